Background: an optimization exercise with open tools, aiming at small area and a short achievable clock period. Do not read the settings as production practice.
RTL that was checked went through simulation tests only; none was proved equivalent to the original.
Order is by start time. A run may have started before the one above it ended, and the first run may already hold edits.
Not every run is shown, and edits may drop behaviour that the tests do not exercise.
Only the layout flow was run in runs 8, 12 to 14, 20, 21, 24, 29, 34, 36 and 38; the RTL was not checked for function there.

==> config.mk <==
export PLATFORM = sky130hd
export DESIGN_NAME = finalproject
export DESIGN_NICKNAME = finalproject
export VERILOG_FILES = /design/flow/design.v
export SDC_FILE = /design/flow/constraint.sdc
export NUM_CORES = 4
export LEC_CHECK = 0
export CAP_MARGIN = 20
export CORE_MARGIN = 2
export CORE_UTILIZATION = 40
export SLEW_MARGIN = 20
==> design.v <==
module finalproject #(
    parameter CLK_FREQ_HZ = 8_000,
    parameter SCAN_RATE   = 1000
)(
    input  wire        CLK,
    input  wire        RST_N,
    input  wire [3:0]  ROWS,
    output reg  [3:0]  COLS,
    output reg  [7:0]  HEX0,
    output reg  [7:0]  HEX1,
    output reg  [7:0]  HEX2,
    output reg  [9:0]  LEDS,
    output reg  [7:0]  DBG
);
    localparam integer COUNT_MAX = CLK_FREQ_HZ / SCAN_RATE;
    reg [$clog2(COUNT_MAX)-1:0] clk_cnt;
    reg clk_en;
    always @(posedge CLK or negedge RST_N) begin
        if (!RST_N) begin
            clk_cnt <= 0;
            clk_en  <= 0;
        end else begin
            if (clk_cnt == COUNT_MAX-1) begin
                clk_cnt <= 0;
                clk_en  <= 1;
            end else begin
                clk_cnt <= clk_cnt + 1;
                clk_en  <= 0;
            end
        end
    end
    reg [1:0] col_index;
    always @(posedge CLK or negedge RST_N) begin
        if (!RST_N) begin
            col_index <= 0;
            COLS <= 4'b1110;
        end else if (clk_en) begin
            case (col_index)
                2'd0: COLS <= 4'b1110;
                2'd1: COLS <= 4'b1101;
                2'd2: COLS <= 4'b1011;
                2'd3: COLS <= 4'b0111;
            endcase
            col_index <= col_index + 1;
        end
    end
    reg [3:0] key_value;
    reg key_pressed;
    reg [3:0] prev_rows;
    reg [15:0] debounce_timer;
    reg key_ready;
    always @(posedge CLK or negedge RST_N) begin
        if (!RST_N) begin
            key_value <= 4'hF;
            key_pressed <= 0;
            prev_rows <= 4'b1111;
            debounce_timer <= 0;
            key_ready <= 1;
        end else if (clk_en) begin
            key_pressed <= 0;
            if (key_ready) begin
                if (ROWS != 4'b1111 && prev_rows == 4'b1111) begin
                    case ({COLS, ROWS})
                        8'b1110_1110: begin key_value <= 4'd1; key_pressed <= 1; end
                        8'b1110_1101: begin key_value <= 4'd4; key_pressed <= 1; end
                        8'b1110_1011: begin key_value <= 4'd7; key_pressed <= 1; end
                        8'b1110_0111: begin key_value <= 4'hE; key_pressed <= 1; end
                        8'b1101_1110: begin key_value <= 4'd2; key_pressed <= 1; end
                        8'b1101_1101: begin key_value <= 4'd5; key_pressed <= 1; end
                        8'b1101_1011: begin key_value <= 4'd8; key_pressed <= 1; end
                        8'b1101_0111: begin key_value <= 4'd0; key_pressed <= 1; end
                        8'b1011_1110: begin key_value <= 4'd3; key_pressed <= 1; end
                        8'b1011_1101: begin key_value <= 4'd6; key_pressed <= 1; end
                        8'b1011_1011: begin key_value <= 4'd9; key_pressed <= 1; end
                        8'b1011_0111: begin key_value <= 4'hF; key_pressed <= 1; end
                        8'b0111_1110: begin key_value <= 4'hA; key_pressed <= 1; end
                        8'b0111_1101: begin key_value <= 4'hB; key_pressed <= 1; end
                        8'b0111_1011: begin key_value <= 4'hC; key_pressed <= 1; end
                        8'b0111_0111: begin key_value <= 4'hD; key_pressed <= 1; end
                        default: key_pressed <= 0;
                    endcase
                    if (key_pressed) begin
                        key_ready <= 0;
                        debounce_timer <= 0;
                    end
                end
            end else begin
                debounce_timer <= debounce_timer + 1;
                if (debounce_timer >= 16'd1000) begin
                    key_ready <= 1;
                end
            end
            prev_rows <= ROWS;
        end
    end
    reg [6:0] operand1;
    reg [6:0] operand2;
    reg [2:0] operation;
    reg [7:0] result;
    reg calculation_done;
    reg display_result;
    reg input_first_operand;
    reg [1:0] digit_count;
    reg [3:0] display_digit1;
    reg [3:0] display_digit0;
    localparam integer INPUT_DELAY = CLK_FREQ_HZ;
    reg [$clog2(INPUT_DELAY+1)-1:0] input_delay_counter;
    reg [3:0] last_key;
    reg input_ready;
    localparam OP_NONE = 3'd0;
    localparam OP_ADD  = 3'd1;
    localparam OP_SUB  = 3'd2;
    localparam OP_MUL  = 3'd3;
    localparam OP_DIV  = 3'd4;
    reg key_pressed_prev;
    always @(posedge CLK or negedge RST_N) begin
        if (!RST_N) begin
            key_pressed_prev <= 0;
        end else begin
            key_pressed_prev <= key_pressed;
        end
    end
    wire key_rising_edge = key_pressed && !key_pressed_prev;
    always @(posedge CLK or negedge RST_N) begin
        if (!RST_N) begin
            operand1 <= 0;
            operand2 <= 0;
            operation <= OP_NONE;
            result <= 0;
            calculation_done <= 0;
            display_result <= 0;
            input_first_operand <= 1;
            digit_count <= 0;
            display_digit1 <= 0;
            display_digit0 <= 0;
            input_delay_counter <= 0;
            input_ready <= 1;
            last_key <= 4'h0;
        end else begin
            if (!input_ready) begin
                input_delay_counter <= input_delay_counter + 1;
                if (input_delay_counter >= INPUT_DELAY) begin  
                    input_ready <= 1;
                    input_delay_counter <= 0;
                end
            end
            if (key_rising_edge && input_ready) begin
                last_key <= key_value;
                if (key_value == 4'hE) begin
                    operand1 <= 0;
                    operand2 <= 0;
                    operation <= OP_NONE;
                    result <= 0;
                    calculation_done <= 0;
                    display_result <= 0;
                    input_first_operand <= 1;
                    digit_count <= 0;
                    display_digit1 <= 0;
                    display_digit0 <= 0;
                    input_ready <= 1;
                end else if (!calculation_done) begin
                    input_ready <= 0;
                    if (key_value <= 4'd9) begin
                        if (input_first_operand) begin
                            case (digit_count)
                                2'd0: begin
                                    operand1 <= key_value;
                                    display_digit1 <= 0;
                                    display_digit0 <= key_value;
                                    digit_count <= 1;
                                end
                                2'd1: begin
                                    operand1 <= (operand1 * 7'd10) + key_value;
                                    display_digit1 <= operand1[3:0];
                                    display_digit0 <= key_value;
                                    digit_count <= 2;
                                end
                                default: begin
                                    operand1 <= key_value;
                                    display_digit1 <= 0;
                                    display_digit0 <= key_value;
                                    digit_count <= 1;
                                end
                            endcase
                        end else begin
                            case (digit_count)
                                2'd0: begin
                                    operand2 <= key_value;
                                    display_digit1 <= 0;
                                    display_digit0 <= key_value;
                                    digit_count <= 1;
                                end
                                2'd1: begin
                                    operand2 <= (operand2 * 7'd10) + key_value;
                                    display_digit1 <= operand2[3:0];
                                    display_digit0 <= key_value;
                                    digit_count <= 2;
                                end
                                default: begin
                                    operand2 <= key_value;
                                    display_digit1 <= 0;
                                    display_digit0 <= key_value;
                                    digit_count <= 1;
                                end
                            endcase
                        end
                    end else if (key_value >= 4'hA && key_value <= 4'hD) begin
                        case (key_value)
                            4'hA: operation <= OP_ADD;
                            4'hB: operation <= OP_SUB;
                            4'hC: operation <= OP_MUL;
                            4'hD: operation <= OP_DIV;
                        endcase
                        display_result <= 0;
                        input_first_operand <= 0;
                        digit_count <= 0;
                    end else if (key_value == 4'hF) begin
                        calculation_done <= 1;
                        display_result <= 1;
                        case (operation)
                            OP_ADD: result <= operand1 + operand2;
                            OP_SUB: result <= (operand1 >= operand2) ? (operand1 - operand2) : 0;
                            OP_MUL: result <= operand1 * operand2;
                            OP_DIV: result <= (operand2 != 0) ? (operand1 / operand2) : 8'hEE;
                            default: result <= 0;
                        endcase
                    end
                end
            end
        end
    end
    function [6:0] bcd2seg7;
        input [3:0] bcd;
        begin
            case (bcd)
                4'd0: bcd2seg7 = 7'b1000000;
                4'd1: bcd2seg7 = 7'b1111001;
                4'd2: bcd2seg7 = 7'b0100100;
                4'd3: bcd2seg7 = 7'b0110000;
                4'd4: bcd2seg7 = 7'b0011001;
                4'd5: bcd2seg7 = 7'b0010010;
                4'd6: bcd2seg7 = 7'b0000010;
                4'd7: bcd2seg7 = 7'b1111000;
                4'd8: bcd2seg7 = 7'b0000000;
                4'd9: bcd2seg7 = 7'b0010000;
                4'hA: bcd2seg7 = 7'b0001000;
                4'hB: bcd2seg7 = 7'b0000011;
                4'hC: bcd2seg7 = 7'b1000110;
                4'hD: bcd2seg7 = 7'b0100001;
                4'hE: bcd2seg7 = 7'b0000110;
                4'hF: bcd2seg7 = 7'b0001110;
                default: bcd2seg7 = 7'b1111111;
            endcase
        end
    endfunction
    function [3:0] get_tens_digit;
        input [6:0] number;
        begin
            if (number >= 90) get_tens_digit = 4'd9;
            else if (number >= 80) get_tens_digit = 4'd8;
            else if (number >= 70) get_tens_digit = 4'd7;
            else if (number >= 60) get_tens_digit = 4'd6;
            else if (number >= 50) get_tens_digit = 4'd5;
            else if (number >= 40) get_tens_digit = 4'd4;
            else if (number >= 30) get_tens_digit = 4'd3;
            else if (number >= 20) get_tens_digit = 4'd2;
            else if (number >= 10) get_tens_digit = 4'd1;
            else get_tens_digit = 4'd0;
        end
    endfunction
    function [3:0] get_units_digit;
        input [6:0] number;
        begin
            get_units_digit = number - (get_tens_digit(number) * 10);
        end
    endfunction
    reg [3:0] op_display;
    always @(*) begin
        case (operation)
            OP_ADD: op_display = 4'hA;
            OP_SUB: op_display = 4'hB;
            OP_MUL: op_display = 4'hC;
            OP_DIV: op_display = 4'hD;
            default: op_display = 4'hF;
        endcase
        if (display_result) begin
            if (result == 8'hEE && operation == OP_DIV) begin
                HEX0 = {1'b1, bcd2seg7(4'hE)};
                HEX1 = {1'b1, bcd2seg7(4'hE)};
            end else begin
                HEX0 = {1'b1, bcd2seg7(get_units_digit(result[6:0]))};
                HEX1 = {1'b1, bcd2seg7(get_tens_digit(result[6:0]))};
            end
            HEX2 = {1'b1, bcd2seg7(op_display)};
        end else begin
            HEX0 = {1'b1, bcd2seg7(display_digit0)};
            if (digit_count == 2'd2) begin
                HEX1 = {1'b1, bcd2seg7(display_digit1)};
            end else begin
                HEX1 = 8'b11111111;
            end
            if (operation != OP_NONE) begin
                HEX2 = {1'b1, bcd2seg7(op_display)};
            end else begin
                HEX2 = 8'b11111111;
            end
        end
        LEDS[9] = calculation_done;
        LEDS[8] = (operation != OP_NONE);
        LEDS[7] = input_first_operand;
        LEDS[6:5] = digit_count;
        LEDS[4] = input_ready;
        LEDS[3:0] = last_key;
        DBG[3:0] = operand1[3:0];
        DBG[7:4] = {operation, calculation_done};
    end
endmodule
==> run.sh <==
#!/bin/bash
# synth_recipe.tcl (not shown) runs the flow's synth.tcl, then flattens the netlist and writes it again
# the make line also repeats each setting of config.mk as NAME=value (left out here)
make -C /OpenROAD-flow-scripts/flow DESIGN_CONFIG=/design/flow/config.mk WORK_HOME=/design/flow/orfs CLKGATE_MAP_FILE= SYNTH_SCRIPT=/design/flow/synth_recipe.tcl finish
==> constraint.sdc <==
create_clock -name core_clock -period 10.0 [get_ports {CLK}]
set_input_delay 2.0000 -clock core_clock [delete_from_list [all_inputs] [get_ports {CLK}]]
set_output_delay 2.0000 -clock core_clock [all_outputs]
set_load 0.01 [all_outputs]
==> run summary, run 1 <==
Hold Vio Cnt, Final=0; Total Routed Length=24,900 µm; vias=8,471; initial antenna violation count=0; status=finished clean; initial core utilization=40.6%; worst min path class=reg2reg; cts bufs inserted=9; Worst-Skew Late Latency=about 0.37 ns; Global Route Usage Sum=19.4%; largest net degree at the start of global routing=70; register area share after synthesis=a little under a quarter; ANT nets after route=0; fraction of synthesized cell area taken by the top area cell type=20.2%; crit path DAT=9.58 ns; worst-margin pin slew=between 1 and 1.5 ns; setup TNS=0 ns; fraction of registers with async set or reset after synthesis=between 90% and 100%; WS Path Type=reg2reg; vias in the first global route=slightly below 8,000; most common cell in the synthesized netlist=nand2_1; share of cells above drive strength 1=under 10%; # port buffers=48; Post-Syn Instances=roughly 1,200; # setup viols final=0; Core Region=roughly 0.024 mm²; # nets final=1,318; clk slew on worst S/H paths=about 0.080 ns; drt pass-1 iters=5; htree depth=3; CP delay by family, top=compound AO/OA/AOI/OAI gates; PnR worst setup slack=0.640 ns; Top Ports=52; Avg Synthesized Cell Area=~8.4 µm²; Post-DP Area=around 0.010 mm²; fmax=between 100 and 150 MHz; CTS max path bufs=2; largest cells by area after synthesis=dfrtp_1 (20%), ha_1 (14%), nand2_1 (4.8%); CTS tree=done; antenna cells=0; CTS Root Buffer Type=clkbuf_16; # DRC=0; cell area after synthesis=0.00981 mm²; Post-DP HPWL=~19,000 µm; # clock sinks=slightly above 90; predominant post-synthesis flop cell=dfrtp_1; GRT overflow=0; DR WL/cell=16.5 µm; Synth top cells by count=nand2_1 (125), ha_1 (113), nor2_1 (88); Slew Viols, Final=0; die height=161 µm; Worst slew margin=around 27%; MaxCap Viol Count=0; Setup crit end kind=register; global-route wire length before repair=about 40,000 µm; period utilisation layout=between 90% and 100%; RD Place Congestion=about 0.87; row count=57; Die X=~160 µm; fin util=around 45%; final worst clock skew=around 0.016 ns; design area=around 0.011 mm²; critical-path maximum fanout=11; CP Buf/Inv Count=3; Place WS=around 0.22 ns; CP peak stage delay=~0.57 ns; area grow syn2layout=11.4%; FF+latch count, synth=93; min cycle time layout=9.36 ns; Setup crit start kind=register; Synth warnings=1; die area=roughly 0.026 mm²; CP required=between 10 and 15 ns; CP dominant cell by count=ha_1; cell taking the most area after synthesis=dfrtp_1; Post-synth EDFFs=0; slowest CP cell=or4_4; initial detailed-routing violation count=569; vias per cell=between 5 and 6; Unique masters post-synth=94
[flip-flops by register name, indices dropped and copies added, names as in the netlist, 2 cells and up]
| register | count |
|---|---|
| operation | 3 |
| display_digit1 | 4 |
| operand1 | 7 |
| operand2 | 7 |
| digit_count | 2 |
| display_digit0 | 4 |
| prev_rows | 4 |
| debounce_timer | 16 |
| clk_cnt | 3 |
| COLS | 4 |
| last_key | 4 |
| key_value | 4 |
| result | 8 |
| input_delay_counter | 13 |
| col_index | 2 |
[area by class of cell]
class                           instances  area (µm²)
Inverter                               78         293
Clock buffer                            9         225
Fill cell                            2378       13300
Multi-Input combinational cell        924        6890
Sequential cell                        93        2340
Clock inverter                          7        91.3
Timing Repair Buffer                   74         673
Tap cell                              324         405
[per-layer routing]
layer	share of wire, %	vias to the layer above	wire length, µm	track usage [%]
li1	-	4175	-	-
met1	47	4048	11700	27.0
met2	46	215	11500	31.2
met3	5.2	33	1300	3.36
met4	2.0	0	486	5.20
met5	0	-	0	0
[logic make-up after synthesis]
family                     Yosys count  share of synthesized area [%]
and+or+nand+nor                    374                           18.7
buffers and inverters              148                           6.48
muxes                               38                           4.58
AOI/OAI and AO/OA                  314                           22.1
xor gates and xnor gates            61                           5.80
DFF                                 93                           23.9
adders and majority gates          133                           18.4
other                                2                         0.0766
[worst paths after layout]
check / start / slack, ns / to / depth (start not counted)
min in group asynchronous: RST_N / 1.54 / debounce_timer[7]$_DFFE_PN0P_ / 1
max in group asynchronous: RST_N / 7.21 / display_digit1[3]$_DFFE_PN0P_ / 2
worst max-delay path: operand2[5]$_DFFE_PN0P_ / 0.64 / result[0]$_DFFE_PN0P_ / 39
worst min-delay path: clk_cnt[0]$_DFF_PN0_ / 0.43 / clk_cnt[0]$_DFF_PN0_ / 1
worst max register to register: operand2[5]$_DFFE_PN0P_ / 0.64 / result[0]$_DFFE_PN0P_ / 39
worst min register to register: clk_cnt[0]$_DFF_PN0_ / 0.43 / clk_cnt[0]$_DFF_PN0_ / 1
[timing repair]
item | 4_1_cts | 5_1_grt
buffers inserted | 0 | 7
hold buffers | 0 | 0
hold endpoints to repair | 0 | 0
setup endpoints to repair | 0 | 1
gates resized for setup | 0 | 15
[per-stage QoR]
| step | hold slack, ns | std cells |
|---|---|---|
| floorplan | 0.393 | 1165 |
| global placement | 0.419 | 1486 |
| detailed placement | 0.426 | 1486 |
| CTS | 0.442 | 1502 |
| global route | 0.474 | 1509 |
| finish | 0.432 | 1509 |
[placed cells by master, fill, tap and decap left out, drive strengths merged, types with 11 or more instances in the layout]
cell type        n
clkdlybuf4s50   47
inv             80
nand2b          16
o21a            18
mux2            19
nor3            30
and2            11
dfrtp           79
dfstp           14
xnor2           37
nand2          125
o31ai           19
nor2            88
a211oi          12
ha             113
xor2            22
a21o            17
nand4           13
nand3           16
fa              19
buf             27
a21oi           69
mux2i           17
nor2b           18
o21ai           70
Power of run 1 is not shown: the default activity estimate is doubtful for this run.
==> run 2: changes to the inputs <==
==> design.v (replaced) <==
module finalproject #(
    parameter CLK_FREQ_HZ = 8_000,
    parameter SCAN_RATE   = 1000
)(
    input  wire        CLK,
    input  wire        RST_N,
    input  wire [3:0]  ROWS,
    output reg  [3:0]  COLS,
    output wire [7:0]  HEX0,
    output wire [7:0]  HEX1,
    output wire [7:0]  HEX2,
    output wire [9:0]  LEDS,
    output wire [7:0]  DBG
);
    reg [2:0] cnt;
    reg       tick;        
    reg       first;       
    reg       first_ev;    
    always @(posedge CLK or negedge RST_N) begin
        if (!RST_N) begin
            cnt      <= 3'd0;
            tick     <= 1'b0;
            first    <= 1'b1;
            first_ev <= 1'b1;
            COLS     <= 4'b1110;
        end else begin
            cnt  <= cnt + 3'd1;
            tick <= (cnt == 3'd7);
            if (tick) begin
                first <= 1'b0;
                if (!first) COLS <= {COLS[2:0], COLS[3]};
            end
            if (cnt == 3'd1 && !first) first_ev <= 1'b0;
        end
    end
    reg [3:0] rows_q;      
    reg       idle_q;      
    always @(posedge CLK or negedge RST_N) begin
        if (!RST_N) begin
            rows_q <= 4'b1111;
            idle_q <= 1'b1;
        end else if (tick) begin
            rows_q <= ROWS;
            idle_q <= (rows_q == 4'b1111);
        end
    end
    wire [3:0] col_t = first_ev ? COLS : {COLS[0], COLS[3:1]};
    wire [1:0] cidx = {~col_t[3] | ~col_t[2], ~col_t[3] | ~col_t[1]};
    wire [1:0] ridx = {~rows_q[3] | ~rows_q[2], ~rows_q[3] | ~rows_q[1]};
    wire one_row = (rows_q == 4'b1110) | (rows_q == 4'b1101) |
                   (rows_q == 4'b1011) | (rows_q == 4'b0111);
    wire ev = (cnt == 3'd1) & idle_q & one_row;
    reg [3:0] code;
    always @(*) begin
        case ({cidx, ridx})
            4'b00_00: code = 4'd1;  4'b00_01: code = 4'd4;
            4'b00_10: code = 4'd7;  4'b00_11: code = 4'hE;
            4'b01_00: code = 4'd2;  4'b01_01: code = 4'd5;
            4'b01_10: code = 4'd8;  4'b01_11: code = 4'd0;
            4'b10_00: code = 4'd3;  4'b10_01: code = 4'd6;
            4'b10_10: code = 4'd9;  4'b10_11: code = 4'hF;
            4'b11_00: code = 4'hA;  4'b11_01: code = 4'hB;
            4'b11_10: code = 4'hC;  default:  code = 4'hD;
        endcase
    end
    wire k_clr   = (cidx == 2'd0) & (ridx == 2'd3);
    wire k_eq    = (cidx == 2'd2) & (ridx == 2'd3);
    wire k_op    = (cidx == 2'd3);
    wire k_digit = ~k_clr & ~k_eq & ~k_op;
    function [6:0] seg;
        input [3:0] v;
        begin
            case (v)
                4'd0: seg = 7'b1000000;  4'd1: seg = 7'b1111001;
                4'd2: seg = 7'b0100100;  4'd3: seg = 7'b0110000;
                4'd4: seg = 7'b0011001;  4'd5: seg = 7'b0010010;
                4'd6: seg = 7'b0000010;  4'd7: seg = 7'b1111000;
                4'd8: seg = 7'b0000000;  4'd9: seg = 7'b0010000;
                4'hA: seg = 7'b0001000;  4'hB: seg = 7'b0000011;
                4'hC: seg = 7'b1000110;  4'hD: seg = 7'b0100001;
                4'hE: seg = 7'b0000110;  default: seg = 7'b0001110;
            endcase
        end
    endfunction
    reg [6:0] opa, opb;
    reg [2:0] op;
    reg       opsel;
    reg       done;
    reg       first_op;
    reg [1:0] dcnt;
    reg [3:0] last_key;
    reg       ready;
    reg [6:0] hex0, hex1, hex2;
    reg [12:0] lfsr;
    reg [6:0] R, Q;
    reg [1:0] ph;
    localparam PH_IDLE = 2'd0, PH_START = 2'd1, PH_STEP = 2'd2, PH_CONV = 2'd3;
    wire acc   = ev & ready;
    wire work  = acc & ~k_clr & ~done;
    wire [3:0] x   = first_op ? opa[3:0] : opb[3:0];
    wire [6:0] x10 = {x, 3'b000} + {2'b00, x, 1'b0} + {3'b000, code};
    wire [6:0] nv  = (dcnt == 2'd1) ? x10 : {3'b000, code};
    localparam [12:0] LFSR_SEED = 13'h0001;
    localparam [12:0] LFSR_END  = 13'h1914;
    wire [12:0] lfsr_nx = {lfsr[11:0], lfsr[12] ^ lfsr[3] ^ lfsr[2] ^ lfsr[0]};
    always @(posedge CLK or negedge RST_N) begin
        if (!RST_N) begin
            opa <= 0; opb <= 0; op <= 0; opsel <= 0; done <= 0;
            first_op <= 1; dcnt <= 0; last_key <= 0; ready <= 1;
            hex0 <= 7'b1000000; hex1 <= 7'b1111111; hex2 <= 7'b1111111;
            lfsr <= LFSR_SEED;
        end else begin
            lfsr <= lfsr_nx;
            if (!ready && lfsr == LFSR_END) ready <= 1'b1;
            if (acc) begin
                last_key <= code;
                if (k_clr) begin
                    opa <= 0; opb <= 0; op <= 0; opsel <= 0; done <= 0;
                    first_op <= 1; dcnt <= 0;
                    hex0 <= 7'b1000000; hex1 <= 7'b1111111; hex2 <= 7'b1111111;
                end else if (!done) begin
                    ready <= 1'b0;
                    lfsr <= LFSR_SEED;
                    if (k_digit) begin
                        if (first_op) opa <= nv; else opb <= nv;
                        hex0 <= seg(code);
                        hex1 <= (dcnt == 2'd1) ? seg(x) : 7'b1111111;
                        dcnt <= (dcnt == 2'd1) ? 2'd2 : 2'd1;
                    end else if (k_op) begin
                        op <= {1'b0, ridx} + 3'd1;
                        opsel <= 1'b1;
                        first_op <= 1'b0;
                        dcnt <= 2'd0;
                        hex1 <= 7'b1111111;
                        hex2 <= seg(code);
                    end else begin
                        done <= 1'b1;
                        hex0 <= seg(R[3:0]);
                        hex1 <= seg(Q[3:0]);
                        if (!opsel) hex2 <= seg(4'hF);
                    end
                end
            end
        end
    end
    wire op_add = (op == 3'd1);
    wire op_sub = (op == 3'd2);
    wire op_mul = (op == 3'd3);
    wire op_div = (op == 3'd4);
    wire conv = (ph == PH_CONV);
    wire [6:0] y   = conv ? 7'd10 : (op_mul ? opa : opb);
    wire       sub = conv | op_sub | op_div;
    wire [7:0] sum = {1'b0, R} + {1'b0, y ^ {7{sub}}} + {7'd0, sub};
    wire       ge  = sum[7];           
    wire       qeb = (Q == opb);
    always @(posedge CLK or negedge RST_N) begin
        if (!RST_N) begin
            R <= 0; Q <= 0; ph <= PH_IDLE;
        end else if (acc & k_clr) begin
            R <= 0; Q <= 0; ph <= PH_IDLE;
        end else if (work & ~k_eq) begin
            Q <= 0; ph <= PH_START;
        end else begin
            case (ph)
                PH_START: begin
                    Q <= 0;
                    if (op_div & qeb) begin
                        R <= 7'd14; Q <= 7'd14; ph <= PH_IDLE;
                    end else begin
                        R <= (op_add | op_sub | op_div) ? opa : 7'd0;
                        ph <= PH_STEP;
                    end
                end
                PH_STEP: begin
                    if (op_add) begin
                        R <= sum[6:0]; ph <= PH_CONV;
                    end else if (op_sub) begin
                        R <= ge ? sum[6:0] : 7'd0; ph <= PH_CONV;
                    end else if (op_mul) begin
                        if (qeb) begin Q <= 0; ph <= PH_CONV; end
                        else begin R <= sum[6:0]; Q <= Q + 7'd1; end
                    end else if (op_div) begin
                        if (ge) begin R <= sum[6:0]; Q <= Q + 7'd1; end
                        else begin R <= Q; Q <= 0; ph <= PH_CONV; end
                    end else begin
                        ph <= PH_CONV;
                    end
                end
                PH_CONV: begin
                    if (ge & ~(Q[3] & Q[0])) begin
                        R <= sum[6:0]; Q <= Q + 7'd1;
                    end else ph <= PH_IDLE;
                end
                default: ;
            endcase
        end
    end
    assign HEX0 = {1'b1, hex0};
    assign HEX1 = {1'b1, hex1};
    assign HEX2 = {1'b1, hex2};
    assign LEDS = {done, opsel, first_op, dcnt, ready, last_key};
    assign DBG  = {op, done, opa[3:0]};
endmodule
==> run summary, run 2 <==
Worst slew margin=32.7% (+5.5 points); CP dominant cell by count=inv_1; die area=0.0178 mm² (-31%); largest net degree at the start of global routing=53 (-24%); slowest CP cell=dfstp_2; predominant post-synthesis flop cell=dfrtp_1; status=finished clean; min cycle time layout=4.57 ns (-4.79 ns); cell taking the most area after synthesis=dfrtp_1; vias=5,644 (-33%); Die X=133 µm (-17%); antenna cells=0 (unchanged); Global Route Usage Sum=21.2% (+1.8 points); final worst clock skew=0.00952 ns (-0.00650 ns); Hold Vio Cnt, Final=0 (unchanged); Synth top cells by count=dfrtp_1 (64), nand2_1 (64), a21oi_1 (53); global-route wire length before repair=30,000 µm (-27%); htree depth=3 (unchanged); CP required=10.23 ns (about the same); GRT overflow=0 (unchanged); cell area after synthesis=0.00669 mm² (-32%); vias per cell=5.76 (+2.6%); register area share after synthesis=34.9% (+11 points); initial core utilization=40.6% (+0.068 points); initial detailed-routing violation count=424 (-25%); WS Path Type=reg2reg; largest cells by area after synthesis=dfrtp_1 (24%), dfstp_2 (11%), ha_1 (9.2%); die height=133 µm (-17%); CP cell instances=and2_1 > inv_1 > ha_1 > and4b_1 > nor2_2 > a32o_1 > inv_2 > fa_1 > inv_1 > fa_1 > inv_1 > a21o_1 > a21oi_1 > xnor2_1 > nor2_1 > mux2_2; dpl cells=964 (-35%); Slew Viols, Final=0 (unchanged); # DRC=0 (unchanged); RSZ-0062 raised after global routing=no; post-route insts no fill=980 (-35%); period utilisation layout=45.7% (-48 points); share of cells above drive strength 1=13.0% (+3.6 points); # port buffers=48 (unchanged); clk slew on worst S/H paths=0.06 ns (-0.02 ns); area grow syn2layout=12.4%; worst-margin pin slew=1.01 ns (-0.0738 ns); Post-synth EDFFs=0 (unchanged); fill cell count=1,613 (-32%); vias in the first global route=5,470 (-31%); max reg flops=13 (-3); worst min path class=reg2reg; critical-path maximum fanout=11 (unchanged); Setup crit end kind=register; Post-Syn Instances=739 (-36%); fmax=219 MHz (+100%); cts bufs inserted=9 (unchanged); Biggest register=lfsr; R2R Setup Slk=5.43 ns (+4.79 ns); Post-CTS Setup Bufs=0 (unchanged); drt pass-1 iters=5 (unchanged); FF+latch count, synth=92 (-1.1%); post-CTS sizing=0 (unchanged); MaxCap Viol Count=0 (unchanged); Post-DP HPWL=13,700 µm (-26%); Hold EP=cnt[0]$_DFF_PN0_; R2R Path Start=rows_q[2]$_DFFE_PN1P_; # clock sinks=92 (-1.1%); cts hold-fix bufs=0 (unchanged); fraction of synthesized cell area taken by the top area cell type=23.9% (+3.8 points); Core Region=0.0165 mm² (-32%); Total Routed Length=18,000 µm (-28%); DR WL/cell=18.3 µm (+11%); RD Place Congestion=0.912 (+4.5%); CP peak stage delay=0.58 ns (about the same); CTS max path bufs=2 (unchanged); Reg2Reg Depth=16 (-59%); CTS tree=done; CTS Root Buffer Type=clkbuf_16; Worst-Skew Late Latency=0.35 ns (-0.02 ns); r2r endpoint=opb[6]$_DFFE_PN0P_; Unique masters post-synth=80 (-15%); Hold Path Origin=cnt[0]$_DFF_PN0_; # nets final=813 (-38%); Avg Synthesized Cell Area=9.05 µm² (+7.4%); commonest non-fill, non-tap cells in the layout=dfrtp_1 (64), nand2_1 (64), a21oi_1 (53); ANT nets after route=0 (unchanged); Top Ports=52 (unchanged); setup TNS=0 ns (unchanged); worst setup path startpoint=rows_q[2]$_DFFE_PN1P_; # setup viols final=0 (unchanged); fraction of registers with async set or reset after synthesis=100% (unchanged); row count=47 (-18%); crit path DAT=4.81 ns (-4.77 ns); initial antenna violation count=0 (unchanged); hold depth=1 (unchanged); Synth warnings=1 (unchanged); Setup crit start kind=register
==> run 2: cell type report <==
type                       instances  area (µm²)  share of cell area, %
tap                              220         275                   3.66
clock inverter                     4        32.5                  0.433
timing repair buffer              51         500                   6.65
inverter                          43         164                   2.18
sequential                        92        2340                   31.1
multi-input combinational        558        3960                   52.6
clock buffer                      12         256                   3.41
==> run 2: how the worst max path moves through the flow <==
stage | end | slack [ns] | cells after the start
after detailed placement | opb[6]$_DFFE_PN0P_ | 5.46 | 16
after global placement | opa[6]$_DFFE_PN0P_ | 5.68 | 16
final | opb[6]$_DFFE_PN0P_ | 5.43 | 16
after CTS | opb[6]$_DFFE_PN0P_ | 5.45 | 16
after floorplan | opa[6]$_DFFE_PN0P_ | 6.17 | 18
after global routing | opb[6]$_DFFE_PN0P_ | 5.12 | 16
==> run 2: worst max-delay path, delay by kind of cell (launching register included) <==
kind / cells / cell delay, ns
adder cells (fa/ha/maj): 3 / 1.28
AND/OR/NAND/NOR: 4 / 1.08
AO/OA/AOI/OAI: 3 / 0.65
flip-flops: 1 / 0.58
buffers and inverters: 4 / 0.47
multiplexers: 1 / 0.26
XOR/XNOR: 1 / 0.13
==> run 2: stage by stage <==
step                      worst slack (ns)  hold slack (ns)  instance area [µm²]  utilization (%)
final                                 5.43            0.454                 7520             45.7
after global routing                  5.12            0.491                 7520             45.7
after global placement                5.68            0.441                 7230             43.9
after detailed placement              5.46            0.449                 7230             43.9
after CTS                             5.45            0.459                 7520             45.7
after floorplan                       6.17            0.428                 6700                -
==> run 2: routing by layer <==
metal  GRT usage (%)  wire (µm)
met1            29.6       8320
met2            33.2       8300
met3            3.12        852
met4            8.63        509
met5               0          0
==> run 2: kinds of logic (layout without fill, tap and decap cells) <==
logic type / after synthesis / after routing / synth area share [%]
flip-flops: 92 / 92 / 34.9
other: 1 / 3 / 0.0561
AND/OR/NAND/NOR: 230 / 230 / 17.1
multiplexers: 41 / 41 / 6.98
AO/OA/AOI/OAI: 205 / 205 / 21.1
XOR/XNOR: 27 / 27 / 3.53
adder cells (fa/ha/maj): 52 / 52 / 10.1
buffers and inverters: 91 / 110 / 6.23
Power of run 2 is not shown: the default activity estimate is doubtful for this run.
==> run 3: changes to the inputs <==
--- a/config.mk
+++ b/config.mk
@@ -5,7 +5,10 @@
 export SDC_FILE = /design/flow/constraint.sdc
 export NUM_CORES = 4
 export LEC_CHECK = 0
+export ABC_CLOCK_PERIOD_IN_PS = 3000
 export CAP_MARGIN = 20
 export CORE_MARGIN = 2
 export CORE_UTILIZATION = 40
+export SETUP_SLACK_MARGIN = 5
 export SLEW_MARGIN = 20
+export TNS_END_PERCENT = 100
==> run summary, run 3 <==
Worst-Skew Late Latency=0.35 ns (about the same); setup TNS=0 ns (unchanged); Slew Viols, Final=0 (unchanged); Worst Setup EP=opb[6]$_DFFE_PN0P_; largest net degree at the start of global routing=53 (unchanged); register area share after synthesis=34.9% (unchanged); Post-DP HPWL=13,700 µm (unchanged); worst setup path startpoint=rows_q[2]$_DFFE_PN1P_; status=finished clean; Worst slew margin=32.7% (unchanged); post-CTS sizing=0 (unchanged); drt pass-1 iters=5 (unchanged); ANT nets after route=0 (unchanged); period utilisation layout=45.7% (unchanged); die area=0.0178 mm² (unchanged); Avg Synthesized Cell Area=9.05 µm² (unchanged); hold slack=0.454 ns (unchanged); Biggest register=lfsr; vias per cell=5.76 (unchanged); # setup viols final=0 (unchanged); FF+latch count, synth=92 (unchanged); Setup crit start kind=register; cell area after synthesis=0.00669 mm² (unchanged); area grow syn2layout=12.4% (unchanged); Post-synth EDFFs=0 (unchanged); cts hold-fix bufs=0 (unchanged); # port buffers=48 (unchanged); initial core utilization=40.6% (unchanged); Core Region=0.0165 mm² (unchanged); commonest non-fill, non-tap cells in the layout=dfrtp_1 (64), nand2_1 (64), a21oi_1 (53); vias=5,644 (unchanged); Sequential Area=0.00234 mm² (unchanged); Synth top cells by count=dfrtp_1 (64), nand2_1 (64), a21oi_1 (53); htree depth=3 (unchanged); # clock sinks=92 (unchanged); share of cells above drive strength 1=13.0% (unchanged); CTS Root Buffer Type=clkbuf_16; crit path DAT=4.81 ns (about the same); RSZ-0062 raised after global routing=no; cts bufs inserted=9 (unchanged); predominant post-synthesis flop cell=dfrtp_1; Global Route Usage Sum=21.2% (unchanged); post-route insts no fill=980 (unchanged); Unique masters post-synth=80 (unchanged); Hold Vio Cnt, Final=0 (unchanged); R2R Setup Slk=5.43 ns (about the same); vias in the first global route=5,470 (unchanged); cell taking the most area after synthesis=dfrtp_1; Post-CTS Setup Bufs=0 (unchanged); row count=47 (unchanged); worst-margin pin slew=1.01 ns (unchanged); Die X=133 µm (unchanged); final worst clock skew=0.00952 ns (unchanged); # nets final=813 (unchanged); multi-input logic area=0.00396 mm² (unchanged); global-route wire length before repair=30,000 µm (unchanged); MaxCap Viol Count=0 (unchanged); antenna cells=0 (unchanged); Total Routed Length=18,000 µm (unchanged); critical-path maximum fanout=11 (unchanged); largest cells by area after synthesis=dfrtp_1 (24%), dfstp_2 (11%), ha_1 (9.2%); R2R Path Start=rows_q[2]$_DFFE_PN1P_; fill cell count=1,613 (unchanged); initial detailed-routing violation count=424 (unchanged); fmax=219 MHz (unchanged); Post-Syn Instances=739 (unchanged); min cycle time layout=4.57 ns (unchanged); CP required=10.23 ns (about the same); r2r endpoint=opb[6]$_DFFE_PN0P_; DR WL/cell=18.3 µm (unchanged); max reg flops=13 (unchanged); CTS tree=done; CTS max path bufs=2 (unchanged); fraction of synthesized cell area taken by the top area cell type=23.9% (unchanged); worst min path class=reg2reg; RD Place Congestion=0.912 (unchanged); GRT overflow=0 (unchanged); Setup crit end kind=register; # DRC=0 (unchanged); dpl cells=964 (unchanged); initial antenna violation count=0 (unchanged); Top Ports=52 (unchanged); clk slew on worst S/H paths=0.06 ns (about the same); WS Path Type=reg2reg; Reg2Reg Depth=16 (unchanged); fraction of registers with async set or reset after synthesis=100% (unchanged); Synth warnings=1 (unchanged); die height=133 µm (unchanged)
==> run 3: cell counts after synthesis <==
Identical to the previous run, type by type.
==> run 3: logic make-up after synthesis <==
family,synth area share (%)
buffers and inverters,6.23
AOI/OAI and AO/OA,21.1
xor gates and xnor gates,3.53
adders and majority gates,10.1
other,0.0561
muxes,6.98
and+or+nand+nor,17.1
DFF,34.9
==> run 3: area by class of cell <==
cell class / instances / area share, %
Sequential cell: 92 / 31.1
Inverter: 43 / 2.18
Clock buffer: 12 / 3.41
Tap cell: 220 / 3.66
Timing Repair Buffer: 51 / 6.65
Clock inverter: 4 / 0.433
Multi-Input combinational cell: 558 / 52.6
==> run 3: worst min path at each step <==
stage          slack, ns                to  depth (start not counted)              from
2_1_floorplan       0.43  cnt[0]$_DFF_PN0_                          1  cnt[0]$_DFF_PN0_
3_5_place_dp        0.45  cnt[0]$_DFF_PN0_                          1  cnt[0]$_DFF_PN0_
3_3_place_gp        0.44  cnt[0]$_DFF_PN0_                          1  cnt[0]$_DFF_PN0_
4_1_cts             0.46  cnt[0]$_DFF_PN0_                          1  cnt[0]$_DFF_PN0_
6_report            0.45  cnt[0]$_DFF_PN0_                          1  cnt[0]$_DFF_PN0_
5_1_grt             0.49  cnt[0]$_DFF_PN0_                          1  cnt[0]$_DFF_PN0_
==> run 3: critical path: stages (launching register included) <==
cell     delay (ns)
dfstp_2        0.58
and2_1         0.38
inv_1          0.15
ha_1           0.27
and4b_1        0.22
nor2_2         0.42
a32o_1         0.47
inv_2          0.18
fa_1           0.55
inv_1          0.07
fa_1           0.46
inv_1          0.07
a21o_1         0.11
a21oi_1        0.07
xnor2_1        0.13
nor2_1         0.06
mux2_2         0.26
==> run 3: through the flow <==
stage | setup WS (ns) | area, µm² | utilization, %
floorplan | 6.17 | 6700 | -
global placement | 5.68 | 7230 | 43.9
detailed placement | 5.46 | 7230 | 43.9
CTS | 5.45 | 7520 | 45.7
global route | 5.12 | 7520 | 45.7
finish | 5.43 | 7520 | 45.7
==> run 3: metal layers <==
| metal | global-route usage [%] | share of wire (%) | up-vias |
|---|---|---|---|
| met4 | 8.63 | 2.8 | 0 |
| li1 | - | - | 2682 |
| met1 | 29.6 | 46 | 2751 |
| met3 | 3.12 | 4.7 | 40 |
| met2 | 33.2 | 46 | 171 |
| met5 | 0 | 0 | - |
Power of run 3 is not shown: the default activity estimate is doubtful for this run.
==> run 4: changes to the inputs <==
==> design.v (replaced) <==
module finalproject #(
    parameter CLK_FREQ_HZ = 8_000,
    parameter SCAN_RATE   = 1000
)(
    input  wire        CLK,
    input  wire        RST_N,
    input  wire [3:0]  ROWS,
    output reg  [3:0]  COLS,
    output wire [7:0]  HEX0,
    output wire [7:0]  HEX1,
    output wire [7:0]  HEX2,
    output wire [9:0]  LEDS,
    output wire [7:0]  DBG
);
    reg [2:0] cnt;
    reg       tick;        
    reg       first;       
    always @(posedge CLK or negedge RST_N) begin
        if (!RST_N) begin
            cnt   <= 3'd0;
            tick  <= 1'b0;
            first <= 1'b1;
            COLS  <= 4'b1110;
        end else begin
            cnt  <= cnt + 3'd1;
            tick <= (cnt == 3'd7);
            if (tick) begin
                first <= 1'b0;
                if (!first) COLS <= {COLS[2:0], COLS[3]};
            end
        end
    end
    wire one_row = (ROWS == 4'b1110) | (ROWS == 4'b1101) |
                   (ROWS == 4'b1011) | (ROWS == 4'b0111);
    wire [1:0] cidx = {~COLS[3] | ~COLS[2], ~COLS[3] | ~COLS[1]};
    wire [1:0] ridx = {~ROWS[3] | ~ROWS[2], ~ROWS[3] | ~ROWS[1]};
    reg [3:0] kcode;
    always @(*) begin
        case ({cidx, ridx})
            4'b00_00: kcode = 4'd1;  4'b00_01: kcode = 4'd4;
            4'b00_10: kcode = 4'd7;  4'b00_11: kcode = 4'hE;
            4'b01_00: kcode = 4'd2;  4'b01_01: kcode = 4'd5;
            4'b01_10: kcode = 4'd8;  4'b01_11: kcode = 4'd0;
            4'b10_00: kcode = 4'd3;  4'b10_01: kcode = 4'd6;
            4'b10_10: kcode = 4'd9;  4'b10_11: kcode = 4'hF;
            4'b11_00: kcode = 4'hA;  4'b11_01: kcode = 4'hB;
            4'b11_10: kcode = 4'hC;  default:  kcode = 4'hD;
        endcase
    end
    reg [3:0] code;        
    reg       kev;         
    reg       idle;        
    always @(posedge CLK) code <= kcode;
    always @(posedge CLK or negedge RST_N) begin
        if (!RST_N) begin
            kev  <= 1'b0;
            idle <= 1'b1;
        end else begin
            kev <= tick & idle & one_row;
            if (tick) idle <= (ROWS == 4'b1111);
        end
    end
    wire k_clr   = (code == 4'hE);
    wire k_eq    = (code == 4'hF);
    wire k_op    = code[3] & (code[2] ^ code[1]);
    wire k_digit = ~k_clr & ~k_eq & ~k_op;
    function [6:0] seg;
        input [3:0] v;
        begin
            case (v)
                4'd0: seg = 7'b1000000;  4'd1: seg = 7'b1111001;
                4'd2: seg = 7'b0100100;  4'd3: seg = 7'b0110000;
                4'd4: seg = 7'b0011001;  4'd5: seg = 7'b0010010;
                4'd6: seg = 7'b0000010;  4'd7: seg = 7'b1111000;
                4'd8: seg = 7'b0000000;  4'd9: seg = 7'b0010000;
                4'hA: seg = 7'b0001000;  4'hB: seg = 7'b0000011;
                4'hC: seg = 7'b1000110;  4'hD: seg = 7'b0100001;
                4'hE: seg = 7'b0000110;  default: seg = 7'b0001110;
            endcase
        end
    endfunction
    reg [6:0] opa, opb;
    reg [2:0] op;
    reg       opsel;
    reg       done;
    reg       first_op;
    reg [1:0] dcnt;
    reg [3:0] last_key;
    reg       ready;
    reg [6:0] hex0, hex1, hex2;
    reg [12:0] lfsr;
    reg [6:0] R, Q;
    wire acc   = kev & ready;
    wire work  = acc & ~k_clr & ~done;      
    wire w_dig = work & k_digit;
    wire w_op  = work & k_op;
    wire w_eq  = work & k_eq;
    wire w_clr = acc & k_clr;
    wire       two = (dcnt == 2'd1);
    wire [6:0] x10 = {last_key, 3'b000} + {2'b00, last_key, 1'b0} + {3'b000, code};
    wire [6:0] nv  = two ? x10 : {3'b000, code};
    localparam [12:0] LFSR_SEED = 13'h0001;
    localparam [12:0] LFSR_END  = 13'h1914;
    wire [12:0] lfsr_nx = {lfsr[11:0], lfsr[12] ^ lfsr[3] ^ lfsr[2] ^ lfsr[0]};
    always @(posedge CLK)
        lfsr <= work ? LFSR_SEED : lfsr_nx;
    wire [3:0] s0 = k_eq ? R[3:0] : (k_clr ? 4'd0 : code);
    wire [3:0] s1 = k_eq ? Q[3:0] : last_key;
    wire       b1 = w_clr | w_op | (w_dig & ~two);
    wire [2:0] op_n   = w_clr ? 3'd0 : (w_op ? code[2:0] - 3'd1 : op);
    wire       done_n = ~w_clr & (done | w_eq);
    function [6:0] seg2;
        input [2:0] o;
        input       d;
        begin
            case (o)
                3'd1: seg2 = 7'b0001000;
                3'd2: seg2 = 7'b0000011;
                3'd3: seg2 = 7'b1000110;
                3'd4: seg2 = 7'b0100001;
                default: seg2 = d ? 7'b0001110 : 7'b1111111;
            endcase
        end
    endfunction
    always @(posedge CLK or negedge RST_N) begin
        if (!RST_N) begin
            opa <= 0; opb <= 0; op <= 0; opsel <= 0; done <= 0;
            first_op <= 1; dcnt <= 0; last_key <= 0; ready <= 1;
            hex0 <= 7'b1000000; hex1 <= 7'b1111111; hex2 <= 7'b1111111;
        end else begin
            if (work) ready <= 1'b0;
            else if (lfsr == LFSR_END) ready <= 1'b1;
            if (acc) last_key <= code;
            if (w_clr | (w_dig & first_op)) opa <= w_clr ? 7'd0 : nv;
            if (w_clr | (w_dig & ~first_op)) opb <= w_clr ? 7'd0 : nv;
            op <= op_n;
            done <= done_n;
            if (w_clr | w_op) opsel <= w_op;
            if (w_clr | w_op) first_op <= w_clr;
            if (w_clr | w_op | w_dig) dcnt <= w_dig ? (two ? 2'd2 : 2'd1) : 2'd0;
            if (w_clr | w_dig | w_eq) hex0 <= seg(s0);
            if (w_clr | w_op | w_dig | w_eq) hex1 <= b1 ? 7'b1111111 : seg(s1);
            if (w_clr | w_op | w_eq) hex2 <= seg2(op_n, done_n);
        end
    end
    reg [1:0] ph;
    localparam PH_IDLE = 2'd0, PH_START = 2'd1, PH_STEP = 2'd2, PH_CONV = 2'd3;
    wire op_add = (op == 3'd1);
    wire op_sub = (op == 3'd2);
    wire op_mul = (op == 3'd3);
    wire op_div = (op == 3'd4);
    wire conv  = (ph == PH_CONV);
    wire start = (ph == PH_START);
    wire step  = (ph == PH_STEP);
    wire [6:0] y   = conv ? 7'd10 : ((op_mul | start) ? opa : opb);
    wire       sub = conv | ((op_sub | op_div) & ~start);
    wire [6:0] yy  = y ^ {7{sub}};
    wire [7:0] c;
    wire [6:0] sum;
    assign c[0] = sub;
    genvar i;
    generate for (i = 0; i < 7; i = i + 1) begin : g_add
        assign sum[i]  = R[i] ^ yy[i] ^ c[i];
        assign c[i+1]  = (R[i] & yy[i]) | (c[i] & (R[i] ^ yy[i]));
    end endgenerate
    wire ge   = c[7];                  
    wire ge10 = R[6] | R[5] | R[4] | (R[3] & (R[2] | R[1]));
    wire qeb  = (Q == opb);
    wire [6:0] qinc = Q + 7'd1;
    wire err     = start & op_div & qeb;               
    wire r_sum   = (start & (op_add | op_sub | op_div) & ~qeb) |
                   (start & (op_add | op_sub) & qeb) |
                   (step & (op_add | (op_sub & ge) | (op_mul & ~qeb) | (op_div & ge))) |
                   (conv & ge10 & ~(Q[3] & Q[0]));
    wire r_zero  = step & op_sub & ~ge;
    wire r_q     = step & op_div & ~ge;
    wire q_inc   = (step & ((op_mul & ~qeb) | (op_div & ge))) |
                   (conv & ge10 & ~(Q[3] & Q[0]));
    wire q_zero  = step & ((op_mul & qeb) | (op_div & ~ge));
    wire to_step = start & ~err;
    wire to_conv = step & (op_add | op_sub | (op_mul & qeb) | (op_div & ~ge) | ~(op_add | op_sub | op_mul | op_div));
    wire to_idle = err | (conv & ~(ge10 & ~(Q[3] & Q[0])));
    always @(posedge CLK or negedge RST_N) begin
        if (!RST_N) begin
            R <= 0; Q <= 0; ph <= PH_IDLE;
        end else if (w_clr | w_dig | w_op) begin
            R <= 0; Q <= 0; ph <= w_clr ? PH_IDLE : PH_START;
        end else begin
            if (err) R <= 7'd14;
            else if (r_sum) R <= sum;
            else if (r_zero) R <= 7'd0;
            else if (r_q) R <= Q;
            if (err) Q <= 7'd14;
            else if (q_inc) Q <= qinc;
            else if (q_zero) Q <= 7'd0;
            if (to_step) ph <= PH_STEP;
            else if (to_conv) ph <= PH_CONV;
            else if (to_idle) ph <= PH_IDLE;
        end
    end
    assign HEX0 = {1'b1, hex0};
    assign HEX1 = {1'b1, hex1};
    assign HEX2 = {1'b1, hex2};
    assign LEDS = {done, opsel, first_op, dcnt, ready, last_key};
    assign DBG  = {op, done, opa[3:0]};
endmodule
==> config.mk (replaced) <==
export PLATFORM = sky130hd
export DESIGN_NAME = finalproject
export DESIGN_NICKNAME = finalproject
export VERILOG_FILES = /design/flow/design.v
export SDC_FILE = /design/flow/constraint.sdc
export NUM_CORES = 4
export LEC_CHECK = 0
export CAP_MARGIN = 20
export CORE_MARGIN = 2
export CORE_UTILIZATION = 40
export SLEW_MARGIN = 20
==> run summary, run 4 <==
vias in the first global route=4,460 (-18%); final worst clock skew=0.0121 ns (+0.00261 ns); CP cell instances=nor2b_1 > or2_2 > mux2i_1 > nor2_1 > a21oi_1 > a21oi_1 > fa_1 > fa_1 > fa_1 > inv_1 > fa_1 > fa_1 > inv_1 > fa_1 > or3b_2 > a211oi_1 > o21ai_0 > and3_1 > a2bb2oi_1 > a211oi_1; CP dominant cell by count=fa_1; Die X=122 µm (-8.3%); fraction of synthesized cell area taken by the top area cell type=23.7% (-0.23 points); Sequential Area=0.00224 mm² (-4.0%); Setup crit start kind=register; predominant post-synthesis flop cell=dfrtp_1; CP Buf/Inv Count=2 (-2); htree depth=3 (unchanged); min cycle time layout=5.54 ns (+0.972 ns); Biggest register=lfsr; fill cell count=1,340 (-17%); WS Path Type=reg2reg; Post-Syn Instances=600 (-19%); CTS Root Buffer Type=clkbuf_16; # port buffers=48 (unchanged); Worst slew margin=32.2% (-0.42 points); multi-input logic area=0.00306 mm² (-23%); register area share after synthesis=40.1% (+5.2 points); Hold Vio Cnt, Final=0 (unchanged); Unique masters post-synth=73 (-8.8%); commonest non-fill, non-tap cells in the layout=nand2_1 (74), nor2_1 (55), dfrtp_1 (53); CP delay by family, top=adder cells; Post-CTS Setup Bufs=0 (unchanged); ANT nets after route=0 (unchanged); Post-DP HPWL=9810 µm (-28%); initial antenna violation count=0 (unchanged); clk slew on worst S/H paths=0.07 ns (about the same); DR WL/cell=16.6 µm (-9.4%); worst min path class=reg2reg; # setup viols final=0 (unchanged); Slew Viols, Final=0 (unchanged); crit path DAT=5.77 ns (+0.96 ns); CTS max path bufs=2 (unchanged); worst-margin pin slew=1.02 ns (+0.00527 ns); RSZ-0062 raised after global routing=no; Core Region=0.0138 mm² (-16%); MaxCap Viol Count=0 (unchanged); Synth top cells by count=nand2_1 (74), nor2_1 (55), dfrtp_1 (53); R2R Path Start=ph[0]$_DFFE_PN0P_; Hold Path Origin=cnt[0]$_DFF_PN0_; period utilisation layout=55.4% (+9.7 points); cts bufs inserted=9 (unchanged); largest cells by area after synthesis=dfrtp_1 (24%), dfstp_2 (10%), dfxtp_1 (6.1%); status=finished clean; CP required=10.23 ns (about the same); vias per cell=5.54 (-3.8%); Avg Synthesized Cell Area=9.32 µm² (+3.0%); drt pass-1 iters=5 (unchanged); global-route wire length before repair=22,600 µm (-25%); cell taking the most area after synthesis=dfrtp_1; critical-path maximum fanout=14 (+3); PnR worst setup slack=4.46 ns (-0.972 ns); Top Ports=52 (unchanged); largest net degree at the start of global routing=76 (+43%); Global Route Usage Sum=19.5% (-1.7 points); Place WS=4.58 ns (-0.879 ns); # clock sinks=92 (unchanged); share of cells above drive strength 1=9.39% (-3.6 points); GRT overflow=0 (unchanged); worst setup path startpoint=ph[0]$_DFFE_PN0P_; Setup crit end kind=register; slowest CP cell=dfrtp_1; most common cell in the synthesized netlist=nand2_1; # nets final=662 (-19%); FF+latch count, synth=92 (unchanged); post-CTS sizing=0 (unchanged); cell area after synthesis=0.00559 mm² (-16%); # DRC=0 (unchanged); Synth warnings=1 (unchanged); row count=43 (-8.5%); cts hold-fix bufs=0 (unchanged); vias=4,478 (-21%); initial core utilization=40.6% (about the same); die height=122 µm (-8.3%); Worst-Skew Late Latency=0.36 ns (about the same); initial detailed-routing violation count=306 (-28%); commonest non-fill, non-tap cell in the layout=nand2_1; CP peak stage delay=0.62 ns (+0.04 ns); antenna cells=0 (unchanged); fraction of registers with async set or reset after synthesis=81.5% (-18 points); max reg flops=13 (unchanged); RD Place Congestion=0.885 (-2.9%); Post-synth EDFFs=0 (unchanged); die area=0.0149 mm² (-16%); CTS tree=done; setup TNS=0 ns (unchanged); fmax=180 MHz (-18%); Total Routed Length=13,400 µm (-25%); area grow syn2layout=14.2%
==> run 4: changes by cell type after synthesis, moves of 8 or more <==
cell | before | now
a211oi_1 | 2 | 12
clkbuf_1 | 25 | 15
ha_1 | 49 | 25
a21oi_1 | 53 | 28
a21o_1 | 13 | 5
mux2_2 | 27 | 4
dfxtp_1 | 0 | 17
dfrtp_1 | 64 | 53
mux2i_1 | 11 | 19
nand3_1 | 25 | 11
inv_1 | 41 | 25
nand2_1 | 64 | 74
o21ai_0 | 38 | 28
nor2b_1 | 18 | 4
==> run 4: routing by layer <==
metal  vias up  wire length, µm  track usage (%)
met2        96             6370             31.7
met4         0              252             5.46
li1       2145                -                -
met1      2206             6210             25.5
met3        31              605             5.62
met5         -                0                0
==> run 4: cell type report <==
cell class	instances	area share [%]
flip-flops and latches	92	35.1
clock buffers	11	3.80
repair buffers	48	7.48
well taps	180	3.52
inverters	25	1.47
multi-input cells	447	47.9
clock inverters	5	0.685
==> run 4: path summary, 6_finish.rpt <==
path	to	slack, ns	cells past startpoint
min in group asynchronous	Q[1]$_DFFE_PN0P_	1.79	1
worst min-delay path	cnt[0]$_DFF_PN0_	0.42	1
worst min register to register	cnt[0]$_DFF_PN0_	0.42	1
max in group asynchronous	hex0[1]$_DFFE_PN0P_	7.61	1
worst max-delay path	R[6]$_DFFE_PN0P_	4.46	20
worst max register to register	R[6]$_DFFE_PN0P_	4.46	20
==> run 4: stage by stage <==
stage / util, % / hold slack (ns) / std cells / area, µm²
6_report: 46.4 / 0.423 / 808 / 6390
3_5_place_dp: 44.3 / 0.418 / 792 / 6100
2_1_floorplan: - / 0.401 / 602 / 5600
3_3_place_gp: 44.3 / 0.414 / 792 / 6100
5_1_grt: 46.4 / 0.476 / 808 / 6390
4_1_cts: 46.4 / 0.429 / 808 / 6390
==> run 4: cell families after synthesis <==
family | count (synthesis) | synth area share (%)
flops | 92 | 40.1
other cells | 1 | 0.0670
xor+xnor | 30 | 4.97
simple gates | 212 | 18.5
buf+inv | 63 | 5.28
mux | 24 | 4.61
compound gates | 145 | 18.0
fa+ha+maj | 33 | 8.45
Power of run 4 is not shown: the default activity estimate is doubtful for this run.
==> run 5: changes to the inputs <==
--- a/design.v
+++ b/design.v
@@ -144,6 +144,7 @@
         end
     end
     reg [1:0] ph;
+    reg       cy;
     localparam PH_IDLE = 2'd0, PH_START = 2'd1, PH_STEP = 2'd2, PH_CONV = 2'd3;
     wire op_add = (op == 3'd1);
     wire op_sub = (op == 3'd2);
@@ -152,50 +153,55 @@
     wire conv  = (ph == PH_CONV);
     wire start = (ph == PH_START);
     wire step  = (ph == PH_STEP);
-    wire [6:0] y   = conv ? 7'd10 : ((op_mul | start) ? opa : opb);
-    wire       sub = conv | ((op_sub | op_div) & ~start);
-    wire [6:0] yy  = y ^ {7{sub}};
+    wire       sub = conv | op_sub | op_div;
+    wire [6:0] yy  = (conv ? 7'd10 : opb) ^ {7{sub}};
+    wire [6:0] p = R ^ yy;
+    wire [6:0] g = R & yy;
     wire [7:0] c;
-    wire [6:0] sum;
     assign c[0] = sub;
-    genvar i;
-    generate for (i = 0; i < 7; i = i + 1) begin : g_add
-        assign sum[i]  = R[i] ^ yy[i] ^ c[i];
-        assign c[i+1]  = (R[i] & yy[i]) | (c[i] & (R[i] ^ yy[i]));
-    end endgenerate
-    wire ge   = c[7];                  
+    assign c[1] = g[0] | (p[0] & c[0]);
+    assign c[2] = g[1] | (p[1] & g[0]) | (p[1] & p[0] & c[0]);
+    wire g32 = g[3] | (p[3] & g[2]);
+    wire p32 = p[3] & p[2];
+    assign c[3] = g[2] | (p[2] & c[2]);
+    assign c[4] = g32 | (p32 & c[2]);
+    wire g54 = g[5] | (p[5] & g[4]);
+    wire p54 = p[5] & p[4];
+    assign c[5] = g[4] | (p[4] & c[4]);
+    assign c[6] = g54 | (p54 & c[4]);
+    assign c[7] = g[6] | (p[6] & c[6]);
+    wire [6:0] sum = p ^ c[6:0];
     wire ge10 = R[6] | R[5] | R[4] | (R[3] & (R[2] | R[1]));
-    wire qeb  = (Q == opb);
+    wire qea  = (Q == opa);
+    wire bz   = (opb == 7'd0);
     wire [6:0] qinc = Q + 7'd1;
-    wire err     = start & op_div & qeb;               
-    wire r_sum   = (start & (op_add | op_sub | op_div) & ~qeb) |
-                   (start & (op_add | op_sub) & qeb) |
-                   (step & (op_add | (op_sub & ge) | (op_mul & ~qeb) | (op_div & ge))) |
-                   (conv & ge10 & ~(Q[3] & Q[0]));
-    wire r_zero  = step & op_sub & ~ge;
-    wire r_q     = step & op_div & ~ge;
-    wire q_inc   = (step & ((op_mul & ~qeb) | (op_div & ge))) |
-                   (conv & ge10 & ~(Q[3] & Q[0]));
-    wire q_zero  = step & ((op_mul & qeb) | (op_div & ~ge));
-    wire to_step = start & ~err;
-    wire to_conv = step & (op_add | op_sub | (op_mul & qeb) | (op_div & ~ge) | ~(op_add | op_sub | op_mul | op_div));
-    wire to_idle = err | (conv & ~(ge10 & ~(Q[3] & Q[0])));
-    always @(posedge CLK or negedge RST_N) begin
-        if (!RST_N) begin
-            R <= 0; Q <= 0; ph <= PH_IDLE;
-        end else if (w_clr | w_dig | w_op) begin
-            R <= 0; Q <= 0; ph <= w_clr ? PH_IDLE : PH_START;
-        end else begin
-            if (err) R <= 7'd14;
-            else if (r_sum) R <= sum;
-            else if (r_zero) R <= 7'd0;
-            else if (r_q) R <= Q;
-            if (err) Q <= 7'd14;
-            else if (q_inc) Q <= qinc;
-            else if (q_zero) Q <= 7'd0;
-            if (to_step) ph <= PH_STEP;
-            else if (to_conv) ph <= PH_CONV;
-            else if (to_idle) ph <= PH_IDLE;
+    wire cgo  = conv & ge10 & ~(Q[3] & Q[0]);
+    wire err  = start & op_div & bz;
+    wire sub1 = Q[6];                     
+    wire r_a    = start & (op_add | op_sub | (op_div & ~bz));
+    wire r_zero = (start & ~(op_add | op_sub | op_div)) | (step & op_sub & ~sub1 & ~cy);
+    wire r_sum  = (step & (op_add | (op_sub & sub1) | (op_mul & ~qea) | (op_div & cy))) | cgo;
+    wire r_q    = step & op_div & ~cy;
+    wire q_m1   = start & (op_sub | op_div);
+    wire q_inc  = (step & ((op_sub & sub1) | (op_mul & ~qea) | (op_div & cy))) | cgo;
+    wire q_zero = (start & ~(op_sub | op_div)) | (step & ((op_mul & qea) | (op_div & ~cy)));
+    wire stay   = (op_sub & sub1) | (op_mul & ~qea) | (op_div & cy);
+    always @(posedge CLK or negedge RST_N) begin
+        if (!RST_N) begin
+            R <= 0; Q <= 0; ph <= PH_IDLE; cy <= 1'b0;
+        end else begin
+            cy <= start | c[7];
+            if (w_clr | w_dig | w_op) begin
+                R <= 0; Q <= 0; ph <= w_clr ? PH_IDLE : PH_START;
+            end else begin
+                R <= ({7{err}} & 7'd14) | ({7{r_a}} & opa) | ({7{r_sum}} & sum) | ({7{r_q}} & Q) |
+                     ({7{~(err | r_a | r_zero | r_sum | r_q)}} & R);
+                Q <= ({7{err | q_m1}} & {~err, ~err, ~err, 3'b111, ~err}) | ({7{q_inc}} & qinc) |
+                     ({7{~(err | q_m1 | q_inc | q_zero)}} & Q);
+                if (start) ph <= err ? PH_IDLE : PH_STEP;
+                else if (step & ~stay) ph <= PH_CONV;
+                else if (conv & ~cgo) ph <= PH_IDLE;
+            end
         end
     end
     assign HEX0 = {1'b1, hex0};
==> run summary, run 5 <==
FF+latch count, synth=93 (+1.1%); Setup crit start kind=register; register area share after synthesis=40.9% (+0.79 points); Post-CTS Setup Bufs=0 (unchanged); die height=122 µm (-0.40%); hold slack=0.422 ns (-0.00143 ns); vias=4,465 (-0.29%); cell area after synthesis=0.00555 mm² (-0.83%); period utilisation layout=37.1% (-18 points); # port buffers=48 (unchanged); most crowded layer after global routing=met2; predominant post-synthesis flop cell=dfrtp_1; Setup crit end kind=register; # clock sinks=93 (+1.1%); die area=0.0148 mm² (-0.80%); CTS Root Buffer Type=clkbuf_16; RD Place Congestion=0.914 (+3.2%); initial detailed-routing violation count=337 (+10%); r2r endpoint=R[6]$_DFF_PN0_; Worst-Skew Late Latency=0.36 ns (about the same); fraction of synthesized cell area taken by the top area cell type=24.4% (+0.65 points); R2R Path Start=op[1]$_DFF_PN0_; Hold EP=cnt[0]$_DFF_PN0_; initial antenna violation count=0 (unchanged); R2R Setup Slk=6.29 ns (+1.83 ns); met2 Usage GRT=30.4% (-1.3 points); GRT overflow=0 (unchanged); Post-synth EDFFs=0 (unchanged); Die X=122 µm (-0.40%); htree depth=3 (unchanged); Slew Viols, Final=0 (unchanged); hold depth=1 (unchanged); commonest non-fill, non-tap cell in the layout=nand2_1; min cycle time layout=3.71 ns (-1.83 ns); Worst slew margin=31.0% (-1.2 points); max reg flops=13 (unchanged); MaxCap Viol Count=0 (unchanged); clk slew on worst S/H paths=0.07 ns (about the same); worst-margin pin slew=1.03 ns (+0.0100 ns); drt pass-1 iters=6 (+1); # DRC=0 (unchanged); row count=43 (unchanged); DR WL/cell=16.6 µm (-0.37%); Reg2Reg Depth=12 (-40%); post-route insts no fill=809 (+0.12%); setup TNS=0 ns (unchanged); Synth top cells by count=nand2_1 (69), dfrtp_1 (54), nor2_1 (46); critical-path maximum fanout=9 (-5); Global Route Usage Sum=19.1% (-0.40 points); RSZ-0062 raised after global routing=no; Total Routed Length=13,400 µm (-0.25%); initial core utilization=40.4% (-0.18 points); WS Path Type=reg2reg; commonest non-fill, non-tap cells in the layout=nand2_1 (69), dfrtp_1 (54), clkdlybuf4s50_1 (47); cts bufs inserted=9 (unchanged); Avg Synthesized Cell Area=9.39 µm² (+0.68%); Core Region=0.0137 mm² (-0.39%); Post-DP HPWL=9930 µm (+1.2%); # setup viols final=0 (unchanged); most common cell in the synthesized netlist=nand2_1; cell taking the most area after synthesis=dfrtp_1; CTS tree=done; fmax=269 MHz (+49%); crit path DAT=3.97 ns (-1.80 ns); fill cell count=1,314 (-1.9%); Unique masters post-synth=64 (-12%); Post-Syn Instances=591 (-1.5%); Biggest register=lfsr; largest net degree at the start of global routing=77 (+1.3%); CTS max path bufs=2 (unchanged); largest cells by area after synthesis=dfrtp_1 (24%), dfstp_2 (10%), ha_1 (7.0%); Top Ports=52 (unchanged); grt met1 use=24.8% (-0.71 points); area grow syn2layout=15.5%; worst min path class=reg2reg; vias in the first global route=4,315 (-3.3%); ANT nets after route=0 (unchanged); Synth warnings=1 (unchanged); dpl cells=793 (+0.13%); fraction of registers with async set or reset after synthesis=81.7% (+0.20 points); global-route wire length before repair=22,000 µm (-2.5%); share of cells above drive strength 1=11.3% (+1.9 points); final worst clock skew=0.0135 ns (+0.00134 ns); antenna cells=0 (unchanged); # nets final=666 (+0.60%); post-CTS sizing=0 (unchanged); cts hold-fix bufs=0 (unchanged); vias per cell=5.52 (-0.41%); CP required=10.25 ns (+0.02 ns); Hold Path Origin=cnt[0]$_DFF_PN0_; Hold Vio Cnt, Final=0 (unchanged); met3 Use GR=4.82% (-0.80 points); status=finished clean
-- run 5: cell count changes after synthesis, sizes merged, moves of 6 or more --
cell | previous run | this run
a211oi | 13 | 6
ha | 25 | 31
nor2 | 56 | 46
nor2b | 4 | 21
buf | 23 | 17
mux2i | 19 | 11
and2 | 13 | 3
mux2 | 4 | 18
a22o | 7 | 1
xor2 | 24 | 17
a21oi | 29 | 39
-- run 5: through the flow --
| step | worst slack (ns) | area [µm²] | utilization [%] |
|---|---|---|---|
| 2_1_floorplan | 6.60 | 5560 | - |
| 3_3_place_gp | 6.50 | 6110 | 44.5 |
| 3_5_place_dp | 6.33 | 6110 | 44.5 |
| 4_1_cts | 6.30 | 6410 | 46.7 |
| 5_1_grt | 6.00 | 6410 | 46.7 |
| 6_report | 6.29 | 6410 | 46.7 |
-- run 5: logic make-up (layout without fill, tap and decap cells) --
family,count (synthesis),in the layout,synth area share (%)
simple gates,197,197,17.4
compound gates,152,152,18.0
flops,93,93,40.9
buf+inv,56,92,4.76
fa+ha+maj,36,36,8.80
mux,30,30,6.04
xor+xnor,26,26,4.10
other cells,1,3,0.0676
-- run 5: routing by layer --
metal / up-vias / wire (µm)
li1: 2144 / -
met4: 0 / 387
met1: 2161 / 5950
met3: 31 / 680
met2: 129 / 6390
met5: - / 0
-- run 5: worst max-delay path by stage --
stage	cells past startpoint	to	startpoint
2_1_floorplan	13	R[6]$_DFF_PN0_	op[1]$_DFF_PN0_
3_3_place_gp	12	R[6]$_DFF_PN0_	op[1]$_DFF_PN0_
3_5_place_dp	12	R[6]$_DFF_PN0_	op[1]$_DFF_PN0_
4_1_cts	12	R[6]$_DFF_PN0_	op[1]$_DFF_PN0_
5_1_grt	12	R[6]$_DFF_PN0_	op[1]$_DFF_PN0_
6_report	12	R[6]$_DFF_PN0_	op[1]$_DFF_PN0_
-- run 5: final cells by class --
type                       count  area (µm²)  area share, %
timing repair buffer          51         500           7.81
clock inverter                 6        67.6           1.05
sequential                    93        2270           35.4
clock buffer                  10         229           3.57
inverter                      25        93.8           1.46
tap                          180         225           3.51
multi-input combinational    444        3020           47.2
-- run 5: worst max-delay path, cell delays in order, from the launching register on --
cell and delay (ns):
dfrtp_1 0.47, nand2b_1 0.31, a21oi_1 0.68, xnor2_1 0.19
nand2_1 0.07, ha_1 0.29, a21boi_0 0.14, o21ai_0 0.28
a21oi_1 0.15, a31oi_1 0.22, fa_1 0.43, nor2b_1 0.14
a211oi_1 0.23
Power of run 5 is not shown: the default activity estimate is doubtful for this run.
==> run 6: changes to the inputs <==
==> flow/run.sh (new file) <==
#!/bin/bash
# Own flow: the standard layout (standard.sh, unchanged synthesis,
# floorplan, power grid, placement, CTS and routing), with two changes:
#  - the port buffers are plain buffers instead of the delay cells that
#    buffer_ports picks by default;
#  - setup repair aims at a margin below the clock period.
# Each tool's full output stays in orfs/logs; make's output goes to
# standard.log in this folder.
set -euo pipefail
bash standard.sh \
  "BUFFER_PORTS_ARGS=-buffer_cell sky130_fd_sc_hd__buf_2" \
  SETUP_SLACK_MARGIN=7 \
  finish > standard.log 2>&1
==> standard.sh (new file) <==
#!/bin/bash
# synth_recipe.tcl (not shown) runs the flow's synth.tcl, then flattens the netlist and writes it again
# the make line also repeats each setting of config.mk as NAME=value (left out here)
make -C /OpenROAD-flow-scripts/flow DESIGN_CONFIG=/design/flow/config.mk WORK_HOME=/design/flow/orfs CLKGATE_MAP_FILE= SYNTH_SCRIPT=/design/flow/synth_recipe.tcl "${@:-finish}"
removed: run.sh
==> run summary, run 6 <==
status=finished clean; largest net degree at the start of global routing=77 (unchanged); CP Depth=2 (-10); Post-DP Area=0.00591 mm² (-3.3%); Unique masters post-synth=64 (unchanged); CTS Root Buffer Type=clkbuf_16; CP cell instances=buf_4 > buf_6; global-route wire length before repair=22,600 µm (+2.7%); cell area after synthesis=0.00555 mm² (unchanged); Place WS=6.77 ns (+0.442 ns); GRT overflow=0 (unchanged); DR WL/cell=16.2 µm (-2.3%); design area=0.00656 mm² (+2.4%); CTS tree=done; Post-DP HPWL=9890 µm (-0.42%); antenna cells=0 (unchanged); vias=4,548 (+1.9%); die area=0.0148 mm² (unchanged); CTS max path bufs=2 (unchanged); predominant post-synthesis flop cell=dfrtp_1; FF+latch count, synth=93 (unchanged); CP required=8.00 ns (-2.25 ns); min cycle time layout=3.05 ns (-0.665 ns); worst-margin pin slew=0.965 ns (-0.0597 ns); Top Ports=52 (unchanged); # nets final=689 (+3.5%); initial core utilization=40.4% (unchanged); cts bufs inserted=9 (unchanged); initial antenna violation count=0 (unchanged); Post-Syn Instances=591 (unchanged); row count=43 (unchanged); drt pass-1 iters=5 (-1); slowest CP cell=dfrtp_2; period utilisation layout=30.5% (-6.7 points); Reg2Reg Depth=12 (unchanged); Hold Vio Cnt, Final=0 (unchanged); die height=122 µm (unchanged); post-route insts no fill=832 (+2.8%); Synth warnings=1 (unchanged); fraction of synthesized cell area taken by the top area cell type=24.4% (unchanged); cell taking the most area after synthesis=dfrtp_1; vias per cell=5.47 (-0.96%); ANT nets after route=0 (unchanged); final worst clock skew=0.00629 ns (-0.00719 ns); fill cell count=1,301 (-0.99%); register area share after synthesis=40.9% (unchanged); setup TNS=0 ns (unchanged); CP peak stage delay=0.43 ns (-0.25 ns); initial detailed-routing violation count=238 (-29%); max reg flops=13 (unchanged); commonest non-fill, non-tap cell in the layout=nand2_1; Post-synth EDFFs=0 (unchanged); Worst-Skew Late Latency=0.36 ns (about the same); hold depth=1 (unchanged); RSZ-0062 raised after global routing=yes; crit path DAT=1.05 ns (-2.92 ns); fmax=328 MHz (+22%); RD Place Congestion=0.922 (+0.96%); worst min path class=reg2reg; CP delay by family, top=flip-flops; Avg Synthesized Cell Area=9.39 µm² (unchanged); Die X=122 µm (unchanged); Core Region=0.0137 mm² (unchanged); Setup crit start kind=register; critical-path maximum fanout=5 (-4); Worst slew margin=35.6% (+4.6 points); clk slew on worst S/H paths=0.07 ns (about the same); vias in the first global route=4,555 (+5.6%); # clock sinks=93 (unchanged); fraction of registers with async set or reset after synthesis=81.7% (unchanged); WS Path Type=reg2out; area grow syn2layout=18.3%; Biggest register=lfsr; # port buffers=48 (unchanged); CP Buf/Inv Count=2 (+2); Setup crit end kind=output pin; Slew Viols, Final=0 (unchanged); # DRC=0 (unchanged); dpl cells=794 (+0.13%); Synth top cells by count=nand2_1 (69), dfrtp_1 (54), nor2_1 (46); commonest non-fill, non-tap cells in the layout=nand2_1 (69), nor2_1 (46), dfrtp_1 (45); htree depth=3 (unchanged); MaxCap Viol Count=0 (unchanged); share of cells above drive strength 1=24.7% (+13 points); largest cells by area after synthesis=dfrtp_1 (24%), dfstp_2 (10%), ha_1 (7.0%); PnR worst setup slack=6.95 ns (+0.665 ns); most common cell in the synthesized netlist=nand2_1; # setup viols final=0 (unchanged); Global Route Usage Sum=19.4% (+0.29 points); Total Routed Length=13,500 µm (+0.50%)
run 6: cells by family (layout without fill, tap and decap cells):
kind of cell | after synthesis | after routing | share of synthesized area (%)
mux | 30 | 30 | 6.04
other cells | 1 | 3 | 0.0676
xor+xnor | 26 | 26 | 4.10
buf+inv | 56 | 115 | 4.76
fa+ha+maj | 36 | 36 | 8.80
flops | 93 | 93 | 40.9
simple gates | 197 | 197 | 17.4
compound gates | 152 | 152 | 18.0
run 6: cell type report:
type | instances | area (µm²) | area share [%]
Clock buffer | 10 | 250 | 3.81
Clock inverter | 6 | 60.1 | 0.915
Inverter | 25 | 93.8 | 1.43
Multi-Input combinational cell | 444 | 3090 | 47.0
Sequential cell | 93 | 2280 | 34.8
Tap cell | 180 | 225 | 3.43
Timing Repair Buffer | 74 | 567 | 8.64
run 6: worst paths after layout:
| kind | end | from | slack (ns) |
|---|---|---|---|
| worst max-delay path | DBG[6] | op[1]$_DFF_PN0_ | 6.95 |
| worst min-delay path | cnt[0]$_DFF_PN0_ | cnt[0]$_DFF_PN0_ | 0.43 |
| worst max register to register | R[6]$_DFF_PN0_ | op[1]$_DFF_PN0_ | 7.10 |
| worst min register to register | cnt[0]$_DFF_PN0_ | cnt[0]$_DFF_PN0_ | 0.43 |
| max in group asynchronous | last_key[2]$_DFFE_PN0P_ | RST_N | 7.51 |
| min in group asynchronous | Q[2]$_DFF_PN0_ | RST_N | 1.77 |
run 6: layer usage:
layer  global-route usage [%]  part of all wire [%]  routed length [µm]
met1                     25.1                    44                5930
met2                     31.4                    48                6440
met3                     3.79                   4.9                 664
met4                     9.20                   3.2                 435
met5                        0                     0                   0
run 6: per-stage QoR:
stage	utilization [%]	hold WS (ns)
after floorplan	-	0.401
after global placement	43.1	0.412
after detailed placement	43.1	0.425
after CTS	47.0	0.436
after global routing	47.8	0.446
final	47.8	0.432
run 6: repair_timing:
item / in CTS / in global routing
setup endpoints to repair: 31 / 33
hold buffers: 0 / 0
resized for setup: 27 / 12
pin swaps: 1 / 3
setup buffers: 14 / 7
Power of run 6 is not shown: the default activity estimate is doubtful for this run.
==> run 7: changes to the inputs <==
--- a/config.mk
+++ b/config.mk
@@ -8,4 +8,5 @@
 export CAP_MARGIN = 20
 export CORE_MARGIN = 2
 export CORE_UTILIZATION = 40
+export CTS_BUF_LIST = sky130_fd_sc_hd__clkbuf_4 sky130_fd_sc_hd__clkbuf_8
 export SLEW_MARGIN = 20
==> run summary, run 7 <==
CP peak stage delay=0.56 ns (+0.13 ns); critical-path maximum fanout=2 (-3); Post-Syn Instances=591 (unchanged); fraction of synthesized cell area taken by the top area cell type=24.4% (unchanged); most common cell in the synthesized netlist=nand2_1; CTS Root Buffer Type=clkbuf_8; row count=43 (unchanged); Avg Synthesized Cell Area=9.39 µm² (unchanged); area grow syn2layout=18.1%; Hold Vio Cnt, Final=0 (unchanged); Hold Path Origin=cnt[0]$_DFF_PN0_; initial detailed-routing violation count=251 (+5.5%); Setup crit start kind=register; vias=4,608 (+1.3%); CP delay by family, top=flip-flops; antenna cells=0 (unchanged); Unique masters post-synth=64 (unchanged); share of cells above drive strength 1=25.8% (+1.1 points); setup TNS=0 ns (unchanged); Core Region=0.0137 mm² (unchanged); cell area after synthesis=0.00555 mm² (unchanged); Hold EP=cnt[0]$_DFF_PN0_; Top Ports=52 (unchanged); CP required=8.00 ns (about the same); CP cell instances=buf_6; PnR worst setup slack=6.95 ns (-0.00357 ns); vias per cell=5.47 (+0.12%); # setup viols final=0 (unchanged); fmax=328 MHz (-0.12%); drt pass-1 iters=5 (unchanged); Post-synth EDFFs=0 (unchanged); global-route wire length before repair=22,600 µm (-0.15%); clk slew on worst S/H paths=0.11 ns (+0.04 ns); RD Place Congestion=0.922 (unchanged); status=finished clean; Slew Viols, Final=0 (unchanged); RSZ-0062 raised after global routing=yes; MaxCap Viol Count=0 (unchanged); cell taking the most area after synthesis=dfrtp_1; FF+latch count, synth=93 (unchanged); fraction of registers with async set or reset after synthesis=81.7% (unchanged); Post-DP HPWL=9890 µm (unchanged); Synth warnings=1 (unchanged); Biggest register=lfsr; WS Path Type=reg2out; Synth top cells by count=nand2_1 (69), dfrtp_1 (54), nor2_1 (46); largest net degree at the start of global routing=77 (unchanged); register area share after synthesis=40.9% (unchanged); slowest CP cell=dfstp_2; htree depth=3 (unchanged); CTS max path bufs=2 (unchanged); worst min path class=reg2reg; Total Routed Length=13,500 µm (+0.48%); vias in the first global route=4,553 (-0.044%); # clock sinks=93 (unchanged); R2R Path Start=op[2]$_DFF_PN0_; predominant post-synthesis flop cell=dfrtp_1; die height=122 µm (unchanged); # port buffers=48 (unchanged); # DRC=0 (unchanged); initial core utilization=40.4% (unchanged); cts hold-fix bufs=0 (unchanged); min cycle time layout=3.05 ns (+0.00357 ns); CP Buf/Inv Count=1 (-1); commonest non-fill, non-tap cells in the layout=nand2_1 (69), nor2_1 (46), dfrtp_1 (45); largest cells by area after synthesis=dfrtp_1 (24%), dfstp_2 (10%), ha_1 (7.0%); GRT overflow=0 (unchanged); final worst clock skew=0.0103 ns (+0.00406 ns); worst-margin pin slew=0.968 ns (+0.00235 ns); CTS tree=done; max reg flops=13 (unchanged); hold depth=1 (unchanged); Global Route Usage Sum=19.4% (-0.022 points); Worst-Skew Late Latency=0.39 ns (+0.03 ns); crit path DAT=1.05 ns (about the same); period utilisation layout=30.5% (+0.036 points); initial antenna violation count=0 (unchanged); commonest non-fill, non-tap cell in the layout=nand2_1; die area=0.0148 mm² (unchanged); DR WL/cell=16.1 µm (-0.72%); # nets final=699 (+1.5%); Die X=122 µm (unchanged); Setup crit end kind=output pin; R2R Setup Slk=7.08 ns (-0.02 ns); ANT nets after route=0 (unchanged); cts bufs inserted=9 (unchanged); Worst slew margin=35.5% (-0.16 points); r2r endpoint=R[6]$_DFF_PN0_; Reg2Reg Depth=13 (+1); Place WS=6.77 ns (unchanged)
==> run 7: cell count changes in the layout (fill, tap and decap cells not counted), sizes merged <==
cell    before  now
buf         73   83
bufinv       0    1
clkbuf      11   10
==> run 7: routing by layer <==
layer | vias up | track usage [%] | share of wire [%]
li1 | 2213 | - | -
met1 | 2246 | 24.9 | 44
met2 | 125 | 31.8 | 48
met3 | 24 | 3.32 | 4.6
met4 | 0 | 9.20 | 3.0
met5 | - | 0 | 0
==> run 7: what timing repair did <==
action,CTS,global route
gates resized for setup,31,9
pin swaps,1,4
setup buffers,28,3
setup endpoints to repair,39,32
gates cloned,0,0
==> run 7: how the worst max path moves through the flow <==
stage                         startpoint              to  slack [ns]  cells past startpoint
global route        first_op$_DFFE_PN1P_         LEDS[7]        6.90                      1
floorplan                op[1]$_DFF_PN0_  R[6]$_DFF_PN0_        7.00                     13
finish              first_op$_DFFE_PN1P_         LEDS[7]        6.95                      1
global placement         op[2]$_DFF_PN0_  R[6]$_DFF_PN0_        6.93                     12
detailed placement       op[2]$_DFF_PN0_  R[6]$_DFF_PN0_        6.77                     12
CTS                 first_op$_DFFE_PN1P_         LEDS[7]        6.92                      1
==> run 7: cell families (layout without fill, tap and decap cells) <==
logic type	count (synthesis)	after routing	share of synthesized area [%]
other cells	1	3	0.0676
xor+xnor	26	26	4.10
flops	93	93	40.9
buf+inv	56	125	4.76
compound gates	152	152	18.0
fa+ha+maj	36	36	8.80
mux	30	30	6.04
simple gates	197	197	17.4
==> run 7: final cells by class <==
class / instances / area, µm²
multi-input combinational: 444 / 3080
inverter: 25 / 93.8
clock buffer: 9 / 124
fill: 1315 / 7170
timing repair buffer: 84 / 654
sequential: 93 / 2280
tap: 180 / 225
clock inverter: 7 / 90.1
==> run 7: metrics by stage <==
stage	std cells	hold WS (ns)	utilization, %	instance area, µm²
detailed placement	794	0.425	43.1	5910
finish	842	0.436	47.7	6550
floorplan	593	0.401	-	5590
global placement	794	0.412	43.1	5910
global route	842	0.451	47.7	6550
CTS	838	0.440	47.2	6470
Power of run 7 is not shown: the default activity estimate is doubtful for this run.
==> run 8: changes to the inputs <==
--- a/design.v
+++ b/design.v
@@ -63,20 +63,17 @@
     wire k_clr   = (code == 4'hE);
     wire k_eq    = (code == 4'hF);
     wire k_op    = code[3] & (code[2] ^ code[1]);
-    wire k_digit = ~k_clr & ~k_eq & ~k_op;
+    wire k_digit = ~code[3] | ~(code[2] | code[1]);
     function [6:0] seg;
         input [3:0] v;
         begin
-            case (v)
-                4'd0: seg = 7'b1000000;  4'd1: seg = 7'b1111001;
-                4'd2: seg = 7'b0100100;  4'd3: seg = 7'b0110000;
-                4'd4: seg = 7'b0011001;  4'd5: seg = 7'b0010010;
-                4'd6: seg = 7'b0000010;  4'd7: seg = 7'b1111000;
-                4'd8: seg = 7'b0000000;  4'd9: seg = 7'b0010000;
-                4'hA: seg = 7'b0001000;  4'hB: seg = 7'b0000011;
-                4'hC: seg = 7'b1000110;  4'hD: seg = 7'b0100001;
-                4'hE: seg = 7'b0000110;  default: seg = 7'b0001110;
-            endcase
+            seg[0] = (v[0] & ~v[1] & ~v[2] & ~v[3]) | (v[0] & ~v[1] & v[2] & v[3]) | (~v[0] & ~v[1] & v[2] & ~v[3]) | (v[0] & v[1] & ~v[2] & v[3]);
+            seg[1] = (~v[0] & v[2] & v[3]) | (v[0] & ~v[1] & v[2] & ~v[3]) | (~v[0] & v[1] & v[2]) | (v[0] & v[1] & v[3]);
+            seg[2] = (~v[0] & v[1] & ~v[2] & ~v[3]) | (v[1] & v[2] & v[3]) | (~v[0] & v[2] & v[3]);
+            seg[3] = (v[0] & ~v[1] & ~v[2] & ~v[3]) | (~v[0] & ~v[1] & v[2] & ~v[3]) | (~v[0] & v[1] & ~v[2] & v[3]) | (v[0] & v[1] & v[2]);
+            seg[4] = (v[0] & ~v[3]) | (~v[1] & v[2] & ~v[3]) | (v[0] & ~v[1] & ~v[2]);
+            seg[5] = (v[0] & ~v[1] & v[2] & v[3]) | (v[1] & ~v[2] & ~v[3]) | (v[0] & ~v[2] & ~v[3]) | (v[0] & v[1] & ~v[3]);
+            seg[6] = (~v[0] & ~v[1] & v[2] & v[3]) | (v[0] & v[1] & v[2] & ~v[3]) | (~v[1] & ~v[2] & ~v[3]);
         end
     endfunction
     reg [6:0] opa, opb;
@@ -89,7 +86,8 @@
     reg       ready;
     reg [6:0] hex0, hex1, hex2;
     reg [12:0] lfsr;
-    reg [6:0] R, Q;
+    reg [6:0] R, Q;        
+    reg       e_start, e_step, e_conv, e_seg;
     wire acc   = kev & ready;
     wire work  = acc & ~k_clr & ~done;      
     wire w_dig = work & k_digit;
@@ -104,24 +102,10 @@
     wire [12:0] lfsr_nx = {lfsr[11:0], lfsr[12] ^ lfsr[3] ^ lfsr[2] ^ lfsr[0]};
     always @(posedge CLK)
         lfsr <= work ? LFSR_SEED : lfsr_nx;
-    wire [3:0] s0 = k_eq ? R[3:0] : (k_clr ? 4'd0 : code);
-    wire [3:0] s1 = k_eq ? Q[3:0] : last_key;
-    wire       b1 = w_clr | w_op | (w_dig & ~two);
+    wire [3:0] s0   = e_seg ? Q[3:0] : (k_eq ? R[3:0] : code);
+    wire [6:0] seg0 = seg(s0);
     wire [2:0] op_n   = w_clr ? 3'd0 : (w_op ? code[2:0] - 3'd1 : op);
     wire       done_n = ~w_clr & (done | w_eq);
-    function [6:0] seg2;
-        input [2:0] o;
-        input       d;
-        begin
-            case (o)
-                3'd1: seg2 = 7'b0001000;
-                3'd2: seg2 = 7'b0000011;
-                3'd3: seg2 = 7'b1000110;
-                3'd4: seg2 = 7'b0100001;
-                default: seg2 = d ? 7'b0001110 : 7'b1111111;
-            endcase
-        end
-    endfunction
     always @(posedge CLK or negedge RST_N) begin
         if (!RST_N) begin
             opa <= 0; opb <= 0; op <= 0; opsel <= 0; done <= 0;
@@ -138,23 +122,29 @@
             if (w_clr | w_op) opsel <= w_op;
             if (w_clr | w_op) first_op <= w_clr;
             if (w_clr | w_op | w_dig) dcnt <= w_dig ? (two ? 2'd2 : 2'd1) : 2'd0;
-            if (w_clr | w_dig | w_eq) hex0 <= seg(s0);
-            if (w_clr | w_op | w_dig | w_eq) hex1 <= b1 ? 7'b1111111 : seg(s1);
-            if (w_clr | w_op | w_eq) hex2 <= seg2(op_n, done_n);
-        end
-    end
-    reg [1:0] ph;
-    reg       cy;
-    localparam PH_IDLE = 2'd0, PH_START = 2'd1, PH_STEP = 2'd2, PH_CONV = 2'd3;
+            if (w_clr) hex0 <= 7'b1000000;
+            else if (w_dig | w_eq) hex0 <= seg0;
+            if (w_eq) hex1 <= Q;
+            else if (w_dig & two) hex1 <= hex0;
+            else if (w_clr | w_op | w_dig) hex1 <= 7'b1111111;
+            if (w_clr) hex2 <= 7'b1111111;
+            else if (w_op)
+                case (code[2:0])
+                    3'b010:  hex2 <= 7'b0001000;     
+                    3'b011:  hex2 <= 7'b0000011;     
+                    3'b100:  hex2 <= 7'b1000110;     
+                    default: hex2 <= 7'b0100001;     
+                endcase
+            else if (w_eq & ~opsel) hex2 <= 7'b0001110;   
+        end
+    end
+    reg cy;
     wire op_add = (op == 3'd1);
     wire op_sub = (op == 3'd2);
     wire op_mul = (op == 3'd3);
     wire op_div = (op == 3'd4);
-    wire conv  = (ph == PH_CONV);
-    wire start = (ph == PH_START);
-    wire step  = (ph == PH_STEP);
-    wire       sub = conv | op_sub | op_div;
-    wire [6:0] yy  = (conv ? 7'd10 : opb) ^ {7{sub}};
+    wire       sub = e_conv | op_sub | op_div;
+    wire [6:0] yy  = (e_conv ? 7'd10 : opb) ^ {7{sub}};
     wire [6:0] p = R ^ yy;
     wire [6:0] g = R & yy;
     wire [7:0] c;
@@ -175,33 +165,33 @@
     wire qea  = (Q == opa);
     wire bz   = (opb == 7'd0);
     wire [6:0] qinc = Q + 7'd1;
-    wire cgo  = conv & ge10 & ~(Q[3] & Q[0]);
-    wire err  = start & op_div & bz;
+    wire cgo  = e_conv & ge10 & ~(Q[3] & Q[0]);
+    wire err  = e_start & op_div & bz;
     wire sub1 = Q[6];                     
-    wire r_a    = start & (op_add | op_sub | (op_div & ~bz));
-    wire r_zero = (start & ~(op_add | op_sub | op_div)) | (step & op_sub & ~sub1 & ~cy);
-    wire r_sum  = (step & (op_add | (op_sub & sub1) | (op_mul & ~qea) | (op_div & cy))) | cgo;
-    wire r_q    = step & op_div & ~cy;
-    wire q_m1   = start & (op_sub | op_div);
-    wire q_inc  = (step & ((op_sub & sub1) | (op_mul & ~qea) | (op_div & cy))) | cgo;
-    wire q_zero = (start & ~(op_sub | op_div)) | (step & ((op_mul & qea) | (op_div & ~cy)));
+    wire r_a    = e_start & (op_add | op_sub | (op_div & ~bz));
+    wire r_zero = (e_start & ~(op_add | op_sub | op_div)) | (e_step & op_sub & ~sub1 & ~cy);
+    wire r_sum  = (e_step & (op_add | (op_sub & sub1) | (op_mul & ~qea) | (op_div & cy))) | cgo;
+    wire r_q    = e_step & op_div & ~cy;
+    wire q_m1   = e_start & (op_sub | op_div);
+    wire q_inc  = (e_step & ((op_sub & sub1) | (op_mul & ~qea) | (op_div & cy))) | cgo;
+    wire q_zero = (e_start & ~(op_sub | op_div)) | (e_step & ((op_mul & qea) | (op_div & ~cy)));
     wire stay   = (op_sub & sub1) | (op_mul & ~qea) | (op_div & cy);
-    always @(posedge CLK or negedge RST_N) begin
-        if (!RST_N) begin
-            R <= 0; Q <= 0; ph <= PH_IDLE; cy <= 1'b0;
-        end else begin
-            cy <= start | c[7];
-            if (w_clr | w_dig | w_op) begin
-                R <= 0; Q <= 0; ph <= w_clr ? PH_IDLE : PH_START;
-            end else begin
-                R <= ({7{err}} & 7'd14) | ({7{r_a}} & opa) | ({7{r_sum}} & sum) | ({7{r_q}} & Q) |
-                     ({7{~(err | r_a | r_zero | r_sum | r_q)}} & R);
-                Q <= ({7{err | q_m1}} & {~err, ~err, ~err, 3'b111, ~err}) | ({7{q_inc}} & qinc) |
-                     ({7{~(err | q_m1 | q_inc | q_zero)}} & Q);
-                if (start) ph <= err ? PH_IDLE : PH_STEP;
-                else if (step & ~stay) ph <= PH_CONV;
-                else if (conv & ~cgo) ph <= PH_IDLE;
-            end
+    wire trig   = w_clr | w_dig | w_op;
+    always @(posedge CLK) begin
+        cy <= e_start | c[7];
+        R <= ({7{err}} & 7'd14) | ({7{r_a}} & opa) | ({7{r_sum}} & sum) | ({7{r_q}} & Q) |
+             ({7{~(err | r_a | r_zero | r_sum | r_q)}} & R);
+        Q <= ({7{err | q_m1}} & {~err, ~err, ~err, 3'b111, ~err}) | ({7{q_inc}} & qinc) |
+             ({7{e_seg}} & seg0) | ({7{~(err | q_m1 | q_inc | q_zero | e_seg)}} & Q);
+    end
+    always @(posedge CLK or negedge RST_N) begin
+        if (!RST_N) begin
+            e_start <= 1'b1; e_step <= 1'b0; e_conv <= 1'b0; e_seg <= 1'b0;
+        end else begin
+            e_start <= trig;
+            e_step  <= ~trig & ((e_start & ~err) | (e_step & stay));
+            e_conv  <= ~trig & ((e_step & ~stay) | cgo);
+            e_seg   <= ~trig & ((e_conv & ~cgo) | err);
         end
     end
     assign HEX0 = {1'b1, hex0};
--- a/config.mk
+++ b/config.mk
@@ -8,5 +8,4 @@
 export CAP_MARGIN = 20
 export CORE_MARGIN = 2
 export CORE_UTILIZATION = 40
-export CTS_BUF_LIST = sky130_fd_sc_hd__clkbuf_4 sky130_fd_sc_hd__clkbuf_8
 export SLEW_MARGIN = 20
==> run summary, run 8 <==
initial detailed-routing violation count=337 (+34%); cts bufs inserted=9 (unchanged); CP Buf/Inv Count=1 (unchanged); htree depth=3 (unchanged); global-route wire length before repair=23,200 µm (+2.7%); min cycle time layout=3.04 ns (-0.00851 ns); Die X=122 µm (about the same); cell area after synthesis=0.00555 mm² (+0.11%); Post-DP Area=0.00583 mm² (-1.3%); PnR worst setup slack=6.96 ns (+0.00851 ns); fill cell count=1,330 (+1.1%); max reg flops=13 (unchanged); largest family of logic cells by synthesized area=simple AND/OR/NAND/NOR gates; vias per cell=5.53 (+1.1%); CTS Root Buffer Type=clkbuf_16; row count=43 (unchanged); period utilisation layout=30.4% (-0.085 points); fraction of the mapped netlist area in simple logic gates=21.7% (+4.4 points); initial core utilization=40.5% (+0.046 points); mux cell area share after synthesis=2.21% (-3.8 points); Total Routed Length=14,400 µm (+6.5%); cell taking the most area after synthesis=dfrtp_1; CTS tree=done; clk slew on worst S/H paths=0.07 ns (-0.04 ns); Setup crit start kind=register; Place WS=6.70 ns (-0.0740 ns); RD Place Congestion=0.944 (+2.4%); # setup viols final=0 (unchanged); die height=122 µm (about the same); Post-DP HPWL=10,300 µm (+4.4%); # port buffers=48 (unchanged); WS Path Type=reg2out; CP delay by family, top=flip-flops; # DRC=0 (unchanged); crit path DAT=1.04 ns (about the same); largest net degree at the start of global routing=64 (-17%); post-synthesis xor/xnor area fraction=4.57% (+0.47 points); FF+latch count, synth=95 (+2.2%); final worst clock skew=0.00848 ns (-0.00186 ns); CP required=8.00 ns (about the same); predominant post-synthesis flop cell=dfrtp_1; fraction of registers with async set or reset after synthesis=66.3% (-15 points); fin util=47.2% (-0.50 points); Adder-Cell Fraction of Synth Area=6.71% (-2.1 points); # clock sinks=95 (+2.2%); critical-path maximum fanout=2 (unchanged); Post-synth EDFFs=0 (unchanged); register area share after synthesis=40.4% (-0.47 points); status=finished clean; Synth Area in Compound Gates=18.9% (+0.93 points); Worst-Skew Late Latency=0.35 ns (-0.04 ns); largest cells by area after synthesis=dfrtp_1 (18%), dfxtp_1 (12%), dfstp_2 (11%); CP cell instances=buf_6; Synth top cells by count=nand2_1 (77), nor2_1 (54), dfrtp_1 (40); Top Ports=52 (unchanged); Core Region=0.0137 mm² (unchanged); Worst slew margin=33.3% (-2.2 points); Synth warnings=1 (unchanged); Global Route Usage Sum=20.1% (+0.68 points); area grow syn2layout=16.7%; MaxCap Viol Count=0 (unchanged); worst min path class=reg2reg; Post-Syn Instances=609 (+3.0%); worst-margin pin slew=0.998 ns (+0.0303 ns); GRT overflow=0 (unchanged); die area=0.0148 mm² (+0.11%); Slew Viols, Final=0 (unchanged); commonest non-fill, non-tap cell in the layout=nand2_1; cts hold-fix bufs=0 (unchanged); fraction of synthesized cell area taken by the top area cell type=18.0% (-6.3 points); most common cell in the synthesized netlist=nand2_1; fmax=329 MHz (+0.28%); R2R Setup Slk=6.96 ns (-0.12 ns); antenna cells=0 (unchanged); vias=4,657 (+1.1%); # nets final=689 (-1.4%); Hold Vio Cnt, Final=0 (unchanged); Avg Synthesized Cell Area=9.12 µm² (-2.8%); share of cells above drive strength 1=23.7% (-2.1 points); setup TNS=0 ns (unchanged); CTS max path bufs=2 (unchanged); RSZ-0062 raised after global routing=yes; initial antenna violation count=0 (unchanged); Biggest register=lfsr; design area=0.00648 mm² (-1.1%); drt pass-1 iters=9 (+4); DR WL/cell=17.1 µm (+6.5%); vias in the first global route=4,440 (-2.5%); commonest non-fill, non-tap cells in the layout=nand2_1 (77), nor2_1 (54), a21oi_1 (34); ANT nets after route=0 (unchanged); CP peak stage delay=0.58 ns (+0.02 ns); Setup crit end kind=output pin; Unique masters post-synth=83 (+30%); slowest CP cell=dfstp_2
run 8: layout make-up:
type | instances | area, µm² | share of cell area [%]
clock buffers | 11 | 264 | 4.07
clock inverters | 5 | 48.8 | 0.753
inverters | 20 | 75.1 | 1.16
multi-input cells | 457 | 3050 | 47.1
flip-flops and latches | 95 | 2260 | 34.8
well taps | 180 | 225 | 3.47
repair buffers | 74 | 561 | 8.65
run 8: through the flow:
stage               cells  hold WS [ns]
CTS                   832         0.431
floorplan             611         0.401
global route          842         0.457
finish                842         0.436
global placement      800         0.414
detailed placement    800         0.422
run 8: repair_timing:
action | CTS | global route
endpoints found under the setup margin | 45 | 30
gates resized for setup | 30 | 1
gates cloned | 0 | 1
buffers inserted | 16 | 9
pin swaps | 1 | 6
run 8: path summary, 6_finish.rpt:
kind	start	cells past startpoint	to
min	cnt[0]$_DFF_PN0_	1	cnt[0]$_DFF_PN0_
max reg2reg	op[2]$_DFFE_PN0P_	13	R[6]$_DFF_P_
min in group asynchronous	RST_N	2	dcnt[1]$_DFFE_PN0P_
max	first_op$_DFFE_PN1P_	1	LEDS[7]
max in group asynchronous	RST_N	2	done$_DFF_PN0_
min reg2reg	cnt[0]$_DFF_PN0_	1	cnt[0]$_DFF_PN0_
run 8: worst reg2reg max path: stages (launching register included):
cell and delay, ns:
dfrtp_2 0.46, nand2b_4 0.18, a21oi_4 0.22, xnor2_1 0.15, nor2_1 0.07, ha_1 0.32
nand2_1 0.09, o21ai_1 0.07, o41a_1 0.41, a21o_1 0.19, a21oi_2 0.14, fa_1 0.42
mux2i_1 0.14, a221o_1 0.12
run 8: layer usage:
layer | track usage, % | routed length [µm] | vias up
li1 | - | - | 2238
met1 | 26.0 | 6330 | 2284
met2 | 33.8 | 7190 | 121
met3 | 4.73 | 648 | 14
met4 | 5.32 | 233 | 0
met5 | 0 | 0 | -
run 8: cells by family after synthesis:
group / after synthesis
AOI/OAI and AO/OA: 151
xor gates and xnor gates: 29
adders and majority gates: 27
buffers and inverters: 60
DFF: 95
muxes: 12
other: 1
and+or+nand+nor: 234
Power of run 8 is not shown: the default activity estimate is doubtful for this run.
==> run 9: changes to the inputs <==
--- a/design.v
+++ b/design.v
@@ -86,8 +86,6 @@
     reg       ready;
     reg [6:0] hex0, hex1, hex2;
     reg [12:0] lfsr;
-    reg [6:0] R, Q;        
-    reg       e_start, e_step, e_conv, e_seg;
     wire acc   = kev & ready;
     wire work  = acc & ~k_clr & ~done;      
     wire w_dig = work & k_digit;
@@ -102,8 +100,93 @@
     wire [12:0] lfsr_nx = {lfsr[11:0], lfsr[12] ^ lfsr[3] ^ lfsr[2] ^ lfsr[0]};
     always @(posedge CLK)
         lfsr <= work ? LFSR_SEED : lfsr_nx;
-    wire [3:0] s0   = e_seg ? Q[3:0] : (k_eq ? R[3:0] : code);
+    localparam S_IDLE = 3'd0, S_WAIT = 3'd1, S_START = 3'd2, S_LOOP = 3'd3,
+               S_FIX = 3'd4, S_CONV = 3'd5, S_SEG = 3'd6;
+    reg [7:0] R, Q;
+    reg       c, qc, eqf;
+    reg [2:0] st;
+    wire op_add = (op == 3'd1);
+    wire op_sub = (op == 3'd2);
+    wire op_mul = (op == 3'd3);
+    wire op_div = (op == 3'd4);
+    wire k0 = (cnt == 3'd0);
+    wire k7 = (cnt == 3'd7);
+    wire [7:0] opa8 = {1'b0, opa};
+    wire [7:0] opb8 = {1'b0, opb};
+    wire ab = opa8[cnt];
+    wire bb = opb8[cnt];
+    wire tb = (cnt == 3'd1) | (cnt == 3'd3);                  
+    wire eb = (cnt == 3'd1) | (cnt == 3'd2) | (cnt == 3'd3);   
+    wire bz  = (opb == 7'd0);
+    wire err = op_div & bz;
+    wire ld  = op_add | op_sub | op_div;
+    wire in_conv = (st == S_CONV);
+    wire sub = in_conv | op_sub | op_div;
+    wire rb  = R[0];
+    wire qb  = Q[0];
+    wire yb  = (in_conv ? tb : bb) ^ sub;
+    wire cin = k0 ? sub : c;
+    wire sb  = rb ^ yb ^ cin;
+    wire cout = (rb & yb) | (cin & (rb ^ yb));
+    wire qcin = k0 | qc;
+    wire qs  = qb ^ qcin;
+    reg nbR, nbQ;
+    always @(*) begin
+        case (st)
+            S_START: begin
+                nbR = err ? eb : (ld & ab);
+                nbQ = err ? eb : ld;
+            end
+            S_LOOP, S_CONV: begin
+                nbR = sb;
+                nbQ = qs;
+            end
+            S_FIX: begin
+                nbR = op_div ? qb : (op_mul & rb);
+                nbQ = 1'b0;
+            end
+            default: begin
+                nbR = rb;
+                nbQ = qb;
+            end
+        endcase
+        if (k7) begin
+            nbR = 1'b0;
+            nbQ = 1'b0;
+        end
+    end
+    wire ge10 = R[7] | R[6] | R[5] | (R[4] & (R[3] | R[2]));
+    wire q9   = Q[4] & Q[1];
+    wire [2:0] s_cs = (ge10 & ~q9) ? S_CONV : S_SEG;
+    wire [3:0] units = {R[2], R[1], R[0], R[7]};       
+    wire [3:0] s0   = (st == S_SEG) ? Q[4:1] : (k_eq ? (units & {4{opsel}}) : code);
     wire [6:0] seg0 = seg(s0);
+    reg [2:0] st_n;
+    always @(*) begin
+        case (st)
+            S_WAIT:  st_n = S_START;
+            S_START: st_n = err ? S_SEG : ((ld | (op_mul & ~eqf)) ? S_LOOP : s_cs);
+            S_LOOP:  st_n = op_mul ? (eqf ? S_FIX : S_LOOP) :
+                            op_div ? (c ? S_LOOP : S_FIX) :
+                            op_sub ? (c ? s_cs : S_FIX) : s_cs;
+            S_FIX:   st_n = s_cs;
+            S_CONV:  st_n = s_cs;
+            default: st_n = S_IDLE;
+        endcase
+    end
+    always @(posedge CLK) begin
+        c   <= cout;
+        qc  <= qcin & qb;
+        eqf <= (k0 | eqf) & ~(nbQ ^ ab);
+        R   <= {nbR, R[7:1]};
+        if ((st == S_SEG) & k7) Q <= {1'b0, seg0};
+        else Q <= {nbQ, Q[7:1]};
+    end
+    always @(posedge CLK or negedge RST_N) begin
+        if (!RST_N) st <= S_IDLE;
+        else if (w_dig | w_op) st <= S_WAIT;
+        else if (k7) st <= st_n;
+    end
     wire [2:0] op_n   = w_clr ? 3'd0 : (w_op ? code[2:0] - 3'd1 : op);
     wire       done_n = ~w_clr & (done | w_eq);
     always @(posedge CLK or negedge RST_N) begin
@@ -124,7 +207,7 @@
             if (w_clr | w_op | w_dig) dcnt <= w_dig ? (two ? 2'd2 : 2'd1) : 2'd0;
             if (w_clr) hex0 <= 7'b1000000;
             else if (w_dig | w_eq) hex0 <= seg0;
-            if (w_eq) hex1 <= Q;
+            if (w_eq) hex1 <= opsel ? {Q[5:0], Q[7]} : 7'b1000000;
             else if (w_dig & two) hex1 <= hex0;
             else if (w_clr | w_op | w_dig) hex1 <= 7'b1111111;
             if (w_clr) hex2 <= 7'b1111111;
@@ -138,62 +221,6 @@
             else if (w_eq & ~opsel) hex2 <= 7'b0001110;   
         end
     end
-    reg cy;
-    wire op_add = (op == 3'd1);
-    wire op_sub = (op == 3'd2);
-    wire op_mul = (op == 3'd3);
-    wire op_div = (op == 3'd4);
-    wire       sub = e_conv | op_sub | op_div;
-    wire [6:0] yy  = (e_conv ? 7'd10 : opb) ^ {7{sub}};
-    wire [6:0] p = R ^ yy;
-    wire [6:0] g = R & yy;
-    wire [7:0] c;
-    assign c[0] = sub;
-    assign c[1] = g[0] | (p[0] & c[0]);
-    assign c[2] = g[1] | (p[1] & g[0]) | (p[1] & p[0] & c[0]);
-    wire g32 = g[3] | (p[3] & g[2]);
-    wire p32 = p[3] & p[2];
-    assign c[3] = g[2] | (p[2] & c[2]);
-    assign c[4] = g32 | (p32 & c[2]);
-    wire g54 = g[5] | (p[5] & g[4]);
-    wire p54 = p[5] & p[4];
-    assign c[5] = g[4] | (p[4] & c[4]);
-    assign c[6] = g54 | (p54 & c[4]);
-    assign c[7] = g[6] | (p[6] & c[6]);
-    wire [6:0] sum = p ^ c[6:0];
-    wire ge10 = R[6] | R[5] | R[4] | (R[3] & (R[2] | R[1]));
-    wire qea  = (Q == opa);
-    wire bz   = (opb == 7'd0);
-    wire [6:0] qinc = Q + 7'd1;
-    wire cgo  = e_conv & ge10 & ~(Q[3] & Q[0]);
-    wire err  = e_start & op_div & bz;
-    wire sub1 = Q[6];                     
-    wire r_a    = e_start & (op_add | op_sub | (op_div & ~bz));
-    wire r_zero = (e_start & ~(op_add | op_sub | op_div)) | (e_step & op_sub & ~sub1 & ~cy);
-    wire r_sum  = (e_step & (op_add | (op_sub & sub1) | (op_mul & ~qea) | (op_div & cy))) | cgo;
-    wire r_q    = e_step & op_div & ~cy;
-    wire q_m1   = e_start & (op_sub | op_div);
-    wire q_inc  = (e_step & ((op_sub & sub1) | (op_mul & ~qea) | (op_div & cy))) | cgo;
-    wire q_zero = (e_start & ~(op_sub | op_div)) | (e_step & ((op_mul & qea) | (op_div & ~cy)));
-    wire stay   = (op_sub & sub1) | (op_mul & ~qea) | (op_div & cy);
-    wire trig   = w_clr | w_dig | w_op;
-    always @(posedge CLK) begin
-        cy <= e_start | c[7];
-        R <= ({7{err}} & 7'd14) | ({7{r_a}} & opa) | ({7{r_sum}} & sum) | ({7{r_q}} & Q) |
-             ({7{~(err | r_a | r_zero | r_sum | r_q)}} & R);
-        Q <= ({7{err | q_m1}} & {~err, ~err, ~err, 3'b111, ~err}) | ({7{q_inc}} & qinc) |
-             ({7{e_seg}} & seg0) | ({7{~(err | q_m1 | q_inc | q_zero | e_seg)}} & Q);
-    end
-    always @(posedge CLK or negedge RST_N) begin
-        if (!RST_N) begin
-            e_start <= 1'b1; e_step <= 1'b0; e_conv <= 1'b0; e_seg <= 1'b0;
-        end else begin
-            e_start <= trig;
-            e_step  <= ~trig & ((e_start & ~err) | (e_step & stay));
-            e_conv  <= ~trig & ((e_step & ~stay) | cgo);
-            e_seg   <= ~trig & ((e_conv & ~cgo) | err);
-        end
-    end
     assign HEX0 = {1'b1, hex0};
     assign HEX1 = {1'b1, hex1};
     assign HEX2 = {1'b1, hex2};
==> run summary, run 9 <==
commonest non-fill, non-tap cell in the layout=nand2_1; final worst clock skew=0.00727 ns (-0.00121 ns); Setup crit start kind=register; crit path DAT=1.01 ns (-0.03 ns); hold slack=0.350 ns (-0.0865 ns); fin util=47.5% (+0.23 points); Biggest register=lfsr; Worst-Skew Late Latency=0.35 ns (about the same); R2R Path Start=code[0]$_DFF_P_; Top Ports=52 (unchanged); area grow syn2layout=14.8%; worst setup path startpoint=COLS[1]$_DFFE_PN1P_; initial detailed-routing violation count=313 (-7.1%); cell taking the most area after synthesis=dfrtp_1; GRT overflow=0 (unchanged); Hold Vio Cnt, Final=0 (unchanged); design area=0.00606 mm² (-6.4%); MaxCap Viol Count=0 (unchanged); WS Path Type=reg2out; cts hold-fix bufs=0 (unchanged); fmax=332 MHz (+1.2%); CTS Root Buffer Type=clkbuf_16; vias in the first global route=4,239 (-4.5%); initial antenna violation count=0 (unchanged); die height=119 µm (-2.4%); CP peak stage delay=0.56 ns (-0.02 ns); register area share after synthesis=43.6% (+3.1 points); Synth top cells by count=nand2_1 (72), nor2_1 (48), dfrtp_1 (40); drt pass-1 iters=5 (-4); vias per cell=5.42 (-2.0%); critical-path maximum fanout=2 (unchanged); die area=0.0141 mm² (-4.8%); cell area after synthesis=0.00528 mm² (-4.9%); CP Buf/Inv Count=1 (unchanged); largest cells by area after synthesis=dfrtp_1 (19%), dfxtp_1 (14%), dfstp_2 (11%); CP delay by family, top=flip-flops; RD Place Congestion=0.899 (-4.8%); slowest CP cell=dfstp_2; largest net degree at the start of global routing=63 (-1.6%); Total Routed Length=12,900 µm (-10%); Core Region=0.0128 mm² (-6.9%); Global Route Usage Sum=19.4% (-0.68 points); max reg flops=13 (unchanged); commonest non-fill, non-tap cells in the layout=nand2_1 (72), nor2_1 (48), o21ai_0 (38); Unique masters post-synth=79 (-4.8%); FF+latch count, synth=98 (+3.2%); Setup crit end kind=output pin; period utilisation layout=30.1% (-0.36 points); antenna cells=0 (unchanged); Post-DP Area=0.00554 mm² (-4.9%); initial core utilization=41.3% (+0.85 points); vias=4,282 (-8.1%); # clock sinks=98 (+3.2%); Post-synth EDFFs=0 (unchanged); cts bufs inserted=9 (unchanged); share of cells above drive strength 1=19.7% (-4.0 points); # port buffers=48 (unchanged); htree depth=3 (unchanged); worst min path class=reg2reg; CTS tree=done; ANT nets after route=0 (unchanged); Die X=119 µm (-2.4%); Avg Synthesized Cell Area=9.10 µm² (-0.18%); fraction of registers with async set or reset after synthesis=63.3% (-3.1 points); Hold Path Origin=R[1]$_DFF_P_; Slew Viols, Final=0 (unchanged); CP cell instances=buf_6; # setup viols final=0 (unchanged); predominant post-synthesis flop cell=dfrtp_1; # nets final=641 (-7.0%); CP required=8.00 ns (about the same); row count=41 (-4.7%); most common cell in the synthesized netlist=nand2_1; leading registers by flop count=lfsr x13, Q x8, R x8; worst-margin pin slew=0.862 ns (-0.136 ns); Post-Syn Instances=580 (-4.8%); RSZ-0062 raised after global routing=yes; min cycle time layout=3.01 ns (-0.0358 ns); setup TNS=0 ns (unchanged); DR WL/cell=16.3 µm (-4.6%); global-route wire length before repair=22,000 µm (-5.4%); fraction of synthesized cell area taken by the top area cell type=19.0% (+0.94 points); CTS max path bufs=2 (unchanged); clk slew on worst S/H paths=0.06 ns (about the same); Synth warnings=1 (unchanged); # DRC=0 (unchanged); Post-DP HPWL=9190 µm (-11%); Worst slew margin=42.4% (+9.1 points); status=finished clean
run 9: final cells by class:
| type | instances | area [µm²] |
|---|---|---|
| repair buffers | 63 | 478 |
| clock buffers | 12 | 246 |
| clock inverters | 4 | 52.6 |
| multi-input cells | 419 | 2680 |
| fillers | 1237 | 6710 |
| well taps | 172 | 215 |
| flip-flops and latches | 98 | 2310 |
| inverters | 22 | 82.6 |
run 9: path summary, 6_finish.rpt:
check / slack, ns / depth (start not counted) / end
max in group asynchronous: 7.55 / 2 / done$_DFF_PN0_
worst max-delay path: 6.99 / 1 / COLS[1]
min in group asynchronous: 1.84 / 2 / st[0]$_DFFE_PN0P_
worst min register to register: 0.35 / 0 / R[0]$_DFF_P_
worst max register to register: 7.22 / 7 / opb[2]$_DFFE_PN0P_
worst min-delay path: 0.35 / 0 / R[0]$_DFF_P_
run 9: kinds of logic (layout without fill, tap and decap cells):
| logic type | count (synthesis) | count (layout) | synth area share, % |
|---|---|---|---|
| AO/OA/AOI/OAI | 146 | 146 | 18.1 |
| XOR/XNOR | 12 | 12 | 1.99 |
| adder cells (fa/ha/maj) | 22 | 22 | 5.64 |
| buffers and inverters | 65 | 101 | 5.78 |
| flip-flops | 98 | 98 | 43.6 |
| multiplexers | 20 | 20 | 4.53 |
| other | 1 | 3 | 0.0710 |
| AND/OR/NAND/NOR | 216 | 216 | 20.3 |
run 9: timing repair:
| item | 4_1_cts | 5_1_grt |
|---|---|---|
| setup endpoints to repair | 24 | 22 |
| resized for setup | 27 | 1 |
| setup buffers | 11 | 1 |
| gates cloned | 0 | 0 |
| endpoints found under the hold margin | 0 | 0 |
run 9: per-layer routing:
| metal | GRT usage, % | wire length [µm] |
|---|---|---|
| met1 | 26.0 | 6040 |
| met2 | 32.0 | 6250 |
| met5 | 0 | 0 |
| met4 | 5.06 | 153 |
| met3 | 3.88 | 457 |
run 9: stage by stage:
step / cells / worst slack (ns)
5_1_grt: 790 / 6.97
3_5_place_dp: 762 / 7.10
4_1_cts: 789 / 6.99
3_3_place_gp: 762 / 7.13
2_1_floorplan: 582 / 7.22
6_report: 790 / 6.99
Power of run 9 is not shown: the default activity estimate is doubtful for this run.
==> run 10: changes to the inputs <==
--- a/config.mk
+++ b/config.mk
@@ -5,6 +5,7 @@
 export SDC_FILE = /design/flow/constraint.sdc
 export NUM_CORES = 4
 export LEC_CHECK = 0
+export ABC_AREA = 1
 export CAP_MARGIN = 20
 export CORE_MARGIN = 2
 export CORE_UTILIZATION = 40
==> run summary, run 10 <==
status=finished clean; period utilisation layout=30.2% (+0.076 points); CTS tree=done; Worst-Skew Late Latency=0.34 ns (about the same); # clock sinks=98 (unchanged); initial detailed-routing violation count=232 (-26%); Slew Viols, Final=0 (unchanged); max reg flops=13 (unchanged); Hold Vio Cnt, Final=0 (unchanged); slowest CP cell=dfstp_2; commonest non-fill, non-tap cell in the layout=nand2_1; share of cells above drive strength 1=18.5% (-1.3 points); CTS max path bufs=2 (unchanged); MaxCap Viol Count=0 (unchanged); Setup crit end kind=output pin; Synth warnings=1 (unchanged); # setup viols final=0 (unchanged); Die X=116 µm (-2.2%); CP Buf/Inv Count=1 (unchanged); Post-DP HPWL=9020 µm (-1.9%); die area=0.0135 mm² (-4.3%); cell taking the most area after synthesis=dfrtp_1; WS Path Type=reg2out; htree depth=3 (unchanged); cts bufs inserted=9 (unchanged); global-route wire length before repair=19,900 µm (-9.5%); fin util=47.4% (about the same); vias in the first global route=4,095 (-3.4%); register area share after synthesis=45.6% (+2.0 points); hold slack=0.351 ns (+0.00150 ns); clk slew on worst S/H paths=0.07 ns (about the same); final worst clock skew=0.00670 ns (-0.000569 ns); Core Region=0.0125 mm² (-2.4%); Top Ports=52 (unchanged); initial core utilization=40.5% (-0.88 points); fill cell count=1,267 (+2.4%); commonest non-fill, non-tap cells in the layout=nand2_1 (157), inv_1 (92), nor2_1 (62); RSZ-0062 raised after global routing=yes; CP cell instances=buf_6; Worst slew margin=46.7% (+4.3 points); vias=4,279 (-0.070%); drt pass-1 iters=4 (-1); predominant post-synthesis flop cell=dfrtp_1; fraction of registers with async set or reset after synthesis=63.3% (unchanged); # nets final=727 (+13%); DR WL/cell=13.6 µm (-17%); Setup crit start kind=register; Global Route Usage Sum=19.0% (-0.35 points); FF+latch count, synth=98 (unchanged); CTS Root Buffer Type=clkbuf_16; Unique masters post-synth=49 (-38%); fmax=332 MHz (-0.25%); ANT nets after route=0 (unchanged); CP peak stage delay=0.56 ns (about the same); most common cell in the synthesized netlist=nand2_1; critical-path maximum fanout=2 (unchanged); # DRC=0 (unchanged); crit path DAT=1.02 ns (about the same); antenna cells=0 (unchanged); GRT overflow=0 (unchanged); Biggest register=lfsr; CP required=8.00 ns (about the same); fraction of synthesized cell area taken by the top area cell type=19.8% (+0.89 points); R2R Setup Slk=7.40 ns (+0.18 ns); Total Routed Length=11,900 µm (-7.7%); largest net degree at the start of global routing=63 (unchanged); # port buffers=48 (unchanged); cell area after synthesis=0.00504 mm² (-4.5%); Post-synth EDFFs=0 (unchanged); vias per cell=4.88 (-9.9%); min cycle time layout=3.02 ns (+0.00762 ns); leading registers by flop count=lfsr x13, Q x8, R x8; area grow syn2layout=17.3%; Post-Syn Instances=643 (+11%); Avg Synthesized Cell Area=7.84 µm² (-14%); worst-margin pin slew=0.800 ns (-0.0620 ns); initial antenna violation count=0 (unchanged); Synth top cells by count=nand2_1 (157), inv_1 (92), nor2_1 (62); setup TNS=0 ns (unchanged); largest cells by area after synthesis=dfrtp_1 (20%), dfxtp_1 (14%), nand2_1 (12%); worst min path class=reg2reg; die height=116 µm (-2.2%); row count=41 (unchanged); CP delay by family, top=flip-flops; RD Place Congestion=0.815 (-9.4%)
## run 10: changes by cell type after synthesis, sizes merged, moves of 6 or more
cell	change
nand2	+91
inv	+79
o21ai	+33
nor2	+21
nor2b	-21
clkbuf	-20
nand3	+18
mux2i	-16
o31ai	-13
and2	-10
buf	-8
nor3	-8
a31oi	-6
nand2b	-6
## run 10: per-layer routing
layer	part of all wire, %	GRT usage (%)	vias up	wire (µm)
li1	-	-	2146	-
met1	49	25.5	2021	5780
met2	45	30.9	95	5410
met3	4.3	3.79	17	515
met4	1.7	6.51	0	206
met5	0	0	-	0
## run 10: final timing paths
| path | startpoint | to | cells after the start |
|---|---|---|---|
| max | hex0[6]$_DFFE_PN1P_ | HEX0[6] | 1 |
| min | R[6]$_DFF_P_ | R[5]$_DFF_P_ | 0 |
| max reg2reg | cnt[0]$_DFF_PN0_ | R[7]$_SDFF_PP0_ | 11 |
| min reg2reg | R[6]$_DFF_P_ | R[5]$_DFF_P_ | 0 |
| max in group asynchronous | RST_N | opsel$_DFFE_PN0P_ | 2 |
| min in group asynchronous | RST_N | opa[6]$_DFFE_PN0P_ | 2 |
## run 10: cell families (layout without fill, tap and decap cells)
group / after synthesis / count (layout) / synth area share, %
AO/OA/AOI/OAI: 115 / 115 / 12.4
other: 1 / 3 / 0.0744
multiplexers: 1 / 1 / 0.223
flip-flops: 98 / 98 / 45.6
buffers and inverters: 117 / 176 / 9.63
AND/OR/NAND/NOR: 284 / 284 / 25.4
XOR/XNOR: 5 / 5 / 0.868
adder cells (fa/ha/maj): 22 / 22 / 5.90
## run 10: layout make-up
class / count / area [µm²] / area share, %
Multi-Input combinational cell: 430 / 2270 / 38.3
Inverter: 102 / 383 / 6.47
Sequential cell: 98 / 2300 / 38.9
Timing Repair Buffer: 58 / 440 / 7.45
Tap cell: 172 / 215 / 3.64
Clock buffer: 12 / 278 / 4.70
Clock inverter: 4 / 31.3 / 0.529
## run 10: timing repair
item                                   CTS  global route
hold buffers                             0             0
setup buffers                            6             3
endpoints found under the hold margin    0             0
gates cloned                             0             0
resized for setup                       25             0
setup endpoints to repair               21            21
## run 10: stage by stage
| step | area [µm²] | worst slack, ns | std cells |
|---|---|---|---|
| 5_1_grt | 5910 | 6.97 | 876 |
| 6_report | 5910 | 6.98 | 876 |
| 3_3_place_gp | 5410 | 7.24 | 851 |
| 2_1_floorplan | 5050 | 7.34 | 645 |
| 4_1_cts | 5890 | 6.97 | 873 |
| 3_5_place_dp | 5410 | 7.11 | 851 |
Power of run 10 is not shown: the default activity estimate is doubtful for this run.
==> run 11: changes to the inputs <==
--- a/flow/run.sh
+++ b/flow/run.sh
@@ -8,6 +8,6 @@
 # standard.log in this folder.
 set -euo pipefail
 bash standard.sh \
-  "BUFFER_PORTS_ARGS=-buffer_cell sky130_fd_sc_hd__buf_2" \
+  "BUFFER_PORTS_ARGS=-buffer_cell sky130_fd_sc_hd__buf_1" \
   SETUP_SLACK_MARGIN=7 \
   finish > standard.log 2>&1
--- a/config.mk
+++ b/config.mk
@@ -9,4 +9,5 @@
 export CAP_MARGIN = 20
 export CORE_MARGIN = 2
 export CORE_UTILIZATION = 40
+export CTS_BUF_LIST = sky130_fd_sc_hd__clkbuf_8
 export SLEW_MARGIN = 20
==> run summary, run 11 <==
status=finished clean; GRT overflow=0 (unchanged); period utilisation layout=30.6% (+0.42 points); Post-Syn Instances=643 (unchanged); # setup viols final=0 (unchanged); predominant post-synthesis flop cell=dfrtp_1; Core Region=0.0125 mm² (unchanged); # DRC=0 (unchanged); MaxCap Viol Count=0 (unchanged); critical-path maximum fanout=4 (+2); Setup crit start kind=register; commonest non-fill, non-tap cells in the layout=nand2_1 (157), inv_1 (93), nor2_1 (62); dpl cells=851 (unchanged); Die X=116 µm (unchanged); # nets final=734 (+0.96%); Biggest register=lfsr; global-route wire length before repair=20,100 µm (+1.4%); Post-DP HPWL=9020 µm (about the same); DR WL/cell=13.6 µm (-0.12%); CP required=8.00 ns (about the same); worst min path class=reg2reg; # port buffers=48 (unchanged); antenna cells=0 (unchanged); CP cell instances=buf_6; R2R Setup Slk=7.47 ns (+0.07 ns); area grow syn2layout=16.2%; Avg Synthesized Cell Area=7.84 µm² (unchanged); register area share after synthesis=45.6% (unchanged); RSZ-0062 raised after global routing=yes; post-route insts no fill=883 (+0.80%); vias per cell=4.81 (-1.6%); Worst-Skew Late Latency=0.37 ns (+0.03 ns); # clock sinks=98 (unchanged); fraction of synthesized cell area taken by the top area cell type=19.8% (unchanged); leading registers by flop count=lfsr x13, Q x8, R x8; Unique masters post-synth=49 (unchanged); WS Path Type=reg2out; Top Ports=52 (unchanged); Global Route Usage Sum=19.2% (+0.15 points); Setup crit end kind=output pin; CTS tree=done; max reg flops=13 (unchanged); vias=4,245 (-0.79%); worst-margin pin slew=0.811 ns (+0.0114 ns); CTS max path bufs=2 (unchanged); initial core utilization=40.5% (unchanged); RD Place Congestion=0.818 (+0.43%); die height=116 µm (unchanged); setup TNS=0 ns (unchanged); FF+latch count, synth=98 (unchanged); cts bufs inserted=9 (unchanged); min cycle time layout=3.06 ns (+0.0424 ns); Worst slew margin=45.9% (-0.76 points); CP delay by family, top=flip-flops; largest net degree at the start of global routing=63 (unchanged); Hold Vio Cnt, Final=0 (unchanged); fmax=327 MHz (-1.4%); initial antenna violation count=0 (unchanged); commonest non-fill, non-tap cell in the layout=nand2_1; CP peak stage delay=0.58 ns (+0.02 ns); share of cells above drive strength 1=17.2% (-1.3 points); Synth top cells by count=nand2_1 (157), inv_1 (92), nor2_1 (62); Total Routed Length=12,000 µm (+0.68%); most common cell in the synthesized netlist=nand2_1; drt pass-1 iters=4 (unchanged); die area=0.0135 mm² (unchanged); crit path DAT=1.06 ns (+0.04 ns); htree depth=3 (unchanged); CP Buf/Inv Count=1 (unchanged); fraction of registers with async set or reset after synthesis=63.3% (unchanged); slowest CP cell=dfstp_2; fill cell count=1,257 (-0.79%); Synth warnings=1 (unchanged); vias in the first global route=4,180 (+2.1%); ANT nets after route=0 (unchanged); clk slew on worst S/H paths=0.10 ns (+0.03 ns); final worst clock skew=0.00796 ns (+0.00126 ns); initial detailed-routing violation count=185 (-20%); cell taking the most area after synthesis=dfrtp_1; cell area after synthesis=0.00504 mm² (unchanged); Post-synth EDFFs=0 (unchanged); CTS Root Buffer Type=clkbuf_8; Slew Viols, Final=0 (unchanged); row count=41 (unchanged); largest cells by area after synthesis=dfrtp_1 (20%), dfxtp_1 (14%), nand2_1 (12%)
==> run 11: path summary, 6_finish.rpt <==
kind,from,end,cells past startpoint
worst max-delay path,COLS[3]$_DFFE_PN1P_,COLS[3],1
worst max register to register,cnt[0]$_DFF_PN0_,R[7]$_SDFF_PP0_,11
worst min-delay path,R[4]$_DFF_P_,R[3]$_DFF_P_,0
worst min register to register,R[4]$_DFF_P_,R[3]$_DFF_P_,0
min in group asynchronous,RST_N,opa[4]$_DFFE_PN0P_,2
max in group asynchronous,RST_N,done$_DFF_PN0_,2
==> run 11: kinds of logic after synthesis <==
kind of cell,Yosys count,synth area share [%]
xor+xnor,5,0.868
other cells,1,0.0744
fa+ha+maj,22,5.90
flops,98,45.6
compound gates,115,12.4
mux,1,0.223
simple gates,284,25.4
buf+inv,117,9.63
==> run 11: layout make-up <==
type / instances / area (µm²) / share of cell area [%]
flip-flops and latches: 98 / 2300 / 39.3
multi-input cells: 430 / 2270 / 38.7
repair buffers: 65 / 485 / 8.29
inverters: 102 / 383 / 6.53
well taps: 172 / 215 / 3.67
clock buffers: 11 / 151 / 2.58
clock inverters: 5 / 55.1 / 0.940
==> run 11: layer usage <==
layer	wire length [µm]	vias to the layer above	global-route usage (%)
met5	0	-	0
met4	120	0	4.37
met3	526	9	5.40
met2	5550	90	31.6
met1	5800	1994	25.2
li1	-	2152	-
==> run 11: metrics by stage <==
| step | hold slack, ns | cell area [µm²] | worst slack (ns) | util [%] |
|---|---|---|---|---|
| CTS | 0.359 | 5740 | 6.92 | 46.1 |
| detailed placement | 0.340 | 5350 | 7.08 | 42.9 |
| global placement | 0.332 | 5350 | 7.21 | 42.9 |
| global route | 0.362 | 5860 | 6.89 | 47.0 |
| floorplan | 0.325 | 5050 | 7.34 | - |
| finish | 0.357 | 5860 | 6.94 | 47.0 |
==> run 11: timing repair <==
action,CTS,global route
hold buffers,0,0
setup buffers,4,12
gates cloned,0,0
endpoints found under the hold margin,0,0
setup endpoints to repair,25,32
resized for setup,47,14
Power of run 11 is not shown: the default activity estimate is doubtful for this run.
==> run 12: changes to the inputs <==
--- a/design.v
+++ b/design.v
@@ -5,7 +5,7 @@
     input  wire        CLK,
     input  wire        RST_N,
     input  wire [3:0]  ROWS,
-    output reg  [3:0]  COLS,
+    output wire [3:0]  COLS,
     output wire [7:0]  HEX0,
     output wire [7:0]  HEX1,
     output wire [7:0]  HEX2,
@@ -15,24 +15,25 @@
     reg [2:0] cnt;
     reg       tick;        
     reg       first;       
+    reg [3:0] ncols;       
     always @(posedge CLK or negedge RST_N) begin
         if (!RST_N) begin
             cnt   <= 3'd0;
             tick  <= 1'b0;
             first <= 1'b1;
-            COLS  <= 4'b1110;
+            ncols <= 4'b0001;
         end else begin
             cnt  <= cnt + 3'd1;
             tick <= (cnt == 3'd7);
             if (tick) begin
                 first <= 1'b0;
-                if (!first) COLS <= {COLS[2:0], COLS[3]};
+                if (!first) ncols <= {ncols[2:0], ncols[3]};
             end
         end
     end
     wire one_row = (ROWS == 4'b1110) | (ROWS == 4'b1101) |
                    (ROWS == 4'b1011) | (ROWS == 4'b0111);
-    wire [1:0] cidx = {~COLS[3] | ~COLS[2], ~COLS[3] | ~COLS[1]};
+    wire [1:0] cidx = {ncols[3] | ncols[2], ncols[3] | ncols[1]};
     wire [1:0] ridx = {~ROWS[3] | ~ROWS[2], ~ROWS[3] | ~ROWS[1]};
     reg [3:0] kcode;
     always @(*) begin
@@ -80,11 +81,16 @@
     reg [2:0] op;
     reg       opsel;
     reg       done;
-    reg       first_op;
+    reg       nfirst_op;   
+    wire      first_op = ~nfirst_op;
     reg [1:0] dcnt;
     reg [3:0] last_key;
-    reg       ready;
-    reg [6:0] hex0, hex1, hex2;
+    reg       nready;      
+    wire      ready = ~nready;
+    reg [6:0] nh0, nh1, nh2;
+    wire [6:0] hex0 = nh0 ^ 7'b1000000;
+    wire [6:0] hex1 = ~nh1;
+    wire [6:0] hex2 = ~nh2;
     reg [12:0] lfsr;
     wire acc   = kev & ready;
     wire work  = acc & ~k_clr & ~done;      
@@ -192,38 +198,39 @@
     always @(posedge CLK or negedge RST_N) begin
         if (!RST_N) begin
             opa <= 0; opb <= 0; op <= 0; opsel <= 0; done <= 0;
-            first_op <= 1; dcnt <= 0; last_key <= 0; ready <= 1;
-            hex0 <= 7'b1000000; hex1 <= 7'b1111111; hex2 <= 7'b1111111;
+            nfirst_op <= 0; dcnt <= 0; last_key <= 0; nready <= 0;
+            nh0 <= 7'd0; nh1 <= 7'd0; nh2 <= 7'd0;
         end else begin
-            if (work) ready <= 1'b0;
-            else if (lfsr == LFSR_END) ready <= 1'b1;
+            if (work) nready <= 1'b1;
+            else if (lfsr == LFSR_END) nready <= 1'b0;
             if (acc) last_key <= code;
             if (w_clr | (w_dig & first_op)) opa <= w_clr ? 7'd0 : nv;
             if (w_clr | (w_dig & ~first_op)) opb <= w_clr ? 7'd0 : nv;
             op <= op_n;
             done <= done_n;
             if (w_clr | w_op) opsel <= w_op;
-            if (w_clr | w_op) first_op <= w_clr;
+            if (w_clr | w_op) nfirst_op <= ~w_clr;
             if (w_clr | w_op | w_dig) dcnt <= w_dig ? (two ? 2'd2 : 2'd1) : 2'd0;
-            if (w_clr) hex0 <= 7'b1000000;
-            else if (w_dig | w_eq) hex0 <= seg0;
-            if (w_eq) hex1 <= opsel ? {Q[5:0], Q[7]} : 7'b1000000;
-            else if (w_dig & two) hex1 <= hex0;
-            else if (w_clr | w_op | w_dig) hex1 <= 7'b1111111;
-            if (w_clr) hex2 <= 7'b1111111;
+            if (w_clr) nh0 <= (7'b1000000) ^ 7'b1000000;
+            else if (w_dig | w_eq) nh0 <= (seg0) ^ 7'b1000000;
+            if (w_eq) nh1 <= ~(opsel ? {Q[5:0], Q[7]} : 7'b1000000);
+            else if (w_dig & two) nh1 <= ~(hex0);
+            else if (w_clr | w_op | w_dig) nh1 <= ~(7'b1111111);
+            if (w_clr) nh2 <= ~(7'b1111111);
             else if (w_op)
                 case (code[2:0])
-                    3'b010:  hex2 <= 7'b0001000;     
-                    3'b011:  hex2 <= 7'b0000011;     
-                    3'b100:  hex2 <= 7'b1000110;     
-                    default: hex2 <= 7'b0100001;     
+                    3'b010:  nh2 <= ~(7'b0001000);     
+                    3'b011:  nh2 <= ~(7'b0000011);     
+                    3'b100:  nh2 <= ~(7'b1000110);     
+                    default: nh2 <= ~(7'b0100001);     
                 endcase
-            else if (w_eq & ~opsel) hex2 <= 7'b0001110;   
+            else if (w_eq & ~opsel) nh2 <= ~(7'b0001110);   
         end
     end
     assign HEX0 = {1'b1, hex0};
     assign HEX1 = {1'b1, hex1};
     assign HEX2 = {1'b1, hex2};
     assign LEDS = {done, opsel, first_op, dcnt, ready, last_key};
+    assign COLS = ~ncols;
     assign DBG  = {op, done, opa[3:0]};
 endmodule
--- a/flow/run.sh
+++ b/flow/run.sh
@@ -8,6 +8,6 @@
 # standard.log in this folder.
 set -euo pipefail
 bash standard.sh \
-  "BUFFER_PORTS_ARGS=-buffer_cell sky130_fd_sc_hd__buf_1" \
+  "BUFFER_PORTS_ARGS=-buffer_cell sky130_fd_sc_hd__buf_2" \
   SETUP_SLACK_MARGIN=7 \
   finish > standard.log 2>&1
--- a/config.mk
+++ b/config.mk
@@ -9,5 +9,4 @@
 export CAP_MARGIN = 20
 export CORE_MARGIN = 2
 export CORE_UTILIZATION = 40
-export CTS_BUF_LIST = sky130_fd_sc_hd__clkbuf_8
 export SLEW_MARGIN = 20
==> run summary, run 12 <==
status=finished clean; Post-DP HPWL=8850 µm (-2.0%); hold depth=0 (unchanged); wire length on met3=430 µm (-18%); RSZ-0062 raised after global routing=yes; Hold EP=R[4]$_DFF_P_; wl on met1=5800 µm (about the same); die height=118 µm (+1.7%); Total Routed Length=11,700 µm (-2.4%); period utilisation layout=30.3% (-0.31 points); r2r endpoint=opa[3]$_DFFE_PN0P_; area grow syn2layout=12.0%; met2 WL=5390 µm (-2.8%); cell taking the most area after synthesis=dfrtp_1; clk slew on worst S/H paths=0.07 ns (-0.03 ns); WS Path Type=reg2out; htree depth=3 (unchanged); CTS tree=done; cts hold-fix bufs=0 (unchanged); vias=4,244 (-0.024%); Hold Path Origin=R[5]$_DFF_P_; vias in the first global route=4,158 (-0.53%); Hold Vio Cnt, Final=0 (unchanged); GRT overflow=0 (unchanged); commonest non-fill, non-tap cell in the layout=nand2_1; Worst-Skew Late Latency=0.35 ns (-0.02 ns); post-route insts no fill=879 (-0.45%); Avg Synthesized Cell Area=7.88 µm² (+0.50%); worst-margin pin slew=0.796 ns (-0.0153 ns); critical-path maximum fanout=2 (-2); share of cells above drive strength 1=16.3% (-0.89 points); min cycle time layout=3.03 ns (-0.0310 ns); setup TNS=0 ns (unchanged); Biggest register=lfsr; initial antenna violation count=0 (unchanged); Sequential Area=0.00228 mm² (-1.1%); RD Place Congestion=0.818 (about the same); Reg2Reg Depth=8 (-3); Post-Syn Instances=663 (+3.1%); crit path DAT=1.03 ns (-0.03 ns); initial detailed-routing violation count=213 (+15%); # nets final=729 (-0.68%); top routing layer in use=met4; row count=41 (unchanged); # port buffers=48 (unchanged); cts bufs inserted=9 (unchanged); worst min path class=reg2reg; CTS max path bufs=2 (unchanged); drt pass-1 iters=4 (unchanged); Die X=118 µm (+1.7%); ANT nets after route=0 (unchanged); Worst slew margin=46.9% (+1.0 points); Unique masters post-synth=48 (-2.0%); Core Region=0.0127 mm² (+1.6%); Global Route Usage Sum=17.6% (-1.6 points); fraction of synthesized cell area taken by the top area cell type=28.2% (+8.4 points); CP required=8.00 ns (about the same); R2R Setup Slk=7.47 ns (about the same); cell area after synthesis=0.00523 mm² (+3.6%); die area=0.0140 mm² (+3.5%); fill cell count=1,300 (+3.4%); predominant post-synthesis flop cell=dfrtp_1; Post-synth EDFFs=0 (unchanged); # clock sinks=98 (unchanged); global-route wire length before repair=20,100 µm (about the same); final worst clock skew=0.0121 ns (+0.00413 ns); CTS Root Buffer Type=clkbuf_16; MaxCap Viol Count=0 (unchanged); Slew Viols, Final=0 (unchanged); initial core utilization=41.2% (+0.79 points); Setup crit start kind=register; multi-input logic area=0.00233 mm² (+2.7%); dpl cells=860 (+1.1%); R2R Path Start=code[3]$_DFF_P_; # setup viols final=0 (unchanged); FF+latch count, synth=98 (unchanged); leading registers by flop count=lfsr x13, Q x8, R x8; register area share after synthesis=43.5% (-2.0 points); fraction of registers with async set or reset after synthesis=63.3% (unchanged); largest cells by area after synthesis=dfrtp_1 (28%), dfxtp_1 (14%), nand2_1 (11%); antenna cells=0 (unchanged); # DRC=0 (unchanged); Synth top cells by count=nand2_1 (148), inv_1 (106), o21ai_0 (63); fmax=330 MHz (+1.0%); largest net degree at the start of global routing=63 (unchanged); DR WL/cell=13.3 µm (-1.9%); commonest non-fill, non-tap cells in the layout=nand2_1 (148), inv_1 (103), o21ai_0 (63); vias per cell=4.83 (+0.43%); max reg flops=13 (unchanged); Top Ports=52 (unchanged); Synth warnings=1 (unchanged); most common cell in the synthesized netlist=nand2_1; Setup crit end kind=output pin
run 12: final cells by class:
| class | count | share of cell area, % |
|---|---|---|
| multi-input combinational | 426 | 39.7 |
| clock buffer | 11 | 4.15 |
| sequential | 98 | 38.9 |
| clock inverter | 5 | 1.32 |
| tap | 172 | 3.68 |
| inverter | 115 | 7.37 |
| timing repair buffer | 52 | 4.83 |
run 12: cell families (layout without fill, tap and decap cells):
kind of cell | Yosys count | count (layout) | synth area share (%)
XOR/XNOR | 6 | 6 | 1.01
flip-flops | 98 | 98 | 43.5
AND/OR/NAND/NOR | 286 | 286 | 25.8
other | 1 | 3 | 0.0718
AO/OA/AOI/OAI | 110 | 110 | 12.1
adder cells (fa/ha/maj) | 21 | 21 | 5.46
buffers and inverters | 141 | 183 | 12.1
run 12: worst max-delay path: stages (launching register included):
cell and delay, ns:
dfstp_2 0.54, inv_2 0.04, buf_6 0.11
run 12: metal layers:
layer | up-vias | global-route usage [%]
met3 | 5 | 4.39
li1 | 2165 | -
met5 | - | 0
met1 | 1986 | 24.0
met4 | 0 | 3.99
met2 | 88 | 28.3
run 12: how the worst max path moves through the flow:
| stage | from | endpoint | slack (ns) | depth (start not counted) |
|---|---|---|---|---|
| detailed placement | ROWS[3] | code[1]$_DFF_P_ | 7.18 | 5 |
| global placement | RST_N | nh0[4]$_DFFE_PN0P_ | 7.23 | 2 |
| CTS | ncols[0]$_DFFE_PN1P_ | COLS[0] | 6.95 | 2 |
| finish | ncols[0]$_DFFE_PN1P_ | COLS[0] | 6.97 | 2 |
| floorplan | nfirst_op$_DFFE_PN0P_ | LEDS[7] | 7.42 | 2 |
| global route | ncols[0]$_DFFE_PN1P_ | COLS[0] | 6.93 | 2 |
run 12: what timing repair did:
action / CTS / global route
setup endpoints to repair: 3 / 6
setup buffers: 0 / 3
gates resized for setup: 4 / 3
pin swaps: 0 / 0
run 12: metrics by stage:
stage / setup slack, ns / utilization [%] / instance area, µm² / hold WS, ns
2_1_floorplan: 7.42 / - / 5230 / 0.325
3_3_place_gp: 7.23 / 43.4 / 5500 / 0.330
3_5_place_dp: 7.18 / 43.4 / 5500 / 0.338
4_1_cts: 6.95 / 46.0 / 5830 / 0.355
5_1_grt: 6.93 / 46.2 / 5860 / 0.358
6_report: 6.97 / 46.2 / 5860 / 0.353
Power of run 12 is not shown: the default activity estimate is doubtful for this run.
==> run 13: changes to the inputs <==
--- a/flow/run.sh
+++ b/flow/run.sh
@@ -9,5 +9,5 @@
 set -euo pipefail
 bash standard.sh \
   "BUFFER_PORTS_ARGS=-buffer_cell sky130_fd_sc_hd__buf_2" \
-  SETUP_SLACK_MARGIN=7 \
+  SETUP_SLACK_MARGIN=7.4 \
   finish > standard.log 2>&1
==> run summary, run 13 <==
worst-margin pin slew=0.803 ns (+0.00698 ns); Post-DP Area=0.00550 mm² (unchanged); Unique masters post-synth=48 (unchanged); initial antenna violation count=0 (unchanged); cts bufs inserted=9 (unchanged); CTS tree=done; CTS max path bufs=2 (unchanged); commonest non-fill, non-tap cells in the layout=nand2_1 (148), inv_1 (96), o21ai_0 (63); vias in the first global route=4,256 (+2.4%); fraction of synthesized cell area taken by the top area cell type=28.2% (unchanged); predominant post-synthesis flop cell=dfrtp_1; # DRC=0 (unchanged); WS Path Type=reg2out; Total Routed Length=12,200 µm (+3.8%); Global Route Usage Sum=18.0% (+0.41 points); die height=118 µm (unchanged); critical-path maximum fanout=2 (unchanged); CP delay by family, top=flip-flops; largest net degree at the start of global routing=63 (unchanged); CP cell instances=inv_2 > buf_6; worst min path class=reg2reg; share of cells above drive strength 1=21.7% (+5.4 points); vias per cell=4.82 (-0.16%); cell area after synthesis=0.00523 mm² (unchanged); Setup crit start kind=register; clk slew on worst S/H paths=0.06 ns (about the same); GRT overflow=0 (unchanged); htree depth=3 (unchanged); Avg Synthesized Cell Area=7.88 µm² (unchanged); crit path DAT=1.03 ns (about the same); largest cells by area after synthesis=dfrtp_1 (28%), dfxtp_1 (14%), nand2_1 (11%); Hold Vio Cnt, Final=0 (unchanged); initial detailed-routing violation count=216 (+1.4%); Reg2Reg Depth=8 (unchanged); Slew Viols, Final=0 (unchanged); status=finished clean; R2R Path Start=code[3]$_DFF_P_; fraction of registers with async set or reset after synthesis=63.3% (unchanged); ANT nets after route=0 (unchanged); CTS Root Buffer Type=clkbuf_16; FF+latch count, synth=98 (unchanged); max reg flops=13 (unchanged); Worst-Skew Late Latency=0.35 ns (about the same); cell taking the most area after synthesis=dfrtp_1; fin util=48.9% (+2.7 points); Biggest register=lfsr; setup TNS=0 ns (unchanged); vias=4,406 (+3.8%); Worst Setup EP=COLS[0]; die area=0.0140 mm² (unchanged); CP Buf/Inv Count=2 (unchanged); final worst clock skew=0.0124 ns (+0.000267 ns); leading registers by flop count=lfsr x13, Q x8, R x8; # port buffers=48 (unchanged); commonest non-fill, non-tap cell in the layout=nand2_1; min cycle time layout=3.03 ns (-0.000720 ns); period utilisation layout=30.3% (about the same); Worst slew margin=46.5% (-0.47 points); design area=0.00620 mm² (+5.9%); initial core utilization=41.2% (unchanged); register area share after synthesis=43.5% (unchanged); Core Region=0.0127 mm² (unchanged); row count=41 (unchanged); DR WL/cell=13.3 µm (-0.18%); Post-synth EDFFs=0 (unchanged); CP required=8.00 ns (about the same); slowest CP cell=dfstp_2; CP Depth=2 (unchanged); Die X=118 µm (unchanged); area grow syn2layout=18.7%; r2r endpoint=opa[3]$_DFFE_PN0P_; RSZ-0062 raised after global routing=yes; Post-DP HPWL=8850 µm (unchanged); MaxCap Viol Count=0 (unchanged); Synth top cells by count=nand2_1 (148), inv_1 (106), o21ai_0 (63); fmax=330 MHz (about the same); Post-Syn Instances=663 (unchanged); fill cell count=1,260 (-3.1%); antenna cells=0 (unchanged); global-route wire length before repair=20,600 µm (+2.2%); Top Ports=52 (unchanged); worst setup path startpoint=ncols[0]$_DFFE_PN1P_; R2R Setup Slk=7.64 ns (+0.17 ns); RD Place Congestion=0.818 (unchanged); # setup viols final=0 (unchanged); most common cell in the synthesized netlist=nand2_1; CP peak stage delay=0.54 ns (about the same); # clock sinks=98 (unchanged); drt pass-1 iters=4 (unchanged); Synth warnings=1 (unchanged); # nets final=764 (+4.8%); Setup crit end kind=output pin
-- run 13: what timing repair did --
action                                  CTS  global route
hold buffers                              0             0
resized for setup                        10            20
buffers inserted                         25            13
endpoints found under the setup margin   43            50
-- run 13: layer usage --
layer  vias to the layer above  GRT usage [%]  share of wire, %
met5                         -              0                 0
met4                         0           3.99              0.77
met3                         7           4.39               3.6
met2                        89           29.2                47
met1                      2078           24.5                49
li1                       2232              -                 -
-- run 13: worst min-delay path by stage --
stage / from / endpoint / cells after the start / slack (ns)
3_3_place_gp: R[4]$_DFF_P_ / R[3]$_DFF_P_ / 0 / 0.33
6_report: R[5]$_DFF_P_ / R[4]$_DFF_P_ / 0 / 0.35
5_1_grt: R[4]$_DFF_P_ / R[3]$_DFF_P_ / 0 / 0.36
3_5_place_dp: R[3]$_DFF_P_ / R[2]$_DFF_P_ / 0 / 0.34
2_1_floorplan: R[4]$_DFF_P_ / R[3]$_DFF_P_ / 0 / 0.32
4_1_cts: R[4]$_DFF_P_ / R[3]$_DFF_P_ / 0 / 0.36
-- run 13: cell families (layout without fill, tap and decap cells) --
group	Yosys count	in the layout	share of synthesized area, %
xor+xnor	6	6	1.01
flops	98	98	43.5
compound gates	110	110	12.1
simple gates	286	286	25.8
fa+ha+maj	21	21	5.46
other cells	1	3	0.0718
buf+inv	141	218	12.1
-- run 13: metrics by stage --
step | worst slack (ns) | hold WS (ns) | cells
after floorplan | 7.42 | 0.325 | 665
after global placement | 7.23 | 0.330 | 860
after detailed placement | 7.18 | 0.338 | 860
after CTS | 6.95 | 0.355 | 901
after global routing | 6.93 | 0.358 | 914
final | 6.97 | 0.353 | 914
-- run 13: final cells by class --
| cell class | count | area (µm²) | area share, % |
|---|---|---|---|
| Clock inverter | 5 | 77.6 | 1.25 |
| Tap cell | 172 | 215 | 3.47 |
| Inverter | 115 | 435 | 7.02 |
| Multi-Input combinational cell | 426 | 2330 | 37.6 |
| Sequential cell | 98 | 2280 | 36.8 |
| Timing Repair Buffer | 87 | 621 | 10.0 |
| Clock buffer | 11 | 243 | 3.91 |
Power of run 13 is not shown: the default activity estimate is doubtful for this run.
==> run 14: changes to the inputs <==
--- a/flow/run.sh
+++ b/flow/run.sh
@@ -9,5 +9,5 @@
 set -euo pipefail
 bash standard.sh \
   "BUFFER_PORTS_ARGS=-buffer_cell sky130_fd_sc_hd__buf_2" \
-  SETUP_SLACK_MARGIN=7.4 \
+  SETUP_SLACK_MARGIN=7.2 \
   finish > standard.log 2>&1
==> run summary, run 14 <==
initial core utilization=41.2% (unchanged); die area=0.0140 mm² (unchanged); Synth warnings=1 (unchanged); clk slew on worst S/H paths=0.06 ns (about the same); DR WL/cell=13.2 µm (-0.39%); row count=41 (unchanged); vias per cell=4.81 (-0.18%); setup TNS=0 ns (unchanged); Sequential Area=0.00228 mm² (-0.11%); most common cell in the synthesized netlist=nand2_1; MaxCap Viol Count=0 (unchanged); initial antenna violation count=0 (unchanged); # nets final=764 (unchanged); Post-DP HPWL=8850 µm (unchanged); Avg Synthesized Cell Area=7.88 µm² (unchanged); largest cells by area after synthesis=dfrtp_1 (28%), dfxtp_1 (14%), nand2_1 (11%); Hold Path Origin=R[5]$_DFF_P_; fraction of synthesized cell area taken by the top area cell type=28.2% (unchanged); share of cells above drive strength 1=21.3% (-0.40 points); FF+latch count, synth=98 (unchanged); fraction of registers with async set or reset after synthesis=63.3% (unchanged); R2R Setup Slk=7.48 ns (-0.16 ns); CTS Root Buffer Type=clkbuf_16; predominant post-synthesis flop cell=dfrtp_1; cell area after synthesis=0.00523 mm² (unchanged); Post-Syn Instances=663 (unchanged); fraction of the mapped netlist area in simple logic gates=25.8% (unchanged); Post-synth EDFFs=0 (unchanged); Setup crit end kind=output pin; Post-DP Area=0.00550 mm² (unchanged); design area=0.00620 mm² (about the same); ANT nets after route=0 (unchanged); hold depth=0 (unchanged); commonest non-fill, non-tap cells in the layout=nand2_1 (148), inv_1 (96), o21ai_0 (63); cell taking the most area after synthesis=dfrtp_1; multi-input logic area=0.00233 mm² (-0.11%); Hold EP=R[4]$_DFF_P_; drt pass-1 iters=5 (+1); # DRC=0 (unchanged); worst-margin pin slew=0.805 ns (+0.00230 ns); largest family of logic cells by synthesized area=simple AND/OR/NAND/NOR gates; # setup viols final=0 (unchanged); RD Place Congestion=0.818 (unchanged); status=finished clean; Biggest register=lfsr; mux cell area share after synthesis=0% (unchanged); # clock sinks=98 (unchanged); cts bufs inserted=9 (unchanged); period utilisation layout=30.2% (about the same); Worst slew margin=46.3% (-0.15 points); commonest non-fill, non-tap cell in the layout=nand2_1; Unique masters post-synth=48 (unchanged); fmax=331 MHz (about the same); vias=4,398 (-0.18%); antenna cells=0 (unchanged); r2r endpoint=opa[3]$_DFFE_PN0P_; initial detailed-routing violation count=209 (-3.2%); vias in the first global route=4,256 (unchanged); Setup crit start kind=register; min cycle time layout=3.02 ns (-0.00160 ns); Worst-Skew Late Latency=0.35 ns (about the same); max reg flops=13 (unchanged); Adder-Cell Fraction of Synth Area=5.46% (unchanged); area grow syn2layout=18.6% (about the same); largest net degree at the start of global routing=63 (unchanged); Die X=118 µm (unchanged); die height=118 µm (unchanged); RSZ-0062 raised after global routing=yes; Synth top cells by count=nand2_1 (148), inv_1 (106), o21ai_0 (63); worst min path class=reg2reg; Reg2Reg Depth=8 (unchanged); post-synthesis xor/xnor area fraction=1.01% (unchanged); global-route wire length before repair=20,600 µm (unchanged); Slew Viols, Final=0 (unchanged); crit path DAT=1.02 ns (about the same); critical-path maximum fanout=2 (unchanged); fill cell count=1,262 (+0.16%); Hold Vio Cnt, Final=0 (unchanged); htree depth=3 (unchanged); Synth Area in Compound Gates=12.1% (unchanged); WS Path Type=reg2out; R2R Path Start=code[3]$_DFF_P_; register area share after synthesis=43.5% (unchanged); # port buffers=48 (unchanged); leading registers by flop count=lfsr x13, Q x8, R x8; CP required=8.00 ns (about the same); Global Route Usage Sum=18.0% (unchanged); CTS max path bufs=2 (unchanged); Core Region=0.0127 mm² (unchanged); GRT overflow=0 (unchanged); Total Routed Length=12,100 µm (-0.39%); Top Ports=52 (unchanged); CTS tree=done; final worst clock skew=0.0119 ns (-0.000418 ns)
-- run 14: what timing repair did --
action	4_1_cts	5_1_grt
cloned	0	0
resized for setup	10	17
hold buffers	0	0
setup buffers	25	13
endpoints found under the setup margin	43	44
-- run 14: stage by stage --
step / utilization, % / setup slack, ns / std cells / hold slack [ns]
6_report: 48.9 / 6.98 / 914 / 0.353
2_1_floorplan: - / 7.42 / 665 / 0.325
5_1_grt: 48.9 / 6.93 / 914 / 0.358
3_3_place_gp: 43.4 / 7.23 / 860 / 0.330
3_5_place_dp: 43.4 / 7.18 / 860 / 0.338
4_1_cts: 47.7 / 6.95 / 901 / 0.355
-- run 14: area by class of cell --
| class | count | area share [%] |
|---|---|---|
| inverters | 115 | 7.03 |
| flip-flops and latches | 98 | 36.8 |
| clock inverters | 5 | 1.25 |
| repair buffers | 87 | 10.0 |
| clock buffers | 11 | 3.92 |
| well taps | 172 | 3.47 |
| multi-input cells | 426 | 37.6 |
-- run 14: metal layers --
| layer | vias to the layer above | part of all wire, % | global-route usage (%) |
|---|---|---|---|
| met4 | 0 | 0.56 | 3.99 |
| met5 | - | 0 | 0 |
| met3 | 6 | 3.6 | 4.39 |
| met1 | 2068 | 49 | 24.5 |
| met2 | 90 | 47 | 29.2 |
| li1 | 2234 | - | - |
-- run 14: how the worst max path moves through the flow --
stage | start | end | slack [ns]
2_1_floorplan | nfirst_op$_DFFE_PN0P_ | LEDS[7] | 7.42
3_3_place_gp | RST_N | nh0[4]$_DFFE_PN0P_ | 7.23
3_5_place_dp | ROWS[3] | code[1]$_DFF_P_ | 7.18
4_1_cts | ncols[0]$_DFFE_PN1P_ | COLS[0] | 6.95
5_1_grt | ncols[0]$_DFFE_PN1P_ | COLS[0] | 6.93
6_report | ncols[0]$_DFFE_PN1P_ | COLS[0] | 6.98
-- run 14: cells by family (layout without fill, tap and decap cells) --
group | Yosys count | count (layout)
buffers and inverters | 141 | 218
AOI/OAI and AO/OA | 110 | 110
DFF | 98 | 98
xor gates and xnor gates | 6 | 6
and+or+nand+nor | 286 | 286
adders and majority gates | 21 | 21
other | 1 | 3
-- run 14: worst max-delay path, cell delays in order (launching register included) --
cell and delay (ns):
dfstp_2 0.54, inv_2 0.04, buf_6 0.11
Power of run 14 is not shown: the default activity estimate is doubtful for this run.
==> run 15: changes to the inputs <==
--- a/design.v
+++ b/design.v
@@ -15,25 +15,26 @@
     reg [2:0] cnt;
     reg       tick;        
     reg       first;       
-    reg [3:0] ncols;       
+    reg [3:0] colsx;       
+    assign COLS = colsx ^ 4'b1110;
     always @(posedge CLK or negedge RST_N) begin
         if (!RST_N) begin
             cnt   <= 3'd0;
             tick  <= 1'b0;
             first <= 1'b1;
-            ncols <= 4'b0001;
+            colsx <= 4'b0000;
         end else begin
             cnt  <= cnt + 3'd1;
             tick <= (cnt == 3'd7);
             if (tick) begin
                 first <= 1'b0;
-                if (!first) ncols <= {ncols[2:0], ncols[3]};
+                if (!first) colsx <= {COLS[2:0], COLS[3]} ^ 4'b1110;
             end
         end
     end
     wire one_row = (ROWS == 4'b1110) | (ROWS == 4'b1101) |
                    (ROWS == 4'b1011) | (ROWS == 4'b0111);
-    wire [1:0] cidx = {ncols[3] | ncols[2], ncols[3] | ncols[1]};
+    wire [1:0] cidx = {~COLS[3] | ~COLS[2], ~COLS[3] | ~COLS[1]};
     wire [1:0] ridx = {~ROWS[3] | ~ROWS[2], ~ROWS[3] | ~ROWS[1]};
     reg [3:0] kcode;
     always @(*) begin
@@ -231,6 +232,5 @@
     assign HEX1 = {1'b1, hex1};
     assign HEX2 = {1'b1, hex2};
     assign LEDS = {done, opsel, first_op, dcnt, ready, last_key};
-    assign COLS = ~ncols;
     assign DBG  = {op, done, opa[3:0]};
 endmodule
==> run summary, run 15 <==
status=finished clean; setup TNS=0 ns (unchanged); share of cells above drive strength 1=20.5% (-0.79 points); r2r endpoint=opa[6]$_DFFE_PN0P_; Die X=117 µm (-0.74%); CTS tree=done; largest net degree at the start of global routing=63 (unchanged); ANT nets after route=0 (unchanged); commonest non-fill, non-tap cells in the layout=nand2_1 (173), inv_1 (92), dfrtp_1 (58); cell area after synthesis=0.00515 mm² (-1.5%); Core Region=0.0126 mm² (-0.81%); Biggest register=lfsr; worst-margin pin slew=0.807 ns (+0.00141 ns); WS Path Type=reg2out; PnR worst setup slack=7.09 ns (+0.114 ns); Synth top cells by count=nand2_1 (173), inv_1 (101), dfrtp_1 (60); Avg Synthesized Cell Area=7.66 µm² (-2.9%); Top Ports=52 (unchanged); post-route insts no fill=923 (+0.98%); Post-Syn Instances=672 (+1.4%); vias per cell=4.81 (about the same); worst min path class=reg2reg; CP required=8.00 ns (about the same); Sequential Area=0.00228 mm² (about the same); # port buffers=48 (unchanged); antenna cells=0 (unchanged); Synth warnings=1 (unchanged); Total Routed Length=12,400 µm (+2.4%); CP Buf/Inv Count=1 (-1); dpl cells=870 (+1.2%); Post-DP HPWL=9020 µm (+2.0%); cts bufs inserted=9 (unchanged); Hold Vio Cnt, Final=0 (unchanged); Unique masters post-synth=45 (-6.3%); R2R Setup Slk=7.54 ns (+0.06 ns); RSZ-0062 raised after global routing=yes; crit path DAT=0.91 ns (-0.11 ns); predominant post-synthesis flop cell=dfrtp_1; Slew Viols, Final=0 (unchanged); Post-synth EDFFs=0 (unchanged); cell taking the most area after synthesis=dfrtp_1; CP delay by family, top=flip-flops; fraction of synthesized cell area taken by the top area cell type=29.2% (+0.93 points); row count=41 (unchanged); DR WL/cell=13.4 µm (+1.4%); initial antenna violation count=0 (unchanged); min cycle time layout=2.91 ns (-0.114 ns); multi-input logic area=0.00229 mm² (-1.7%); CP cell instances=buf_2; die area=0.0138 mm² (-1.5%); # setup viols final=0 (unchanged); global-route wire length before repair=20,900 µm (+1.5%); # nets final=773 (+1.2%); Worst Setup EP=DBG[5]; max reg flops=13 (unchanged); Reg2Reg Depth=11 (+3); drt pass-1 iters=4 (-1); fill cell count=1,261 (-0.079%); Place WS=7.16 ns (-0.0142 ns); Global Route Usage Sum=18.6% (+0.57 points); # DRC=0 (unchanged); critical-path maximum fanout=4 (+2); die height=117 µm (-0.74%); CP peak stage delay=0.41 ns (-0.13 ns); commonest non-fill, non-tap cell in the layout=nand2_1; MaxCap Viol Count=0 (unchanged); period utilisation layout=29.1% (-1.1 points); Setup crit start kind=register; largest cells by area after synthesis=dfrtp_1 (29%), dfxtp_1 (14%), nand2_1 (13%); initial core utilization=40.9% (-0.30 points); initial detailed-routing violation count=269 (+29%); fmax=344 MHz (+3.9%); most common cell in the synthesized netlist=nand2_1; worst setup path startpoint=op[0]$_DFFE_PN0P_; # clock sinks=98 (unchanged); R2R Path Start=code[3]$_DFF_P_; register area share after synthesis=44.2% (+0.65 points); slowest CP cell=dfrtp_1; htree depth=3 (unchanged); GRT overflow=0 (unchanged); Worst slew margin=46.2% (-0.094 points); fraction of registers with async set or reset after synthesis=63.3% (unchanged); CP Depth=1 (-1); RD Place Congestion=0.888 (+8.5%); Setup crit end kind=output pin; leading registers by flop count=lfsr x13, Q x8, R x8; CTS Root Buffer Type=clkbuf_16; FF+latch count, synth=98 (unchanged); cts hold-fix bufs=0 (unchanged); vias=4,438 (+0.91%); final worst clock skew=0.00731 ns (-0.00464 ns); area grow syn2layout=19.3%; CTS max path bufs=2 (unchanged); hold slack=0.352 ns (-0.000378 ns); clk slew on worst S/H paths=0.07 ns (about the same); vias in the first global route=4,343 (+2.0%); Worst-Skew Late Latency=0.34 ns (about the same)
-- run 15: cells by family (layout without fill, tap and decap cells) --
| group | after synthesis | after routing | synth area share [%] |
|---|---|---|---|
| adder cells (fa/ha/maj) | 21 | 21 | 5.54 |
| multiplexers | 1 | 1 | 0.219 |
| AO/OA/AOI/OAI | 110 | 110 | 12.3 |
| buffers and inverters | 137 | 214 | 11.5 |
| other | 1 | 3 | 0.0729 |
| AND/OR/NAND/NOR | 299 | 299 | 25.4 |
| XOR/XNOR | 5 | 5 | 0.851 |
| flip-flops | 98 | 98 | 44.2 |
-- run 15: through the flow --
step                utilization, %  instance area (µm²)
detailed placement            43.3                 5450
CTS                           47.9                 6020
global placement              43.3                 5450
global route                  48.8                 6140
finish                        48.8                 6140
floorplan                        -                 5150
-- run 15: how the worst min path moves through the flow --
stage | startpoint | to | slack, ns | cells past startpoint
after floorplan | R[4]$_DFF_P_ | R[3]$_DFF_P_ | 0.32 | 0
after global placement | R[4]$_DFF_P_ | R[3]$_DFF_P_ | 0.33 | 0
after detailed placement | R[4]$_DFF_P_ | R[3]$_DFF_P_ | 0.34 | 0
after CTS | R[5]$_DFF_P_ | R[4]$_DFF_P_ | 0.35 | 0
after global routing | R[5]$_DFF_P_ | R[4]$_DFF_P_ | 0.36 | 0
final | R[5]$_DFF_P_ | R[4]$_DFF_P_ | 0.35 | 0
-- run 15: what timing repair did --
| item | 4_1_cts | 5_1_grt |
|---|---|---|
| buffers inserted | 28 | 9 |
| resized for setup | 10 | 15 |
| endpoints found under the setup margin | 43 | 44 |
| hold endpoints to repair | 0 | 0 |
-- run 15: area by class of cell --
type                    count  share of cell area (%)
clock inverters             5                    1.02
flip-flops and latches     98                    37.1
well taps                 172                    3.51
inverters                 112                    6.91
multi-input cells         439                    37.3
clock buffers              11                    4.30
repair buffers             86                    9.89
-- run 15: metal layers --
layer	share of wire [%]	global-route usage [%]	up-vias
met5	0	0	-
met4	1.5	5.95	0
met3	3.9	3.60	16
met2	45	29.1	87
met1	49	26.1	2069
li1	-	-	2266
Power of run 15 is not shown: the default activity estimate is doubtful for this run.
==> run 16: changes to the inputs <==
--- a/flow/run.sh
+++ b/flow/run.sh
@@ -9,5 +9,5 @@
 set -euo pipefail
 bash standard.sh \
   "BUFFER_PORTS_ARGS=-buffer_cell sky130_fd_sc_hd__buf_2" \
-  SETUP_SLACK_MARGIN=7.2 \
+  SETUP_SLACK_MARGIN=7.1 \
   finish > standard.log 2>&1
==> run summary, run 16 <==
# port buffers=48 (unchanged); CP delay by family, top=flip-flops; crit path DAT=0.92 ns (about the same); FF+latch count, synth=98 (unchanged); # setup viols final=0 (unchanged); Die X=117 µm (unchanged); slowest CP cell=dfrtp_1; CP Buf/Inv Count=1 (unchanged); initial detailed-routing violation count=234 (-13%); Setup crit end kind=output pin; # nets final=768 (-0.65%); Hold EP=R[4]$_DFF_P_; DR WL/cell=13.5 µm (+0.43%); setup TNS=0 ns (unchanged); commonest non-fill, non-tap cell in the layout=nand2_1; ANT nets after route=0 (unchanged); fraction of synthesized cell area taken by the top area cell type=29.2% (unchanged); CP Depth=1 (unchanged); largest net degree at the start of global routing=63 (unchanged); predominant post-synthesis flop cell=dfrtp_1; area grow syn2layout=18.4%; Total Routed Length=12,400 µm (-0.11%); fraction of registers with async set or reset after synthesis=63.3% (unchanged); Post-synth EDFFs=0 (unchanged); CTS max path bufs=2 (unchanged); Slew Viols, Final=0 (unchanged); Unique masters post-synth=45 (unchanged); max reg flops=13 (unchanged); RD Place Congestion=0.888 (unchanged); Global Route Usage Sum=18.6% (-0.031 points); CTS tree=done; share of cells above drive strength 1=19.8% (-0.67 points); dpl cells=870 (unchanged); Synth top cells by count=nand2_1 (173), inv_1 (101), dfrtp_1 (60); initial core utilization=40.9% (unchanged); fmax=343 MHz (-0.14%); final worst clock skew=0.00851 ns (+0.00120 ns); Post-Syn Instances=672 (unchanged); r2r endpoint=R[7]$_SDFF_PP0_; # DRC=0 (unchanged); die area=0.0138 mm² (unchanged); Avg Synthesized Cell Area=7.66 µm² (unchanged); Hold Path Origin=R[5]$_DFF_P_; Synth warnings=1 (unchanged); CP required=8.00 ns (about the same); Worst-Skew Late Latency=0.34 ns (about the same); hold depth=0 (unchanged); vias per cell=4.83 (+0.48%); vias in the first global route=4,324 (-0.44%); Core Region=0.0126 mm² (unchanged); CP cell instances=buf_2; CTS Root Buffer Type=clkbuf_16; fill cell count=1,252 (-0.71%); grt met1 use=26.1% (unchanged); clk slew on worst S/H paths=0.07 ns (about the same); Hold Vio Cnt, Final=0 (unchanged); min cycle time layout=2.92 ns (+0.00409 ns); die height=117 µm (unchanged); global-route wire length before repair=20,800 µm (-0.17%); most crowded layer after global routing=met2; # clock sinks=98 (unchanged); cts bufs inserted=9 (unchanged); MaxCap Viol Count=0 (unchanged); vias=4,435 (-0.068%); commonest non-fill, non-tap cells in the layout=nand2_1 (173), inv_1 (92), dfrtp_1 (59); Reg2Reg Depth=11 (unchanged); htree depth=3 (unchanged); WS Path Type=reg2out; initial antenna violation count=0 (unchanged); Biggest register=lfsr; met2 Usage GRT=28.9% (-0.11 points); status=finished clean; most common cell in the synthesized netlist=nand2_1; RSZ-0062 raised after global routing=yes; R2R Path Start=cnt[0]$_DFF_PN0_; antenna cells=0 (unchanged); GRT overflow=0 (unchanged); Post-DP HPWL=9020 µm (unchanged); leading registers by flop count=lfsr x13, Q x8, R x8; largest cells by area after synthesis=dfrtp_1 (29%), dfxtp_1 (14%), nand2_1 (13%); Worst slew margin=46.3% (+0.13 points); drt pass-1 iters=5 (+1); R2R Setup Slk=7.45 ns (-0.09 ns); critical-path maximum fanout=4 (unchanged); cell area after synthesis=0.00515 mm² (unchanged); register area share after synthesis=44.2% (unchanged); met3 Use GR=3.60% (unchanged); Setup crit start kind=register; CP peak stage delay=0.42 ns (about the same); period utilisation layout=29.2% (+0.041 points); Top Ports=52 (unchanged); post-route insts no fill=918 (-0.54%); worst-margin pin slew=0.805 ns (-0.00195 ns); cell taking the most area after synthesis=dfrtp_1; row count=41 (unchanged); worst min path class=reg2reg
[run 16: cell counts after synthesis]
No cell type changed its count.
[run 16: worst max-delay path by stage]
stage,slack [ns],end,startpoint
global placement,7.25,nh1[1]$_DFFE_PN0P_,RST_N
CTS,7.06,COLS[2],colsx[2]$_DFFE_PN0P_
floorplan,7.41,kev$_DFF_PN0_,ROWS[2]
finish,7.08,DBG[5],op[0]$_DFFE_PN0P_
detailed placement,7.16,kev$_DFF_PN0_,ROWS[3]
global route,7.04,COLS[2],colsx[2]$_DFFE_PN0P_
[run 16: final cells by class]
cell class                 count  area (µm²)  share of cell area, %
multi-input combinational    439        2290                   37.6
sequential                    98        2280                   37.4
clock buffer                  11         264                   4.33
inverter                     112         424                   6.96
timing repair buffer          81         563                   9.24
tap                          172         215                   3.53
clock inverter                 5        62.6                   1.03
[run 16: timing repair]
action / 4_1_cts / 5_1_grt
endpoints found under the hold margin: 0 / 0
setup buffers: 20 / 12
hold buffers: 0 / 0
gates resized for setup: 10 / 13
endpoints found under the setup margin: 31 / 39
[run 16: cell families after synthesis]
kind of cell,after synthesis,share of synthesized area (%)
compound gates,110,12.3
buf+inv,137,11.5
simple gates,299,25.4
other cells,1,0.0729
xor+xnor,5,0.851
fa+ha+maj,21,5.54
flops,98,44.2
mux,1,0.219
[run 16: stage by stage]
stage | hold slack, ns | setup slack, ns | utilization [%] | instance area, µm²
after detailed placement | 0.342 | 7.16 | 43.3 | 5450
final | 0.353 | 7.08 | 48.5 | 6090
after CTS | 0.355 | 7.06 | 47.4 | 5960
after floorplan | 0.325 | 7.41 | - | 5150
after global routing | 0.358 | 7.04 | 48.5 | 6090
after global placement | 0.332 | 7.25 | 43.3 | 5450
[run 16: per-layer routing]
metal	part of all wire, %	up-vias
met2	45	108
met4	1.2	0
li1	-	2251
met3	4.7	12
met5	0	-
met1	49	2064
Power of run 16 is not shown: the default activity estimate is doubtful for this run.
==> run 17: changes to the inputs <==
--- a/flow/run.sh
+++ b/flow/run.sh
@@ -9,5 +9,5 @@
 set -euo pipefail
 bash standard.sh \
   "BUFFER_PORTS_ARGS=-buffer_cell sky130_fd_sc_hd__buf_2" \
-  SETUP_SLACK_MARGIN=7.1 \
+  SETUP_SLACK_MARGIN=7 \
   finish > standard.log 2>&1
--- a/config.mk
+++ b/config.mk
@@ -9,4 +9,6 @@
 export CAP_MARGIN = 20
 export CORE_MARGIN = 2
 export CORE_UTILIZATION = 40
+export CTS_CLUSTER_DIAMETER = 100
+export CTS_CLUSTER_SIZE = 30
 export SLEW_MARGIN = 20
==> run summary, run 17 <==
Biggest register=lfsr; WS Path Type=reg2out; min cycle time layout=2.96 ns (+0.0419 ns); Adder-Cell Fraction of Synth Area=5.54% (unchanged); initial core utilization=40.9% (unchanged); CP required=8.00 ns (about the same); # clock sinks=98 (unchanged); DR WL/cell=13.5 µm (-0.19%); CTS tree=done; max reg flops=13 (unchanged); Post-synth EDFFs=0 (unchanged); drt pass-1 iters=5 (unchanged); final worst clock skew=0.00752 ns (-0.000985 ns); clk slew on worst S/H paths=0.07 ns (about the same); row count=41 (unchanged); RD Place Congestion=0.888 (unchanged); Synth top cells by count=nand2_1 (173), inv_1 (101), dfrtp_1 (60); Setup crit start kind=register; vias=4,305 (-2.9%); share of cells above drive strength 1=15.5% (-4.3 points); Worst slew margin=46.6% (+0.26 points); dpl cells=870 (unchanged); Sequential Area=0.00228 mm² (about the same); CP delay by family, top=flip-flops; MaxCap Viol Count=0 (unchanged); largest family of logic cells by synthesized area=simple AND/OR/NAND/NOR gates; Setup crit end kind=output pin; Hold Vio Cnt, Final=0 (unchanged); htree depth=3 (unchanged); # port buffers=48 (unchanged); initial detailed-routing violation count=238 (+1.7%); CP Buf/Inv Count=2 (+1); worst min path class=reg2reg; # setup viols final=0 (unchanged); CTS max path bufs=2 (unchanged); antenna cells=0 (unchanged); FF+latch count, synth=98 (unchanged); Avg Synthesized Cell Area=7.66 µm² (unchanged); predominant post-synthesis flop cell=dfrtp_1; vias per cell=4.85 (+0.46%); fill cell count=1,273 (+1.7%); Post-Syn Instances=672 (unchanged); setup TNS=0 ns (unchanged); commonest non-fill, non-tap cell in the layout=nand2_1; ANT nets after route=0 (unchanged); period utilisation layout=29.6% (+0.42 points); commonest non-fill, non-tap cells in the layout=nand2_1 (173), inv_1 (98), dfrtp_1 (58); Synth Area in Compound Gates=12.3% (unchanged); largest net degree at the start of global routing=63 (unchanged); # nets final=737 (-4.0%); Unique masters post-synth=45 (unchanged); cts hold-fix bufs=0 (unchanged); post-synthesis xor/xnor area fraction=0.851% (unchanged); crit path DAT=0.96 ns (+0.04 ns); vias in the first global route=4,225 (-2.3%); register area share after synthesis=44.2% (unchanged); Global Route Usage Sum=18.2% (-0.37 points); die height=117 µm (unchanged); critical-path maximum fanout=4 (unchanged); CTS Root Buffer Type=clkbuf_16; RSZ-0062 raised after global routing=yes; Die X=117 µm (unchanged); largest cells by area after synthesis=dfrtp_1 (29%), dfxtp_1 (14%), nand2_1 (13%); area grow syn2layout=12.5%; Total Routed Length=11,900 µm (-3.6%); fraction of registers with async set or reset after synthesis=63.3% (unchanged); Core Region=0.0126 mm² (unchanged); GRT overflow=0 (unchanged); slowest CP cell=dfrtp_1; CP cell instances=inv_1 > buf_2; leading registers by flop count=lfsr x13, Q x8, R x8; initial antenna violation count=0 (unchanged); die area=0.0138 mm² (unchanged); fraction of synthesized cell area taken by the top area cell type=29.2% (unchanged); status=finished clean; fmax=338 MHz (-1.4%); CP peak stage delay=0.41 ns (about the same); post-route insts no fill=887 (-3.4%); cell area after synthesis=0.00515 mm² (unchanged); cts bufs inserted=9 (unchanged); most common cell in the synthesized netlist=nand2_1; Post-DP HPWL=9020 µm (unchanged); # DRC=0 (unchanged); global-route wire length before repair=20,500 µm (-1.8%); multi-input logic area=0.00229 mm² (unchanged); mux cell area share after synthesis=0.219% (unchanged); Slew Viols, Final=0 (unchanged); fraction of the mapped netlist area in simple logic gates=25.4% (unchanged); worst-margin pin slew=0.801 ns (-0.00394 ns); cell taking the most area after synthesis=dfrtp_1; Top Ports=52 (unchanged); Worst-Skew Late Latency=0.34 ns (about the same); fin util=46.1% (-2.4 points); Synth warnings=1 (unchanged)
run 17: cell counts after synthesis:
Identical to the previous run, type by type.
run 17: through the flow:
step                      area (µm²)  setup WS (ns)  hold WS, ns
after floorplan                 5150           7.41        0.325
after global placement          5450           7.25        0.332
after detailed placement        5450           7.16        0.342
after CTS                       5790           7.01        0.355
after global routing            5790           7.00        0.358
final                           5790           7.04        0.353
run 17: routing by layer:
layer  track usage [%]  wire length, µm  vias to the layer above
met2              28.1             5330                       95
met1              25.7             5900                     2008
met4              5.95              170                        0
li1                  -                -                     2189
met3              3.55              541                       13
met5                 0                0                        -
run 17: cells by family (layout without fill, tap and decap cells):
kind of cell / Yosys count / count (layout)
compound gates: 110 / 110
other cells: 1 / 3
mux: 1 / 1
xor+xnor: 5 / 5
simple gates: 299 / 299
buf+inv: 137 / 178
fa+ha+maj: 21 / 21
flops: 98 / 98
run 17: final timing paths:
kind	start	endpoint	slack, ns	cells after the start
max reg2reg	cnt[0]$_DFF_PN0_	R[7]$_SDFF_PP0_	7.42	11
max	colsx[2]$_DFFE_PN0P_	COLS[2]	7.04	2
max in group asynchronous	RST_N	colsx[3]$_DFFE_PN0P_	7.60	2
min reg2reg	R[5]$_DFF_P_	R[4]$_DFF_P_	0.35	0
min	R[5]$_DFF_P_	R[4]$_DFF_P_	0.35	0
min in group asynchronous	RST_N	opa[2]$_DFFE_PN0P_	1.82	2
run 17: final cells by class:
type	count	area share, %
multi-input combinational	439	39.5
sequential	98	39.3
inverter	112	7.26
clock buffer	11	4.56
timing repair buffer	50	4.52
tap	172	3.72
clock inverter	5	1.08
run 17: repair_timing:
action                     CTS  global route
gates resized for setup      2             4
buffers inserted             1             0
hold endpoints to repair     0             0
setup endpoints to repair    2             3
gates cloned                 0             0
Power of run 17 is not shown: the default activity estimate is doubtful for this run.
==> run 18: changes to the inputs <==
--- a/flow/run.sh
+++ b/flow/run.sh
@@ -9,5 +9,5 @@
 set -euo pipefail
 bash standard.sh \
   "BUFFER_PORTS_ARGS=-buffer_cell sky130_fd_sc_hd__buf_2" \
-  SETUP_SLACK_MARGIN=7 \
+  SETUP_SLACK_MARGIN=6.8 \
   finish > standard.log 2>&1
--- a/config.mk
+++ b/config.mk
@@ -9,6 +9,4 @@
 export CAP_MARGIN = 20
 export CORE_MARGIN = 2
 export CORE_UTILIZATION = 40
-export CTS_CLUSTER_DIAMETER = 100
-export CTS_CLUSTER_SIZE = 30
 export SLEW_MARGIN = 20
==> run summary, run 18 <==
Worst slew margin=46.6% (about the same); Reg2Reg Depth=11 (unchanged); Avg Synthesized Cell Area=7.66 µm² (unchanged); Post-synth EDFFs=0 (unchanged); die height=117 µm (unchanged); most common cell in the synthesized netlist=nand2_1; initial antenna violation count=0 (unchanged); antenna cells=0 (unchanged); Adder-Cell Fraction of Synth Area=5.54% (unchanged); Post-DP HPWL=9020 µm (unchanged); fraction of the mapped netlist area in simple logic gates=25.4% (unchanged); commonest non-fill, non-tap cell in the layout=nand2_1; final worst clock skew=0.00682 ns (-0.000703 ns); post-synthesis xor/xnor area fraction=0.851% (unchanged); row count=41 (unchanged); CP peak stage delay=0.57 ns (+0.16 ns); Core Region=0.0126 mm² (unchanged); CTS Root Buffer Type=clkbuf_16; min cycle time layout=3.12 ns (+0.166 ns); Post-Syn Instances=672 (unchanged); commonest non-fill, non-tap cells in the layout=nand2_1 (173), inv_1 (101), dfrtp_1 (60); drt pass-1 iters=4 (-1); CP Buf/Inv Count=1 (-1); CTS tree=done; Post-DP Area=0.00545 mm² (unchanged); fmax=320 MHz (-5.3%); RD Place Congestion=0.888 (unchanged); # clock sinks=98 (unchanged); CP cell instances=buf_2; area grow syn2layout=12.2%; hold depth=0 (unchanged); vias in the first global route=4,222 (-0.071%); largest family of logic cells by synthesized area=simple AND/OR/NAND/NOR gates; die area=0.0138 mm² (unchanged); critical-path maximum fanout=10 (+6); Worst-Skew Late Latency=0.34 ns (about the same); ANT nets after route=0 (unchanged); predominant post-synthesis flop cell=dfrtp_1; Post-CTS Setup Bufs=0 (-1); CP Depth=1 (-1); RSZ-0062 raised after global routing=no; CP delay by family, top=flip-flops; post-CTS sizing=0 (-2); Slew Viols, Final=0 (unchanged); cts bufs inserted=9 (unchanged); vias=4,304 (-0.023%); # setup viols final=0 (unchanged); Setup crit end kind=output pin; MaxCap Viol Count=0 (unchanged); initial detailed-routing violation count=255 (+7.1%); largest net degree at the start of global routing=63 (unchanged); FF+latch count, synth=98 (unchanged); Setup crit start kind=register; fraction of synthesized cell area taken by the top area cell type=29.2% (unchanged); design area=0.00577 mm² (-0.28%); vias per cell=4.86 (about the same); Synth warnings=1 (unchanged); Biggest register=lfsr; initial core utilization=40.9% (unchanged); Global Route Usage Sum=18.2% (about the same); Synth top cells by count=nand2_1 (173), inv_1 (101), dfrtp_1 (60); global-route wire length before repair=20,500 µm (about the same); period utilisation layout=31.2% (+1.7 points); CP required=8.00 ns (about the same); share of cells above drive strength 1=14.7% (-0.82 points); CTS max path bufs=2 (unchanged); worst min path class=reg2reg; setup TNS=0 ns (unchanged); # DRC=0 (unchanged); slowest CP cell=dfrtp_1; worst-margin pin slew=0.801 ns (-0.000104 ns); max reg flops=13 (unchanged); mux cell area share after synthesis=0.219% (unchanged); DR WL/cell=13.5 µm (+0.26%); crit path DAT=1.12 ns (+0.16 ns); register area share after synthesis=44.2% (unchanged); # port buffers=48 (unchanged); fraction of registers with async set or reset after synthesis=63.3% (unchanged); largest cells by area after synthesis=dfrtp_1 (29%), dfxtp_1 (14%), nand2_1 (13%); Total Routed Length=12,000 µm (+0.15%); Top Ports=52 (unchanged); cts hold-fix bufs=0 (unchanged); Hold Vio Cnt, Final=0 (unchanged); WS Path Type=reg2out; clk slew on worst S/H paths=0.07 ns (about the same); status=finished clean; # nets final=736 (-0.14%); GRT overflow=0 (unchanged); Unique masters post-synth=45 (unchanged); cell area after synthesis=0.00515 mm² (unchanged); htree depth=3 (unchanged); cell taking the most area after synthesis=dfrtp_1; Die X=117 µm (unchanged); Synth Area in Compound Gates=12.3% (unchanged); leading registers by flop count=lfsr x13, Q x8, R x8
==> run 18: through the flow <==
| step | hold slack, ns | instances | setup WS [ns] | util (%) |
|---|---|---|---|---|
| global route | 0.358 | 886 | 6.84 | 45.9 |
| CTS | 0.355 | 886 | 6.88 | 45.9 |
| detailed placement | 0.342 | 870 | 7.16 | 43.3 |
| global placement | 0.332 | 870 | 7.25 | 43.3 |
| finish | 0.353 | 886 | 6.88 | 45.9 |
| floorplan | 0.325 | 674 | 7.41 | - |
==> run 18: cell type report <==
cell class                 count  area, µm²
timing repair buffer          49        248
clock buffer                  11        264
inverter                     112        420
sequential                    98       2270
fill                        1275       6800
multi-input combinational    439       2290
clock inverter                 5       62.6
tap                          172        215
==> run 18: path summary, 6_finish.rpt <==
check	from	endpoint	slack [ns]
worst min-delay path	R[5]$_DFF_P_	R[4]$_DFF_P_	0.35
max in group asynchronous	RST_N	nh0[2]$_DFFE_PN0P_	7.64
worst max-delay path	opsel$_DFFE_PN0P_	LEDS[8]	6.88
worst min register to register	R[5]$_DFF_P_	R[4]$_DFF_P_	0.35
min in group asynchronous	RST_N	opa[0]$_DFFE_PN0P_	1.82
worst max register to register	cnt[0]$_DFF_PN0_	R[7]$_SDFF_PP0_	7.43
==> run 18: worst register-to-register path: cells and delay by family, from the launching register on <==
kind / cells / cell delay, ns
adder cells (fa/ha/maj): 1 / 0.52
AND/OR/NAND/NOR: 3 / 0.28
XOR/XNOR: 1 / 0.16
AO/OA/AOI/OAI: 4 / 0.65
buffers and inverters: 2 / 0.35
flip-flops: 1 / 0.52
==> run 18: kinds of logic after synthesis <==
group           after synthesis
compound gates              110
xor+xnor                      5
fa+ha+maj                    21
buf+inv                     137
flops                        98
mux                           1
other cells                   1
simple gates                299
==> run 18: per-layer routing <==
| layer | vias to the layer above | GRT usage [%] | wire length (µm) | part of all wire [%] |
|---|---|---|---|---|
| li1 | 2183 | - | - | - |
| met1 | 2009 | 25.7 | 5970 | 50 |
| met2 | 97 | 27.9 | 5310 | 44 |
| met3 | 15 | 3.60 | 498 | 4.2 |
| met4 | 0 | 6.17 | 186 | 1.6 |
| met5 | - | 0 | 0 | 0 |
Power of run 18 is not shown: the default activity estimate is doubtful for this run.
==> run 19: changes to the inputs <==
--- a/flow/run.sh
+++ b/flow/run.sh
@@ -9,5 +9,5 @@
 set -euo pipefail
 bash standard.sh \
   "BUFFER_PORTS_ARGS=-buffer_cell sky130_fd_sc_hd__buf_2" \
-  SETUP_SLACK_MARGIN=6.8 \
+  SETUP_SLACK_MARGIN=7 \
   finish > standard.log 2>&1
==> run summary, run 19 <==
cell area after synthesis=0.00515 mm² (unchanged); Die X=117 µm (unchanged); share of cells above drive strength 1=15.5% (+0.82 points); # DRC=0 (unchanged); global-route wire length before repair=20,500 µm (about the same); CTS max path bufs=2 (unchanged); GRT overflow=0 (unchanged); period utilisation layout=29.6% (-1.7 points); WS Path Type=reg2out; Global Route Usage Sum=18.2% (about the same); # setup viols final=0 (unchanged); commonest non-fill, non-tap cells in the layout=nand2_1 (173), inv_1 (98), dfrtp_1 (58); MaxCap Viol Count=0 (unchanged); Total Routed Length=11,900 µm (-0.15%); cell taking the most area after synthesis=dfrtp_1; largest net degree at the start of global routing=63 (unchanged); Worst slew margin=46.6% (about the same); CP required=8.00 ns (about the same); RSZ-0062 raised after global routing=yes; Unique masters post-synth=45 (unchanged); DR WL/cell=13.5 µm (-0.26%); FF+latch count, synth=98 (unchanged); die area=0.0138 mm² (unchanged); Top Ports=52 (unchanged); Post-DP HPWL=9020 µm (unchanged); # clock sinks=98 (unchanged); Biggest register=lfsr; antenna cells=0 (unchanged); ANT nets after route=0 (unchanged); Core Region=0.0126 mm² (unchanged); status=finished clean; Synth top cells by count=nand2_1 (173), inv_1 (101), dfrtp_1 (60); Post-synth EDFFs=0 (unchanged); vias=4,305 (+0.023%); CTS tree=done; CTS Root Buffer Type=clkbuf_16; drt pass-1 iters=5 (+1); max reg flops=13 (unchanged); initial core utilization=40.9% (unchanged); htree depth=3 (unchanged); leading registers by flop count=lfsr x13, Q x8, R x8; vias per cell=4.85 (about the same); fraction of registers with async set or reset after synthesis=63.3% (unchanged); Setup crit start kind=register; Setup crit end kind=output pin; vias in the first global route=4,225 (+0.071%); critical-path maximum fanout=4 (-6); Post-Syn Instances=672 (unchanged); fmax=338 MHz (+5.6%); RD Place Congestion=0.888 (unchanged); # port buffers=48 (unchanged); # nets final=737 (+0.14%); Worst-Skew Late Latency=0.34 ns (about the same); setup TNS=0 ns (unchanged); die height=117 µm (unchanged); final worst clock skew=0.00752 ns (+0.000703 ns); crit path DAT=0.96 ns (-0.16 ns); worst-margin pin slew=0.801 ns (+0.000104 ns); register area share after synthesis=44.2% (unchanged); min cycle time layout=2.96 ns (-0.166 ns); commonest non-fill, non-tap cell in the layout=nand2_1; largest cells by area after synthesis=dfrtp_1 (29%), dfxtp_1 (14%), nand2_1 (13%); cts bufs inserted=9 (unchanged); initial antenna violation count=0 (unchanged); clk slew on worst S/H paths=0.07 ns (about the same); most common cell in the synthesized netlist=nand2_1; Avg Synthesized Cell Area=7.66 µm² (unchanged); R2R Setup Slk=7.42 ns (about the same); Hold Vio Cnt, Final=0 (unchanged); predominant post-synthesis flop cell=dfrtp_1; initial detailed-routing violation count=238 (-6.7%); Slew Viols, Final=0 (unchanged); Synth warnings=1 (unchanged); area grow syn2layout=12.5%; fraction of synthesized cell area taken by the top area cell type=29.2% (unchanged); worst min path class=reg2reg; row count=41 (unchanged)
-- run 19: what timing repair did --
item | CTS | global route
hold buffers | 0 | 0
buffers inserted | 1 | 0
setup endpoints to repair | 2 | 3
cloned | 0 | 0
gates resized for setup | 2 | 4
-- run 19: final timing paths --
path	cells past startpoint	from	endpoint
min in group asynchronous	2	RST_N	opa[2]$_DFFE_PN0P_
min	0	R[5]$_DFF_P_	R[4]$_DFF_P_
max in group asynchronous	2	RST_N	colsx[3]$_DFFE_PN0P_
max	2	colsx[2]$_DFFE_PN0P_	COLS[2]
min reg2reg	0	R[5]$_DFF_P_	R[4]$_DFF_P_
max reg2reg	11	cnt[0]$_DFF_PN0_	R[7]$_SDFF_PP0_
-- run 19: critical path: stages (launching register included) --
cell and delay (ns):
dfrtp_1 0.41, inv_1 0.08, buf_2 0.12
-- run 19: layout make-up --
type / instances / area, µm²
timing repair buffer: 50 / 262
clock inverter: 5 / 62.6
sequential: 98 / 2280
tap: 172 / 215
clock buffer: 11 / 264
inverter: 112 / 420
multi-input combinational: 439 / 2290
fill: 1273 / 6780
-- run 19: through the flow --
| step | worst slack (ns) | hold slack (ns) | instances | util [%] | cell area, µm² |
|---|---|---|---|---|---|
| 2_1_floorplan | 7.41 | 0.325 | 674 | - | 5150 |
| 3_3_place_gp | 7.25 | 0.332 | 870 | 43.3 | 5450 |
| 3_5_place_dp | 7.16 | 0.342 | 870 | 43.3 | 5450 |
| 4_1_cts | 7.01 | 0.355 | 887 | 46.1 | 5790 |
| 5_1_grt | 7.00 | 0.358 | 887 | 46.1 | 5790 |
| 6_report | 7.04 | 0.353 | 887 | 46.1 | 5790 |
-- run 19: cells by family after synthesis --
logic type	count (synthesis)	share of synthesized area, %
AND/OR/NAND/NOR	299	25.4
buffers and inverters	137	11.5
AO/OA/AOI/OAI	110	12.3
flip-flops	98	44.2
adder cells (fa/ha/maj)	21	5.54
XOR/XNOR	5	0.851
other	1	0.0729
multiplexers	1	0.219
-- run 19: metal layers --
| metal | up-vias | global-route usage, % | part of all wire [%] |
|---|---|---|---|
| li1 | 2189 | - | - |
| met1 | 2008 | 25.7 | 49 |
| met2 | 95 | 28.1 | 45 |
| met3 | 13 | 3.55 | 4.5 |
| met5 | - | 0 | 0 |
| met4 | 0 | 5.95 | 1.4 |
Power of run 19 is not shown: the default activity estimate is doubtful for this run.
==> run 20: changes to the inputs <==
--- a/design.v
+++ b/design.v
@@ -92,7 +92,7 @@
     wire [6:0] hex0 = nh0 ^ 7'b1000000;
     wire [6:0] hex1 = ~nh1;
     wire [6:0] hex2 = ~nh2;
-    reg [12:0] lfsr;
+    reg [9:0] lfsr;
     wire acc   = kev & ready;
     wire work  = acc & ~k_clr & ~done;      
     wire w_dig = work & k_digit;
@@ -102,9 +102,9 @@
     wire       two = (dcnt == 2'd1);
     wire [6:0] x10 = {last_key, 3'b000} + {2'b00, last_key, 1'b0} + {3'b000, code};
     wire [6:0] nv  = two ? x10 : {3'b000, code};
-    localparam [12:0] LFSR_SEED = 13'h0001;
-    localparam [12:0] LFSR_END  = 13'h1914;
-    wire [12:0] lfsr_nx = {lfsr[11:0], lfsr[12] ^ lfsr[3] ^ lfsr[2] ^ lfsr[0]};
+    localparam [9:0] LFSR_SEED = 10'h001;
+    localparam [9:0] LFSR_END  = 10'h2d3;
+    wire [9:0] lfsr_nx = {lfsr[8:0], lfsr[9] ^ lfsr[6]};
     always @(posedge CLK)
         lfsr <= work ? LFSR_SEED : lfsr_nx;
     localparam S_IDLE = 3'd0, S_WAIT = 3'd1, S_START = 3'd2, S_LOOP = 3'd3,
@@ -203,7 +203,7 @@
             nh0 <= 7'd0; nh1 <= 7'd0; nh2 <= 7'd0;
         end else begin
             if (work) nready <= 1'b1;
-            else if (lfsr == LFSR_END) nready <= 1'b0;
+            else if (lfsr == LFSR_END && cnt == 3'd2) nready <= 1'b0;
             if (acc) last_key <= code;
             if (w_clr | (w_dig & first_op)) opa <= w_clr ? 7'd0 : nv;
             if (w_clr | (w_dig & ~first_op)) opb <= w_clr ? 7'd0 : nv;
==> run summary, run 20 <==
Core Region=0.0125 mm² (-0.82%); vias per cell=4.78 (-1.4%); CTS Root Buffer Type=clkbuf_16; status=finished clean; WS Path Type=reg2out; htree depth=3 (unchanged); fmax=340 MHz (+0.46%); max reg flops=10 (-3); # nets final=707 (-4.1%); Total Routed Length=11,100 µm (-7.1%); cell taking the most area after synthesis=dfrtp_1; fill cell count=1,268 (-0.39%); Unique masters post-synth=43 (-4.4%); FF+latch count, synth=95 (-3.1%); area grow syn2layout=12.5% (about the same); Top Ports=52 (unchanged); crit path DAT=0.94 ns (-0.02 ns); DR WL/cell=13.0 µm (-3.7%); Setup crit end kind=output pin; Hold Vio Cnt, Final=0 (unchanged); # clock sinks=95 (-3.1%); slowest CP cell=dfrtp_1; Synth top cells by count=nand2_1 (158), inv_1 (84), dfrtp_1 (60), o21ai_0 (60), nor2_1 (53); initial detailed-routing violation count=197 (-17%); predominant post-synthesis flop cell=dfrtp_1; # DRC=0 (unchanged); share of cells above drive strength 1=17.1% (+1.6 points); Global Route Usage Sum=17.9% (-0.28 points); wire length on met3=372 µm (-31%); CP peak stage delay=0.39 ns (-0.02 ns); vias=4,095 (-4.9%); vias in the first global route=3,860 (-8.6%); commonest non-fill, non-tap cells in the layout=nand2_1 (158), inv_1 (83), o21ai_0 (60); RD Place Congestion=0.935 (+5.3%); worst min path class=reg2reg; Post-DP HPWL=8450 µm (-6.4%); Die X=116 µm (-0.93%); # setup viols final=0 (unchanged); most common cell in the synthesized netlist=nand2_1; critical-path maximum fanout=3 (-1); min cycle time layout=2.94 ns (-0.0136 ns); top routing layer in use=met4; ANT nets after route=0 (unchanged); CTS tree=done; largest net degree at the start of global routing=63 (unchanged); Post-synth EDFFs=0 (unchanged); # port buffers=48 (unchanged); clk slew on worst S/H paths=0.07 ns (about the same); Worst-Skew Late Latency=0.34 ns (about the same); drt pass-1 iters=5 (unchanged); global-route wire length before repair=18,900 µm (-7.5%); CP cell instances=inv_2 > buf_2; die height=116 µm (-0.93%); period utilisation layout=29.4% (-0.14 points); Avg Synthesized Cell Area=7.91 µm² (+3.3%); fraction of registers with async set or reset after synthesis=65.3% (+2.0 points); Synth warnings=1 (unchanged); CP required=8.00 ns (about the same); met2 WL=5040 µm (-5.4%); initial core utilization=40.5% (-0.46 points); setup TNS=0 ns (unchanged); MaxCap Viol Count=0 (unchanged); CTS max path bufs=2 (unchanged); Post-Syn Instances=638 (-5.1%); worst-margin pin slew=0.797 ns (-0.00382 ns); Setup crit start kind=register; largest cells by area after synthesis=dfrtp_1 (30%), dfxtp_1 (13%), nand2_1 (12%); commonest non-fill, non-tap cell in the layout=nand2_1; leading registers by flop count=lfsr x10, Q x8, R x8; cts bufs inserted=9 (unchanged); cell area after synthesis=0.00505 mm² (-1.9%); final worst clock skew=0.00350 ns (-0.00403 ns); fraction of synthesized cell area taken by the top area cell type=29.7% (+0.57 points); antenna cells=0 (unchanged); die area=0.0135 mm² (-1.9%); wl on met1=5530 µm (-6.2%); initial antenna violation count=0 (unchanged); Slew Viols, Final=0 (unchanged); Biggest register=lfsr; RSZ-0062 raised after global routing=no; row count=41 (unchanged); Worst slew margin=46.9% (+0.25 points); GRT overflow=0 (unchanged); register area share after synthesis=43.9% (-0.32 points)
-- run 20: worst paths after layout --
kind / start / slack (ns) / cells past startpoint / end
worst min register to register: R[4]$_DFF_P_ / 0.35 / 0 / R[3]$_DFF_P_
worst min-delay path: R[4]$_DFF_P_ / 0.35 / 0 / R[3]$_DFF_P_
max in group asynchronous: RST_N / 7.61 / 2 / opsel$_DFFE_PN0P_
worst max register to register: code[3]$_DFF_P_ / 7.56 / 8 / opa[3]$_DFFE_PN0P_
min in group asynchronous: RST_N / 1.80 / 2 / kev$_DFF_PN0_
worst max-delay path: nfirst_op$_DFFE_PN0P_ / 7.06 / 2 / LEDS[7]
-- run 20: cell families after synthesis --
family	Yosys count	synth area share, %
AO/OA/AOI/OAI	105	11.8
XOR/XNOR	3	0.521
adder cells (fa/ha/maj)	22	5.90
buffers and inverters	121	10.7
flip-flops	95	43.9
multiplexers	1	0.223
other	1	0.0743
AND/OR/NAND/NOR	290	26.9
-- run 20: metal layers --
metal	GRT usage (%)	vias to the layer above
met2	28.0	72
met4	5.71	0
met3	3.58	11
li1	-	2098
met5	0	-
met1	25.1	1914
-- run 20: stage by stage --
step	std cells	instance area (µm²)	utilization (%)	hold slack, ns	setup slack, ns
2_1_floorplan	640	5050	-	0.325	7.37
3_3_place_gp	837	5340	42.9	0.331	7.20
3_5_place_dp	837	5340	42.9	0.340	7.14
4_1_cts	853	5650	45.3	0.353	7.01
5_1_grt	856	5680	45.6	0.355	7.00
6_report	856	5680	45.6	0.351	7.06
-- run 20: cell type report --
class | count | area [µm²] | share of cell area (%)
well taps | 172 | 215 | 3.79
clock buffers | 9 | 225 | 3.97
clock inverters | 7 | 80.1 | 1.41
flip-flops and latches | 95 | 2220 | 39.0
inverters | 97 | 364 | 6.41
multi-input cells | 424 | 2300 | 40.5
repair buffers | 52 | 277 | 4.87
-- run 20: timing repair --
item,in CTS,in global routing
gates resized for setup,2,1
setup endpoints to repair,2,3
setup buffers,0,3
hold buffers,0,0
-- run 20: critical path, delay by kind of cell, from the launching register on --
kind | cells | cell delay, ns
buffers and inverters | 2 | 0.21
flip-flops | 1 | 0.39
Power of run 20 is not shown: the default activity estimate is doubtful for this run.
==> run 21: changes to the inputs <==
--- a/config.mk
+++ b/config.mk
@@ -9,4 +9,5 @@
 export CAP_MARGIN = 20
 export CORE_MARGIN = 2
 export CORE_UTILIZATION = 40
+export CTS_BUF_LIST = sky130_fd_sc_hd__clkbuf_8 sky130_fd_sc_hd__clkbuf_16
 export SLEW_MARGIN = 20
==> run summary, run 21 <==
die height=116 µm (unchanged); largest cells by area after synthesis=dfrtp_1 (30%), dfxtp_1 (13%), nand2_1 (12%); fraction of registers with async set or reset after synthesis=65.3% (unchanged); # nets final=707 (unchanged); Synth warnings=1 (unchanged); FF+latch count, synth=95 (unchanged); register area share after synthesis=43.9% (unchanged); Sequential Area=0.00222 mm² (unchanged); Synth top cells by count=nand2_1 (158), inv_1 (84), dfrtp_1 (60), o21ai_0 (60), nor2_1 (53); drt pass-1 iters=5 (unchanged); worst setup path startpoint=nfirst_op$_DFFE_PN0P_; R2R Setup Slk=7.56 ns (about the same); vias=4,095 (unchanged); DR WL/cell=13.0 µm (unchanged); setup TNS=0 ns (unchanged); max reg flops=10 (unchanged); commonest non-fill, non-tap cells in the layout=nand2_1 (158), inv_1 (83), o21ai_0 (60); fraction of synthesized cell area taken by the top area cell type=29.7% (unchanged); Global Route Usage Sum=17.9% (unchanged); CTS Root Buffer Type=clkbuf_16; fmax=340 MHz (unchanged); initial core utilization=40.5% (unchanged); Avg Synthesized Cell Area=7.91 µm² (unchanged); Biggest register=lfsr; hold depth=0 (unchanged); Post-DP HPWL=8450 µm (unchanged); initial antenna violation count=0 (unchanged); final worst clock skew=0.00350 ns (unchanged); # DRC=0 (unchanged); # port buffers=48 (unchanged); Die X=116 µm (unchanged); fill cell count=1,268 (unchanged); initial detailed-routing violation count=197 (unchanged); Worst slew margin=46.9% (unchanged); Top Ports=52 (unchanged); Core Region=0.0125 mm² (unchanged); CTS tree=done; most common cell in the synthesized netlist=nand2_1; row count=41 (unchanged); Reg2Reg Depth=8 (unchanged); WS Path Type=reg2out; min cycle time layout=2.94 ns (unchanged); CTS max path bufs=2 (unchanged); r2r endpoint=opa[3]$_DFFE_PN0P_; htree depth=3 (unchanged); vias per cell=4.78 (unchanged); ANT nets after route=0 (unchanged); worst min path class=reg2reg; Total Routed Length=11,100 µm (unchanged); global-route wire length before repair=18,900 µm (unchanged); Slew Viols, Final=0 (unchanged); GRT overflow=0 (unchanged); cell area after synthesis=0.00505 mm² (unchanged); Setup crit end kind=output pin; period utilisation layout=29.4% (unchanged); critical-path maximum fanout=3 (unchanged); Unique masters post-synth=43 (unchanged); CP required=8.00 ns (about the same); cts hold-fix bufs=0 (unchanged); Setup crit start kind=register; MaxCap Viol Count=0 (unchanged); largest net degree at the start of global routing=63 (unchanged); predominant post-synthesis flop cell=dfrtp_1; cell taking the most area after synthesis=dfrtp_1; cts bufs inserted=9 (unchanged); die area=0.0135 mm² (unchanged); antenna cells=0 (unchanged); vias in the first global route=3,860 (unchanged); Worst-Skew Late Latency=0.34 ns (about the same); Post-synth EDFFs=0 (unchanged); R2R Path Start=code[3]$_DFF_P_; Post-Syn Instances=638 (unchanged); Worst Setup EP=LEDS[7]; multi-input logic area=0.00230 mm² (unchanged); Hold Vio Cnt, Final=0 (unchanged); # setup viols final=0 (unchanged); RSZ-0062 raised after global routing=no; commonest non-fill, non-tap cell in the layout=nand2_1; # clock sinks=95 (unchanged); share of cells above drive strength 1=17.1% (unchanged); clk slew on worst S/H paths=0.07 ns (about the same); crit path DAT=0.94 ns (about the same); area grow syn2layout=12.5% (unchanged); RD Place Congestion=0.935 (unchanged); worst-margin pin slew=0.797 ns (unchanged); leading registers by flop count=lfsr x10, Q x8, R x8; status=finished clean
-- run 21: cells by family after synthesis --
logic type,synth area share (%)
xor gates and xnor gates,0.521
buffers and inverters,10.7
other,0.0743
DFF,43.9
muxes,0.223
adders and majority gates,5.90
and+or+nand+nor,26.9
AOI/OAI and AO/OA,11.8
-- run 21: what timing repair did --
item,in CTS,in global routing
gates resized for setup,2,1
setup buffers,0,3
setup endpoints to repair,2,3
-- run 21: critical path: stages (launching register included) --
cell,delay (ns)
dfrtp_1,0.39
inv_2,0.08
buf_2,0.13
-- run 21: stage by stage --
stage	setup WS (ns)	instance area [µm²]	std cells	hold WS (ns)	util (%)
after floorplan	7.37	5050	640	0.325	-
after global placement	7.20	5340	837	0.331	42.9
after detailed placement	7.14	5340	837	0.340	42.9
after CTS	7.01	5650	853	0.353	45.3
after global routing	7.00	5680	856	0.355	45.6
final	7.06	5680	856	0.351	45.6
-- run 21: routing by layer --
layer	share of wire, %	global-route usage (%)	vias up
li1	-	-	2098
met1	50	25.1	1914
met2	45	28.0	72
met3	3.4	3.58	11
met4	1.4	5.71	0
met5	0	0	-
-- run 21: how the worst min path moves through the flow --
stage                    to    startpoint  slack, ns
2_1_floorplan  R[3]$_DFF_P_  R[4]$_DFF_P_       0.32
3_3_place_gp   R[3]$_DFF_P_  R[4]$_DFF_P_       0.33
3_5_place_dp   R[3]$_DFF_P_  R[4]$_DFF_P_       0.34
4_1_cts        R[2]$_DFF_P_  R[3]$_DFF_P_       0.35
5_1_grt        R[2]$_DFF_P_  R[3]$_DFF_P_       0.36
6_report       R[3]$_DFF_P_  R[4]$_DFF_P_       0.35
-- run 21: cell type report --
cell class	count	area share, %
sequential	95	39.0
tap	172	3.79
multi-input combinational	424	40.5
clock buffer	9	3.97
timing repair buffer	52	4.87
inverter	97	6.41
clock inverter	7	1.41
Power of run 21 is not shown: the default activity estimate is doubtful for this run.
==> run 22: changes to the inputs <==
--- a/design.v
+++ b/design.v
@@ -112,7 +112,6 @@
     reg [7:0] R, Q;
     reg       c, qc, eqf;
     reg [2:0] st;
-    wire op_add = (op == 3'd1);
     wire op_sub = (op == 3'd2);
     wire op_mul = (op == 3'd3);
     wire op_div = (op == 3'd4);
@@ -126,7 +125,7 @@
     wire eb = (cnt == 3'd1) | (cnt == 3'd2) | (cnt == 3'd3);   
     wire bz  = (opb == 7'd0);
     wire err = op_div & bz;
-    wire ld  = op_add | op_sub | op_div;
+    wire ld  = ~op_mul;    
     wire in_conv = (st == S_CONV);
     wire sub = in_conv | op_sub | op_div;
     wire rb  = R[0];
@@ -172,7 +171,7 @@
     always @(*) begin
         case (st)
             S_WAIT:  st_n = S_START;
-            S_START: st_n = err ? S_SEG : ((ld | (op_mul & ~eqf)) ? S_LOOP : s_cs);
+            S_START: st_n = err ? S_SEG : ((ld | ~eqf) ? S_LOOP : s_cs);
             S_LOOP:  st_n = op_mul ? (eqf ? S_FIX : S_LOOP) :
                             op_div ? (c ? S_LOOP : S_FIX) :
                             op_sub ? (c ? s_cs : S_FIX) : s_cs;
--- a/config.mk
+++ b/config.mk
@@ -9,5 +9,4 @@
 export CAP_MARGIN = 20
 export CORE_MARGIN = 2
 export CORE_UTILIZATION = 40
-export CTS_BUF_LIST = sky130_fd_sc_hd__clkbuf_8 sky130_fd_sc_hd__clkbuf_16
 export SLEW_MARGIN = 20
==> run summary, run 22 <==
Top Ports=52 (unchanged); fraction of registers with async set or reset after synthesis=65.3% (unchanged); GRT overflow=0 (unchanged); # setup viols final=0 (unchanged); Core Region=0.0121 mm² (-3.2%); commonest non-fill, non-tap cells in the layout=nand2_1 (159), inv_1 (86), o21ai_0 (64); RD Place Congestion=0.889 (-4.9%); initial detailed-routing violation count=189 (-4.1%); PnR worst setup slack=7.05 ns (-0.00850 ns); die area=0.0133 mm² (-1.8%); cell taking the most area after synthesis=dfrtp_1; area grow syn2layout=12.1%; die height=115 µm (-0.92%); register area share after synthesis=44.7% (+0.85 points); Worst slew margin=46.1% (-0.72 points); predominant post-synthesis flop cell=dfrtp_1; cell area after synthesis=0.00495 mm² (-1.9%); Hold Vio Cnt, Final=0 (unchanged); antenna cells=0 (unchanged); share of cells above drive strength 1=16.0% (-1.1 points); Slew Viols, Final=0 (unchanged); leading registers by flop count=lfsr x10, Q x8, R x8; global-route wire length before repair=18,600 µm (-1.9%); ANT nets after route=0 (unchanged); wl on met1=5320 µm (-3.9%); worst min path class=reg2reg; Place WS=7.20 ns (+0.0616 ns); Biggest register=lfsr; initial core utilization=41.0% (+0.56 points); Unique masters post-synth=45 (+4.7%); multi-input logic area=0.00219 mm² (-4.8%); Setup crit start kind=register; fill cell count=1,272 (+0.32%); DR WL/cell=13.1 µm (+1.3%); # port buffers=48 (unchanged); CTS tree=done; period utilisation layout=29.5% (+0.085 points); CP required=8.00 ns (about the same); setup TNS=0 ns (unchanged); Worst-Skew Late Latency=0.34 ns (about the same); largest cells by area after synthesis=dfrtp_1 (30%), dfxtp_1 (13%), nand2_1 (12%); min cycle time layout=2.95 ns (+0.00850 ns); Die X=115 µm (-0.92%); Total Routed Length=11,000 µm (-0.43%); CTS max path bufs=2 (unchanged); Setup crit end kind=output pin; cts bufs inserted=9 (unchanged); Global Route Usage Sum=17.8% (-0.16 points); commonest non-fill, non-tap cell in the layout=nand2_1; most common cell in the synthesized netlist=nand2_1; fraction of synthesized cell area taken by the top area cell type=30.3% (+0.58 points); # clock sinks=95 (unchanged); Post-Syn Instances=631 (-1.1%); max reg flops=10 (unchanged); drt pass-1 iters=4 (-1); fmax=339 MHz (-0.29%); MaxCap Viol Count=0 (unchanged); vias=4,044 (-1.2%); Sequential Area=0.00222 mm² (+0.11%); initial antenna violation count=0 (unchanged); FF+latch count, synth=95 (unchanged); row count=40 (-2.4%); # nets final=696 (-1.6%); # DRC=0 (unchanged); crit path DAT=0.95 ns (about the same); largest net degree at the start of global routing=63 (unchanged); WS Path Type=reg2out; final worst clock skew=0.00810 ns (+0.00461 ns); met2 WL=5090 µm (+0.95%); status=finished clean; wire length on met3=469 µm (+26%); vias in the first global route=3,819 (-1.1%); top routing layer in use=met4; Synth top cells by count=nand2_1 (159), inv_1 (88), o21ai_0 (64); clk slew on worst S/H paths=0.07 ns (about the same); CTS Root Buffer Type=clkbuf_16; Avg Synthesized Cell Area=7.85 µm² (-0.82%); Post-synth EDFFs=0 (unchanged); vias per cell=4.81 (+0.52%); Synth warnings=1 (unchanged); critical-path maximum fanout=6 (+3); RSZ-0062 raised after global routing=yes; htree depth=3 (unchanged); worst-margin pin slew=0.808 ns (+0.0108 ns); Post-DP HPWL=8300 µm (-1.8%)
[run 22: critical path, stage by stage, from the launching register on]
cell and delay (ns):
dfrtp_2 0.44, inv_1 0.06, buf_2 0.12
[run 22: layout make-up]
type | instances | area share [%]
Inverter | 98 | 6.63
Tap cell | 168 | 3.79
Multi-Input combinational cell | 414 | 39.5
Sequential cell | 95 | 40.0
Clock buffer | 10 | 4.30
Clock inverter | 6 | 1.24
Timing Repair Buffer | 50 | 4.60
[run 22: stage by stage]
stage	hold WS (ns)	area (µm²)	util (%)	cells
4_1_cts	0.355	5550	46.0	841
3_3_place_gp	0.330	5230	43.4	824
6_report	0.354	5550	46.0	841
3_5_place_dp	0.343	5230	43.4	824
2_1_floorplan	0.325	4960	-	633
5_1_grt	0.365	5550	46.0	841
[run 22: repair_timing]
| item | in CTS | in global routing |
|---|---|---|
| gates resized for setup | 2 | 3 |
| setup buffers | 1 | 0 |
| hold buffers | 0 | 0 |
| pin swaps | 0 | 0 |
| endpoints found under the setup margin | 2 | 3 |
[run 22: layer usage]
metal,vias to the layer above,GRT usage [%]
li1,2072,-
met1,1871,24.6
met5,-,0
met4,0,6.83
met2,87,27.6
met3,14,3.48
[run 22: cells by family after synthesis]
| group | count (synthesis) | synth area share, % |
|---|---|---|
| AOI/OAI and AO/OA | 109 | 12.3 |
| buffers and inverters | 124 | 11.1 |
| adders and majority gates | 22 | 6.01 |
| and+or+nand+nor | 274 | 24.7 |
| muxes | 1 | 0.227 |
| DFF | 95 | 44.7 |
| other | 1 | 0.0757 |
| xor gates and xnor gates | 5 | 0.884 |
[run 22: path summary, 6_finish.rpt]
kind,startpoint,to,slack [ns],depth (start not counted)
hold reg to reg,R[3]$_DFF_P_,R[2]$_DFF_P_,0.35,0
setup / recovery,colsx[3]$_DFFE_PN0P_,COLS[3],7.05,2
setup reg to reg,code[3]$_DFF_P_,opa[3]$_DFFE_PN0P_,7.61,8
hold / removal,R[3]$_DFF_P_,R[2]$_DFF_P_,0.35,0
max in group asynchronous,RST_N,colsx[3]$_DFFE_PN0P_,7.60,2
min in group asynchronous,RST_N,opa[1]$_DFFE_PN0P_,1.83,2
Power of run 22 is not shown: the default activity estimate is doubtful for this run.
==> run 23: changes to the inputs <==
--- a/flow/run.sh
+++ b/flow/run.sh
@@ -9,5 +9,5 @@
 set -euo pipefail
 bash standard.sh \
   "BUFFER_PORTS_ARGS=-buffer_cell sky130_fd_sc_hd__buf_2" \
-  SETUP_SLACK_MARGIN=7 \
+  SETUP_SLACK_MARGIN=6.9 \
   finish > standard.log 2>&1
==> run summary, run 23 <==
slowest CP cell=dfrtp_2; cts hold-fix bufs=0 (unchanged); Post-DP HPWL=8300 µm (unchanged); row count=40 (unchanged); CTS tree=done; MaxCap Viol Count=0 (unchanged); Synth warnings=1 (unchanged); worst-margin pin slew=0.807 ns (-0.00111 ns); status=finished clean; Global Route Usage Sum=17.7% (-0.045 points); Post-Syn Instances=631 (unchanged); fraction of synthesized cell area taken by the top area cell type=30.3% (unchanged); area grow syn2layout=11.9%; CTS Root Buffer Type=clkbuf_16; vias in the first global route=3,815 (-0.10%); Hold Path Origin=R[3]$_DFF_P_; initial antenna violation count=0 (unchanged); crit path DAT=0.99 ns (+0.04 ns); # clock sinks=95 (unchanged); ANT nets after route=0 (unchanged); CP peak stage delay=0.49 ns (+0.05 ns); predominant post-synthesis flop cell=dfrtp_1; Worst slew margin=46.2% (+0.074 points); worst min path class=reg2reg; Core Region=0.0121 mm² (unchanged); vias=4,031 (-0.32%); leading registers by flop count=lfsr x10, Q x8, R x8; Hold EP=R[2]$_DFF_P_; Top Ports=52 (unchanged); drt pass-1 iters=4 (unchanged); initial core utilization=41.0% (unchanged); RSZ-0062 raised after global routing=no; CP Buf/Inv Count=1 (-1); critical-path maximum fanout=9 (+3); worst setup path startpoint=opsel$_DFFE_PN0P_; FF+latch count, synth=95 (unchanged); initial detailed-routing violation count=191 (+1.1%); fin util=45.9% (-0.083 points); CTS max path bufs=2 (unchanged); largest net degree at the start of global routing=63 (unchanged); clk slew on worst S/H paths=0.07 ns (about the same); Slew Viols, Final=0 (unchanged); CP required=8.00 ns (about the same); Post-synth EDFFs=0 (unchanged); # setup viols final=0 (unchanged); # nets final=695 (-0.14%); vias per cell=4.80 (-0.20%); min cycle time layout=2.99 ns (+0.0418 ns); DR WL/cell=13.1 µm (-0.30%); htree depth=3 (unchanged); RD Place Congestion=0.889 (unchanged); Worst-Skew Late Latency=0.34 ns (about the same); most common cell in the synthesized netlist=nand2_1; Die X=115 µm (unchanged); die area=0.0133 mm² (unchanged); CP delay by family, top=flip-flops; antenna cells=0 (unchanged); Setup crit start kind=register; WS Path Type=reg2out; period utilisation layout=29.9% (+0.42 points); r2r endpoint=opa[3]$_DFFE_PN0P_; commonest non-fill, non-tap cells in the layout=nand2_1 (159), inv_1 (88), o21ai_0 (64); R2R Setup Slk=7.60 ns (about the same); Hold Vio Cnt, Final=0 (unchanged); Unique masters post-synth=45 (unchanged); Synth top cells by count=nand2_1 (159), inv_1 (88), o21ai_0 (64); cts bufs inserted=9 (unchanged); final worst clock skew=0.00831 ns (+0.000203 ns); global-route wire length before repair=18,500 µm (-0.26%); # port buffers=48 (unchanged); largest cells by area after synthesis=dfrtp_1 (30%), dfxtp_1 (13%), nand2_1 (12%); cell area after synthesis=0.00495 mm² (unchanged); share of cells above drive strength 1=15.3% (-0.72 points); fmax=334 MHz (-1.4%); Reg2Reg Depth=8 (unchanged); Biggest register=lfsr; hold slack=0.354 ns (-0.000285 ns); Setup crit end kind=output pin; cell taking the most area after synthesis=dfrtp_1; hold depth=0 (unchanged); # DRC=0 (unchanged); Avg Synthesized Cell Area=7.85 µm² (unchanged); R2R Path Start=code[3]$_DFF_P_; GRT overflow=0 (unchanged); Total Routed Length=11,000 µm (-0.42%); fraction of registers with async set or reset after synthesis=65.3% (unchanged); register area share after synthesis=44.7% (unchanged); max reg flops=10 (unchanged); CP cell instances=buf_2; commonest non-fill, non-tap cell in the layout=nand2_1; setup TNS=0 ns (unchanged); die height=115 µm (unchanged)
run 23: cell count changes in the layout (fill, tap and decap cells not counted):
cell / change
dfrtp_2: -2
dfrtp_1: +2
inv_1: +2
inv_2: -2
buf_4: -1
run 23: layout make-up:
| type | count | area [µm²] |
|---|---|---|
| clock buffer | 10 | 239 |
| inverter | 98 | 368 |
| multi-input combinational | 414 | 2190 |
| fill | 1272 | 6520 |
| tap | 168 | 210 |
| timing repair buffer | 49 | 248 |
| clock inverter | 6 | 68.8 |
| sequential | 95 | 2220 |
run 23: cells by family (layout without fill, tap and decap cells):
kind of cell / after synthesis / after routing / synth area share [%]
mux: 1 / 1 / 0.227
fa+ha+maj: 22 / 22 / 6.01
compound gates: 109 / 109 / 12.3
other cells: 1 / 3 / 0.0757
xor+xnor: 5 / 5 / 0.884
flops: 95 / 95 / 44.7
buf+inv: 124 / 163 / 11.1
simple gates: 274 / 274 / 24.7
run 23: what timing repair did:
item / 4_1_cts / 5_1_grt
buffers inserted: 0 / 0
resized for setup: 1 / 0
endpoints found under the setup margin: 1 / 0
run 23: worst max path at each step:
stage                               to  cells after the start
floorplan                      LEDS[7]                      2
global placement    nh0[1]$_DFFE_PN0P_                      2
detailed placement  nh1[6]$_DFFE_PN0P_                      2
CTS                            LEDS[8]                      1
global route                   LEDS[7]                      2
finish                         LEDS[8]                      1
run 23: through the flow:
stage	setup WS, ns	area [µm²]	instances
after floorplan	7.42	4960	633
after global placement	7.23	5230	824
after detailed placement	7.20	5230	824
after CTS	6.99	5540	840
after global routing	6.96	5540	840
final	7.01	5540	840
run 23: routing by layer:
| metal | share of wire (%) | routed length (µm) | global-route usage (%) |
|---|---|---|---|
| met5 | 0 | 0 | 0 |
| met4 | 1.1 | 123 | 6.83 |
| met3 | 3.8 | 418 | 3.48 |
| met2 | 47 | 5120 | 27.4 |
| met1 | 49 | 5340 | 24.6 |
run 23: worst register-to-register path, delay by kind of cell, from the launching register on:
kind | cells | cell delay (ns)
AND/OR/NAND/NOR | 1 | 0.09
AO/OA/AOI/OAI | 2 | 0.44
buffers and inverters | 3 | 0.26
adder cells (fa/ha/maj) | 2 | 1.03
flip-flops | 1 | 0.51
Power of run 23 is not shown: the default activity estimate is doubtful for this run.
==> run 24: changes to the inputs <==
--- a/design.v
+++ b/design.v
@@ -110,7 +110,7 @@
     localparam S_IDLE = 3'd0, S_WAIT = 3'd1, S_START = 3'd2, S_LOOP = 3'd3,
                S_FIX = 3'd4, S_CONV = 3'd5, S_SEG = 3'd6;
     reg [7:0] R, Q;
-    reg       c, qc, eqf;
+    reg       c, qc, qz;
     reg [2:0] st;
     wire op_sub = (op == 3'd2);
     wire op_mul = (op == 3'd3);
@@ -134,21 +134,22 @@
     wire cin = k0 ? sub : c;
     wire sb  = rb ^ yb ^ cin;
     wire cout = (rb & yb) | (cin & (rb ^ yb));
+    wire qx  = (st == S_START) ? ~ab : qb;
     wire qcin = k0 | qc;
-    wire qs  = qb ^ qcin;
+    wire qs  = qx ^ qcin;
     reg nbR, nbQ;
     always @(*) begin
         case (st)
             S_START: begin
                 nbR = err ? eb : (ld & ab);
-                nbQ = err ? eb : ld;
+                nbQ = err ? eb : (ld | qs);
             end
             S_LOOP, S_CONV: begin
                 nbR = sb;
                 nbQ = qs;
             end
             S_FIX: begin
-                nbR = op_div ? qb : (op_mul & rb);
+                nbR = op_div & qb;
                 nbQ = 1'b0;
             end
             default: begin
@@ -171,8 +172,8 @@
     always @(*) begin
         case (st)
             S_WAIT:  st_n = S_START;
-            S_START: st_n = err ? S_SEG : ((ld | ~eqf) ? S_LOOP : s_cs);
-            S_LOOP:  st_n = op_mul ? (eqf ? S_FIX : S_LOOP) :
+            S_START: st_n = err ? S_SEG : ((ld | ~qz) ? S_LOOP : s_cs);
+            S_LOOP:  st_n = op_mul ? (qz ? s_cs : S_LOOP) :
                             op_div ? (c ? S_LOOP : S_FIX) :
                             op_sub ? (c ? s_cs : S_FIX) : s_cs;
             S_FIX:   st_n = s_cs;
@@ -182,8 +183,8 @@
     end
     always @(posedge CLK) begin
         c   <= cout;
-        qc  <= qcin & qb;
-        eqf <= (k0 | eqf) & ~(nbQ ^ ab);
+        qc  <= qcin & qx;
+        qz  <= (k0 | qz) & ~nbQ;             
         R   <= {nbR, R[7:1]};
         if ((st == S_SEG) & k7) Q <= {1'b0, seg0};
         else Q <= {nbQ, Q[7:1]};
--- a/flow/run.sh
+++ b/flow/run.sh
@@ -9,5 +9,5 @@
 set -euo pipefail
 bash standard.sh \
   "BUFFER_PORTS_ARGS=-buffer_cell sky130_fd_sc_hd__buf_2" \
-  SETUP_SLACK_MARGIN=6.9 \
+  SETUP_SLACK_MARGIN=7 \
   finish > standard.log 2>&1
==> run summary, run 24 <==
status=finished clean; CP Buf/Inv Count=1 (unchanged); CP peak stage delay=0.45 ns (-0.04 ns); CTS Root Buffer Type=clkbuf_16; min cycle time layout=2.96 ns (-0.0311 ns); worst setup path startpoint=op[1]$_DFFE_PN0P_; Synth warnings=1 (unchanged); share of cells above drive strength 1=16.8% (+1.5 points); area grow syn2layout=11.0%; crit path DAT=0.96 ns (-0.03 ns); FF+latch count, synth=95 (unchanged); Worst Setup EP=DBG[6]; antenna cells=0 (unchanged); Place WS=7.18 ns (-0.0244 ns); global-route wire length before repair=19,300 µm (+4.2%); initial detailed-routing violation count=251 (+31%); Setup crit end kind=output pin; worst min path class=reg2reg; fmax=338 MHz (+1.0%); cell area after synthesis=0.00509 mm² (+2.9%); CP Depth=1 (unchanged); vias in the first global route=3,970 (+4.1%); Hold Vio Cnt, Final=0 (unchanged); Synth top cells by count=nand2_1 (172), inv_1 (82), dfrtp_1 (60); design area=0.00566 mm² (+2.1%); CP required=8.00 ns (about the same); most common cell in the synthesized netlist=nand2_1; max reg flops=10 (unchanged); CTS tree=done; fraction of synthesized cell area taken by the top area cell type=29.5% (-0.86 points); cts hold-fix bufs=0 (unchanged); Total Routed Length=11,600 µm (+5.4%); cell taking the most area after synthesis=dfrtp_1; Post-DP HPWL=8690 µm (+4.7%); clk slew on worst S/H paths=0.06 ns (about the same); Worst slew margin=44.3% (-1.9 points); WS Path Type=reg2out; final worst clock skew=0.00688 ns (-0.00143 ns); initial antenna violation count=0 (unchanged); leading registers by flop count=lfsr x10, Q x8, R x8; cts bufs inserted=9 (unchanged); Avg Synthesized Cell Area=7.80 µm² (-0.56%); R2R Path Start=code[3]$_DFF_P_; Die X=117 µm (+1.4%); vias=4,181 (+3.7%); # DRC=0 (unchanged); Slew Viols, Final=0 (unchanged); ANT nets after route=0 (unchanged); slowest CP cell=dfrtp_1; r2r endpoint=opb[3]$_DFFE_PN0P_; largest net degree at the start of global routing=63 (unchanged); commonest non-fill, non-tap cells in the layout=nand2_1 (172), inv_1 (79), dfrtp_1 (58); # port buffers=48 (unchanged); # clock sinks=95 (unchanged); most crowded layer after global routing=met2; Worst-Skew Late Latency=0.34 ns (about the same); fraction of registers with async set or reset after synthesis=65.3% (unchanged); drt pass-1 iters=5 (+1); Setup crit start kind=register; Post-Syn Instances=653 (+3.5%); row count=41 (+2.5%); die height=117 µm (+1.4%); die area=0.0137 mm² (+2.8%); critical-path maximum fanout=5 (-4); commonest non-fill, non-tap cell in the layout=nand2_1; vias per cell=4.81 (+0.26%); Reg2Reg Depth=8 (unchanged); R2R Setup Slk=7.63 ns (+0.03 ns); RD Place Congestion=0.875 (-1.5%); period utilisation layout=29.6% (-0.31 points); hold slack=0.346 ns (-0.00717 ns); initial core utilization=40.7% (-0.34 points); Post-DP Area=0.00538 mm² (+2.8%); worst-margin pin slew=0.836 ns (+0.0289 ns); Core Region=0.0125 mm² (+3.8%); met3 Use GR=3.09% (-0.39 points); Top Ports=52 (unchanged); CP cell instances=buf_2; met2 Usage GRT=28.4% (+1.1 points); GRT overflow=0 (unchanged); PnR worst setup slack=7.04 ns (+0.0311 ns); largest cells by area after synthesis=dfrtp_1 (29%), dfxtp_1 (13%), nand2_1 (13%); RSZ-0062 raised after global routing=yes; CP delay by family, top=flip-flops; Global Route Usage Sum=18.1% (+0.41 points); # setup viols final=0 (unchanged); setup TNS=0 ns (unchanged); CTS max path bufs=2 (unchanged); DR WL/cell=13.3 µm (+1.9%); MaxCap Viol Count=0 (unchanged); Biggest register=lfsr; Post-synth EDFFs=0 (unchanged); htree depth=3 (unchanged); predominant post-synthesis flop cell=dfrtp_1; grt met1 use=25.4% (+0.73 points); Unique masters post-synth=43 (-4.4%); # nets final=719 (+3.5%); register area share after synthesis=43.5% (-1.3 points)
## run 24: worst min-delay path by stage
| stage | endpoint | cells after the start | slack, ns | from |
|---|---|---|---|---|
| after detailed placement | R[3]$_DFF_P_ | 0 | 0.33 | R[4]$_DFF_P_ |
| after CTS | R[3]$_DFF_P_ | 0 | 0.35 | R[4]$_DFF_P_ |
| after floorplan | R[3]$_DFF_P_ | 0 | 0.32 | R[4]$_DFF_P_ |
| after global placement | R[3]$_DFF_P_ | 0 | 0.33 | R[4]$_DFF_P_ |
| after global routing | R[3]$_DFF_P_ | 0 | 0.36 | R[4]$_DFF_P_ |
| final | R[3]$_DFF_P_ | 0 | 0.35 | R[4]$_DFF_P_ |
## run 24: kinds of logic after synthesis
| kind of cell | Yosys count | share of synthesized area, % |
|---|---|---|
| other | 1 | 0.0736 |
| and+or+nand+nor | 311 | 28.5 |
| xor gates and xnor gates | 4 | 0.688 |
| muxes | 1 | 0.221 |
| AOI/OAI and AO/OA | 102 | 10.9 |
| buffers and inverters | 118 | 10.6 |
| DFF | 95 | 43.5 |
| adders and majority gates | 21 | 5.60 |
## run 24: per-layer routing
layer,part of all wire (%),vias up
met1,48,1937
met5,0,-
met3,4.3,12
met2,46,89
met4,1.4,0
li1,-,2143
## run 24: through the flow
stage | util, % | instances
finish | 45.2 | 869
global route | 45.2 | 869
CTS | 45.2 | 869
detailed placement | 43.0 | 852
global placement | 43.0 | 852
floorplan | - | 655
## run 24: cell type report
cell class              count  area (µm²)
fillers                  1289        6860
multi-input cells         442        2350
flip-flops and latches     95        2220
inverters                  94         353
repair buffers             50         255
clock buffers              11         233
well taps                 172         215
clock inverters             5        33.8
## run 24: repair_timing
action / 4_1_cts / 5_1_grt
resized for setup: 2 / 3
pin swaps: 0 / 0
setup buffers: 1 / 0
setup endpoints to repair: 2 / 3
Power of run 24 is not shown: the default activity estimate is doubtful for this run.
==> run 25: changes to the inputs <==
--- a/design.v
+++ b/design.v
@@ -110,7 +110,7 @@
     localparam S_IDLE = 3'd0, S_WAIT = 3'd1, S_START = 3'd2, S_LOOP = 3'd3,
                S_FIX = 3'd4, S_CONV = 3'd5, S_SEG = 3'd6;
     reg [7:0] R, Q;
-    reg       c, qc, qz;
+    reg       c, qc, eqf;
     reg [2:0] st;
     wire op_sub = (op == 3'd2);
     wire op_mul = (op == 3'd3);
@@ -134,22 +134,21 @@
     wire cin = k0 ? sub : c;
     wire sb  = rb ^ yb ^ cin;
     wire cout = (rb & yb) | (cin & (rb ^ yb));
-    wire qx  = (st == S_START) ? ~ab : qb;
     wire qcin = k0 | qc;
-    wire qs  = qx ^ qcin;
+    wire qs  = qb ^ qcin;
     reg nbR, nbQ;
     always @(*) begin
         case (st)
             S_START: begin
                 nbR = err ? eb : (ld & ab);
-                nbQ = err ? eb : (ld | qs);
+                nbQ = err ? eb : ld;
             end
             S_LOOP, S_CONV: begin
                 nbR = sb;
                 nbQ = qs;
             end
             S_FIX: begin
-                nbR = op_div & qb;
+                nbR = op_div ? qb : (op_mul & rb);
                 nbQ = 1'b0;
             end
             default: begin
@@ -172,8 +171,8 @@
     always @(*) begin
         case (st)
             S_WAIT:  st_n = S_START;
-            S_START: st_n = err ? S_SEG : ((ld | ~qz) ? S_LOOP : s_cs);
-            S_LOOP:  st_n = op_mul ? (qz ? s_cs : S_LOOP) :
+            S_START: st_n = err ? S_SEG : ((ld | ~eqf) ? S_LOOP : s_cs);
+            S_LOOP:  st_n = op_mul ? (eqf ? S_FIX : S_LOOP) :
                             op_div ? (c ? S_LOOP : S_FIX) :
                             op_sub ? (c ? s_cs : S_FIX) : s_cs;
             S_FIX:   st_n = s_cs;
@@ -183,8 +182,8 @@
     end
     always @(posedge CLK) begin
         c   <= cout;
-        qc  <= qcin & qx;
-        qz  <= (k0 | qz) & ~nbQ;             
+        qc  <= qcin & qb;
+        eqf <= (k0 | eqf) & ~(nbQ ^ ab);
         R   <= {nbR, R[7:1]};
         if ((st == S_SEG) & k7) Q <= {1'b0, seg0};
         else Q <= {nbQ, Q[7:1]};
--- a/flow/run.sh
+++ b/flow/run.sh
@@ -8,6 +8,6 @@
 # standard.log in this folder.
 set -euo pipefail
 bash standard.sh \
-  "BUFFER_PORTS_ARGS=-buffer_cell sky130_fd_sc_hd__buf_2" \
+  "BUFFER_PORTS_ARGS=-buffer_cell sky130_fd_sc_hd__buf_1" \
   SETUP_SLACK_MARGIN=7 \
   finish > standard.log 2>&1
==> run summary, run 25 <==
setup TNS=0 ns (unchanged); commonest non-fill, non-tap cells in the layout=nand2_1 (159), inv_1 (87), o21ai_0 (64); max reg flops=10 (unchanged); Slew Viols, Final=0 (unchanged); Global Route Usage Sum=17.2% (-0.93 points); Setup crit start kind=register; largest net degree at the start of global routing=63 (unchanged); global-route wire length before repair=18,000 µm (-7.0%); period utilisation layout=29.6% (-0.035 points); WS Path Type=reg2out; status=finished clean; die area=0.0133 mm² (-2.7%); slowest CP cell=dfrtp_2; Post-synth EDFFs=0 (unchanged); fmax=338 MHz (+0.12%); ANT nets after route=0 (unchanged); FF+latch count, synth=95 (unchanged); fin util=45.6% (+0.39 points); cell area after synthesis=0.00495 mm² (-2.8%); Unique masters post-synth=45 (+4.7%); CP required=8.00 ns (about the same); CP Buf/Inv Count=2 (+1); CP delay by family, top=flip-flops; Total Routed Length=11,000 µm (-4.7%); row count=40 (-2.4%); Synth top cells by count=nand2_1 (159), inv_1 (88), o21ai_0 (64); # port buffers=48 (unchanged); Setup crit end kind=output pin; initial antenna violation count=0 (unchanged); cts bufs inserted=9 (unchanged); # nets final=697 (-3.1%); CTS max path bufs=2 (unchanged); cts hold-fix bufs=0 (unchanged); final worst clock skew=0.00888 ns (+0.00201 ns); R2R Setup Slk=7.61 ns (-0.02 ns); die height=115 µm (-1.4%); cell taking the most area after synthesis=dfrtp_1; initial detailed-routing violation count=187 (-25%); min cycle time layout=2.96 ns (-0.00354 ns); # DRC=0 (unchanged); Synth warnings=1 (unchanged); Post-DP HPWL=8270 µm (-4.8%); Worst slew margin=45.5% (+1.3 points); vias in the first global route=3,730 (-6.0%); worst min path class=reg2reg; Hold Path Origin=R[5]$_DFF_P_; predominant post-synthesis flop cell=dfrtp_1; R2R Path Start=code[3]$_DFF_P_; drt pass-1 iters=6 (+1); register area share after synthesis=44.7% (+1.3 points); area grow syn2layout=11.0% (about the same); Worst-Skew Late Latency=0.34 ns (about the same); leading registers by flop count=lfsr x10, Q x8, R x8; commonest non-fill, non-tap cell in the layout=nand2_1; vias per cell=4.84 (+0.52%); CP cell instances=inv_1 > clkbuf_2; CTS tree=done; fraction of synthesized cell area taken by the top area cell type=30.3% (+0.86 points); Die X=115 µm (-1.4%); DR WL/cell=13.1 µm (-1.7%); RD Place Congestion=0.925 (+5.7%); vias=4,072 (-2.6%); fraction of registers with async set or reset after synthesis=65.3% (unchanged); CP peak stage delay=0.44 ns (about the same); RSZ-0062 raised after global routing=yes; Core Region=0.0121 mm² (-3.6%); Top Ports=52 (unchanged); share of cells above drive strength 1=9.79% (-7.0 points); CTS Root Buffer Type=clkbuf_16; Biggest register=lfsr; # clock sinks=95 (unchanged); # setup viols final=0 (unchanged); Avg Synthesized Cell Area=7.85 µm² (+0.56%); worst setup path startpoint=colsx[3]$_DFFE_PN0P_; most common cell in the synthesized netlist=nand2_1; clk slew on worst S/H paths=0.07 ns (about the same); critical-path maximum fanout=6 (+1); Post-Syn Instances=631 (-3.4%); worst-margin pin slew=0.817 ns (-0.0189 ns); initial core utilization=41.0% (+0.34 points); htree depth=3 (unchanged); GRT overflow=0 (unchanged); MaxCap Viol Count=0 (unchanged); crit path DAT=0.96 ns (about the same); antenna cells=0 (unchanged); Hold Vio Cnt, Final=0 (unchanged); largest cells by area after synthesis=dfrtp_1 (30%), dfxtp_1 (13%), nand2_1 (12%); fill cell count=1,249 (-3.1%)
run 25: what timing repair did:
action,CTS,global route
endpoints found under the setup margin,3,6
setup buffers,0,2
gates resized for setup,4,5
run 25: metal layers:
layer | routed length, µm | vias to the layer above | GRT usage, %
met5 | 0 | - | 0
met4 | 218 | 0 | 5.94
met3 | 521 | 18 | 3.32
met2 | 5010 | 81 | 27.1
met1 | 5300 | 1891 | 23.8
li1 | - | 2082 | -
run 25: final timing paths:
kind / depth (start not counted) / endpoint
worst max-delay path: 2 / COLS[3]
worst min-delay path: 0 / R[4]$_DFF_P_
worst max register to register: 8 / opb[3]$_DFFE_PN0P_
worst min register to register: 0 / R[4]$_DFF_P_
max in group asynchronous: 2 / colsx[3]$_DFFE_PN0P_
min in group asynchronous: 2 / opa[0]$_DFFE_PN0P_
run 25: area by class of cell:
class | count | area [µm²] | share of cell area, %
Sequential cell | 95 | 2220 | 40.4
Multi-Input combinational cell | 414 | 2190 | 39.9
Inverter | 98 | 368 | 6.69
Clock buffer | 9 | 225 | 4.10
Timing Repair Buffer | 51 | 210 | 3.82
Tap cell | 168 | 210 | 3.82
Clock inverter | 7 | 72.6 | 1.32
run 25: worst register-to-register path, cell delays in order, from the launching register on:
cell and delay [ns]:
dfxtp_1 0.49, inv_1 0.14, fa_1 0.50, inv_1 0.07, fa_1 0.53, inv_1 0.04
a211oi_1 0.37, nand2_1 0.10, o21ai_0 0.09
run 25: stage by stage:
| stage | setup slack [ns] | hold WS (ns) | instances | instance area (µm²) |
|---|---|---|---|---|
| 2_1_floorplan | 7.42 | 0.325 | 633 | 4960 |
| 6_report | 7.04 | 0.350 | 842 | 5500 |
| 3_3_place_gp | 7.22 | 0.330 | 824 | 5170 |
| 5_1_grt | 6.99 | 0.363 | 842 | 5500 |
| 3_5_place_dp | 7.17 | 0.336 | 824 | 5170 |
| 4_1_cts | 7.00 | 0.350 | 840 | 5480 |
run 25: cells by family after synthesis:
family	share of synthesized area (%)
adders and majority gates	6.01
xor gates and xnor gates	0.884
and+or+nand+nor	24.7
buffers and inverters	11.1
other	0.0757
muxes	0.227
AOI/OAI and AO/OA	12.3
DFF	44.7
Power of run 25 is not shown: the default activity estimate is doubtful for this run.
==> run 26: changes to the inputs <==
--- a/config.mk
+++ b/config.mk
@@ -8,5 +8,5 @@
 export ABC_AREA = 1
 export CAP_MARGIN = 20
 export CORE_MARGIN = 2
-export CORE_UTILIZATION = 40
+export CORE_UTILIZATION = 60
 export SLEW_MARGIN = 20
==> run summary, run 26 <==
Post-DP HPWL=8090 µm (-2.2%); max reg flops=10 (unchanged); CP cell instances=buf_1; Hold Vio Cnt, Final=0 (unchanged); worst-margin pin slew=0.800 ns (-0.0171 ns); DR WL/cell=14.1 µm (+7.6%); WS Path Type=reg2out; Worst slew margin=46.7% (+1.1 points); period utilisation layout=29.8% (+0.24 points); fraction of synthesized cell area taken by the top area cell type=30.3% (unchanged); register area share after synthesis=44.7% (unchanged); most common cell in the synthesized netlist=nand2_1; CP peak stage delay=0.46 ns (+0.02 ns); Biggest register=lfsr; largest cells by area after synthesis=dfrtp_1 (30%), dfxtp_1 (13%), nand2_1 (12%); row count=33 (-18%); FF+latch count, synth=95 (unchanged); slowest CP cell=dfrtp_2; Top Ports=52 (unchanged); critical-path maximum fanout=7 (+1); # DRC=0 (unchanged); RD Place Congestion=0.909 (-1.7%); clk slew on worst S/H paths=0.09 ns (+0.02 ns); Unique masters post-synth=45 (unchanged); leading registers by flop count=lfsr x10, Q x8, R x8; predominant post-synthesis flop cell=dfrtp_1; hold depth=0 (unchanged); cts bufs inserted=9 (unchanged); crit path DAT=0.98 ns (+0.02 ns); # setup viols final=0 (unchanged); antenna cells=0 (unchanged); Hold Path Origin=R[4]$_DFF_P_; largest family of logic cells by synthesized area=simple AND/OR/NAND/NOR gates; min cycle time layout=2.98 ns (+0.0237 ns); Synth Area in Compound Gates=12.3% (unchanged); global-route wire length before repair=18,100 µm (+0.96%); drt pass-1 iters=5 (-1); CTS tree=done; CTS Root Buffer Type=clkbuf_8; share of cells above drive strength 1=11.8% (+2.0 points); CTS max path bufs=2 (unchanged); CP Buf/Inv Count=1 (-1); Avg Synthesized Cell Area=7.85 µm² (unchanged); post-synthesis xor/xnor area fraction=0.885% (unchanged); CP Depth=1 (-1); CP required=8.00 ns (about the same); initial antenna violation count=0 (unchanged); Reg2Reg Depth=10 (+2); Hold EP=R[3]$_DFF_P_; Worst-Skew Late Latency=0.36 ns (+0.02 ns); fraction of the mapped netlist area in simple logic gates=24.7% (unchanged); # clock sinks=95 (unchanged); CP delay by family, top=flip-flops; ANT nets after route=0 (unchanged); vias per cell=5.30 (+9.6%); Post-synth EDFFs=0 (unchanged); R2R Setup Slk=7.48 ns (-0.13 ns); largest net degree at the start of global routing=63 (unchanged); cell area after synthesis=0.00495 mm² (unchanged); fraction of registers with async set or reset after synthesis=65.3% (unchanged); r2r endpoint=opb[6]$_DFFE_PN0P_; area grow syn2layout=8.69%; Synth top cells by count=nand2_1 (159), inv_1 (88), o21ai_0 (64); Core Region=0.00809 mm² (-33%); die height=94.8 µm (-18%); cell taking the most area after synthesis=dfrtp_1; fmax=335 MHz (-0.79%); worst setup path startpoint=opsel$_DFFE_PN0P_; vias=4,159 (+2.1%); initial detailed-routing violation count=227 (+21%); initial core utilization=61.2% (+20 points); # nets final=703 (+0.86%); die area=0.00899 mm² (-32%); commonest non-fill, non-tap cell in the layout=nand2_1; setup TNS=0 ns (unchanged); status=finished clean; Post-Syn Instances=631 (unchanged); GRT overflow=0 (unchanged); Slew Viols, Final=0 (unchanged); htree depth=3 (unchanged); final worst clock skew=0.0143 ns (+0.00546 ns); commonest non-fill, non-tap cells in the layout=nand2_1 (159), inv_1 (85), o21ai_0 (64); R2R Path Start=code[3]$_DFF_P_; worst min path class=reg2reg; MaxCap Viol Count=0 (unchanged); Synth warnings=1 (unchanged); RSZ-0062 raised after global routing=yes; Total Routed Length=11,100 µm (+0.29%); Setup crit end kind=output pin; Global Route Usage Sum=25.9% (+8.7 points); mux cell area share after synthesis=0.227% (unchanged); Die X=94.8 µm (-18%); Adder-Cell Fraction of Synth Area=6.01% (unchanged); Setup crit start kind=register; # port buffers=48 (unchanged); vias in the first global route=3,838 (+2.9%)
run 26: through the flow:
stage	setup WS (ns)	area, µm²	cells	hold slack (ns)	utilization [%]
final	7.02	5380	785	0.356	66.5
after global routing	6.97	5380	785	0.366	66.5
after CTS	6.98	5300	778	0.358	65.5
after detailed placement	7.21	5090	761	0.337	63.0
after global placement	7.24	5090	761	0.327	63.0
after floorplan	7.42	4960	633	0.325	-
run 26: cells by family after synthesis:
group	count (synthesis)
AO/OA/AOI/OAI	109
multiplexers	1
other	1
AND/OR/NAND/NOR	274
buffers and inverters	124
flip-flops	95
adder cells (fa/ha/maj)	22
XOR/XNOR	5
run 26: what timing repair did:
item | 4_1_cts | 5_1_grt
endpoints found under the setup margin | 6 | 17
cloned | 0 | 0
hold buffers | 0 | 0
setup buffers | 1 | 7
gates resized for setup | 6 | 14
run 26: how the worst max path moves through the flow:
stage,end,slack (ns)
after floorplan,LEDS[7],7.42
after global placement,nh2[0]$_DFFE_PN0P_,7.24
after detailed placement,code[2]$_DFF_P_,7.21
after CTS,LEDS[8],6.98
after global routing,LEDS[8],6.97
final,LEDS[8],7.02
run 26: routing by layer:
layer	global-route usage [%]	up-vias	routed length, µm
met1	36.1	1966	5270
li1	-	2072	-
met4	9.18	0	229
met5	0	-	0
met3	5.27	20	569
met2	40.1	101	5010
run 26: final cells by class:
type                            count  area (µm²)
Sequential cell                    95        2220
Tap cell                          105         131
Timing Repair Buffer               57         278
Clock buffer                       10         128
Clock inverter                      6        67.6
Multi-Input combinational cell    414        2190
Inverter                           98         368
Fill cell                         727        2710
Power of run 26 is not shown: the default activity estimate is doubtful for this run.
==> run 27: changes to the inputs <==
--- a/config.mk
+++ b/config.mk
@@ -8,5 +8,6 @@
 export ABC_AREA = 1
 export CAP_MARGIN = 20
 export CORE_MARGIN = 2
-export CORE_UTILIZATION = 60
+export CORE_UTILIZATION = 40
+export PLACE_DENSITY = 0.75
 export SLEW_MARGIN = 20
==> run summary, run 27 <==
# port buffers=48 (unchanged); row count=40 (+21%); area grow syn2layout=11.5%; global-route wire length before repair=18,500 µm (+2.3%); initial antenna violation count=0 (unchanged); GRT overflow=0 (unchanged); cell area after synthesis=0.00495 mm² (unchanged); Hold Vio Cnt, Final=0 (unchanged); most common cell in the synthesized netlist=nand2_1; CP delay by family, top=flip-flops; Slew Viols, Final=0 (unchanged); CTS Root Buffer Type=clkbuf_16; vias in the first global route=3,880 (+1.1%); Synth warnings=1 (unchanged); largest net degree at the start of global routing=63 (unchanged); slowest CP cell=dfrtp_2; # clock sinks=95 (unchanged); CP peak stage delay=0.44 ns (-0.02 ns); hold slack=0.351 ns (-0.00526 ns); PnR worst setup slack=7.03 ns (+0.00896 ns); wire length on met3=557 µm (-2.1%); worst setup path startpoint=colsx[3]$_DFFE_PN0P_; clk slew on worst S/H paths=0.07 ns (-0.02 ns); CTS max path bufs=2 (unchanged); FF+latch count, synth=95 (unchanged); vias per cell=4.82 (-9.1%); drt pass-1 iters=7 (+2); Unique masters post-synth=45 (unchanged); die area=0.0133 mm² (+48%); Worst slew margin=46.8% (+0.071 points); top routing layer in use=met4; Avg Synthesized Cell Area=7.85 µm² (unchanged); cell taking the most area after synthesis=dfrtp_1; initial core utilization=41.0% (-20 points); period utilisation layout=29.7% (-0.090 points); RSZ-0062 raised after global routing=yes; fill cell count=1,181 (+62%); CP required=8.00 ns (about the same); vias=4,060 (-2.4%); commonest non-fill, non-tap cells in the layout=nand2_1 (159), inv_1 (86), o21ai_0 (64); wl on met1=5160 µm (-2.0%); Die X=115 µm (+22%); worst-margin pin slew=0.799 ns (-0.00107 ns); Worst-Skew Late Latency=0.34 ns (-0.02 ns); R2R Path Start=code[3]$_DFF_P_; Core Region=0.0121 mm² (+49%); die height=115 µm (+22%); min cycle time layout=2.97 ns (-0.00896 ns); share of cells above drive strength 1=10.7% (-1.1 points); DR WL/cell=12.9 µm (-8.9%); max reg flops=10 (unchanged); Setup crit start kind=register; CTS tree=done; CP Buf/Inv Count=2 (+1); Setup crit end kind=output pin; Post-synth EDFFs=0 (unchanged); Synth top cells by count=nand2_1 (159), inv_1 (88), o21ai_0 (64); initial detailed-routing violation count=238 (+4.8%); met2 WL=4910 µm (-2.1%); ANT nets after route=0 (unchanged); RD Place Congestion=0.877 (-3.6%); worst min path class=reg2reg; fraction of registers with async set or reset after synthesis=65.3% (unchanged); largest cells by area after synthesis=dfrtp_1 (30%), dfxtp_1 (13%), nand2_1 (12%); Top Ports=52 (unchanged); fmax=336 MHz (+0.30%); status=finished clean; # setup viols final=0 (unchanged); Hold Path Origin=R[4]$_DFF_P_; # nets final=698 (-0.71%); commonest non-fill, non-tap cell in the layout=nand2_1; MaxCap Viol Count=0 (unchanged); Post-Syn Instances=631 (unchanged); leading registers by flop count=lfsr x10, Q x8, R x8; predominant post-synthesis flop cell=dfrtp_1; fraction of synthesized cell area taken by the top area cell type=30.3% (unchanged); Place WS=7.22 ns (+0.0105 ns); WS Path Type=reg2out; # DRC=0 (unchanged); crit path DAT=0.97 ns (about the same); cts hold-fix bufs=0 (unchanged); critical-path maximum fanout=6 (-1); cts bufs inserted=9 (unchanged); final worst clock skew=0.00782 ns (-0.00652 ns); setup TNS=0 ns (unchanged); htree depth=3 (unchanged); antenna cells=0 (unchanged); Post-DP HPWL=8130 µm (+0.59%); register area share after synthesis=44.7% (unchanged); Global Route Usage Sum=17.6% (-8.3 points); Biggest register=lfsr; CP cell instances=inv_1 > buf_1; Total Routed Length=10,800 µm (-2.2%)
run 27: logic make-up (layout without fill, tap and decap cells):
kind of cell,count (synthesis),in the layout,share of synthesized area [%]
AND/OR/NAND/NOR,274,274,24.7
other,1,3,0.0757
multiplexers,1,1,0.227
buffers and inverters,124,166,11.1
adder cells (fa/ha/maj),22,22,6.01
XOR/XNOR,5,5,0.884
AO/OA/AOI/OAI,109,109,12.3
flip-flops,95,95,44.7
run 27: per-stage QoR:
step                      instances  cell area (µm²)  utilization (%)
final                           843             5520             45.8
after global routing            843             5520             45.8
after CTS                       840             5480             45.4
after detailed placement        824             5170             42.9
after global placement          824             5170             42.9
after floorplan                 633             4960                -
run 27: layout make-up:
type	count	area (µm²)	share of cell area, %
flip-flops and latches	95	2220	40.2
multi-input cells	414	2190	39.7
inverters	98	368	6.66
repair buffers	52	229	4.15
clock buffers	9	225	4.08
well taps	168	210	3.81
clock inverters	7	78.8	1.43
run 27: repair_timing:
item | CTS | global route
endpoints found under the hold margin | 0 | 0
setup buffers | 0 | 3
resized for setup | 4 | 11
endpoints found under the setup margin | 3 | 11
run 27: worst paths after layout:
path,to,slack [ns],cells past startpoint
worst min-delay path,R[3]$_DFF_P_,0.35,0
max in group asynchronous,colsx[3]$_DFFE_PN0P_,7.59,2
worst max register to register,opa[3]$_DFFE_PN0P_,7.60,8
worst max-delay path,COLS[3],7.03,2
worst min register to register,R[3]$_DFF_P_,0.35,0
min in group asynchronous,nh1[0]$_DFFE_PN0P_,1.81,2
run 27: metal layers:
layer,up-vias,global-route usage [%]
met5,-,0
met4,0,7.23
met3,14,3.85
met2,95,27.1
met1,1884,24.2
li1,2067,-
Power of run 27 is not shown: the default activity estimate is doubtful for this run.
==> run 28: changes to the inputs <==
--- a/config.mk
+++ b/config.mk
@@ -5,9 +5,7 @@
 export SDC_FILE = /design/flow/constraint.sdc
 export NUM_CORES = 4
 export LEC_CHECK = 0
-export ABC_AREA = 1
 export CAP_MARGIN = 20
 export CORE_MARGIN = 2
 export CORE_UTILIZATION = 40
-export PLACE_DENSITY = 0.75
 export SLEW_MARGIN = 20
==> run summary, run 28 <==
Unique masters post-synth=73 (+62%); row count=41 (+2.5%); die height=119 µm (+3.2%); max reg flops=10 (unchanged); cell taking the most area after synthesis=dfrtp_1; GRT overflow=0 (unchanged); Top Ports=52 (unchanged); worst min path class=reg2reg; CP required=8.00 ns (about the same); # DRC=0 (unchanged); initial core utilization=41.4% (+0.31 points); FF+latch count, synth=95 (unchanged); share of cells above drive strength 1=11.7% (+0.99 points); period utilisation layout=29.9% (+0.12 points); CTS max path bufs=2 (unchanged); Biggest register=lfsr; status=finished clean; # setup viols final=0 (unchanged); fmax=335 MHz (-0.39%); die area=0.0141 mm² (+6.5%); Total Routed Length=12,800 µm (+18%); Synth top cells by count=dfrtp_1 (60), nand2_1 (51), o21ai_0 (47); final worst clock skew=0.00500 ns (-0.00282 ns); commonest non-fill, non-tap cell in the layout=dfrtp_1; area grow syn2layout=9.52%; largest family of logic cells by synthesized area=compound AO/OA/AOI/OAI gates; Avg Synthesized Cell Area=9.08 µm² (+16%); top routing layer in use=met4; cell area after synthesis=0.00528 mm² (+6.7%); critical-path maximum fanout=3 (-3); min cycle time layout=2.99 ns (+0.0118 ns); Worst slew margin=41.2% (-5.6 points); antenna cells=0 (unchanged); met2 WL=6120 µm (+25%); global-route wire length before repair=21,100 µm (+14%); cts bufs inserted=9 (unchanged); drt pass-1 iters=5 (-2); initial antenna violation count=0 (unchanged); register area share after synthesis=41.9% (-2.8 points); initial detailed-routing violation count=317 (+33%); Die X=119 µm (+3.2%); leading registers by flop count=lfsr x10, Q x8, R x8; most common cell in the synthesized netlist=dfrtp_1; MaxCap Viol Count=0 (unchanged); # port buffers=48 (unchanged); vias in the first global route=4,183 (+7.8%); worst-margin pin slew=0.882 ns (+0.0834 ns); clk slew on worst S/H paths=0.06 ns (about the same); crit path DAT=0.99 ns (+0.02 ns); post-synthesis xor/xnor area fraction=1.99% (+1.1 points); Post-DP HPWL=9440 µm (+16%); Global Route Usage Sum=18.7% (+1.1 points); RSZ-0062 raised after global routing=yes; RD Place Congestion=0.894 (+1.9%); Core Region=0.0128 mm² (+5.9%); mux cell area share after synthesis=5.16% (+4.9 points); # nets final=632 (-9.5%); fraction of the mapped netlist area in simple logic gates=16.7% (-8.0 points); CTS tree=done; ANT nets after route=0 (unchanged); Synth warnings=1 (unchanged); Adder-Cell Fraction of Synth Area=5.64% (-0.38 points); Worst-Skew Late Latency=0.35 ns (about the same); vias=4,275 (+5.3%); commonest non-fill, non-tap cells in the layout=dfrtp_1 (52), nand2_1 (51), o21ai_0 (47); setup TNS=0 ns (unchanged); htree depth=3 (unchanged); design area=0.00579 mm² (+4.8%); cts hold-fix bufs=0 (unchanged); largest cells by area after synthesis=dfrtp_1 (28%), dfxtp_1 (13%), ha_1 (4.5%); predominant post-synthesis flop cell=dfrtp_1; Post-DP Area=0.00543 mm² (+4.9%); largest net degree at the start of global routing=63 (unchanged); Hold Vio Cnt, Final=0 (unchanged); DR WL/cell=16.4 µm (+27%); WS Path Type=reg2out; Post-synth EDFFs=0 (unchanged); Post-Syn Instances=582 (-7.8%); CTS Root Buffer Type=clkbuf_16; Setup crit end kind=output pin; # clock sinks=95 (unchanged); vias per cell=5.47 (+14%); fin util=45.3% (-0.48 points); wire length on met3=601 µm (+7.9%); fraction of synthesized cell area taken by the top area cell type=28.4% (-1.9 points); Synth Area in Compound Gates=20.2% (+7.9 points); Setup crit start kind=register; fraction of registers with async set or reset after synthesis=65.3% (unchanged); Slew Viols, Final=0 (unchanged); wl on met1=5750 µm (+11%)
==> run 28: final timing paths <==
check / start / endpoint / slack, ns / cells past startpoint
max in group asynchronous: RST_N / opsel$_DFFE_PN0P_ / 7.60 / 2
min reg2reg: R[3]$_DFF_P_ / R[2]$_DFF_P_ / 0.35 / 0
max reg2reg: code[0]$_DFF_P_ / opb[5]$_DFFE_PN0P_ / 7.22 / 7
max: colsx[3]$_DFFE_PN0P_ / COLS[3] / 7.01 / 2
min: R[3]$_DFF_P_ / R[2]$_DFF_P_ / 0.35 / 0
min in group asynchronous: RST_N / opb[5]$_DFFE_PN0P_ / 1.81 / 2
==> run 28: critical path, stage by stage, from the launching register on <==
cell and delay [ns]:
dfrtp_2 0.41, inv_1 0.09, clkbuf_2 0.14
==> run 28: what timing repair did <==
action	in CTS	in global routing
endpoints found under the setup margin	8	9
setup buffers	3	4
resized for setup	12	8
==> run 28: area by class of cell <==
type,count,area (µm²)
Fill cell,1263,6990
Multi-Input combinational cell,398,2640
Inverter,44,165
Sequential cell,95,2220
Clock inverter,4,47.5
Tap cell,172,215
Timing Repair Buffer,56,255
Clock buffer,12,236
==> run 28: kinds of logic (layout without fill, tap and decap cells) <==
family | after synthesis | after routing
AOI/OAI and AO/OA | 163 | 163
muxes | 22 | 22
other | 1 | 3
buffers and inverters | 91 | 116
xor gates and xnor gates | 12 | 12
and+or+nand+nor | 176 | 176
adders and majority gates | 22 | 22
DFF | 95 | 95
==> run 28: per-layer routing <==
metal	up-vias	GRT usage, %
li1	2077	-
met1	2053	23.9
met3	23	3.88
met5	-	0
met2	122	30.9
met4	0	7.66
==> run 28: through the flow <==
stage               setup slack [ns]  instances  hold slack [ns]
detailed placement              7.08        758            0.338
global placement                7.16        758            0.330
finish                          7.01        781            0.351
global route                    6.98        781            0.362
floorplan                       7.21        584            0.324
CTS                             6.98        777            0.352
Power of run 28 is not shown: the default activity estimate is doubtful for this run.
==> run 29: changes to the inputs <==
--- a/design.v
+++ b/design.v
@@ -80,10 +80,10 @@
     endfunction
     reg [6:0] opa, opb;
     reg [2:0] op;
-    reg       opsel;
     reg       done;
     reg       nfirst_op;   
     wire      first_op = ~nfirst_op;
+    wire      opsel = nfirst_op;
     reg [1:0] dcnt;
     reg [3:0] last_key;
     reg       nready;      
@@ -197,7 +197,7 @@
     wire       done_n = ~w_clr & (done | w_eq);
     always @(posedge CLK or negedge RST_N) begin
         if (!RST_N) begin
-            opa <= 0; opb <= 0; op <= 0; opsel <= 0; done <= 0;
+            opa <= 0; opb <= 0; op <= 0; done <= 0;
             nfirst_op <= 0; dcnt <= 0; last_key <= 0; nready <= 0;
             nh0 <= 7'd0; nh1 <= 7'd0; nh2 <= 7'd0;
         end else begin
@@ -208,7 +208,6 @@
             if (w_clr | (w_dig & ~first_op)) opb <= w_clr ? 7'd0 : nv;
             op <= op_n;
             done <= done_n;
-            if (w_clr | w_op) opsel <= w_op;
             if (w_clr | w_op) nfirst_op <= ~w_clr;
             if (w_clr | w_op | w_dig) dcnt <= w_dig ? (two ? 2'd2 : 2'd1) : 2'd0;
             if (w_clr) nh0 <= (7'b1000000) ^ 7'b1000000;
--- a/config.mk
+++ b/config.mk
@@ -5,6 +5,7 @@
 export SDC_FILE = /design/flow/constraint.sdc
 export NUM_CORES = 4
 export LEC_CHECK = 0
+export ABC_AREA = 1
 export CAP_MARGIN = 20
 export CORE_MARGIN = 2
 export CORE_UTILIZATION = 40
==> run summary, run 29 <==
cell area after synthesis=0.00498 mm² (-5.8%); # nets final=704 (+11%); final worst clock skew=0.00784 ns (+0.00283 ns); commonest non-fill, non-tap cell in the layout=nand2_1; # DRC=0 (unchanged); vias in the first global route=3,806 (-9.0%); initial core utilization=41.3% (-0.090 points); # setup viols final=0 (unchanged); CP required=8.00 ns (about the same); R2R Path Start=cnt[1]$_DFF_PN0_; initial detailed-routing violation count=265 (-16%); cts hold-fix bufs=0 (unchanged); cts bufs inserted=9 (unchanged); die height=116 µm (-2.8%); CTS tree=done; Worst Setup EP=LEDS[7]; Post-synth EDFFs=0 (unchanged); # clock sinks=94 (-1.1%); vias=4,060 (-5.0%); crit path DAT=0.98 ns (about the same); leading registers by flop count=lfsr x10, Q x8, R x8; Unique masters post-synth=49 (-33%); area grow syn2layout=11.8%; worst-margin pin slew=0.779 ns (-0.103 ns); Global Route Usage Sum=17.9% (-0.83 points); global-route wire length before repair=18,500 µm (-12%); initial antenna violation count=0 (unchanged); Total Routed Length=11,100 µm (-13%); Synth warnings=1 (unchanged); GRT overflow=0 (unchanged); setup TNS=0 ns (unchanged); Top Ports=52 (unchanged); fraction of registers with async set or reset after synthesis=64.9% (-0.37 points); CTS max path bufs=2 (unchanged); Biggest register=lfsr; die area=0.0134 mm² (-5.6%); WS Path Type=reg2out; Worst-Skew Late Latency=0.35 ns (about the same); commonest non-fill, non-tap cells in the layout=nand2_1 (155), inv_1 (86), o21ai_0 (58); row count=40 (-2.4%); largest net degree at the start of global routing=62 (-1.6%); htree depth=3 (unchanged); RD Place Congestion=0.859 (-3.8%); Worst slew margin=48.1% (+6.9 points); Setup crit end kind=output pin; ANT nets after route=0 (unchanged); MaxCap Viol Count=0 (unchanged); fraction of synthesized cell area taken by the top area cell type=29.7% (+1.2 points); fmax=336 MHz (+0.24%); RSZ-0062 raised after global routing=yes; r2r endpoint=R[7]$_SDFF_PP0_; worst setup path startpoint=nfirst_op$_DFFE_PN0P_; cell taking the most area after synthesis=dfrtp_1; share of cells above drive strength 1=11.5% (-0.20 points); Core Region=0.0121 mm² (-5.6%); critical-path maximum fanout=6 (+3); Hold Vio Cnt, Final=0 (unchanged); drt pass-1 iters=4 (-1); Reg2Reg Depth=12 (+5); Hold Path Origin=R[6]$_DFF_P_; min cycle time layout=2.98 ns (-0.00724 ns); FF+latch count, synth=94 (-1.1%); status=finished clean; most common cell in the synthesized netlist=nand2_1; R2R Setup Slk=7.49 ns (+0.27 ns); Setup crit start kind=register; Post-DP HPWL=8510 µm (-9.9%); Die X=116 µm (-2.8%); largest cells by area after synthesis=dfrtp_1 (30%), dfxtp_1 (13%), nand2_1 (12%); clk slew on worst S/H paths=0.07 ns (about the same); # port buffers=48 (unchanged); vias per cell=4.78 (-13%); register area share after synthesis=44.0% (+2.1 points); period utilisation layout=29.8% (-0.072 points); Slew Viols, Final=0 (unchanged); Avg Synthesized Cell Area=7.89 µm² (-13%); worst min path class=reg2reg; Synth top cells by count=nand2_1 (155), inv_1 (87), dfrtp_1 (59); CTS Root Buffer Type=clkbuf_16; antenna cells=0 (unchanged); predominant post-synthesis flop cell=dfrtp_1; Post-Syn Instances=631 (+8.4%); max reg flops=10 (unchanged); DR WL/cell=13.1 µm (-20%)
## run 29: cell types whose count changed in the layout (fill, tap and decap cells not counted), moves of 8 or more
| cell | delta |
|---|---|
| nand2_1 | +104 |
| inv_1 | +45 |
| nand3_1 | +15 |
| mux2_2 | -13 |
| a21oi_1 | -12 |
| and2_1 | -12 |
| o21ai_0 | +11 |
| nor2b_1 | -10 |
| nor2_1 | +9 |
| nor2_4 | +9 |
| xnor2_1 | -8 |
## run 29: cell families (layout without fill, tap and decap cells)
kind of cell / after synthesis / in the layout / synth area share [%]
flops: 94 / 94 / 44.0
buf+inv: 125 / 173 / 11.3
fa+ha+maj: 22 / 22 / 5.98
mux: 2 / 2 / 0.427
simple gates: 275 / 275 / 25.2
xor+xnor: 2 / 2 / 0.352
compound gates: 110 / 110 / 12.7
other cells: 1 / 3 / 0.0753
## run 29: worst min-delay path by stage
stage	endpoint	slack, ns	cells past startpoint
after floorplan	R[3]$_DFF_P_	0.32	0
after global placement	R[3]$_DFF_P_	0.33	0
after detailed placement	R[2]$_DFF_P_	0.34	0
after CTS	R[5]$_DFF_P_	0.35	0
after global routing	R[2]$_DFF_P_	0.35	0
final	R[5]$_DFF_P_	0.35	0
## run 29: worst max-delay path: stages (launching register included)
cell and delay, ns:
dfrtp_2 0.44, clkinv_4 0.08, buf_6 0.12
## run 29: layout make-up
| class | instances | area [µm²] |
|---|---|---|
| clock buffer | 9 | 225 |
| clock inverter | 7 | 57.6 |
| fill | 1237 | 6500 |
| inverter | 101 | 392 |
| multi-input combinational | 414 | 2230 |
| sequential | 94 | 2190 |
| tap | 168 | 210 |
| timing repair buffer | 56 | 255 |
## run 29: repair_timing
| action | in CTS | in global routing |
|---|---|---|
| buffers inserted | 4 | 3 |
| setup endpoints to repair | 4 | 9 |
| resized for setup | 6 | 7 |
| pin swaps | 0 | 0 |
## run 29: routing by layer
layer / global-route usage (%) / part of all wire, % / vias up
met5: 0 / 0 / -
met4: 8.67 / 1.5 / 0
met3: 2.72 / 4.0 / 11
met2: 27.3 / 45 / 85
met1: 25.0 / 49 / 1881
li1: - / - / 2083
## run 29: through the flow
stage / hold WS (ns) / cell area, µm² / worst slack, ns / utilization (%) / instances
after global placement: 0.331 / 5210 / 7.08 / 43.2 / 826
after CTS: 0.351 / 5530 / 6.99 / 45.9 / 846
after floorplan: 0.325 / 4980 / 7.18 / - / 633
after detailed placement: 0.341 / 5210 / 7.03 / 43.2 / 826
final: 0.350 / 5570 / 7.02 / 46.1 / 849
after global routing: 0.355 / 5570 / 6.97 / 46.1 / 849
Power of run 29 is not shown: the default activity estimate is doubtful for this run.
==> run 30: changes to the inputs <==
--- a/design.v
+++ b/design.v
@@ -80,10 +80,10 @@
     endfunction
     reg [6:0] opa, opb;
     reg [2:0] op;
+    reg       opsel;
     reg       done;
     reg       nfirst_op;   
     wire      first_op = ~nfirst_op;
-    wire      opsel = nfirst_op;
     reg [1:0] dcnt;
     reg [3:0] last_key;
     reg       nready;      
@@ -197,7 +197,7 @@
     wire       done_n = ~w_clr & (done | w_eq);
     always @(posedge CLK or negedge RST_N) begin
         if (!RST_N) begin
-            opa <= 0; opb <= 0; op <= 0; done <= 0;
+            opa <= 0; opb <= 0; op <= 0; opsel <= 0; done <= 0;
             nfirst_op <= 0; dcnt <= 0; last_key <= 0; nready <= 0;
             nh0 <= 7'd0; nh1 <= 7'd0; nh2 <= 7'd0;
         end else begin
@@ -208,6 +208,7 @@
             if (w_clr | (w_dig & ~first_op)) opb <= w_clr ? 7'd0 : nv;
             op <= op_n;
             done <= done_n;
+            if (w_clr | w_op) opsel <= w_op;
             if (w_clr | w_op) nfirst_op <= ~w_clr;
             if (w_clr | w_op | w_dig) dcnt <= w_dig ? (two ? 2'd2 : 2'd1) : 2'd0;
             if (w_clr) nh0 <= (7'b1000000) ^ 7'b1000000;
--- a/config.mk
+++ b/config.mk
@@ -6,7 +6,7 @@
 export NUM_CORES = 4
 export LEC_CHECK = 0
 export ABC_AREA = 1
-export CAP_MARGIN = 20
+export CAP_MARGIN = 10
 export CORE_MARGIN = 2
 export CORE_UTILIZATION = 40
-export SLEW_MARGIN = 20
+export SLEW_MARGIN = 10
==> run summary, run 30 <==
max reg flops=10 (unchanged); ANT nets after route=0 (unchanged); critical-path maximum fanout=6 (unchanged); Hold Vio Cnt, Final=0 (unchanged); leading registers by flop count=lfsr x10, Q x8, R x8; Biggest register=lfsr; Worst Setup EP=COLS[3]; antenna cells=0 (unchanged); # nets final=697 (-0.99%); clk slew on worst S/H paths=0.07 ns (about the same); # clock sinks=95 (+1.1%); # setup viols final=0 (unchanged); cts bufs inserted=9 (unchanged); Total Routed Length=11,000 µm (-0.66%); worst setup path startpoint=colsx[3]$_DFFE_PN0P_; cell area after synthesis=0.00495 mm² (-0.53%); Avg Synthesized Cell Area=7.85 µm² (-0.53%); Post-Syn Instances=631 (unchanged); CP peak stage delay=0.44 ns (about the same); register area share after synthesis=44.7% (+0.74 points); crit path DAT=0.96 ns (-0.02 ns); Unique masters post-synth=45 (-8.2%); WS Path Type=reg2out; Worst slew margin=45.5% (-2.5 points); period utilisation layout=29.6% (-0.19 points); hold slack=0.350 ns (-0.000754 ns); cts hold-fix bufs=0 (unchanged); GRT overflow=0 (unchanged); drt pass-1 iters=6 (+2); CTS tree=done; FF+latch count, synth=95 (+1.1%); MaxCap Viol Count=0 (unchanged); R2R Path Start=code[3]$_DFF_P_; RD Place Congestion=0.925 (+7.7%); commonest non-fill, non-tap cell in the layout=nand2_1; Setup crit start kind=register; vias per cell=4.84 (+1.1%); R2R Setup Slk=7.61 ns (+0.12 ns); initial antenna violation count=0 (unchanged); fill cell count=1,249 (+0.97%); Reg2Reg Depth=8 (-4); vias=4,072 (+0.30%); status=finished clean; predominant post-synthesis flop cell=dfrtp_1; Synth top cells by count=nand2_1 (159), inv_1 (88), o21ai_0 (64); Worst-Skew Late Latency=0.34 ns (about the same); initial detailed-routing violation count=187 (-29%); Synth warnings=1 (unchanged); largest net degree at the start of global routing=63 (+1.6%); fmax=338 MHz (+0.65%); die height=115 µm (-0.26%); worst min path class=reg2reg; CTS max path bufs=2 (unchanged); slowest CP cell=dfrtp_2; Global Route Usage Sum=17.2% (-0.72 points); Core Region=0.0121 mm² (unchanged); dpl cells=824 (-0.24%); htree depth=3 (unchanged); share of cells above drive strength 1=9.79% (-1.7 points); CP required=8.00 ns (about the same); RSZ-0062 raised after global routing=yes; largest cells by area after synthesis=dfrtp_1 (30%), dfxtp_1 (13%), nand2_1 (12%); initial core utilization=41.0% (-0.22 points); CTS Root Buffer Type=clkbuf_16; Post-DP HPWL=8270 µm (-2.8%); Hold Path Origin=R[5]$_DFF_P_; cell taking the most area after synthesis=dfrtp_1; post-route insts no fill=842 (-0.82%); setup TNS=0 ns (unchanged); Post-synth EDFFs=0 (unchanged); area grow syn2layout=11.0%; die area=0.0133 mm² (-0.51%); r2r endpoint=opb[3]$_DFFE_PN0P_; fraction of registers with async set or reset after synthesis=65.3% (+0.37 points); most common cell in the synthesized netlist=nand2_1; fraction of synthesized cell area taken by the top area cell type=30.3% (+0.66 points); global-route wire length before repair=18,000 µm (-3.1%); Top Ports=52 (unchanged); Setup crit end kind=output pin; # DRC=0 (unchanged); commonest non-fill, non-tap cells in the layout=nand2_1 (159), inv_1 (87), o21ai_0 (64); worst-margin pin slew=0.817 ns (+0.0378 ns); row count=40 (unchanged); min cycle time layout=2.96 ns (-0.0192 ns); Slew Viols, Final=0 (unchanged); DR WL/cell=13.1 µm (+0.17%); final worst clock skew=0.00888 ns (+0.00104 ns); # port buffers=48 (unchanged); CP cell instances=inv_1 > clkbuf_2; Die X=115 µm (-0.26%); vias in the first global route=3,730 (-2.0%)
## run 30: cell count changes after synthesis, sizes merged, moves of 2 or more
cell / delta
o21ai: +4
xnor2: +3
nand3: -7
o22ai: -4
a21oi: +3
nor2: -3
clkinv: -3
nor3: +2
nand3b: +2
nand4: +3
## run 30: per-stage QoR
| stage | setup WS (ns) | util, % | instance area (µm²) |
|---|---|---|---|
| after floorplan | 7.42 | - | 4960 |
| after global placement | 7.22 | 42.9 | 5170 |
| after detailed placement | 7.17 | 42.9 | 5170 |
| after CTS | 7.00 | 45.4 | 5480 |
| after global routing | 6.99 | 45.6 | 5500 |
| final | 7.04 | 45.6 | 5500 |
## run 30: cell families (layout without fill, tap and decap cells)
logic type | count (synthesis) | after routing | synth area share (%)
and+or+nand+nor | 274 | 274 | 24.7
AOI/OAI and AO/OA | 109 | 109 | 12.3
muxes | 1 | 1 | 0.227
DFF | 95 | 95 | 44.7
buffers and inverters | 124 | 165 | 11.1
adders and majority gates | 22 | 22 | 6.01
xor gates and xnor gates | 5 | 5 | 0.884
other | 1 | 3 | 0.0757
## run 30: cell type report
| class | count | area, µm² | area share (%) |
|---|---|---|---|
| clock inverter | 7 | 72.6 | 1.32 |
| sequential | 95 | 2220 | 40.4 |
| tap | 168 | 210 | 3.82 |
| timing repair buffer | 51 | 210 | 3.82 |
| multi-input combinational | 414 | 2190 | 39.9 |
| clock buffer | 9 | 225 | 4.10 |
| inverter | 98 | 368 | 6.69 |
## run 30: how the worst min path moves through the flow
stage	end	depth (start not counted)	slack (ns)
floorplan	R[3]$_DFF_P_	0	0.32
global placement	R[3]$_DFF_P_	0	0.33
detailed placement	R[4]$_DFF_P_	0	0.34
CTS	R[4]$_DFF_P_	0	0.35
global route	R[2]$_DFF_P_	0	0.36
finish	R[4]$_DFF_P_	0	0.35
## run 30: what timing repair did
action / CTS / global route
resized for setup: 4 / 5
buffers inserted: 0 / 2
endpoints found under the setup margin: 3 / 6
## run 30: per-layer routing
metal | vias up | routed length [µm] | share of wire (%) | GRT usage [%]
li1 | 2082 | - | - | -
met1 | 1891 | 5300 | 48 | 23.8
met2 | 81 | 5010 | 45 | 27.1
met3 | 18 | 521 | 4.7 | 3.32
met4 | 0 | 218 | 2.0 | 5.94
met5 | - | 0 | 0 | 0
## run 30: worst max-delay path, delay by kind of cell, from the launching register on
kind / cells / cell delay [ns]
flops: 1 / 0.44
buf+inv: 2 / 0.18
Power of run 30 is not shown: the default activity estimate is doubtful for this run.
==> run 31: changes to the inputs <==
--- a/config.mk
+++ b/config.mk
@@ -6,7 +6,7 @@
 export NUM_CORES = 4
 export LEC_CHECK = 0
 export ABC_AREA = 1
-export CAP_MARGIN = 10
+export CAP_MARGIN = 0
 export CORE_MARGIN = 2
 export CORE_UTILIZATION = 40
-export SLEW_MARGIN = 10
+export SLEW_MARGIN = 0
==> run summary, run 31 <==
RSZ-0062 raised after global routing=yes; cts hold-fix bufs=0 (unchanged); vias=4,072 (unchanged); DR WL/cell=13.1 µm (unchanged); # port buffers=48 (unchanged); Die X=115 µm (unchanged); register area share after synthesis=44.7% (unchanged); fill cell count=1,249 (unchanged); CTS max path bufs=2 (unchanged); Hold Vio Cnt, Final=0 (unchanged); Worst-Skew Late Latency=0.34 ns (about the same); Biggest register=lfsr; Top Ports=52 (unchanged); # nets final=697 (unchanged); leading registers by flop count=lfsr x10, Q x8, R x8; hold slack=0.350 ns (unchanged); predominant post-synthesis flop cell=dfrtp_1; cell taking the most area after synthesis=dfrtp_1; Avg Synthesized Cell Area=7.85 µm² (unchanged); Post-DP Area=0.00517 mm² (unchanged); # clock sinks=95 (unchanged); Unique masters post-synth=45 (unchanged); Post-synth EDFFs=0 (unchanged); initial antenna violation count=0 (unchanged); final worst clock skew=0.00888 ns (unchanged); CTS Root Buffer Type=clkbuf_16; largest net degree at the start of global routing=63 (unchanged); Core Region=0.0121 mm² (unchanged); die area=0.0133 mm² (unchanged); cts bufs inserted=9 (unchanged); # DRC=0 (unchanged); MaxCap Viol Count=0 (unchanged); Global Route Usage Sum=17.2% (unchanged); drt pass-1 iters=6 (unchanged); commonest non-fill, non-tap cell in the layout=nand2_1; largest cells by area after synthesis=dfrtp_1 (30%), dfxtp_1 (13%), nand2_1 (12%); vias per cell=4.84 (unchanged); min cycle time layout=2.96 ns (unchanged); Post-DP HPWL=8270 µm (unchanged); CP required=8.00 ns (about the same); crit path DAT=0.96 ns (about the same); period utilisation layout=29.6% (unchanged); row count=40 (unchanged); worst min path class=reg2reg; clk slew on worst S/H paths=0.07 ns (about the same); fraction of registers with async set or reset after synthesis=65.3% (unchanged); antenna cells=0 (unchanged); Synth top cells by count=nand2_1 (159), inv_1 (88), o21ai_0 (64); critical-path maximum fanout=6 (unchanged); worst-margin pin slew=0.817 ns (unchanged); FF+latch count, synth=95 (unchanged); setup TNS=0 ns (unchanged); ANT nets after route=0 (unchanged); initial detailed-routing violation count=187 (unchanged); # setup viols final=0 (unchanged); RD Place Congestion=0.925 (unchanged); Total Routed Length=11,000 µm (unchanged); dpl cells=824 (unchanged); post-route insts no fill=842 (unchanged); share of cells above drive strength 1=9.79% (unchanged); cell area after synthesis=0.00495 mm² (unchanged); Setup crit start kind=register; Synth warnings=1 (unchanged); commonest non-fill, non-tap cells in the layout=nand2_1 (159), inv_1 (87), o21ai_0 (64); Worst slew margin=45.5% (unchanged); vias in the first global route=3,730 (unchanged); most common cell in the synthesized netlist=nand2_1; die height=115 µm (unchanged); status=finished clean; GRT overflow=0 (unchanged); Slew Viols, Final=0 (unchanged); max reg flops=10 (unchanged); global-route wire length before repair=18,000 µm (unchanged); area grow syn2layout=11.0% (unchanged); WS Path Type=reg2out; htree depth=3 (unchanged); fmax=338 MHz (unchanged); Post-Syn Instances=631 (unchanged); design area=0.00550 mm² (unchanged); initial core utilization=41.0% (unchanged); CTS tree=done; fraction of synthesized cell area taken by the top area cell type=30.3% (unchanged); Setup crit end kind=output pin
==> run 31: cell counts after synthesis <==
No cell type changed its count.
==> run 31: worst paths after layout <==
kind	start	endpoint	slack, ns	cells past startpoint
hold reg to reg	R[5]$_DFF_P_	R[4]$_DFF_P_	0.35	0
setup reg to reg	code[3]$_DFF_P_	opb[3]$_DFFE_PN0P_	7.61	8
hold / removal	R[5]$_DFF_P_	R[4]$_DFF_P_	0.35	0
max in group asynchronous	RST_N	colsx[3]$_DFFE_PN0P_	7.59	2
setup / recovery	colsx[3]$_DFFE_PN0P_	COLS[3]	7.04	2
min in group asynchronous	RST_N	opa[0]$_DFFE_PN0P_	1.83	2
==> run 31: layout make-up <==
cell class	count	area (µm²)	share of cell area (%)
flip-flops and latches	95	2220	40.4
multi-input cells	414	2190	39.9
inverters	98	368	6.69
clock buffers	9	225	4.10
repair buffers	51	210	3.82
well taps	168	210	3.82
clock inverters	7	72.6	1.32
==> run 31: logic make-up after synthesis <==
group | synth area share (%)
adder cells (fa/ha/maj) | 6.01
XOR/XNOR | 0.884
other | 0.0757
AND/OR/NAND/NOR | 24.7
buffers and inverters | 11.1
AO/OA/AOI/OAI | 12.3
multiplexers | 0.227
flip-flops | 44.7
==> run 31: what timing repair did <==
item,in CTS,in global routing
gates resized for setup,4,5
endpoints found under the setup margin,3,6
setup buffers,0,2
pin swaps,0,0
==> run 31: per-layer routing <==
layer | vias to the layer above | global-route usage [%] | share of wire [%]
met1 | 1891 | 23.8 | 48
met3 | 18 | 3.32 | 4.7
met4 | 0 | 5.94 | 2.0
met5 | - | 0 | 0
met2 | 81 | 27.1 | 45
li1 | 2082 | - | -
==> run 31: worst max-delay path, stage by stage, from the launching register on <==
cell      delay (ns)
dfrtp_2         0.44
inv_1           0.06
clkbuf_2        0.12
==> run 31: per-stage QoR <==
stage                     util [%]  setup slack (ns)
after floorplan                  -              7.42
after global placement        42.9              7.22
after detailed placement      42.9              7.17
after CTS                     45.4              7.00
after global routing          45.6              6.99
final                         45.6              7.04
Power of run 31 is not shown: the default activity estimate is doubtful for this run.
==> run 32: changes to the inputs <==
--- a/config.mk
+++ b/config.mk
@@ -6,7 +6,8 @@
 export NUM_CORES = 4
 export LEC_CHECK = 0
 export ABC_AREA = 1
-export CAP_MARGIN = 0
+export CAP_MARGIN = 20
 export CORE_MARGIN = 2
 export CORE_UTILIZATION = 40
-export SLEW_MARGIN = 0
+export GPL_TIMING_DRIVEN = 0
+export SLEW_MARGIN = 20
==> run summary, run 32 <==
fmax=330 MHz (-2.2%); Worst slew margin=65.8% (+20 points); cts hold-fix bufs=0 (unchanged); # nets final=739 (+6.0%); post-synthesis xor/xnor area fraction=0.885% (unchanged); slowest CP cell=dfrtp_1; clk slew on worst S/H paths=0.07 ns (about the same); MaxCap Viol Count=0 (unchanged); # clock sinks=95 (unchanged); period utilisation layout=30.3% (+0.67 points); commonest non-fill, non-tap cell in the layout=nand2_1; Die X=115 µm (unchanged); Global Route Usage Sum=18.5% (+1.3 points); Avg Synthesized Cell Area=7.85 µm² (unchanged); CTS tree=done; CP delay by family, top=flip-flops; Worst-Skew Late Latency=0.35 ns (about the same); cell area after synthesis=0.00495 mm² (unchanged); CP cell instances=inv_2 > buf_6 > buf_6; max reg flops=10 (unchanged); multi-input logic area=0.00219 mm² (unchanged); Slew Viols, Final=0 (unchanged); largest net degree at the start of global routing=32 (-49%); Synth top cells by count=nand2_1 (159), inv_1 (88), o21ai_0 (64); WS Path Type=reg2out; Post-synth EDFFs=0 (unchanged); cts bufs inserted=9 (unchanged); ANT nets after route=0 (unchanged); mux cell area share after synthesis=0.227% (unchanged); Setup crit end kind=output pin; Core Region=0.0121 mm² (unchanged); CP dominant cell by count=buf_6; final worst clock skew=0.00922 ns (+0.000340 ns); R2R Setup Slk=7.56 ns (-0.05 ns); leading registers by flop count=lfsr x10, Q x8, R x8; cell taking the most area after synthesis=dfrtp_1; critical-path maximum fanout=2 (-4); Synth Area in Compound Gates=12.3% (unchanged); worst-margin pin slew=0.511 ns (-0.306 ns); initial antenna violation count=0 (unchanged); Unique masters post-synth=45 (unchanged); commonest non-fill, non-tap cells in the layout=nand2_1 (159), inv_1 (86), o21ai_0 (64); Top Ports=52 (unchanged); GRT overflow=0 (unchanged); Post-DP HPWL=8530 µm (+3.2%); largest family of logic cells by synthesized area=simple AND/OR/NAND/NOR gates; initial detailed-routing violation count=197 (+5.3%); vias in the first global route=4,067 (+9.0%); CTS Root Buffer Type=clkbuf_16; post-route insts no fill=885 (+5.1%); RD Place Congestion=0.896 (-3.1%); largest cells by area after synthesis=dfrtp_1 (30%), dfxtp_1 (13%), nand2_1 (12%); drt pass-1 iters=5 (-1); predominant post-synthesis flop cell=dfrtp_1; # DRC=0 (unchanged); most common cell in the synthesized netlist=nand2_1; fraction of synthesized cell area taken by the top area cell type=30.3% (unchanged); global-route wire length before repair=19,200 µm (+6.9%); fraction of registers with async set or reset after synthesis=65.3% (unchanged); htree depth=3 (unchanged); CTS max path bufs=2 (unchanged); fill cell count=1,187 (-5.0%); fraction of the mapped netlist area in simple logic gates=24.7% (unchanged); Adder-Cell Fraction of Synth Area=6.01% (unchanged); # setup viols final=0 (unchanged); worst min path class=reg2reg; CP Buf/Inv Count=3 (+1); # port buffers=48 (unchanged); FF+latch count, synth=95 (unchanged); CP required=8.00 ns (about the same); Synth warnings=1 (unchanged); register area share after synthesis=44.7% (unchanged); die area=0.0133 mm² (unchanged); RSZ-0062 raised after global routing=yes; min cycle time layout=3.03 ns (+0.0665 ns); row count=40 (unchanged); Hold Vio Cnt, Final=0 (unchanged); dpl cells=851 (+3.3%); Biggest register=lfsr; hold slack=0.351 ns (+0.00160 ns); share of cells above drive strength 1=16.1% (+6.3 points); initial core utilization=41.0% (unchanged); setup TNS=0 ns (unchanged); vias=4,213 (+3.5%); DR WL/cell=12.9 µm (-1.5%); status=finished clean; die height=115 µm (unchanged); Sequential Area=0.00222 mm² (-0.11%); vias per cell=4.76 (-1.6%); Post-Syn Instances=631 (unchanged); Total Routed Length=11,400 µm (+3.5%); CP peak stage delay=0.40 ns (-0.04 ns); Setup crit start kind=register; crit path DAT=1.03 ns (+0.07 ns); area grow syn2layout=20.0%
## run 32: cell counts after synthesis
Identical to the previous run, type by type.
## run 32: path summary, 6_finish.rpt
| kind | cells after the start | start | end |
|---|---|---|---|
| max | 3 | nfirst_op$_DFFE_PN0P_ | LEDS[7] |
| min | 0 | R[4]$_DFF_P_ | R[3]$_DFF_P_ |
| max reg2reg | 13 | cnt[1]$_DFF_PN0_ | R[7]$_SDFF_PP0_ |
| min reg2reg | 0 | R[4]$_DFF_P_ | R[3]$_DFF_P_ |
| max in group asynchronous | 3 | RST_N | done$_DFF_PN0_ |
| min in group asynchronous | 1 | RST_N | opa[4]$_DFFE_PN0P_ |
## run 32: cell families (layout without fill, tap and decap cells)
family,count (synthesis),count (layout)
xor+xnor,5,5
simple gates,274,274
buf+inv,124,207
fa+ha+maj,22,22
flops,95,95
compound gates,109,109
other cells,1,4
mux,1,1
## run 32: area by class of cell
type | count | share of cell area [%]
diodes | 1 | 0.0421
clock buffers | 10 | 4.02
inverters | 98 | 6.19
multi-input cells | 414 | 36.9
well taps | 168 | 3.54
flip-flops and latches | 95 | 37.3
repair buffers | 67 | 7.35
clock inverters | 6 | 1.12
plain buffers | 26 | 3.54
## run 32: metrics by stage
stage               utilization, %  instance area [µm²]  worst slack, ns
floorplan                        -                 4960             7.42
global placement              44.3                 5350             4.59
CTS                           48.1                 5800             6.95
finish                        49.3                 5940             6.97
detailed placement            44.7                 5390             7.15
global route                  49.2                 5940             6.97
## run 32: routing by layer
layer	vias up	part of all wire [%]	GRT usage, %
met3	17	3.3	3.00
met2	66	46	29.3
met5	-	0	0
met1	1965	48	25.1
li1	2165	-	-
met4	0	2.2	7.95
## run 32: timing repair
action / CTS / global route
gates resized for setup: 15 / 27
gates cloned: 0 / 0
endpoints found under the setup margin: 11 / 19
setup buffers: 8 / 9
Power of run 32 is not shown: the default activity estimate is doubtful for this run.
==> run 33: changes to the inputs <==
--- a/config.mk
+++ b/config.mk
@@ -9,5 +9,5 @@
 export CAP_MARGIN = 20
 export CORE_MARGIN = 2
 export CORE_UTILIZATION = 40
-export GPL_TIMING_DRIVEN = 0
+export GPL_ROUTABILITY_DRIVEN = 0
 export SLEW_MARGIN = 20
==> run summary, run 33 <==
status=finished clean; htree depth=3 (unchanged); MaxCap Viol Count=0 (unchanged); hold depth=0 (unchanged); worst-margin pin slew=0.817 ns (+0.306 ns); commonest non-fill, non-tap cells in the layout=nand2_1 (159), inv_1 (87), o21ai_0 (64); initial core utilization=41.0% (unchanged); # setup viols final=0 (unchanged); slowest CP cell=dfrtp_2; cell taking the most area after synthesis=dfrtp_1; Unique masters post-synth=45 (unchanged); ANT nets after route=0 (unchanged); GRT overflow=0 (unchanged); FF+latch count, synth=95 (unchanged); drt pass-1 iters=6 (+1); worst setup path startpoint=colsx[3]$_DFFE_PN0P_; # DRC=0 (unchanged); Post-DP HPWL=8270 µm (-3.1%); Hold EP=R[4]$_DFF_P_; Worst-Skew Late Latency=0.34 ns (about the same); CTS max path bufs=2 (unchanged); Top Ports=52 (unchanged); setup TNS=0 ns (unchanged); clk slew on worst S/H paths=0.07 ns (about the same); antenna cells=0 (-1); Hold Vio Cnt, Final=0 (unchanged); row count=40 (unchanged); R2R Path Start=code[3]$_DFF_P_; vias=4,072 (-3.3%); die height=115 µm (unchanged); CP delay by family, top=flip-flops; RSZ-0062 raised after global routing=yes; Reg2Reg Depth=8 (-5); largest cells by area after synthesis=dfrtp_1 (30%), dfxtp_1 (13%), nand2_1 (12%); CP cell instances=inv_1 > clkbuf_2; initial detailed-routing violation count=187 (-5.1%); min cycle time layout=2.96 ns (-0.0665 ns); Setup crit start kind=register; Core Region=0.0121 mm² (unchanged); cell area after synthesis=0.00495 mm² (unchanged); Setup crit end kind=output pin; # clock sinks=95 (unchanged); DR WL/cell=13.1 µm (+1.5%); CP peak stage delay=0.44 ns (+0.04 ns); largest net degree at the start of global routing=63 (+97%); Biggest register=lfsr; R2R Setup Slk=7.61 ns (+0.05 ns); Hold Path Origin=R[5]$_DFF_P_; global-route wire length before repair=18,000 µm (-6.4%); area grow syn2layout=11.0%; fraction of synthesized cell area taken by the top area cell type=30.3% (unchanged); predominant post-synthesis flop cell=dfrtp_1; Synth warnings=1 (unchanged); Slew Viols, Final=0 (unchanged); CTS Root Buffer Type=clkbuf_16; die area=0.0133 mm² (unchanged); Synth top cells by count=nand2_1 (159), inv_1 (88), o21ai_0 (64); fmax=338 MHz (+2.2%); r2r endpoint=opb[3]$_DFFE_PN0P_; cts bufs inserted=9 (unchanged); Worst slew margin=45.5% (-20 points); leading registers by flop count=lfsr x10, Q x8, R x8; final worst clock skew=0.00888 ns (-0.000340 ns); Post-synth EDFFs=0 (unchanged); critical-path maximum fanout=6 (+4); commonest non-fill, non-tap cell in the layout=nand2_1; CTS tree=done; period utilisation layout=29.6% (-0.67 points); # nets final=697 (-5.7%); # port buffers=48 (unchanged); WS Path Type=reg2out; fraction of registers with async set or reset after synthesis=65.3% (unchanged); initial antenna violation count=0 (unchanged); vias per cell=4.84 (+1.6%); Global Route Usage Sum=17.2% (-1.3 points); Post-Syn Instances=631 (unchanged); register area share after synthesis=44.7% (unchanged); crit path DAT=0.96 ns (-0.07 ns); CP required=8.00 ns (about the same); Avg Synthesized Cell Area=7.85 µm² (unchanged); vias in the first global route=3,730 (-8.3%); cts hold-fix bufs=0 (unchanged); most common cell in the synthesized netlist=nand2_1; max reg flops=10 (unchanged); Total Routed Length=11,000 µm (-3.4%); CP Buf/Inv Count=2 (-1); worst min path class=reg2reg; share of cells above drive strength 1=9.79% (-6.3 points); Die X=115 µm (unchanged)
==> run 33: cell counts after synthesis <==
Identical to the previous run, type by type.
==> run 33: timing repair <==
action / 4_1_cts / 5_1_grt
setup buffers: 0 / 2
setup endpoints to repair: 3 / 6
resized for setup: 4 / 5
pin swaps: 0 / 0
==> run 33: how the worst max path moves through the flow <==
stage	depth (start not counted)	endpoint
3_5_place_dp	6	code[2]$_DFF_P_
6_report	2	COLS[3]
3_3_place_gp	2	nh0[1]$_DFFE_PN0P_
2_1_floorplan	2	LEDS[7]
4_1_cts	2	COLS[3]
5_1_grt	2	COLS[3]
==> run 33: cells by family (layout without fill, tap and decap cells) <==
| logic type | Yosys count | in the layout | share of synthesized area (%) |
|---|---|---|---|
| DFF | 95 | 95 | 44.7 |
| and+or+nand+nor | 274 | 274 | 24.7 |
| adders and majority gates | 22 | 22 | 6.01 |
| muxes | 1 | 1 | 0.227 |
| AOI/OAI and AO/OA | 109 | 109 | 12.3 |
| buffers and inverters | 124 | 165 | 11.1 |
| xor gates and xnor gates | 5 | 5 | 0.884 |
| other | 1 | 3 | 0.0757 |
==> run 33: stage by stage <==
stage	cell area [µm²]	worst slack (ns)	instances	util, %	hold slack (ns)
after floorplan	4960	7.42	633	-	0.325
after global placement	5170	7.22	824	42.9	0.330
after detailed placement	5170	7.17	824	42.9	0.336
after CTS	5480	7.00	840	45.4	0.350
after global routing	5500	6.99	842	45.6	0.363
final	5500	7.04	842	45.6	0.350
==> run 33: layout make-up <==
type	count	area, µm²
Timing Repair Buffer	51	210
Multi-Input combinational cell	414	2190
Inverter	98	368
Fill cell	1249	6570
Tap cell	168	210
Sequential cell	95	2220
Clock buffer	9	225
Clock inverter	7	72.6
==> run 33: routing by layer <==
layer  up-vias  global-route usage, %  wire length, µm
met3        18                   3.32              521
met1      1891                   23.8             5300
met2        81                   27.1             5010
met5         -                      0                0
li1       2082                      -                -
met4         0                   5.94              218
Power of run 33 is not shown: the default activity estimate is doubtful for this run.
==> run 34: changes to the inputs <==
--- a/design.v
+++ b/design.v
@@ -156,10 +156,6 @@
                 nbQ = qb;
             end
         endcase
-        if (k7) begin
-            nbR = 1'b0;
-            nbQ = 1'b0;
-        end
     end
     wire ge10 = R[7] | R[6] | R[5] | (R[4] & (R[3] | R[2]));
     wire q9   = Q[4] & Q[1];
--- a/config.mk
+++ b/config.mk
@@ -9,5 +9,4 @@
 export CAP_MARGIN = 20
 export CORE_MARGIN = 2
 export CORE_UTILIZATION = 40
-export GPL_ROUTABILITY_DRIVEN = 0
 export SLEW_MARGIN = 20
==> run summary, run 34 <==
CP cell instances=inv_2 > buf_4; antenna cells=0 (unchanged); leading registers by flop count=lfsr x10, Q x8, R x8; CTS tree=done; htree depth=3 (unchanged); most common cell in the synthesized netlist=nand2_1; die height=115 µm (+0.17%); Post-Syn Instances=628 (-0.48%); min cycle time layout=2.97 ns (+0.00994 ns); post-synthesis xor/xnor area fraction=0.881% (-0.0031 points); CTS max path bufs=2 (unchanged); fraction of the mapped netlist area in simple logic gates=25.1% (+0.42 points); final worst clock skew=0.00440 ns (-0.00448 ns); worst setup path startpoint=nfirst_op$_DFFE_PN0P_; largest cells by area after synthesis=dfrtp_1 (30%), dfxtp_1 (13%), nand2_1 (11%); max reg flops=10 (unchanged); # setup viols final=0 (unchanged); mux cell area share after synthesis=0.227% (-0.00080 points); Worst Setup EP=LEDS[7]; Global Route Usage Sum=17.8% (+0.65 points); largest family of logic cells by synthesized area=simple AND/OR/NAND/NOR gates; r2r endpoint=opb[6]$_DFFE_PN0P_; initial detailed-routing violation count=164 (-12%); critical-path maximum fanout=3 (-3); cts hold-fix bufs=0 (unchanged); Setup crit end kind=output pin; WS Path Type=reg2out; Synth top cells by count=nand2_1 (142), inv_1 (90), dfrtp_1 (60); # nets final=699 (+0.29%); # port buffers=48 (unchanged); ANT nets after route=0 (unchanged); Total Routed Length=11,100 µm (+0.90%); row count=40 (unchanged); clk slew on worst S/H paths=0.07 ns (about the same); Unique masters post-synth=42 (-6.7%); met2 Usage GRT=27.6% (+0.50 points); Synth Area in Compound Gates=12.2% (-0.094 points); CP peak stage delay=0.39 ns (-0.05 ns); # DRC=0 (unchanged); Synth warnings=1 (unchanged); fraction of registers with async set or reset after synthesis=65.3% (unchanged); cell taking the most area after synthesis=dfrtp_1; RSZ-0062 raised after global routing=yes; Die X=115 µm (+0.17%); area grow syn2layout=11.9%; Worst-Skew Late Latency=0.34 ns (about the same); Core Region=0.0121 mm² (unchanged); crit path DAT=0.97 ns (about the same); predominant post-synthesis flop cell=dfrtp_1; CTS Root Buffer Type=clkbuf_16; largest net degree at the start of global routing=63 (unchanged); RD Place Congestion=~0.86; Slew Viols, Final=0 (unchanged); vias=4,056 (-0.39%); cts bufs inserted=9 (unchanged); period utilisation layout=29.7% (+0.099 points); drt pass-1 iters=5 (-1); Top Ports=52 (unchanged); met3 Use GR=2.20% (-1.1 points); Biggest register=lfsr; FF+latch count, synth=95 (unchanged); initial antenna violation count=0 (unchanged); worst min path class=reg2reg; global-route wire length before repair=18,800 µm (+4.6%); most crowded layer after global routing=met2; vias in the first global route=3,908 (+4.8%); Reg2Reg Depth=11 (+3); fmax=337 MHz (-0.33%); Avg Synthesized Cell Area=7.91 µm² (+0.83%); Post-DP HPWL=8390 µm (+1.5%); R2R Setup Slk=7.56 ns (-0.05 ns); slowest CP cell=dfrtp_1; Adder-Cell Fraction of Synth Area=5.99% (-0.021 points); vias per cell=4.81 (-0.63%); DR WL/cell=13.2 µm (+0.66%); grt met1 use=25.4% (+1.6 points); CP required=8.00 ns (about the same); GRT overflow=0 (unchanged); initial core utilization=41.2% (+0.15 points); R2R Path Start=code[3]$_DFF_P_; Post-synth EDFFs=0 (unchanged); worst-margin pin slew=0.822 ns (+0.00512 ns); commonest non-fill, non-tap cells in the layout=nand2_1 (142), inv_1 (88), dfrtp_1 (57); setup TNS=0 ns (unchanged); share of cells above drive strength 1=10.7% (+0.86 points); fraction of synthesized cell area taken by the top area cell type=30.2% (-0.11 points); # clock sinks=95 (unchanged); Hold Vio Cnt, Final=0 (unchanged); commonest non-fill, non-tap cell in the layout=nand2_1; die area=0.0133 mm² (+0.34%); cell area after synthesis=0.00497 mm² (+0.35%); status=finished clean; Worst slew margin=45.2% (-0.34 points); Setup crit start kind=register; register area share after synthesis=44.6% (-0.16 points); MaxCap Viol Count=0 (unchanged)
## run 34: cell count changes in the layout (fill, tap and decap cells not counted), moves of 5 or more
cell and delta:
o311ai_0 -6, nor2_1 +8, buf_4 +5, o21ai_2 +5, nand3_1 +10, nand2_1 -17, o21ai_0 -13
## run 34: worst max-delay path, delay by kind of cell, from the launching register on
family | cells | cell delay [ns]
DFF | 1 | 0.39
buffers and inverters | 2 | 0.24
## run 34: final cells by class
type                       instances  area, µm²
sequential                        95       2220
clock inverter                     6       50.0
inverter                         100        375
fill                            1207       6500
multi-input combinational        410       2210
timing repair buffer              55        241
tap                              168        210
clock buffer                      10        250
## run 34: worst min-delay path by stage
stage | start | endpoint | slack (ns) | cells past startpoint
after floorplan | R[4]$_DFF_P_ | R[3]$_DFF_P_ | 0.32 | 0
after global placement | R[4]$_DFF_P_ | R[3]$_DFF_P_ | 0.33 | 0
after detailed placement | R[4]$_DFF_P_ | R[3]$_DFF_P_ | 0.34 | 0
after CTS | R[4]$_DFF_P_ | R[3]$_DFF_P_ | 0.35 | 0
after global routing | R[4]$_DFF_P_ | R[3]$_DFF_P_ | 0.36 | 0
final | R[4]$_DFF_P_ | R[3]$_DFF_P_ | 0.35 | 0
## run 34: cell families (layout without fill, tap and decap cells)
family	Yosys count	after routing
AND/OR/NAND/NOR	275	275
XOR/XNOR	5	5
adder cells (fa/ha/maj)	22	22
AO/OA/AOI/OAI	104	104
buffers and inverters	125	171
multiplexers	1	1
other	1	3
flip-flops	95	95
## run 34: what timing repair did
item | in CTS | in global routing
pin swaps | 0 | 0
resized for setup | 7 | 3
endpoints found under the setup margin | 6 | 5
setup buffers | 3 | 3
## run 34: layer usage
metal | part of all wire (%) | up-vias
met5 | 0 | -
met4 | 1.0 | 0
met3 | 4.7 | 6
met2 | 45 | 86
met1 | 49 | 1886
li1 | - | 2078
## run 34: per-stage QoR
stage	std cells	area (µm²)	setup WS [ns]	hold slack [ns]	util (%)
floorplan	630	4980	7.36	0.325	-
global placement	822	5200	7.21	0.331	43.1
detailed placement	822	5200	7.05	0.335	43.1
CTS	841	5530	7.01	0.350	45.9
global route	844	5560	6.98	0.358	46.1
finish	844	5560	7.03	0.349	46.1
Power of run 34 is not shown: the default activity estimate is doubtful for this run.
==> run 35: changes to the inputs <==
--- a/design.v
+++ b/design.v
@@ -14,21 +14,21 @@
 );
     reg [2:0] cnt;
     reg       tick;        
-    reg       first;       
+    reg       started;     
     reg [3:0] colsx;       
     assign COLS = colsx ^ 4'b1110;
     always @(posedge CLK or negedge RST_N) begin
         if (!RST_N) begin
             cnt   <= 3'd0;
             tick  <= 1'b0;
-            first <= 1'b1;
+            started <= 1'b0;
             colsx <= 4'b0000;
         end else begin
             cnt  <= cnt + 3'd1;
             tick <= (cnt == 3'd7);
             if (tick) begin
-                first <= 1'b0;
-                if (!first) colsx <= {COLS[2:0], COLS[3]} ^ 4'b1110;
+                started <= 1'b1;
+                if (started) colsx <= {COLS[2:0], COLS[3]} ^ 4'b1110;
             end
         end
     end
@@ -51,15 +51,15 @@
     end
     reg [3:0] code;        
     reg       kev;         
-    reg       idle;        
+    reg       busy;        
     always @(posedge CLK) code <= kcode;
     always @(posedge CLK or negedge RST_N) begin
         if (!RST_N) begin
             kev  <= 1'b0;
-            idle <= 1'b1;
+            busy <= 1'b0;
         end else begin
-            kev <= tick & idle & one_row;
-            if (tick) idle <= (ROWS == 4'b1111);
+            kev <= tick & ~busy & one_row;
+            if (tick) busy <= (ROWS != 4'b1111);
         end
     end
     wire k_clr   = (code == 4'hE);
@@ -80,10 +80,10 @@
     endfunction
     reg [6:0] opa, opb;
     reg [2:0] op;
-    reg       opsel;
     reg       done;
     reg       nfirst_op;   
     wire      first_op = ~nfirst_op;
+    wire      opsel = nfirst_op;
     reg [1:0] dcnt;
     reg [3:0] last_key;
     reg       nready;      
@@ -156,6 +156,10 @@
                 nbQ = qb;
             end
         endcase
+        if (k7) begin
+            nbR = 1'b0;
+            nbQ = 1'b0;
+        end
     end
     wire ge10 = R[7] | R[6] | R[5] | (R[4] & (R[3] | R[2]));
     wire q9   = Q[4] & Q[1];
@@ -193,7 +197,7 @@
     wire       done_n = ~w_clr & (done | w_eq);
     always @(posedge CLK or negedge RST_N) begin
         if (!RST_N) begin
-            opa <= 0; opb <= 0; op <= 0; opsel <= 0; done <= 0;
+            opa <= 0; opb <= 0; op <= 0; done <= 0;
             nfirst_op <= 0; dcnt <= 0; last_key <= 0; nready <= 0;
             nh0 <= 7'd0; nh1 <= 7'd0; nh2 <= 7'd0;
         end else begin
@@ -204,7 +208,6 @@
             if (w_clr | (w_dig & ~first_op)) opb <= w_clr ? 7'd0 : nv;
             op <= op_n;
             done <= done_n;
-            if (w_clr | w_op) opsel <= w_op;
             if (w_clr | w_op) nfirst_op <= ~w_clr;
             if (w_clr | w_op | w_dig) dcnt <= w_dig ? (two ? 2'd2 : 2'd1) : 2'd0;
             if (w_clr) nh0 <= (7'b1000000) ^ 7'b1000000;
==> run summary, run 35 <==
status=finished clean; predominant post-synthesis flop cell=dfrtp_1; # setup viols final=0 (unchanged); vias per cell=4.94 (+2.8%); Setup crit end kind=output pin; met2 Usage GRT=28.2% (+0.61 points); Setup crit start kind=register; CP Buf/Inv Count=2 (unchanged); max reg flops=10 (unchanged); CTS max path bufs=2 (unchanged); slowest CP cell=dfrtp_2; die height=114 µm (-1.3%); Post-synth EDFFs=0 (unchanged); critical-path maximum fanout=5 (+2); Worst slew margin=45.9% (+0.66 points); RD Place Congestion=0.861 (about the same); antenna cells=0 (unchanged); hold depth=0 (unchanged); Global Route Usage Sum=18.0% (+0.20 points); Reg2Reg Depth=12 (+1); min cycle time layout=2.96 ns (-0.00524 ns); cell area after synthesis=0.00484 mm² (-2.7%); FF+latch count, synth=94 (-1.1%); worst min path class=reg2reg; # clock sinks=94 (-1.1%); leading registers by flop count=lfsr x10, Q x8, R x8; # port buffers=48 (unchanged); CP peak stage delay=0.45 ns (+0.06 ns); Biggest register=lfsr; Top Ports=52 (unchanged); drt pass-1 iters=5 (unchanged); DR WL/cell=13.7 µm (+3.9%); Synth warnings=1 (unchanged); met3 Use GR=3.83% (+1.6 points); Hold Vio Cnt, Final=0 (unchanged); CP required=8.00 ns (about the same); initial detailed-routing violation count=122 (-26%); Core Region=0.0119 mm² (-1.2%); r2r endpoint=R[7]$_SDFF_PP0_; crit path DAT=0.96 ns (about the same); Worst-Skew Late Latency=0.34 ns (about the same); initial antenna violation count=0 (unchanged); area grow syn2layout=11.9% (about the same); WS Path Type=reg2out; R2R Path Start=cnt[1]$_DFF_PN0_; largest net degree at the start of global routing=62 (-1.6%); CTS Root Buffer Type=clkbuf_16; worst-margin pin slew=0.812 ns (-0.00987 ns); most common cell in the synthesized netlist=nand2_1; Unique masters post-synth=42 (unchanged); CP delay by family, top=flip-flops; vias=4,038 (-0.44%); fraction of registers with async set or reset after synthesis=64.9% (-0.37 points); fraction of synthesized cell area taken by the top area cell type=31.6% (+1.3 points); # DRC=0 (unchanged); fill cell count=1,222 (+1.2%); setup TNS=0 ns (unchanged); Slew Viols, Final=0 (unchanged); CTS tree=done; die area=0.0130 mm² (-2.6%); Synth top cells by count=nand2_1 (158), inv_1 (84), dfrtp_1 (61); global-route wire length before repair=18,600 µm (-1.2%); vias in the first global route=3,804 (-2.7%); largest cells by area after synthesis=dfrtp_1 (32%), dfxtp_1 (14%), nand2_1 (12%); R2R Setup Slk=7.58 ns (+0.02 ns); # nets final=693 (-0.86%); register area share after synthesis=45.2% (+0.65 points); Post-DP HPWL=8470 µm (+0.95%); Die X=114 µm (-1.3%); fmax=337 MHz (+0.18%); commonest non-fill, non-tap cell in the layout=nand2_1; GRT overflow=0 (unchanged); period utilisation layout=29.6% (-0.052 points); Hold Path Origin=R[6]$_DFF_P_; CP cell instances=inv_4 > buf_6; Post-Syn Instances=622 (-0.96%); Total Routed Length=11,200 µm (+0.61%); grt met1 use=25.1% (-0.35 points); cell taking the most area after synthesis=dfrtp_1; final worst clock skew=0.00948 ns (+0.00508 ns); most crowded layer after global routing=met2; cts bufs inserted=9 (unchanged); clk slew on worst S/H paths=0.07 ns (about the same); initial core utilization=40.6% (-0.59 points); ANT nets after route=0 (unchanged); htree depth=3 (unchanged); commonest non-fill, non-tap cells in the layout=nand2_1 (158), inv_1 (82), o21ai_0 (60); Avg Synthesized Cell Area=7.77 µm² (-1.7%); RSZ-0062 raised after global routing=yes; MaxCap Viol Count=0 (unchanged); row count=40 (unchanged); cts hold-fix bufs=0 (unchanged); Hold EP=R[5]$_DFF_P_; share of cells above drive strength 1=9.25% (-1.4 points)
[run 35: how the worst max path moves through the flow]
stage	startpoint	endpoint	depth (start not counted)
floorplan	nfirst_op$_DFFE_PN0P_	LEDS[7]	3
global placement	nfirst_op$_DFFE_PN0P_	LEDS[7]	2
detailed placement	ROWS[1]	kev$_DFF_PN0_	4
CTS	colsx[3]$_DFFE_PN0P_	COLS[3]	2
global route	colsx[3]$_DFFE_PN0P_	COLS[3]	2
finish	nfirst_op$_DFFE_PN0P_	LEDS[7]	2
[run 35: timing repair]
item,4_1_cts,5_1_grt
endpoints found under the setup margin,4,8
hold endpoints to repair,0,0
setup buffers,2,2
resized for setup,7,9
[run 35: kinds of logic after synthesis]
family,count (synthesis),synth area share (%)
simple gates,280,25.0
buf+inv,118,10.7
compound gates,105,12.5
flops,94,45.2
fa+ha+maj,22,6.16
xor+xnor,2,0.362
other cells,1,0.0775
[run 35: per-layer routing]
| metal | part of all wire, % | vias up |
|---|---|---|
| met3 | 4.0 | 11 |
| met5 | 0 | - |
| met1 | 49 | 1882 |
| met2 | 46 | 80 |
| li1 | - | 2065 |
| met4 | 1.3 | 0 |
[run 35: cell type report]
class                      instances  area, µm²  share of cell area (%)
sequential                        94       2190                    40.5
multi-input combinational        412       2140                    39.5
inverter                          95        359                    6.63
clock buffer                      12        278                    5.13
timing repair buffer              53        235                    4.35
tap                              147        184                    3.40
clock inverter                     4       26.3                   0.485
[run 35: per-stage QoR]
stage	util [%]	setup WS [ns]	area, µm²	instances	hold WS (ns)
final	45.4	7.04	5410	817	0.348
after global routing	45.4	6.99	5410	817	0.367
after CTS	45.2	7.00	5390	815	0.347
after detailed placement	42.4	7.05	5060	797	0.337
after global placement	42.4	7.13	5060	797	0.333
after floorplan	-	7.23	4840	624	0.325
Power of run 35 is not shown: the default activity estimate is doubtful for this run.
==> run 36: changes to the inputs <==
--- a/design.v
+++ b/design.v
@@ -78,7 +78,8 @@
             seg[6] = (~v[0] & ~v[1] & v[2] & v[3]) | (v[0] & v[1] & v[2] & ~v[3]) | (~v[1] & ~v[2] & ~v[3]);
         end
     endfunction
-    reg [6:0] opa, opb;
+    reg [6:0] opa;
+    reg [7:0] opbr;
     reg [2:0] op;
     reg       done;
     reg       nfirst_op;   
@@ -118,12 +119,11 @@
     wire k0 = (cnt == 3'd0);
     wire k7 = (cnt == 3'd7);
     wire [7:0] opa8 = {1'b0, opa};
-    wire [7:0] opb8 = {1'b0, opb};
     wire ab = opa8[cnt];
-    wire bb = opb8[cnt];
+    wire bb = opbr[0];
     wire tb = (cnt == 3'd1) | (cnt == 3'd3);                  
     wire eb = (cnt == 3'd1) | (cnt == 3'd2) | (cnt == 3'd3);   
-    wire bz  = (opb == 7'd0);
+    wire bz  = (opbr == 8'd0);
     wire err = op_div & bz;
     wire ld  = ~op_mul;    
     wire in_conv = (st == S_CONV);
@@ -197,7 +197,7 @@
     wire       done_n = ~w_clr & (done | w_eq);
     always @(posedge CLK or negedge RST_N) begin
         if (!RST_N) begin
-            opa <= 0; opb <= 0; op <= 0; done <= 0;
+            opa <= 0; opbr <= 0; op <= 0; done <= 0;
             nfirst_op <= 0; dcnt <= 0; last_key <= 0; nready <= 0;
             nh0 <= 7'd0; nh1 <= 7'd0; nh2 <= 7'd0;
         end else begin
@@ -205,7 +205,9 @@
             else if (lfsr == LFSR_END && cnt == 3'd2) nready <= 1'b0;
             if (acc) last_key <= code;
             if (w_clr | (w_dig & first_op)) opa <= w_clr ? 7'd0 : nv;
-            if (w_clr | (w_dig & ~first_op)) opb <= w_clr ? 7'd0 : nv;
+            if (w_clr) opbr <= 8'd0;
+            else if (w_dig & ~first_op) opbr <= {nv[1:0], 1'b0, nv[6:2]};
+            else opbr <= {opbr[0], opbr[7:1]};
             op <= op_n;
             done <= done_n;
             if (w_clr | w_op) nfirst_op <= ~w_clr;
==> run summary, run 36 <==
status=finished clean; post-synthesis xor/xnor area fraction=0.175% (-0.19 points); Post-Syn Instances=634 (+1.9%); cts bufs inserted=9 (unchanged); initial core utilization=41.4% (+0.80 points); # nets final=702 (+1.3%); Post-DP HPWL=8870 µm (+4.7%); Top Ports=52 (unchanged); fraction of the mapped netlist area in simple logic gates=25.1% (+0.063 points); FF+latch count, synth=95 (+1.1%); CTS tree=done; largest cells by area after synthesis=dfrtp_1 (31%), dfxtp_1 (13%), nand2_1 (10%); CTS Root Buffer Type=clkbuf_16; CP delay by family, top=flip-flops; commonest non-fill, non-tap cell in the layout=nand2_1; CP peak stage delay=0.40 ns (-0.05 ns); row count=40 (unchanged); die area=0.0134 mm² (+3.5%); vias in the first global route=3,984 (+4.7%); CP Buf/Inv Count=2 (unchanged); setup TNS=0 ns (unchanged); Unique masters post-synth=44 (+4.8%); cell taking the most area after synthesis=dfrtp_1; CP required=8.00 ns (about the same); worst min path class=reg2reg; critical-path maximum fanout=3 (-2); predominant post-synthesis flop cell=dfrtp_1; # clock sinks=95 (+1.1%); # setup viols final=0 (unchanged); fraction of synthesized cell area taken by the top area cell type=30.9% (-0.62 points); crit path DAT=1.03 ns (+0.07 ns); Synth top cells by count=nand2_1 (139), inv_1 (98), dfrtp_1 (62); Core Region=0.0121 mm² (+1.7%); multi-input logic area=0.00221 mm² (+3.5%); Post-synth EDFFs=0 (unchanged); WS Path Type=reg2out; period utilisation layout=30.3% (+0.66 points); ANT nets after route=0 (unchanged); commonest non-fill, non-tap cells in the layout=nand2_1 (139), inv_1 (96), o21ai_0 (59), dfrtp_1 (59), nor2_1 (51); final worst clock skew=0.0115 ns (+0.00202 ns); initial antenna violation count=1 (+1); Sequential Area=0.00222 mm² (+1.1%); die height=116 µm (+1.8%); Worst slew margin=46.5% (+0.66 points); antenna cells=0 (unchanged); fraction of registers with async set or reset after synthesis=65.3% (+0.37 points); Worst-Skew Late Latency=0.35 ns (about the same); Total Routed Length=11,500 µm (+2.4%); CTS max path bufs=2 (unchanged); Synth Area in Compound Gates=12.8% (+0.33 points); # port buffers=48 (unchanged); Biggest register=lfsr; Setup crit end kind=output pin; mux cell area share after synthesis=0.200% (+0.20 points); largest family of logic cells by synthesized area=simple AND/OR/NAND/NOR gates; fmax=330 MHz (-2.2%); vias=4,069 (+0.77%); most common cell in the synthesized netlist=nand2_1; min cycle time layout=3.03 ns (+0.0656 ns); register area share after synthesis=44.1% (-1.1 points); RD Place Congestion=0.833 (-3.2%); largest net degree at the start of global routing=63 (+1.6%); Adder-Cell Fraction of Synth Area=5.69% (-0.47 points); max reg flops=10 (unchanged); fill cell count=1,252 (+2.5%); Slew Viols, Final=0 (unchanged); worst-margin pin slew=0.802 ns (-0.00996 ns); clk slew on worst S/H paths=0.07 ns (about the same); GRT overflow=0 (unchanged); Avg Synthesized Cell Area=7.91 µm² (+1.7%); Hold Vio Cnt, Final=0 (unchanged); drt pass-1 iters=4 (-1); CP cell instances=clkinvlp_4 > buf_6; DR WL/cell=13.5 µm (-1.3%); Die X=116 µm (+1.8%); cell area after synthesis=0.00501 mm² (+3.7%); cts hold-fix bufs=0 (unchanged); Setup crit start kind=register; share of cells above drive strength 1=11.0% (+1.8 points); area grow syn2layout=11.2%; global-route wire length before repair=19,500 µm (+5.2%); # DRC=0 (unchanged); htree depth=3 (unchanged); RSZ-0062 raised after global routing=yes; initial detailed-routing violation count=232 (+90%); Synth warnings=1 (unchanged); slowest CP cell=dfrtp_2; vias per cell=4.80 (-2.9%); Global Route Usage Sum=18.7% (+0.70 points); MaxCap Viol Count=0 (unchanged)
[run 36: cell types whose count changed in the layout (fill, tap and decap cells not counted), sizes merged, moves of 3 or more]
cell | before | now
nand3 | 36 | 40
clkinv | 6 | 3
clkbuf | 19 | 12
buf | 46 | 52
nand4 | 6 | 3
nand3b | 3 | 0
nor3 | 9 | 6
inv | 92 | 107
o21ai | 65 | 68
nand2 | 163 | 151
clkinvlp | 1 | 5
nor2 | 57 | 65
[run 36: layer usage]
layer	vias to the layer above	track usage [%]	wire, µm
met3	9	2.98	427
met1	1922	26.3	5580
met5	-	0	0
met2	59	29.4	5320
li1	2079	-	-
met4	0	6.90	150
[run 36: path summary, 6_finish.rpt]
| check | cells after the start | from | slack (ns) | to |
|---|---|---|---|---|
| max | 2 | nfirst_op$_DFFE_PN0P_ | 6.97 | LEDS[7] |
| min | 0 | R[4]$_DFF_P_ | 0.35 | R[3]$_DFF_P_ |
| max reg2reg | 11 | code[3]$_DFF_P_ | 7.68 | opbr[4]$_DFF_PN0_ |
| min reg2reg | 0 | R[4]$_DFF_P_ | 0.35 | R[3]$_DFF_P_ |
| max in group asynchronous | 2 | RST_N | 7.61 | nfirst_op$_DFFE_PN0P_ |
| min in group asynchronous | 2 | RST_N | 1.81 | opa[1]$_DFFE_PN0P_ |
[run 36: cell type report]
class                      count  area share, %
clock buffer                  10           4.11
inverter                     109           7.50
timing repair buffer          54           4.27
multi-input combinational    406           39.7
tap                          168           3.77
sequential                    95           39.8
clock inverter                 6          0.853
[run 36: what timing repair did]
action / CTS / global route
gates resized for setup: 4 / 7
endpoints found under the setup margin: 2 / 8
pin swaps: 0 / 0
setup buffers: 3 / 2
[run 36: per-stage QoR]
stage	utilization (%)	instance area [µm²]	hold slack, ns	instances	worst slack (ns)
final	46.0	5570	0.351	848	6.97
after global routing	46.0	5570	0.363	848	6.93
after CTS	45.8	5550	0.351	846	6.95
after detailed placement	43.3	5240	0.336	827	6.88
after global placement	43.3	5240	0.331	827	6.92
after floorplan	-	5020	0.325	636	7.03
[run 36: cells by family (layout without fill, tap and decap cells)]
logic type / Yosys count / count (layout)
AOI/OAI and AO/OA: 111 / 111
xor gates and xnor gates: 1 / 1
adders and majority gates: 21 / 21
buffers and inverters: 135 / 179
DFF: 95 / 95
muxes: 1 / 1
other: 1 / 3
and+or+nand+nor: 269 / 269
Power of run 36 is not shown: the default activity estimate is doubtful for this run.
==> run 37: changes to the inputs <==
--- a/design.v
+++ b/design.v
@@ -78,8 +78,7 @@
             seg[6] = (~v[0] & ~v[1] & v[2] & v[3]) | (v[0] & v[1] & v[2] & ~v[3]) | (~v[1] & ~v[2] & ~v[3]);
         end
     endfunction
-    reg [6:0] opa;
-    reg [7:0] opbr;
+    reg [6:0] opa, opb;
     reg [2:0] op;
     reg       done;
     reg       nfirst_op;   
@@ -119,11 +118,12 @@
     wire k0 = (cnt == 3'd0);
     wire k7 = (cnt == 3'd7);
     wire [7:0] opa8 = {1'b0, opa};
+    wire [7:0] opb8 = {1'b0, opb};
     wire ab = opa8[cnt];
-    wire bb = opbr[0];
+    wire bb = opb8[cnt];
     wire tb = (cnt == 3'd1) | (cnt == 3'd3);                  
     wire eb = (cnt == 3'd1) | (cnt == 3'd2) | (cnt == 3'd3);   
-    wire bz  = (opbr == 8'd0);
+    wire bz  = (opb == 7'd0);
     wire err = op_div & bz;
     wire ld  = ~op_mul;    
     wire in_conv = (st == S_CONV);
@@ -197,7 +197,7 @@
     wire       done_n = ~w_clr & (done | w_eq);
     always @(posedge CLK or negedge RST_N) begin
         if (!RST_N) begin
-            opa <= 0; opbr <= 0; op <= 0; done <= 0;
+            opa <= 0; opb <= 0; op <= 0; done <= 0;
             nfirst_op <= 0; dcnt <= 0; last_key <= 0; nready <= 0;
             nh0 <= 7'd0; nh1 <= 7'd0; nh2 <= 7'd0;
         end else begin
@@ -205,9 +205,7 @@
             else if (lfsr == LFSR_END && cnt == 3'd2) nready <= 1'b0;
             if (acc) last_key <= code;
             if (w_clr | (w_dig & first_op)) opa <= w_clr ? 7'd0 : nv;
-            if (w_clr) opbr <= 8'd0;
-            else if (w_dig & ~first_op) opbr <= {nv[1:0], 1'b0, nv[6:2]};
-            else opbr <= {opbr[0], opbr[7:1]};
+            if (w_clr | (w_dig & ~first_op)) opb <= w_clr ? 7'd0 : nv;
             op <= op_n;
             done <= done_n;
             if (w_clr | w_op) nfirst_op <= ~w_clr;
--- a/config.mk
+++ b/config.mk
@@ -9,4 +9,5 @@
 export CAP_MARGIN = 20
 export CORE_MARGIN = 2
 export CORE_UTILIZATION = 40
+export CTS_BUF_LIST = sky130_fd_sc_hd__clkbuf_8
 export SLEW_MARGIN = 20
==> run summary, run 37 <==
status=finished clean; vias in the first global route=3,867 (-2.9%); setup TNS=0 ns (unchanged); WS Path Type=reg2out; # nets final=703 (+0.14%); CP cell instances=inv_4 > buf_6; commonest non-fill, non-tap cells in the layout=nand2_1 (158), inv_1 (82), o21ai_0 (60); CP Buf/Inv Count=2 (unchanged); # setup viols final=0 (unchanged); cell area after synthesis=0.00484 mm² (-3.5%); Setup crit start kind=register; Die X=114 µm (-1.7%); largest cells by area after synthesis=dfrtp_1 (32%), dfxtp_1 (14%), nand2_1 (12%); slowest CP cell=dfrtp_2; global-route wire length before repair=18,700 µm (-3.9%); Post-Syn Instances=622 (-1.9%); DR WL/cell=13.8 µm (+1.8%); Synth warnings=1 (unchanged); vias per cell=4.95 (+3.2%); Biggest register=lfsr; largest net degree at the start of global routing=62 (-1.6%); Hold Vio Cnt, Final=0 (unchanged); CTS tree=done; fraction of registers with async set or reset after synthesis=64.9% (-0.37 points); ANT nets after route=0 (unchanged); # DRC=0 (unchanged); htree depth=3 (unchanged); fmax=333 MHz (+0.88%); Slew Viols, Final=0 (unchanged); Total Routed Length=11,400 µm (-0.70%); Worst-Skew Late Latency=0.37 ns (+0.02 ns); critical-path maximum fanout=5 (+2); most common cell in the synthesized netlist=nand2_1; CP delay by family, top=flip-flops; min cycle time layout=3.00 ns (-0.0263 ns); initial detailed-routing violation count=143 (-38%); crit path DAT=1.00 ns (-0.03 ns); cell taking the most area after synthesis=dfrtp_1; predominant post-synthesis flop cell=dfrtp_1; commonest non-fill, non-tap cell in the layout=nand2_1; cts bufs inserted=9 (unchanged); vias=4,096 (+0.66%); Post-DP HPWL=8470 µm (-4.5%); max reg flops=10 (unchanged); CTS max path bufs=2 (unchanged); Top Ports=52 (unchanged); dpl cells=797 (-3.6%); # clock sinks=94 (-1.1%); CP required=8.00 ns (about the same); worst-margin pin slew=0.816 ns (+0.0141 ns); Synth top cells by count=nand2_1 (158), inv_1 (84), dfrtp_1 (61); # port buffers=48 (unchanged); row count=40 (unchanged); MaxCap Viol Count=0 (unchanged); die area=0.0130 mm² (-3.4%); FF+latch count, synth=94 (-1.1%); antenna cells=0 (unchanged); period utilisation layout=30.0% (-0.26 points); die height=114 µm (-1.7%); fraction of synthesized cell area taken by the top area cell type=31.6% (+0.62 points); Core Region=0.0119 mm² (-1.7%); worst min path class=reg2reg; RD Place Congestion=0.861 (+3.3%); CP peak stage delay=0.46 ns (+0.06 ns); register area share after synthesis=45.2% (+1.1 points); final worst clock skew=0.0153 ns (+0.00385 ns); Worst slew margin=45.6% (-0.94 points); drt pass-1 iters=4 (unchanged); area grow syn2layout=12.0%; post-route insts no fill=827 (-2.5%); GRT overflow=0 (unchanged); Post-synth EDFFs=0 (unchanged); clk slew on worst S/H paths=0.10 ns (+0.03 ns); CTS Root Buffer Type=clkbuf_8; initial core utilization=40.6% (-0.80 points); initial antenna violation count=0 (-1); Avg Synthesized Cell Area=7.77 µm² (-1.7%); Unique masters post-synth=42 (-4.5%); Setup crit end kind=output pin; share of cells above drive strength 1=12.5% (+1.5 points); Global Route Usage Sum=18.2% (-0.56 points); leading registers by flop count=lfsr x10, Q x8, R x8; RSZ-0062 raised after global routing=yes
==> run 37: layout make-up <==
class / instances / area (µm²)
Clock inverter: 5 / 56.3
Clock buffer: 11 / 151
Sequential cell: 94 / 2190
Tap cell: 147 / 184
Timing Repair Buffer: 63 / 334
Multi-Input combinational cell: 412 / 2140
Fill cell: 1245 / 6500
Inverter: 95 / 359
==> run 37: logic make-up after synthesis <==
logic type	Yosys count	synth area share, %
adders and majority gates	22	6.16
other	1	0.0775
DFF	94	45.2
and+or+nand+nor	280	25.0
buffers and inverters	118	10.7
AOI/OAI and AO/OA	105	12.5
xor gates and xnor gates	2	0.362
==> run 37: what timing repair did <==
| item | 4_1_cts | 5_1_grt |
|---|---|---|
| endpoints found under the setup margin | 12 | 20 |
| buffers inserted | 9 | 5 |
| cloned | 0 | 0 |
| hold buffers | 0 | 0 |
| gates resized for setup | 15 | 18 |
==> run 37: stage by stage <==
step | hold slack, ns | instance area, µm² | setup WS [ns] | util, %
2_1_floorplan | 0.325 | 4840 | 7.23 | -
3_3_place_gp | 0.333 | 5060 | 7.13 | 42.4
3_5_place_dp | 0.337 | 5060 | 7.05 | 42.4
4_1_cts | 0.346 | 5350 | 6.97 | 44.9
5_1_grt | 0.364 | 5410 | 6.97 | 45.5
6_report | 0.344 | 5410 | 7.00 | 45.5
==> run 37: worst paths after layout <==
kind / cells after the start / end / slack, ns / from
hold reg to reg: 0 / R[5]$_DFF_P_ / 0.34 / R[6]$_DFF_P_
setup reg to reg: 12 / R[7]$_SDFF_PP0_ / 7.58 / cnt[1]$_DFF_PN0_
max in group asynchronous: 2 / nfirst_op$_DFFE_PN0P_ / 7.62 / RST_N
hold / removal: 0 / R[5]$_DFF_P_ / 0.34 / R[6]$_DFF_P_
min in group asynchronous: 2 / kev$_DFF_PN0_ / 1.79 / RST_N
setup / recovery: 2 / LEDS[7] / 7.00 / nfirst_op$_DFFE_PN0P_
==> run 37: layer usage <==
metal  track usage [%]  part of all wire, %  vias to the layer above  wire length (µm)
li1                  -                    -                     2085                 -
met1              25.4                   49                     1915              5600
met2              28.5                   46                       84              5200
met3              3.19                  3.6                       12               410
met4              6.26                  1.7                        0               195
met5                 0                    0                        -                 0
Power of run 37 is not shown: the default activity estimate is doubtful for this run.
==> run 38: changes to the inputs <==
--- a/design.v
+++ b/design.v
@@ -78,7 +78,8 @@
             seg[6] = (~v[0] & ~v[1] & v[2] & v[3]) | (v[0] & v[1] & v[2] & ~v[3]) | (~v[1] & ~v[2] & ~v[3]);
         end
     endfunction
-    reg [6:0] opa, opb;
+    reg [6:0] opa;
+    reg [6:0] opb;
     reg [2:0] op;
     reg       done;
     reg       nfirst_op;   
@@ -190,14 +191,17 @@
     end
     always @(posedge CLK or negedge RST_N) begin
         if (!RST_N) st <= S_IDLE;
-        else if (w_dig | w_op) st <= S_WAIT;
+        else if ((w_dig & opsel) | w_op) st <= S_WAIT;
         else if (k7) st <= st_n;
     end
     wire [2:0] op_n   = w_clr ? 3'd0 : (w_op ? code[2:0] - 3'd1 : op);
     wire       done_n = ~w_clr & (done | w_eq);
+    always @(posedge CLK)
+        if (w_op & first_op) opb <= 7'd0;
+        else if (w_dig & ~first_op) opb <= nv;
     always @(posedge CLK or negedge RST_N) begin
         if (!RST_N) begin
-            opa <= 0; opb <= 0; op <= 0; done <= 0;
+            opa <= 0; op <= 0; done <= 0;
             nfirst_op <= 0; dcnt <= 0; last_key <= 0; nready <= 0;
             nh0 <= 7'd0; nh1 <= 7'd0; nh2 <= 7'd0;
         end else begin
@@ -205,7 +209,6 @@
             else if (lfsr == LFSR_END && cnt == 3'd2) nready <= 1'b0;
             if (acc) last_key <= code;
             if (w_clr | (w_dig & first_op)) opa <= w_clr ? 7'd0 : nv;
-            if (w_clr | (w_dig & ~first_op)) opb <= w_clr ? 7'd0 : nv;
             op <= op_n;
             done <= done_n;
             if (w_clr | w_op) nfirst_op <= ~w_clr;
--- a/config.mk
+++ b/config.mk
@@ -9,5 +9,4 @@
 export CAP_MARGIN = 20
 export CORE_MARGIN = 2
 export CORE_UTILIZATION = 40
-export CTS_BUF_LIST = sky130_fd_sc_hd__clkbuf_8
 export SLEW_MARGIN = 20
==> run summary, run 38 <==
status=finished clean; cell taking the most area after synthesis=dfrtp_1; vias in the first global route=3,928 (+1.6%); Reg2Reg Depth=10 (-2); WS Path Type=reg2out; DR WL/cell=13.3 µm (-3.5%); Top Ports=52 (unchanged); CP cell instances=inv_4 > buf_6; crit path DAT=1.00 ns (about the same); vias per cell=4.91 (-0.84%); slowest CP cell=dfrtp_4; Hold Vio Cnt, Final=0 (unchanged); global-route wire length before repair=18,600 µm (-0.85%); hold depth=0 (unchanged); R2R Path Start=code[3]$_DFF_P_; Hold Path Origin=R[4]$_DFF_P_; htree depth=3 (unchanged); predominant post-synthesis flop cell=dfrtp_1; cell area after synthesis=0.00491 mm² (+1.6%); Worst slew margin=51.0% (+5.4 points); fraction of synthesized cell area taken by the top area cell type=27.5% (-4.1 points); register area share after synthesis=43.8% (-1.4 points); Place WS=6.88 ns (-0.170 ns); CTS tree=done; Unique masters post-synth=47 (+12%); fraction of registers with async set or reset after synthesis=57.4% (-7.4 points); cts bufs inserted=9 (unchanged); Hold EP=R[3]$_DFF_P_; hold slack=0.355 ns (+0.0118 ns); die area=0.0132 mm² (+1.5%); PnR worst setup slack=7.00 ns (+0.00593 ns); min cycle time layout=3.00 ns (-0.00593 ns); RSZ-0062 raised after global routing=yes; die height=115 µm (+0.77%); initial core utilization=40.9% (+0.31 points); # setup viols final=0 (unchanged); Global Route Usage Sum=17.8% (-0.38 points); CTS Root Buffer Type=clkbuf_16; Avg Synthesized Cell Area=7.81 µm² (+0.47%); Synth warnings=1 (unchanged); Post-synth EDFFs=0 (unchanged); r2r endpoint=opa[6]$_DFFE_PN0P_; Die X=115 µm (+0.77%); ANT nets after route=0 (unchanged); Setup crit end kind=output pin; Post-Syn Instances=629 (+1.1%); largest net degree at the start of global routing=55 (-11%); Setup crit start kind=register; initial antenna violation count=0 (unchanged); # port buffers=48 (unchanged); CP Depth=2 (unchanged); clk slew on worst S/H paths=0.07 ns (-0.03 ns); CP required=8.00 ns (about the same); drt pass-1 iters=4 (unchanged); area grow syn2layout=10.8%; largest cells by area after synthesis=dfrtp_1 (28%), dfxtp_1 (16%), nand2_1 (10%); vias=4,032 (-1.6%); period utilisation layout=30.0% (-0.059 points); CTS max path bufs=2 (unchanged); fmax=334 MHz (+0.20%); Core Region=0.0120 mm² (+0.84%); Synth top cells by count=nand2_1 (135), inv_1 (86), o21ai_0 (60); antenna cells=0 (unchanged); Worst-Skew Late Latency=0.34 ns (-0.03 ns); CP peak stage delay=0.50 ns (+0.04 ns); MaxCap Viol Count=0 (unchanged); # DRC=0 (unchanged); commonest non-fill, non-tap cells in the layout=nand2_1 (135), inv_1 (84), o21ai_0 (60); commonest non-fill, non-tap cell in the layout=nand2_1; R2R Setup Slk=7.50 ns (-0.08 ns); worst-margin pin slew=0.735 ns (-0.0814 ns); setup TNS=0 ns (unchanged); CP delay by family, top=flip-flops; final worst clock skew=0.00923 ns (-0.00612 ns); most common cell in the synthesized netlist=nand2_1; initial detailed-routing violation count=147 (+2.8%); Post-DP HPWL=8250 µm (-2.5%); critical-path maximum fanout=3 (-2); GRT overflow=0 (unchanged); # clock sinks=94 (unchanged); Biggest register=lfsr; # nets final=697 (-0.85%); leading registers by flop count=lfsr x10, Q x8, R x8; Slew Viols, Final=0 (unchanged); share of cells above drive strength 1=10.8% (-1.7 points); row count=40 (unchanged); FF+latch count, synth=94 (unchanged); max reg flops=10 (unchanged); RD Place Congestion=0.896 (+4.1%); Total Routed Length=10,900 µm (-4.2%); worst min path class=reg2reg; CP Buf/Inv Count=2 (unchanged)
## run 38: cell types whose count changed in the layout (fill, tap and decap cells not counted), sizes merged, moves of 6 or more
cell | before | now
a21oi | 17 | 28
clkbuf | 25 | 13
dfrtp | 61 | 54
dfxtp | 33 | 40
inv | 92 | 99
nand2 | 163 | 143
nor2 | 57 | 63
o21ai | 65 | 73
o311ai | 7 | 0
## run 38: worst max-delay path by stage
stage	start	to	slack, ns
6_report	nfirst_op$_DFFE_PN0P_	LEDS[7]	7.00
5_1_grt	nfirst_op$_DFFE_PN0P_	LEDS[7]	6.97
4_1_cts	nfirst_op$_DFFE_PN0P_	LEDS[7]	6.98
3_5_place_dp	nfirst_op$_DFFE_PN0P_	LEDS[7]	6.88
3_3_place_gp	nfirst_op$_DFFE_PN0P_	LEDS[7]	6.90
2_1_floorplan	nfirst_op$_DFFE_PN0P_	LEDS[7]	7.03
## run 38: logic make-up after synthesis
| group | after synthesis | share of synthesized area (%) |
|---|---|---|
| mux | 1 | 0.204 |
| flops | 94 | 43.8 |
| buf+inv | 124 | 11.3 |
| other cells | 1 | 0.0763 |
| fa+ha+maj | 22 | 6.06 |
| simple gates | 263 | 24.2 |
| compound gates | 121 | 13.8 |
| xor+xnor | 3 | 0.535 |
## run 38: routing by layer
metal	vias up	track usage, %	share of wire, %
li1	2076	-	-
met1	1874	23.9	49
met2	75	28.2	46
met3	7	3.74	4.2
met4	0	7.23	1.2
met5	-	0	0
## run 38: stage by stage
stage	cell area (µm²)	utilization, %	cells
2_1_floorplan	4920	-	631
3_3_place_gp	5110	42.6	802
3_5_place_dp	5110	42.6	802
4_1_cts	5430	45.2	820
5_1_grt	5450	45.3	821
6_report	5450	45.3	821
## run 38: repair_timing
| action | in CTS | in global routing |
|---|---|---|
| endpoints found under the setup margin | 5 | 6 |
| setup buffers | 2 | 1 |
| hold buffers | 0 | 0 |
| gates resized for setup | 7 | 6 |
## run 38: cell type report
type / count / area [µm²]
fill: 1214 / 6570
multi-input combinational: 413 / 2210
sequential: 94 / 2160
inverter: 99 / 377
clock buffer: 11 / 254
timing repair buffer: 52 / 224
tap: 147 / 184
clock inverter: 5 / 37.5
## run 38: worst register-to-register path, stage by stage, from the launching register on
cell	delay [ns]
dfxtp_1	0.46
inv_1	0.16
fa_1	0.50
inv_1	0.07
fa_1	0.47
nand2_1	0.08
nand2_1	0.05
a21oi_1	0.14
xor2_1	0.08
or2_2	0.29
o21ai_0	0.14
Power of run 38 is not shown: the default activity estimate is doubtful for this run.

==> afterwards: timing with drivers on the ports <==
No port has a modelled driver above. Below, the same layouts with a new extraction and two added sets of constraints.
Step 1, drivers: a clkbuf_16 drives CLK and a buf_2 each remaining input, both assumed.
Step 2, shift: input delay + t, output delay - t, t = (earliest + latest rising clock arrival at the registers) / 2. This alone moves slack from input paths to output paths.
Three values: no drivers, after step 1, after step 2; two values: the first two.
| run | t (ns) | setup WS [ns] | hold slack, ns | worst data-port slew with drivers (ns) |
|---|---|---|---|---|
| run 1 | 0.401 | 0.640 / 0.640 / 0.640 | 0.432 / 0.432 / 0.432 | 0.03 |
| run 2 | 0.394 | 5.428 / 5.428 / 5.428 | 0.454 / 0.454 / 0.454 | 0.04 |
| run 3 | 0.394 | 5.428 / 5.428 / 5.428 | 0.454 / 0.454 / 0.454 | 0.04 |
| run 4 | 0.398 | 4.457 / 4.457 / 4.457 | 0.423 / 0.423 / 0.423 | 0.03 |
| run 5 | 0.391 | 6.286 / 6.286 / 6.286 | 0.422 / 0.422 / 0.422 | 0.03 |
| run 6 | 0.395 | 6.951 / 6.910 / 7.095 | 0.432 / 0.432 / 0.432 | 0.03 |
| run 7 | 0.416 | 6.948 / 6.914 / 7.079 | 0.436 / 0.436 / 0.436 | 0.03 |
| run 8 | 0.388 | 6.956 / 6.917 / 6.962 | 0.436 / 0.436 / 0.436 | 0.03 |
| run 9 | 0.381 | 6.992 / 6.954 / 7.107 | 0.350 / 0.350 / 0.350 | 0.03 |
| run 10 | 0.376 | 6.984 / 6.949 / 7.128 | 0.351 / 0.351 / 0.351 | 0.03 |
| run 11 | 0.402 | 6.942 / 6.909 / 7.084 | 0.357 / 0.357 / 0.357 | 0.03 |
| run 12 | 0.381 | 6.973 / 6.935 / 7.139 | 0.353 / 0.353 / 0.353 | 0.03 |
| run 13 | 0.380 | 6.974 / 6.936 / 7.126 | 0.353 / 0.353 / 0.353 | 0.03 |
| run 14 | 0.378 | 6.975 / 6.937 / 7.146 | 0.353 / 0.353 / 0.353 | 0.03 |
| run 15 | 0.371 | 7.089 / 7.053 / 7.192 | 0.352 / 0.352 / 0.352 | 0.03 |
| run 16 | 0.372 | 7.085 / 7.049 / 7.190 | 0.353 / 0.353 / 0.353 | 0.03 |
| run 17 | 0.372 | 7.043 / 7.007 / 7.189 | 0.353 / 0.353 / 0.353 | 0.03 |
| run 18 | 0.374 | 6.877 / 6.842 / 7.189 | 0.353 / 0.353 / 0.353 | 0.03 |
| run 19 | 0.372 | 7.043 / 7.007 / 7.189 | 0.353 / 0.353 / 0.353 | 0.03 |
| run 20 | 0.378 | 7.056 / 7.019 / 7.153 | 0.351 / 0.351 / 0.351 | 0.03 |
| run 21 | 0.378 | 7.056 / 7.019 / 7.153 | 0.351 / 0.351 / 0.351 | 0.03 |
| run 22 | 0.372 | 7.048 / 7.008 / 7.226 | 0.354 / 0.354 / 0.354 | 0.03 |
| run 23 | 0.372 | 7.006 / 6.967 / 7.227 | 0.354 / 0.354 / 0.354 | 0.03 |
| run 24 | 0.379 | 7.037 / 6.997 / 7.196 | 0.346 / 0.346 / 0.346 | 0.03 |
| run 25 | 0.378 | 7.041 / 7.003 / 7.165 | 0.350 / 0.350 / 0.350 | 0.03 |
| run 26 | 0.388 | 7.017 / 6.984 / 7.189 | 0.356 / 0.356 / 0.356 | 0.03 |
| run 27 | 0.379 | 7.026 / 6.986 / 7.207 | 0.351 / 0.351 / 0.351 | 0.03 |
| run 28 | 0.385 | 7.014 / 6.976 / 7.038 | 0.351 / 0.351 / 0.351 | 0.03 |
| run 29 | 0.382 | 7.022 / 6.986 / 7.179 | 0.350 / 0.350 / 0.350 | 0.03 |
| run 30 | 0.378 | 7.041 / 7.003 / 7.165 | 0.350 / 0.350 / 0.350 | 0.03 |
| run 31 | 0.378 | 7.041 / 7.003 / 7.165 | 0.350 / 0.350 / 0.350 | 0.03 |
| run 32 | 0.384 | 6.974 / 6.936 / 7.148 | 0.351 / 0.351 / 0.351 | 0.03 |
| run 33 | 0.378 | 7.041 / 7.003 / 7.165 | 0.350 / 0.350 / 0.350 | 0.03 |
| run 34 | 0.377 | 7.031 / 6.994 / 7.042 | 0.349 / 0.349 / 0.349 | 0.03 |
| run 35 | 0.376 | 7.036 / 6.999 / 7.082 | 0.348 / 0.348 / 0.348 | 0.03 |
| run 36 | 0.383 | 6.970 / 6.934 / 7.005 | 0.351 / 0.351 / 0.351 | 0.03 |
| run 37 | 0.399 | 6.997 / 6.964 / 7.077 | 0.344 / 0.344 / 0.344 | 0.03 |
| run 38 | 0.378 | 7.003 / 6.964 / 7.109 | 0.355 / 0.355 / 0.355 | 0.03 |
After both steps setup and hold are still met in every run listed. The worst setup slack also covers recovery checks on asynchronous resets.
